This is an optimization exercise on Yosys and OpenROAD, whose aim is small area, a short achievable clock period and few clock cycles per item, not a production implementation. Where RTL was checked, it was by simulation tests only, not by an equivalence proof against the original. The runs stand in the order in which they began. Some may have run side by side, so a run need not build on the results above it, and the first need not be the original design. The series may have gaps, and a smaller design here may also do less where the tests do not look. No functional check of the RTL was part of runs 1 to 4, 6 to 14, 16, 17, 23 and 24. Power and IR drop assume default switching activity.

**flow/design.v**
```verilog
`timescale 1ns / 1ps
module collision(clk, rst, data_in_x, data_in_y, data_in_z, collision_detect, done_valid);
  input clk, rst;
  input signed [9:0]data_in_x, data_in_y, data_in_z;
  output reg collision_detect, done_valid;
  reg [3:0]state_next;
  wire [3:0]state;
  reg [4:0]input_cnt_reg;
  wire [4:0]counter;
  reg [4:0]separate_cnt_reg;
  wire [4:0]separate_cnt;
  reg signed [9:0]crossx_A, crossx_B;
  reg signed [9:0]crossy_A, crossy_B;
  reg signed [9:0]crossz_A, crossz_B;
  reg signed [9:0]x_point[0:15];
  reg signed [9:0]y_point[0:15];
  reg signed [9:0]z_point[0:15];
  reg signed [18:0]separate;
  reg [4:0]max_min_cnt_reg;
  wire [4:0]max_min_cnt;
  wire signed [27:0]max1, max2, min1, min2, max_all, min_all;
  reg signed [27:0]max1_reg, max2_reg, min1_reg, min2_reg, max_all_reg, min_all_reg;
  reg signed [27:0]proj1,proj2;
  reg [1:0]t;
always @(posedge clk) begin
    if(rst)begin
        state_next <= 0;
        input_cnt_reg <= 0;
        separate_cnt_reg <= 0;
        collision_detect <= 0;
        separate <= 0;
        max_min_cnt_reg <= 0;
        t <= 0;
        done_valid <= 0;
    end
    else begin
    case(state)
        4'b0000:begin
            if(counter < 16)begin
                x_point[counter] <= data_in_x;
                y_point[counter] <= data_in_y;
                z_point[counter] <= data_in_z;
                input_cnt_reg <= input_cnt_reg +1;
                state_next <= 4'b0000;
            end
            else begin
                state_next <= 4'b0001;
            end
        end
        4'b0001: begin  
            if(separate_cnt < 3)begin
                separate <= (x_point[separate_cnt +1] - x_point[0]);           
            end
            else if((separate_cnt < 6)&&(separate_cnt > 3)) begin
                separate <= (x_point[separate_cnt +6] - x_point[8]);
            end
            state_next <= 4'b0101;
        end
        4'b0010: begin  
            if(separate_cnt < 9)begin
                crossx_A <= x_point[1] - x_point[0];
                crossy_A <= y_point[1] - y_point[0];
                crossz_A <= z_point[1] - z_point[0];
                crossx_B <= x_point[separate_cnt +3] - x_point[8];
                crossy_B <= y_point[separate_cnt +3] - y_point[8];
                crossz_B <= z_point[separate_cnt +3] - z_point[8];
            end
            else if(separate_cnt < 12)begin
                crossx_A <= x_point[2] - x_point[0];
                crossy_A <= y_point[2] - y_point[0];
                crossz_A <= z_point[2] - z_point[0];
                crossx_B <= x_point[separate_cnt] - x_point[8];
                crossy_B <= y_point[separate_cnt] - y_point[8];
                crossz_B <= z_point[separate_cnt] - z_point[8];
            end
            else begin
                crossx_A <= x_point[3] - x_point[0];
                crossy_A <= y_point[3] - y_point[0];
                crossz_A <= z_point[3] - z_point[0];
                crossx_B <= x_point[separate_cnt -3] - x_point[8];
                crossy_B <= y_point[separate_cnt -3] - y_point[8];
                crossz_B <= z_point[separate_cnt -3] - z_point[8];
            end
            t <= 0;
            state_next <= 4'b0011;
        end
        4'b0011: begin
            case(t)
            0:begin
            	separate <= (crossy_A * crossz_B) - (crossy_B * crossz_A);
            	state_next <= 4'b0100;
            	end
            1:begin
                separate <= (crossz_A * crossx_B) - (crossz_B * crossx_A);
                state_next <= 4'b0100;
                end
            2:begin
		        separate <= (crossx_A * crossy_B) - (crossx_B * crossy_A);
		        state_next <= 4'b0100;
		        end
            3: begin
  		        state_next <= 4'b1001;
                separate_cnt_reg <= separate_cnt_reg + 1;
            end
            endcase
        end
        4'b0100: begin
           if(separate == 0) begin
               state_next <= 4'b0011;
               t <= t + 1;	  
           end
           else state_next <= 5+t;
        end
        4'b0101: begin
            if(max_min_cnt == 0)begin
                max1_reg <= separate * x_point[0];                    
                max2_reg <= separate * x_point[8];  
                min1_reg <= separate * x_point[0];
                min2_reg <= separate * x_point[8];
                max_all_reg <= separate * x_point[0];
                min_all_reg <= separate * x_point[0];
                max_min_cnt_reg <= max_min_cnt_reg +1;
            end
            else begin
                proj1 <= separate * x_point[max_min_cnt];
                proj2 <= separate * x_point[max_min_cnt +8];  
                state_next <= 4'b1000;                       
            end
        end
	    4'b0110: begin
            if(max_min_cnt == 0)begin
                max1_reg <= separate * y_point[0];                    
                max2_reg <= separate * y_point[8];  
                min1_reg <= separate * y_point[0];
                min2_reg <= separate * y_point[8];
                max_all_reg <= separate * y_point[0];
                min_all_reg <= separate * y_point[0];
                max_min_cnt_reg <= max_min_cnt_reg +1;
            end
            else begin
                proj1 <= separate * y_point[max_min_cnt];
                proj2 <= separate * y_point[max_min_cnt +8];  
                state_next <= 4'b1000;                       
            end
        end
	    4'b0111: begin
            if(max_min_cnt == 0)begin
                max1_reg <= separate * z_point[0];                    
                max2_reg <= separate * z_point[8];  
                min1_reg <= separate * z_point[0];
                min2_reg <= separate * z_point[8];
                max_all_reg <= separate * z_point[0];
                min_all_reg <= separate * z_point[0];
                max_min_cnt_reg <= max_min_cnt_reg +1;
            end
            else begin
                proj1 <= separate * z_point[max_min_cnt];
                proj2 <= separate * z_point[max_min_cnt +8];  
                state_next <= 4'b1000;                       
            end
        end
        4'b1000: begin
            if(max_min_cnt < 8)begin
                if(proj1 > max1) max1_reg <= proj1;
                if(proj1 < min1) min1_reg <= proj1;
                if(proj2 > max2) max2_reg <= proj2;
                if(proj2 < min2) min2_reg <= proj2;
                if((proj1 > max_all)&&(proj1 > proj2))  max_all_reg <= proj1;                  
                else if((proj2 > max_all)&&(proj2 > proj1))  max_all_reg <= proj2;
                if((proj1 < min_all)&&(proj1 < proj2))  min_all_reg <= proj1;
                else if((proj2 < min_all)&&(proj2 < proj1))  min_all_reg <= proj2;
                max_min_cnt_reg <= max_min_cnt_reg +1;
                if(max_min_cnt < 7) state_next <= 4'b0101 + t;
            end
            else begin
                if((max1_reg + max2_reg - min1_reg - min2_reg) < (max_all_reg - min_all_reg))begin
                   state_next <= 4'b1010;
                end
                else state_next <= 4'b1001;
                separate_cnt_reg <= separate_cnt_reg +1;
                max_min_cnt_reg <= 0;
            end                                              
        end
        4'b1001: begin
            if((done_valid == 0)&&(separate_cnt < 6))begin
                state_next <= 4'b0001;
            end
            else if((done_valid == 0)&&(separate_cnt >= 6)&&(separate_cnt < 15)) begin
                state_next <= 4'b0010;
            end
            else begin
                state_next <= 4'b1011;
            end  
        end
        4'b1010: begin
            done_valid <= 1;
            collision_detect <= 0;
            state_next <= 4'b1100;
        end
        4'b1011: begin
            done_valid <= 1;
            collision_detect <= 1;
            state_next <= 4'b1100;
        end      
        default: begin
            done_valid <= 0;
            collision_detect <= 0;
            state_next <= 4'b1100;
            end
    endcase   
end
end
assign counter = input_cnt_reg;
assign separate_cnt = separate_cnt_reg;
assign max_min_cnt = max_min_cnt_reg;
assign state = state_next;
assign max1 = max1_reg;
assign max2 = max2_reg;
assign min1 = min1_reg;
assign min2 = min2_reg;
assign max_all = max_all_reg;
assign min_all = min_all_reg;
endmodule
```
**flow/run.sh**
```bash
#!/bin/bash
# synth_recipe.tcl (not shown) runs the flow's synth.tcl, then flattens the netlist and writes it again
# the make line also repeats each setting of config.mk as NAME=value (left out here)
make -C /OpenROAD-flow-scripts/flow DESIGN_CONFIG=/design/flow/config.mk WORK_HOME=/design/flow/orfs CLKGATE_MAP_FILE= SYNTH_SCRIPT=/design/flow/synth_recipe.tcl finish
```
**flow/config.mk**
```make
export PLATFORM = sky130hd
export DESIGN_NAME = collision
export DESIGN_NICKNAME = collision
export VERILOG_FILES = /design/flow/design.v
export SDC_FILE = /design/flow/constraint.sdc
export NUM_CORES = 4
export LEC_CHECK = 0
export CAP_MARGIN = 20
export CORE_MARGIN = 2
export CORE_UTILIZATION = 40
export SLEW_MARGIN = 20
```
**flow/constraint.sdc**
```tcl
create_clock -name core_clock -period 10.0 [get_ports {clk}]
set_input_delay 2.0000 -clock core_clock [delete_from_list [all_inputs] [get_ports {clk}]]
set_output_delay 2.0000 -clock core_clock [all_outputs]
set_load 0.01 [all_outputs]
```
==> results of run 1 <==
cell type report:
class | instances | area [µm²] | share of cell area
Clock inverter | 73 | 877 | 0.00500
Antenna cell | 16 | 40.0 | 0.000228
Tap cell | 5474 | 6850 | 0.0390
Sequential cell | 814 | 24100 | 0.137
Multi-Input combinational cell | 11400 | 126000 | 0.718
Timing Repair Buffer | 346 | 2920 | 0.0166
Inverter | 3278 | 12300 | 0.0701
Clock buffer | 108 | 2470 | 0.0141
synth_stat cells, types with 396 or more instances:
master / number / share of area
mux4_2: 781 / 0.11
a21oi_1: 427 / 0.013
nand2_1: 1692 / 0.038
clkbuf_1: 651 / 0.015
o21ai_0: 431 / 0.013
inv_1: 3271 / 0.074
edfxtp_1: 764 / 0.14
ha_1: 1431 / 0.11
fa_1: 2592 / 0.31
xnor2_1: 396 / 0.021
and2_1: 1202 / 0.045
nor2_1: 544 / 0.012
layer usage:
metal	global-route usage	up-vias	wire, µm
met4	0.120	20	29400
met1	0.348	63200	216000
met3	0.0641	969	58400
met2	0.401	6089	241000
met5	0	-	118
li1	-	52000	-
final timing paths:
kind                                      endpoint  depth (start not counted)
worst min register to register  max_min_cnt_reg[4]                          1
worst max-delay path                     proj2[27]                         22
worst max register to register           proj2[27]                         22
worst min-delay path            max_min_cnt_reg[4]                          1
metrics by stage:
step	cell area, µm²	utilization	hold WS (ps)	instances	setup slack (ps)
final	176000	0.425	477	21500	1400
after global routing	175000	0.425	517	21500	1060
after CTS	175000	0.425	480	21500	1450
after detailed placement	172000	0.417	471	21300	1440
after global placement	172000	0.417	468	21300	1540
after floorplan	165000	-	457	16400	752
cell families (layout without fill, tap and decap cells):
family / after synthesis / count (layout)
AO/OA/AOI/OAI: 1689 / 1689
XOR/XNOR: 559 / 559
adder cells (fa/ha/maj): 4023 / 4023
buffers and inverters: 4148 / 3805
flip-flops: 814 / 814
multiplexers: 969 / 969
other: 0 / 16
AND/OR/NAND/NOR: 4157 / 4157
==> flow_summary_export.csv, run 1 <==
group,metric,value,unit
final_layout,layout-drive-gt1-share,0.0897,
floorplanning,io_pins,34,
yosys,syn_inst,16400,
critical_path,crit_fanout,43,
yosys,ys_ff_latch,814,
timing,fin_crit,8600,ps
cts,cts-buffers-inserted,97,
timing,setup-violations-final,0,
critical_path,critPathTopFamily,"adder cells",
final_layout,mostFrequentLayoutCells,"3,269 x inv_1, 2,592 x fa_1, 1,690 x nand2_1, 1,430 x ha_1, 1,200 x and2_1",
timing,final_max_slew_viol_count,0,
min_path,holdCritStartpoint,"max_min_cnt_reg[4]",
cts,post-cts-setup-buffers,0,
global_routing,grtUsageTotal,0.261,
routing,num_vias,122000,
run,drv_cap,0,
critical_path,cp_num_buf_inv,5,
routing,vias_per_cell,5.69,
final_layout,final_common_cell,"inv_1",
timing,tightestPinTransition,1260,ps
final_layout,top_regs,"x_point: 160 flops, y_point: 160 flops, z_point: 160 flops",
cts,clock_path_buffers,3,
timing,setup_tns,0,ps
yosys,syn_area_per_cell,10.1,µm²
routing,routedWlPerCell,25.3,µm
final_layout,n_fill_cell,39400,
critical_path,r2r_slack,1400,ps
yosys,synth_edf_count,764,
routing,remaining_drc_errors,0,
critical_path,cp_common_cell,"fa_1",
yosys,synth_compound_area_frac,0.0658,
yosys,synth_top_family_by_area,"adder cells",
global_routing,grt_max_degree,126,
yosys,yosysWarnings,1,
yosys,synth_xor_area_frac,0.0297,
floorplanning,coreArea,0.413,mm²
critical_path,crit_arrival,9080,ps
timing,skew,78.3,ps
critical_path,start_kind,"flop",
min_path,hold_path.class,"reg -> reg",
yosys,synthesis.nets,20400,
yosys,yosysSeqAreaShare,0.145,
yosys,ys_types,105,
placement,port_buffers,33,
final_layout,nets,20000,
final_layout,area_growth,6.10,%
floorplanning,die_h,647,µm
routing,drt_wl_total,545,mm
global_routing,antenna_found_initial,41,
critical_path,startpoint,"max_min_cnt_reg[0]",
cts,cts_resized,0,
floorplanning,initial_core_util,0.401,
yosys,async_flop_share,0,
yosys,syn-cell-area,0.165,mm²
yosys,synth_ff_type,"edfxtp_1",
cts,clk_pin_slew_worst_paths,70,ps
global_routing,grt_overflow,0,
routing,first_pass_iters,6,
timing,rsz0062_at_grt,"no",
critical_path,slowest_stage,"dfxtp_4",
cts,root_buffer,"clkbuf_16",
routing,ant_nets,0,
yosys,synth_mux_area_frac,0.120,
timing,hold_violations,0,
floorplanning,dieArea,0.419,mm²
cts,cts_htree_levels,3,
cts,clk_latency,780,ps
yosys,synthSimpleGateAreaFrac,0.123,
critical_path,critPathMaxStageDelay,970,ps
global_routing,first_global_vias,124000,
status,status,"complete, no violations",
yosys,synthAdderAreaFrac,0.422,
placement,globalplace.congestion,0.939,
critical_path,r2r_start,"max_min_cnt_reg[0]",
timing,min_period_over_period,0.860,
critical_path,critPathKind,"reg -> reg",
timing,clock.fmax,116,MHz
cts,cts_tree,"built",
routing,drt_first_iter_violations,12200,
cts,cts_sinks,814,
floorplanning,die_w,647,µm
cts,ctsHoldBuffers,0,
critical_path,required,10480,ps
critical_path,cp-end-kind,"flop",
global_routing,grt_pass1_wl,814,mm
placement,dpl.hpwl,415,mm
timing,slew_headroom,0.153,
critical_path,crit_chain,"buf_12 -> mux4_2 -> mux4_2 -> and2_1 -> fa_1 -> inv_1 -> fa_1 -> inv_1 -> fa_1 -> inv_1 -> fa_1 -> fa_1 -> inv_1 -> ha_1 -> and2_1 -> a221oi_1 -> o21ai_0 -> o41ai_2 -> o31ai_1 -> a31oi_1 -> xnor2_1 -> o22ai_1",
floorplanning,rows,236,
Power of run 1 is not shown: the default activity estimate is doubtful for this run.
==> inputs of run 2 (changes only) <==
==> flow/design.v (replaced) <==
`timescale 1ns / 1ps
module collision(clk, rst, data_in_x, data_in_y, data_in_z, collision_detect, done_valid);
  input clk, rst;
  input signed [9:0] data_in_x, data_in_y, data_in_z;
  output reg collision_detect, done_valid;
  reg [29:0] r [0:15];
  reg [3:0] idx;
  reg loading;
  integer i;
  always @(posedge clk) begin
    r[0] <= loading ? {data_in_z, data_in_y, data_in_x} : r[15];
    for (i = 1; i < 16; i = i + 1) r[i] <= r[i-1];
  end
  always @(posedge clk) begin
    if (rst) begin
      idx <= 4'd15;
      loading <= 1'b1;
    end else begin
      idx <= idx + 4'd1;
      if (idx == 4'd14) loading <= 1'b0;
    end
  end
  reg prime;    
  function lt10(input [9:0] a, input [9:0] b, input pr);
    reg am, bm;
    begin
      am = (a == 10'h200);
      bm = (b == 10'h200);
      if (pr) lt10 = (bm & ~am) | (~am & ~bm & ($signed(a) < $signed(b)));
      else    lt10 = $signed(a) < $signed(b);
    end
  endfunction
  reg [9:0] amax [0:2], amin [0:2], bmax [0:2], bmin [0:2], smax [0:2], smin [0:2];
  wire [29:0] r0 = r[0];
  wire [29:0] r8 = r[8];
  genvar g;
  generate for (g = 0; g < 3; g = g + 1) begin : st
    wire [9:0] v = r0[10*g +: 10];
    wire [9:0] u = r8[10*g +: 10];
    wire uv = lt10(u, v, prime);
    wire [9:0] hi = uv ? v : u;
    wire [9:0] lo = uv ? u : v;
    always @(posedge clk) begin
      if (idx == 4'd0) begin
        amax[g] <= v; amin[g] <= v;
        smax[g] <= v; smin[g] <= v;
      end else if (idx < 4'd8) begin
        if (lt10(amax[g], v, prime)) amax[g] <= v;
        if (lt10(v, amin[g], prime)) amin[g] <= v;
      end
      if (idx == 4'd8) begin
        bmax[g] <= v; bmin[g] <= v;
      end else if (idx > 4'd8) begin
        if (lt10(bmax[g], v, prime)) bmax[g] <= v;
        if (lt10(v, bmin[g], prime)) bmin[g] <= v;
        if (u != v) begin
          if (lt10(smax[g], hi, prime)) smax[g] <= hi;
          if (lt10(lo, smin[g], prime)) smin[g] <= lo;
        end
      end
    end
    wire [11:0] xs = {{2{amax[g][9]}}, amax[g]} - {{2{amin[g][9]}}, amin[g]}
                   + {{2{bmax[g][9]}}, bmax[g]} - {{2{bmin[g][9]}}, bmin[g]};
    wire [11:0] ys = {{2{smax[g][9]}}, smax[g]} - {{2{smin[g][9]}}, smin[g]};
  end endgenerate
  wire [2:0] sep_comb;
  assign sep_comb[0] = $signed(st[0].xs) < $signed(st[0].ys);
  assign sep_comb[1] = $signed(st[1].xs) < $signed(st[1].ys);
  assign sep_comb[2] = $signed(st[2].xs) < $signed(st[2].ys);
  reg [29:0] ev [0:2], fv [0:2];
  wire [1:0] dk = idx[1:0];
  wire [29:0] rk = (dk == 2'd1) ? r[1] : (dk == 2'd2) ? r[2] : r[3];
  wire [29:0] dd;
  assign dd[9:0]   = r0[9:0]   - rk[9:0];
  assign dd[19:10] = r0[19:10] - rk[19:10];
  assign dd[29:20] = r0[29:20] - rk[29:20];
  wire ld_ef = (idx[2:0] != 3'd0) && (idx[2] == 1'b0) && (dk != 2'd0);
  always @(posedge clk) begin
    if (ld_ef) begin
      if (!idx[3]) ev[dk-2'd1] <= dd; else fv[dk-2'd1] <= dd;
    end
  end
  reg [3:0] xcnt;             
  reg [8:0] need_y, need_z;   
  reg [2:0] fast_use;         
  reg [8:0] big;              
  reg [3:0] st_s;             
  reg [3:0] sn;               
  reg [1:0] sc;               
  function [3:0] low9(input [8:0] m);
    integer t;
    begin
      low9 = 4'd0;
      for (t = 8; t >= 0; t = t - 1) if (m[t]) low9 = t[3:0];
    end
  endfunction
  wire x_go = (xcnt != 4'd0 || (idx == 4'd10 && loading)) && xcnt < 4'd9;
  wire [3:0] ny = low9(need_y);
  wire [3:0] nz = low9(need_z);
  reg iss;
  reg [3:0] in_n;
  reg [1:0] in_c;
  always @(*) begin
    iss = 1'b0; in_n = xcnt; in_c = 2'd0;
    if (st_s == 4'd1) begin
      iss = 1'b1; in_n = sn; in_c = sc;
    end else if (st_s == 4'd0) begin
      if (x_go) begin
        iss = 1'b1; in_n = xcnt; in_c = 2'd0;
      end else if (need_y != 9'd0) begin
        iss = 1'b1; in_n = ny; in_c = 2'd1;
      end else if (need_z != 9'd0) begin
        iss = 1'b1; in_n = nz; in_c = 2'd2;
      end
    end
  end
  reg [1:0] ia, ib;
  always @(*) begin
    case (in_n)
      4'd0: begin ia = 2'd0; ib = 2'd0; end
      4'd1: begin ia = 2'd1; ib = 2'd0; end
      4'd2: begin ia = 2'd2; ib = 2'd0; end
      4'd3: begin ia = 2'd0; ib = 2'd1; end
      4'd4: begin ia = 2'd1; ib = 2'd1; end
      4'd5: begin ia = 2'd2; ib = 2'd1; end
      4'd6: begin ia = 2'd0; ib = 2'd2; end
      4'd7: begin ia = 2'd1; ib = 2'd2; end
      default: begin ia = 2'd2; ib = 2'd2; end
    endcase
  end
  wire [29:0] e = ev[ia];
  wire [29:0] f = fv[ib];
  reg signed [9:0] m1a, m1b, m2a, m2b;
  always @(*) begin
    case (in_c)
      2'd0:    begin m1a = e[19:10]; m1b = f[29:20]; m2a = f[19:10]; m2b = e[29:20]; end
      2'd1:    begin m1a = e[29:20]; m1b = f[9:0];   m2a = f[29:20]; m2b = e[9:0];   end
      default: begin m1a = e[9:0];   m1b = f[19:10]; m2a = f[9:0];   m2b = e[19:10]; end
    endcase
  end
  reg [18:0] p1, p2;
  reg rv;
  reg [3:0] rn;
  reg [1:0] rc;
  always @(posedge clk) begin
    p1 <= m1a * m1b;
    p2 <= m2a * m2b;
    rn <= in_n;
    rc <= in_c;
  end
  wire [18:0] k = p1 - p2;
  wire kz = (k == 19'd0);
  wire kfast = (k[18:16] == 3'b000) || (k[18:16] == 3'b111);
  reg statfin, stats_rdy, finished;
  reg [2:0] sepreg;
  wire [2:0] sep_use = stats_rdy ? sepreg : sep_comb;
  wire sepany = statfin && ((sep_use & fast_use) != 3'd0);
  wire cross_done = (xcnt == 4'd9) && need_y == 9'd0 && need_z == 9'd0 && !rv;
  reg [18:0] sh;
  reg neg, seen, lt;
  reg [4:0] bc;
  reg [11:0] xr, yr;
  reg [12:0] acca, accb;
  wire sb = (bc < 5'd19) && (neg ? (sh[0] ^ seen) : sh[0]);
  wire [12:0] na = acca + (sb ? {1'b0, xr} : 13'd0);
  wire [12:0] nb = accb + (sb ? {1'b0, yr} : 13'd0);
  always @(posedge clk) begin
    if (rst) begin
      xcnt <= 4'd0; need_y <= 9'd0; need_z <= 9'd0; fast_use <= 3'd0; big <= 9'd0;
      rv <= 1'b0; statfin <= 1'b0; stats_rdy <= 1'b0; finished <= 1'b0;
      done_valid <= 1'b0; collision_detect <= 1'b0; st_s <= 4'd0; prime <= 1'b0;
      sepreg <= 3'd0;
    end else begin
      done_valid <= 1'b0;
      if (ld_ef && dd[9:0] != 10'd0 && !(idx[3] && dk == 2'd1)) fast_use[0] <= 1'b1;
      rv <= iss;
      if (st_s == 4'd0) begin
        if (x_go) xcnt <= xcnt + 4'd1;
        else if (need_y != 9'd0) need_y[ny] <= 1'b0;
        else if (need_z != 9'd0) need_z[nz] <= 1'b0;
      end
      if (rv && st_s == 4'd0) begin
        if (kz) begin
          if (rc == 2'd0) need_y[rn] <= 1'b1;
          else if (rc == 2'd1) need_z[rn] <= 1'b1;
        end else if (kfast) fast_use[rc] <= 1'b1;
        else big[rn] <= 1'b1;
      end
      if (idx == 4'd15 && !loading) statfin <= 1'b1;
      if (statfin && !stats_rdy) begin
        stats_rdy <= 1'b1;
        sepreg <= sep_comb;
      end
      case (st_s)
        4'd0: if (!finished && statfin) begin
          if (sepany) begin
            done_valid <= 1'b1; collision_detect <= 1'b0; finished <= 1'b1;
          end else if (cross_done) begin
            if (big == 9'd0) begin
              done_valid <= 1'b1; collision_detect <= 1'b1; finished <= 1'b1;
            end else begin
              st_s <= 4'd1; sn <= low9(big); sc <= 2'd0;
            end
          end
        end
        4'd1: st_s <= 4'd2;                      
        4'd2: begin                              
          if (kz) begin
            sc <= sc + 2'd1; st_s <= 4'd1;
          end else begin
            sh <= k; neg <= k[18]; st_s <= 4'd3;
          end
        end
        4'd3: if (idx == 4'd15) begin            
          prime <= (sh == 19'h40000);
          st_s <= 4'd4;
        end
        4'd4: if (idx == 4'd15) st_s <= 4'd5;    
        4'd5: begin                              
          prime <= 1'b0;
          xr <= (sc == 2'd0) ? st[0].xs : (sc == 2'd1) ? st[1].xs : st[2].xs;
          yr <= (sc == 2'd0) ? st[0].ys : (sc == 2'd1) ? st[1].ys : st[2].ys;
          acca <= 13'd0; accb <= 13'd0; bc <= 5'd0; seen <= 1'b0; lt <= 1'b0;
          st_s <= 4'd6;
        end
        4'd6: begin                              
          acca <= na >> 1;
          accb <= nb >> 1;
          sh <= sh >> 1;
          seen <= seen | sh[0];
          if (na[0] != nb[0]) lt <= (bc == 5'd27) ? na[0] : nb[0];
          bc <= bc + 5'd1;
          if (bc == 5'd27) st_s <= 4'd7;
        end
        4'd7: begin
          if (lt) begin
            done_valid <= 1'b1; collision_detect <= 1'b0; finished <= 1'b1; st_s <= 4'd8;
          end else begin
            big[sn] <= 1'b0;
            st_s <= 4'd9;
          end
        end
        4'd9: begin
          if (big == 9'd0) begin
            done_valid <= 1'b1; collision_detect <= 1'b1; finished <= 1'b1; st_s <= 4'd8;
          end else begin
            st_s <= 4'd1; sn <= low9(big); sc <= 2'd0;
          end
        end
        default: ;
      endcase
    end
  end
endmodule
==> run 2 against run 1 <==
Clock skew shrank 38 ps. Critical path type unchanged. Largest cell class unchanged. First-iteration DRC count fell by 79%. Still clean on timing, DRC and antenna. Highest routed layer is now met4. Via count decreased by 71%.
==> flow_summary_export.csv, run 2 <==
group,metric,value,unit
critical_path,cp_common_cell,"a21oi_1",
yosys,async_flop_share,0,
yosys,syn-cell-area,0.0532,mm²
final_layout,largest-register,"r",
timing,hold_violations,0,
final_layout,layout-drive-gt1-share,0.0882,
yosys,synth_area_leaders,"dfxtp_1 24%, edfxtp_1 21%, ha_1 11%",
critical_path,critPathMaxStageDelay,690,ps
yosys,synthTopCellsByCount,"637 x dfxtp_1, 533 x inv_1, 488 x ha_1, 455 x nor2_1, 380 x edfxtp_1",
run,drv_cap,0,
final_layout,largest_reg_flops,480,
final_layout,nets,5809,
yosys,ys_ff_latch,1017,
yosys,synth_edf_count,380,
global_routing,grtUsageTotal,0.195,
timing,skew,40.5,ps
min_path,hold_path.class,"reg -> reg",
routing,remaining_drc_errors,0,
final_layout,antenna_cells,0,
cts,cts_htree_levels,3,
floorplanning,io_pins,34,
placement,port_buffers,33,
critical_path,crit_arrival,9940,ps
yosys,yosysTopAreaCell,"dfxtp_1",
timing,setup-violations-final,0,
routing,routedWlPerCell,19.2,µm
critical_path,start_kind,"flop",
timing,rsz0062_at_grt,"no",
routing,num_vias,35600,
cts,clock_path_buffers,3,
global_routing,grt_max_degree,69,
global_routing,antenna_found_initial,3,
yosys,syn_inst,4936,
global_routing,grt_pass1_wl,207,mm
critical_path,critPathKind,"reg -> reg",
routing,first_pass_iters,5,
routing,drt_wl_total,132,mm
final_layout,mostFrequentLayoutCells,"636 x dfxtp_1, 533 x inv_1, 486 x ha_1, 451 x nor2_1, 380 x edfxtp_1",
cts,cts_tree,"built",
floorplanning,die_h,369,µm
yosys,synth_most_common_cell,"dfxtp_1",
placement,dpl.hpwl,98.1,mm
critical_path,required,10630,ps
yosys,synth_ff_type,"dfxtp_1",
yosys,yosysTopAreaCellShare,0.240,
timing,min_period_over_period,0.931,
timing,setup_tns,0,ps
final_layout,n_fill_cell,12400,
global_routing,first_global_vias,35600,
cts,clk_pin_slew_worst_paths,60,ps
cts,root_buffer,"clkbuf_16",
yosys,yosysSeqAreaShare,0.454,
placement,globalplace.congestion,0.906,
yosys,yosysWarnings,8,
routing,vias_per_cell,5.16,
final_layout,multi_input_area,0.0266,mm²
cts,cts-buffers-inserted,106,
critical_path,slowest_stage,"a21oi_1",
timing,fin_crit,9310,ps
yosys,ys_types,86,
critical_path,cp-end-kind,"flop",
floorplanning,rows,133,
routing,ant_nets,0,
timing,tightestPinTransition,1190,ps
floorplanning,initial_core_util,0.404,
timing,slew_headroom,0.203,
final_layout,final_common_cell,"dfxtp_1",
floorplanning,die_w,369,µm
final_layout,seq_area,0.0242,mm²
final_layout,top_regs,"r: 480 flops, ev: 90 flops, fv: 90 flops",
cts,cts_sinks,1017,
timing,clock.fmax,107,MHz
critical_path,cp_num_buf_inv,5,
routing,drt_first_iter_violations,2529,
cts,clk_latency,730,ps
final_layout,area_growth,12.6,%
status,status,"complete, no violations",
critical_path,crit_fanout,27,
floorplanning,coreArea,0.132,mm²
yosys,synthesis.nets,5702,
timing,final_max_slew_viol_count,0,
global_routing,grt_overflow,0,
yosys,syn_area_per_cell,10.8,µm²
floorplanning,dieArea,0.136,mm²
critical_path,critPathTopFamily,"adder cells",
run 2: cell types whose count changed after synthesis, moves of 562 or more:
| cell | change |
|---|---|
| inv_1 | -2738 |
| fa_1 | -2346 |
| nand2_1 | -1504 |
| and2_1 | -1160 |
| ha_1 | -943 |
| mux4_2 | -781 |
| dfxtp_1 | +587 |
| clkbuf_1 | -562 |
run 2: path summary, 6_finish.rpt:
path	from	to	slack, ps	depth (start not counted)
setup / recovery	need_z[2]	p2[17]	690	38
setup reg to reg	need_z[2]	p2[17]	690	38
hold reg to reg	r[4][3]	r[5][3]	320	0
hold / removal	r[4][3]	r[5][3]	320	0
run 2: area by class of cell:
type	count	share of cell area
inverter	535	0.0335
clock buffer	132	0.0500
clock inverter	69	0.0143
sequential	1017	0.403
timing repair buffer	122	0.0172
tap	1755	0.0367
multi-input combinational	3261	0.445
run 2: timing repair:
action / in CTS / in global routing
setup endpoints to repair: 0 / 5
hold endpoints to repair: 0 / 0
setup buffers: 0 / 0
gates resized for setup: 0 / 5
hold buffers: 0 / 0
run 2: through the flow:
step / hold WS [ps] / cells / utilization / setup slack (ps) / instance area, µm²
floorplan: 310 / 4936 / - / 1440 / 53200
global placement: 310 / 6689 / 0.425 / 634 / 56000
detailed placement: 312 / 6690 / 0.425 / 457 / 56000
CTS: 321 / 6891 / 0.454 / 380 / 59900
global route: 325 / 6891 / 0.454 / 57.5 / 59900
finish: 318 / 6891 / 0.454 / 692 / 59900
run 2: cells by family after synthesis:
logic type / count (synthesis) / share of synthesized area
adder cells (fa/ha/maj): 734 / 0.207
multiplexers: 226 / 0.0442
XOR/XNOR: 167 / 0.0275
AO/OA/AOI/OAI: 941 / 0.109
buffers and inverters: 658 / 0.0476
flip-flops: 1017 / 0.454
AND/OR/NAND/NOR: 1193 / 0.110
run 2: layer usage:
layer,part of all wire,global-route usage,vias to the layer above
met5,0,0,-
met1,0.46,0.267,17300
met3,0.049,0.0269,193
met4,0.029,0.0586,0
met2,0.46,0.321,852
li1,-,-,17200
Power of run 2 is left out: the tool's default activity adds up to more than one toggle a clock period on the data nets, which glitch-free logic cannot reach.
==> inputs of run 3 (changes only) <==
==> flow/design.v (replaced) <==
`timescale 1ns / 1ps
module collision(clk, rst, data_in_x, data_in_y, data_in_z, collision_detect, done_valid);
  input clk, rst;
  input signed [9:0] data_in_x, data_in_y, data_in_z;
  output reg collision_detect, done_valid;
  reg [29:0] r [0:15];
  reg [3:0] idx;
  reg loading;
  integer i;
  always @(posedge clk) begin
    r[0] <= loading ? {data_in_z, data_in_y, data_in_x} : r[15];
    for (i = 1; i < 16; i = i + 1) r[i] <= r[i-1];
  end
  always @(posedge clk) begin
    if (rst) begin
      idx <= 4'd15;
      loading <= 1'b1;
    end else begin
      idx <= idx + 4'd1;
      if (idx == 4'd14) loading <= 1'b0;
    end
  end
  function [11:0] add12(input [11:0] a, input [11:0] b);
    reg [11:0] gg, pp;
    integer t, d;
    begin
      gg = a & b; pp = a ^ b;
      for (d = 1; d < 12; d = d * 2)
        for (t = 11; t >= d; t = t - 1) begin
          gg[t] = gg[t] | (pp[t] & gg[t-d]);
          pp[t] = pp[t] & pp[t-d];
        end
      add12 = (a ^ b) ^ {gg[10:0], 1'b0};
    end
  endfunction
  function [18:0] add19(input [18:0] a, input [18:0] b);
    reg [18:0] gg, pp;
    integer t, d;
    begin
      gg = a & b; pp = a ^ b;
      for (d = 1; d < 19; d = d * 2)
        for (t = 18; t >= d; t = t - 1) begin
          gg[t] = gg[t] | (pp[t] & gg[t-d]);
          pp[t] = pp[t] & pp[t-d];
        end
      add19 = (a ^ b) ^ {gg[17:0], 1'b0};
    end
  endfunction
  reg prime;    
  function lt10(input [9:0] a, input [9:0] b, input pr);
    reg [9:0] aa, bb;
    reg lt, eq, am, bm;
    integer t;
    begin
      aa = {~a[9], a[8:0]};
      bb = {~b[9], b[8:0]};
      lt = 1'b0; eq = 1'b1;
      for (t = 9; t >= 0; t = t - 1) begin
        lt = lt | (eq & ~aa[t] & bb[t]);
        eq = eq & ~(aa[t] ^ bb[t]);
      end
      am = pr & (a == 10'h200);
      bm = pr & (b == 10'h200);
      lt10 = ~am & (bm | lt);
    end
  endfunction
  wire [29:0] w = loading ? {data_in_z, data_in_y, data_in_x} : r[15];
  wire [29:0] r0 = r[0];
  wire [29:0] r7 = r[7];
  wire [3:0] widx = idx + 4'd1;
  reg [9:0] hi [0:2], lo [0:2], smax [0:2], smin [0:2];
  reg [10:0] ra [0:2];
  wire [11:0] xs [0:2], ys [0:2];
  wire [2:0] sep_comb;
  genvar g;
  generate for (g = 0; g < 3; g = g + 1) begin : st
    wire [9:0] v = w[10*g +: 10];
    wire [9:0] u = r7[10*g +: 10];
    wire ne = (u != v);
    wire c_uv = lt10(u, v, prime);
    wire c_mv = lt10(smax[g], v, prime);
    wire c_mu = lt10(smax[g], u, prime);
    wire c_vm = lt10(v, smin[g], prime);
    wire c_um = lt10(u, smin[g], prime);
    always @(posedge clk) begin
      if (widx == 4'd0 || widx == 4'd8) begin
        hi[g] <= v; lo[g] <= v;
      end else begin
        if (lt10(hi[g], v, prime)) hi[g] <= v;
        if (lt10(v, lo[g], prime)) lo[g] <= v;
      end
      if (widx == 4'd8) ra[g] <= {hi[g][9], hi[g]} - {lo[g][9], lo[g]};
      if (widx == 4'd0) begin
        smax[g] <= v; smin[g] <= v;
      end else if (widx > 4'd8 && ne) begin
        if (c_uv & c_mv) smax[g] <= v;
        else if (!c_uv & c_mu) smax[g] <= u;
        if (c_uv & c_um) smin[g] <= u;
        else if (!c_uv & c_vm) smin[g] <= v;
      end
    end
    assign xs[g] = {ra[g][10], ra[g]} + {{2{hi[g][9]}}, hi[g]} - {{2{lo[g][9]}}, lo[g]};
    assign ys[g] = {{2{smax[g][9]}}, smax[g]} - {{2{smin[g][9]}}, smin[g]};
    wire [11:0] q0 = {ra[g][10], ra[g]};
    wire [11:0] q1 = {{2{hi[g][9]}}, hi[g]};
    wire [11:0] q2 = {{2{smin[g][9]}}, smin[g]};
    wire [11:0] q3 = ~{{2{lo[g][9]}}, lo[g]};
    wire [11:0] q4 = ~{{2{smax[g][9]}}, smax[g]};
    wire [11:0] t0s = q0 ^ q1 ^ q2;
    wire [11:0] t0c = {((q0[10:0] & q1[10:0]) | (q0[10:0] & q2[10:0]) | (q1[10:0] & q2[10:0])), 1'b0};
    wire [11:0] t1s = q3 ^ q4 ^ 12'd2;
    wire [11:0] t1c = {((q3[10:0] & q4[10:0]) | (q3[10:0] & 11'd2) | (q4[10:0] & 11'd2)), 1'b0};
    wire [11:0] t2s = t0s ^ t0c ^ t1s;
    wire [11:0] t2c = {((t0s[10:0] & t0c[10:0]) | (t0s[10:0] & t1s[10:0]) | (t0c[10:0] & t1s[10:0])), 1'b0};
    wire [11:0] t3s = t2s ^ t2c ^ t1c;
    wire [11:0] t3c = {((t2s[10:0] & t2c[10:0]) | (t2s[10:0] & t1c[10:0]) | (t2c[10:0] & t1c[10:0])), 1'b0};
    wire [11:0] dsum = add12(t3s, t3c);
    assign sep_comb[g] = dsum[11];
  end endgenerate
  reg [29:0] ev [0:2], fv [0:2];
  wire [1:0] dk = idx[1:0];
  wire [29:0] rk = (dk == 2'd1) ? r[1] : (dk == 2'd2) ? r[2] : r[3];
  wire [29:0] dd;
  assign dd[9:0]   = r0[9:0]   - rk[9:0];
  assign dd[19:10] = r0[19:10] - rk[19:10];
  assign dd[29:20] = r0[29:20] - rk[29:20];
  wire ld_ef = (idx[2] == 1'b0) && (dk != 2'd0);
  always @(posedge clk) begin
    if (ld_ef) begin
      if (!idx[3]) ev[dk-2'd1] <= dd; else fv[dk-2'd1] <= dd;
    end
  end
  reg [3:0] xcnt;             
  reg [8:0] need_y, need_z;   
  reg [2:0] fast_use;         
  reg [8:0] big;              
  reg [3:0] st_s;             
  reg [3:0] sn;               
  reg [1:0] sc;               
  function [3:0] low9(input [8:0] m);
    integer t;
    begin
      low9 = 4'd0;
      for (t = 8; t >= 0; t = t - 1) if (m[t]) low9 = t[3:0];
    end
  endfunction
  wire x_go = (xcnt != 4'd0 || (idx == 4'd10 && loading)) && xcnt < 4'd9;
  wire [3:0] ny = low9(need_y);
  wire [3:0] nz = low9(need_z);
  reg iss;
  reg [3:0] in_n;
  reg [1:0] in_c;
  always @(*) begin
    iss = 1'b0; in_n = xcnt; in_c = 2'd0;
    if (st_s == 4'd1) begin
      iss = 1'b1; in_n = sn; in_c = sc;
    end else if (st_s == 4'd0) begin
      if (x_go) begin
        iss = 1'b1; in_n = xcnt; in_c = 2'd0;
      end else if (need_y != 9'd0) begin
        iss = 1'b1; in_n = ny; in_c = 2'd1;
      end else if (need_z != 9'd0) begin
        iss = 1'b1; in_n = nz; in_c = 2'd2;
      end
    end
  end
  reg [1:0] ia, ib;
  always @(*) begin
    case (in_n)
      4'd0: begin ia = 2'd0; ib = 2'd0; end
      4'd1: begin ia = 2'd1; ib = 2'd0; end
      4'd2: begin ia = 2'd2; ib = 2'd0; end
      4'd3: begin ia = 2'd0; ib = 2'd1; end
      4'd4: begin ia = 2'd1; ib = 2'd1; end
      4'd5: begin ia = 2'd2; ib = 2'd1; end
      4'd6: begin ia = 2'd0; ib = 2'd2; end
      4'd7: begin ia = 2'd1; ib = 2'd2; end
      default: begin ia = 2'd2; ib = 2'd2; end
    endcase
  end
  wire [29:0] e = ev[ia];
  wire [29:0] f = fv[ib];
  reg [9:0] s1a, s1b, s2a, s2b;
  always @(*) begin
    case (in_c)
      2'd0:    begin s1a = e[19:10]; s1b = f[29:20]; s2a = f[19:10]; s2b = e[29:20]; end
      2'd1:    begin s1a = e[29:20]; s1b = f[9:0];   s2a = f[29:20]; s2b = e[9:0];   end
      default: begin s1a = e[9:0];   s1b = f[19:10]; s2a = f[9:0];   s2b = e[19:10]; end
    endcase
  end
  reg [9:0] o1a, o1b, o2a, o2b;
  reg [18:0] ks, kc;
  reg v1, v2;
  reg [3:0] n1, n2;
  reg [1:0] c1, c2;
  wire [18:0] L0 [0:20];
  genvar gj, gi;
  generate
    for (gj = 0; gj < 10; gj = gj + 1) begin : pr
      wire [9:0] t1, t2;
      for (gi = 0; gi < 10; gi = gi + 1) begin : pb
        if ((gi == 9) != (gj == 9)) begin : inv
          assign t1[gi] = ~(o1a[gi] & o1b[gj]);
          assign t2[gi] = o2a[gi] & o2b[gj];
        end else begin : pos
          assign t1[gi] = o1a[gi] & o1b[gj];
          assign t2[gi] = ~(o2a[gi] & o2b[gj]);
        end
      end
      wire [28:0] sh1 = {19'd0, t1} << gj;
      wire [28:0] sh2 = {19'd0, t2} << gj;
      assign L0[gj] = sh1[18:0];
      assign L0[10+gj] = sh2[18:0];
    end
  endgenerate
  assign L0[20] = 19'd2047;
  function [37:0] csa(input [18:0] a, input [18:0] b, input [18:0] c);
    csa = {a ^ b ^ c, (a & b) | (a & c) | (b & c)};
  endfunction
  wire [18:0] L1 [0:13];
  wire [18:0] L2 [0:9];
  wire [18:0] L3 [0:6];
  wire [18:0] L4 [0:4];
  wire [18:0] L5 [0:3];
  wire [18:0] L6 [0:2];
  wire [18:0] L7 [0:1];
  generate
    for (gi = 0; gi < 7; gi = gi + 1) begin : c1l
      wire [37:0] x = csa(L0[3*gi], L0[3*gi+1], L0[3*gi+2]);
      assign L1[2*gi] = x[37:19];
      assign L1[2*gi+1] = {x[17:0], 1'b0};
    end
    for (gi = 0; gi < 4; gi = gi + 1) begin : c2l
      wire [37:0] x = csa(L1[3*gi], L1[3*gi+1], L1[3*gi+2]);
      assign L2[2*gi] = x[37:19];
      assign L2[2*gi+1] = {x[17:0], 1'b0};
    end
    assign L2[8] = L1[12];
    assign L2[9] = L1[13];
    for (gi = 0; gi < 3; gi = gi + 1) begin : c3l
      wire [37:0] x = csa(L2[3*gi], L2[3*gi+1], L2[3*gi+2]);
      assign L3[2*gi] = x[37:19];
      assign L3[2*gi+1] = {x[17:0], 1'b0};
    end
    assign L3[6] = L2[9];
    for (gi = 0; gi < 2; gi = gi + 1) begin : c4l
      wire [37:0] x = csa(L3[3*gi], L3[3*gi+1], L3[3*gi+2]);
      assign L4[2*gi] = x[37:19];
      assign L4[2*gi+1] = {x[17:0], 1'b0};
    end
    assign L4[4] = L3[6];
    begin : c5l
      wire [37:0] x = csa(L4[0], L4[1], L4[2]);
      assign L5[0] = x[37:19];
      assign L5[1] = {x[17:0], 1'b0};
      assign L5[2] = L4[3];
      assign L5[3] = L4[4];
    end
    begin : c6l
      wire [37:0] x = csa(L5[0], L5[1], L5[2]);
      assign L6[0] = x[37:19];
      assign L6[1] = {x[17:0], 1'b0};
      assign L6[2] = L5[3];
    end
    begin : c7l
      wire [37:0] x = csa(L6[0], L6[1], L6[2]);
      assign L7[0] = x[37:19];
      assign L7[1] = {x[17:0], 1'b0};
    end
  endgenerate
  always @(posedge clk) begin
    o1a <= s1a; o1b <= s1b; o2a <= s2a; o2b <= s2b;
    n1 <= in_n; c1 <= in_c;
    ks <= L7[0];
    kc <= L7[1];
    n2 <= n1; c2 <= c1;
  end
  wire [18:0] k = add19(ks, kc);
  wire kz = (k == 19'd0);
  wire kfast = (k[18:16] == 3'b000) || (k[18:16] == 3'b111);
  reg statfin, stats_rdy, finished;
  reg [2:0] sepreg;
  wire [2:0] sep_use = stats_rdy ? sepreg : sep_comb;
  wire sepany = statfin && ((sep_use & fast_use) != 3'd0);
  wire cross_done = (xcnt == 4'd9) && need_y == 9'd0 && need_z == 9'd0 && !v1 && !v2;
  reg [18:0] sh;
  reg neg, seen, lt;
  reg [4:0] bc;
  reg [11:0] xr, yr;
  reg [12:0] acca, accb;
  wire sb = (bc < 5'd19) && (neg ? (sh[0] ^ seen) : sh[0]);
  wire [12:0] na = acca + (sb ? {1'b0, xr} : 13'd0);
  wire [12:0] nb = accb + (sb ? {1'b0, yr} : 13'd0);
  always @(posedge clk) begin
    if (rst) begin
      xcnt <= 4'd0; need_y <= 9'd0; need_z <= 9'd0; fast_use <= 3'd0; big <= 9'd0;
      v1 <= 1'b0; v2 <= 1'b0; statfin <= 1'b0; stats_rdy <= 1'b0; finished <= 1'b0;
      done_valid <= 1'b0; collision_detect <= 1'b0; st_s <= 4'd0; prime <= 1'b0;
      sepreg <= 3'd0;
    end else begin
      done_valid <= 1'b0;
      if (ld_ef && dd[9:0] != 10'd0 && !(idx[3] && dk == 2'd1)) fast_use[0] <= 1'b1;
      v1 <= iss;
      v2 <= v1;
      if (st_s == 4'd0) begin
        if (x_go) xcnt <= xcnt + 4'd1;
        else if (need_y != 9'd0) need_y[ny] <= 1'b0;
        else if (need_z != 9'd0) need_z[nz] <= 1'b0;
      end
      if (v2 && st_s == 4'd0) begin
        if (kz) begin
          if (c2 == 2'd0) need_y[n2] <= 1'b1;
          else if (c2 == 2'd1) need_z[n2] <= 1'b1;
        end else if (kfast) fast_use[c2] <= 1'b1;
        else big[n2] <= 1'b1;
      end
      if (idx == 4'd14 && loading) statfin <= 1'b1;
      if (statfin && !stats_rdy) begin
        stats_rdy <= 1'b1;
        sepreg <= sep_comb;
      end
      case (st_s)
        4'd0: if (!finished && statfin) begin
          if (sepany) begin
            done_valid <= 1'b1; collision_detect <= 1'b0; finished <= 1'b1; st_s <= 4'd10;
          end else if (cross_done) begin
            if (big == 9'd0) begin
              done_valid <= 1'b1; collision_detect <= 1'b1; finished <= 1'b1; st_s <= 4'd10;
            end else begin
              st_s <= 4'd1; sn <= low9(big); sc <= 2'd0;
            end
          end
        end
        4'd1: st_s <= 4'd2;                      
        4'd2: st_s <= 4'd3;                      
        4'd3: begin                              
          if (kz) begin
            sc <= sc + 2'd1; st_s <= 4'd1;
          end else begin
            sh <= k; neg <= k[18]; st_s <= 4'd4;
          end
        end
        4'd4: if (idx == 4'd14) begin            
          prime <= (sh == 19'h40000);
          st_s <= 4'd5;
        end
        4'd5: if (idx == 4'd14) st_s <= 4'd6;    
        4'd6: begin                              
          prime <= 1'b0;
          xr <= (sc == 2'd0) ? xs[0] : (sc == 2'd1) ? xs[1] : xs[2];
          yr <= (sc == 2'd0) ? ys[0] : (sc == 2'd1) ? ys[1] : ys[2];
          acca <= 13'd0; accb <= 13'd0; bc <= 5'd0; seen <= 1'b0; lt <= 1'b0;
          st_s <= 4'd7;
        end
        4'd7: begin                              
          acca <= na >> 1;
          accb <= nb >> 1;
          sh <= sh >> 1;
          seen <= seen | sh[0];
          if (na[0] != nb[0]) lt <= (bc == 5'd27) ? na[0] : nb[0];
          bc <= bc + 5'd1;
          if (bc == 5'd27) st_s <= 4'd8;
        end
        4'd8: begin
          if (lt) begin
            done_valid <= 1'b1; collision_detect <= 1'b0; finished <= 1'b1; st_s <= 4'd10;
          end else begin
            big[sn] <= 1'b0;
            st_s <= 4'd9;
          end
        end
        4'd9: begin
          if (big == 9'd0) begin
            done_valid <= 1'b1; collision_detect <= 1'b1; finished <= 1'b1; st_s <= 4'd10;
          end else begin
            st_s <= 4'd1; sn <= low9(big); sc <= 2'd0;
          end
        end
        default: ;
      endcase
    end
  end
endmodule
--- a/flow/config.mk
+++ b/flow/config.mk
@@ -8,4 +8,5 @@
 export CAP_MARGIN = 20
 export CORE_MARGIN = 2
 export CORE_UTILIZATION = 40
+export SETUP_SLACK_MARGIN = 5
 export SLEW_MARGIN = 20
==> run 3 against run 2 <==
Highest routed layer unchanged. Final cell count rose by 0.73%. Critical path depth fell by 27. First-iteration DRC count up 8.7%. Clock skew is 19 ps higher. Still clean. Critical endpoint is now smin[2][8]. Final area increased by 1.5%. Via count grew 2.2%. Sequential share of layout area up 0.52 points. Worst hold slack got worse by 23 ps. Fmax grew 90%. Synthesized area rose by 2.1%. Setup slack gained 4400 ps.
==> flow_summary_export.csv, run 3 <==
group,metric,value,unit
status,status,"complete, no violations",
floorplanning,dieArea,0.139,mm²
routing,vias_per_cell,5.24,
floorplanning,die_h,373,µm
timing,tightestPinTransition,1180,ps
timing,rsz0062_at_grt,"no",
critical_path,crit_fanout,10,
yosys,yosysSeqAreaShare,0.457,
final_layout,top_regs,"r: 480 flops, ev: 90 flops, fv: 90 flops",
routing,route.met3.wl,7.24,mm
critical_path,worst_r2r_path_depth,18,
cts,clk_pin_slew_worst_paths,70,ps
cts,clock_path_buffers,3,
final_layout,antenna_cells,0,
global_routing,grtUsageTotal,0.194,
critical_path,crit_chain,"clkdlybuf4s50_1 -> mux2_2 -> inv_1 -> ha_1 -> nor2b_1 -> and2_1 -> o31ai_1 -> nand2_1 -> a2111oi_0 -> o31a_1 -> o21bai_1",
final_layout,largest_reg_flops,480,
placement,port_buffers,33,
yosys,synthTopCellsByCount,"721 x inv_1, 621 x dfxtp_1, 413 x edfxtp_1, 347 x ha_1, 333 x nand2_1",
yosys,yosysTopAreaCell,"dfxtp_1",
final_layout,layout-drive-gt1-share,0.0833,
cts,cts-buffers-inserted,107,
yosys,synth_ff_type,"dfxtp_1",
critical_path,r2r_start,"hi[1][5]",
critical_path,r2r_end,"collision_detect",
floorplanning,initial_core_util,0.402,
timing,setup_tns,0,ps
floorplanning,io_pins,34,
critical_path,critPathKind,"in -> reg",
final_layout,final_common_cell,"inv_1",
timing,skew,59.8,ps
yosys,syn_area_per_cell,10.9,µm²
timing,clock.fmax,204,MHz
critical_path,slowest_stage,"o21bai_1",
global_routing,grt_overflow,0,
critical_path,critPathMaxStageDelay,470,ps
yosys,yosysWarnings,7,
yosys,yosysTopAreaCellShare,0.229,
timing,slew_headroom,0.215,
timing,min_period_over_period,0.490,
yosys,syn-cell-area,0.0543,mm²
global_routing,antenna_found_initial,4,
final_layout,nets,5740,
critical_path,r2r_slack,5210,ps
min_path,hold_path.class,"reg -> reg",
routing,num_vias,36400,
timing,fin_crit,4900,ps
floorplanning,coreArea,0.135,mm²
placement,globalplace.congestion,0.895,
routing,ant_nets,0,
min_path,holdCritStartpoint,"r[9][8]",
yosys,synth_edf_count,413,
min_path,min_path_cells,0,
cts,ctsHoldBuffers,0,
cts,cts_tree,"built",
global_routing,grt_pass1_wl,208,mm
floorplanning,rows,135,
routing,drt_first_iter_violations,2748,
min_path,hold_end,"r[10][8]",
critical_path,critPathTopFamily,"compound AO/OA/AOI/OAI gates",
timing,setup-violations-final,0,
critical_path,cp_num_buf_inv,2,
yosys,async_flop_share,0,
routing,highest_layer,"met4",
timing,final_max_slew_viol_count,0,
placement,dpl.hpwl,99.9,mm
critical_path,required,10350,ps
routing,remaining_drc_errors,0,
global_routing,grt_max_degree,60,
final_layout,mostFrequentLayoutCells,"719 x inv_1, 620 x dfxtp_1, 413 x edfxtp_1, 345 x ha_1, 333 x nand2_1",
yosys,synth_area_leaders,"dfxtp_1 23%, edfxtp_1 23%, fa_1 11%",
cts,root_buffer,"clkbuf_16",
routing,drt_wl_total,134,mm
routing,first_pass_iters,5,
yosys,synth_most_common_cell,"inv_1",
cts,cts_sinks,1034,
cts,clk_latency,750,ps
critical_path,start_kind,"primary input",
floorplanning,die_w,373,µm
critical_path,cp-end-kind,"flop",
cts,cts_htree_levels,3,
run,drv_cap,0,
yosys,synthesis.nets,5677,
critical_path,crit_arrival,5250,ps
routing,routedWlPerCell,19.4,µm
routing,wl_met2,60.9,mm
final_layout,area_growth,11.9,%
yosys,ys_ff_latch,1034,
timing,hold_violations,0,
routing,wl_met1,62.5,mm
yosys,syn_inst,5003,
global_routing,first_global_vias,36000,
yosys,ys_types,105,
final_layout,largest-register,"r",
## run 3: cell count changes in the layout (fill, tap and decap cells not counted), sizes merged, moves of 56 or more
cell / delta
a21oi: -173
nand2: +144
nand2b: -63
a21o: -74
ha: -141
nor2: -150
or2: -56
and2: +117
inv: +188
## run 3: logic make-up after synthesis
logic type                 Yosys count  synth area share
buffers and inverters              865            0.0625
AOI/OAI and AO/OA                  870             0.109
adders and majority gates          695             0.199
DFF                               1034             0.457
muxes                              196            0.0398
and+or+nand+nor                   1196             0.109
xor gates and xnor gates           147            0.0237
## run 3: how the worst max path moves through the flow
stage | start | endpoint | slack [ps] | depth (start not counted)
floorplan | data_in_y[9] | smax[1][0] | 5010 | 9
global placement | data_in_x[2] | smax[0][0] | 4180 | 10
detailed placement | data_in_y[4] | smax[1][1] | 4150 | 10
CTS | idx[0] | o1a[2] | 5010 | 17
global route | data_in_x[8] | smax[0][0] | 5000 | 11
finish | data_in_z[9] | smin[2][8] | 5100 | 11
## run 3: final cells by class
class                           instances  area, µm²
Fill cell                           12500      74400
Multi-Input combinational cell       3104      26400
Sequential cell                      1034      24800
Clock buffer                          148       3230
Inverter                              727       2730
Tap cell                             1781       2230
Timing Repair Buffer                   92        785
Clock inverter                         55        614
## run 3: through the flow
step | util | worst slack, ps | instances | area [µm²] | hold WS [ps]
after floorplan | - | 5010 | 5003 | 54300 | 310
after global placement | 0.419 | 4180 | 6724 | 56700 | 310
after detailed placement | 0.419 | 4150 | 6724 | 56700 | 312
after CTS | 0.448 | 5010 | 6929 | 60600 | 294
after global routing | 0.450 | 5000 | 6941 | 60800 | 311
final | 0.450 | 5100 | 6941 | 60800 | 295
## run 3: worst register-to-register path, cell delays in order (launching register included)
cell       delay [ps]
edfxtp_1          380
inv_1             140
fa_1              550
inv_1              50
fa_1              470
inv_1              50
fa_1              470
inv_1              40
ha_1              280
nand2_1            90
nor4bb_4          330
a2111oi_4         120
buf_6             150
or3_1             390
a311o_1           340
and3_2            240
a221oi_4          330
a21oi_1           110
nor3_1            170
## run 3: what timing repair did
action / CTS / global route
setup endpoints to repair: 32 / 90
setup buffers: 2 / 11
resized for setup: 8 / 24
pin swaps: 1 / 7
gates cloned: 0 / 0
## run 3: layer usage
layer | global-route usage | vias up
li1 | - | 17300
met1 | 0.274 | 17900
met2 | 0.310 | 951
met3 | 0.0288 | 203
met4 | 0.0563 | 0
met5 | 0 | -
Power of run 3 is not shown: the default activity estimate is doubtful for this run.
==> inputs of run 4 (changes only) <==
--- a/flow/config.mk
+++ b/flow/config.mk
@@ -8,5 +8,4 @@
 export CAP_MARGIN = 20
 export CORE_MARGIN = 2
 export CORE_UTILIZATION = 40
-export SETUP_SLACK_MARGIN = 5
 export SLEW_MARGIN = 20
==> run 4 against run 3 <==
Flip-flop and latch count unchanged. Setup slack worse by 640 ps. Critical path depth is 3 higher. Utilization down 0.41 points. Via count down 0.40%. Fmax is 12% lower. Synthesized cell count did not move. Global-route usage about the same. Register-to-register slack lost 750 ps. Sequential share of layout area grew 0.38 points. Wire length shrank 0.30%. Count of clock-buffer cells in the layout decreased by 5. Critical endpoint is now sn[0]. Largest cell class unchanged.
==> flow_summary_export.csv, run 4 <==
group,metric,value,unit
status,status,"complete, no violations",
timing,fin_crit,5540,ps
routing,drt_first_iter_violations,2543,
yosys,syn-cell-area,0.0543,mm²
routing,vias_per_cell,5.23,
floorplanning,dieArea,0.139,mm²
final_layout,multi_input_area,0.0262,mm²
critical_path,r2r_start,"hi[1][9]",
min_path,holdCritStartpoint,"r[5][9]",
floorplanning,initial_core_util,0.402,
critical_path,required,10350,ps
yosys,yosysWarnings,7,
global_routing,grt_overflow,0,
cts,clock_path_buffers,3,
cts,post-cts-setup-buffers,0,
cts,cts_htree_levels,3,
critical_path,r2r_end,"sn[0]",
global_routing,first_global_vias,36000,
yosys,synth_most_common_cell,"inv_1",
yosys,ys_types,105,
yosys,synth_area_leaders,"dfxtp_1 23%, edfxtp_1 23%, fa_1 11%",
cts,clk_latency,740,ps
final_layout,layout-drive-gt1-share,0.0743,
final_layout,seq_area,0.0248,mm²
critical_path,cp-end-kind,"flop",
final_layout,final_common_cell,"inv_1",
yosys,synthesis.nets,5677,
timing,final_max_slew_viol_count,0,
critical_path,crit_arrival,5890,ps
min_path,min_path_cells,0,
timing,setup-violations-final,0,
yosys,yosysTopAreaCell,"dfxtp_1",
timing,tightestPinTransition,1130,ps
timing,slew_headroom,0.244,
yosys,syn_area_per_cell,10.9,µm²
critical_path,r2r_slack,4460,ps
min_path,hold_path.class,"reg -> reg",
yosys,ys_ff_latch,1034,
yosys,synthTopCellsByCount,"721 x inv_1, 621 x dfxtp_1, 413 x edfxtp_1, 347 x ha_1, 333 x nand2_1",
final_layout,largest_reg_flops,480,
cts,cts_resized,0,
yosys,yosysSeqAreaShare,0.457,
cts,clk_pin_slew_worst_paths,70,ps
critical_path,worst_r2r_path_depth,14,
routing,first_pass_iters,5,
yosys,yosysTopAreaCellShare,0.229,
final_layout,top_regs,"r: 480 flops, ev: 90 flops, fv: 90 flops",
global_routing,grt_max_degree,61,
floorplanning,io_pins,34,
routing,ant_nets,0,
cts,ctsHoldBuffers,0,
final_layout,nets,5723,
timing,clock.fmax,181,MHz
timing,hold_violations,0,
routing,remaining_drc_errors,0,
critical_path,critPathKind,"reg -> reg",
floorplanning,die_w,373,µm
timing,min_period_over_period,0.554,
yosys,synth_ff_type,"dfxtp_1",
placement,globalplace.congestion,0.885,
routing,num_vias,36200,
final_layout,mostFrequentLayoutCells,"721 x inv_1, 620 x dfxtp_1, 413 x edfxtp_1, 345 x ha_1, 333 x nand2_1",
floorplanning,die_h,373,µm
global_routing,grtUsageTotal,0.195,
floorplanning,rows,135,
timing,rsz0062_at_grt,"no",
cts,cts_sinks,1034,
placement,dpl.hpwl,100,mm
final_layout,n_fill_cell,12700,
routing,routedWlPerCell,19.3,µm
cts,cts_tree,"built",
run,drv_cap,0,
final_layout,largest-register,"r",
timing,setup_tns,0,ps
cts,cts-buffers-inserted,105,
floorplanning,coreArea,0.135,mm²
min_path,hold_end,"r[6][9]",
critical_path,start_kind,"flop",
final_layout,area_growth,10.9,%
timing,skew,41.3,ps
placement,port_buffers,33,
cts,root_buffer,"clkbuf_16",
yosys,synth_edf_count,413,
critical_path,crit_fanout,6,
global_routing,grt_pass1_wl,209,mm
global_routing,antenna_found_initial,6,
yosys,async_flop_share,0,
yosys,syn_inst,5003,
routing,drt_wl_total,134,mm
-- run 4: cell count changes in the layout (fill, tap and decap cells not counted), moves of 4 or more --
cell,change
clkinv_2,-5
o21ai_1,-4
clkbuf_8,-7
clkinv_1,+5
clkbuf_1,+9
clkbuf_16,-7
buf_4,-12
-- run 4: metal layers --
layer	vias up	global-route usage	part of all wire
met5	-	0	0.000052
met3	193	0.0292	0.049
li1	17300	-	-
met1	17900	0.275	0.47
met2	888	0.311	0.46
met4	2	0.0528	0.026
-- run 4: how the worst max path moves through the flow --
stage / startpoint / endpoint / depth (start not counted)
final: hi[1][9] / sn[0] / 14
after global routing: hi[1][9] / sn[0] / 14
after CTS: hi[1][9] / sn[0] / 14
after detailed placement: data_in_x[2] / smax[0][0] / 10
after global placement: data_in_x[2] / smax[0][0] / 10
after floorplan: idx[0] / ev[1][0] / 6
-- run 4: logic make-up after synthesis --
family / share of synthesized area
AND/OR/NAND/NOR: 0.109
flip-flops: 0.457
AO/OA/AOI/OAI: 0.109
buffers and inverters: 0.0625
adder cells (fa/ha/maj): 0.199
multiplexers: 0.0398
XOR/XNOR: 0.0237
-- run 4: layout make-up --
| type | count | area share |
|---|---|---|
| diodes | 3 | 0.000125 |
| clock buffers | 143 | 0.0496 |
| clock inverters | 55 | 0.00902 |
| inverters | 727 | 0.0453 |
| multi-input cells | 3104 | 0.435 |
| flip-flops and latches | 1034 | 0.412 |
| well taps | 1781 | 0.0370 |
| repair buffers | 77 | 0.0110 |
-- run 4: worst max-delay path, cell delays in order, from the launching register on --
cell       delay [ps]
edfxtp_1          520
fa_1              570
fa_1              500
inv_1              50
fa_1              510
inv_1              50
ha_1              300
a21oi_1           210
o211ai_1          160
a2111oi_2         820
or3_1             250
a311o_1           200
and3_1            240
a21oi_1           120
nor3b_1           630
-- run 4: metrics by stage --
stage / std cells / hold WS, ps / cell area, µm² / utilization / worst slack [ps]
2_1_floorplan: 5003 / 310 / 54300 / - / 4550
5_1_grt: 6921 / 316 / 60200 / 0.446 / 4190
3_3_place_gp: 6722 / 310 / 56600 / 0.419 / 4190
4_1_cts: 6921 / 302 / 60200 / 0.445 / 4420
6_report: 6924 / 296 / 60200 / 0.446 / 4460
3_5_place_dp: 6723 / 312 / 56600 / 0.419 / 4120
Power of run 4 is not shown: the default activity estimate is doubtful for this run.
==> inputs of run 5 (changes only) <==
--- a/flow/design.v
+++ b/flow/design.v
@@ -3,13 +3,14 @@
   input clk, rst;
   input signed [9:0] data_in_x, data_in_y, data_in_z;
   output reg collision_detect, done_valid;
-  reg [29:0] r [0:15];
+  reg [29:0] r [0:7];
   reg [3:0] idx;
   reg loading;
   integer i;
+  wire [29:0] w = {data_in_z, data_in_y, data_in_x};
   always @(posedge clk) begin
-    r[0] <= loading ? {data_in_z, data_in_y, data_in_x} : r[15];
-    for (i = 1; i < 16; i = i + 1) r[i] <= r[i-1];
+    r[0] <= w;
+    for (i = 1; i < 8; i = i + 1) r[i] <= r[i-1];
   end
   always @(posedge clk) begin
     if (rst) begin
@@ -46,7 +47,6 @@
       add19 = (a ^ b) ^ {gg[17:0], 1'b0};
     end
   endfunction
-  reg prime;    
   function lt10(input [9:0] a, input [9:0] b, input pr);
     reg [9:0] aa, bb;
     reg lt, eq, am, bm;
@@ -64,54 +64,69 @@
       lt10 = ~am & (bm | lt);
     end
   endfunction
-  wire [29:0] w = loading ? {data_in_z, data_in_y, data_in_x} : r[15];
   wire [29:0] r0 = r[0];
   wire [29:0] r7 = r[7];
   wire [3:0] widx = idx + 4'd1;
-  reg [9:0] hi [0:2], lo [0:2], smax [0:2], smin [0:2];
-  reg [10:0] ra [0:2];
-  wire [11:0] xs [0:2], ys [0:2];
+  localparam [9:0] NEG = 10'h200;
+  reg [9:0] amx [0:2], am2 [0:2], bmx [0:2], bm2 [0:2], smx [0:2], sm2 [0:2];
+  reg [2:0] ahs, bhs, shs;
   wire [2:0] sep_comb;
   genvar g;
   generate for (g = 0; g < 3; g = g + 1) begin : st
     wire [9:0] v = w[10*g +: 10];
     wire [9:0] u = r7[10*g +: 10];
+    wire vn = (v == NEG);
+    wire un = (u == NEG);
     wire ne = (u != v);
-    wire c_uv = lt10(u, v, prime);
-    wire c_mv = lt10(smax[g], v, prime);
-    wire c_mu = lt10(smax[g], u, prime);
-    wire c_vm = lt10(v, smin[g], prime);
-    wire c_um = lt10(u, smin[g], prime);
+    wire c_uv = lt10(u, v, 1'b0);
+    wire c_mv = lt10(smx[g], v, 1'b0);
+    wire c_mu = lt10(smx[g], u, 1'b0);
+    wire c_vm = ~vn & lt10(v, sm2[g], 1'b1);
+    wire c_um = ~un & lt10(u, sm2[g], 1'b1);
     always @(posedge clk) begin
-      if (widx == 4'd0 || widx == 4'd8) begin
-        hi[g] <= v; lo[g] <= v;
-      end else begin
-        if (lt10(hi[g], v, prime)) hi[g] <= v;
-        if (lt10(v, lo[g], prime)) lo[g] <= v;
-      end
-      if (widx == 4'd8) ra[g] <= {hi[g][9], hi[g]} - {lo[g][9], lo[g]};
-      if (widx == 4'd0) begin
-        smax[g] <= v; smin[g] <= v;
-      end else if (widx > 4'd8 && ne) begin
-        if (c_uv & c_mv) smax[g] <= v;
-        else if (!c_uv & c_mu) smax[g] <= u;
-        if (c_uv & c_um) smin[g] <= u;
-        else if (!c_uv & c_vm) smin[g] <= v;
+      if (loading) begin
+        if (widx == 4'd0) begin
+          amx[g] <= v; am2[g] <= v; ahs[g] <= vn;
+          smx[g] <= v; sm2[g] <= v; shs[g] <= vn;
+        end else if (widx < 4'd8) begin
+          if (lt10(amx[g], v, 1'b0)) amx[g] <= v;
+          if (~vn & lt10(v, am2[g], 1'b1)) am2[g] <= v;
+          if (vn) ahs[g] <= 1'b1;
+        end
+        if (widx == 4'd8) begin
+          bmx[g] <= v; bm2[g] <= v; bhs[g] <= vn;
+        end else if (widx > 4'd8) begin
+          if (lt10(bmx[g], v, 1'b0)) bmx[g] <= v;
+          if (~vn & lt10(v, bm2[g], 1'b1)) bm2[g] <= v;
+          if (vn) bhs[g] <= 1'b1;
+          if (ne) begin
+            if (c_uv & c_mv) smx[g] <= v;
+            else if (!c_uv & c_mu) smx[g] <= u;
+            if (c_um & (~c_vm | c_uv)) sm2[g] <= u;
+            else if (c_vm) sm2[g] <= v;
+            if (un | vn) shs[g] <= 1'b1;
+          end
+        end
       end
     end
-    assign xs[g] = {ra[g][10], ra[g]} + {{2{hi[g][9]}}, hi[g]} - {{2{lo[g][9]}}, lo[g]};
-    assign ys[g] = {{2{smax[g][9]}}, smax[g]} - {{2{smin[g][9]}}, smin[g]};
-    wire [11:0] q0 = {ra[g][10], ra[g]};
-    wire [11:0] q1 = {{2{hi[g][9]}}, hi[g]};
-    wire [11:0] q2 = {{2{smin[g][9]}}, smin[g]};
-    wire [11:0] q3 = ~{{2{lo[g][9]}}, lo[g]};
-    wire [11:0] q4 = ~{{2{smax[g][9]}}, smax[g]};
+    wire [11:0] amn = ahs[g] ? 12'hE00 : {{2{am2[g][9]}}, am2[g]};
+    wire [11:0] bmn = bhs[g] ? 12'hE00 : {{2{bm2[g][9]}}, bm2[g]};
+    wire [11:0] smn = shs[g] ? 12'hE00 : {{2{sm2[g][9]}}, sm2[g]};
+    wire [11:0] amx12 = {{2{amx[g][9]}}, amx[g]};
+    wire [11:0] bmx12 = {{2{bmx[g][9]}}, bmx[g]};
+    wire [11:0] smx12 = {{2{smx[g][9]}}, smx[g]};
+    wire [11:0] q0 = amx12;
+    wire [11:0] q1 = bmx12;
+    wire [11:0] q2 = smn;
+    wire [11:0] q3 = ~amn;
+    wire [11:0] q4 = ~bmn;
+    wire [11:0] q5 = ~smx12;
     wire [11:0] t0s = q0 ^ q1 ^ q2;
-    wire [11:0] t0c = {((q0[10:0] & q1[10:0]) | (q0[10:0] & q2[10:0]) | (q1[10:0] & q2[10:0])), 1'b0};
-    wire [11:0] t1s = q3 ^ q4 ^ 12'd2;
-    wire [11:0] t1c = {((q3[10:0] & q4[10:0]) | (q3[10:0] & 11'd2) | (q4[10:0] & 11'd2)), 1'b0};
+    wire [11:0] t0c = {((q0[10:0] & q1[10:0]) | (q0[10:0] & q2[10:0]) | (q1[10:0] & q2[10:0])), 1'b1};
+    wire [11:0] t1s = q3 ^ q4 ^ q5;
+    wire [11:0] t1c = {((q3[10:0] & q4[10:0]) | (q3[10:0] & q5[10:0]) | (q4[10:0] & q5[10:0])), 1'b1};
     wire [11:0] t2s = t0s ^ t0c ^ t1s;
-    wire [11:0] t2c = {((t0s[10:0] & t0c[10:0]) | (t0s[10:0] & t1s[10:0]) | (t0c[10:0] & t1s[10:0])), 1'b0};
+    wire [11:0] t2c = {((t0s[10:0] & t0c[10:0]) | (t0s[10:0] & t1s[10:0]) | (t0c[10:0] & t1s[10:0])), 1'b1};
     wire [11:0] t3s = t2s ^ t2c ^ t1c;
     wire [11:0] t3c = {((t2s[10:0] & t2c[10:0]) | (t2s[10:0] & t1c[10:0]) | (t2c[10:0] & t1c[10:0])), 1'b0};
     wire [11:0] dsum = add12(t3s, t3c);
@@ -124,7 +139,7 @@
   assign dd[9:0]   = r0[9:0]   - rk[9:0];
   assign dd[19:10] = r0[19:10] - rk[19:10];
   assign dd[29:20] = r0[29:20] - rk[29:20];
-  wire ld_ef = (idx[2] == 1'b0) && (dk != 2'd0);
+  wire ld_ef = loading && (idx[2] == 1'b0) && (dk != 2'd0);
   always @(posedge clk) begin
     if (ld_ef) begin
       if (!idx[3]) ev[dk-2'd1] <= dd; else fv[dk-2'd1] <= dd;
@@ -278,11 +293,22 @@
   wire [18:0] k = add19(ks, kc);
   wire kz = (k == 19'd0);
   wire kfast = (k[18:16] == 3'b000) || (k[18:16] == 3'b111);
-  reg statfin, stats_rdy, finished;
-  reg [2:0] sepreg;
-  wire [2:0] sep_use = stats_rdy ? sepreg : sep_comb;
-  wire sepany = statfin && ((sep_use & fast_use) != 3'd0);
+  reg statfin, finished;
+  wire sepany = statfin && ((sep_comb & fast_use) != 3'd0);
   wire cross_done = (xcnt == 4'd9) && need_y == 9'd0 && need_z == 9'd0 && !v1 && !v2;
+  wire kneg = (k == 19'h40000);
+  function [9:0] sel3(input [1:0] c, input [29:0] a);
+    sel3 = (c == 2'd0) ? a[9:0] : (c == 2'd1) ? a[19:10] : a[29:20];
+  endfunction
+  wire [2:0] hsel = {shs[sc], bhs[sc], ahs[sc]};
+  wire [9:0] xa = (kneg & hsel[0]) ? NEG : sel3(sc, {amx[2], amx[1], amx[0]});
+  wire [9:0] xb = (kneg & hsel[1]) ? NEG : sel3(sc, {bmx[2], bmx[1], bmx[0]});
+  wire [9:0] xc = (kneg & hsel[2]) ? NEG : sel3(sc, {smx[2], smx[1], smx[0]});
+  wire [9:0] na_ = (~kneg & hsel[0]) ? NEG : sel3(sc, {am2[2], am2[1], am2[0]});
+  wire [9:0] nb_ = (~kneg & hsel[1]) ? NEG : sel3(sc, {bm2[2], bm2[1], bm2[0]});
+  wire [9:0] nc_ = (~kneg & hsel[2]) ? NEG : sel3(sc, {sm2[2], sm2[1], sm2[0]});
+  wire [11:0] xsel = {{2{xa[9]}}, xa} - {{2{na_[9]}}, na_} + {{2{xb[9]}}, xb} - {{2{nb_[9]}}, nb_};
+  wire [11:0] ysel = {{2{xc[9]}}, xc} - {{2{nc_[9]}}, nc_};
   reg [18:0] sh;
   reg neg, seen, lt;
   reg [4:0] bc;
@@ -294,9 +320,8 @@
   always @(posedge clk) begin
     if (rst) begin
       xcnt <= 4'd0; need_y <= 9'd0; need_z <= 9'd0; fast_use <= 3'd0; big <= 9'd0;
-      v1 <= 1'b0; v2 <= 1'b0; statfin <= 1'b0; stats_rdy <= 1'b0; finished <= 1'b0;
-      done_valid <= 1'b0; collision_detect <= 1'b0; st_s <= 4'd0; prime <= 1'b0;
-      sepreg <= 3'd0;
+      v1 <= 1'b0; v2 <= 1'b0; statfin <= 1'b0; finished <= 1'b0;
+      done_valid <= 1'b0; collision_detect <= 1'b0; st_s <= 4'd0;
     end else begin
       done_valid <= 1'b0;
       if (ld_ef && dd[9:0] != 10'd0 && !(idx[3] && dk == 2'd1)) fast_use[0] <= 1'b1;
@@ -315,10 +340,6 @@
         else big[n2] <= 1'b1;
       end
       if (idx == 4'd14 && loading) statfin <= 1'b1;
-      if (statfin && !stats_rdy) begin
-        stats_rdy <= 1'b1;
-        sepreg <= sep_comb;
-      end
       case (st_s)
         4'd0: if (!finished && statfin) begin
           if (sepany) begin
@@ -337,21 +358,12 @@
           if (kz) begin
             sc <= sc + 2'd1; st_s <= 4'd1;
           end else begin
-            sh <= k; neg <= k[18]; st_s <= 4'd4;
+            sh <= k; neg <= k[18]; st_s <= 4'd7;
+            xr <= xsel;
+            yr <= ysel;
+            acca <= 13'd0; accb <= 13'd0; bc <= 5'd0; seen <= 1'b0; lt <= 1'b0;
           end
         end
-        4'd4: if (idx == 4'd14) begin            
-          prime <= (sh == 19'h40000);
-          st_s <= 4'd5;
-        end
-        4'd5: if (idx == 4'd14) st_s <= 4'd6;    
-        4'd6: begin                              
-          prime <= 1'b0;
-          xr <= (sc == 2'd0) ? xs[0] : (sc == 2'd1) ? xs[1] : xs[2];
-          yr <= (sc == 2'd0) ? ys[0] : (sc == 2'd1) ? ys[1] : ys[2];
-          acca <= 13'd0; accb <= 13'd0; bc <= 5'd0; seen <= 1'b0; lt <= 1'b0;
-          st_s <= 4'd7;
-        end
         4'd7: begin                              
           acca <= na >> 1;
           accb <= nb >> 1;
--- a/flow/config.mk
+++ b/flow/config.mk
@@ -8,4 +8,5 @@
 export CAP_MARGIN = 20
 export CORE_MARGIN = 2
 export CORE_UTILIZATION = 40
+export SETUP_SLACK_MARGIN = 5
 export SLEW_MARGIN = 20
==> run 5 against run 4 <==
Worst hold slack improved by 21 ps. Synthesized cell count decreased by 5.5%. Wire length grew 6.6%. Non-clock buffer count grew 118. Final area shrank 7.0%. Count of clock-buffer cells in the layout shrank 21. Register-to-register slack worse by 550 ps. Global-route usage grew 3.0 points. Die area decreased by 9.4%. Via count decreased by 1.2%. Synthesized area decreased by 9.5%. Utilization grew 1.4 points.
==> flow_summary_export.csv, run 5 <==
group,metric,value,unit
critical_path,critPathKind,"reg -> reg",
critical_path,cp-end-kind,"flop",
timing,slew_headroom,0.201,
final_layout,utilization,0.460,
placement,globalplace.congestion,0.977,
yosys,ys_ff_latch,825,
min_path,holdCritStartpoint,"r[5][28]",
routing,drt_first_iter_violations,3101,
timing,skew,25.4,ps
critical_path,crit_arrival,6510,ps
yosys,synth_edf_count,449,
floorplanning,rows,128,
final_layout,n_fill_cell,11200,
cts,clock_path_buffers,3,
floorplanning,coreArea,0.122,mm²
final_layout,layout-drive-gt1-share,0.0980,
yosys,synthTopCellsByCount,"546 x inv_1, 449 x edfxtp_1, 376 x dfxtp_1, 359 x nor2_1, 340 x nand2_1",
floorplanning,dieArea,0.126,mm²
yosys,syn-cell-area,0.0492,mm²
final_layout,stdcell_area,0.0560,mm²
timing,clock.fmax,164,MHz
floorplanning,io_pins,34,
yosys,yosysTopAreaCell,"edfxtp_1",
placement,port_buffers,33,
critical_path,r2r_slack,3910,ps
cts,cts_htree_levels,3,
routing,vias_per_cell,5.49,
yosys,syn_inst,4728,
timing,final_max_slew_viol_count,0,
yosys,yosysTopAreaCellShare,0.274,
floorplanning,initial_core_util,0.403,
yosys,synth_ff_type,"edfxtp_1",
yosys,synthesis.nets,5318,
final_layout,final_common_cell,"inv_1",
timing,fin_crit,6090,ps
placement,placed_cell_area,0.0513,mm²
timing,min_period_over_period,0.609,
routing,num_vias,35800,
timing,tightestPinTransition,1190,ps
critical_path,worst_r2r_path_depth,23,
timing,setup-violations-final,0,
global_routing,antenna_found_initial,4,
yosys,synth_area_leaders,"edfxtp_1 27%, dfxtp_1 15%, fa_1 13%",
cts,cts_sinks,825,
global_routing,grtUsageTotal,0.225,
cts,ctsHoldBuffers,0,
cts,cts-buffers-inserted,89,
timing,hold_violations,0,
global_routing,grt_pass1_wl,217,mm
critical_path,r2r_end,"xr[10]",
final_layout,nets,5411,
cts,cts_tree,"built",
routing,ant_nets,0,
critical_path,crit_fanout,4,
final_layout,largest_reg_flops,240,
critical_path,startpoint,"ks[3]",
placement,pre_cts_ws,3320,ps
timing,rsz0062_at_grt,"yes",
status,status,"complete, no violations",
timing,setup_ws,3910,ps
floorplanning,die_w,355,µm
yosys,yosysWarnings,8,
critical_path,r2r_start,"ks[3]",
min_path,min_path_cells,0,
cts,clk_pin_slew_worst_paths,60,ps
yosys,synth_most_common_cell,"inv_1",
cts,root_buffer,"clkbuf_16",
global_routing,grt_max_degree,105,
floorplanning,die_h,355,µm
yosys,syn_area_per_cell,10.4,µm²
critical_path,required,10420,ps
global_routing,first_global_vias,35400,
routing,routedWlPerCell,21.9,µm
critical_path,start_kind,"flop",
placement,dpl.hpwl,104,mm
yosys,ys_types,97,
timing,setup_tns,0,ps
final_layout,area_growth,13.9,%
cts,clk_latency,690,ps
global_routing,grt_overflow,0,
routing,drt_wl_total,143,mm
yosys,async_flop_share,0,
min_path,hold_path.class,"reg -> reg",
final_layout,mostFrequentLayoutCells,"538 x inv_1, 449 x edfxtp_1, 374 x dfxtp_1, 344 x nor2_1, 334 x nand2_1",
yosys,yosysSeqAreaShare,0.427,
routing,first_pass_iters,9,
routing,remaining_drc_errors,0,
run,drv_cap,0,
final_layout,largest-register,"r",
final_layout,top_regs,"r: 240 flops, ev: 90 flops, fv: 90 flops",
min_path,hold_end,"r[6][28]",
[run 5: cell count changes in the layout (fill, tap and decap cells not counted), sizes merged, moves of 30 or more]
cell,delta
dfxtp,-245
a31oi,+39
nor2b,+63
nand2b,+32
a221o,+41
mux2,-58
maj3,+31
nor2,+57
ha,-97
buf,+117
edfxtp,+36
inv,-184
and3,+30
[run 5: critical path, cell delays in order, from the launching register on]
cell,delay (ps)
dfxtp_2,340
ha_4,160
fa_2,350
a211o_1,370
a211oi_2,300
nor3_2,100
a221oi_2,360
xnor2_2,110
or4b_4,640
a221oi_4,300
fa_1,460
fa_1,530
inv_1,50
ha_2,190
fa_2,340
a21o_1,200
a21oi_2,170
o21bai_1,100
a21oi_2,170
o21bai_1,120
a21oi_2,170
o21bai_1,70
a21oi_1,170
xnor2_1,80
[run 5: layout make-up]
cell class	instances	area, µm²	share of cell area
Antenna cell	2	5.00	0.0000893
Clock buffer	122	2520	0.0449
Clock inverter	45	537	0.00958
Inverter	549	2060	0.0368
Multi-Input combinational cell	3161	26200	0.467
Sequential cell	825	21000	0.375
Tap cell	1625	2030	0.0363
Timing Repair Buffer	195	1700	0.0304
[run 5: worst max-delay path by stage]
stage	slack (ps)	end
6_report	3910	xr[10]
4_1_cts	4030	xr[10]
3_5_place_dp	3320	xr[11]
3_3_place_gp	3350	xr[11]
2_1_floorplan	4170	xr[10]
5_1_grt	3660	xr[10]
[run 5: stage by stage]
step | hold slack (ps) | std cells
2_1_floorplan | 310 | 4728
3_3_place_gp | 310 | 6244
3_5_place_dp | 312 | 6244
4_1_cts | 313 | 6482
5_1_grt | 319 | 6523
6_report | 317 | 6524
[run 5: routing by layer]
| layer | wire length [µm] | track usage | up-vias | share of wire |
|---|---|---|---|---|
| met5 | 14 | 0 | - | 0.000098 |
| met4 | 3960 | 0.0680 | 2 | 0.028 |
| met3 | 10800 | 0.0451 | 228 | 0.076 |
| met1 | 61300 | 0.303 | 17700 | 0.43 |
| met2 | 66700 | 0.365 | 1231 | 0.47 |
| li1 | - | - | 16600 | - |
[run 5: logic make-up (layout without fill, tap and decap cells)]
logic type	count (synthesis)	in the layout	synth area share
simple gates	1367	1368	0.138
buf+inv	745	911	0.0585
fa+ha+maj	642	642	0.206
other cells	0	2	0
flops	825	825	0.427
mux	129	129	0.0263
xor+xnor	118	118	0.0210
compound gates	902	904	0.123
[run 5: what timing repair did]
action                                  CTS  global route
setup buffers                            69            38
gates cloned                              2             1
endpoints found under the setup margin  169           131
pin swaps                                31            47
resized for setup                       100            95
hold endpoints to repair                  0             0
Testbench counts for the RTL of run 5, summed over its fixed seeds: cycles 4,007, items 192.
Power of run 5 is left out: the tool's default activity adds up to more than one toggle a clock period on the data nets, which glitch-free logic cannot reach.
==> inputs of run 6 (changes only) <==
--- a/flow/design.v
+++ b/flow/design.v
@@ -3,24 +3,39 @@
   input clk, rst;
   input signed [9:0] data_in_x, data_in_y, data_in_z;
   output reg collision_detect, done_valid;
-  reg [29:0] r [0:7];
-  reg [3:0] idx;
-  reg loading;
-  integer i;
-  wire [29:0] w = {data_in_z, data_in_y, data_in_x};
-  always @(posedge clk) begin
-    r[0] <= w;
-    for (i = 1; i < 8; i = i + 1) r[i] <= r[i-1];
-  end
-  always @(posedge clk) begin
-    if (rst) begin
-      idx <= 4'd15;
-      loading <= 1'b1;
-    end else begin
-      idx <= idx + 4'd1;
-      if (idx == 4'd14) loading <= 1'b0;
+  localparam [9:0] NEG = 10'h200;
+  function lt10(input [9:0] a, input [9:0] b, input pr);
+    reg [9:0] aa, bb;
+    reg lt, eq, am, bm;
+    integer t;
+    begin
+      aa = {~a[9], a[8:0]};
+      bb = {~b[9], b[8:0]};
+      lt = 1'b0; eq = 1'b1;
+      for (t = 9; t >= 0; t = t - 1) begin
+        lt = lt | (eq & ~aa[t] & bb[t]);
+        eq = eq & ~(aa[t] ^ bb[t]);
+      end
+      am = pr & (a == 10'h200);
+      bm = pr & (b == 10'h200);
+      lt10 = ~am & (bm | lt);
     end
-  end
+  endfunction
+  function [9:0] sub10(input [9:0] a, input [9:0] b);
+    reg [9:0] gg, pp, bb;
+    integer t, d;
+    begin
+      bb = ~b;
+      gg = a & bb; pp = a ^ bb;
+      gg[0] = gg[0] | pp[0];
+      for (d = 1; d < 10; d = d * 2)
+        for (t = 9; t >= d; t = t - 1) begin
+          gg[t] = gg[t] | (pp[t] & gg[t-d]);
+          pp[t] = pp[t] & pp[t-d];
+        end
+      sub10 = (a ^ bb) ^ {gg[8:0], 1'b1};
+    end
+  endfunction
   function [11:0] add12(input [11:0] a, input [11:0] b);
     reg [11:0] gg, pp;
     integer t, d;
@@ -47,34 +62,38 @@
       add19 = (a ^ b) ^ {gg[17:0], 1'b0};
     end
   endfunction
-  function lt10(input [9:0] a, input [9:0] b, input pr);
-    reg [9:0] aa, bb;
-    reg lt, eq, am, bm;
-    integer t;
-    begin
-      aa = {~a[9], a[8:0]};
-      bb = {~b[9], b[8:0]};
-      lt = 1'b0; eq = 1'b1;
-      for (t = 9; t >= 0; t = t - 1) begin
-        lt = lt | (eq & ~aa[t] & bb[t]);
-        eq = eq & ~(aa[t] ^ bb[t]);
-      end
-      am = pr & (a == 10'h200);
-      bm = pr & (b == 10'h200);
-      lt10 = ~am & (bm | lt);
-    end
+  function [37:0] csa(input [18:0] a, input [18:0] b, input [18:0] c);
+    csa = {a ^ b ^ c, (a & b) | (a & c) | (b & c)};
   endfunction
+  reg [29:0] r [0:8];
+  reg [3:0] idx;
+  reg loading;      
+  reg stat_on;      
+  integer i;
+  always @(posedge clk) begin
+    r[0] <= {data_in_z, data_in_y, data_in_x};
+    for (i = 1; i < 9; i = i + 1) r[i] <= r[i-1];
+  end
+  always @(posedge clk) begin
+    if (rst) begin
+      idx <= 4'd15;
+      loading <= 1'b1;
+      stat_on <= 1'b0;
+    end else begin
+      idx <= idx + 4'd1;
+      if (idx == 4'd14) loading <= 1'b0;
+      stat_on <= loading;
+    end
+  end
   wire [29:0] r0 = r[0];
-  wire [29:0] r7 = r[7];
-  wire [3:0] widx = idx + 4'd1;
-  localparam [9:0] NEG = 10'h200;
+  wire [29:0] r8 = r[8];
   reg [9:0] amx [0:2], am2 [0:2], bmx [0:2], bm2 [0:2], smx [0:2], sm2 [0:2];
   reg [2:0] ahs, bhs, shs;
   wire [2:0] sep_comb;
   genvar g;
   generate for (g = 0; g < 3; g = g + 1) begin : st
-    wire [9:0] v = w[10*g +: 10];
-    wire [9:0] u = r7[10*g +: 10];
+    wire [9:0] v = r0[10*g +: 10];
+    wire [9:0] u = r8[10*g +: 10];
     wire vn = (v == NEG);
     wire un = (u == NEG);
     wire ne = (u != v);
@@ -84,18 +103,18 @@
     wire c_vm = ~vn & lt10(v, sm2[g], 1'b1);
     wire c_um = ~un & lt10(u, sm2[g], 1'b1);
     always @(posedge clk) begin
-      if (loading) begin
-        if (widx == 4'd0) begin
+      if (stat_on) begin
+        if (idx == 4'd0) begin
           amx[g] <= v; am2[g] <= v; ahs[g] <= vn;
           smx[g] <= v; sm2[g] <= v; shs[g] <= vn;
-        end else if (widx < 4'd8) begin
+        end else if (idx < 4'd8) begin
           if (lt10(amx[g], v, 1'b0)) amx[g] <= v;
           if (~vn & lt10(v, am2[g], 1'b1)) am2[g] <= v;
           if (vn) ahs[g] <= 1'b1;
         end
-        if (widx == 4'd8) begin
+        if (idx == 4'd8) begin
           bmx[g] <= v; bm2[g] <= v; bhs[g] <= vn;
-        end else if (widx > 4'd8) begin
+        end else if (idx > 4'd8) begin
           if (lt10(bmx[g], v, 1'b0)) bmx[g] <= v;
           if (~vn & lt10(v, bm2[g], 1'b1)) bm2[g] <= v;
           if (vn) bhs[g] <= 1'b1;
@@ -136,10 +155,10 @@
   wire [1:0] dk = idx[1:0];
   wire [29:0] rk = (dk == 2'd1) ? r[1] : (dk == 2'd2) ? r[2] : r[3];
   wire [29:0] dd;
-  assign dd[9:0]   = r0[9:0]   - rk[9:0];
-  assign dd[19:10] = r0[19:10] - rk[19:10];
-  assign dd[29:20] = r0[29:20] - rk[29:20];
-  wire ld_ef = loading && (idx[2] == 1'b0) && (dk != 2'd0);
+  assign dd[9:0]   = sub10(r0[9:0],   rk[9:0]);
+  assign dd[19:10] = sub10(r0[19:10], rk[19:10]);
+  assign dd[29:20] = sub10(r0[29:20], rk[29:20]);
+  wire ld_ef = stat_on && (idx[2] == 1'b0) && (dk != 2'd0);
   always @(posedge clk) begin
     if (ld_ef) begin
       if (!idx[3]) ev[dk-2'd1] <= dd; else fv[dk-2'd1] <= dd;
@@ -159,7 +178,7 @@
       for (t = 8; t >= 0; t = t - 1) if (m[t]) low9 = t[3:0];
     end
   endfunction
-  wire x_go = (xcnt != 4'd0 || (idx == 4'd10 && loading)) && xcnt < 4'd9;
+  wire x_go = (xcnt != 4'd0 || (idx == 4'd9 && stat_on)) && xcnt < 4'd9;
   wire [3:0] ny = low9(need_y);
   wire [3:0] nz = low9(need_z);
   reg iss;
@@ -179,30 +198,30 @@
       end
     end
   end
-  reg [1:0] ia, ib;
-  always @(*) begin
+  reg [2:0] sa, sb_, scm;     
+  reg v0;
+  reg [3:0] n0;
+  reg [1:0] c0;
+  always @(posedge clk) begin
     case (in_n)
-      4'd0: begin ia = 2'd0; ib = 2'd0; end
-      4'd1: begin ia = 2'd1; ib = 2'd0; end
-      4'd2: begin ia = 2'd2; ib = 2'd0; end
-      4'd3: begin ia = 2'd0; ib = 2'd1; end
-      4'd4: begin ia = 2'd1; ib = 2'd1; end
-      4'd5: begin ia = 2'd2; ib = 2'd1; end
-      4'd6: begin ia = 2'd0; ib = 2'd2; end
-      4'd7: begin ia = 2'd1; ib = 2'd2; end
-      default: begin ia = 2'd2; ib = 2'd2; end
+      4'd0, 4'd3, 4'd6: sa <= 3'b001;
+      4'd1, 4'd4, 4'd7: sa <= 3'b010;
+      default:          sa <= 3'b100;
     endcase
-  end
-  wire [29:0] e = ev[ia];
-  wire [29:0] f = fv[ib];
-  reg [9:0] s1a, s1b, s2a, s2b;
-  always @(*) begin
-    case (in_c)
-      2'd0:    begin s1a = e[19:10]; s1b = f[29:20]; s2a = f[19:10]; s2b = e[29:20]; end
-      2'd1:    begin s1a = e[29:20]; s1b = f[9:0];   s2a = f[29:20]; s2b = e[9:0];   end
-      default: begin s1a = e[9:0];   s1b = f[19:10]; s2a = f[9:0];   s2b = e[19:10]; end
+    case (in_n)
+      4'd0, 4'd1, 4'd2: sb_ <= 3'b001;
+      4'd3, 4'd4, 4'd5: sb_ <= 3'b010;
+      default:          sb_ <= 3'b100;
     endcase
+    scm <= (in_c == 2'd0) ? 3'b001 : (in_c == 2'd1) ? 3'b010 : 3'b100;
+    n0 <= in_n; c0 <= in_c;
   end
+  wire [29:0] e = ({30{sa[0]}} & ev[0]) | ({30{sa[1]}} & ev[1]) | ({30{sa[2]}} & ev[2]);
+  wire [29:0] f = ({30{sb_[0]}} & fv[0]) | ({30{sb_[1]}} & fv[1]) | ({30{sb_[2]}} & fv[2]);
+  wire [9:0] s1a = ({10{scm[0]}} & e[19:10]) | ({10{scm[1]}} & e[29:20]) | ({10{scm[2]}} & e[9:0]);
+  wire [9:0] s1b = ({10{scm[0]}} & f[29:20]) | ({10{scm[1]}} & f[9:0])   | ({10{scm[2]}} & f[19:10]);
+  wire [9:0] s2a = ({10{scm[0]}} & f[19:10]) | ({10{scm[1]}} & f[29:20]) | ({10{scm[2]}} & f[9:0]);
+  wire [9:0] s2b = ({10{scm[0]}} & e[29:20]) | ({10{scm[1]}} & e[9:0])   | ({10{scm[2]}} & e[19:10]);
   reg [9:0] o1a, o1b, o2a, o2b;
   reg [18:0] ks, kc;
   reg v1, v2;
@@ -229,9 +248,6 @@
     end
   endgenerate
   assign L0[20] = 19'd2047;
-  function [37:0] csa(input [18:0] a, input [18:0] b, input [18:0] c);
-    csa = {a ^ b ^ c, (a & b) | (a & c) | (b & c)};
-  endfunction
   wire [18:0] L1 [0:13];
   wire [18:0] L2 [0:9];
   wire [18:0] L3 [0:6];
@@ -285,7 +301,7 @@
   endgenerate
   always @(posedge clk) begin
     o1a <= s1a; o1b <= s1b; o2a <= s2a; o2b <= s2b;
-    n1 <= in_n; c1 <= in_c;
+    n1 <= n0; c1 <= c0;
     ks <= L7[0];
     kc <= L7[1];
     n2 <= n1; c2 <= c1;
@@ -293,9 +309,9 @@
   wire [18:0] k = add19(ks, kc);
   wire kz = (k == 19'd0);
   wire kfast = (k[18:16] == 3'b000) || (k[18:16] == 3'b111);
-  reg statfin, finished;
+  reg statfin, finished, sepany_r, cdone_r;
   wire sepany = statfin && ((sep_comb & fast_use) != 3'd0);
-  wire cross_done = (xcnt == 4'd9) && need_y == 9'd0 && need_z == 9'd0 && !v1 && !v2;
+  wire cross_done = (xcnt == 4'd9) && need_y == 9'd0 && need_z == 9'd0 && !v0 && !v1 && !v2;
   wire kneg = (k == 19'h40000);
   function [9:0] sel3(input [1:0] c, input [29:0] a);
     sel3 = (c == 2'd0) ? a[9:0] : (c == 2'd1) ? a[19:10] : a[29:20];
@@ -318,15 +334,20 @@
   wire [12:0] na = acca + (sb ? {1'b0, xr} : 13'd0);
   wire [12:0] nb = accb + (sb ? {1'b0, yr} : 13'd0);
   always @(posedge clk) begin
+    v0 <= iss;
+    v1 <= v0;
+    v2 <= v1;
+    sepany_r <= sepany;
+    cdone_r <= cross_done;
     if (rst) begin
       xcnt <= 4'd0; need_y <= 9'd0; need_z <= 9'd0; fast_use <= 3'd0; big <= 9'd0;
-      v1 <= 1'b0; v2 <= 1'b0; statfin <= 1'b0; finished <= 1'b0;
+      v0 <= 1'b0; v1 <= 1'b0; v2 <= 1'b0; statfin <= 1'b0; finished <= 1'b0;
       done_valid <= 1'b0; collision_detect <= 1'b0; st_s <= 4'd0;
+      sepany_r <= 1'b0; cdone_r <= 1'b0;
     end else begin
       done_valid <= 1'b0;
+      if (done_valid) finished <= 1'b1;
       if (ld_ef && dd[9:0] != 10'd0 && !(idx[3] && dk == 2'd1)) fast_use[0] <= 1'b1;
-      v1 <= iss;
-      v2 <= v1;
       if (st_s == 4'd0) begin
         if (x_go) xcnt <= xcnt + 4'd1;
         else if (need_y != 9'd0) need_y[ny] <= 1'b0;
@@ -339,22 +360,20 @@
         end else if (kfast) fast_use[c2] <= 1'b1;
         else big[n2] <= 1'b1;
       end
-      if (idx == 4'd14 && loading) statfin <= 1'b1;
+      if (idx == 4'd15 && stat_on) statfin <= 1'b1;
       case (st_s)
-        4'd0: if (!finished && statfin) begin
-          if (sepany) begin
-            done_valid <= 1'b1; collision_detect <= 1'b0; finished <= 1'b1; st_s <= 4'd10;
-          end else if (cross_done) begin
-            if (big == 9'd0) begin
-              done_valid <= 1'b1; collision_detect <= 1'b1; finished <= 1'b1; st_s <= 4'd10;
-            end else begin
-              st_s <= 4'd1; sn <= low9(big); sc <= 2'd0;
-            end
+        4'd0: begin
+          collision_detect <= !sepany;
+          if (!finished && !done_valid && statfin && (sepany || (cross_done && big == 9'd0)))
+            done_valid <= 1'b1;
+          if (!finished && !done_valid && cdone_r && !sepany_r && big != 9'd0) begin
+            st_s <= 4'd1; sn <= low9(big); sc <= 2'd0;
           end
         end
         4'd1: st_s <= 4'd2;                      
         4'd2: st_s <= 4'd3;                      
-        4'd3: begin                              
+        4'd3: st_s <= 4'd4;                      
+        4'd4: begin                              
           if (kz) begin
             sc <= sc + 2'd1; st_s <= 4'd1;
           end else begin
@@ -375,7 +394,7 @@
         end
         4'd8: begin
           if (lt) begin
-            done_valid <= 1'b1; collision_detect <= 1'b0; finished <= 1'b1; st_s <= 4'd10;
+            done_valid <= 1'b1; collision_detect <= 1'b0; st_s <= 4'd10;
           end else begin
             big[sn] <= 1'b0;
             st_s <= 4'd9;
@@ -383,7 +402,7 @@
         end
         4'd9: begin
           if (big == 9'd0) begin
-            done_valid <= 1'b1; collision_detect <= 1'b1; finished <= 1'b1; st_s <= 4'd10;
+            done_valid <= 1'b1; collision_detect <= 1'b1; st_s <= 4'd10;
           end else begin
             st_s <= 4'd1; sn <= low9(big); sc <= 2'd0;
           end
==> run 6 against run 5 <==
Register-to-register slack better by 290 ps. Still clean. Count of clock-buffer cells in the layout unchanged. Sequential share of layout area up 1.5 points. Synthesized cell count down 0.11%.
==> flow_summary_export.csv, run 6 <==
group,metric,value,unit
status,status,"complete, no violations",
yosys,yosysWarnings,8,
timing,clock.fmax,173,MHz
min_path,hold_path.class,"reg -> reg",
yosys,async_flop_share,0,
routing,drt_first_iter_violations,3252,
yosys,ys_types,93,
yosys,synth_most_common_cell,"inv_1",
cts,cts_htree_levels,3,
placement,globalplace.congestion,0.995,
final_layout,largest-register,"r",
timing,hold_violations,0,
floorplanning,rows,129,
yosys,synth_area_leaders,"edfxtp_1 27%, dfxtp_1 17%, fa_1 12%",
min_path,min_path_cells,0,
yosys,syn-cell-area,0.0498,mm²
timing,rsz0062_at_grt,"yes",
final_layout,nets,5351,
cts,ctsHoldBuffers,0,
critical_path,critPathKind,"reg -> reg",
placement,port_buffers,33,
final_layout,area_growth,13.2,%
floorplanning,die_h,357,µm
cts,cts_sinks,874,
global_routing,grtUsageTotal,0.225,
yosys,yosysSeqAreaShare,0.442,
final_layout,top_regs,"r: 270 flops, ev: 90 flops, fv: 90 flops",
yosys,yosysTopAreaCell,"edfxtp_1",
critical_path,r2r_slack,4200,ps
timing,slew_headroom,0.213,
final_layout,mostFrequentLayoutCells,"551 x inv_1, 449 x edfxtp_1, 442 x nand2_1, 415 x dfxtp_1, 306 x fa_1",
routing,num_vias,35500,
yosys,synthesis.nets,5310,
run,drv_cap,0,
critical_path,r2r_end,"xr[10]",
yosys,synth_ff_type,"edfxtp_1",
timing,final_max_slew_viol_count,0,
global_routing,antenna_found_initial,2,
floorplanning,coreArea,0.124,mm²
routing,drt_wl_total,144,mm
yosys,syn_inst,4723,
final_layout,final_common_cell,"inv_1",
critical_path,cp_common_cell,"a21boi_2",
final_layout,largest_reg_flops,270,
yosys,synthTopCellsByCount,"553 x inv_1, 449 x edfxtp_1, 445 x nand2_1, 425 x dfxtp_1, 308 x fa_1",
routing,first_pass_iters,9,
critical_path,crit_arrival,6210,ps
yosys,synth_edf_count,449,
final_layout,antenna_cells,0,
routing,vias_per_cell,5.48,
cts,clk_pin_slew_worst_paths,70,ps
critical_path,worst_r2r_path_depth,25,
global_routing,grt_pass1_wl,217,mm
timing,setup-violations-final,0,
critical_path,slowest_stage,"fa_1",
timing,min_period_over_period,0.580,
critical_path,crit_fanout,7,
timing,setup_ws,4200,ps
routing,ant_nets,0,
yosys,yosysTopAreaCellShare,0.271,
floorplanning,dieArea,0.127,mm²
critical_path,cp-end-kind,"flop",
routing,routedWlPerCell,22.1,µm
cts,cts_tree,"built",
cts,clock_path_buffers,3,
placement,dpl.hpwl,106,mm
critical_path,crit_end,"xr[10]",
critical_path,required,10420,ps
yosys,ys_ff_latch,874,
floorplanning,io_pins,34,
global_routing,first_global_vias,34800,
timing,skew,69.9,ps
final_layout,layout-drive-gt1-share,0.0890,
timing,fin_crit,5800,ps
floorplanning,die_w,357,µm
critical_path,startpoint,"kc[3]",
routing,remaining_drc_errors,0,
cts,root_buffer,"clkbuf_16",
yosys,syn_area_per_cell,10.5,µm²
timing,setup_tns,0,ps
critical_path,r2r_start,"kc[3]",
critical_path,start_kind,"flop",
critical_path,critPathMaxStageDelay,530,ps
placement,pre_cts_ws,3620,ps
cts,clk_latency,740,ps
global_routing,grt_overflow,0,
cts,cts-buffers-inserted,95,
timing,tightestPinTransition,1180,ps
global_routing,grt_max_degree,108,
floorplanning,initial_core_util,0.403,
==> run 6: changes by cell type after synthesis, sizes merged, moves of 24 or more <==
cell    previous run  this run
buf               55        26
clkbuf           141       165
a21oi            197       168
nand3             79        48
a221o             44        18
dfxtp            376       425
nand2            340       445
o21ai            210       175
nor2             362       284
a222oi             3        42
a22oi             20        77
==> run 6: how the worst min path moves through the flow <==
stage	from	end	slack, ps
floorplan	c0[0]	c1[0]	310
global placement	n0[3]	n1[3]	310
detailed placement	r[4][4]	r[5][4]	310
CTS	c1[0]	c2[0]	310
global route	r[4][9]	r[5][9]	330
finish	c1[0]	c2[0]	310
==> run 6: stage by stage <==
stage / hold WS [ps] / std cells / area [µm²] / utilization
final: 315 / 6482 / 56400 / 0.456
after global routing: 326 / 6482 / 56400 / 0.456
after CTS: 314 / 6469 / 56100 / 0.453
after detailed placement: 312 / 6261 / 52100 / 0.421
after global placement: 310 / 6261 / 52100 / 0.421
after floorplan: 310 / 4723 / 49900 / -
==> run 6: repair_timing <==
item / CTS / global route
setup buffers: 30 / 11
resized for setup: 55 / 50
endpoints found under the setup margin: 17 / 16
pin swaps: 46 / 51
==> run 6: logic make-up after synthesis <==
group                      share of synthesized area
AOI/OAI and AO/OA                              0.125
xor gates and xnor gates                      0.0186
adders and majority gates                      0.201
buffers and inverters                         0.0573
DFF                                            0.442
muxes                                         0.0240
and+or+nand+nor                                0.132
==> run 6: metal layers <==
| layer | wire (µm) | GRT usage |
|---|---|---|
| met5 | 23 | 0 |
| met4 | 5530 | 0.0901 |
| met3 | 9690 | 0.0357 |
| met2 | 65000 | 0.353 |
| met1 | 63300 | 0.311 |
==> run 6: layout make-up <==
class,count,area (µm²)
inverters,563,2110
multi-input cells,3095,25600
repair buffers,135,1160
clock buffers,122,2670
fillers,11600,67300
flip-flops and latches,874,22000
clock inverters,56,807
well taps,1637,2050
==> run 6: worst max-delay path, delay by kind of cell, from the launching register on <==
| family | cells | cell delay, ps |
|---|---|---|
| AND/OR/NAND/NOR | 6 | 1180 |
| buffers and inverters | 5 | 590 |
| flip-flops | 1 | 330 |
| AO/OA/AOI/OAI | 9 | 1490 |
| adder cells (fa/ha/maj) | 5 | 1860 |
Power of run 6 is left out for the same reason.
==> inputs of run 7 (changes only) <==
--- a/flow/design.v
+++ b/flow/design.v
@@ -227,83 +227,102 @@
   reg v1, v2;
   reg [3:0] n1, n2;
   reg [1:0] c1, c2;
-  wire [18:0] L0 [0:20];
-  genvar gj, gi;
+  localparam [18:0] KB = 19'd350208;
+  wire [18:0] B [0:10];
+  wire [4:0] ng1, ng2;
+  genvar gm, gi;
   generate
-    for (gj = 0; gj < 10; gj = gj + 1) begin : pr
-      wire [9:0] t1, t2;
-      for (gi = 0; gi < 10; gi = gi + 1) begin : pb
-        if ((gi == 9) != (gj == 9)) begin : inv
-          assign t1[gi] = ~(o1a[gi] & o1b[gj]);
-          assign t2[gi] = o2a[gi] & o2b[gj];
-        end else begin : pos
-          assign t1[gi] = o1a[gi] & o1b[gj];
-          assign t2[gi] = ~(o2a[gi] & o2b[gj]);
+    for (gm = 0; gm < 5; gm = gm + 1) begin : bo
+      wire p2 = o1b[2*gm+1], p1 = o1b[2*gm];
+      wire q2 = o2b[2*gm+1], q1 = o2b[2*gm];
+      wire p0, q0;
+      if (gm == 0) begin : lsb
+        assign p0 = 1'b0; assign q0 = 1'b0;
+      end else begin : mid
+        assign p0 = o1b[2*gm-1]; assign q0 = o2b[2*gm-1];
+      end
+      wire one1 = p1 ^ p0;
+      wire two1 = (p2 & ~p1 & ~p0) | (~p2 & p1 & p0);
+      wire one2 = q1 ^ q0;
+      wire two2 = (q2 & ~q1 & ~q0) | (~q2 & q1 & q0);
+      assign ng1[gm] = p2;
+      assign ng2[gm] = ~q2;
+      wire [10:0] ae = {o1a[9], o1a};
+      wire [10:0] ce = {o2a[9], o2a};
+      wire [10:0] x1, x2;
+      for (gi = 0; gi < 11; gi = gi + 1) begin : bb
+        wire m1, m2;
+        if (gi == 0) begin : b0
+          assign m1 = one1 & ae[0];
+          assign m2 = one2 & ce[0];
+        end else begin : bn
+          assign m1 = (one1 & ae[gi]) | (two1 & ae[gi-1]);
+          assign m2 = (one2 & ce[gi]) | (two2 & ce[gi-1]);
+        end
+        if (gi == 10) begin : top
+          assign x1[gi] = ~(m1 ^ ng1[gm]);
+          assign x2[gi] = ~(m2 ^ ng2[gm]);
+        end else begin : low
+          assign x1[gi] = m1 ^ ng1[gm];
+          assign x2[gi] = m2 ^ ng2[gm];
         end
       end
-      wire [28:0] sh1 = {19'd0, t1} << gj;
-      wire [28:0] sh2 = {19'd0, t2} << gj;
-      assign L0[gj] = sh1[18:0];
-      assign L0[10+gj] = sh2[18:0];
+      wire [28:0] w1 = {18'd0, x1} << (2*gm);
+      wire [28:0] w2 = {18'd0, x2} << (2*gm);
+      if (gm == 0) begin : r0
+        assign B[0] = w1[18:0];
+        assign B[1] = w2[18:0];
+      end else begin : rn
+        wire [28:0] c1_ = {28'd0, ng1[gm-1]} << (2*gm-2);
+        wire [28:0] c2_ = {28'd0, ng2[gm-1]} << (2*gm-2);
+        assign B[2*gm] = w1[18:0] | c1_[18:0];
+        assign B[2*gm+1] = w2[18:0] | c2_[18:0];
+      end
     end
   endgenerate
-  assign L0[20] = 19'd2047;
-  wire [18:0] L1 [0:13];
-  wire [18:0] L2 [0:9];
-  wire [18:0] L3 [0:6];
-  wire [18:0] L4 [0:4];
-  wire [18:0] L5 [0:3];
-  wire [18:0] L6 [0:2];
-  wire [18:0] L7 [0:1];
+  assign B[10] = KB | {9'd0, ng1[4] & ng2[4], ng1[4] ^ ng2[4], 8'd0};
+  wire [18:0] L1 [0:7];
+  wire [18:0] L2 [0:5];
+  wire [18:0] L3 [0:3];
+  wire [18:0] L4 [0:2];
+  wire [18:0] L5 [0:1];
   generate
-    for (gi = 0; gi < 7; gi = gi + 1) begin : c1l
-      wire [37:0] x = csa(L0[3*gi], L0[3*gi+1], L0[3*gi+2]);
+    for (gi = 0; gi < 3; gi = gi + 1) begin : c1l
+      wire [37:0] x = csa(B[3*gi], B[3*gi+1], B[3*gi+2]);
       assign L1[2*gi] = x[37:19];
       assign L1[2*gi+1] = {x[17:0], 1'b0};
     end
-    for (gi = 0; gi < 4; gi = gi + 1) begin : c2l
+    assign L1[6] = B[9];
+    assign L1[7] = B[10];
+    for (gi = 0; gi < 2; gi = gi + 1) begin : c2l
       wire [37:0] x = csa(L1[3*gi], L1[3*gi+1], L1[3*gi+2]);
       assign L2[2*gi] = x[37:19];
       assign L2[2*gi+1] = {x[17:0], 1'b0};
     end
-    assign L2[8] = L1[12];
-    assign L2[9] = L1[13];
-    for (gi = 0; gi < 3; gi = gi + 1) begin : c3l
+    assign L2[4] = L1[6];
+    assign L2[5] = L1[7];
+    for (gi = 0; gi < 2; gi = gi + 1) begin : c3l
       wire [37:0] x = csa(L2[3*gi], L2[3*gi+1], L2[3*gi+2]);
       assign L3[2*gi] = x[37:19];
       assign L3[2*gi+1] = {x[17:0], 1'b0};
     end
-    assign L3[6] = L2[9];
-    for (gi = 0; gi < 2; gi = gi + 1) begin : c4l
-      wire [37:0] x = csa(L3[3*gi], L3[3*gi+1], L3[3*gi+2]);
-      assign L4[2*gi] = x[37:19];
-      assign L4[2*gi+1] = {x[17:0], 1'b0};
+    begin : c4l
+      wire [37:0] x = csa(L3[0], L3[1], L3[2]);
+      assign L4[0] = x[37:19];
+      assign L4[1] = {x[17:0], 1'b0};
+      assign L4[2] = L3[3];
     end
-    assign L4[4] = L3[6];
     begin : c5l
       wire [37:0] x = csa(L4[0], L4[1], L4[2]);
       assign L5[0] = x[37:19];
       assign L5[1] = {x[17:0], 1'b0};
-      assign L5[2] = L4[3];
-      assign L5[3] = L4[4];
-    end
-    begin : c6l
-      wire [37:0] x = csa(L5[0], L5[1], L5[2]);
-      assign L6[0] = x[37:19];
-      assign L6[1] = {x[17:0], 1'b0};
-      assign L6[2] = L5[3];
-    end
-    begin : c7l
-      wire [37:0] x = csa(L6[0], L6[1], L6[2]);
-      assign L7[0] = x[37:19];
-      assign L7[1] = {x[17:0], 1'b0};
     end
   endgenerate
   always @(posedge clk) begin
     o1a <= s1a; o1b <= s1b; o2a <= s2a; o2b <= s2b;
     n1 <= n0; c1 <= c0;
-    ks <= L7[0];
-    kc <= L7[1];
+    ks <= L5[0];
+    kc <= L5[1];
     n2 <= n1; c2 <= c1;
   end
   wire [18:0] k = add19(ks, kc);
@@ -312,7 +331,7 @@
   reg statfin, finished, sepany_r, cdone_r;
   wire sepany = statfin && ((sep_comb & fast_use) != 3'd0);
   wire cross_done = (xcnt == 4'd9) && need_y == 9'd0 && need_z == 9'd0 && !v0 && !v1 && !v2;
-  wire kneg = (k == 19'h40000);
+  wire kneg = (sh == 19'h40000);
   function [9:0] sel3(input [1:0] c, input [29:0] a);
     sel3 = (c == 2'd0) ? a[9:0] : (c == 2'd1) ? a[19:10] : a[29:20];
   endfunction
@@ -377,12 +396,15 @@
           if (kz) begin
             sc <= sc + 2'd1; st_s <= 4'd1;
           end else begin
-            sh <= k; neg <= k[18]; st_s <= 4'd7;
-            xr <= xsel;
-            yr <= ysel;
-            acca <= 13'd0; accb <= 13'd0; bc <= 5'd0; seen <= 1'b0; lt <= 1'b0;
+            sh <= k; neg <= k[18]; st_s <= 4'd5;
           end
         end
+        4'd5: begin                              
+          xr <= xsel;
+          yr <= ysel;
+          acca <= 13'd0; accb <= 13'd0; bc <= 5'd0; seen <= 1'b0; lt <= 1'b0;
+          st_s <= 4'd7;
+        end
         4'd7: begin                              
           acca <= na >> 1;
           accb <= nb >> 1;
==> run 7 against run 6 <==
Synthesized cell count rose by 4.5%. Critical path depth fell by 8. Clock skew down 18 ps. First-iteration DRC count is 15% higher. Utilization down 0.94 points. Fmax up 21%. Wire length is 2.6% higher. Register-to-register slack gained 990 ps.
==> flow_summary_export.csv, run 7 <==
group,metric,value,unit
yosys,synth_edf_count,449,
critical_path,start_kind,"flop",
timing,tightestPinTransition,1080,ps
yosys,synth_area_leaders,"edfxtp_1 27%, dfxtp_1 17%, fa_1 9.1%",
yosys,synth_compound_area_frac,0.149,
yosys,synth_top_family_by_area,"adder cells",
global_routing,grt_max_degree,116,
routing,vias_per_cell,5.65,
final_layout,antenna_cells,0,
yosys,synth_most_common_cell,"nand2_1",
timing,holdWs,315,ps
global_routing,first_global_vias,35100,
yosys,yosysWarnings,8,
yosys,syn_area_per_cell,10.1,µm²
timing,min_period_over_period,0.481,
final_layout,final_common_cell,"nand2_1",
routing,first_pass_iters,12,
routing,ant_nets,0,
final_layout,largest-register,"r",
timing,clock.fmax,208,MHz
yosys,ys_ff_latch,873,
cts,clk_latency,730,ps
timing,fin_crit,4810,ps
yosys,synthSimpleGateAreaFrac,0.129,
cts,cts_sinks,873,
critical_path,required,10600,ps
final_layout,largest_reg_flops,270,
timing,hold_violations,0,
yosys,yosysTopAreaCell,"edfxtp_1",
routing,routedWlPerCell,22.4,µm
placement,globalplace.congestion,0.972,
cts,clock_path_buffers,3,
critical_path,crit_arrival,5400,ps
routing,drt_wl_total,147,mm
cts,ctsHoldBuffers,0,
final_layout,mostFrequentLayoutCells,"466 x nand2_1, 449 x edfxtp_1, 419 x inv_1, 418 x dfxtp_1, 372 x nor2_1",
timing,slew_headroom,0.280,
yosys,synth_mux_area_frac,0.0242,
floorplanning,die_h,356,µm
cts,clk_pin_slew_worst_paths,70,ps
global_routing,antenna_found_initial,1,
yosys,synthesis.nets,5401,
global_routing,grt_pass1_wl,221,mm
yosys,synthAdderAreaFrac,0.173,
run,drv_cap,0,
routing,remaining_drc_errors,0,
timing,setup-violations-final,0,
final_layout,layout-drive-gt1-share,0.0682,
yosys,syn-cell-area,0.0497,mm²
status,status,"complete, no violations",
critical_path,critPathKind,"reg -> reg",
yosys,synth_xor_area_frac,0.0282,
floorplanning,coreArea,0.123,mm²
timing,setup_tns,0,ps
critical_path,cp-end-kind,"flop",
yosys,synthTopCellsByCount,"466 x nand2_1, 449 x edfxtp_1, 424 x dfxtp_1, 420 x inv_1, 381 x nor2_1",
final_layout,nets,5332,
timing,rsz0062_at_grt,"yes",
floorplanning,rows,129,
timing,final_max_slew_viol_count,0,
floorplanning,dieArea,0.127,mm²
final_layout,n_fill_cell,11600,
global_routing,grt_overflow,0,
placement,port_buffers,33,
min_path,hold_path.class,"reg -> reg",
floorplanning,io_pins,34,
routing,num_vias,37200,
cts,cts_htree_levels,3,
yosys,synth_ff_type,"edfxtp_1",
yosys,async_flop_share,0,
final_layout,utilization,0.447,
cts,cts-buffers-inserted,89,
cts,cts_tree,"built",
yosys,syn_inst,4936,
critical_path,crit_fanout,4,
yosys,yosysSeqAreaShare,0.442,
routing,drt_first_iter_violations,3733,
final_layout,area_growth,11.0,%
global_routing,grtUsageTotal,0.229,
cts,root_buffer,"clkbuf_16",
final_layout,top_regs,"r: 270 flops, ev: 90 flops, fv: 90 flops",
yosys,ys_types,82,
yosys,yosysTopAreaCellShare,0.271,
floorplanning,die_w,356,µm
floorplanning,initial_core_util,0.402,
placement,dpl.hpwl,106,mm
timing,skew,52.0,ps
==> run 7: kinds of logic (layout without fill, tap and decap cells) <==
group                    Yosys count  count (layout)
AO/OA/AOI/OAI                   1109            1109
XOR/XNOR                         160             160
adder cells (fa/ha/maj)          575             575
buffers and inverters            717             725
flip-flops                       873             873
multiplexers                     119             119
AND/OR/NAND/NOR                 1383            1383
==> run 7: path summary, 6_finish.rpt <==
kind	startpoint	cells after the start	endpoint	slack [ps]
hold reg to reg	r[7][3]	0	r[8][3]	320
setup / recovery	bm2[0][2]	17	collision_detect	5190
hold / removal	r[7][3]	0	r[8][3]	320
setup reg to reg	bm2[0][2]	17	collision_detect	5190
==> run 7: final cells by class <==
| class | count | area [µm²] | area share |
|---|---|---|---|
| clock buffers | 111 | 2430 | 0.0440 |
| well taps | 1637 | 2050 | 0.0371 |
| flip-flops and latches | 873 | 22000 | 0.399 |
| repair buffers | 125 | 1160 | 0.0210 |
| clock inverters | 57 | 743 | 0.0135 |
| multi-input cells | 3346 | 25200 | 0.456 |
| inverters | 432 | 1620 | 0.0294 |
==> run 7: what timing repair did <==
item / CTS / global route
buffers inserted: 2 / 12
resized for setup: 12 / 14
gates cloned: 0 / 3
pin swaps: 1 / 2
endpoints found under the setup margin: 10 / 9
==> run 7: layer usage <==
| layer | global-route usage | up-vias | routed length (µm) |
|---|---|---|---|
| met3 | 0.0407 | 316 | 12200 |
| li1 | - | 17300 | - |
| met1 | 0.321 | 18000 | 63800 |
| met5 | 0 | - | 0 |
| met2 | 0.348 | 1579 | 64800 |
| met4 | 0.101 | 0 | 6530 |
==> run 7: metrics by stage <==
stage	setup WS, ps	instances	cell area, µm²
floorplan	5110	4936	49700
global placement	4230	6392	51600
detailed placement	4210	6392	51600
CTS	4890	6562	54800
global route	4930	6581	55100
finish	5190	6581	55100
==> run 7: critical path, cell delays in order (launching register included) <==
cell and delay (ps):
edfxtp_1 470, nor2b_1 190, fa_1 510, inv_1 60, fa_1 530, inv_1 50, fa_1 470, inv_1 40
ha_1 260, a21o_1 180, a21o_1 180, a21o_1 190, a211o_1 300, a21oi_1 150, o21ai_0 150, xnor2_2 360
a211oi_2 200, a311o_1 380
Power of run 7 is not shown: the default activity estimate is doubtful for this run.
==> inputs of run 8 (changes only) <==
==> flow/flow/run.sh (new file) <==
#!/bin/bash
set -o pipefail
bash standard.sh SETUP_SLACK_MARGIN=6.5 finish > flow_make.log 2>&1
==> flow/standard.sh (new file) <==
#!/bin/bash
# synth_recipe.tcl (not shown) runs the flow's synth.tcl, then flattens the netlist and writes it again
# the make line also repeats each setting of config.mk as NAME=value (left out here)
make -C /OpenROAD-flow-scripts/flow DESIGN_CONFIG=/design/flow/config.mk WORK_HOME=/design/flow/orfs CLKGATE_MAP_FILE= SYNTH_SCRIPT=/design/flow/synth_recipe.tcl "${@:-finish}"
--- a/flow/config.mk
+++ b/flow/config.mk
@@ -8,5 +8,4 @@
 export CAP_MARGIN = 20
 export CORE_MARGIN = 2
 export CORE_UTILIZATION = 40
-export SETUP_SLACK_MARGIN = 5
 export SLEW_MARGIN = 20
removed: flow/run.sh
==> run 8 against run 7 <==
Final cell count increased by 4.2%. Via count increased by 4.7%. Die area unchanged. Critical path type unchanged. Largest cell class unchanged. Clock skew increased by 14 ps. Synthesized cell count unchanged. Sequential share of layout area decreased by 3.1 points. Global-route usage increased by 0.70 points. Still clean on timing, DRC and antenna.
==> flow_summary_export.csv, run 8 <==
group,metric,value,unit
critical_path,r2r_slack,5410,ps
critical_path,r2r_end,"xr[11]",
floorplanning,coreArea,0.123,mm²
final_layout,layout.cells.non_filler,6857,
routing,num_vias,38900,
critical_path,cp-end-kind,"flop",
timing,rsz0062_at_grt,"yes",
routing,drt_wl_total,156,mm
timing,setup-violations-final,0,
timing,fin_crit,4590,ps
critical_path,required,10400,ps
final_layout,n_fill_cell,11100,
cts,clock_path_buffers,3,
routing,ant_nets,0,
cts,cts_sinks,873,
yosys,ys_ff_latch,873,
critical_path,crit_arrival,4990,ps
cts,cts_htree_levels,3,
timing,min_period_over_period,0.459,
critical_path,critPathKind,"reg -> reg",
final_layout,top_regs,"r: 270 flops, ev: 90 flops, fv: 90 flops",
timing,setup_tns,0,ps
yosys,yosysWarnings,8,
routing,routedWlPerCell,22.8,µm
critical_path,start_kind,"flop",
floorplanning,initial_core_util,0.402,
global_routing,grt_overflow,0,
floorplanning,rows,129,
yosys,yosysTopAreaCell,"edfxtp_1",
yosys,synth_area_leaders,"edfxtp_1 27%, dfxtp_1 17%, fa_1 9.1%",
critical_path,worst_r2r_path_depth,21,
routing,remaining_drc_errors,0,
final_layout,nets,5605,
yosys,syn-cell-area,0.0497,mm²
cts,ctsHoldBuffers,0,
placement,globalplace.congestion,0.966,
yosys,syn_area_per_cell,10.1,µm²
cts,cts_tree,"built",
critical_path,cp_num_buf_inv,3,
final_layout,largest_reg_flops,270,
run,drv_cap,0,
status,status,"complete, no violations",
cts,cts-buffers-inserted,93,
global_routing,grt_pass1_wl,229,mm
yosys,async_flop_share,0,
cts,clk_pin_slew_worst_paths,60,ps
yosys,syn_inst,4936,
final_layout,seq_area,0.0221,mm²
cts,root_buffer,"clkbuf_16",
routing,drt_first_iter_violations,4058,
critical_path,cp_num_cells,21,
critical_path,cp_common_cell,"inv_2",
yosys,yosysTopAreaCellShare,0.271,
final_layout,mostFrequentLayoutCells,"459 x nand2_1, 449 x edfxtp_1, 377 x inv_1, 374 x dfxtp_1, 356 x nor2_1",
critical_path,crit_fanout,6,
yosys,yosysSeqAreaShare,0.442,
global_routing,antenna_found_initial,0,
final_layout,layout-drive-gt1-share,0.190,
floorplanning,die_h,356,µm
floorplanning,io_pins,34,
critical_path,critPathTopFamily,"compound AO/OA/AOI/OAI gates",
timing,final_max_slew_viol_count,0,
floorplanning,dieArea,0.127,mm²
routing,first_pass_iters,7,
min_path,hold_path.class,"reg -> reg",
yosys,synth_most_common_cell,"nand2_1",
timing,slew_headroom,0.299,
critical_path,slowest_stage,"fa_1",
yosys,synthTopCellsByCount,"466 x nand2_1, 449 x edfxtp_1, 424 x dfxtp_1, 420 x inv_1, 381 x nor2_1",
timing,skew,65.8,ps
critical_path,crit_end,"xr[11]",
placement,dpl.hpwl,104,mm
yosys,ys_types,82,
floorplanning,die_w,356,µm
global_routing,grt_max_degree,116,
final_layout,area_growth,21.1,%
routing,vias_per_cell,5.68,
timing,hold_violations,0,
final_layout,final_common_cell,"nand2_1",
critical_path,startpoint,"sh[5]",
critical_path,r2r_start,"sh[5]",
placement,placedCellCount,6386,
placement,port_buffers,33,
timing,clock.fmax,218,MHz
critical_path,crit_chain,"nor4_2 -> nand2_1 -> nor4_4 -> nand3_2 -> buf_12 -> nand2b_4 -> nand2_2 -> fa_1 -> inv_2 -> fa_2 -> inv_2 -> ha_4 -> a21o_1 -> a21oi_4 -> o21ai_2 -> a31o_2 -> a21oi_2 -> nor2b_1 -> o21a_1 -> o41a_1 -> xnor2_1",
timing,tightestPinTransition,1050,ps
yosys,synth_ff_type,"edfxtp_1",
final_layout,largest-register,"r",
cts,clk_latency,720,ps
global_routing,first_global_vias,36800,
final_layout,multi_input_area,0.0270,mm²
global_routing,grtUsageTotal,0.236,
critical_path,critPathMaxStageDelay,560,ps
yosys,synth_edf_count,449,
yosys,synthesis.nets,5401,
[run 8: cell counts after synthesis]
No cell type changed its count.
[run 8: per-stage QoR]
step | cell area (µm²) | utilization | hold slack (ps) | setup WS [ps]
floorplan | 50300 | - | 310 | 5550
global placement | 51800 | 0.419 | 310 | 4480
finish | 60200 | 0.487 | 301 | 5410
global route | 60200 | 0.487 | 315 | 5230
CTS | 58300 | 0.472 | 298 | 5290
detailed placement | 51800 | 0.419 | 312 | 4520
[run 8: what timing repair did]
action                     CTS  global route
setup endpoints to repair  322           315
resized for setup          380           226
pin swaps                  156           121
buffers inserted           173            87
gates cloned                16            14
[run 8: cell families after synthesis]
kind of cell / share of synthesized area
flops: 0.442
compound gates: 0.149
buf+inv: 0.0549
xor+xnor: 0.0282
mux: 0.0242
simple gates: 0.129
fa+ha+maj: 0.173
[run 8: layout make-up]
cell class,instances,share of cell area
multi-input cells,3350,0.449
flip-flops and latches,873,0.368
repair buffers,389,0.0697
clock buffers,132,0.0449
well taps,1637,0.0340
inverters,432,0.0276
clock inverters,42,0.00738
repair inverters,1,0.000125
diodes,1,0.0000416
[run 8: how the worst min path moves through the flow]
| stage | start | end | cells past startpoint |
|---|---|---|---|
| 5_1_grt | r[4][11] | r[5][11] | 0 |
| 4_1_cts | r[4][11] | r[5][11] | 0 |
| 2_1_floorplan | c0[0] | c1[0] | 0 |
| 3_3_place_gp | c0[1] | c1[1] | 0 |
| 3_5_place_dp | r[4][6] | r[5][6] | 0 |
| 6_report | r[7][10] | r[8][10] | 0 |
[run 8: metal layers]
layer | up-vias | GRT usage | routed length, µm
met5 | - | 0 | 0
met4 | 0 | 0.0940 | 6340
met3 | 336 | 0.0342 | 12200
met2 | 1745 | 0.364 | 69600
met1 | 19000 | 0.335 | 68000
li1 | 17900 | - | -
Power of run 8 is not shown: the default activity estimate is doubtful for this run.
==> inputs of run 9 (changes only) <==
--- a/flow/design.v
+++ b/flow/design.v
@@ -89,6 +89,7 @@
   wire [29:0] r8 = r[8];
   reg [9:0] amx [0:2], am2 [0:2], bmx [0:2], bm2 [0:2], smx [0:2], sm2 [0:2];
   reg [2:0] ahs, bhs, shs;
+  reg [10:0] ra [0:2];        
   wire [2:0] sep_comb;
   genvar g;
   generate for (g = 0; g < 3; g = g + 1) begin : st
@@ -134,24 +135,21 @@
     wire [11:0] amx12 = {{2{amx[g][9]}}, amx[g]};
     wire [11:0] bmx12 = {{2{bmx[g][9]}}, bmx[g]};
     wire [11:0] smx12 = {{2{smx[g][9]}}, smx[g]};
-    wire [11:0] q0 = amx12;
-    wire [11:0] q1 = bmx12;
-    wire [11:0] q2 = smn;
-    wire [11:0] q3 = ~amn;
-    wire [11:0] q4 = ~bmn;
-    wire [11:0] q5 = ~smx12;
-    wire [11:0] t0s = q0 ^ q1 ^ q2;
-    wire [11:0] t0c = {((q0[10:0] & q1[10:0]) | (q0[10:0] & q2[10:0]) | (q1[10:0] & q2[10:0])), 1'b1};
-    wire [11:0] t1s = q3 ^ q4 ^ q5;
-    wire [11:0] t1c = {((q3[10:0] & q4[10:0]) | (q3[10:0] & q5[10:0]) | (q4[10:0] & q5[10:0])), 1'b1};
-    wire [11:0] t2s = t0s ^ t0c ^ t1s;
-    wire [11:0] t2c = {((t0s[10:0] & t0c[10:0]) | (t0s[10:0] & t1s[10:0]) | (t0c[10:0] & t1s[10:0])), 1'b1};
-    wire [11:0] t3s = t2s ^ t2c ^ t1c;
-    wire [11:0] t3c = {((t2s[10:0] & t2c[10:0]) | (t2s[10:0] & t1c[10:0]) | (t2c[10:0] & t1c[10:0])), 1'b0};
-    wire [11:0] dsum = add12(t3s, t3c);
+    wire [11:0] ra_n = amx12 - amn;
+    always @(posedge clk)
+      if (stat_on && idx == 4'd8) ra[g] <= ra_n[10:0];
+    wire [11:0] rb1 = add12(bmx12, ~bmn);
+    wire [11:0] rm1 = add12(smx12, ~smn);
+    wire [11:0] q0 = {1'b0, ra[g]};
+    wire [11:0] q1 = rb1;
+    wire [11:0] q2 = ~rm1;
+    wire [11:0] ts = q0 ^ q1 ^ q2;
+    wire [11:0] tc = {((q0[10:0] & q1[10:0]) | (q0[10:0] & q2[10:0]) | (q1[10:0] & q2[10:0])), 1'b1};
+    wire [11:0] dsum = add12(ts, tc);
     assign sep_comb[g] = dsum[11];
   end endgenerate
   reg [29:0] ev [0:2], fv [0:2];
+  reg [1:0] ph;
   wire [1:0] dk = idx[1:0];
   wire [29:0] rk = (dk == 2'd1) ? r[1] : (dk == 2'd2) ? r[2] : r[3];
   wire [29:0] dd;
@@ -160,9 +158,14 @@
   assign dd[29:20] = sub10(r0[29:20], rk[29:20]);
   wire ld_ef = stat_on && (idx[2] == 1'b0) && (dk != 2'd0);
   always @(posedge clk) begin
-    if (ld_ef) begin
-      if (!idx[3]) ev[dk-2'd1] <= dd; else fv[dk-2'd1] <= dd;
-    end
+    ev[0] <= (ld_ef && !idx[3]) ? dd : ev[2];
+    ev[1] <= ev[0];
+    ev[2] <= ev[1];
+    fv[0] <= (ld_ef && idx[3]) ? dd : fv[2];
+    fv[1] <= fv[0];
+    fv[2] <= fv[1];
+    if (rst) ph <= 2'd1;
+    else ph <= (ph == 2'd2) ? 2'd0 : ph + 2'd1;
   end
   reg [3:0] xcnt;             
   reg [8:0] need_y, need_z;   
@@ -202,17 +205,30 @@
   reg v0;
   reg [3:0] n0;
   reg [1:0] c0;
-  always @(posedge clk) begin
+  reg [1:0] am3, bm3;         
+  always @(*) begin
     case (in_n)
-      4'd0, 4'd3, 4'd6: sa <= 3'b001;
-      4'd1, 4'd4, 4'd7: sa <= 3'b010;
-      default:          sa <= 3'b100;
+      4'd0, 4'd3, 4'd6: am3 = 2'd1;
+      4'd1, 4'd4, 4'd7: am3 = 2'd2;
+      default:          am3 = 2'd0;
     endcase
     case (in_n)
-      4'd0, 4'd1, 4'd2: sb_ <= 3'b001;
-      4'd3, 4'd4, 4'd5: sb_ <= 3'b010;
-      default:          sb_ <= 3'b100;
+      4'd0, 4'd1, 4'd2: bm3 = 2'd1;
+      4'd3, 4'd4, 4'd5: bm3 = 2'd2;
+      default:          bm3 = 2'd0;
     endcase
+  end
+  function [2:0] pos3(input [1:0] p, input [1:0] off, input [1:0] m);
+    reg [3:0] t;
+    begin
+      t = {2'd0, p} + {2'd0, off} + 4'd3 - {2'd0, m};
+      t = (t >= 4'd6) ? t - 4'd6 : (t >= 4'd3) ? t - 4'd3 : t;
+      pos3 = (t == 4'd0) ? 3'b001 : (t == 4'd1) ? 3'b010 : 3'b100;
+    end
+  endfunction
+  always @(posedge clk) begin
+    sa <= pos3(ph, 2'd1, am3);
+    sb_ <= pos3(ph, 2'd2, bm3);
     scm <= (in_c == 2'd0) ? 3'b001 : (in_c == 2'd1) ? 3'b010 : 3'b100;
     n0 <= in_n; c0 <= in_c;
   end
@@ -331,7 +347,7 @@
   reg statfin, finished, sepany_r, cdone_r;
   wire sepany = statfin && ((sep_comb & fast_use) != 3'd0);
   wire cross_done = (xcnt == 4'd9) && need_y == 9'd0 && need_z == 9'd0 && !v0 && !v1 && !v2;
-  wire kneg = (sh == 19'h40000);
+  reg kneg;                   
   function [9:0] sel3(input [1:0] c, input [29:0] a);
     sel3 = (c == 2'd0) ? a[9:0] : (c == 2'd1) ? a[19:10] : a[29:20];
   endfunction
@@ -342,8 +358,12 @@
   wire [9:0] na_ = (~kneg & hsel[0]) ? NEG : sel3(sc, {am2[2], am2[1], am2[0]});
   wire [9:0] nb_ = (~kneg & hsel[1]) ? NEG : sel3(sc, {bm2[2], bm2[1], bm2[0]});
   wire [9:0] nc_ = (~kneg & hsel[2]) ? NEG : sel3(sc, {sm2[2], sm2[1], sm2[0]});
-  wire [11:0] xsel = {{2{xa[9]}}, xa} - {{2{na_[9]}}, na_} + {{2{xb[9]}}, xb} - {{2{nb_[9]}}, nb_};
-  wire [11:0] ysel = {{2{xc[9]}}, xc} - {{2{nc_[9]}}, nc_};
+  wire [11:0] xa12 = {{2{xa[9]}}, xa};
+  wire [11:0] xb12 = {{2{xb[9]}}, xb};
+  wire [11:0] xc12 = {{2{xc[9]}}, xc};
+  wire [11:0] na12 = {{2{na_[9]}}, na_};
+  wire [11:0] nb12 = {{2{nb_[9]}}, nb_};
+  wire [11:0] nc12 = {{2{nc_[9]}}, nc_};
   reg [18:0] sh;
   reg neg, seen, lt;
   reg [4:0] bc;
@@ -396,12 +416,20 @@
           if (kz) begin
             sc <= sc + 2'd1; st_s <= 4'd1;
           end else begin
-            sh <= k; neg <= k[18]; st_s <= 4'd5;
+            sh <= k; neg <= k[18]; kneg <= (k == 19'h40000); st_s <= 4'd5;
           end
         end
         4'd5: begin                              
-          xr <= xsel;
-          yr <= ysel;
+          xr <= xa12 - na12;
+          yr <= xc12 - nc12;
+          st_s <= 4'd6;
+        end
+        4'd6: begin
+          xr <= xr + xb12;
+          st_s <= 4'd11;
+        end
+        4'd11: begin
+          xr <= xr - nb12;
           acca <= 13'd0; accb <= 13'd0; bc <= 5'd0; seen <= 1'b0; lt <= 1'b0;
           st_s <= 4'd7;
         end
==> flow/run.sh (new file) <==
#!/bin/bash
# synth_recipe.tcl (not shown) runs the flow's synth.tcl, then flattens the netlist and writes it again
# the make line also repeats each setting of config.mk as NAME=value (left out here)
make -C /OpenROAD-flow-scripts/flow DESIGN_CONFIG=/design/flow/config.mk WORK_HOME=/design/flow/orfs CLKGATE_MAP_FILE= SYNTH_SCRIPT=/design/flow/synth_recipe.tcl finish
--- a/flow/config.mk
+++ b/flow/config.mk
@@ -8,4 +8,5 @@
 export CAP_MARGIN = 20
 export CORE_MARGIN = 2
 export CORE_UTILIZATION = 40
+export SETUP_SLACK_MARGIN = 5
 export SLEW_MARGIN = 20
removed: flow/flow/run.sh
removed: flow/standard.sh
==> run 9 against run 8 <==
Highest routed layer is now met5. Sequential share of layout area up 0.12 points. Register-to-register slack worse by 420 ps. Still clean. Setup slack worse by 420 ps. Non-clock buffer count down 242. Global-route usage down 0.44 points. Count of clock-buffer cells in the layout down 14. Final area down 4.3%.
==> flow_summary_export.csv, run 9 <==
group,metric,value,unit
status,status,"complete, no violations",
routing,drt_first_iter_violations,4537,
yosys,ys_types,95,
routing,num_vias,41200,
routing,drt_wl_total,156,mm
final_layout,layout.cells.non_filler,7202,
critical_path,required,10620,ps
cts,cts_sinks,909,
run,drv_cap,0,
critical_path,slowest_stage,"xnor2_2",
timing,rsz0062_at_grt,"yes",
yosys,syn_area_per_cell,9.35,µm²
floorplanning,die_w,363,µm
timing,clock.fmax,200,MHz
critical_path,critPathTopFamily,"compound AO/OA/AOI/OAI gates",
yosys,ys_ff_latch,909,
cts,cts_htree_levels,3,
routing,wl_met1,70.8,mm
placement,globalplace.congestion,0.970,
critical_path,crit_chain,"buf_4 -> nand2b_4 -> fa_2 -> a21o_1 -> a21oi_2 -> o21bai_1 -> a21oi_2 -> nor2b_1 -> o21a_1 -> or3_1 -> nand2_1 -> fa_1 -> inv_2 -> ha_4 -> a2111o_1 -> o21ai_2 -> xnor2_1 -> xnor2_1 -> xnor2_2 -> a22oi_2 -> buf_4 -> a31oi_1",
cts,cts-buffers-inserted,97,
yosys,synth_ff_type,"dfxtp_1",
critical_path,start_kind,"flop",
power,sequentialPowerShare,0.285,
yosys,yosysTopAreaCell,"dfxtp_1",
floorplanning,io_pins,34,
final_layout,mostFrequentLayoutCells,"594 x dfxtp_1, 535 x nand2_1, 456 x inv_1, 408 x nor2_1, 328 x o21ai_0",
timing,fin_crit,5010,ps
routing,remaining_drc_errors,0,
timing,hold_violations,0,
critical_path,cp-end-kind,"flop",
cts,cts_tree,"built",
critical_path,critPathKind,"reg -> reg",
placement,placedCellCount,6973,
routing,highest_layer,"met5",
yosys,yosysSeqAreaShare,0.413,
final_layout,layout-drive-gt1-share,0.0822,
floorplanning,rows,131,
final_layout,final_common_cell,"dfxtp_1",
placement,dpl.hpwl,114,mm
placement,port_buffers,33,
yosys,yosysWarnings,11,
final_layout,area_growth,12.0,%
final_layout,nets,5940,
timing,holdWs,307,ps
routing,ant_nets,0,
global_routing,grt_max_degree,84,
placement,placed_cell_area,0.0533,mm²
critical_path,crit_arrival,5630,ps
yosys,synth_most_common_cell,"dfxtp_1",
global_routing,grt_overflow,0,
yosys,synthTopCellsByCount,"606 x dfxtp_1, 536 x nand2_1, 458 x inv_1, 413 x nor2_1, 334 x o21ai_0",
power,sw_frac_of_total,0.432,
cts,clock_path_buffers,3,
cts,root_buffer,"clkbuf_16",
timing,slew_headroom,0.302,
final_layout,stdcell_area,0.0576,mm²
cts,clk_latency,730,ps
routing,vias_per_cell,5.72,
timing,final_max_slew_viol_count,0,
routing,route.met3.wl,13.0,mm
power,cellLeakagePower,23.5,nW
yosys,synthesis.nets,5984,
floorplanning,dieArea,0.131,mm²
routing,routedWlPerCell,21.7,µm
floorplanning,die_h,363,µm
power,clkPwrFrac,0.190,
power,p_switching,8.71,mW
timing,setup-violations-final,0,
yosys,yosysTopAreaCellShare,0.236,
power,pwr-share-comb,0.524,
global_routing,antenna_found_initial,6,
min_path,hold_path.class,"reg -> reg",
global_routing,grtUsageTotal,0.232,
floorplanning,coreArea,0.128,mm²
routing,first_pass_iters,10,
cts,ctsHoldBuffers,0,
cts,clk_pin_slew_worst_paths,60,ps
timing,skew,68.8,ps
power,ir_drop,0.000335,V
final_layout,largest_reg_flops,270,
yosys,syn-cell-area,0.0514,mm²
final_layout,largest-register,"r",
final_layout,top_regs,"r: 270 flops, ev: 90 flops, fv: 90 flops",
global_routing,first_global_vias,38300,
power,powerDensity,350,mW/mm²
final_layout,n_fill_cell,12100,
yosys,syn_inst,5497,
critical_path,cp_num_buf_inv,3,
critical_path,critPathMaxStageDelay,510,ps
final_layout,utilization,0.452,
timing,tightestPinTransition,1040,ps
yosys,async_flop_share,0,
routing,wl_met2,67.4,mm
floorplanning,initial_core_util,0.403,
timing,setup_tns,0,ps
power,p_int,11.5,mW
global_routing,grt_pass1_wl,236,mm
critical_path,crit_fanout,4,
yosys,synth_edf_count,303,
timing,min_period_over_period,0.501,
yosys,synth_area_leaders,"dfxtp_1 24%, edfxtp_1 18%, ha_1 7.9%",
## run 9: layout make-up
class / count / area, µm² / share of cell area
sequential: 909 / 21200 / 0.369
clock inverter: 64 / 774 / 0.0134
antenna: 4 / 10.0 / 0.000174
clock buffer: 118 / 2680 / 0.0465
inverter: 470 / 1770 / 0.0307
multi-input combinational: 3828 / 27800 / 0.482
tap: 1662 / 2080 / 0.0361
timing repair buffer: 147 / 1260 / 0.0219
## run 9: what timing repair did
action                                  CTS  global route
gates cloned                              0             2
pin swaps                                 5            31
setup buffers                            13            28
gates resized for setup                  31            63
endpoints found under the setup margin   12            16
## run 9: kinds of logic (layout without fill, tap and decap cells)
kind of cell	count (synthesis)	in the layout	share of synthesized area
buffers and inverters	760	799	0.0559
multiplexers	114	114	0.0226
other	0	4	0
flip-flops	909	909	0.413
AND/OR/NAND/NOR	1560	1560	0.144
XOR/XNOR	185	185	0.0315
AO/OA/AOI/OAI	1409	1409	0.182
adder cells (fa/ha/maj)	560	560	0.151
## run 9: layer usage
layer  global-route usage  vias to the layer above
met1                0.336                    19700
met5                    0                        -
met2                0.350                     1764
li1                     -                    19400
met4               0.0743                        4
met3               0.0395                      306
## run 9: per-stage QoR
step	power [mW]	setup slack [ps]
finish	20.2	4990
global route	22.0	4890
CTS	20.0	4960
detailed placement	16.0	4260
global placement	15.8	4270
floorplan	12.9	5210
## run 9: worst reg2reg max path: stages, from the launching register on
cell and delay [ps]:
edfxtp_1 420, buf_4 180, nand2b_4 150, fa_2 380, a21o_1 180, a21oi_2 150
o21bai_1 110, a21oi_2 170, nor2b_1 70, o21a_1 170, or3_1 300, nand2_1 90
fa_1 430, inv_2 90, ha_4 190, a2111o_1 370, o21ai_2 160, xnor2_1 150
xnor2_1 140, xnor2_2 510, a22oi_2 200, buf_4 160, a31oi_1 150
## run 9: path summary, 6_finish.rpt
kind | from | endpoint | slack, ps | cells past startpoint
worst min-delay path | r[7][9] | r[8][9] | 310 | 0
worst min register to register | r[7][9] | r[8][9] | 310 | 0
worst max-delay path | bhs[2] | done_valid | 4990 | 22
worst max register to register | bhs[2] | done_valid | 4990 | 22
## run 9: power by group through the flow
| stage | Combinational (mW) | Clock [mW] | Sequential (mW) |
|---|---|---|---|
| 5_1_grt | 12.1 | 4.05 | 5.85 |
| 6_report | 10.6 | 3.84 | 5.76 |
| 4_1_cts | 10.4 | 3.90 | 5.73 |
| 3_5_place_dp | 10.2 | 0 | 5.80 |
| 2_1_floorplan | 7.63 | 0 | 5.24 |
| 3_3_place_gp | 10.1 | 0 | 5.78 |
==> inputs of run 10 (changes only) <==
==> flow/flow/run.sh (new file) <==
#!/bin/bash
set -o pipefail
bash standard.sh SETUP_SLACK_MARGIN=6 finish > flow_make.log 2>&1
==> flow/standard.sh (new file) <==
#!/bin/bash
# synth_recipe.tcl (not shown) runs the flow's synth.tcl, then flattens the netlist and writes it again
# the make line also repeats each setting of config.mk as NAME=value (left out here)
make -C /OpenROAD-flow-scripts/flow DESIGN_CONFIG=/design/flow/config.mk WORK_HOME=/design/flow/orfs CLKGATE_MAP_FILE= SYNTH_SCRIPT=/design/flow/synth_recipe.tcl "${@:-finish}"
--- a/flow/config.mk
+++ b/flow/config.mk
@@ -8,5 +8,4 @@
 export CAP_MARGIN = 20
 export CORE_MARGIN = 2
 export CORE_UTILIZATION = 40
-export SETUP_SLACK_MARGIN = 5
 export SLEW_MARGIN = 20
removed: flow/run.sh
==> run 10 against run 9 <==
Final cell count increased by 1.8%. Flip-flop and latch count unchanged. Final area rose by 4.7%. Critical endpoint is now sepany_r. Highest routed layer unchanged. Utilization is 2.1 points higher. Count of clock-buffer cells in the layout grew 11. Still clean on timing, DRC and antenna. Die area unchanged. Total power rose by 4.0%.
==> flow_summary_export.csv, run 10 <==
group,metric,value,unit
timing,setup_tns,0,ps
yosys,synth_compound_area_frac,0.182,
critical_path,required,10600,ps
global_routing,grt_pass1_wl,239,mm
critical_path,crit_fanout,6,
yosys,synth_ff_type,"dfxtp_1",
floorplanning,initial_core_util,0.403,
cts,cts-buffers-inserted,96,
floorplanning,die_h,363,µm
final_layout,antenna_cells,0,
timing,skew,34.3,ps
yosys,synth_area_leaders,"dfxtp_1 24%, edfxtp_1 18%, ha_1 7.9%",
yosys,syn_area_per_cell,9.35,µm²
yosys,ys_types,95,
cts,clk_latency,720,ps
routing,first_pass_iters,8,
timing,rsz0062_at_grt,"yes",
yosys,syn_inst,5497,
yosys,synth_mux_area_frac,0.0226,
global_routing,grt_max_degree,62,
timing,slew_headroom,0.276,
final_layout,final_common_cell,"dfxtp_1",
timing,min_period_over_period,0.474,
yosys,synthSimpleGateAreaFrac,0.144,
yosys,synth_xor_area_frac,0.0315,
yosys,yosysSeqAreaShare,0.413,
cts,clk_pin_slew_worst_paths,70,ps
cts,cts_htree_levels,3,
cts,ctsHoldBuffers,0,
cts,cts_sinks,909,
yosys,synth_most_common_cell,"dfxtp_1",
final_layout,stdcell_area,0.0603,mm²
final_layout,top_regs,"r: 270 flops, ev: 90 flops, fv: 90 flops",
yosys,syn-cell-area,0.0514,mm²
final_layout,layout-drive-gt1-share,0.142,
yosys,synthAdderAreaFrac,0.151,
timing,tightestPinTransition,1080,ps
final_layout,n_fill_cell,12000,
final_layout,largest_reg_flops,270,
yosys,synthTopCellsByCount,"606 x dfxtp_1, 536 x nand2_1, 458 x inv_1, 413 x nor2_1, 334 x o21ai_0",
final_layout,area_growth,17.3,%
final_layout,nets,6071,
yosys,ys_ff_latch,909,
floorplanning,coreArea,0.128,mm²
routing,drt_wl_total,163,mm
critical_path,crit_arrival,5340,ps
timing,setup-violations-final,0,
min_path,holdCritStartpoint,"r[4][15]",
global_routing,grtUsageTotal,0.235,
critical_path,critPathTopFamily,"compound AO/OA/AOI/OAI gates",
power,cellLeakagePower,24.5,nW
routing,vias_per_cell,5.70,
cts,cts_tree,"built",
critical_path,start_kind,"flop",
routing,ant_nets,0,
critical_path,crit_chain,"nand2b_4 -> ha_4 -> a21o_1 -> a21oi_4 -> nor2b_1 -> o21a_1 -> o41ai_4 -> o21bai_1 -> a21oi_1 -> xor2_1 -> fa_1 -> ha_2 -> or4_4 -> o22ai_4 -> xnor2_2 -> xnor2_2 -> xnor2_4 -> a22oi_2 -> buf_4 -> a21oi_1",
placement,placed_cell_area,0.0535,mm²
cts,clock_path_buffers,3,
run,drv_cap,0,
critical_path,r2r_start,"sm2[0][1]",
critical_path,critPathMaxStageDelay,530,ps
timing,final_max_slew_viol_count,0,
power,ir_drop,0.000320,V
critical_path,startpoint,"sm2[0][1]",
critical_path,critPathKind,"reg -> reg",
routing,remaining_drc_errors,0,
placement,dpl.hpwl,113,mm
power,powerDensity,348,mW/mm²
floorplanning,rows,131,
routing,num_vias,41800,
global_routing,grt_overflow,0,
timing,fin_crit,4740,ps
global_routing,antenna_found_initial,6,
timing,hold_violations,0,
yosys,yosysTopAreaCell,"dfxtp_1",
yosys,async_flop_share,0,
cts,root_buffer,"clkbuf_16",
status,status,"complete, no violations",
final_layout,largest-register,"r",
yosys,synth_top_family_by_area,"compound AO/OA/AOI/OAI gates",
floorplanning,dieArea,0.131,mm²
floorplanning,io_pins,34,
routing,routedWlPerCell,22.2,µm
global_routing,first_global_vias,38900,
final_layout,mostFrequentLayoutCells,"564 x dfxtp_1, 526 x nand2_1, 449 x inv_1, 398 x nor2_1, 303 x edfxtp_1",
yosys,synth_edf_count,303,
yosys,yosysTopAreaCellShare,0.236,
placement,port_buffers,33,
critical_path,cp_num_buf_inv,1,
placement,globalplace.congestion,0.992,
min_path,hold_path.class,"reg -> reg",
critical_path,cp-end-kind,"flop",
yosys,yosysWarnings,11,
yosys,synthesis.nets,5984,
routing,drt_first_iter_violations,3985,
timing,clock.fmax,211,MHz
floorplanning,die_w,363,µm
critical_path,slowest_stage,"edfxtp_1",
run 10: metal layers:
layer,track usage,part of all wire
met1,0.324,0.44
met2,0.365,0.44
met3,0.0510,0.089
met4,0.0789,0.035
met5,0,0.00017
run 10: where the power goes:
group | leakage [nW] | internal [mW] | total, mW | switching, mW
logic | 14.9 | 4.97 | 11.5 | 6.56
registers | 7.90 | 4.87 | 5.72 | 0.852
clock network | 1.63 | 2.12 | 3.72 | 1.61
run 10: cell type report:
cell class	count	area, µm²	area share
Tap cell	1662	2080	0.0345
Sequential cell	909	21400	0.354
Timing Repair inverter	1	5.00	0.0000829
Clock inverter	52	572	0.00948
Inverter	470	1790	0.0296
Multi-Input combinational cell	3829	29100	0.483
Timing Repair Buffer	277	2670	0.0443
Clock buffer	129	2750	0.0456
run 10: repair_timing:
item	in CTS	in global routing
setup endpoints to repair	104	113
endpoints found under the hold margin	0	0
gates resized for setup	248	212
setup buffers	76	89
cloned	5	6
pin swaps	59	121
run 10: metrics by stage:
stage	utilization	total power [mW]	std cells	hold slack [ps]	setup slack (ps)
floorplan	-	12.9	5497	310	5610
global placement	0.419	15.8	6971	310	4640
detailed placement	0.420	16.0	6972	312	4640
finish	0.473	21.0	7329	323	5260
CTS	0.459	20.4	7234	322	5320
global route	0.473	22.9	7329	327	5010
run 10: path summary, 6_finish.rpt:
check | depth (start not counted) | slack [ps] | to
setup / recovery | 20 | 5260 | sepany_r
hold / removal | 0 | 320 | r[5][15]
setup reg to reg | 20 | 5260 | sepany_r
hold reg to reg | 0 | 320 | r[5][15]
run 10: cell families after synthesis:
| kind of cell | Yosys count |
|---|---|
| AO/OA/AOI/OAI | 1409 |
| AND/OR/NAND/NOR | 1560 |
| buffers and inverters | 760 |
| multiplexers | 114 |
| XOR/XNOR | 185 |
| adder cells (fa/ha/maj) | 560 |
| flip-flops | 909 |
==> inputs of run 11 (changes only) <==
--- a/flow/design.v
+++ b/flow/design.v
@@ -89,7 +89,6 @@
   wire [29:0] r8 = r[8];
   reg [9:0] amx [0:2], am2 [0:2], bmx [0:2], bm2 [0:2], smx [0:2], sm2 [0:2];
   reg [2:0] ahs, bhs, shs;
-  reg [10:0] ra [0:2];        
   wire [2:0] sep_comb;
   genvar g;
   generate for (g = 0; g < 3; g = g + 1) begin : st
@@ -135,17 +134,21 @@
     wire [11:0] amx12 = {{2{amx[g][9]}}, amx[g]};
     wire [11:0] bmx12 = {{2{bmx[g][9]}}, bmx[g]};
     wire [11:0] smx12 = {{2{smx[g][9]}}, smx[g]};
-    wire [11:0] ra_n = amx12 - amn;
-    always @(posedge clk)
-      if (stat_on && idx == 4'd8) ra[g] <= ra_n[10:0];
-    wire [11:0] rb1 = add12(bmx12, ~bmn);
-    wire [11:0] rm1 = add12(smx12, ~smn);
-    wire [11:0] q0 = {1'b0, ra[g]};
-    wire [11:0] q1 = rb1;
-    wire [11:0] q2 = ~rm1;
-    wire [11:0] ts = q0 ^ q1 ^ q2;
-    wire [11:0] tc = {((q0[10:0] & q1[10:0]) | (q0[10:0] & q2[10:0]) | (q1[10:0] & q2[10:0])), 1'b1};
-    wire [11:0] dsum = add12(ts, tc);
+    wire [11:0] q0 = amx12;
+    wire [11:0] q1 = bmx12;
+    wire [11:0] q2 = smn;
+    wire [11:0] q3 = ~amn;
+    wire [11:0] q4 = ~bmn;
+    wire [11:0] q5 = ~smx12;
+    wire [11:0] t0s = q0 ^ q1 ^ q2;
+    wire [11:0] t0c = {((q0[10:0] & q1[10:0]) | (q0[10:0] & q2[10:0]) | (q1[10:0] & q2[10:0])), 1'b1};
+    wire [11:0] t1s = q3 ^ q4 ^ q5;
+    wire [11:0] t1c = {((q3[10:0] & q4[10:0]) | (q3[10:0] & q5[10:0]) | (q4[10:0] & q5[10:0])), 1'b1};
+    wire [11:0] t2s = t0s ^ t0c ^ t1s;
+    wire [11:0] t2c = {((t0s[10:0] & t0c[10:0]) | (t0s[10:0] & t1s[10:0]) | (t0c[10:0] & t1s[10:0])), 1'b1};
+    wire [11:0] t3s = t2s ^ t2c ^ t1c;
+    wire [11:0] t3c = {((t2s[10:0] & t2c[10:0]) | (t2s[10:0] & t1c[10:0]) | (t2c[10:0] & t1c[10:0])), 1'b0};
+    wire [11:0] dsum = add12(t3s, t3c);
     assign sep_comb[g] = dsum[11];
   end endgenerate
   reg [29:0] ev [0:2], fv [0:2];
@@ -347,7 +350,7 @@
   reg statfin, finished, sepany_r, cdone_r;
   wire sepany = statfin && ((sep_comb & fast_use) != 3'd0);
   wire cross_done = (xcnt == 4'd9) && need_y == 9'd0 && need_z == 9'd0 && !v0 && !v1 && !v2;
-  reg kneg;                   
+  wire kneg = (sh == 19'h40000);
   function [9:0] sel3(input [1:0] c, input [29:0] a);
     sel3 = (c == 2'd0) ? a[9:0] : (c == 2'd1) ? a[19:10] : a[29:20];
   endfunction
@@ -358,12 +361,8 @@
   wire [9:0] na_ = (~kneg & hsel[0]) ? NEG : sel3(sc, {am2[2], am2[1], am2[0]});
   wire [9:0] nb_ = (~kneg & hsel[1]) ? NEG : sel3(sc, {bm2[2], bm2[1], bm2[0]});
   wire [9:0] nc_ = (~kneg & hsel[2]) ? NEG : sel3(sc, {sm2[2], sm2[1], sm2[0]});
-  wire [11:0] xa12 = {{2{xa[9]}}, xa};
-  wire [11:0] xb12 = {{2{xb[9]}}, xb};
-  wire [11:0] xc12 = {{2{xc[9]}}, xc};
-  wire [11:0] na12 = {{2{na_[9]}}, na_};
-  wire [11:0] nb12 = {{2{nb_[9]}}, nb_};
-  wire [11:0] nc12 = {{2{nc_[9]}}, nc_};
+  wire [11:0] xsel = {{2{xa[9]}}, xa} - {{2{na_[9]}}, na_} + {{2{xb[9]}}, xb} - {{2{nb_[9]}}, nb_};
+  wire [11:0] ysel = {{2{xc[9]}}, xc} - {{2{nc_[9]}}, nc_};
   reg [18:0] sh;
   reg neg, seen, lt;
   reg [4:0] bc;
@@ -416,20 +415,12 @@
           if (kz) begin
             sc <= sc + 2'd1; st_s <= 4'd1;
           end else begin
-            sh <= k; neg <= k[18]; kneg <= (k == 19'h40000); st_s <= 4'd5;
+            sh <= k; neg <= k[18]; st_s <= 4'd5;
           end
         end
         4'd5: begin                              
-          xr <= xa12 - na12;
-          yr <= xc12 - nc12;
-          st_s <= 4'd6;
-        end
-        4'd6: begin
-          xr <= xr + xb12;
-          st_s <= 4'd11;
-        end
-        4'd11: begin
-          xr <= xr - nb12;
+          xr <= xsel;
+          yr <= ysel;
           acca <= 13'd0; accb <= 13'd0; bc <= 5'd0; seen <= 1'b0; lt <= 1'b0;
           st_s <= 4'd7;
         end
==> flow/run.sh (new file) <==
#!/bin/bash
# synth_recipe.tcl (not shown) runs the flow's synth.tcl, then flattens the netlist and writes it again
# the make line also repeats each setting of config.mk as NAME=value (left out here)
make -C /OpenROAD-flow-scripts/flow DESIGN_CONFIG=/design/flow/config.mk WORK_HOME=/design/flow/orfs CLKGATE_MAP_FILE= SYNTH_SCRIPT=/design/flow/synth_recipe.tcl finish
--- a/flow/config.mk
+++ b/flow/config.mk
@@ -8,4 +8,5 @@
 export CAP_MARGIN = 20
 export CORE_MARGIN = 2
 export CORE_UTILIZATION = 40
+export SETUP_SLACK_MARGIN = 5
 export SLEW_MARGIN = 20
removed: flow/flow/run.sh
removed: flow/standard.sh
==> run 11 against run 10 <==
Sequential share of layout area is 1.9 points higher. Flip-flop and latch count fell by 34. Critical path depth stayed put. Count of clock-buffer cells in the layout is 5 lower. Die area down 4.6%. Global-route usage down 1.2 points. Non-clock buffer count shrank 161.
==> flow_summary_export.csv, run 11 <==
group,metric,value,unit
yosys,yosysSeqAreaShare,0.412,
timing,setup_tns,0,ps
final_layout,top_regs,"r: 270 flops, ev: 90 flops, fv: 90 flops",
yosys,synthTopCellsByCount,"606 x dfxtp_1, 522 x nand2_1, 475 x inv_1, 388 x nor2_1, 297 x a21oi_1",
critical_path,critPathMaxStageDelay,550,ps
floorplanning,coreArea,0.122,mm²
critical_path,crit_chain,"ha_4 -> buf_16 -> mux2i_1 -> nor2_1 -> a21oi_1 -> nor2_1 -> fa_1 -> inv_1 -> fa_1 -> inv_1 -> ha_1 -> a21o_1 -> a21oi_2 -> nand2b_1 -> a21boi_0 -> o311a_1 -> o21a_1 -> o21a_1 -> o41a_1 -> xnor2_1",
global_routing,grt_max_degree,116,
routing,vias_per_cell,5.59,
cts,cts-buffers-inserted,90,
placement,port_buffers,33,
placement,placedCellCount,6584,
routing,num_vias,37800,
cts,cts_tree,"built",
routing,routedWlPerCell,21.1,µm
routing,remaining_drc_errors,0,
timing,skew,55.8,ps
final_layout,layout-drive-gt1-share,0.0657,
cts,clk_latency,710,ps
timing,fin_crit,4890,ps
critical_path,slowest_stage,"edfxtp_1",
critical_path,required,10410,ps
floorplanning,io_pins,34,
status,status,"complete, no violations",
global_routing,grt_overflow,0,
floorplanning,initial_core_util,0.403,
yosys,syn_inst,5158,
final_layout,layout.cells.non_filler,6772,
cts,ctsHoldBuffers,0,
timing,rsz0062_at_grt,"yes",
critical_path,crit_fanout,38,
yosys,yosysTopAreaCell,"dfxtp_1",
yosys,synth_most_common_cell,"dfxtp_1",
yosys,synthesis.nets,5639,
final_layout,antenna_cells,0,
final_layout,nets,5551,
timing,min_period_over_period,0.489,
floorplanning,rows,128,
final_layout,final_common_cell,"dfxtp_1",
timing,final_max_slew_viol_count,0,
timing,clock.fmax,204,MHz
run,drv_cap,0,
global_routing,use_met1,0.320,
yosys,syn_area_per_cell,9.51,µm²
yosys,yosysTopAreaCellShare,0.247,
critical_path,cp-end-kind,"flop",
critical_path,critPathTopFamily,"compound AO/OA/AOI/OAI gates",
timing,tightestPinTransition,1170,ps
final_layout,largest-register,"r",
floorplanning,die_w,354,µm
cts,cts_htree_levels,3,
timing,slew_headroom,0.216,
yosys,yosysWarnings,10,
timing,setup-violations-final,0,
timing,hold_violations,0,
yosys,synth_area_leaders,"dfxtp_1 25%, edfxtp_1 16%, fa_1 9.3%",
critical_path,cp_num_buf_inv,3,
routing,ant_nets,0,
final_layout,largest_reg_flops,270,
global_routing,grt_use_met3,0.0334,
yosys,synth_ff_type,"dfxtp_1",
yosys,async_flop_share,0,
cts,cts_sinks,875,
global_routing,grtUsageTotal,0.224,
routing,first_pass_iters,10,
routing,drt_first_iter_violations,4006,
global_routing,grt_pass1_wl,218,mm
placement,globalplace.congestion,0.938,
yosys,synth_edf_count,269,
critical_path,start_kind,"flop",
final_layout,area_growth,10.6,%
cts,root_buffer,"clkbuf_16",
final_layout,mostFrequentLayoutCells,"602 x dfxtp_1, 521 x nand2_1, 474 x inv_1, 385 x nor2_1, 295 x a21oi_1",
global_routing,first_global_vias,35800,
critical_path,critPathKind,"reg -> reg",
floorplanning,dieArea,0.125,mm²
global_routing,antenna_found_initial,3,
routing,drt_wl_total,143,mm
min_path,hold_path.class,"reg -> reg",
cts,clock_path_buffers,3,
critical_path,crit_arrival,5300,ps
yosys,syn-cell-area,0.0490,mm²
placement,dpl.hpwl,104,mm
cts,clk_pin_slew_worst_paths,60,ps
global_routing,busiest_layer,"met2",
floorplanning,die_h,354,µm
global_routing,use_met2,0.344,
yosys,ys_ff_latch,875,
yosys,ys_types,101,
## run 11: logic make-up after synthesis
logic type | Yosys count | synth area share
and+or+nand+nor | 1454 | 0.139
AOI/OAI and AO/OA | 1246 | 0.169
DFF | 875 | 0.412
buffers and inverters | 782 | 0.0611
adders and majority gates | 542 | 0.169
xor gates and xnor gates | 137 | 0.0245
muxes | 122 | 0.0252
## run 11: what timing repair did
action,4_1_cts,5_1_grt
setup buffers,3,15
cloned,0,1
resized for setup,12,17
setup endpoints to repair,11,13
pin swaps,2,3
## run 11: final cells by class
type	count	area [µm²]
fillers	11700	67500
well taps	1625	2030
inverters	486	1820
flip-flops and latches	875	20200
multi-input cells	3501	26000
clock buffers	124	2510
repair buffers	116	1010
clock inverters	45	647
## run 11: worst paths after layout
check / startpoint / depth (start not counted) / endpoint / slack, ps
worst max register to register: sc[0] / 20 / xr[11] / 5110
worst min register to register: c1[0] / 0 / c2[0] / 320
worst max-delay path: sc[0] / 20 / xr[11] / 5110
worst min-delay path: c1[0] / 0 / c2[0] / 320
## run 11: layer usage
metal / up-vias / part of all wire
met5: - / 0
met4: 0 / 0.034
met1: 18300 / 0.45
li1: 17800 / -
met3: 235 / 0.074
met2: 1490 / 0.44
## run 11: per-stage QoR
step | instance area (µm²) | util | hold WS (ps) | worst slack [ps]
3_5_place_dp | 50800 | 0.417 | 312 | 4210
6_report | 54200 | 0.446 | 319 | 5110
4_1_cts | 54000 | 0.444 | 313 | 4900
5_1_grt | 54200 | 0.446 | 328 | 4800
3_3_place_gp | 50800 | 0.417 | 310 | 4130
2_1_floorplan | 49000 | - | 310 | 5080
## run 11: worst register-to-register path, stage by stage (launching register included)
cell and delay (ps):
edfxtp_1 550, ha_4 280, buf_16 250, mux2i_1 230, nor2_1 60, a21oi_1 130
nor2_1 80, fa_1 530, inv_1 50, fa_1 410, inv_1 80, ha_1 220
a21o_1 190, a21oi_2 160, nand2b_1 110, a21boi_0 110, o311a_1 330, o21a_1 190
o21a_1 190, o41a_1 320, xnor2_1 130
Power of run 11 is not shown: the default activity estimate is doubtful for this run.
==> inputs of run 12 (changes only) <==
--- a/flow/config.mk
+++ b/flow/config.mk
@@ -7,6 +7,6 @@
 export LEC_CHECK = 0
 export CAP_MARGIN = 20
 export CORE_MARGIN = 2
-export CORE_UTILIZATION = 40
+export CORE_UTILIZATION = 60
 export SETUP_SLACK_MARGIN = 5
 export SLEW_MARGIN = 20
==> run 12 against run 11 <==
Still clean on timing, DRC and antenna. Die area shrank 33%. Global-route usage grew 11 points. Fmax grew 0.65%. First-iteration DRC count shrank 0.27%. Critical path type unchanged. Critical endpoint unchanged.
==> flow_summary_export.csv, run 12 <==
group,metric,value,unit
yosys,synth_ff_type,"dfxtp_1",
final_layout,largest-register,"r",
cts,root_buffer,"clkbuf_16",
yosys,syn_inst,5158,
final_layout,top_regs,"r: 270 flops, ev: 90 flops, fv: 90 flops",
floorplanning,rows,104,
min_path,hold_path.class,"reg -> reg",
yosys,synth_most_common_cell,"dfxtp_1",
cts,cts-buffers-inserted,91,
critical_path,startpoint,"sh[10]",
placement,dpl.hpwl,103,mm
cts,cts_tree,"built",
critical_path,r2r_start,"sh[10]",
cts,ctsHoldBuffers,0,
cts,clock_path_buffers,3,
timing,final_max_slew_viol_count,0,
floorplanning,io_pins,34,
cts,cts_htree_levels,3,
yosys,syn_area_per_cell,9.51,µm²
yosys,async_flop_share,0,
final_layout,mostFrequentLayoutCells,"595 x dfxtp_1, 521 x nand2_1, 475 x inv_1, 385 x nor2_1, 295 x a21oi_1",
floorplanning,coreArea,0.0807,mm²
placement,placed_cell_area,0.0501,mm²
critical_path,cp_num_buf_inv,3,
placement,globalplace.congestion,0.998,
final_layout,largest_reg_flops,270,
yosys,yosysTopAreaCellShare,0.247,
floorplanning,initial_core_util,0.608,
routing,routedWlPerCell,22.7,µm
final_layout,layout-drive-gt1-share,0.0679,
routing,first_pass_iters,8,
final_layout,antenna_cells,0,
critical_path,critPathKind,"reg -> reg",
yosys,synth_area_leaders,"dfxtp_1 25%, edfxtp_1 16%, fa_1 9.3%",
routing,num_vias,38300,
critical_path,required,10420,ps
final_layout,nets,5553,
run,drv_cap,0,
cts,cts_sinks,875,
routing,vias_per_cell,6.16,
cts,clk_latency,710,ps
timing,setup_tns,0,ps
critical_path,crit_chain,"nor4_1 -> nand2_1 -> nor4_4 -> nand3_2 -> buf_4 -> nand2b_4 -> nand2_1 -> fa_1 -> inv_1 -> fa_1 -> inv_1 -> ha_1 -> a21o_1 -> a21oi_2 -> nand2b_1 -> a21boi_0 -> o311a_1 -> o21a_1 -> o21a_1 -> o41a_1 -> xnor2_1",
critical_path,crit_arrival,5280,ps
routing,ant_nets,0,
routing,remaining_drc_errors,0,
yosys,synthTopCellsByCount,"606 x dfxtp_1, 522 x nand2_1, 475 x inv_1, 388 x nor2_1, 297 x a21oi_1",
yosys,ys_types,101,
global_routing,grt_pass1_wl,215,mm
final_layout,final_common_cell,"dfxtp_1",
routing,drt_first_iter_violations,3995,
floorplanning,die_w,290,µm
floorplanning,dieArea,0.0840,mm²
min_path,holdCritStartpoint,"r[6][11]",
timing,skew,80.6,ps
yosys,yosysTopAreaCell,"dfxtp_1",
critical_path,cp-end-kind,"flop",
yosys,yosysSeqAreaShare,0.412,
yosys,syn-cell-area,0.0490,mm²
timing,slew_headroom,0.249,
floorplanning,die_h,290,µm
critical_path,r2r_slack,5140,ps
timing,min_period_over_period,0.486,
timing,rsz0062_at_grt,"yes",
critical_path,crit_fanout,10,
timing,setup-violations-final,0,
cts,clk_pin_slew_worst_paths,60,ps
critical_path,slowest_stage,"fa_1",
yosys,synthesis.nets,5639,
global_routing,grtUsageTotal,0.329,
timing,tightestPinTransition,1120,ps
global_routing,antenna_found_initial,1,
timing,fin_crit,4860,ps
placement,port_buffers,33,
timing,clock.fmax,206,MHz
routing,drt_wl_total,141,mm
global_routing,grt_max_degree,116,
yosys,ys_ff_latch,875,
critical_path,critPathTopFamily,"compound AO/OA/AOI/OAI gates",
yosys,synth_edf_count,269,
timing,hold_violations,0,
final_layout,stdcell_area,0.0537,mm²
timing,holdWs,305,ps
final_layout,area_growth,9.47,%
status,status,"complete, no violations",
global_routing,grt_overflow,0,
critical_path,critPathMaxStageDelay,510,ps
global_routing,first_global_vias,36200,
yosys,yosysWarnings,10,
critical_path,start_kind,"flop",
-- run 12: repair_timing --
action,CTS,global route
endpoints found under the setup margin,16,23
gates resized for setup,11,23
setup buffers,3,14
pin swaps,2,3
endpoints found under the hold margin,0,0
gates cloned,0,0
-- run 12: area by class of cell --
cell class	instances	area [µm²]
fillers	6554	27000
multi-input cells	3501	26000
flip-flops and latches	875	20200
clock buffers	124	2580
inverters	486	1820
well taps	1060	1330
repair buffers	117	1030
clock inverters	48	696
-- run 12: path summary, 6_finish.rpt --
| kind | end | depth (start not counted) |
|---|---|---|
| setup / recovery | xr[11] | 21 |
| hold / removal | r[7][11] | 0 |
| setup reg to reg | xr[11] | 21 |
| hold reg to reg | r[7][11] | 0 |
-- run 12: cells by family (layout without fill, tap and decap cells) --
kind of cell,count (synthesis),count (layout),share of synthesized area
mux,122,122,0.0252
flops,875,875,0.412
simple gates,1454,1454,0.139
compound gates,1246,1246,0.169
buf+inv,782,775,0.0611
xor+xnor,137,137,0.0245
fa+ha+maj,542,542,0.169
-- run 12: stage by stage --
step                       util  setup slack, ps  instances
after floorplan               -             5080       5158
after global placement    0.621             4230       6021
after detailed placement  0.621             4210       6021
after CTS                 0.662             4910       6196
after global routing      0.665             4910       6211
final                     0.665             5140       6211
-- run 12: layer usage --
metal  GRT usage  wire length, µm  up-vias
met5           0                0        -
met4       0.117             5080        0
met3      0.0780            14200      292
met2       0.487            60200     1724
met1       0.472            61300    18400
li1            -                -    17900
Power of run 12 is not shown: the default activity estimate is doubtful for this run.
==> inputs of run 13 (changes only) <==
--- a/flow/design.v
+++ b/flow/design.v
@@ -89,7 +89,8 @@
   wire [29:0] r8 = r[8];
   reg [9:0] amx [0:2], am2 [0:2], bmx [0:2], bm2 [0:2], smx [0:2], sm2 [0:2];
   reg [2:0] ahs, bhs, shs;
-  wire [2:0] sep_comb;
+  wire sepx;                  
+  reg sepy, sepz, sepyz;       
   genvar g;
   generate for (g = 0; g < 3; g = g + 1) begin : st
     wire [9:0] v = r0[10*g +: 10];
@@ -134,22 +135,24 @@
     wire [11:0] amx12 = {{2{amx[g][9]}}, amx[g]};
     wire [11:0] bmx12 = {{2{bmx[g][9]}}, bmx[g]};
     wire [11:0] smx12 = {{2{smx[g][9]}}, smx[g]};
-    wire [11:0] q0 = amx12;
-    wire [11:0] q1 = bmx12;
-    wire [11:0] q2 = smn;
-    wire [11:0] q3 = ~amn;
-    wire [11:0] q4 = ~bmn;
-    wire [11:0] q5 = ~smx12;
-    wire [11:0] t0s = q0 ^ q1 ^ q2;
-    wire [11:0] t0c = {((q0[10:0] & q1[10:0]) | (q0[10:0] & q2[10:0]) | (q1[10:0] & q2[10:0])), 1'b1};
-    wire [11:0] t1s = q3 ^ q4 ^ q5;
-    wire [11:0] t1c = {((q3[10:0] & q4[10:0]) | (q3[10:0] & q5[10:0]) | (q4[10:0] & q5[10:0])), 1'b1};
-    wire [11:0] t2s = t0s ^ t0c ^ t1s;
-    wire [11:0] t2c = {((t0s[10:0] & t0c[10:0]) | (t0s[10:0] & t1s[10:0]) | (t0c[10:0] & t1s[10:0])), 1'b1};
-    wire [11:0] t3s = t2s ^ t2c ^ t1c;
-    wire [11:0] t3c = {((t2s[10:0] & t2c[10:0]) | (t2s[10:0] & t1c[10:0]) | (t2c[10:0] & t1c[10:0])), 1'b0};
-    wire [11:0] dsum = add12(t3s, t3c);
-    assign sep_comb[g] = dsum[11];
+    if (g == 0) begin : sx
+      wire [11:0] q0 = amx12;
+      wire [11:0] q1 = bmx12;
+      wire [11:0] q2 = smn;
+      wire [11:0] q3 = ~amn;
+      wire [11:0] q4 = ~bmn;
+      wire [11:0] q5 = ~smx12;
+      wire [11:0] t0s = q0 ^ q1 ^ q2;
+      wire [11:0] t0c = {((q0[10:0] & q1[10:0]) | (q0[10:0] & q2[10:0]) | (q1[10:0] & q2[10:0])), 1'b1};
+      wire [11:0] t1s = q3 ^ q4 ^ q5;
+      wire [11:0] t1c = {((q3[10:0] & q4[10:0]) | (q3[10:0] & q5[10:0]) | (q4[10:0] & q5[10:0])), 1'b1};
+      wire [11:0] t2s = t0s ^ t0c ^ t1s;
+      wire [11:0] t2c = {((t0s[10:0] & t0c[10:0]) | (t0s[10:0] & t1s[10:0]) | (t0c[10:0] & t1s[10:0])), 1'b1};
+      wire [11:0] t3s = t2s ^ t2c ^ t1c;
+      wire [11:0] t3c = {((t2s[10:0] & t2c[10:0]) | (t2s[10:0] & t1c[10:0]) | (t2c[10:0] & t1c[10:0])), 1'b0};
+      wire [11:0] dsum = add12(t3s, t3c);
+      assign sepx = dsum[11];
+    end
   end endgenerate
   reg [29:0] ev [0:2], fv [0:2];
   reg [1:0] ph;
@@ -348,19 +351,22 @@
   wire kz = (k == 19'd0);
   wire kfast = (k[18:16] == 3'b000) || (k[18:16] == 3'b111);
   reg statfin, finished, sepany_r, cdone_r;
-  wire sepany = statfin && ((sep_comb & fast_use) != 3'd0);
+  wire sepany = statfin && ((sepx && fast_use[0]) || (sepyz && ((sepy && fast_use[1]) || (sepz && fast_use[2]))));
   wire cross_done = (xcnt == 4'd9) && need_y == 9'd0 && need_z == 9'd0 && !v0 && !v1 && !v2;
   wire kneg = (sh == 19'h40000);
   function [9:0] sel3(input [1:0] c, input [29:0] a);
     sel3 = (c == 2'd0) ? a[9:0] : (c == 2'd1) ? a[19:10] : a[29:20];
   endfunction
-  wire [2:0] hsel = {shs[sc], bhs[sc], ahs[sc]};
-  wire [9:0] xa = (kneg & hsel[0]) ? NEG : sel3(sc, {amx[2], amx[1], amx[0]});
-  wire [9:0] xb = (kneg & hsel[1]) ? NEG : sel3(sc, {bmx[2], bmx[1], bmx[0]});
-  wire [9:0] xc = (kneg & hsel[2]) ? NEG : sel3(sc, {smx[2], smx[1], smx[0]});
-  wire [9:0] na_ = (~kneg & hsel[0]) ? NEG : sel3(sc, {am2[2], am2[1], am2[0]});
-  wire [9:0] nb_ = (~kneg & hsel[1]) ? NEG : sel3(sc, {bm2[2], bm2[1], bm2[0]});
-  wire [9:0] nc_ = (~kneg & hsel[2]) ? NEG : sel3(sc, {sm2[2], sm2[1], sm2[0]});
+  reg [1:0] yz;
+  wire [1:0] cs = (st_s == 4'd0) ? yz : sc;
+  wire kng = kneg & (st_s != 4'd0);
+  wire [2:0] hsel = {shs[cs], bhs[cs], ahs[cs]};
+  wire [9:0] xa = (kng & hsel[0]) ? NEG : sel3(cs, {amx[2], amx[1], amx[0]});
+  wire [9:0] xb = (kng & hsel[1]) ? NEG : sel3(cs, {bmx[2], bmx[1], bmx[0]});
+  wire [9:0] xc = (kng & hsel[2]) ? NEG : sel3(cs, {smx[2], smx[1], smx[0]});
+  wire [9:0] na_ = (~kng & hsel[0]) ? NEG : sel3(cs, {am2[2], am2[1], am2[0]});
+  wire [9:0] nb_ = (~kng & hsel[1]) ? NEG : sel3(cs, {bm2[2], bm2[1], bm2[0]});
+  wire [9:0] nc_ = (~kng & hsel[2]) ? NEG : sel3(cs, {sm2[2], sm2[1], sm2[0]});
   wire [11:0] xsel = {{2{xa[9]}}, xa} - {{2{na_[9]}}, na_} + {{2{xb[9]}}, xb} - {{2{nb_[9]}}, nb_};
   wire [11:0] ysel = {{2{xc[9]}}, xc} - {{2{nc_[9]}}, nc_};
   reg [18:0] sh;
@@ -381,7 +387,7 @@
       xcnt <= 4'd0; need_y <= 9'd0; need_z <= 9'd0; fast_use <= 3'd0; big <= 9'd0;
       v0 <= 1'b0; v1 <= 1'b0; v2 <= 1'b0; statfin <= 1'b0; finished <= 1'b0;
       done_valid <= 1'b0; collision_detect <= 1'b0; st_s <= 4'd0;
-      sepany_r <= 1'b0; cdone_r <= 1'b0;
+      sepany_r <= 1'b0; cdone_r <= 1'b0; yz <= 2'd1; sepyz <= 1'b0;
     end else begin
       done_valid <= 1'b0;
       if (done_valid) finished <= 1'b1;
@@ -401,8 +407,18 @@
       if (idx == 4'd15 && stat_on) statfin <= 1'b1;
       case (st_s)
         4'd0: begin
+          if (statfin && !sepyz) begin
+            xr <= xsel;
+            yr <= ysel;
+            if (yz == 2'd2) sepy <= (xr < yr);
+            if (yz == 2'd3) begin
+              sepz <= (xr < yr);
+              sepyz <= 1'b1;
+            end
+            yz <= yz + 2'd1;
+          end
           collision_detect <= !sepany;
-          if (!finished && !done_valid && statfin && (sepany || (cross_done && big == 9'd0)))
+          if (!finished && !done_valid && statfin && (sepany || (sepyz && cross_done && big == 9'd0)))
             done_valid <= 1'b1;
           if (!finished && !done_valid && cdone_r && !sepany_r && big != 9'd0) begin
             st_s <= 4'd1; sn <= low9(big); sc <= 2'd0;
--- a/flow/config.mk
+++ b/flow/config.mk
@@ -7,6 +7,6 @@
 export LEC_CHECK = 0
 export CAP_MARGIN = 20
 export CORE_MARGIN = 2
-export CORE_UTILIZATION = 60
+export CORE_UTILIZATION = 40
 export SETUP_SLACK_MARGIN = 5
 export SLEW_MARGIN = 20
==> run 13 against run 12 <==
Critical path type unchanged. Utilization decreased by 21 points. Sequential share of layout area grew 1.3 points. Non-clock buffer count is 24 higher. Setup slack worse by 310 ps. Global-route usage is 11 points lower. Highest routed layer unchanged. Largest cell class unchanged. Via count decreased by 5.0%. Still clean on timing, DRC and antenna. Fmax fell by 6.1%. Synthesized cell count down 5.8%. Clock skew is 16 ps lower. Final cell count grew 3.0%. Synthesized area fell by 5.1%.
==> flow_summary_export.csv, run 13 <==
group,metric,value,unit
cts,cts-buffers-inserted,94,
routing,routedWlPerCell,21.3,µm
cts,cts_tree,"built",
final_layout,layout-drive-gt1-share,0.0755,
timing,min_period_over_period,0.517,
final_layout,mostFrequentLayoutCells,"596 x dfxtp_1, 459 x nand2_1, 396 x inv_1, 357 x nor2_1, 271 x edfxtp_1",
yosys,yosysWarnings,10,
routing,vias_per_cell,5.69,
critical_path,slowest_stage,"fa_2",
routing,ant_nets,0,
run,drv_cap,0,
routing,first_pass_iters,10,
floorplanning,dieArea,0.119,mm²
final_layout,multi_input_area,0.0237,mm²
yosys,async_flop_share,0,
routing,drt_wl_total,136,mm
yosys,yosysSeqAreaShare,0.437,
timing,tightestPinTransition,1110,ps
yosys,syn_inst,4859,
critical_path,crit_fanout,5,
global_routing,grt_overflow,0,
yosys,syn-cell-area,0.0466,mm²
yosys,synth_area_leaders,"dfxtp_1 26%, edfxtp_1 17%, fa_1 6.4%",
final_layout,nets,5185,
timing,rsz0062_at_grt,"yes",
final_layout,largest-register,"r",
yosys,synth_ff_type,"dfxtp_1",
global_routing,first_global_vias,34000,
critical_path,cp_num_buf_inv,2,
floorplanning,die_w,345,µm
critical_path,critPathMaxStageDelay,570,ps
status,status,"complete, no violations",
min_path,hold_path.class,"reg -> reg",
yosys,ys_ff_latch,880,
yosys,synth_edf_count,271,
global_routing,grtUsageTotal,0.223,
critical_path,start_kind,"flop",
final_layout,final_common_cell,"dfxtp_1",
final_layout,largest_reg_flops,270,
routing,num_vias,36400,
final_layout,seq_area,0.0204,mm²
yosys,synthesis.nets,5253,
yosys,yosysTopAreaCellShare,0.262,
cts,clock_path_buffers,3,
cts,clk_latency,680,ps
final_layout,layout.cells.non_filler,6396,
cts,ctsHoldBuffers,0,
yosys,syn_area_per_cell,9.58,µm²
yosys,synthTopCellsByCount,"609 x dfxtp_1, 461 x nand2_1, 396 x inv_1, 362 x nor2_1, 271 x edfxtp_1",
placement,port_buffers,33,
cts,clk_pin_slew_worst_paths,60,ps
placement,pre_cts_ws,3460,ps
floorplanning,rows,125,
timing,clock.fmax,193,MHz
timing,skew,64.9,ps
critical_path,critPathKind,"reg -> reg",
floorplanning,die_h,345,µm
timing,hold_violations,0,
floorplanning,initial_core_util,0.402,
global_routing,antenna_found_initial,1,
final_layout,top_regs,"r: 270 flops, ev: 90 flops, fv: 90 flops",
placement,globalplace.congestion,0.951,
yosys,ys_types,92,
critical_path,crit_arrival,5540,ps
cts,cts_htree_levels,3,
timing,setup_tns,0,ps
yosys,synth_most_common_cell,"dfxtp_1",
critical_path,critPathTopFamily,"compound AO/OA/AOI/OAI gates",
floorplanning,coreArea,0.116,mm²
global_routing,grt_pass1_wl,208,mm
placement,placedCellCount,6179,
critical_path,crit_chain,"nor4_4 -> buf_4 -> mux2i_4 -> buf_12 -> mux2i_1 -> o21ai_1 -> nor2b_4 -> a211o_1 -> fa_2 -> fa_2 -> ha_2 -> a21o_1 -> a21oi_2 -> nand2b_1 -> a21boi_2 -> o311a_1 -> o21a_1 -> o21a_1 -> o41a_1 -> xnor2_1",
final_layout,area_growth,12.2,%
cts,cts_sinks,880,
critical_path,cp-end-kind,"flop",
final_layout,n_fill_cell,11000,
global_routing,grt_max_degree,61,
floorplanning,io_pins,34,
cts,root_buffer,"clkbuf_16",
critical_path,required,10370,ps
yosys,yosysTopAreaCell,"dfxtp_1",
timing,setup_ws,4830,ps
timing,setup-violations-final,0,
routing,remaining_drc_errors,0,
timing,slew_headroom,0.254,
final_layout,antenna_cells,0,
placement,dpl.hpwl,97.2,mm
routing,drt_first_iter_violations,4184,
timing,final_max_slew_viol_count,0,
timing,fin_crit,5170,ps
-- run 13: cell count changes in the layout (fill, tap and decap cells not counted), moves of 24 or more --
cell	change
nor2_1	-28
fa_1	-83
a21oi_1	-47
o211ai_1	-24
a211oi_1	+26
inv_1	-79
mux2i_1	-25
nand2b_1	-31
nand2_1	-62
o21ai_0	-42
nand3_1	+30
-- run 13: through the flow --
| stage | util | hold slack (ps) | cell area [µm²] |
|---|---|---|---|
| final | 0.451 | 297 | 52200 |
| after global routing | 0.451 | 311 | 52200 |
| after CTS | 0.450 | 297 | 52000 |
| after detailed placement | 0.417 | 312 | 48200 |
| after global placement | 0.416 | 310 | 48200 |
| after floorplan | - | 310 | 46600 |
-- run 13: cell type report --
class	count	share of cell area
multi-input cells	3267	0.455
flip-flops and latches	880	0.390
clock buffers	130	0.0521
well taps	1524	0.0365
inverters	407	0.0293
repair buffers	141	0.0278
clock inverters	47	0.00985
-- run 13: cells by family after synthesis --
kind of cell,count (synthesis),share of synthesized area
DFF,880,0.437
adders and majority gates,460,0.143
xor gates and xnor gates,147,0.0277
muxes,96,0.0208
buffers and inverters,712,0.0582
and+or+nand+nor,1295,0.129
AOI/OAI and AO/OA,1269,0.185
-- run 13: final timing paths --
kind,to,from,slack (ps),cells after the start
worst max-delay path,xr[11],st_s[3],4830,20
worst max register to register,xr[11],st_s[3],4830,20
worst min-delay path,r[8][26],r[7][26],300,0
worst min register to register,r[8][26],r[7][26],300,0
-- run 13: layer usage --
metal  up-vias  global-route usage  share of wire
li1      17200                   -              -
met1     17600               0.326           0.46
met2      1448               0.340           0.44
met3       192              0.0334          0.079
met4         0              0.0675          0.028
met5         -                   0              0
-- run 13: timing repair --
action | CTS | global route
gates cloned | 7 | 0
gates resized for setup | 42 | 30
pin swaps | 8 | 10
setup buffers | 25 | 7
hold endpoints to repair | 0 | 0
endpoints found under the setup margin | 25 | 32
-- run 13: worst register-to-register path, stage by stage, from the launching register on --
cell	delay (ps)
dfxtp_4	350
nor4_4	290
buf_4	180
mux2i_4	250
buf_12	160
mux2i_1	200
o21ai_1	100
nor2b_4	150
a211o_1	320
fa_2	570
fa_2	440
ha_2	200
a21o_1	180
a21oi_2	150
nand2b_1	130
a21boi_2	70
o311a_1	310
o21a_1	190
o21a_1	200
o41a_1	330
xnor2_1	130
Power of run 13 is not shown: the default activity estimate is doubtful for this run.
==> inputs of run 14 (changes only) <==
--- a/flow/config.mk
+++ b/flow/config.mk
@@ -7,6 +7,6 @@
 export LEC_CHECK = 0
 export CAP_MARGIN = 20
 export CORE_MARGIN = 2
-export CORE_UTILIZATION = 40
+export CORE_UTILIZATION = 60
 export SETUP_SLACK_MARGIN = 5
 export SLEW_MARGIN = 20
==> run 14 against run 13 <==
Clock skew shrank 21 ps. Still clean on timing, DRC and antenna. Critical path depth is the same. Via count grew 0.53%. Largest cell class unchanged. Utilization grew 21 points. Global-route usage grew 11 points. Register-to-register slack lost 50 ps. Setup slack lost 48 ps.
==> flow_summary_export.csv, run 14 <==
group,metric,value,unit
global_routing,busiest_layer,"met2",
timing,fin_crit,5220,ps
floorplanning,die_w,283,µm
yosys,yosysTopAreaCellShare,0.262,
yosys,synthTopCellsByCount,"609 x dfxtp_1, 461 x nand2_1, 396 x inv_1, 362 x nor2_1, 271 x edfxtp_1",
final_layout,layout.cells.non_filler,5899,
yosys,synth_area_leaders,"dfxtp_1 26%, edfxtp_1 17%, fa_1 6.4%",
global_routing,antenna_found_initial,3,
cts,cts_sinks,880,
critical_path,slowest_stage,"fa_1",
critical_path,crit_fanout,6,
floorplanning,die_h,283,µm
final_layout,nets,5174,
global_routing,grt_use_met3,0.0613,
routing,ant_nets,0,
timing,tightestPinTransition,1210,ps
cts,cts_htree_levels,3,
yosys,synthesis.nets,5253,
timing,slew_headroom,0.191,
routing,drt_first_iter_violations,4161,
global_routing,grt_pass1_wl,205,mm
routing,vias_per_cell,6.20,
yosys,yosysSeqAreaShare,0.437,
yosys,yosysWarnings,10,
final_layout,area_growth,10.1,%
global_routing,use_met2,0.519,
global_routing,grt_max_degree,83,
critical_path,crit_chain,"nor4_4 -> buf_4 -> mux2i_4 -> buf_12 -> mux2i_1 -> o21ai_1 -> nor2b_4 -> buf_12 -> a211o_1 -> fa_1 -> fa_1 -> ha_4 -> a21oi_2 -> nand2b_4 -> a21boi_2 -> o311a_1 -> o21a_1 -> o21a_1 -> o41a_1 -> xnor2_1",
yosys,ys_types,92,
placement,placedCellCount,5701,
timing,setup-violations-final,0,
global_routing,use_met1,0.473,
placement,dpl.hpwl,96.2,mm
timing,clock.fmax,192,MHz
final_layout,layout-drive-gt1-share,0.0714,
yosys,syn_inst,4859,
routing,drt_wl_total,136,mm
yosys,yosysTopAreaCell,"dfxtp_1",
routing,routedWlPerCell,23.0,µm
floorplanning,io_pins,34,
floorplanning,dieArea,0.0798,mm²
final_layout,n_fill_cell,6284,
critical_path,critPathKind,"reg -> reg",
cts,ctsHoldBuffers,0,
final_layout,final_common_cell,"dfxtp_1",
yosys,syn-cell-area,0.0466,mm²
placement,port_buffers,33,
timing,setup_tns,0,ps
final_layout,largest_reg_flops,270,
cts,clk_pin_slew_worst_paths,60,ps
global_routing,grt_overflow,0,
critical_path,start_kind,"flop",
cts,cts-buffers-inserted,92,
cts,clock_path_buffers,3,
global_routing,first_global_vias,33800,
final_layout,seq_area,0.0204,mm²
critical_path,critPathMaxStageDelay,560,ps
critical_path,crit_arrival,5650,ps
critical_path,cp-end-kind,"flop",
routing,first_pass_iters,10,
final_layout,multi_input_area,0.0237,mm²
floorplanning,initial_core_util,0.604,
yosys,synth_most_common_cell,"dfxtp_1",
status,status,"complete, no violations",
cts,clk_latency,680,ps
yosys,ys_ff_latch,880,
min_path,hold_path.class,"reg -> reg",
final_layout,largest-register,"r",
timing,skew,44.1,ps
final_layout,mostFrequentLayoutCells,"595 x dfxtp_1, 460 x nand2_1, 396 x inv_1, 357 x nor2_1, 271 x edfxtp_1",
timing,min_period_over_period,0.522,
routing,num_vias,36600,
cts,root_buffer,"clkbuf_16",
final_layout,top_regs,"r: 270 flops, ev: 90 flops, fv: 90 flops",
floorplanning,coreArea,0.0771,mm²
yosys,synth_ff_type,"dfxtp_1",
final_layout,stdcell_area,0.0512,mm²
cts,cts_tree,"built",
yosys,syn_area_per_cell,9.58,µm²
placement,globalplace.congestion,0.997,
timing,rsz0062_at_grt,"yes",
placement,placed_cell_area,0.0477,mm²
floorplanning,rows,102,
run,drv_cap,0,
yosys,synth_edf_count,271,
global_routing,grtUsageTotal,0.337,
timing,hold_violations,0,
critical_path,required,10430,ps
yosys,async_flop_share,0,
timing,final_max_slew_viol_count,0,
routing,remaining_drc_errors,0,
==> run 14: cell counts after synthesis <==
Identical to the previous run, type by type.
==> run 14: repair_timing <==
action | in CTS | in global routing
pin swaps | 6 | 10
buffers inserted | 15 | 6
setup endpoints to repair | 26 | 14
resized for setup | 29 | 18
gates cloned | 1 | 0
==> run 14: metal layers <==
| layer | share of wire | routed length [µm] | up-vias |
|---|---|---|---|
| met1 | 0.42 | 57600 | 17500 |
| met3 | 0.088 | 11900 | 284 |
| met4 | 0.044 | 5970 | 2 |
| met2 | 0.44 | 60200 | 1670 |
| met5 | 0.000096 | 13 | - |
| li1 | - | - | 17100 |
==> run 14: final timing paths <==
check,start,depth (start not counted),end,slack [ps]
worst max register to register,st_s[0],20,xr[11],4780
worst min register to register,c1[1],0,c2[1],310
worst max-delay path,st_s[0],20,xr[11],4780
worst min-delay path,c1[1],0,c2[1],310
==> run 14: logic make-up after synthesis <==
family,count (synthesis),share of synthesized area
compound gates,1269,0.185
xor+xnor,147,0.0277
fa+ha+maj,460,0.143
buf+inv,712,0.0582
flops,880,0.437
mux,96,0.0208
simple gates,1295,0.129
==> run 14: stage by stage <==
| stage | utilization | hold WS, ps | setup slack, ps |
|---|---|---|---|
| 2_1_floorplan | - | 310 | 4900 |
| 3_3_place_gp | 0.618 | 310 | 3650 |
| 3_5_place_dp | 0.618 | 312 | 3510 |
| 4_1_cts | 0.663 | 306 | 4800 |
| 5_1_grt | 0.665 | 311 | 4560 |
| 6_report | 0.665 | 315 | 4780 |
==> run 14: critical path: cells and delay by family, from the launching register on <==
family	cells	cell delay (ps)
and+or+nand+nor	3	600
DFF	1	360
adders and majority gates	3	1250
AOI/OAI and AO/OA	8	1630
xor gates and xnor gates	1	130
muxes	2	490
buffers and inverters	3	510
==> run 14: area by class of cell <==
type | count | area share
clock inverter | 50 | 0.0108
tap | 1040 | 0.0254
multi-input combinational | 3267 | 0.463
clock buffer | 122 | 0.0505
antenna | 1 | 0.0000488
timing repair buffer | 132 | 0.0232
inverter | 407 | 0.0298
sequential | 880 | 0.397
Power of run 14 is not shown: the default activity estimate is doubtful for this run.
==> inputs of run 15 (changes only) <==
--- a/flow/design.v
+++ b/flow/design.v
@@ -244,7 +244,11 @@
   wire [9:0] s1b = ({10{scm[0]}} & f[29:20]) | ({10{scm[1]}} & f[9:0])   | ({10{scm[2]}} & f[19:10]);
   wire [9:0] s2a = ({10{scm[0]}} & f[19:10]) | ({10{scm[1]}} & f[29:20]) | ({10{scm[2]}} & f[9:0]);
   wire [9:0] s2b = ({10{scm[0]}} & e[29:20]) | ({10{scm[1]}} & e[9:0])   | ({10{scm[2]}} & e[19:10]);
-  reg [9:0] o1a, o1b, o2a, o2b;
+  reg [9:0] o1a, o2a;
+  integer bi;
+  wire [4:0] bl1 = {s1b[7], s1b[5], s1b[3], s1b[1], 1'b0};
+  wire [4:0] bl2 = {s2b[7], s2b[5], s2b[3], s2b[1], 1'b0};
+  reg [4:0] d1one, d1two, d1neg, d2one, d2two, d2neg;    
   reg [18:0] ks, kc;
   reg v1, v2;
   reg [3:0] n1, n2;
@@ -255,20 +259,10 @@
   genvar gm, gi;
   generate
     for (gm = 0; gm < 5; gm = gm + 1) begin : bo
-      wire p2 = o1b[2*gm+1], p1 = o1b[2*gm];
-      wire q2 = o2b[2*gm+1], q1 = o2b[2*gm];
-      wire p0, q0;
-      if (gm == 0) begin : lsb
-        assign p0 = 1'b0; assign q0 = 1'b0;
-      end else begin : mid
-        assign p0 = o1b[2*gm-1]; assign q0 = o2b[2*gm-1];
-      end
-      wire one1 = p1 ^ p0;
-      wire two1 = (p2 & ~p1 & ~p0) | (~p2 & p1 & p0);
-      wire one2 = q1 ^ q0;
-      wire two2 = (q2 & ~q1 & ~q0) | (~q2 & q1 & q0);
-      assign ng1[gm] = p2;
-      assign ng2[gm] = ~q2;
+      wire one1 = d1one[gm], two1 = d1two[gm];
+      wire one2 = d2one[gm], two2 = d2two[gm];
+      assign ng1[gm] = d1neg[gm];
+      assign ng2[gm] = d2neg[gm];
       wire [10:0] ae = {o1a[9], o1a};
       wire [10:0] ce = {o2a[9], o2a};
       wire [10:0] x1, x2;
@@ -341,7 +335,15 @@
     end
   endgenerate
   always @(posedge clk) begin
-    o1a <= s1a; o1b <= s1b; o2a <= s2a; o2b <= s2b;
+    o1a <= s1a; o2a <= s2a;
+    for (bi = 0; bi < 5; bi = bi + 1) begin
+      d1one[bi] <= s1b[2*bi] ^ bl1[bi];
+      d1two[bi] <= (s1b[2*bi+1] & ~s1b[2*bi] & ~bl1[bi]) | (~s1b[2*bi+1] & s1b[2*bi] & bl1[bi]);
+      d1neg[bi] <= s1b[2*bi+1];
+      d2one[bi] <= s2b[2*bi] ^ bl2[bi];
+      d2two[bi] <= (s2b[2*bi+1] & ~s2b[2*bi] & ~bl2[bi]) | (~s2b[2*bi+1] & s2b[2*bi] & bl2[bi]);
+      d2neg[bi] <= ~s2b[2*bi+1];
+    end
     n1 <= n0; c1 <= c0;
     ks <= L5[0];
     kc <= L5[1];
@@ -350,15 +352,15 @@
   wire [18:0] k = add19(ks, kc);
   wire kz = (k == 19'd0);
   wire kfast = (k[18:16] == 3'b000) || (k[18:16] == 3'b111);
-  reg statfin, finished, sepany_r, cdone_r;
-  wire sepany = statfin && ((sepx && fast_use[0]) || (sepyz && ((sepy && fast_use[1]) || (sepz && fast_use[2]))));
+  reg statfin, statfin2, sepx_r, finished, sepany_r, cdone_r;
+  wire sepany = (statfin2 && sepx_r && fast_use[0]) || (sepyz && ((sepy && fast_use[1]) || (sepz && fast_use[2])));
   wire cross_done = (xcnt == 4'd9) && need_y == 9'd0 && need_z == 9'd0 && !v0 && !v1 && !v2;
-  wire kneg = (sh == 19'h40000);
+  reg kneg;                   
   function [9:0] sel3(input [1:0] c, input [29:0] a);
     sel3 = (c == 2'd0) ? a[9:0] : (c == 2'd1) ? a[19:10] : a[29:20];
   endfunction
-  reg [1:0] yz;
-  wire [1:0] cs = (st_s == 4'd0) ? yz : sc;
+  reg [2:0] yz;
+  wire [1:0] cs = (st_s == 4'd0) ? ((yz < 3'd3) ? 2'd1 : 2'd2) : sc;
   wire kng = kneg & (st_s != 4'd0);
   wire [2:0] hsel = {shs[cs], bhs[cs], ahs[cs]};
   wire [9:0] xa = (kng & hsel[0]) ? NEG : sel3(cs, {amx[2], amx[1], amx[0]});
@@ -367,8 +369,12 @@
   wire [9:0] na_ = (~kng & hsel[0]) ? NEG : sel3(cs, {am2[2], am2[1], am2[0]});
   wire [9:0] nb_ = (~kng & hsel[1]) ? NEG : sel3(cs, {bm2[2], bm2[1], bm2[0]});
   wire [9:0] nc_ = (~kng & hsel[2]) ? NEG : sel3(cs, {sm2[2], sm2[1], sm2[0]});
-  wire [11:0] xsel = {{2{xa[9]}}, xa} - {{2{na_[9]}}, na_} + {{2{xb[9]}}, xb} - {{2{nb_[9]}}, nb_};
-  wire [11:0] ysel = {{2{xc[9]}}, xc} - {{2{nc_[9]}}, nc_};
+  wire [11:0] xa12 = {{2{xa[9]}}, xa};
+  wire [11:0] xb12 = {{2{xb[9]}}, xb};
+  wire [11:0] xc12 = {{2{xc[9]}}, xc};
+  wire [11:0] na12 = {{2{na_[9]}}, na_};
+  wire [11:0] nb12 = {{2{nb_[9]}}, nb_};
+  wire [11:0] nc12 = {{2{nc_[9]}}, nc_};
   reg [18:0] sh;
   reg neg, seen, lt;
   reg [4:0] bc;
@@ -382,12 +388,13 @@
     v1 <= v0;
     v2 <= v1;
     sepany_r <= sepany;
+    sepx_r <= sepx;
     cdone_r <= cross_done;
     if (rst) begin
       xcnt <= 4'd0; need_y <= 9'd0; need_z <= 9'd0; fast_use <= 3'd0; big <= 9'd0;
-      v0 <= 1'b0; v1 <= 1'b0; v2 <= 1'b0; statfin <= 1'b0; finished <= 1'b0;
+      v0 <= 1'b0; v1 <= 1'b0; v2 <= 1'b0; statfin <= 1'b0; statfin2 <= 1'b0; finished <= 1'b0;
       done_valid <= 1'b0; collision_detect <= 1'b0; st_s <= 4'd0;
-      sepany_r <= 1'b0; cdone_r <= 1'b0; yz <= 2'd1; sepyz <= 1'b0;
+      sepany_r <= 1'b0; cdone_r <= 1'b0; yz <= 3'd1; sepyz <= 1'b0;
     end else begin
       done_valid <= 1'b0;
       if (done_valid) finished <= 1'b1;
@@ -405,20 +412,26 @@
         else big[n2] <= 1'b1;
       end
       if (idx == 4'd15 && stat_on) statfin <= 1'b1;
+      statfin2 <= statfin;
       case (st_s)
         4'd0: begin
           if (statfin && !sepyz) begin
-            xr <= xsel;
-            yr <= ysel;
-            if (yz == 2'd2) sepy <= (xr < yr);
-            if (yz == 2'd3) begin
+            if (yz == 3'd1 || yz == 3'd3) begin
+              xr <= xa12 - na12;
+              yr <= xc12 - nc12;
+              acca <= {1'b0, xb12 - nb12};
+            end else begin
+              xr <= xr + acca[11:0];
+            end
+            if (yz == 3'd3) sepy <= (xr < yr);
+            if (yz == 3'd5) begin
               sepz <= (xr < yr);
               sepyz <= 1'b1;
             end
-            yz <= yz + 2'd1;
+            yz <= yz + 3'd1;
           end
           collision_detect <= !sepany;
-          if (!finished && !done_valid && statfin && (sepany || (sepyz && cross_done && big == 9'd0)))
+          if (!finished && !done_valid && (sepany || (sepyz && cross_done && big == 9'd0)))
             done_valid <= 1'b1;
           if (!finished && !done_valid && cdone_r && !sepany_r && big != 9'd0) begin
             st_s <= 4'd1; sn <= low9(big); sc <= 2'd0;
@@ -431,12 +444,17 @@
           if (kz) begin
             sc <= sc + 2'd1; st_s <= 4'd1;
           end else begin
-            sh <= k; neg <= k[18]; st_s <= 4'd5;
+            sh <= k; neg <= k[18]; kneg <= (k == 19'h40000); st_s <= 4'd5;
           end
         end
         4'd5: begin                              
-          xr <= xsel;
-          yr <= ysel;
+          xr <= xa12 - na12;
+          yr <= xc12 - nc12;
+          acca <= {1'b0, xb12 - nb12};
+          st_s <= 4'd6;
+        end
+        4'd6: begin
+          xr <= xr + acca[11:0];
           acca <= 13'd0; accb <= 13'd0; bc <= 5'd0; seen <= 1'b0; lt <= 1'b0;
           st_s <= 4'd7;
         end
--- a/flow/config.mk
+++ b/flow/config.mk
@@ -7,6 +7,6 @@
 export LEC_CHECK = 0
 export CAP_MARGIN = 20
 export CORE_MARGIN = 2
-export CORE_UTILIZATION = 60
+export CORE_UTILIZATION = 40
 export SETUP_SLACK_MARGIN = 5
 export SLEW_MARGIN = 20
==> run 15 against run 14 <==
Still clean. Register-to-register slack improved by 500 ps. Critical path type unchanged. Highest routed layer is now met4. Clock skew fell by 5.6 ps. Synthesized cell count fell by 4.2%.
==> flow_summary_export.csv, run 15 <==
group,metric,value,unit
timing,tightestPinTransition,1060,ps
yosys,ys_ff_latch,894,
cts,ctsHoldBuffers,0,
yosys,synth_most_common_cell,"dfxtp_1",
final_layout,antenna_cells,0,
final_layout,top_regs,"r: 270 flops, ev: 90 flops, fv: 90 flops",
timing,hold_violations,0,
yosys,yosysSeqAreaShare,0.450,
final_layout,stdcell_area,0.0510,mm²
floorplanning,rows,124,
global_routing,first_global_vias,33500,
critical_path,crit_arrival,5230,ps
cts,clock_path_buffers,3,
final_layout,multi_input_area,0.0231,mm²
cts,root_buffer,"clkbuf_16",
routing,num_vias,34600,
routing,vias_per_cell,5.58,
final_layout,largest-register,"r",
yosys,yosysTopAreaCell,"dfxtp_1",
placement,placed_cell_area,0.0476,mm²
timing,skew,38.6,ps
final_layout,final_common_cell,"dfxtp_1",
yosys,synth_ff_type,"dfxtp_1",
critical_path,start_kind,"flop",
critical_path,required,10500,ps
floorplanning,dieArea,0.117,mm²
final_layout,largest_reg_flops,270,
placement,pre_cts_ws,4060,ps
timing,setup_tns,0,ps
yosys,synth_area_leaders,"dfxtp_1 27%, edfxtp_1 18%, ha_1 6.4%",
critical_path,crit_fanout,43,
timing,clock.fmax,212,MHz
yosys,yosysTopAreaCellShare,0.272,
routing,routedWlPerCell,20.9,µm
cts,cts-buffers-inserted,92,
final_layout,seq_area,0.0206,mm²
cts,cts_sinks,894,
timing,setup_ws,5280,ps
global_routing,busiest_layer,"met2",
final_layout,area_growth,11.4,%
cts,clk_latency,670,ps
routing,first_pass_iters,6,
yosys,syn-cell-area,0.0458,mm²
yosys,syn_inst,4657,
timing,final_max_slew_viol_count,0,
global_routing,grt_overflow,0,
global_routing,use_met1,0.305,
timing,rsz0062_at_grt,"no",
timing,setup-violations-final,0,
routing,remaining_drc_errors,0,
timing,fin_crit,4720,ps
final_layout,n_fill_cell,10900,
final_layout,nets,5017,
floorplanning,die_w,342,µm
global_routing,grt_use_met3,0.0318,
floorplanning,io_pins,34,
critical_path,cp-end-kind,"flop",
final_layout,mostFrequentLayoutCells,"617 x dfxtp_1, 540 x nand2_1, 357 x inv_1, 272 x edfxtp_1, 246 x nor2_1",
global_routing,antenna_found_initial,0,
yosys,async_flop_share,0,
yosys,yosysWarnings,10,
status,status,"complete, no violations",
routing,ant_nets,0,
yosys,synth_edf_count,272,
global_routing,grt_pass1_wl,200,mm
final_layout,layout.cells.non_filler,6209,
cts,cts_htree_levels,3,
global_routing,grtUsageTotal,0.218,
placement,dpl.hpwl,94.2,mm
floorplanning,coreArea,0.114,mm²
routing,drt_wl_total,130,mm
global_routing,use_met2,0.338,
floorplanning,die_h,342,µm
critical_path,critPathKind,"reg -> reg",
run,drv_cap,0,
global_routing,grt_max_degree,66,
routing,drt_first_iter_violations,3692,
yosys,syn_area_per_cell,9.84,µm²
floorplanning,initial_core_util,0.402,
final_layout,layout-drive-gt1-share,0.0717,
timing,min_period_over_period,0.472,
cts,cts_tree,"built",
timing,slew_headroom,0.293,
yosys,synthesis.nets,5053,
min_path,hold_path.class,"reg -> reg",
placement,port_buffers,33,
placement,globalplace.congestion,0.914,
yosys,synthTopCellsByCount,"622 x dfxtp_1, 542 x nand2_1, 357 x inv_1, 272 x edfxtp_1, 252 x nor2_1",
cts,clk_pin_slew_worst_paths,60,ps
placement,placedCellCount,6028,
yosys,ys_types,93,
[run 15: cell types whose count changed in the layout (fill, tap and decap cells not counted), moves of 31 or more]
| cell | before | now |
|---|---|---|
| o22ai_1 | 73 | 33 |
| xor2_1 | 56 | 96 |
| inv_1 | 396 | 357 |
| xnor2_1 | 91 | 141 |
| a21oi_1 | 247 | 204 |
| nand2_1 | 460 | 540 |
| mux2i_1 | 87 | 56 |
| a211oi_1 | 103 | 29 |
| nor2_1 | 357 | 246 |
| a22oi_1 | 112 | 197 |
[run 15: cell type report]
cell class,count,area share
Multi-Input combinational cell,3160,0.453
Sequential cell,894,0.404
Clock buffer,125,0.0528
Tap cell,1512,0.0371
Inverter,365,0.0269
Timing Repair Buffer,108,0.0179
Clock inverter,45,0.00792
[run 15: cell families (layout without fill, tap and decap cells)]
kind of cell             Yosys count  in the layout  share of synthesized area
adder cells (fa/ha/maj)          451            451                      0.140
AND/OR/NAND/NOR                 1280           1281                      0.132
multiplexers                      60             60                     0.0132
AO/OA/AOI/OAI                   1131           1131                      0.169
XOR/XNOR                         237            237                     0.0453
flip-flops                       894            894                      0.450
buffers and inverters            604            643                     0.0500
[run 15: final timing paths]
path | from | end | slack [ps] | depth (start not counted)
max reg2reg | st_s[2] | acca[11] | 5280 | 21
min | n1[1] | n2[1] | 300 | 0
max | st_s[2] | acca[11] | 5280 | 21
min reg2reg | n1[1] | n2[1] | 300 | 0
[run 15: metal layers]
metal  up-vias  part of all wire
li1      16500                 -
met1     16600              0.45
met2      1313              0.44
met3       254             0.072
met4         0             0.040
met5         -                 0
[run 15: repair_timing]
action                                  CTS  global route
endpoints found under the setup margin   26            20
buffers inserted                          4             6
gates resized for setup                  15            35
gates cloned                              1             0
pin swaps                                 2             6
[run 15: critical path, cell delays in order, from the launching register on]
cell and delay, ps:
dfxtp_1 430, or2_2 390, nor3_4 260, nor2_1 140, nand2_1 130, buf_12 230, nor2_1 60, a21oi_1 240
and3_1 400, a21o_1 130, ha_1 150, inv_1 60, fa_1 460, a21o_1 180, a21oi_1 200, o21ai_0 100
a21oi_1 210, o21ai_0 100, a21oi_1 200, nand2b_1 140, a31oi_1 150, o211ai_1 200
[run 15: through the flow]
step           utilization  hold WS [ps]
5_1_grt              0.448           293
3_5_place_dp         0.418           312
4_1_cts              0.446           287
2_1_floorplan            -           310
6_report             0.448           298
3_3_place_gp         0.418           310
Testbench counts for the RTL of run 15, summed over its fixed seeds: cycles 4,254, items 192.
Power of run 15 is not shown: the default activity estimate is doubtful for this run.
==> inputs of run 16 (changes only) <==
--- a/flow/design.v
+++ b/flow/design.v
@@ -6,16 +6,27 @@
   localparam [9:0] NEG = 10'h200;
   function lt10(input [9:0] a, input [9:0] b, input pr);
     reg [9:0] aa, bb;
-    reg lt, eq, am, bm;
+    reg [9:0] l0, e0;
+    reg [4:0] l1, e1;
+    reg [2:0] l2, e2;
+    reg [1:0] l3, e3;
+    reg lt, am, bm;
     integer t;
     begin
       aa = {~a[9], a[8:0]};
       bb = {~b[9], b[8:0]};
-      lt = 1'b0; eq = 1'b1;
-      for (t = 9; t >= 0; t = t - 1) begin
-        lt = lt | (eq & ~aa[t] & bb[t]);
-        eq = eq & ~(aa[t] ^ bb[t]);
+      l0 = ~aa & bb;
+      e0 = ~(aa ^ bb);
+      for (t = 0; t < 5; t = t + 1) begin
+        l1[t] = l0[2*t+1] | (e0[2*t+1] & l0[2*t]);
+        e1[t] = e0[2*t+1] & e0[2*t];
       end
+      l2[0] = l1[1] | (e1[1] & l1[0]); e2[0] = e1[1] & e1[0];
+      l2[1] = l1[3] | (e1[3] & l1[2]); e2[1] = e1[3] & e1[2];
+      l2[2] = l1[4];                   e2[2] = e1[4];
+      l3[0] = l2[1] | (e2[1] & l2[0]); e3[0] = e2[1] & e2[0];
+      l3[1] = l2[2];                   e3[1] = e2[2];
+      lt = l3[1] | (e3[1] & l3[0]);
       am = pr & (a == 10'h200);
       bm = pr & (b == 10'h200);
       lt10 = ~am & (bm | lt);
@@ -211,30 +222,39 @@
   reg v0;
   reg [3:0] n0;
   reg [1:0] c0;
-  reg [1:0] am3, bm3;         
-  always @(*) begin
-    case (in_n)
-      4'd0, 4'd3, 4'd6: am3 = 2'd1;
-      4'd1, 4'd4, 4'd7: am3 = 2'd2;
-      default:          am3 = 2'd0;
-    endcase
-    case (in_n)
-      4'd0, 4'd1, 4'd2: bm3 = 2'd1;
-      4'd3, 4'd4, 4'd5: bm3 = 2'd2;
-      default:          bm3 = 2'd0;
-    endcase
-  end
-  function [2:0] pos3(input [1:0] p, input [1:0] off, input [1:0] m);
-    reg [3:0] t;
+  function [8:0] dec9(input [3:0] n);
+    dec9 = 9'd1 << n;
+  endfunction
+  function [8:0] low1h(input [8:0] m);
+    reg [8:0] below;
+    integer t;
     begin
-      t = {2'd0, p} + {2'd0, off} + 4'd3 - {2'd0, m};
-      t = (t >= 4'd6) ? t - 4'd6 : (t >= 4'd3) ? t - 4'd3 : t;
-      pos3 = (t == 4'd0) ? 3'b001 : (t == 4'd1) ? 3'b010 : 3'b100;
+      below[0] = 1'b0;
+      for (t = 1; t < 9; t = t + 1) below[t] = below[t-1] | m[t-1];
+      low1h = m & ~below;
     end
   endfunction
+  reg [8:0] m9;
+  always @(*) begin
+    if (st_s == 4'd1) m9 = dec9(sn);
+    else if (x_go) m9 = dec9(xcnt);
+    else if (need_y != 9'd0) m9 = low1h(need_y);
+    else m9 = low1h(need_z);
+  end
+  wire [2:0] am = {m9[1] | m9[4] | m9[7], m9[0] | m9[3] | m9[6], m9[2] | m9[5] | m9[8]};
+  wire [2:0] bm = {m9[3] | m9[4] | m9[5], m9[0] | m9[1] | m9[2], m9[6] | m9[7] | m9[8]};
+  function [2:0] rot3(input [2:0] v, input [1:0] rr);
+    case (rr)
+      2'd0:    rot3 = {v[1], v[2], v[0]};
+      2'd1:    rot3 = {v[2], v[0], v[1]};
+      default: rot3 = {v[0], v[1], v[2]};
+    endcase
+  endfunction
+  wire [1:0] re = (ph == 2'd2) ? 2'd0 : ph + 2'd1;
+  wire [1:0] rf = (ph == 2'd0) ? 2'd2 : ph - 2'd1;
   always @(posedge clk) begin
-    sa <= pos3(ph, 2'd1, am3);
-    sb_ <= pos3(ph, 2'd2, bm3);
+    sa <= rot3(am, re);
+    sb_ <= rot3(bm, rf);
     scm <= (in_c == 2'd0) ? 3'b001 : (in_c == 2'd1) ? 3'b010 : 3'b100;
     n0 <= in_n; c0 <= in_c;
   end
==> flow/flow/run.sh (new file) <==
#!/bin/bash
set -o pipefail
bash standard.sh SETUP_SLACK_MARGIN=6.4 finish > flow_make.log 2>&1
==> flow/standard.sh (new file) <==
#!/bin/bash
# synth_recipe.tcl (not shown) runs the flow's synth.tcl, then flattens the netlist and writes it again
# the make line also repeats each setting of config.mk as NAME=value (left out here)
make -C /OpenROAD-flow-scripts/flow DESIGN_CONFIG=/design/flow/config.mk WORK_HOME=/design/flow/orfs CLKGATE_MAP_FILE= SYNTH_SCRIPT=/design/flow/synth_recipe.tcl "${@:-finish}"
--- a/flow/config.mk
+++ b/flow/config.mk
@@ -8,5 +8,4 @@
 export CAP_MARGIN = 20
 export CORE_MARGIN = 2
 export CORE_UTILIZATION = 40
-export SETUP_SLACK_MARGIN = 5
 export SLEW_MARGIN = 20
removed: flow/run.sh
==> run 16 against run 15 <==
Flip-flop and latch count stayed put. Count of clock-buffer cells in the layout is 1 lower. Largest cell class unchanged. Via count is 2.7% higher. Final cell count is 2.7% higher. Final area is 7.6% higher. Worst hold slack worse by 2.4 ps. Fmax is 21% higher. Wire length is 5.5% higher. Critical path type unchanged.
==> flow_summary_export.csv, run 16 <==
group,metric,value,unit
status,status,"complete, no violations",
cts,cts-buffers-inserted,96,
timing,slew_headroom,0.297,
min_path,hold_end,"c2[0]",
timing,final_max_slew_viol_count,0,
cts,clk_pin_slew_worst_paths,70,ps
timing,setup_tns,0,ps
critical_path,required,10540,ps
timing,setup_ws,6080,ps
routing,vias_per_cell,5.58,
timing,min_period_over_period,0.392,
yosys,synthTopCellsByCount,"622 x dfxtp_1, 484 x nand2_1, 446 x ha_1, 403 x inv_1, 272 x edfxtp_1",
critical_path,crit_arrival,4460,ps
routing,routedWlPerCell,21.5,µm
yosys,synth_area_leaders,"dfxtp_1 26%, edfxtp_1 17%, ha_1 12%",
routing,ant_nets,0,
yosys,syn-cell-area,0.0470,mm²
floorplanning,die_w,347,µm
floorplanning,io_pins,34,
cts,cts_tree,"built",
final_layout,mostFrequentLayoutCells,"564 x dfxtp_1, 475 x nand2_1, 437 x ha_1, 399 x inv_1, 272 x edfxtp_1",
routing,drt_wl_total,137,mm
timing,rsz0062_at_grt,"yes",
placement,pre_cts_ws,4830,ps
cts,root_buffer,"clkbuf_16",
timing,fin_crit,3920,ps
floorplanning,coreArea,0.116,mm²
yosys,yosysTopAreaCellShare,0.265,
final_layout,largest_reg_flops,270,
routing,drt_first_iter_violations,2970,
timing,setup-violations-final,0,
timing,tightestPinTransition,1050,ps
yosys,synth_most_common_cell,"dfxtp_1",
yosys,yosysWarnings,10,
yosys,ys_types,91,
timing,skew,35.2,ps
cts,cts_htree_levels,3,
yosys,syn_inst,4644,
final_layout,final_common_cell,"dfxtp_1",
yosys,synth_edf_count,272,
floorplanning,rows,125,
run,drv_cap,0,
routing,num_vias,35600,
global_routing,grtUsageTotal,0.223,
critical_path,cp-end-kind,"flop",
critical_path,start_kind,"flop",
yosys,async_flop_share,0,
floorplanning,dieArea,0.120,mm²
yosys,ys_ff_latch,894,
global_routing,first_global_vias,34700,
critical_path,r2r_start,"st_s[0]",
placement,globalplace.congestion,0.926,
critical_path,r2r_slack,6080,ps
timing,clock.fmax,255,MHz
final_layout,largest-register,"r",
final_layout,layout-drive-gt1-share,0.138,
cts,clock_path_buffers,3,
min_path,holdCritStartpoint,"c1[0]",
yosys,yosysTopAreaCell,"dfxtp_1",
cts,cts_sinks,894,
placement,dpl.hpwl,97.3,mm
final_layout,stdcell_area,0.0549,mm²
floorplanning,initial_core_util,0.404,
routing,wl_met2,60.5,mm
cts,ctsHoldBuffers,0,
min_path,hold_path.class,"reg -> reg",
floorplanning,die_h,347,µm
global_routing,antenna_found_initial,1,
placement,placed_cell_area,0.0492,mm²
routing,route.met3.wl,9.48,mm
critical_path,r2r_end,"acca[10]",
final_layout,top_regs,"r: 270 flops, ev: 90 flops, fv: 90 flops",
critical_path,crit_fanout,4,
yosys,yosysSeqAreaShare,0.438,
routing,highest_layer,"met4",
routing,remaining_drc_errors,0,
min_path,min_path_cells,0,
yosys,synthesis.nets,5251,
cts,clk_latency,690,ps
yosys,synth_ff_type,"dfxtp_1",
critical_path,worst_r2r_path_depth,21,
routing,wl_met1,61.9,mm
timing,holdWs,296,ps
routing,first_pass_iters,9,
global_routing,grt_pass1_wl,209,mm
timing,hold_violations,0,
global_routing,grt_overflow,0,
critical_path,critPathKind,"reg -> reg",
final_layout,nets,5379,
final_layout,area_growth,16.7,%
placement,port_buffers,33,
global_routing,grt_max_degree,58,
yosys,syn_area_per_cell,10.1,µm²
run 16: layer usage:
metal  global-route usage  vias to the layer above
met5                    0                        -
met4               0.0818                        0
met3               0.0364                      260
met2                0.348                     1249
met1                0.310                    17200
li1                     -                    16900
run 16: how the worst max path moves through the flow:
stage                to  slack, ps     from
6_report       acca[10]       6080  st_s[0]
5_1_grt        acca[11]       5910  st_s[0]
4_1_cts        acca[10]       5990  st_s[0]
3_5_place_dp   acca[10]       4830  st_s[1]
3_3_place_gp   acca[10]       4850  st_s[1]
2_1_floorplan  acca[10]       6250  st_s[1]
run 16: cell type report:
class | count | area, µm²
multi-input combinational | 3155 | 25300
fill | 10900 | 61500
clock buffer | 124 | 2690
inverter | 404 | 1520
tap | 1524 | 1910
sequential | 894 | 20800
clock inverter | 54 | 648
antenna | 2 | 5.00
timing repair buffer | 221 | 2060
run 16: stage by stage:
stage               std cells  utilization
floorplan                4644            -
global placement         6072        0.423
detailed placement       6073        0.423
CTS                      6330        0.463
global route             6377        0.472
finish                   6378        0.472
run 16: worst max-delay path, stage by stage (launching register included):
cell and delay (ps):
dfxtp_4 370, buf_12 120, nor2_4 100, nand2_4 80, a211oi_4 310, nor2_4 80
buf_12 130, nor2_4 130, buf_12 120, mux2i_1 180, a211o_1 140, ha_2 180
inv_2 40, fa_2 360, a21o_1 180, a21oi_2 170, o21bai_2 100, a2111o_1 400
a311oi_2 240, mux2_4 180, nand2_2 50, o21ai_1 80
run 16: repair_timing:
item                                    4_1_cts  5_1_grt
gates cloned                                  7        1
gates resized for setup                     210      152
pin swaps                                    63       83
endpoints found under the setup margin      171      140
setup buffers                                72       44
run 16: cell families after synthesis:
group | share of synthesized area
buf+inv | 0.0478
mux | 0.0148
flops | 0.438
fa+ha+maj | 0.174
xor+xnor | 0.0397
compound gates | 0.162
simple gates | 0.123
Power of run 16 is not shown: the default activity estimate is doubtful for this run.
==> inputs of run 17 (changes only) <==
==> flow/flow/run.sh (replaced) <==
#!/bin/bash
set -o pipefail
bash standard.sh SETUP_SLACK_MARGIN=6 finish > flow_make.log 2>&1
==> run 17 against run 16 <==
Still clean on timing, DRC and antenna. Synthesized cell count stayed put. Critical path depth stayed put. Flip-flop and latch count stayed put. Sequential share of layout area is 0.77 points higher. Synthesized area stayed put. Worst hold slack better by 23 ps. Setup slack worse by 240 ps. Die area stayed put. Clock skew is 5.9 ps lower. Wire length is 1.0% higher. Register-to-register slack worse by 240 ps. Final area is 2.8% lower.
==> flow_summary_export.csv, run 17 <==
group,metric,value,unit
timing,min_period_over_period,0.416,
final_layout,largest_reg_flops,270,
placement,globalplace.congestion,0.920,
global_routing,grt_pass1_wl,209,mm
cts,cts_sinks,894,
timing,rsz0062_at_grt,"yes",
routing,num_vias,35200,
yosys,synth_edf_count,272,
final_layout,final_common_cell,"dfxtp_1",
timing,clock.fmax,240,MHz
floorplanning,initial_core_util,0.404,
floorplanning,die_h,347,µm
cts,clk_latency,690,ps
yosys,synthesis.nets,5251,
critical_path,crit_arrival,4700,ps
yosys,syn_area_per_cell,10.1,µm²
critical_path,cp-end-kind,"flop",
timing,skew,29.3,ps
global_routing,grtUsageTotal,0.225,
cts,clock_path_buffers,3,
final_layout,top_regs,"r: 270 flops, ev: 90 flops, fv: 90 flops",
floorplanning,io_pins,34,
yosys,synth_area_leaders,"dfxtp_1 26%, edfxtp_1 17%, ha_1 12%",
timing,slew_headroom,0.267,
final_layout,largest-register,"r",
yosys,synth_ff_type,"dfxtp_1",
final_layout,layout-drive-gt1-share,0.0908,
global_routing,first_global_vias,33800,
routing,drt_first_iter_violations,3185,
yosys,yosysWarnings,10,
critical_path,crit_chain,"buf_12 -> nor2_4 -> nand2_4 -> a211oi_4 -> buf_4 -> a21oi_4 -> nor2_4 -> buf_6 -> mux2i_1 -> a211o_1 -> ha_2 -> inv_2 -> fa_2 -> a21o_1 -> a21oi_2 -> o21bai_1 -> a2111o_1 -> a311oi_1 -> mux2_4 -> nand2_2 -> nand4_1",
timing,tightestPinTransition,1090,ps
cts,clk_pin_slew_worst_paths,60,ps
routing,remaining_drc_errors,0,
yosys,ys_ff_latch,894,
final_layout,area_growth,13.5,%
placement,dpl.hpwl,100,mm
critical_path,slowest_stage,"a2111o_1",
yosys,yosysSeqAreaShare,0.438,
floorplanning,die_w,347,µm
run,drv_cap,0,
cts,cts_tree,"built",
critical_path,cp_common_cell,"nor2_4",
timing,setup_tns,0,ps
global_routing,antenna_found_initial,4,
timing,setup_ws,5840,ps
final_layout,nets,5330,
critical_path,critPathTopFamily,"compound AO/OA/AOI/OAI gates",
timing,hold_violations,0,
critical_path,critPathKind,"reg -> reg",
cts,root_buffer,"clkbuf_16",
critical_path,crit_fanout,6,
placement,pre_cts_ws,4800,ps
yosys,synthTopCellsByCount,"622 x dfxtp_1, 484 x nand2_1, 446 x ha_1, 403 x inv_1, 272 x edfxtp_1",
status,status,"complete, no violations",
timing,fin_crit,4160,ps
min_path,hold_path.class,"reg -> reg",
timing,final_max_slew_viol_count,0,
floorplanning,dieArea,0.120,mm²
yosys,syn-cell-area,0.0470,mm²
routing,first_pass_iters,8,
yosys,yosysTopAreaCell,"dfxtp_1",
floorplanning,rows,125,
global_routing,grt_max_degree,68,
critical_path,start_kind,"flop",
yosys,syn_inst,4644,
routing,drt_wl_total,138,mm
global_routing,grt_overflow,0,
cts,cts_htree_levels,3,
routing,ant_nets,0,
floorplanning,coreArea,0.116,mm²
yosys,ys_types,91,
routing,vias_per_cell,5.56,
timing,setup-violations-final,0,
cts,ctsHoldBuffers,0,
placement,port_buffers,33,
final_layout,mostFrequentLayoutCells,"614 x dfxtp_1, 477 x nand2_1, 442 x ha_1, 401 x inv_1, 272 x edfxtp_1",
yosys,async_flop_share,0,
routing,routedWlPerCell,21.9,µm
yosys,yosysTopAreaCellShare,0.265,
critical_path,required,10540,ps
critical_path,cp_num_buf_inv,4,
yosys,synth_most_common_cell,"dfxtp_1",
critical_path,critPathMaxStageDelay,450,ps
cts,cts-buffers-inserted,94,
timing,holdWs,319,ps
-- run 17: stage by stage --
stage,cell area (µm²),cells,utilization
floorplan,47100,4644,-
global placement,49100,6077,0.422
detailed placement,49100,6077,0.422
CTS,52800,6285,0.454
global route,53400,6327,0.459
finish,53400,6328,0.459
-- run 17: path summary, 6_finish.rpt --
path	startpoint	end	slack, ps	cells after the start
worst max-delay path	st_s[0]	acca[11]	5840	21
worst min-delay path	n0[2]	n1[2]	320	0
worst max register to register	st_s[0]	acca[11]	5840	21
worst min register to register	n0[2]	n1[2]	320	0
-- run 17: kinds of logic after synthesis --
logic type,share of synthesized area
mux,0.0148
xor+xnor,0.0397
fa+ha+maj,0.174
flops,0.438
buf+inv,0.0478
compound gates,0.162
simple gates,0.123
-- run 17: what timing repair did --
action / CTS / global route
hold endpoints to repair: 0 / 0
setup endpoints to repair: 56 / 56
gates cloned: 3 / 3
pin swaps: 11 / 35
gates resized for setup: 55 / 50
buffers inserted: 29 / 38
-- run 17: routing by layer --
layer  global-route usage  wire [µm]
met2                0.356      62400
met1                0.317      63500
met3               0.0267       7640
met4               0.0772       4870
met5                    0         12
-- run 17: cell type report --
class,instances,area [µm²]
Sequential cell,894,20600
Timing Repair Buffer,174,1630
Multi-Input combinational cell,3155,24500
Clock buffer,128,2770
Inverter,404,1520
Fill cell,11000,63000
Tap cell,1524,1910
Antenna cell,1,2.50
Clock inverter,48,375
Power of run 17 is not shown: the default activity estimate is doubtful for this run.
==> inputs of run 18 (changes only) <==
==> flow/design.v: back to that of run 15 <==
==> run 18 against run 17 <==
Critical path type unchanged. Non-clock buffer count grew 58. Still clean. Fmax increased by 3.2%. Critical path depth decreased by 5. Utilization rose by 0.82 points. Sequential share of layout area grew 0.18 points. First-iteration DRC count rose by 21%. Global-route usage decreased by 0.26 points. Flip-flop and latch count is the same. Count of clock-buffer cells in the layout fell by 4. Setup slack gained 130 ps. Largest cell class unchanged. Worst hold slack worse by 6.0 ps.
==> flow_summary_export.csv, run 18 <==
group,metric,value,unit
yosys,synth_area_leaders,"dfxtp_1 27%, edfxtp_1 18%, ha_1 6.4%",
yosys,synth_compound_area_frac,0.169,
yosys,synth_mux_area_frac,0.0132,
yosys,synthAdderAreaFrac,0.140,
run,drv_cap,0,
yosys,yosysSeqAreaShare,0.450,
cts,root_buffer,"clkbuf_16",
yosys,async_flop_share,0,
critical_path,r2r_slack,5970,ps
timing,skew,27.3,ps
final_layout,layout-drive-gt1-share,0.125,
critical_path,cp-end-kind,"flop",
final_layout,largest-register,"r",
yosys,syn_inst,4657,
timing,slew_headroom,0.227,
routing,routedWlPerCell,21.0,µm
timing,tightestPinTransition,1160,ps
cts,clock_path_buffers,3,
timing,clock.fmax,248,MHz
critical_path,start_kind,"flop",
yosys,synth_top_family_by_area,"compound AO/OA/AOI/OAI gates",
final_layout,nets,5140,
placement,globalplace.congestion,0.925,
global_routing,grt_pass1_wl,202,mm
cts,cts_tree,"built",
yosys,synth_xor_area_frac,0.0453,
placement,port_buffers,33,
timing,fin_crit,4030,ps
critical_path,crit_fanout,5,
final_layout,top_regs,"r: 270 flops, ev: 90 flops, fv: 90 flops",
yosys,syn_area_per_cell,9.84,µm²
yosys,synth_ff_type,"dfxtp_1",
final_layout,area_growth,16.1,%
final_layout,n_fill_cell,10700,
yosys,yosysTopAreaCellShare,0.272,
timing,setup_ws,5970,ps
placement,dpl.hpwl,95.4,mm
timing,setup_tns,0,ps
timing,rsz0062_at_grt,"yes",
timing,min_period_over_period,0.403,
cts,clk_latency,680,ps
global_routing,grt_overflow,0,
floorplanning,initial_core_util,0.402,
yosys,synthSimpleGateAreaFrac,0.132,
status,status,"complete, no violations",
floorplanning,die_w,342,µm
global_routing,grtUsageTotal,0.222,
global_routing,grt_max_degree,65,
routing,ant_nets,0,
routing,drt_first_iter_violations,3838,
critical_path,crit_arrival,4590,ps
floorplanning,io_pins,34,
yosys,yosysWarnings,10,
final_layout,largest_reg_flops,270,
critical_path,required,10560,ps
cts,cts_sinks,894,
final_layout,mostFrequentLayoutCells,"603 x dfxtp_1, 531 x nand2_1, 343 x inv_1, 272 x edfxtp_1, 236 x nor2_1",
routing,num_vias,35300,
min_path,hold_path.class,"reg -> reg",
yosys,ys_ff_latch,894,
yosys,synthTopCellsByCount,"622 x dfxtp_1, 542 x nand2_1, 357 x inv_1, 272 x edfxtp_1, 252 x nor2_1",
yosys,syn-cell-area,0.0458,mm²
floorplanning,die_h,342,µm
timing,setup-violations-final,0,
timing,final_max_slew_viol_count,0,
floorplanning,dieArea,0.117,mm²
timing,hold_violations,0,
yosys,synth_edf_count,272,
cts,cts_htree_levels,3,
yosys,synthesis.nets,5053,
yosys,ys_types,93,
critical_path,critPathKind,"reg -> reg",
global_routing,first_global_vias,33500,
final_layout,final_common_cell,"dfxtp_1",
routing,remaining_drc_errors,0,
yosys,synth_most_common_cell,"dfxtp_1",
routing,first_pass_iters,6,
final_layout,multi_input_area,0.0239,mm²
routing,vias_per_cell,5.57,
final_layout,seq_area,0.0207,mm²
floorplanning,coreArea,0.114,mm²
floorplanning,rows,124,
cts,ctsHoldBuffers,0,
yosys,yosysTopAreaCell,"dfxtp_1",
placement,pre_cts_ws,4620,ps
routing,drt_wl_total,133,mm
cts,clk_pin_slew_worst_paths,60,ps
global_routing,antenna_found_initial,1,
cts,cts-buffers-inserted,92,
==> run 18: path summary, 6_finish.rpt <==
| check | start | to | cells past startpoint |
|---|---|---|---|
| setup / recovery | bhs[0] | sepx_r | 16 |
| hold / removal | r[6][16] | r[7][16] | 0 |
| setup reg to reg | bhs[0] | sepx_r | 16 |
| hold reg to reg | r[6][16] | r[7][16] | 0 |
==> run 18: cell families after synthesis <==
group | Yosys count
AND/OR/NAND/NOR | 1280
AO/OA/AOI/OAI | 1131
flip-flops | 894
buffers and inverters | 604
adder cells (fa/ha/maj) | 451
XOR/XNOR | 237
multiplexers | 60
==> run 18: per-stage QoR <==
step | cell area [µm²] | hold slack [ps] | cells | util
floorplan | 46000 | 310 | 4657 | -
finish | 53200 | 313 | 6333 | 0.467
global route | 53200 | 322 | 6332 | 0.467
detailed placement | 47800 | 312 | 6029 | 0.420
CTS | 52200 | 319 | 6272 | 0.459
global placement | 47800 | 310 | 6028 | 0.420
==> run 18: worst max-delay path, cell delays in order, from the launching register on <==
cell	delay, ps
edfxtp_1	510
nand2b_4	200
fa_1	500
fa_1	510
inv_1	60
fa_2	380
inv_2	50
ha_1	210
nor2b_1	120
o21a_1	170
o21a_1	170
o21a_1	160
o21a_1	170
o21a_1	180
o211ai_1	190
nand2_1	80
a311o_1	250
==> run 18: cell type report <==
class                           count  area share
Multi-Input combinational cell   3159       0.450
Sequential cell                   894       0.388
Clock buffer                      124      0.0492
Timing Repair Buffer              232      0.0402
Tap cell                         1512      0.0356
Inverter                          365      0.0262
Clock inverter                     46      0.0101
Antenna cell                        1   0.0000471
==> run 18: per-layer routing <==
| layer | vias to the layer above | share of wire | global-route usage |
|---|---|---|---|
| met1 | 16900 | 0.46 | 0.318 |
| met4 | 0 | 0.036 | 0.0842 |
| met3 | 273 | 0.072 | 0.0317 |
| li1 | 16700 | - | - |
| met2 | 1365 | 0.44 | 0.338 |
| met5 | - | 0 | 0 |
==> run 18: what timing repair did <==
| action | in CTS | in global routing |
|---|---|---|
| gates resized for setup | 152 | 119 |
| gates cloned | 6 | 2 |
| setup endpoints to repair | 147 | 108 |
| pin swaps | 61 | 97 |
| setup buffers | 67 | 57 |
Testbench counts for the RTL of run 18, summed over its fixed seeds: cycles 4,254, items 192.
Power of run 18 is not shown: the default activity estimate is doubtful for this run.
==> inputs of run 19 (changes only) <==
==> flow/flow/run.sh (replaced) <==
#!/bin/bash
set -o pipefail
bash standard.sh SETUP_SLACK_MARGIN=6.4 finish > flow_make.log 2>&1
==> run 19 against run 18 <==
Still clean on timing, DRC and antenna. Setup slack got worse by 130 ps. Critical path depth fell by 2. First-iteration DRC count fell by 2.2%. Worst hold slack got worse by 3.5 ps. Utilization rose by 1.7 points. Final cell count rose by 1.5%. Largest cell class unchanged.
==> flow_summary_export.csv, run 19 <==
group,metric,value,unit
cts,ctsHoldBuffers,0,
yosys,synth_ff_type,"dfxtp_1",
yosys,synth_most_common_cell,"dfxtp_1",
floorplanning,die_h,342,µm
yosys,synthesis.nets,5053,
yosys,yosysSeqAreaShare,0.450,
timing,setup_tns,0,ps
timing,slew_headroom,0.241,
floorplanning,rows,124,
floorplanning,dieArea,0.117,mm²
critical_path,critPathKind,"reg -> reg",
final_layout,area_growth,20.5,%
final_layout,largest_reg_flops,270,
timing,setup-violations-final,0,
routing,drt_wl_total,143,mm
routing,vias_per_cell,5.66,
critical_path,slowest_stage,"edfxtp_1",
yosys,ys_ff_latch,894,
min_path,holdCritStartpoint,"r[6][26]",
routing,first_pass_iters,8,
yosys,syn_area_per_cell,9.84,µm²
floorplanning,initial_core_util,0.402,
critical_path,critPathMaxStageDelay,550,ps
critical_path,cp-end-kind,"flop",
routing,drt_first_iter_violations,3754,
run,drv_cap,0,
routing,num_vias,36400,
placement,port_buffers,33,
yosys,syn-cell-area,0.0458,mm²
floorplanning,io_pins,34,
yosys,yosysWarnings,10,
final_layout,final_common_cell,"dfxtp_1",
critical_path,cp_common_cell,"o21a_1",
placement,dpl.hpwl,98.2,mm
floorplanning,die_w,342,µm
yosys,async_flop_share,0,
global_routing,grtUsageTotal,0.234,
critical_path,cp_num_buf_inv,0,
final_layout,layout-drive-gt1-share,0.180,
timing,hold_violations,0,
routing,remaining_drc_errors,0,
timing,clock.fmax,241,MHz
cts,cts-buffers-inserted,96,
min_path,hold_path.class,"reg -> reg",
global_routing,grt_overflow,0,
timing,rsz0062_at_grt,"yes",
global_routing,grt_pass1_wl,211,mm
timing,tightestPinTransition,1140,ps
global_routing,first_global_vias,34200,
final_layout,top_regs,"r: 270 flops, ev: 90 flops, fv: 90 flops",
critical_path,crit_fanout,5,
critical_path,crit_chain,"nor2_1 -> fa_1 -> fa_1 -> fa_1 -> ha_1 -> nor2b_1 -> o21a_1 -> o21a_1 -> o21a_1 -> o21a_1 -> o21a_1 -> o211ai_1 -> nand2_1 -> a311o_1",
cts,cts_tree,"built",
yosys,ys_types,93,
yosys,synth_area_leaders,"dfxtp_1 27%, edfxtp_1 18%, ha_1 6.4%",
final_layout,mostFrequentLayoutCells,"553 x dfxtp_1, 525 x nand2_1, 337 x inv_1, 272 x edfxtp_1, 236 x nor2_1",
critical_path,r2r_start,"shs[0]",
critical_path,critPathTopFamily,"adder cells",
timing,final_max_slew_viol_count,0,
critical_path,required,10570,ps
yosys,syn_inst,4657,
final_layout,nets,5231,
critical_path,start_kind,"flop",
yosys,synth_edf_count,272,
routing,routedWlPerCell,22.2,µm
yosys,yosysTopAreaCellShare,0.272,
placement,globalplace.congestion,0.945,
cts,cts_htree_levels,3,
status,status,"complete, no violations",
global_routing,grt_max_degree,65,
cts,root_buffer,"clkbuf_16",
routing,ant_nets,0,
cts,clk_latency,690,ps
yosys,yosysTopAreaCell,"dfxtp_1",
timing,skew,39.6,ps
timing,fin_crit,4160,ps
final_layout,largest-register,"r",
critical_path,crit_arrival,4720,ps
global_routing,antenna_found_initial,7,
timing,min_period_over_period,0.416,
cts,clk_pin_slew_worst_paths,60,ps
floorplanning,coreArea,0.114,mm²
yosys,synthTopCellsByCount,"622 x dfxtp_1, 542 x nand2_1, 357 x inv_1, 272 x edfxtp_1, 252 x nor2_1",
critical_path,startpoint,"shs[0]",
cts,cts_sinks,894,
cts,clock_path_buffers,3,
## run 19: changes by cell type in the layout (fill, tap and decap cells not counted), sizes merged, moves of 2 or more
cell / previous run / this run
inv: 369 / 366
dlygate4sd2: 0 / 2
buf: 193 / 278
clkinvlp: 2 / 4
nand3: 67 / 69
bufinv: 8 / 4
clkbuf: 125 / 139
clkdlybuf4s50: 32 / 30
## run 19: path summary, 6_finish.rpt
path                   end  cells after the start  slack [ps]
setup reg to reg    sepx_r                     14        5840
setup / recovery    sepx_r                     14        5840
hold reg to reg   r[7][26]                      0         310
hold / removal    r[7][26]                      0         310
## run 19: logic make-up (layout without fill, tap and decap cells)
| kind of cell | Yosys count | after routing | share of synthesized area |
|---|---|---|---|
| fa+ha+maj | 451 | 451 | 0.140 |
| mux | 60 | 60 | 0.0132 |
| xor+xnor | 237 | 237 | 0.0453 |
| buf+inv | 604 | 859 | 0.0500 |
| compound gates | 1131 | 1131 | 0.169 |
| flops | 894 | 894 | 0.450 |
| other cells | 0 | 1 | 0 |
| simple gates | 1280 | 1283 | 0.132 |
## run 19: worst reg2reg max path: cells and delay by family, from the launching register on
kind            cells  cell delay [ps]
flops               1              550
compound gates      7             1290
simple gates        3              500
fa+ha+maj           4             1700
## run 19: what timing repair did
| item | 4_1_cts | 5_1_grt |
|---|---|---|
| buffers inserted | 145 | 73 |
| gates resized for setup | 287 | 268 |
| endpoints found under the setup margin | 248 | 187 |
| pin swaps | 119 | 162 |
| endpoints found under the hold margin | 0 | 0 |
| cloned | 7 | 3 |
## run 19: area by class of cell
class                           count  area, µm²
Inverter                          365       1410
Timing Repair Buffer              316       2980
Clock buffer                      138       2870
Sequential cell                   894      20800
Clock inverter                     40        398
Antenna cell                        1       2.50
Tap cell                         1512       1890
Multi-Input combinational cell   3162      24800
Fill cell                       10500      58700
## run 19: through the flow
stage,std cells,setup WS [ps],instance area [µm²],hold slack (ps),utilization
after floorplan,4657,5740,46100,310,-
after global placement,6021,5120,47800,310,0.420
after detailed placement,6021,5000,47800,312,0.420
after CTS,6351,5910,53400,302,0.469
after global routing,6427,5730,55200,324,0.484
final,6428,5840,55200,309,0.485
## run 19: metal layers
metal | vias up | share of wire | GRT usage
met4 | 2 | 0.037 | 0.0867
met5 | - | 0.000084 | 0
met3 | 308 | 0.090 | 0.0467
met2 | 1654 | 0.43 | 0.350
li1 | 16900 | - | -
met1 | 17500 | 0.44 | 0.333
Power of run 19 is not shown: the default activity estimate is doubtful for this run.
==> inputs of run 20 (changes only) <==
==> flow/flow/run.sh (replaced) <==
#!/bin/bash
set -o pipefail
bash standard.sh SETUP_SLACK_MARGIN=6 finish > flow_make.log 2>&1
--- a/flow/config.mk
+++ b/flow/config.mk
@@ -8,4 +8,6 @@
 export CAP_MARGIN = 20
 export CORE_MARGIN = 2
 export CORE_UTILIZATION = 40
+export CTS_CLUSTER_DIAMETER = 100
+export CTS_CLUSTER_SIZE = 30
 export SLEW_MARGIN = 20
==> run 20 against run 19 <==
Still clean. Synthesized cell count unchanged. Register-to-register slack improved by 100 ps. Wire length decreased by 7.3%. Critical endpoint is now sa[0]. Count of clock-buffer cells in the layout decreased by 88. Worst hold slack improved by 0.94 ps. Via count decreased by 4.1%. Sequential share of layout area increased by 2.6 points.
==> flow_summary_export.csv, run 20 <==
group,metric,value,unit
cts,cts_htree_levels,2,
timing,rsz0062_at_grt,"yes",
final_layout,area_growth,12.0,%
yosys,yosysTopAreaCellShare,0.272,
global_routing,grtUsageTotal,0.220,
floorplanning,die_w,342,µm
timing,min_period_over_period,0.406,
cts,ctsHoldBuffers,0,
global_routing,grt_pass1_wl,201,mm
critical_path,critPathTopFamily,"simple AND/OR/NAND/NOR gates",
critical_path,critPathKind,"reg -> reg",
placement,port_buffers,33,
global_routing,grt_max_degree,65,
cts,clk_latency,660,ps
routing,ant_nets,0,
critical_path,crit_chain,"or4_4 -> nor3b_4 -> buf_4 -> buf_6 -> o31ai_4 -> a22oi_2 -> a21oi_2 -> buf_4 -> xnor2_4 -> a22o_1 -> ha_2 -> fa_2 -> inv_4 -> ha_4 -> and3_4 -> o21ai_2 -> o311ai_2 -> o311ai_2 -> nor2_1",
yosys,synth_edf_count,272,
routing,drt_first_iter_violations,3769,
cts,cts_sinks,894,
critical_path,critPathMaxStageDelay,570,ps
final_layout,largest_reg_flops,270,
min_path,holdCritStartpoint,"n1[2]",
min_path,hold_path.class,"reg -> reg",
routing,vias_per_cell,5.60,
yosys,synthTopCellsByCount,"622 x dfxtp_1, 542 x nand2_1, 357 x inv_1, 272 x edfxtp_1, 252 x nor2_1",
critical_path,crit_arrival,4570,ps
cts,cts-buffers-inserted,40,
critical_path,cp-end-kind,"flop",
floorplanning,io_pins,34,
critical_path,r2r_start,"need_z[5]",
final_layout,antenna_cells,0,
run,drv_cap,0,
critical_path,startpoint,"need_z[5]",
final_layout,mostFrequentLayoutCells,"594 x dfxtp_1, 533 x nand2_1, 347 x inv_1, 272 x edfxtp_1, 237 x nor2_1",
global_routing,antenna_found_initial,1,
timing,fin_crit,4060,ps
cts,cts_tree,"built",
final_layout,nets,5084,
yosys,synth_most_common_cell,"dfxtp_1",
yosys,yosysWarnings,10,
critical_path,start_kind,"flop",
routing,drt_wl_total,132,mm
yosys,ys_types,93,
timing,slew_headroom,0.212,
yosys,syn_inst,4657,
placement,dpl.hpwl,95.4,mm
floorplanning,die_h,342,µm
critical_path,required,10510,ps
yosys,async_flop_share,0,
final_layout,n_fill_cell,10900,
timing,setup_tns,0,ps
final_layout,layout-drive-gt1-share,0.108,
floorplanning,coreArea,0.114,mm²
floorplanning,rows,124,
critical_path,cp_num_buf_inv,4,
critical_path,slowest_stage,"or4_4",
cts,root_buffer,"clkbuf_16",
final_layout,final_common_cell,"dfxtp_1",
yosys,syn-cell-area,0.0458,mm²
floorplanning,dieArea,0.117,mm²
cts,clk_pin_slew_worst_paths,120,ps
timing,final_max_slew_viol_count,0,
status,status,"complete, no violations",
routing,remaining_drc_errors,0,
routing,routedWlPerCell,21.2,µm
yosys,synth_ff_type,"dfxtp_1",
final_layout,top_regs,"r: 270 flops, ev: 90 flops, fv: 90 flops",
timing,tightestPinTransition,1180,ps
global_routing,grt_overflow,0,
yosys,ys_ff_latch,894,
global_routing,first_global_vias,33000,
cts,clock_path_buffers,3,
timing,clock.fmax,247,MHz
timing,skew,49.8,ps
routing,num_vias,34900,
timing,setup-violations-final,0,
yosys,synthesis.nets,5053,
critical_path,crit_fanout,5,
routing,first_pass_iters,8,
placement,globalplace.congestion,0.925,
yosys,synth_area_leaders,"dfxtp_1 27%, edfxtp_1 18%, ha_1 6.4%",
final_layout,largest-register,"r",
yosys,yosysTopAreaCell,"dfxtp_1",
yosys,yosysSeqAreaShare,0.450,
yosys,syn_area_per_cell,9.84,µm²
timing,hold_violations,0,
floorplanning,initial_core_util,0.402,
[run 20: cell counts after synthesis]
No cell type changed its count.
[run 20: final timing paths]
| check | to | slack [ps] | cells past startpoint |
|---|---|---|---|
| min reg2reg | n2[2] | 310 | 0 |
| max reg2reg | sa[0] | 5940 | 19 |
| min | n2[2] | 310 | 0 |
| max | sa[0] | 5940 | 19 |
[run 20: through the flow]
step                      cell area [µm²]  worst slack [ps]   util  cells  hold slack (ps)
final                               51300              5940  0.450   6225              310
after global routing                51300              5770  0.450   6225              315
after CTS                           50500              5900  0.443   6183              313
after detailed placement            47800              4620  0.420   6029              312
after global placement              47800              4680  0.420   6028              310
after floorplan                     46000              5740      -   4657              310
[run 20: cells by family after synthesis]
group / after synthesis / share of synthesized area
AO/OA/AOI/OAI: 1131 / 0.169
flip-flops: 894 / 0.450
buffers and inverters: 604 / 0.0500
multiplexers: 60 / 0.0132
XOR/XNOR: 237 / 0.0453
AND/OR/NAND/NOR: 1280 / 0.132
adder cells (fa/ha/maj): 451 / 0.140
[run 20: layout make-up]
type | count | area [µm²] | area share
Sequential cell | 894 | 20700 | 0.403
Timing Repair Buffer | 228 | 2060 | 0.0401
Multi-Input combinational cell | 3159 | 23900 | 0.467
Tap cell | 1512 | 1890 | 0.0369
Clock inverter | 17 | 264 | 0.00515
Inverter | 365 | 1390 | 0.0271
Clock buffer | 50 | 1080 | 0.0211
[run 20: repair_timing]
action                                  4_1_cts  5_1_grt
endpoints found under the setup margin      149      121
buffers inserted                             81       41
pin swaps                                    46       75
resized for setup                           138      131
cloned                                        6        1
[run 20: per-layer routing]
metal,part of all wire,vias to the layer above,GRT usage
met5,0,-,0
met4,0.037,0,0.0774
met3,0.064,235,0.0252
met2,0.43,1290,0.336
met1,0.46,16900,0.321
li1,-,16500,-
Power of run 20 is not shown: the default activity estimate is doubtful for this run.
==> inputs of run 21 (changes only) <==
--- a/flow/design.v
+++ b/flow/design.v
@@ -21,21 +21,6 @@
       lt10 = ~am & (bm | lt);
     end
   endfunction
-  function [9:0] sub10(input [9:0] a, input [9:0] b);
-    reg [9:0] gg, pp, bb;
-    integer t, d;
-    begin
-      bb = ~b;
-      gg = a & bb; pp = a ^ bb;
-      gg[0] = gg[0] | pp[0];
-      for (d = 1; d < 10; d = d * 2)
-        for (t = 9; t >= d; t = t - 1) begin
-          gg[t] = gg[t] | (pp[t] & gg[t-d]);
-          pp[t] = pp[t] & pp[t-d];
-        end
-      sub10 = (a ^ bb) ^ {gg[8:0], 1'b1};
-    end
-  endfunction
   function [11:0] add12(input [11:0] a, input [11:0] b);
     reg [11:0] gg, pp;
     integer t, d;
@@ -158,10 +143,10 @@
   reg [1:0] ph;
   wire [1:0] dk = idx[1:0];
   wire [29:0] rk = (dk == 2'd1) ? r[1] : (dk == 2'd2) ? r[2] : r[3];
-  wire [29:0] dd;
-  assign dd[9:0]   = sub10(r0[9:0],   rk[9:0]);
-  assign dd[19:10] = sub10(r0[19:10], rk[19:10]);
-  assign dd[29:20] = sub10(r0[29:20], rk[29:20]);
+  wire [29:0] dd;    
+  assign dd[9:0] = r0[9:0] - rk[9:0];
+  assign dd[19:10] = r0[19:10] - rk[19:10];
+  assign dd[29:20] = r0[29:20] - rk[29:20];
   wire ld_ef = stat_on && (idx[2] == 1'b0) && (dk != 2'd0);
   always @(posedge clk) begin
     ev[0] <= (ld_ef && !idx[3]) ? dd : ev[2];
==> flow/flow/run.sh (replaced) <==
#!/bin/bash
set -o pipefail
bash standard.sh SETUP_SLACK_MARGIN=6.2 finish > flow_make.log 2>&1
--- a/flow/config.mk
+++ b/flow/config.mk
@@ -7,7 +7,7 @@
 export LEC_CHECK = 0
 export CAP_MARGIN = 20
 export CORE_MARGIN = 2
-export CORE_UTILIZATION = 40
-export CTS_CLUSTER_DIAMETER = 100
-export CTS_CLUSTER_SIZE = 30
+export CORE_UTILIZATION = 50
+export CTS_CLUSTER_DIAMETER = 80
+export CTS_CLUSTER_SIZE = 22
 export SLEW_MARGIN = 20
==> run 21 against run 20 <==
Synthesized cell count down 2.1%. Final cell count shrank 6.2%. Fmax fell by 2.3%. Die area down 20%. Still clean. First-iteration DRC count fell by 17%. Synthesized area down 0.71%. Sequential share of layout area is 0.075 points higher. Register-to-register slack got worse by 97 ps. Highest routed layer unchanged. Worst hold slack better by 12 ps. Setup slack lost 97 ps. Critical path depth fell by 2. Global-route usage is 6.0 points higher. Critical path type unchanged.
==> flow_summary_export.csv, run 21 <==
group,metric,value,unit
status,status,"complete, no violations",
critical_path,critPathKind,"reg -> reg",
floorplanning,die_w,306,µm
yosys,yosysTopAreaCellShare,0.274,
final_layout,nets,5026,
yosys,yosysWarnings,10,
placement,dpl.hpwl,93.8,mm
routing,vias_per_cell,5.87,
floorplanning,die_h,306,µm
yosys,synth_most_common_cell,"dfxtp_1",
routing,routedWlPerCell,22.6,µm
final_layout,mostFrequentLayoutCells,"568 x dfxtp_1, 443 x nand2_1, 366 x inv_1, 272 x edfxtp_1, 224 x nor2_1",
critical_path,cp-end-kind,"flop",
routing,remaining_drc_errors,0,
yosys,ys_types,81,
cts,clk_pin_slew_worst_paths,90,ps
floorplanning,rows,110,
yosys,yosysSeqAreaShare,0.453,
routing,num_vias,34300,
routing,drt_first_iter_violations,3143,
timing,setup_tns,0,ps
timing,tightestPinTransition,1020,ps
timing,holdWs,322,ps
timing,slew_headroom,0.313,
yosys,syn_area_per_cell,9.97,µm²
cts,cts_sinks,894,
timing,skew,48.5,ps
critical_path,crit_fanout,5,
yosys,syn-cell-area,0.0455,mm²
final_layout,layout-drive-gt1-share,0.120,
cts,ctsHoldBuffers,0,
cts,cts_tree,"built",
final_layout,largest_reg_flops,270,
cts,clock_path_buffers,3,
floorplanning,io_pins,34,
yosys,ys_ff_latch,894,
timing,clock.fmax,241,MHz
yosys,synth_ff_type,"dfxtp_1",
yosys,synthesis.nets,4956,
global_routing,grt_overflow,0,
yosys,synthTopCellsByCount,"622 x dfxtp_1, 456 x nand2_1, 372 x inv_1, 272 x edfxtp_1, 238 x nor2_1",
final_layout,largest-register,"r",
final_layout,top_regs,"r: 270 flops, ev: 90 flops, fv: 90 flops",
run,drv_cap,0,
cts,cts_htree_levels,2,
critical_path,crit_arrival,4730,ps
global_routing,grt_pass1_wl,202,mm
timing,hold_violations,0,
routing,drt_wl_total,132,mm
global_routing,grtUsageTotal,0.280,
floorplanning,initial_core_util,0.505,
placement,port_buffers,33,
cts,cts-buffers-inserted,53,
timing,fin_crit,4150,ps
yosys,syn_inst,4560,
routing,ant_nets,0,
critical_path,start_kind,"flop",
floorplanning,dieArea,0.0934,mm²
yosys,yosysTopAreaCell,"dfxtp_1",
critical_path,required,10580,ps
global_routing,first_global_vias,33200,
yosys,synth_area_leaders,"dfxtp_1 27%, edfxtp_1 18%, ha_1 6.4%",
timing,rsz0062_at_grt,"yes",
cts,clk_latency,690,ps
placement,globalplace.congestion,0.922,
routing,first_pass_iters,8,
timing,setup-violations-final,0,
global_routing,grt_max_degree,70,
global_routing,antenna_found_initial,2,
yosys,synth_edf_count,272,
final_layout,final_common_cell,"dfxtp_1",
floorplanning,coreArea,0.0900,mm²
yosys,async_flop_share,0,
timing,final_max_slew_viol_count,0,
timing,min_period_over_period,0.415,
cts,root_buffer,"clkbuf_16",
final_layout,area_growth,12.8,%
min_path,hold_path.class,"reg -> reg",
==> run 21: changes by cell type in the layout (fill, tap and decap cells not counted), sizes merged, moves of 18 or more <==
cell,previous run,this run
nand2,542,456
o31ai,43,12
nand3,67,39
nor3,46,73
inv,366,390
a221o,24,47
clkbuf,50,69
nand3b,18,36
==> run 21: worst paths after layout <==
check | from | end | slack, ps | depth (start not counted)
worst max register to register | need_y[6] | sa[1] | 5850 | 17
worst min-delay path | r[7][19] | r[8][19] | 320 | 0
worst max-delay path | need_y[6] | sa[1] | 5850 | 17
worst min register to register | r[7][19] | r[8][19] | 320 | 0
==> run 21: layout make-up <==
class / count / area (µm²)
multi-input combinational: 3053 / 23600
fill: 7898 / 38700
inverter: 382 / 1440
antenna: 2 / 5.00
clock buffer: 69 / 1410
clock inverter: 20 / 250
timing repair buffer: 246 / 2400
tap: 1176 / 1470
sequential: 894 / 20700
==> run 21: routing by layer <==
layer  global-route usage  vias to the layer above  part of all wire  wire length [µm]
met2                0.457                     1177              0.46             60700
met4                0.104                        0             0.039              5170
li1                     -                    16300                 -                 -
met5                    0                        -                 0                 0
met1                0.384                    16600              0.45             58900
met3               0.0297                      255             0.056              7460
==> run 21: logic make-up (layout without fill, tap and decap cells) <==
| group | after synthesis | count (layout) | share of synthesized area |
|---|---|---|---|
| mux | 80 | 80 | 0.0178 |
| flops | 894 | 894 | 0.453 |
| other cells | 0 | 2 | 0 |
| simple gates | 1208 | 1210 | 0.128 |
| compound gates | 1070 | 1070 | 0.162 |
| xor+xnor | 231 | 231 | 0.0445 |
| buf+inv | 615 | 717 | 0.0511 |
| fa+ha+maj | 462 | 462 | 0.144 |
==> run 21: worst max-delay path, stage by stage, from the launching register on <==
cell and delay, ps:
dfxtp_2 330, or4_4 560, or3_4 450, a211oi_4 250
o21ai_2 130, a31oi_4 250, buf_6 160, xnor2_4 60
a22o_1 260, ha_2 180, fa_1 520, inv_2 80
ha_4 270, nor3b_4 190, a21oi_2 40, o21ai_1 170
o21ai_2 90, nor2_1 100
==> run 21: stage by stage <==
step	cells	area, µm²	utilization	setup WS, ps
floorplan	4560	45700	-	5960
global placement	5602	47000	0.523	4690
detailed placement	5602	47100	0.523	4480
CTS	5813	50600	0.562	5960
global route	5840	51300	0.570	5720
finish	5842	51300	0.570	5850
==> run 21: timing repair <==
action | in CTS | in global routing
pin swaps | 75 | 67
gates cloned | 13 | 0
endpoints found under the setup margin | 203 | 147
resized for setup | 189 | 135
buffers inserted | 109 | 26
Testbench counts for the RTL of run 21, summed over its fixed seeds: cycles 4,254, items 192.
Power of run 21 is not shown: the default activity estimate is doubtful for this run.
==> inputs of run 22 (changes only) <==
==> flow/flow/run.sh (replaced) <==
#!/bin/bash
set -o pipefail
bash standard.sh SETUP_SLACK_MARGIN=6 finish > flow_make.log 2>&1
--- a/flow/config.mk
+++ b/flow/config.mk
@@ -7,7 +7,7 @@
 export LEC_CHECK = 0
 export CAP_MARGIN = 20
 export CORE_MARGIN = 2
-export CORE_UTILIZATION = 50
+export CORE_UTILIZATION = 40
 export CTS_CLUSTER_DIAMETER = 80
 export CTS_CLUSTER_SIZE = 22
 export SLEW_MARGIN = 20
==> run 22 against run 21 <==
Final area shrank 0.16%. Clock skew shrank 13 ps. First-iteration DRC count up 4.9%. Sequential share of layout area barely moved. Synthesized cell count unchanged.
==> flow_summary_export.csv, run 22 <==
group,metric,value,unit
critical_path,required,10430,ps
floorplanning,die_w,341,µm
cts,clock_path_buffers,3,
final_layout,area_growth,12.6,%
status,status,"complete, no violations",
critical_path,cp_common_cell,"o21ai_1",
yosys,synth_edf_count,272,
global_routing,grt_max_degree,60,
yosys,syn-cell-area,0.0455,mm²
global_routing,grt_use_met3,0.0300,
yosys,yosysTopAreaCell,"dfxtp_1",
cts,cts-buffers-inserted,55,
timing,fin_crit,4100,ps
yosys,synth_most_common_cell,"dfxtp_1",
cts,cts_htree_levels,2,
yosys,syn_inst,4560,
critical_path,crit_chain,"or2_4 -> nor3_4 -> buf_12 -> nor2_4 -> or2_4 -> o21ai_2 -> a21oi_2 -> nor2b_4 -> buf_6 -> a211oi_4 -> ha_1 -> nor2b_1 -> o21ai_1 -> a21boi_2 -> o21ai_1 -> a21boi_1 -> o21ai_1 -> a21oi_2 -> or3_1 -> a31o_2",
global_routing,use_met2,0.334,
yosys,synthAdderAreaFrac,0.144,
timing,tightestPinTransition,1060,ps
routing,first_pass_iters,8,
timing,final_max_slew_viol_count,0,
critical_path,cp_num_buf_inv,2,
yosys,synth_xor_area_frac,0.0445,
yosys,yosysTopAreaCellShare,0.274,
global_routing,grt_overflow,0,
yosys,synth_compound_area_frac,0.162,
floorplanning,rows,123,
timing,skew,35.5,ps
final_layout,antenna_cells,0,
final_layout,largest-register,"r",
yosys,synthTopCellsByCount,"622 x dfxtp_1, 456 x nand2_1, 372 x inv_1, 272 x edfxtp_1, 238 x nor2_1",
run,drv_cap,0,
yosys,synth_mux_area_frac,0.0178,
yosys,yosysWarnings,10,
timing,setup-violations-final,0,
critical_path,slowest_stage,"dfxtp_4",
global_routing,grtUsageTotal,0.214,
min_path,min_path_cells,0,
yosys,synth_ff_type,"dfxtp_1",
final_layout,top_regs,"r: 270 flops, ev: 90 flops, fv: 90 flops",
critical_path,cp_num_cells,20,
cts,cts_tree,"built",
critical_path,critPathMaxStageDelay,370,ps
critical_path,start_kind,"flop",
routing,vias_per_cell,5.56,
timing,rsz0062_at_grt,"yes",
global_routing,first_global_vias,32700,
global_routing,busiest_layer,"met2",
routing,num_vias,34100,
critical_path,worst_r2r_path_depth,20,
cts,clk_pin_slew_worst_paths,90,ps
timing,clock.fmax,244,MHz
placement,port_buffers,33,
critical_path,r2r_slack,5900,ps
timing,min_period_over_period,0.410,
routing,ant_nets,0,
yosys,syn_area_per_cell,9.97,µm²
placement,globalplace.congestion,0.945,
floorplanning,io_pins,34,
placement,dpl.hpwl,90.9,mm
routing,remaining_drc_errors,0,
critical_path,critPathKind,"reg -> reg",
cts,root_buffer,"clkbuf_16",
global_routing,grt_pass1_wl,195,mm
timing,hold_violations,0,
cts,ctsHoldBuffers,0,
cts,cts_sinks,894,
yosys,async_flop_share,0,
final_layout,mostFrequentLayoutCells,"601 x dfxtp_1, 446 x nand2_1, 367 x inv_1, 272 x edfxtp_1, 224 x nor2_1",
floorplanning,coreArea,0.113,mm²
yosys,synthesis.nets,4956,
cts,clk_latency,680,ps
min_path,hold_path.class,"reg -> reg",
floorplanning,dieArea,0.116,mm²
floorplanning,initial_core_util,0.404,
final_layout,largest_reg_flops,270,
final_layout,final_common_cell,"dfxtp_1",
critical_path,cp-end-kind,"flop",
yosys,ys_ff_latch,894,
yosys,synthSimpleGateAreaFrac,0.128,
critical_path,critPathTopFamily,"compound AO/OA/AOI/OAI gates",
routing,routedWlPerCell,20.8,µm
global_routing,antenna_found_initial,4,
yosys,yosysSeqAreaShare,0.453,
routing,drt_wl_total,128,mm
final_layout,nets,4995,
floorplanning,die_h,341,µm
final_layout,layout-drive-gt1-share,0.103,
timing,slew_headroom,0.290,
global_routing,use_met1,0.300,
yosys,synth_top_family_by_area,"compound AO/OA/AOI/OAI gates",
yosys,synth_area_leaders,"dfxtp_1 27%, edfxtp_1 18%, ha_1 6.4%",
critical_path,crit_arrival,4530,ps
critical_path,crit_fanout,8,
yosys,ys_types,81,
timing,setup_tns,0,ps
routing,drt_first_iter_violations,3298,
## run 22: final timing paths
path	startpoint	end
min	r[6][16]	r[7][16]
min reg2reg	r[6][16]	r[7][16]
max	st_s[1]	acca[9]
max reg2reg	st_s[1]	acca[9]
## run 22: area by class of cell
class,count,area (µm²)
Inverter,382,1440
Tap cell,1500,1880
Timing Repair Buffer,214,2010
Clock buffer,68,1540
Clock inverter,19,244
Multi-Input combinational cell,3052,23400
Sequential cell,894,20700
Fill cell,10700,61400
## run 22: routing by layer
metal,wire length [µm],up-vias
li1,-,16200
met1,56900,16400
met5,13,-
met4,5330,2
met2,56500,1261
met3,8930,234
## run 22: per-stage QoR
step	setup WS [ps]	area, µm²	hold slack [ps]	cells	utilization
6_report	5900	51200	318	6129	0.455
3_5_place_dp	4370	47400	312	5920	0.421
2_1_floorplan	5960	45600	310	4560	-
3_3_place_gp	4480	47400	310	5920	0.421
4_1_cts	5880	50300	322	6079	0.447
5_1_grt	5710	51200	328	6129	0.455
## run 22: cells by family after synthesis
family,after synthesis
adder cells (fa/ha/maj),462
XOR/XNOR,231
AND/OR/NAND/NOR,1208
multiplexers,80
buffers and inverters,615
AO/OA/AOI/OAI,1070
flip-flops,894
## run 22: timing repair
action,4_1_cts,5_1_grt
setup endpoints to repair,128,112
pin swaps,64,70
gates resized for setup,120,110
gates cloned,6,3
setup buffers,66,45
hold endpoints to repair,0,0
Power of run 22 is not shown: the default activity estimate is doubtful for this run.
==> inputs of run 23 (changes only) <==
--- a/flow/design.v
+++ b/flow/design.v
@@ -21,6 +21,34 @@
       lt10 = ~am & (bm | lt);
     end
   endfunction
+  function lt10t(input [9:0] a, input [9:0] b, input pr);
+    reg [9:0] aa, bb;
+    reg [9:0] l0, e0;
+    reg [4:0] l1, e1;
+    reg [2:0] l2, e2;
+    reg [1:0] l3, e3;
+    reg lt, am, bm;
+    integer t;
+    begin
+      aa = {~a[9], a[8:0]};
+      bb = {~b[9], b[8:0]};
+      l0 = ~aa & bb;
+      e0 = ~(aa ^ bb);
+      for (t = 0; t < 5; t = t + 1) begin
+        l1[t] = l0[2*t+1] | (e0[2*t+1] & l0[2*t]);
+        e1[t] = e0[2*t+1] & e0[2*t];
+      end
+      l2[0] = l1[1] | (e1[1] & l1[0]); e2[0] = e1[1] & e1[0];
+      l2[1] = l1[3] | (e1[3] & l1[2]); e2[1] = e1[3] & e1[2];
+      l2[2] = l1[4];                   e2[2] = e1[4];
+      l3[0] = l2[1] | (e2[1] & l2[0]); e3[0] = e2[1] & e2[0];
+      l3[1] = l2[2];                   e3[1] = e2[2];
+      lt = l3[1] | (e3[1] & l3[0]);
+      am = pr & (a == 10'h200);
+      bm = pr & (b == 10'h200);
+      lt10t = ~am & (bm | lt);
+    end
+  endfunction
   function [11:0] add12(input [11:0] a, input [11:0] b);
     reg [11:0] gg, pp;
     integer t, d;
@@ -34,6 +62,20 @@
       add12 = (a ^ b) ^ {gg[10:0], 1'b0};
     end
   endfunction
+  function [11:0] add12c(input [11:0] a, input [11:0] b, input ci);
+    reg [11:0] gg, pp;
+    integer t, d;
+    begin
+      gg = a & b; pp = a ^ b;
+      gg[0] = gg[0] | (pp[0] & ci);
+      for (d = 1; d < 12; d = d * 2)
+        for (t = 11; t >= d; t = t - 1) begin
+          gg[t] = gg[t] | (pp[t] & gg[t-d]);
+          pp[t] = pp[t] & pp[t-d];
+        end
+      add12c = (a ^ b) ^ {gg[10:0], ci};
+    end
+  endfunction
   function [18:0] add19(input [18:0] a, input [18:0] b);
     reg [18:0] gg, pp;
     integer t, d;
@@ -83,26 +125,41 @@
     wire vn = (v == NEG);
     wire un = (u == NEG);
     wire ne = (u != v);
-    wire c_uv = lt10(u, v, 1'b0);
-    wire c_mv = lt10(smx[g], v, 1'b0);
-    wire c_mu = lt10(smx[g], u, 1'b0);
-    wire c_vm = ~vn & lt10(v, sm2[g], 1'b1);
-    wire c_um = ~un & lt10(u, sm2[g], 1'b1);
+    wire c_uv, c_mv, c_mu, c_vm, c_um, a_up, a_dn, b_up, b_dn;
+    if (g == 0) begin : cmpt
+      assign c_uv = lt10t(u, v, 1'b0);
+      assign c_mv = lt10t(smx[g], v, 1'b0);
+      assign c_mu = lt10t(smx[g], u, 1'b0);
+      assign c_vm = ~vn & lt10t(v, sm2[g], 1'b1);
+      assign c_um = ~un & lt10t(u, sm2[g], 1'b1);
+      assign b_up = lt10t(bmx[g], v, 1'b0);
+      assign b_dn = ~vn & lt10t(v, bm2[g], 1'b1);
+    end else begin : cmpc
+      assign c_uv = lt10(u, v, 1'b0);
+      assign c_mv = lt10(smx[g], v, 1'b0);
+      assign c_mu = lt10(smx[g], u, 1'b0);
+      assign c_vm = ~vn & lt10(v, sm2[g], 1'b1);
+      assign c_um = ~un & lt10(u, sm2[g], 1'b1);
+      assign b_up = lt10(bmx[g], v, 1'b0);
+      assign b_dn = ~vn & lt10(v, bm2[g], 1'b1);
+    end
+    assign a_up = lt10(amx[g], v, 1'b0);
+    assign a_dn = ~vn & lt10(v, am2[g], 1'b1);
     always @(posedge clk) begin
       if (stat_on) begin
         if (idx == 4'd0) begin
           amx[g] <= v; am2[g] <= v; ahs[g] <= vn;
           smx[g] <= v; sm2[g] <= v; shs[g] <= vn;
         end else if (idx < 4'd8) begin
-          if (lt10(amx[g], v, 1'b0)) amx[g] <= v;
-          if (~vn & lt10(v, am2[g], 1'b1)) am2[g] <= v;
+          if (a_up) amx[g] <= v;
+          if (a_dn) am2[g] <= v;
           if (vn) ahs[g] <= 1'b1;
         end
         if (idx == 4'd8) begin
           bmx[g] <= v; bm2[g] <= v; bhs[g] <= vn;
         end else if (idx > 4'd8) begin
-          if (lt10(bmx[g], v, 1'b0)) bmx[g] <= v;
-          if (~vn & lt10(v, bm2[g], 1'b1)) bm2[g] <= v;
+          if (b_up) bmx[g] <= v;
+          if (b_dn) bm2[g] <= v;
           if (vn) bhs[g] <= 1'b1;
           if (ne) begin
             if (c_uv & c_mv) smx[g] <= v;
@@ -121,21 +178,30 @@
     wire [11:0] bmx12 = {{2{bmx[g][9]}}, bmx[g]};
     wire [11:0] smx12 = {{2{smx[g][9]}}, smx[g]};
     if (g == 0) begin : sx
-      wire [11:0] q0 = amx12;
-      wire [11:0] q1 = bmx12;
-      wire [11:0] q2 = smn;
-      wire [11:0] q3 = ~amn;
-      wire [11:0] q4 = ~bmn;
-      wire [11:0] q5 = ~smx12;
-      wire [11:0] t0s = q0 ^ q1 ^ q2;
-      wire [11:0] t0c = {((q0[10:0] & q1[10:0]) | (q0[10:0] & q2[10:0]) | (q1[10:0] & q2[10:0])), 1'b1};
-      wire [11:0] t1s = q3 ^ q4 ^ q5;
-      wire [11:0] t1c = {((q3[10:0] & q4[10:0]) | (q3[10:0] & q5[10:0]) | (q4[10:0] & q5[10:0])), 1'b1};
-      wire [11:0] t2s = t0s ^ t0c ^ t1s;
-      wire [11:0] t2c = {((t0s[10:0] & t0c[10:0]) | (t0s[10:0] & t1s[10:0]) | (t0c[10:0] & t1s[10:0])), 1'b1};
-      wire [11:0] t3s = t2s ^ t2c ^ t1c;
-      wire [11:0] t3c = {((t2s[10:0] & t2c[10:0]) | (t2s[10:0] & t1c[10:0]) | (t2c[10:0] & t1c[10:0])), 1'b0};
-      wire [11:0] dsum = add12(t3s, t3c);
+      wire s_on = (idx > 4'd8) & ne;
+      wire [9:0] bmx_n = (idx == 4'd8 || b_up) ? v : bmx[g];
+      wire [9:0] bm2_n = (idx == 4'd8 || b_dn) ? v : bm2[g];
+      wire bhs_n = (idx == 4'd8) ? vn : (bhs[g] | vn);
+      wire [9:0] smx_n = (idx == 4'd0 || (s_on & c_uv & c_mv)) ? v : (s_on & !c_uv & c_mu) ? u : smx[g];
+      wire [9:0] sm2_n = (idx == 4'd0) ? v : (s_on & c_um & (~c_vm | c_uv)) ? u : (s_on & c_vm) ? v : sm2[g];
+      wire shs_n = (idx == 4'd0) ? vn : (shs[g] | (s_on & (un | vn)));
+      wire [11:0] rb_n = add12c({{2{bmx_n[9]}}, bmx_n}, ~(bhs_n ? 12'hE00 : {{2{bm2_n[9]}}, bm2_n}), 1'b1);
+      wire [11:0] rm_n = add12c({{2{smx_n[9]}}, smx_n}, ~(shs_n ? 12'hE00 : {{2{sm2_n[9]}}, sm2_n}), 1'b1);
+      wire [11:0] ra_n = add12c(amx12, ~amn, 1'b1);
+      reg [10:0] rax, rbx, rmx;
+      always @(posedge clk) begin
+        if (stat_on) begin
+          if (idx == 4'd8) rax <= ra_n[10:0];
+          if (idx >= 4'd8) rbx <= rb_n[10:0];
+          if (idx == 4'd0 || idx > 4'd8) rmx <= rm_n[10:0];
+        end
+      end
+      wire [11:0] q0 = {1'b0, rax};
+      wire [11:0] q1 = {1'b0, rbx};
+      wire [11:0] q2 = ~{1'b0, rmx};
+      wire [11:0] ts = q0 ^ q1 ^ q2;
+      wire [11:0] tc = {((q0[10:0] & q1[10:0]) | (q0[10:0] & q2[10:0]) | (q1[10:0] & q2[10:0])), 1'b1};
+      wire [11:0] dsum = add12c(ts, tc, 1'b0);
       assign sepx = dsum[11];
     end
   end endgenerate
@@ -196,30 +262,39 @@
   reg v0;
   reg [3:0] n0;
   reg [1:0] c0;
-  reg [1:0] am3, bm3;         
-  always @(*) begin
-    case (in_n)
-      4'd0, 4'd3, 4'd6: am3 = 2'd1;
-      4'd1, 4'd4, 4'd7: am3 = 2'd2;
-      default:          am3 = 2'd0;
-    endcase
-    case (in_n)
-      4'd0, 4'd1, 4'd2: bm3 = 2'd1;
-      4'd3, 4'd4, 4'd5: bm3 = 2'd2;
-      default:          bm3 = 2'd0;
-    endcase
-  end
-  function [2:0] pos3(input [1:0] p, input [1:0] off, input [1:0] m);
-    reg [3:0] t;
+  function [8:0] dec9(input [3:0] n);
+    dec9 = 9'd1 << n;
+  endfunction
+  function [8:0] low1h(input [8:0] m);
+    reg [8:0] below;
+    integer t;
     begin
-      t = {2'd0, p} + {2'd0, off} + 4'd3 - {2'd0, m};
-      t = (t >= 4'd6) ? t - 4'd6 : (t >= 4'd3) ? t - 4'd3 : t;
-      pos3 = (t == 4'd0) ? 3'b001 : (t == 4'd1) ? 3'b010 : 3'b100;
+      below[0] = 1'b0;
+      for (t = 1; t < 9; t = t + 1) below[t] = below[t-1] | m[t-1];
+      low1h = m & ~below;
     end
   endfunction
+  reg [8:0] m9;
+  always @(*) begin
+    if (st_s == 4'd1) m9 = dec9(sn);
+    else if (x_go) m9 = dec9(xcnt);
+    else if (need_y != 9'd0) m9 = low1h(need_y);
+    else m9 = low1h(need_z);
+  end
+  wire [2:0] am = {m9[1] | m9[4] | m9[7], m9[0] | m9[3] | m9[6], m9[2] | m9[5] | m9[8]};
+  wire [2:0] bm = {m9[3] | m9[4] | m9[5], m9[0] | m9[1] | m9[2], m9[6] | m9[7] | m9[8]};
+  function [2:0] rot3(input [2:0] v, input [1:0] rr);
+    case (rr)
+      2'd0:    rot3 = {v[1], v[2], v[0]};
+      2'd1:    rot3 = {v[2], v[0], v[1]};
+      default: rot3 = {v[0], v[1], v[2]};
+    endcase
+  endfunction
+  wire [1:0] re = (ph == 2'd2) ? 2'd0 : ph + 2'd1;
+  wire [1:0] rf = (ph == 2'd0) ? 2'd2 : ph - 2'd1;
   always @(posedge clk) begin
-    sa <= pos3(ph, 2'd1, am3);
-    sb_ <= pos3(ph, 2'd2, bm3);
+    sa <= rot3(am, re);
+    sb_ <= rot3(bm, rf);
     scm <= (in_c == 2'd0) ? 3'b001 : (in_c == 2'd1) ? 3'b010 : 3'b100;
     n0 <= in_n; c0 <= in_c;
   end
@@ -402,11 +477,11 @@
         4'd0: begin
           if (statfin && !sepyz) begin
             if (yz == 3'd1 || yz == 3'd3) begin
-              xr <= xa12 - na12;
-              yr <= xc12 - nc12;
-              acca <= {1'b0, xb12 - nb12};
+              xr <= add12c(xa12, ~na12, 1'b1);
+              yr <= add12c(xc12, ~nc12, 1'b1);
+              acca <= {1'b0, add12c(xb12, ~nb12, 1'b1)};
             end else begin
-              xr <= xr + acca[11:0];
+              xr <= add12c(xr, acca[11:0], 1'b0);
             end
             if (yz == 3'd3) sepy <= (xr < yr);
             if (yz == 3'd5) begin
@@ -433,13 +508,13 @@
           end
         end
         4'd5: begin                              
-          xr <= xa12 - na12;
-          yr <= xc12 - nc12;
-          acca <= {1'b0, xb12 - nb12};
+          xr <= add12c(xa12, ~na12, 1'b1);
+          yr <= add12c(xc12, ~nc12, 1'b1);
+          acca <= {1'b0, add12c(xb12, ~nb12, 1'b1)};
           st_s <= 4'd6;
         end
         4'd6: begin
-          xr <= xr + acca[11:0];
+          xr <= add12c(xr, acca[11:0], 1'b0);
           acca <= 13'd0; accb <= 13'd0; bc <= 5'd0; seen <= 1'b0; lt <= 1'b0;
           st_s <= 4'd7;
         end
==> run 23 against run 22 <==
Final area rose by 6.5%. Final cell count grew 8.4%. Count of clock-buffer cells in the layout up 5. Setup slack worse by 67 ps. Register-to-register slack worse by 70 ps. Worst hold slack got worse by 3.3 ps. Clock skew grew 3.0 ps. Sequential share of layout area is 0.47 points lower.
==> flow_summary_export.csv, run 23 <==
group,metric,value,unit
timing,tightestPinTransition,1070,ps
critical_path,critPathTopFamily,"compound AO/OA/AOI/OAI gates",
routing,routedWlPerCell,21.4,µm
yosys,async_flop_share,0,
yosys,synthTopCellsByCount,"622 x dfxtp_1, 563 x nand2_1, 388 x inv_1, 315 x ha_1, 307 x nor2_1",
timing,setup_tns,0,ps
placement,globalplace.congestion,0.925,
final_layout,layout-drive-gt1-share,0.119,
timing,final_max_slew_viol_count,0,
timing,setup_ws,5830,ps
cts,cts_tree,"built",
placement,dpl.hpwl,101,mm
yosys,yosysSeqAreaShare,0.445,
cts,cts-buffers-inserted,55,
timing,slew_headroom,0.285,
yosys,syn_area_per_cell,9.83,µm²
global_routing,grt_max_degree,61,
floorplanning,io_pins,34,
critical_path,critPathMaxStageDelay,450,ps
yosys,syn_inst,4946,
timing,setup-violations-final,0,
min_path,hold_path.class,"reg -> reg",
cts,root_buffer,"clkbuf_16",
yosys,synth_area_leaders,"dfxtp_1 26%, edfxtp_1 19%, ha_1 8.1%",
placement,port_buffers,33,
critical_path,crit_chain,"inv_2 -> ha_4 -> o211ai_1 -> nor2_2 -> o31ai_4 -> a31o_2 -> o211ai_1 -> buf_2 -> o21ai_2 -> or3_1 -> ha_1 -> nor2b_1 -> o21ai_1 -> a21boi_2 -> o21ai_2 -> a21oi_2 -> o21ai_2 -> mux2i_1 -> nand2_1",
yosys,yosysTopAreaCellShare,0.256,
run,drv_cap,0,
critical_path,slowest_stage,"edfxtp_1",
final_layout,area_growth,12.1,%
global_routing,first_global_vias,35900,
routing,drt_wl_total,142,mm
global_routing,grt_overflow,0,
yosys,synth_ff_type,"dfxtp_1",
routing,ant_nets,0,
global_routing,antenna_found_initial,2,
critical_path,cp-end-kind,"flop",
routing,num_vias,37300,
final_layout,largest-register,"r",
global_routing,grt_pass1_wl,217,mm
critical_path,start_kind,"flop",
yosys,ys_ff_latch,928,
cts,clk_pin_slew_worst_paths,100,ps
final_layout,n_fill_cell,11500,
final_layout,mostFrequentLayoutCells,"575 x dfxtp_1, 557 x nand2_1, 375 x inv_1, 306 x edfxtp_1, 296 x ha_1",
final_layout,multi_input_area,0.0254,mm²
critical_path,crit_arrival,4630,ps
yosys,synth_most_common_cell,"dfxtp_1",
yosys,syn-cell-area,0.0486,mm²
final_layout,utilization,0.453,
cts,cts_sinks,928,
timing,min_period_over_period,0.417,
yosys,yosysWarnings,10,
yosys,synthesis.nets,5396,
floorplanning,die_h,353,µm
floorplanning,initial_core_util,0.404,
yosys,synth_edf_count,306,
critical_path,crit_fanout,4,
floorplanning,rows,127,
cts,clock_path_buffers,3,
timing,rsz0062_at_grt,"yes",
cts,cts_htree_levels,2,
timing,fin_crit,4170,ps
status,status,"complete, no violations",
critical_path,required,10470,ps
cts,clk_latency,720,ps
final_layout,top_regs,"r: 270 flops, ev: 90 flops, fv: 90 flops",
floorplanning,coreArea,0.120,mm²
placement,pre_cts_ws,4360,ps
routing,first_pass_iters,6,
global_routing,grtUsageTotal,0.222,
routing,drt_first_iter_violations,3327,
timing,skew,38.5,ps
final_layout,seq_area,0.0217,mm²
timing,clock.fmax,240,MHz
final_layout,nets,5442,
final_layout,largest_reg_flops,270,
yosys,ys_types,109,
final_layout,final_common_cell,"dfxtp_1",
critical_path,critPathKind,"reg -> reg",
critical_path,cp_num_buf_inv,2,
floorplanning,dieArea,0.124,mm²
timing,hold_violations,0,
yosys,yosysTopAreaCell,"dfxtp_1",
routing,remaining_drc_errors,0,
routing,vias_per_cell,5.61,
critical_path,cp_common_cell,"o21ai_2",
floorplanning,die_w,353,µm
## run 23: kinds of logic (layout without fill, tap and decap cells)
group / after synthesis / count (layout) / synth area share
other: 0 / 1 / 0
multiplexers: 72 / 72 / 0.0152
adder cells (fa/ha/maj): 468 / 468 / 0.134
AND/OR/NAND/NOR: 1377 / 1380 / 0.132
XOR/XNOR: 251 / 251 / 0.0455
buffers and inverters: 651 / 730 / 0.0530
flip-flops: 928 / 928 / 0.445
AO/OA/AOI/OAI: 1199 / 1199 / 0.175
## run 23: worst paths after layout
path	from	to	slack, ps	cells after the start
setup / recovery	sm2[0][9]	st[0].sx.rmx[9]	5830	19
hold / removal	r[5][7]	r[6][7]	310	0
setup reg to reg	sm2[0][9]	st[0].sx.rmx[9]	5830	19
hold reg to reg	r[5][7]	r[6][7]	310	0
## run 23: metal layers
metal | vias to the layer above | routed length, µm | GRT usage
met5 | - | 0 | 0
met4 | 0 | 5100 | 0.0818
met3 | 236 | 9130 | 0.0265
met2 | 1311 | 63200 | 0.349
met1 | 18000 | 64400 | 0.313
li1 | 17700 | - | -
## run 23: final cells by class
class                   count  share of cell area
multi-input cells        3370               0.466
clock buffers              73              0.0274
clock inverters            20             0.00512
inverters                 396              0.0279
flip-flops and latches    928               0.399
diodes                      1           0.0000459
well taps                1612              0.0370
repair buffers            241              0.0381
## run 23: through the flow
step	hold WS, ps	cell area [µm²]	std cells
floorplan	310	48700	4946
CTS	311	53400	6581
global placement	310	50400	6392
global route	326	54500	6640
finish	314	54500	6641
detailed placement	312	50400	6392
## run 23: repair_timing
item                                    4_1_cts  5_1_grt
hold buffers                                  0        0
resized for setup                           123      160
buffers inserted                             89       55
gates cloned                                  7        2
endpoints found under the setup margin       81       93
pin swaps                                    37       85
Power of run 23 is not shown: the default activity estimate is doubtful for this run.
==> inputs of run 24 (changes only) <==
==> flow/flow/run.sh (replaced) <==
#!/bin/bash
set -o pipefail
bash standard.sh SETUP_SLACK_MARGIN=6.4 finish > flow_make.log 2>&1
==> run 24 against run 23 <==
Setup slack got worse by 10 ps. Critical endpoint is now st[0].sx.rmx[10]. Global-route usage up 0.43 points. Synthesized area unchanged. Flip-flop and latch count unchanged. Die area is the same. Via count is 1.6% higher. Final cell count rose by 1.2%. Final area grew 3.1%. Non-clock buffer count rose by 81. Worst hold slack gained 4.4 ps.
==> flow_summary_export.csv, run 24 <==
group,metric,value,unit
min_path,hold_path.class,"reg -> reg",
floorplanning,die_w,353,µm
floorplanning,die_h,353,µm
routing,routedWlPerCell,21.9,µm
yosys,syn_inst,4946,
final_layout,n_fill_cell,11200,
timing,clock.fmax,239,MHz
critical_path,critPathKind,"reg -> reg",
critical_path,slowest_stage,"edfxtp_1",
final_layout,top_regs,"r: 270 flops, ev: 90 flops, fv: 90 flops",
final_layout,nets,5523,
cts,cts_sinks,928,
critical_path,start_kind,"flop",
placement,globalplace.congestion,0.900,
final_layout,largest-register,"r",
yosys,ys_ff_latch,928,
timing,min_period_over_period,0.418,
routing,drt_wl_total,147,mm
placement,dpl.hpwl,102,mm
critical_path,critPathMaxStageDelay,550,ps
yosys,synthesis.nets,5396,
final_layout,largest_reg_flops,270,
critical_path,cp_num_buf_inv,1,
timing,slew_headroom,0.249,
yosys,synthTopCellsByCount,"622 x dfxtp_1, 563 x nand2_1, 388 x inv_1, 315 x ha_1, 307 x nor2_1",
critical_path,cp_common_cell,"o21ai_2",
yosys,synth_edf_count,306,
yosys,synth_ff_type,"dfxtp_1",
global_routing,grt_pass1_wl,220,mm
global_routing,grtUsageTotal,0.226,
cts,cts-buffers-inserted,53,
floorplanning,rows,127,
timing,setup_tns,0,ps
routing,remaining_drc_errors,0,
yosys,yosysTopAreaCellShare,0.256,
yosys,async_flop_share,0,
cts,clock_path_buffers,3,
global_routing,grt_max_degree,59,
critical_path,crit_arrival,4630,ps
timing,setup-violations-final,0,
yosys,synth_area_leaders,"dfxtp_1 26%, edfxtp_1 19%, ha_1 8.1%",
critical_path,cp-end-kind,"flop",
placement,placedCellCount,6392,
cts,root_buffer,"clkbuf_16",
cts,cts_tree,"built",
yosys,synth_most_common_cell,"dfxtp_1",
timing,rsz0062_at_grt,"yes",
routing,vias_per_cell,5.64,
global_routing,first_global_vias,36200,
cts,clk_pin_slew_worst_paths,100,ps
final_layout,area_growth,15.7,%
yosys,syn_area_per_cell,9.83,µm²
floorplanning,coreArea,0.120,mm²
yosys,yosysSeqAreaShare,0.445,
routing,first_pass_iters,9,
run,drv_cap,0,
final_layout,utilization,0.467,
cts,ctsHoldBuffers,0,
timing,tightestPinTransition,1130,ps
yosys,syn-cell-area,0.0486,mm²
critical_path,required,10450,ps
timing,hold_violations,0,
yosys,yosysTopAreaCell,"dfxtp_1",
cts,clk_latency,690,ps
timing,skew,35.9,ps
placement,port_buffers,33,
global_routing,antenna_found_initial,4,
routing,num_vias,37900,
global_routing,grt_overflow,0,
final_layout,layout-drive-gt1-share,0.162,
final_layout,layout.cells.non_filler,6722,
yosys,yosysWarnings,10,
routing,ant_nets,0,
critical_path,crit_fanout,5,
yosys,ys_types,109,
cts,cts_htree_levels,2,
floorplanning,initial_core_util,0.404,
critical_path,critPathTopFamily,"compound AO/OA/AOI/OAI gates",
final_layout,final_common_cell,"nand2_1",
timing,final_max_slew_viol_count,0,
critical_path,crit_chain,"ha_4 -> o21ai_2 -> o21ai_1 -> o211ai_1 -> a31o_2 -> o211ai_1 -> buf_6 -> o31a_1 -> a31oi_4 -> ha_4 -> fa_2 -> nor2b_2 -> o21ai_2 -> a21boi_2 -> o21ai_2 -> a21boi_2 -> o21a_1 -> nor2_2 -> o221a_2",
final_layout,mostFrequentLayoutCells,"554 x nand2_1, 551 x dfxtp_1, 366 x inv_1, 306 x edfxtp_1, 289 x nor2_1",
timing,holdWs,319,ps
final_layout,antenna_cells,0,
floorplanning,io_pins,34,
status,status,"complete, no violations",
floorplanning,dieArea,0.124,mm²
routing,drt_first_iter_violations,3797,
timing,fin_crit,4180,ps
run 24: cell counts after synthesis:
No cell type changed its count.
run 24: logic make-up after synthesis:
| group | count (synthesis) | share of synthesized area |
|---|---|---|
| buffers and inverters | 651 | 0.0530 |
| AOI/OAI and AO/OA | 1199 | 0.175 |
| DFF | 928 | 0.445 |
| xor gates and xnor gates | 251 | 0.0455 |
| and+or+nand+nor | 1377 | 0.132 |
| adders and majority gates | 468 | 0.134 |
| muxes | 72 | 0.0152 |
run 24: path summary, 6_finish.rpt:
kind	slack, ps	startpoint	cells past startpoint	to
setup / recovery	5820	sm2[0][7]	19	st[0].sx.rmx[10]
hold / removal	320	r[6][3]	0	r[7][3]
setup reg to reg	5820	sm2[0][7]	19	st[0].sx.rmx[10]
hold reg to reg	320	r[6][3]	0	r[7][3]
run 24: stage by stage:
| step | setup slack [ps] | area (µm²) |
|---|---|---|
| final | 5820 | 56200 |
| after global routing | 5640 | 56200 |
| after CTS | 5860 | 54200 |
| after detailed placement | 4380 | 50600 |
| after global placement | 4460 | 50500 |
| after floorplan | 5970 | 48900 |
run 24: what timing repair did:
item,CTS,global route
pin swaps,81,167
setup endpoints to repair,199,179
gates cloned,12,4
gates resized for setup,232,280
endpoints found under the hold margin,0,0
setup buffers,126,95
run 24: cell type report:
class,count,area [µm²],share of cell area
Multi-Input combinational cell,3372,26200,0.466
Sequential cell,928,21900,0.389
Inverter,396,1530,0.0273
Clock inverter,22,262,0.00465
Clock buffer,70,1400,0.0249
Tap cell,1612,2020,0.0359
Timing Repair Buffer,322,2910,0.0518
run 24: routing by layer:
layer / up-vias / global-route usage / part of all wire
met5: - / 0 / 0.00016
met4: 4 / 0.0856 / 0.040
met3: 293 / 0.0312 / 0.066
met2: 1320 / 0.351 / 0.44
met1: 18400 / 0.320 / 0.45
li1: 17900 / - / -
Power of run 24 is not shown: the default activity estimate is doubtful for this run.
==> inputs of run 25 (changes only) <==
==> flow/design.v: back to that of run 21 <==
==> flow/flow/run.sh (replaced) <==
#!/bin/bash
set -o pipefail
bash standard.sh SETUP_SLACK_MARGIN=5.8 finish > flow_make.log 2>&1
==> run 25 against run 24 <==
Register-to-register slack about the same. Global-route usage down 1.2 points. Critical path type unchanged. Final area down 9.3%. Clock skew down 13 ps. Synthesized area down 6.4%. Still clean on timing, DRC and antenna. Non-clock buffer count down 109. First-iteration DRC count down 17%. Critical path depth down 5. Flip-flop and latch count down 34. Utilization down 1.5 points. Die area down 6.4%.
==> flow_summary_export.csv, run 25 <==
group,metric,value,unit
status,status,"complete, no violations",
cts,cts_htree_levels,2,
floorplanning,die_w,341,µm
critical_path,crit_fanout,5,
placement,globalplace.congestion,0.941,
yosys,synth_area_leaders,"dfxtp_1 27%, edfxtp_1 18%, ha_1 6.4%",
timing,slew_headroom,0.325,
final_layout,stdcell_area,0.0510,mm²
routing,first_pass_iters,6,
yosys,yosysTopAreaCell,"dfxtp_1",
routing,ant_nets,0,
yosys,yosysTopAreaCellShare,0.274,
cts,cts-buffers-inserted,54,
min_path,hold_path.class,"reg -> reg",
critical_path,cp-end-kind,"flop",
yosys,syn_inst,4560,
global_routing,use_met1,0.303,
placement,port_buffers,33,
critical_path,slowest_stage,"fa_1",
global_routing,first_global_vias,32800,
final_layout,n_fill_cell,10600,
floorplanning,rows,123,
routing,vias_per_cell,5.56,
cts,clk_pin_slew_worst_paths,100,ps
global_routing,use_met2,0.334,
cts,cts_sinks,894,
final_layout,top_regs,"r: 270 flops, ev: 90 flops, fv: 90 flops",
global_routing,grtUsageTotal,0.215,
timing,tightestPinTransition,1010,ps
yosys,yosysSeqAreaShare,0.453,
floorplanning,initial_core_util,0.404,
final_layout,final_common_cell,"dfxtp_1",
global_routing,busiest_layer,"met2",
routing,remaining_drc_errors,0,
global_routing,grt_max_degree,61,
critical_path,crit_arrival,4690,ps
final_layout,largest-register,"r",
yosys,synth_most_common_cell,"dfxtp_1",
floorplanning,io_pins,34,
routing,num_vias,34100,
placement,dpl.hpwl,91.4,mm
cts,clock_path_buffers,3,
critical_path,required,10510,ps
final_layout,area_growth,12.1,%
cts,cts_tree,"built",
cts,clk_latency,660,ps
critical_path,critPathKind,"reg -> reg",
final_layout,largest_reg_flops,270,
global_routing,grt_overflow,0,
yosys,synth_ff_type,"dfxtp_1",
floorplanning,dieArea,0.116,mm²
yosys,async_flop_share,0,
floorplanning,coreArea,0.113,mm²
final_layout,antenna_cells,0,
critical_path,critPathMaxStageDelay,550,ps
yosys,ys_ff_latch,894,
yosys,ys_types,81,
global_routing,grt_use_met3,0.0268,
run,drv_cap,0,
critical_path,crit_chain,"inv_1 -> nor2_1 -> fa_1 -> fa_1 -> inv_1 -> fa_1 -> inv_1 -> ha_1 -> o21a_1 -> o21a_1 -> o21a_1 -> o211ai_1 -> nand2_1 -> a311o_1",
global_routing,antenna_found_initial,2,
timing,min_period_over_period,0.418,
final_layout,mostFrequentLayoutCells,"610 x dfxtp_1, 443 x nand2_1, 368 x inv_1, 272 x edfxtp_1, 224 x nor2_1",
timing,skew,22.8,ps
timing,setup-violations-final,0,
global_routing,grt_pass1_wl,196,mm
timing,fin_crit,4180,ps
placement,placed_cell_area,0.0474,mm²
routing,drt_first_iter_violations,3161,
yosys,yosysWarnings,10,
timing,clock.fmax,239,MHz
timing,hold_violations,0,
final_layout,nets,4994,
yosys,synthesis.nets,4956,
routing,drt_wl_total,128,mm
routing,routedWlPerCell,20.9,µm
critical_path,start_kind,"flop",
floorplanning,die_h,341,µm
final_layout,layout-drive-gt1-share,0.0981,
yosys,syn-cell-area,0.0455,mm²
timing,final_max_slew_viol_count,0,
yosys,synthTopCellsByCount,"622 x dfxtp_1, 456 x nand2_1, 372 x inv_1, 272 x edfxtp_1, 238 x nor2_1",
yosys,syn_area_per_cell,9.97,µm²
timing,rsz0062_at_grt,"yes",
cts,ctsHoldBuffers,0,
cts,root_buffer,"clkbuf_16",
timing,setup_tns,0,ps
yosys,synth_edf_count,272,
-- run 25: cell count changes in the layout (fill, tap and decap cells not counted), sizes merged, moves of 27 or more --
cell	previous run	this run
fa	103	131
nand2	565	456
nor3	100	73
nand3	72	39
nor2	307	239
o31ai	43	12
a221o	17	47
ha	315	233
maj3	50	98
edfxtp	306	272
a311oi	35	7
a31oi	54	20
buf	283	176
-- run 25: routing by layer --
metal	vias up	part of all wire
li1	16200	-
met1	16400	0.45
met2	1246	0.44
met3	267	0.069
met4	0	0.045
met5	-	0
-- run 25: area by class of cell --
cell class / instances / area, µm² / area share
clock inverter: 20 / 249 / 0.00488
inverter: 382 / 1440 / 0.0282
timing repair buffer: 213 / 2000 / 0.0393
clock buffer: 65 / 1440 / 0.0281
sequential: 894 / 20600 / 0.405
multi-input combinational: 3053 / 23300 / 0.458
tap: 1500 / 1880 / 0.0368
-- run 25: cell families after synthesis --
family,count (synthesis),share of synthesized area
muxes,80,0.0178
DFF,894,0.453
xor gates and xnor gates,231,0.0445
and+or+nand+nor,1208,0.128
buffers and inverters,615,0.0511
AOI/OAI and AO/OA,1070,0.162
adders and majority gates,462,0.144
-- run 25: critical path, delay by kind of cell (launching register included) --
| family | cells | cell delay (ps) |
|---|---|---|
| fa+ha+maj | 4 | 1860 |
| compound gates | 5 | 960 |
| flops | 1 | 540 |
| simple gates | 2 | 410 |
| buf+inv | 3 | 260 |
-- run 25: through the flow --
stage,std cells,util,worst slack (ps),hold WS (ps)
after detailed placement,5924,0.421,3970,312
after global placement,5924,0.420,4150,310
after global routing,6127,0.453,5620,317
final,6127,0.453,5820,318
after CTS,6064,0.443,5710,319
after floorplan,4560,-,5730,310
-- run 25: timing repair --
action | in CTS | in global routing
pin swaps | 17 | 71
cloned | 6 | 1
hold endpoints to repair | 0 | 0
buffers inserted | 49 | 61
setup endpoints to repair | 86 | 94
resized for setup | 91 | 131
-- run 25: worst paths after layout --
check / start / end / depth (start not counted) / slack, ps
max: sm2[0][5] / sepx_r / 14 / 5820
min: r[7][11] / r[8][11] / 0 / 320
max reg2reg: sm2[0][5] / sepx_r / 14 / 5820
min reg2reg: r[7][11] / r[8][11] / 0 / 320
Testbench counts for the RTL of run 25, summed over its fixed seeds: cycles 4,254, items 192.
Power of run 25 is not shown: the default activity estimate is doubtful for this run.
==> inputs of run 26 (changes only) <==
==> flow/flow/run.sh (replaced) <==
#!/bin/bash
set -o pipefail
bash standard.sh SETUP_SLACK_MARGIN=6 finish > flow_make.log 2>&1
--- a/flow/config.mk
+++ b/flow/config.mk
@@ -8,6 +8,6 @@
 export CAP_MARGIN = 20
 export CORE_MARGIN = 2
 export CORE_UTILIZATION = 40
-export CTS_CLUSTER_DIAMETER = 80
-export CTS_CLUSTER_SIZE = 22
+export CTS_CLUSTER_DIAMETER = 90
+export CTS_CLUSTER_SIZE = 26
 export SLEW_MARGIN = 20
==> run 26 against run 25 <==
Still clean. Clock skew is 19 ps higher. Synthesized area stayed put. Worst hold slack better by 2.8 ps. Utilization hardly changed. Final area hardly changed. Critical path depth is 8 higher. Sequential share of layout area hardly changed. Die area stayed put.
==> flow_summary_export.csv, run 26 <==
group,metric,value,unit
status,status,"complete, no violations",
cts,cts_htree_levels,2,
floorplanning,coreArea,0.113,mm²
critical_path,crit_chain,"or2_4 -> nor3_4 -> nor2_2 -> buf_6 -> nor2_4 -> buf_12 -> nor2_4 -> buf_12 -> buf_12 -> mux2i_1 -> a211o_1 -> ha_4 -> fa_2 -> nor2b_2 -> o21ai_2 -> a21boi_2 -> o21ai_2 -> a21boi_2 -> o21ai_1 -> nand2b_1 -> a211oi_2 -> mux2_4",
final_layout,area_growth,12.1,%
global_routing,grt_overflow,0,
placement,port_buffers,33,
floorplanning,die_w,341,µm
final_layout,top_regs,"r: 270 flops, ev: 90 flops, fv: 90 flops",
global_routing,first_global_vias,32700,
final_layout,n_fill_cell,10700,
yosys,syn_inst,4560,
timing,rsz0062_at_grt,"yes",
final_layout,mostFrequentLayoutCells,"601 x dfxtp_1, 445 x nand2_1, 368 x inv_1, 272 x edfxtp_1",
final_layout,nets,4999,
critical_path,start_kind,"flop",
yosys,yosysTopAreaCellShare,0.274,
yosys,syn_area_per_cell,9.97,µm²
critical_path,cp_common_cell,"buf_12",
critical_path,crit_fanout,5,
final_layout,seq_area,0.0207,mm²
yosys,yosysTopAreaCell,"dfxtp_1",
cts,cts-buffers-inserted,46,
yosys,syn-cell-area,0.0455,mm²
yosys,ys_ff_latch,894,
min_path,min_path_cells,0,
placement,dpl.hpwl,90.9,mm
yosys,synthesis.nets,4956,
timing,fin_crit,4080,ps
final_layout,largest_reg_flops,270,
yosys,synth_area_leaders,"dfxtp_1 27%, edfxtp_1 18%, ha_1 6.4%",
timing,min_period_over_period,0.408,
cts,cts_sinks,894,
routing,ant_nets,0,
global_routing,grt_max_degree,60,
yosys,yosysWarnings,10,
yosys,synth_ff_type,"dfxtp_1",
placement,pre_cts_ws,4370,ps
timing,setup_tns,0,ps
timing,skew,41.5,ps
critical_path,r2r_slack,5920,ps
global_routing,antenna_found_initial,3,
floorplanning,initial_core_util,0.404,
floorplanning,dieArea,0.116,mm²
routing,vias_per_cell,5.56,
yosys,synth_mux_area_frac,0.0178,
routing,num_vias,34100,
cts,cts_tree,"built",
yosys,async_flop_share,0,
yosys,synth_xor_area_frac,0.0445,
routing,drt_first_iter_violations,3144,
critical_path,critPathKind,"reg -> reg",
final_layout,layout-drive-gt1-share,0.105,
floorplanning,die_h,341,µm
critical_path,critPathMaxStageDelay,370,ps
critical_path,worst_r2r_path_depth,22,
yosys,synthTopCellsByCount,"622 x dfxtp_1, 456 x nand2_1, 372 x inv_1, 272 x edfxtp_1, 238 x nor2_1",
yosys,synthSimpleGateAreaFrac,0.128,
final_layout,largest-register,"r",
critical_path,required,10400,ps
critical_path,r2r_start,"st_s[1]",
global_routing,grt_pass1_wl,196,mm
yosys,synth_most_common_cell,"dfxtp_1",
critical_path,cp-end-kind,"flop",
placement,globalplace.congestion,0.945,
min_path,holdCritStartpoint,"n1[2]",
routing,drt_wl_total,128,mm
routing,first_pass_iters,6,
yosys,synth_top_family_by_area,"compound AO/OA/AOI/OAI gates",
cts,root_buffer,"clkbuf_16",
timing,final_max_slew_viol_count,0,
yosys,synthAdderAreaFrac,0.144,
floorplanning,rows,123,
final_layout,final_common_cell,"dfxtp_1",
cts,clock_path_buffers,3,
global_routing,grtUsageTotal,0.214,
run,drv_cap,0,
timing,hold_violations,0,
routing,routedWlPerCell,20.8,µm
critical_path,crit_arrival,4480,ps
yosys,yosysSeqAreaShare,0.453,
cts,clk_pin_slew_worst_paths,100,ps
floorplanning,io_pins,34,
timing,slew_headroom,0.300,
min_path,hold_path.class,"reg -> reg",
cts,clk_latency,670,ps
yosys,synth_compound_area_frac,0.162,
final_layout,utilization,0.453,
critical_path,slowest_stage,"dfxtp_4",
routing,remaining_drc_errors,0,
critical_path,r2r_end,"yr[10]",
min_path,hold_end,"n2[2]",
yosys,synth_edf_count,272,
timing,setup_ws,5920,ps
timing,clock.fmax,245,MHz
timing,setup-violations-final,0,
final_layout,multi_input_area,0.0234,mm²
yosys,ys_types,81,
timing,tightestPinTransition,1050,ps
run 26: cell count changes in the layout (fill, tap and decap cells not counted), sizes merged:
cell	before	now
or2	17	16
buf	176	187
bufbuf	4	5
clkbuf	66	57
inv	389	387
clkinv	12	14
diode	0	1
run 26: final cells by class:
| cell class | instances | share of cell area |
|---|---|---|
| clock inverter | 20 | 0.00515 |
| tap | 1500 | 0.0368 |
| inverter | 382 | 0.0282 |
| timing repair buffer | 227 | 0.0409 |
| clock buffer | 54 | 0.0240 |
| antenna | 1 | 0.0000491 |
| multi-input combinational | 3052 | 0.460 |
| sequential | 894 | 0.405 |
run 26: per-stage QoR:
step           hold WS (ps)  instance area [µm²]  cells
3_3_place_gp            310                47400   5920
3_5_place_dp            312                47400   5920
6_report                321                51000   6130
5_1_grt                 328                51000   6129
2_1_floorplan           310                45600   4560
4_1_cts                 328                50100   6075
run 26: how the worst max path moves through the flow:
stage                          from        to  slack [ps]  cells past startpoint
after floorplan             stat_on    sb_[1]        5960                     20
after global placement      st_s[0]  acca[11]        4480                     20
after detailed placement    st_s[0]  acca[11]        4370                     21
after CTS                    ahs[0]    sepx_r        5920                     14
after global routing      need_y[1]     sa[0]        5720                     16
final                       st_s[1]    yr[10]        5920                     22
run 26: kinds of logic (layout without fill, tap and decap cells):
family,Yosys count,count (layout)
other cells,0,1
xor+xnor,231,231
buf+inv,615,683
compound gates,1070,1070
simple gates,1208,1209
flops,894,894
mux,80,80
fa+ha+maj,462,462
run 26: critical path: cells and delay by family, from the launching register on:
kind	cells	cell delay [ps]
AND/OR/NAND/NOR	7	1050
AO/OA/AOI/OAI	7	970
buffers and inverters	4	530
adder cells (fa/ha/maj)	2	520
multiplexers	2	380
flip-flops	1	370
run 26: layer usage:
metal | GRT usage | up-vias | wire (µm)
li1 | - | 16200 | -
met3 | 0.0274 | 231 | 8860
met5 | 0 | - | 0
met4 | 0.0764 | 0 | 4910
met2 | 0.337 | 1286 | 56700
met1 | 0.304 | 16400 | 57200
run 26: repair_timing:
action	4_1_cts	5_1_grt
gates resized for setup	117	119
hold buffers	0	0
gates cloned	6	3
hold endpoints to repair	0	0
setup endpoints to repair	122	116
pin swaps	62	64
buffers inserted	75	49
Power of run 26 is not shown: the default activity estimate is doubtful for this run.

port drivers added, routing unchanged:
Ports are ideal in the flow. The routed layouts listed here were re-timed in OpenROAD. Step 1 sets driving cells, clkbuf_16 on the clock port and buf_2 on the other inputs (assumed; they add their load-dependent delay and slew). Step 2, shift: input delay + t, output delay - t, t = (earliest + latest rising clock arrival at the registers) / 2. This alone moves slack from input paths to output paths. Slacks: ideal / step 1 / step 2; pairs: ideal / step 1.
run	t (ns)	setup WS [ns]	worst register clock-pin slew, ns	worst slew at a driven data input, ns	cell pins on the clock port's net
run 1	0.850	1.398 / 1.398 / 1.398	0.07 / 0.07	0.24	1
run 2	0.792	0.692 / 0.692 / 0.692	0.07 / 0.07	0.05	1
run 3	0.791	5.103 / 5.144 / 4.353	0.07 / 0.07	0.04	1
run 4	0.794	4.463 / 4.463 / 4.160	0.07 / 0.07	0.04	1
run 5	0.746	3.909 / 3.909 / 3.909	0.07 / 0.07	0.10	1
run 6	0.778	4.204 / 4.204 / 4.204	0.07 / 0.07	0.07	1
run 7	0.780	5.195 / 5.195 / 5.195	0.07 / 0.07	0.07	1
run 8	0.754	5.411 / 5.411 / 5.411	0.08 / 0.08	0.04	1
run 9	0.770	4.992 / 4.992 / 4.992	0.08 / 0.08	0.04	1
run 10	0.779	5.256 / 5.256 / 5.256	0.07 / 0.07	0.06	1
run 11	0.751	5.108 / 5.108 / 5.108	0.07 / 0.07	0.05	1
run 12	0.737	5.140 / 5.140 / 5.140	0.08 / 0.08	0.03	1
run 13	0.720	4.826 / 4.826 / 4.826	0.07 / 0.07	0.04	1
run 14	0.727	4.779 / 4.779 / 4.779	0.07 / 0.07	0.05	1
run 15	0.718	5.275 / 5.275 / 5.275	0.07 / 0.07	0.04	1
run 16	0.753	6.080 / 6.080 / 5.878	0.07 / 0.07	0.03	1
run 17	0.743	5.842 / 5.842 / 5.659	0.07 / 0.07	0.05	1
run 18	0.734	5.969 / 5.969 / 5.969	0.07 / 0.07	0.03	1
run 19	0.741	5.842 / 5.842 / 5.842	0.07 / 0.07	0.04	1
run 20	0.713	5.944 / 5.944 / 5.944	0.12 / 0.12	0.03	1
run 21	0.725	5.847 / 5.847 / 5.847	0.10 / 0.10	0.05	1
run 22	0.722	5.900 / 5.900 / 5.730	0.10 / 0.10	0.04	1
run 23	0.762	5.833 / 5.833 / 5.833	0.10 / 0.10	0.04	1
run 24	0.738	5.823 / 5.823 / 5.823	0.10 / 0.10	0.05	1
run 25	0.717	5.822 / 5.822 / 5.822	0.10 / 0.10	0.04	1
run 26	0.710	5.922 / 5.922 / 5.735	0.11 / 0.11	0.04	1
After both steps every run listed still meets setup and hold. For run 3, which loses most, drivers alone change the setup slack by +0.041 ns; drivers and shift together by -0.750 ns.
